This design comes from an exercise in tuning for small area and a short achievable clock period on the open sky130 flow, not from production work.
At most, simulation tests tie the RTL to the original design; equivalence was not proved.
The runs stand in the order in which they began. Some may have run side by side, so a run need not build on the results above it, and the first need not be the original design.
Not every run is shown, and edits may drop behaviour that the tests do not exercise.
No functional check of the RTL was part of runs 2 to 5, 11, 12, 29, 32, 41, 42 and 49.
In runs 8 to 12 and 16 to 54 the design's own scripts or RTL, not TritonCTS, make the clock network.
The flow treats the clock pin as an ideal source. Dropping or thinning the clock tree relies on that and would not hold on a real chip.
Power is estimated from default activity; no workload was simulated.

File: flow/config.mk
export PLATFORM = sky130hd
export DESIGN_NAME = lightpipe_recv
export DESIGN_NICKNAME = lightpipe_recv
export VERILOG_FILES = /design/flow/design.v
export SDC_FILE = /design/flow/constraint.sdc
export NUM_CORES = 4
export LEC_CHECK = 0
export CAP_MARGIN = 20
export CORE_MARGIN = 2
export CORE_UTILIZATION = 40
export PLACE_DENSITY = 0.6
export SLEW_MARGIN = 20
File: flow/constraint.sdc
create_clock -name core_clock -period 3.0 [get_ports {mclk}]
set_input_delay 0.6000 -clock core_clock [delete_from_list [all_inputs] [get_ports {mclk}]]
set_output_delay 0.6000 -clock core_clock [all_outputs]
set_load 0.01 [all_outputs]
File: flow/design.v
module nrzi_decoder
(
    input refclk,
    input reset,
    input in,
    output oe,
    output reg out,
    output loss
);
reg [5:0] accum;
reg reset_d, reset_dd;
wire transition;
reg in_d, in_dd, in_ddd, in_dddd;
assign transition = in_dddd ^ in_ddd;
assign oe = (accum[1:0] == 2'b11 ? 1'b1 : 1'b0);
assign loss = (accum > 32 ? 1'b1 : 1'b0);
always @(posedge refclk) reset_d <= reset;
always @(posedge refclk) reset_dd <= reset_d;
always @(posedge refclk) begin
    if (reset_dd) begin
        in_d <= 1'b0;
        in_dd <= 1'b0;
        in_ddd <= 1'b0;
        in_dddd <= 1'b0;
    end else begin
        in_d <= in;
        in_dd <= in_d;
        in_ddd <= in_dd;
        in_dddd <= in_ddd;
    end
end
always @(posedge refclk) begin
    if (reset_dd || transition)
        accum <= 4'b0;
    else
        accum <= accum + 1'b1;
end
always @(posedge refclk) begin
    if (reset_dd)
        out <= 1'b0;
    else if (transition)
        out <= 1'b1;
    else if (accum == 3'b100)
        out <= 1'b0;
end
endmodule
module lightpipe_recv(
    input mclk,  
    input rst,
    input adat,
    output reg wclk, 
    output reg [23:0] word0,
    output reg [23:0] word1,
    output reg [23:0] word2,
    output reg [23:0] word3,
    output reg [23:0] word4,
    output reg [23:0] word5,
    output reg [23:0] word6,
    output reg [23:0] word7,
    output reg [3:0] user
);
reg [7:0]framebit;
reg [4:0]chan;
reg [7:0]chstart;
reg [29:0]word;
wire [23:0]oword;
wire oe, in, nrzi_loss;
wire bitclock = oe;
wire nloss = ~nrzi_loss;
reg nloss_d;
assign oword = {
	word[29], word[28], word[27], word[26],
	word[24], word[23], word[22], word[21],
	word[19], word[18], word[17], word[16],
	word[14], word[13], word[12], word[11],
	word[9],  word[8],  word[7],  word[6],
	word[4],  word[3],  word[2],  word[1]
};
nrzi_decoder nrzi_inst (
    mclk,
    ~rst,
    adat,
    oe,
    in,
    nrzi_loss
);
always @(posedge mclk)
    if(!rst)
        user <= 0;
    else if(bitclock && framebit == 0) 
        user[3:0]<=word[29:26];
always @(posedge mclk)
    if(!rst)
       wclk <= 0;
    else if(bitclock && framebit == 0) 
        wclk <= 1;
    else if(bitclock && framebit == 128) 
        wclk <= 0;
always @(posedge mclk)
    if(!rst)
        nloss_d <= 1;
    else if(bitclock)
        nloss_d <= nloss;
always @(posedge mclk)
    if(!rst)
        word <= 0;
    else if(bitclock)
        word <= {in, word[29:1]};
always @(posedge mclk)
begin
    if(!rst)
    begin
        chstart <= 0;
        chan <= 0;
        framebit <= 0;
        word0 <= 0;
        word1 <= 'hff;
        word2 <= 0;
        word3 <= 'hff;
        word4 <= 0;
        word5 <= 'hff;
        word6 <= 0;
        word7 <= 'hff;
    end else 
        if(bitclock)
            begin
                if(nloss && !nloss_d)
                begin
                    framebit <= 252;
                    chstart <= 252;
                    chan <= 8;
                end
                else
                begin
                    if(framebit == 255) begin
                        chstart <= framebit+1;
                        chan <= 0;
                    end else if(framebit == 30)begin
                        chstart <= framebit+1;
                        chan <= 1;
                        word0<=oword;
                    end else if(framebit == 60)begin
                        chstart <= framebit+1;
                        chan <= 2;
                        word1<=oword;
                    end else if(framebit == 90)begin
                        chstart <= framebit+1;
                        chan <= 3;
                        word2<=oword;
                    end else if(framebit == 120)begin
                        chstart <= framebit+1;
                        chan <= 4;
                        word3<=oword;
                    end else if(framebit == 150)begin
                        chstart <= framebit+1;
                        chan <= 5;
                        word4<=oword;
                    end else if(framebit == 180)begin
                        chstart <= framebit+1;
                        chan <= 6;
                        word5<=oword;
                    end else if(framebit == 210)begin
                        chstart <= framebit+1;
                        chan <= 7;
                        word6<=oword;
                    end else if(framebit == 240)begin
                        chstart <= framebit+1;
                        chan <= 8;
                        word7<=oword;
                    end
                    framebit <= framebit + 1;
                end
            end
end
endmodule
File: flow/run.sh
#!/bin/bash
# synth_recipe.tcl (not shown) runs the flow's synth.tcl, then flattens the netlist and writes it again
# the make line also repeats each setting of config.mk as NAME=value (left out here)
make -C /OpenROAD-flow-scripts/flow DESIGN_CONFIG=/design/flow/config.mk WORK_HOME=/design/flow/orfs CLKGATE_MAP_FILE= SYNTH_SCRIPT=/design/flow/synth_recipe.tcl finish
==> summary.txt, run 1 <==
status complete, no violations; clock skew ~13 ps; Total Die Area 0.0232 mm²; leakage power 4.57 nW; Crit path arrival time 2920 ps; vias in the first global route approximately 6300; Synth Register Bits 248; setup ws final 506 ps; gr busiest metal met2; final core utilization 55.1%; Sink Count 248; top_reg_cell synth dfxtp_1; GR Util met1 29.9%; final hold viol count 0; critical path type reg -> reg; Post-Route WL 24200 µm; Die W 152 µm; synthesized area 0.00882 mm²; via count 6857; Setup TNS 0 ps; Clk Tree Root Cell clkbuf_16; Diodes inserted 0; Avg Cell Area, Syn 9.78 µm²; H-Tree Depth 1; Die Span Y 152 µm; Placer Congestion 0.805; WP buf/inv 3; worst vdd ir 0.000396 V; Global Route met3 Usage 4.21%; fraction of the cycle the final worst path needs 83.1%; Reg clk slew, reported paths 60 ps; Min-Delay Path Class reg -> reg; ANT nets after route 0; number of vias per cell 4.98; CP endpoint kind flip-flop; Power Dens Cells 579 mW/mm²; drt pass-1 iters 4; cell total after placement approximately 1300; delay-heaviest family, CP simple AND/OR/NAND/NOR gates; # DRC 0; RSZ-0062 raised after global routing no; Crit Path Max Fanout 32; Clk Latency, worst-skew pair 510 ps; initial DRC count about 370; slowest stage cell, crit path or4b_1; hold_buf cts 0; WHS roughly 330 ps; max_slew headroom 57.3%; CTS tree yes; GRT met2 Usage 30.8%; wire per inst 17.6 µm; Max-Cap Viols 0; share of layout cells above drive strength 1 roughly 7.5%; total setup buffers inserted after CTS 0; Async SR Flop Fraction 0%; pre-CTS WS 502 ps; worst slew pin tran about 640 ps; Slew Limit Fails 0; core area 0.0218 mm²; critical-path cell list inv_1 > ha_1 > or4b_1 > buf_4 > o2111ai_4 > buf_4 > nand3_1 > o21ai_0; syn_nets around 900; Worst path max stage delay 600 ps; Max Freq 0.401 GHz; GRT overflow 0; PortBufs 199; Non-Filler Instances 1376; # nets final 1086; Post-CTS Resized 0; I/O pins 200; Rows 54; Syn Inst Count roughly 900; min Tclk post-route ~2500 ps; gr usage total 20.2%; final setup fails 0; startpoint types flip-flop; crit-path most repeated cell buf_4; DP Wirelength between 15000 and 20000 µm; antenna violations before repair 0; clock buffer count from CTS 26; sequential cell area fraction in the yosys report 56.3%; Layout area overhead 36.0%; first-pass GRT wire length between 30000 and 40000 µm; Post-synth EDFFs 0; Initial Util about 41%; Bufs on Longest Clock Path 3; Distinct cells, synth 46; Synthesis Warnings 2; CP required 3430 ps; largest net degree at the start of global routing 61
[state kept, by name, indices dropped and copies added, names as in the netlist, 4 cells and up]
signal,flops
framebit,8
word0,24
word2,24
word,29
word3,24
nrzi_inst.accum,6
word4,24
user,4
word7,24
word5,24
word6,24
word1,24
[cells in the mapped netlist (all sizes together) (2+ instances only)]
cell type,instances,area share (%)
o2111ai,6,1.0
o21ai,136,7.7
and4,2,0.20
nand4bb,2,0.26
buf,30,2.7
nor3b,2,0.17
nor3,5,0.28
clkbuf,43,1.8
a21oi,4,0.27
nand3,135,7.7
o21a,3,0.34
ha,5,0.71
dfxtp,248,56
xnor2,3,0.30
nor2b,4,0.28
xor2,2,0.20
mux2i,97,11
and3,2,0.14
and4bb,3,0.43
nor2,70,3.0
inv,5,0.21
nand2,78,3.3
o22ai,3,0.21
[area by class of cell]
class	instances	area, µm²
clock buffers	36	769
well taps	280	350
multi-input cells	575	3500
fillers	1970	9760
repair buffers	221	2210
flip-flops and latches	248	4960
inverters	6	22.5
clock inverters	10	178
[final timing paths]
path                                          from                  to  slack, ps  depth (start not counted)
worst max-delay path            nrzi_inst.accum[0]            word1[8]        510                          8
worst min-delay path             nrzi_inst.reset_d  nrzi_inst.reset_dd        330                          0
worst max register to register  nrzi_inst.accum[0]            word1[8]        510                          8
worst min register to register   nrzi_inst.reset_d  nrzi_inst.reset_dd        330                          0
[power by group]
part           total (mW)  leakage, nW  switching, mW  internal, mW
clock network        3.48        0.466           1.27          2.21
logic               0.151         2.10          0.108        0.0438
registers            3.31         2.00        0.00710          3.30
total                6.94         4.57           1.38          5.56
[cell usage in the layout, fill, tap and decap left out, types with 5 or more instances in the layout]
cell / n
o2111ai_4: 6
clkbuf_16: 27
nand2_1: 78
bufinv_16: 5
clkdlybuf4s50_1: 198
inv_1: 5
buf_4: 18
nor3_1: 5
o21ai_0: 123
o21ai_1: 13
mux2i_1: 97
nor2_1: 70
dfxtp_1: 248
nand3_1: 134
clkbuf_8: 6
[cells by family (layout without fill, tap and decap cells)]
group,Yosys count,after routing,synth area share (%)
DFF,248,248,56.3
buffers and inverters,79,273,4.81
adders and majority gates,5,5,0.710
xor gates and xnor gates,5,5,0.497
AOI/OAI and AO/OA,156,156,9.90
and+or+nand+nor,312,312,16.8
muxes,97,97,11.0
[worst reg2reg max path, cell delays in order (launching register included)]
cell,delay (ps)
dfxtp_1,330
inv_1,60
ha_1,150
or4b_1,600
buf_4,260
o2111ai_4,430
buf_4,380
nand3_1,110
o21ai_0,100
[metal layers]
layer,wire length [µm],part of all wire [%]
met2,10600,44
met3,1300,5.4
met5,0,0
met1,11900,49
met4,394,1.6
[through the flow]
stage | total power, mW | area (µm²)
floorplan | 3.49 | 8820
global placement | 3.54 | 11000
detailed placement | 3.53 | 11000
CTS | 7.01 | 12000
global route | 7.17 | 12000
finish | 6.94 | 12000
==> run 2, diff against run 1 <==
==> flow/design.v (replaced) <==
module lightpipe_recv(
    input mclk,
    input rst,
    input adat,
    output reg wclk,
    output reg [23:0] word0,
    output reg [23:0] word1,
    output reg [23:0] word2,
    output reg [23:0] word3,
    output reg [23:0] word4,
    output reg [23:0] word5,
    output reg [23:0] word6,
    output reg [23:0] word7,
    output reg [3:0] user
);
reg reset_d, reset_dd;
reg in_d, in_dd, in_ddd, in_dddd;
reg [5:0] accum;
reg dbit;
wire transition = in_dddd ^ in_ddd;
wire strobe = accum[1] & accum[0];
wire loss = accum[5] & (|accum[4:0]);
always @(posedge mclk) begin
    reset_d <= ~rst;
    reset_dd <= reset_d;
end
always @(posedge mclk)
    if (reset_dd) {in_d, in_dd, in_ddd, in_dddd} <= 4'b0;
    else {in_d, in_dd, in_ddd, in_dddd} <= {adat, in_d, in_dd, in_ddd};
always @(posedge mclk)
    if (reset_dd || transition) accum <= 6'd0;
    else accum <= accum + 6'd1;
always @(posedge mclk)
    if (reset_dd) dbit <= 1'b0;
    else if (transition) dbit <= 1'b1;
    else if (accum == 6'd4) dbit <= 1'b0;
reg [7:0] framebit;
reg nloss_d;
reg [29:1] sr;
wire resync = strobe & ~loss & ~nloss_d;
wire [23:0] oword = {sr[29:26], sr[24:21], sr[19:16], sr[14:11], sr[9:6], sr[4:1]};
always @(posedge mclk)
    if (!rst) nloss_d <= 1'b1;
    else if (strobe) nloss_d <= ~loss;
always @(posedge mclk)
    if (!rst) framebit <= 8'd0;
    else if (resync) framebit <= 8'd252;
    else if (strobe) framebit <= framebit + 8'd1;
wire ls = strobe & rst;
wire hs = ~strobe & rst;
wire [29:1] sr_d;
ao22 #(29) u_sr (.a({29{ls}}), .b({dbit, sr[29:2]}), .c({29{hs}}), .d(sr), .y(sr_d));
always @(posedge mclk) sr <= sr_d;
wire at0 = strobe & (framebit == 8'd0);
wire lu = at0 & rst;
wire hu = ~at0 & rst;
wire [3:0] user_d;
ao22 #(4) u_user (.a({4{lu}}), .b(sr[29:26]), .c({4{hu}}), .d(user), .y(user_d));
always @(posedge mclk) user <= user_d;
always @(posedge mclk)
    if (!rst) wclk <= 1'b0;
    else if (at0) wclk <= 1'b1;
    else if (strobe & (framebit == 8'd128)) wclk <= 1'b0;
wire ld = strobe & ~resync;
wire [7:0] ldw;
assign ldw[0] = ld & (framebit == 8'd30);
assign ldw[1] = ld & (framebit == 8'd60);
assign ldw[2] = ld & (framebit == 8'd90);
assign ldw[3] = ld & (framebit == 8'd120);
assign ldw[4] = ld & (framebit == 8'd150);
assign ldw[5] = ld & (framebit == 8'd180);
assign ldw[6] = ld & (framebit == 8'd210);
assign ldw[7] = ld & (framebit == 8'd240);
wire [7:0] L = ldw & {8{rst}};           
wire [7:0] L1 = ldw | {8{~rst}};         
wire [7:0] H = ~ldw & {8{rst}};          
wire [23:0] o1 = {oword[23:8], oword[7:0] | {8{~rst}}};
wire [23:0] d0, d1, d2, d3, d4, d5, d6, d7;
ao22 #(24) u_w0 (.a({24{L[0]}}), .b(oword), .c({24{H[0]}}), .d(word0), .y(d0));
ao22 #(24) u_w1 (.a({{16{L[1]}}, {8{L1[1]}}}), .b(o1), .c({24{H[1]}}), .d(word1), .y(d1));
ao22 #(24) u_w2 (.a({24{L[2]}}), .b(oword), .c({24{H[2]}}), .d(word2), .y(d2));
ao22 #(24) u_w3 (.a({{16{L[3]}}, {8{L1[3]}}}), .b(o1), .c({24{H[3]}}), .d(word3), .y(d3));
ao22 #(24) u_w4 (.a({24{L[4]}}), .b(oword), .c({24{H[4]}}), .d(word4), .y(d4));
ao22 #(24) u_w5 (.a({{16{L[5]}}, {8{L1[5]}}}), .b(o1), .c({24{H[5]}}), .d(word5), .y(d5));
ao22 #(24) u_w6 (.a({24{L[6]}}), .b(oword), .c({24{H[6]}}), .d(word6), .y(d6));
ao22 #(24) u_w7 (.a({{16{L[7]}}, {8{L1[7]}}}), .b(o1), .c({24{H[7]}}), .d(word7), .y(d7));
always @(posedge mclk) begin
    word0 <= d0; word1 <= d1; word2 <= d2; word3 <= d3;
    word4 <= d4; word5 <= d5; word6 <= d6; word7 <= d7;
end
endmodule
module ao22 #(parameter W = 1) (
    input [W-1:0] a,
    input [W-1:0] b,
    input [W-1:0] c,
    input [W-1:0] d,
    output [W-1:0] y
);
assign y = (a & b) | (c & d);
endmodule
--- a/flow/config.mk
+++ b/flow/config.mk
@@ -12 +12,2 @@
 export SLEW_MARGIN = 20
+export SYNTH_HIERARCHICAL = 1
==> run 2 against run 1 <==
Against the previous run:
- fmax rose by 6.6%
- critical path depth fell by 2
- cell count fell by 18%
- routed wire length fell by 0.12%
- synthesized area fell by 11%
- die area fell by 11%
- final area fell by 6.6%
- worst setup slack improved by 150 ps
- core utilization rose by 2.8 points
- clock skew fell by 4.2 ps
- flip-flop and latch count did not move
- largest power group is now sequential cells
==> summary.txt, run 2 <==
CP required 3460 ps; most frequent cells in the layout 248 x dfxtp_1, 225 x a22o_1, 199 x clkdlybuf4s50_1; max reg flops 29; final setup fails 0; first-pass GRT wire length 36400 µm; Worst path max stage delay 830 ps; # nets final 858; switch share 21.7%; cell depth of the worst setup path 6; Min-Delay Path Class reg -> reg; Setup TNS 0 ps; Synth Register Bits 248; CP endpoint kind flip-flop; pre-CTS WS 478 ps; wire per inst 21.3 µm; Final Instance Area 0.0112 mm²; Internal 5.42 mW; core area 0.0193 mm²; WHS around 340 ps; antenna violations before repair 0; share of layout cells above drive strength 1 10.3%; Rows 51; P_sw 1.50 mW; critical-path cell list inv_1 > ha_1 > nor4b_2 > o211a_4 > o21ai_0 > a22o_1; DP Wirelength 15700 µm; Die W 144 µm; count leader, synth dfxtp_1; drt pass-1 iters 5; slack of the worst reg-to-reg path between 600 and 700 ps; I/O pins 200; syn_nets 617; Avg Cell Area, Syn 12.8 µm²; Max Freq 0.428 GHz; Slew Limit Fails 0; leakage power roughly 4.2 nW; GRT overflow 0; H-Tree Depth 1; Async SR Flop Fraction 0%; clock buffer count from CTS 26; status complete, no violations; final hold viol count 0; RSZ-0062 raised after global routing no; Post-Route WL roughly 24000 µm; Critical Path Start accum[0]; FF-to-FF End word5[0]; Initial Util 40.5%; Post-CTS Resized 0; Placer Congestion 0.809; fraction of the cycle the final worst path needs ~80%; dominant cell type by area after synthesis dfxtp_1; Bufs on Longest Clock Path 3; Max-Cap Viols 0; worst vdd ir 0.000386 V; sequential cell area fraction in the yosys report between 60% and 70%; Post-synth EDFFs 0; CP Capture Point word5[0]; Layout area overhead 43.2%; Synth area leaders dfxtp_1 63%, a22o_1 25%, o21a_1 0.96%; Reg2Reg Depth 6; # DRC 0; Power Dens Cells just over 600 mW/mm²; sequential power share 48.9%; Comb power frac 4.1%; gr usage total approximately 22%; Clk network pwr share 47.0%; initial DRC count 377; delay-heaviest family, CP compound AO/OA/AOI/OAI gates; worst slew pin tran ~1000 ps; min Tclk post-route 2340 ps; Synthesis Warnings 7; Crit Path Max Fanout 24; vias in the first global route 6033; post-synth top area share a little under two thirds; most common cell after layout, fill and taps aside dfxtp_1; synthesized area just under 0.008 mm²; slowest stage cell, crit path o21ai_0; ANT nets after route 0; Diodes inserted 0; via count 6303; Syn Inst Count just over 600; max_slew headroom 32.9%; largest net degree at the start of global routing 30; clock skew 8.82 ps; top_reg_cell synth dfxtp_1; WP buf/inv 1; startpoint types flip-flop; Placed Area 0.0103 mm²; Distinct cells, synth 39; Clk Latency, worst-skew pair about 520 ps; number of vias per cell 5.55; total setup buffers inserted after CTS 0; Clk Tree Root Cell clkbuf_16; largest reg by FF count sr; CTS tree yes; Commonest cells post-synth 248 x dfxtp_1, 225 x a22o_1, 11 x nand2_1, 11 x nand3_1; Crit path arrival time ~2800 ps; setup ws final 661 ps; PortBufs 199; critical path type reg -> reg; Total Die Area around 0.021 mm²; Reg clk slew, reported paths approximately 60 ps; worst r2r src accum[0]; hold_buf cts 0; Sink Count 248; Die Span Y 144 µm
-- run 2: changes by cell type in the layout (fill, tap and decap cells not counted), sizes merged, moves of 6 or more --
cell | before | now
nand2b | 1 | 9
a22o | 0 | 225
nand3 | 135 | 11
o21a | 3 | 10
o31a | 0 | 6
mux2i | 97 | 1
nand2 | 78 | 11
o2111ai | 6 | 0
o21ai | 136 | 6
nor2 | 70 | 9
-- run 2: cells by family after synthesis --
group           count (synthesis)  synth area share (%)
buf+inv                        18                  1.14
mux                             1                 0.128
xor+xnor                        7                 0.784
compound gates                257                  28.1
fa+ha+maj                       5                 0.799
flops                         248                  63.4
simple gates                   73                  5.56
-- run 2: cell type report --
cell class / instances / area, µm²
fill: 1615 / 8130
multi-input combinational: 343 / 2830
tap: 265 / 332
clock inverter: 12 / 121
clock buffer: 36 / 759
inverter: 9 / 33.8
sequential: 248 / 4960
timing repair buffer: 222 / 2160
-- run 2: metrics by stage --
stage | cells | total power [mW] | util (%)
4_1_cts | 1134 | 6.96 | 57.9
3_5_place_dp | 1086 | 3.74 | 53.4
3_3_place_gp | 1086 | 3.73 | 53.4
2_1_floorplan | 609 | 3.58 | -
6_report | 1135 | 6.92 | 57.9
5_1_grt | 1135 | 7.12 | 57.9
-- run 2: worst min path at each step --
| stage | slack (ps) | cells past startpoint | endpoint | start |
|---|---|---|---|---|
| 3_3_place_gp | 320 | 0 | reset_dd | reset_d |
| 5_1_grt | 350 | 0 | reset_dd | reset_d |
| 6_report | 340 | 0 | reset_dd | reset_d |
| 4_1_cts | 340 | 0 | reset_dd | reset_d |
| 2_1_floorplan | 310 | 0 | reset_dd | reset_d |
| 3_5_place_dp | 320 | 0 | reset_dd | reset_d |
-- run 2: power groups by stage --
stage | clock network (mW) | registers [mW] | logic [mW]
after floorplan | 0 | 3.46 | 0.118
after global placement | 0 | 3.46 | 0.277
after detailed placement | 0 | 3.46 | 0.283
after CTS | 3.29 | 3.38 | 0.284
after global routing | 3.43 | 3.39 | 0.305
final | 3.25 | 3.38 | 0.284
-- run 2: worst register-to-register path: stages, from the launching register on --
cell and delay, ps:
dfxtp_1 380, inv_1 60, ha_1 200, nor4b_2 180
o211a_4 350, o21ai_0 830, a22o_1 270
-- run 2: metal layers --
layer	up-vias	global-route usage, %	wire length (µm)
met1	3115	32.4	11200
met3	41	3.67	1610
met2	270	34.9	10700
met5	-	0	0
li1	2877	-	-
met4	0	5.99	563
==> run 3, diff against run 2 <==
--- a/flow/design.v
+++ b/flow/design.v
@@ -21,3 +21,2 @@
 wire strobe = accum[1] & accum[0];
-wire loss = accum[5] & (|accum[4:0]);
 always @(posedge mclk) begin
@@ -39,3 +38,5 @@
 reg [29:1] sr;
-wire resync = strobe & ~loss & ~nloss_d;
+wire loss_s = accum[5];
+wire resync = strobe & ~loss_s & ~nloss_d;
+wire ld = strobe & (loss_s | nloss_d);
 wire [23:0] oword = {sr[29:26], sr[24:21], sr[19:16], sr[14:11], sr[9:6], sr[4:1]};
@@ -43,3 +44,3 @@
     if (!rst) nloss_d <= 1'b1;
-    else if (strobe) nloss_d <= ~loss;
+    else if (strobe) nloss_d <= ~loss_s;
 always @(posedge mclk)
@@ -63,3 +64,2 @@
     else if (strobe & (framebit == 8'd128)) wclk <= 1'b0;
-wire ld = strobe & ~resync;
 wire [7:0] ldw;
==> flow/flow/run.sh (new file) <==
#!/bin/bash
# Standard synthesis and layout, with the ports buffered by the smallest buffer.
set -euo pipefail
export BUFFER_PORTS_ARGS="-buffer_cell sky130_fd_sc_hd__buf_1"
bash standard.sh > make.log 2>&1
==> flow/standard.sh (new file) <==
#!/bin/bash
# synth_recipe.tcl (not shown) runs the flow's synth.tcl, then flattens the netlist and writes it again
# the make line also repeats each setting of config.mk as NAME=value (left out here)
make -C /OpenROAD-flow-scripts/flow DESIGN_CONFIG=/design/flow/config.mk WORK_HOME=/design/flow/orfs CLKGATE_MAP_FILE= SYNTH_SCRIPT=/design/flow/synth_recipe.tcl "${@:-finish}"
removed: flow/run.sh
==> run 3 against run 2 <==
Against the previous run:
- synthesized cell count down 1.5%
- clock power down 3%
- fmax up 2.3%
==> summary.txt, run 3 <==
WHS around 280 ps; ANT nets after route 0; leakage power 3.70 nW; CP required approximately 3500 ps; # nets final roughly 840; most frequent cells in the layout 248 x dfxtp_1, 225 x a22o_1, 199 x buf_1; dominant cell type by area after synthesis dfxtp_1; largest reg by FF count sr; Post-synth EDFFs 0; drt pass-1 iters 5; vias in the first global route about 6000; Initial Util 41.0%; Syn Inst Count 600; CTS tree yes; Slew Limit Fails 0; startpoint types flip-flop; Reg area 0.00496 mm²; Reg2Reg Depth 6; Total Die Area 0.0204 mm²; Diodes inserted 0; min Tclk post-route 2290 ps; hold_buf cts 0; Commonest cells post-synth 248 x dfxtp_1, 225 x a22o_1, 18 x nor2_1; worst r2r src framebit[1]; WP buf/inv 1; via count 6214; GRT overflow 0; Critical Path Start framebit[1]; Async SR Flop Fraction 0%; total setup buffers inserted after CTS 0; cell depth of the worst setup path 6; core area 0.0188 mm²; wire per inst ~20 µm; I/O pins 200; fraction of the cycle the final worst path needs 76.2%; Crit Path Max Fanout 24; gr usage total 21.1%; CP endpoint kind flip-flop; Final Instance Area 0.00975 mm²; critical-path cell list inv_1 > ha_1 > and3_1 > nand2_1 > o21a_1 > a22o_1; number of vias per cell 5.59; Reg clk slew, reported paths approximately 60 ps; most common cell after layout, fill and taps aside dfxtp_1; # DRC 0; Rows 50; clock buffer count from CTS 25; Min-Delay Path Class in -> reg; sequential cell area fraction in the yosys report 64.3%; syn_nets 608; clock skew approximately 19 ps; Synthesis Warnings 7; Worst path max stage delay 850 ps; FF-to-FF End word7[7]; H-Tree Depth 1; setup ws final 714 ps; Max-Cap Viols 0; Max Freq between 0.4 and 0.5 GHz; worst vdd ir roughly 0.00036 V; Post-Route WL approximately 22000 µm; Clk Latency, worst-skew pair roughly 530 ps; final setup fails 0; Die W 143 µm; Die Span Y between 100 and 150 µm; critical path type reg -> reg; final core utilization 51.8%; fill cell count 1676; initial DRC count 293; slack of the worst reg-to-reg path 710 ps; Clk Tree Root Cell clkbuf_16; PortBufs 199; final hold viol count 0; largest net degree at the start of global routing 30; Multi-input gate area 0.00271 mm²; Layout area overhead 26.3%; Distinct cells, synth 38; DP Wirelength 14700 µm; CP Capture Point word7[7]; Post-CTS Resized 0; worst slew pin tran 1070 ps; Placed Area 0.00891 mm²; antenna violations before repair 0; Synth Register Bits approximately 250; Synth area leaders dfxtp_1 64%, a22o_1 26%, nor2_1 0.88%; post-synth top area share about 64%; count leader, synth dfxtp_1; RSZ-0062 raised after global routing no; pre-CTS WS 707 ps; status complete, no violations; max_slew headroom 28.8%; Placer Congestion just under 0.9; synthesized area between 0.007 and 0.008 mm²; top_reg_cell synth dfxtp_1; Sink Count ~250; first-pass GRT wire length 34000 µm; Crit path arrival time around 2700 ps; Power Dens Cells 692 mW/mm²; share of layout cells above drive strength 1 8.57%; Setup TNS 0 ps; Avg Cell Area, Syn 12.9 µm²; delay-heaviest family, CP compound AO/OA/AOI/OAI gates; slowest stage cell, crit path o21a_1; Bufs on Longest Clock Path 3; max reg flops 29
==> run 3: power by group <==
group | switching (mW) | internal [mW] | total [mW]
logic | 0.147 | 0.0712 | 0.218
registers | 0.0330 | 3.34 | 3.38
clock network | 1.27 | 1.88 | 3.15
==> run 3: per-layer routing <==
metal,track usage [%],wire (µm),vias to the layer above
met4,8.34,719,0
li1,-,-,2833
met5,0,0,-
met1,29.8,10400,3051
met3,3.99,1640,45
met2,31.9,9670,285
==> run 3: worst min-delay path by stage <==
stage            start       end  slack (ps)  cells past startpoint
5_1_grt           adat      in_d         300                      2
3_5_place_dp   reset_d  reset_dd         320                      0
2_1_floorplan  reset_d  reset_dd         310                      0
3_3_place_gp   reset_d  reset_dd         330                      0
6_report          adat      in_d         280                      2
4_1_cts           adat      in_d         280                      2
==> run 3: area by class of cell <==
| type | instances | area share, % |
|---|---|---|
| Inverter | 6 | 0.231 |
| Timing Repair Buffer | 217 | 9.05 |
| Multi-Input combinational cell | 338 | 27.8 |
| Tap cell | 260 | 3.34 |
| Clock buffer | 36 | 7.56 |
| Sequential cell | 248 | 50.9 |
| Clock inverter | 7 | 1.07 |
==> run 3: cells by family after synthesis <==
logic type | share of synthesized area (%)
AOI/OAI and AO/OA | 28.1
and+or+nand+nor | 4.67
xor gates and xnor gates | 0.795
muxes | 0.405
buffers and inverters | 0.859
adders and majority gates | 0.811
DFF | 64.3
==> run 3: stage by stage <==
step | total power [mW] | instances
final | 6.75 | 1112
after detailed placement | 3.67 | 1069
after CTS | 6.79 | 1112
after floorplan | 3.57 | 600
after global routing | 6.96 | 1112
after global placement | 3.66 | 1069
==> run 4, diff against run 3 <==
==> flow/flow/run.sh (replaced) <==
#!/bin/bash
# Standard synthesis and layout, with the ports buffered by the smallest buffer
# and a clock tree of smaller buffers without dummy loads.
set -euo pipefail
export BUFFER_PORTS_ARGS="-buffer_cell sky130_fd_sc_hd__buf_1"
export CTS_ARGS="-sink_clustering_enable -repair_clock_nets -buf_list {sky130_fd_sc_hd__clkbuf_4 sky130_fd_sc_hd__clkbuf_8} -root_buf sky130_fd_sc_hd__clkbuf_16 -dont_use_dummy_load"
bash standard.sh > make.log 2>&1
--- a/flow/config.mk
+++ b/flow/config.mk
@@ -11,2 +11,3 @@
 export PLACE_DENSITY = 0.6
+export SETUP_SLACK_MARGIN = 1.5
 export SLEW_MARGIN = 20
==> run 4 against run 3 <==
Against the previous run:
- routed wire length up 36%
- sequential power about the same
- flip-flop and latch count unchanged
- highest routed layer unchanged
==> summary.txt, run 4 <==
gr usage total 27.7%; core area around 0.019 mm²; fill cell count 1225; Clk Latency, worst-skew pair around 500 ps; Placer Congestion 0.827; Synth area leaders dfxtp_1 64%, a22o_1 26%, nor2_1 0.88%; final setup fails 0; H-Tree Depth 2; slack of the worst reg-to-reg path 1080 ps; sequential cell area fraction in the yosys report roughly 64%; Commonest cells post-synth 248 x dfxtp_1, 225 x a22o_1, 18 x nor2_1; Met1 Wirelength 12200 µm; Syn Inst Count 600; Sink Count ~250; Non-Filler Instances 1254; min Tclk post-route 1920 ps; clock skew 35.9 ps; Diodes inserted 0; Rows 50; synthesized area roughly 0.0077 mm²; most frequent cells in the layout 225 x a22o_1, 212 x buf_6, 201 x dfxtp_2; Slew Limit Fails 0; worst vdd ir 0.000287 V; Crit path arrival time 2310 ps; critical path type reg -> reg; Synth Register Bits 248; Async SR Flop Fraction 0%; # nets final roughly 1000; Die Span Y roughly 140 µm; switch share 22.7%; largest reg by FF count sr; final hold viol count 0; Comb power frac 6.2%; I/O pins 200; dominant cell type by area after synthesis dfxtp_1; ANT nets after route 0; Avg Cell Area, Syn 12.9 µm²; PortBufs 199; worst slew pin tran 668 ps; Clk Tree Root Cell clkbuf_16; RSZ-0062 raised after global routing yes; GRT overflow 0; Reg2Reg Depth 6; CP required roughly 3400 ps; initial DRC count 560; Setup TNS 0 ps; Distinct cells, synth 38; Min-Delay Path Class reg -> reg; Worst Hold Depth 0; Clk network pwr share 40.0%; largest net degree at the start of global routing 30; Die W 143 µm; top sig layer met4; Max-Cap Viols 0; count leader, synth dfxtp_1; startpoint types flip-flop; number of vias per cell 5.83; Layout area overhead 69.8%; Max Freq 0.520 GHz; CP endpoint kind flip-flop; Internal 4.88 mW; status complete, no violations; Post-Route WL slightly above 30000 µm; post-synth top area share 64.3%; fraction of the cycle the final worst path needs 64.1%; Reg clk slew, reported paths ~60 ps; Total Die Area 0.0204 mm²; sequential power share approximately 54%; Crit Path Max Fanout 7; max reg flops 29; P_sw 1.43 mW; drt pass-1 iters 5; most common cell after layout, fill and taps aside a22o_1; CTS tree yes; wire per inst 24.3 µm; # DRC 0; cell total after placement 1053; WL met2 ~15000 µm; Initial Util between 40% and 50%; top_reg_cell synth dfxtp_1; antenna violations before repair 0; syn_nets approximately 600; max_slew headroom between 50% and 60%; Post-synth EDFFs 0; first-pass GRT wire length around 43000 µm; met3 routed wirelength approximately 2400 µm; share of layout cells above drive strength 1 65.5%; Power Dens Cells between 400 and 500 mW/mm²; via count 7305; Synthesis Warnings 7; Bufs on Longest Clock Path 3; DP Wirelength roughly 15000 µm; clock buffer count from CTS 40; leakage power 5.49 nW; vias in the first global route 7380
[run 4: cell counts after synthesis]
Identical to the previous run, type by type.
[run 4: final cells by class]
type	count	area, µm²	area share [%]
Tap cell	260	325	2.48
Sequential cell	248	5240	40.0
Clock buffer	40	607	4.63
Multi-Input combinational cell	356	3310	25.2
Timing Repair Buffer	344	3600	27.5
Inverter	6	25.0	0.191
[run 4: critical path: stages (launching register included)]
cell and delay (ps):
dfxtp_1 530, nand2_2 130, or4_4 480, buf_12 180
nor2_4 210, buf_12 160, a22o_1 160
[run 4: worst paths after layout]
check | start | to
hold reg to reg | reset_d | reset_dd
setup / recovery | framebit[4] | word2[6]
setup reg to reg | framebit[4] | word2[6]
hold / removal | reset_d | reset_dd
[run 4: power groups by stage]
stage	Clock (mW)	Sequential, mW	Combinational, mW
after floorplan	0	3.46	0.121
after global placement	0	3.45	0.210
after detailed placement	0	3.45	0.217
after CTS	2.52	3.39	0.343
after global routing	2.69	3.39	0.412
final	2.52	3.39	0.391
[run 4: per-layer routing]
metal  vias up  track usage (%)
li1       3172                -
met1      3657             35.0
met2       410             45.4
met3        66             6.64
met4         0             11.4
met5         -                0
[run 4: per-stage QoR]
step | setup slack, ps | utilization [%] | area, µm² | total power [mW] | hold slack, ps
2_1_floorplan | 1160 | - | 7910 | 3.58 | 310
3_3_place_gp | 762 | 47.5 | 8940 | 3.66 | 323
3_5_place_dp | 731 | 47.5 | 8940 | 3.67 | 322
4_1_cts | 1150 | 66.7 | 12600 | 6.26 | 330
5_1_grt | 1060 | 69.6 | 13100 | 6.50 | 345
6_report | 1080 | 69.6 | 13100 | 6.30 | 329
[run 4: repair_timing]
item                       in CTS  in global routing
setup buffers                 107                 33
gates cloned                   13                  8
gates resized for setup       651                 30
hold buffers                    0                  0
pin swaps                      50                 42
setup endpoints to repair     393                426
[run 4: cell families (layout without fill, tap and decap cells)]
kind of cell | count (synthesis) | after routing | synth area share [%]
AO/OA/AOI/OAI | 255 | 266 | 28.1
flip-flops | 248 | 248 | 64.3
AND/OR/NAND/NOR | 68 | 75 | 4.67
buffers and inverters | 14 | 390 | 0.859
XOR/XNOR | 7 | 7 | 0.795
adder cells (fa/ha/maj) | 5 | 5 | 0.811
multiplexers | 3 | 3 | 0.405
==> run 5, diff against run 4 <==
==> flow/flow/run.sh (replaced) <==
#!/bin/bash
# Standard synthesis and layout, with the ports buffered by the smallest buffer.
set -euo pipefail
export BUFFER_PORTS_ARGS="-buffer_cell sky130_fd_sc_hd__buf_1"
bash standard.sh > make.log 2>&1
==> run 5 against run 4 <==
Against the previous run:
- still clean on timing, DRC and antenna
- flip-flop and latch count stayed put
- register-to-register slack better by 50 ps
- clock skew is 16 ps lower
- count of clock-buffer cells in the layout fell by 2
- worst setup slack better by 47 ps
- die area is the same
- cell count grew 1.7%
- global-route usage up 2.0 points
- first-iteration DRC count is 27% higher
- routed wire length grew 6.4%
- critical path type unchanged
- largest power group unchanged
- highest routed layer unchanged
==> summary.txt, run 5 <==
I/O pins 200; Max-Cap Viols 0; DP Wirelength 15000 µm; P_sw 1.49 mW; share of layout cells above drive strength 1 about two thirds; first-pass GRT wire length around 46000 µm; # nets final 1010; fraction of the cycle the final worst path needs 62.5%; worst slew pin tran roughly 670 ps; final hold viol count 0; initial DRC count 709; slack of the worst reg-to-reg path about 1100 ps; FF-to-FF End word2[17]; Clk Tree Root Cell clkbuf_16; Die W 143 µm; core area ~0.019 mm²; Reg clk slew, reported paths 60 ps; Reg2Reg Depth 8; CP Capture Point word2[17]; drt pass-1 iters 5; switch share 22.0%; Distinct cells, synth 38; Die Span Y 143 µm; startpoint types flip-flop; Clk Latency, worst-skew pair 520 ps; Critical Path Start accum[1]; Crit path arrival time 2330 ps; most frequent cells in the layout 225 x a22o_1, 215 x buf_6, 199 x dfxtp_2; RSZ-0062 raised after global routing yes; syn_nets roughly 610; number of vias per cell 5.95; H-Tree Depth 1; final setup fails 0; # DRC 0; Power Dens Cells 500 mW/mm²; cell total after placement approximately 1100; critical path type reg -> reg; critical-path cell list ha_4 > o21ai_4 > or4_4 > buf_12 > buf_12 > nor2_4 > buf_6 > a22o_1; worst vdd ir 0.000425 V; Diodes inserted 0; Commonest cells post-synth 248 x dfxtp_1, 225 x a22o_1, 18 x nor2_1; post-synth top area share roughly 64%; antenna violations before repair 0; Internal 5.28 mW; Max Freq 0.533 GHz; wire per inst around 25 µm; top_reg_cell synth dfxtp_1; min Tclk post-route 1870 ps; CP endpoint kind flip-flop; crit-path most repeated cell buf_12; hold_buf cts 0; Post-Route WL 32400 µm; Min-Delay Path Class in -> reg; largest reg by FF count sr; CP required 3460 ps; most common cell after layout, fill and taps aside a22o_1; PortBufs 199; GRT overflow 0; Synth area leaders dfxtp_1 64%, a22o_1 26%, nor2_1 0.88%; CTS tree yes; gr usage total 29.7%; leakage power 5.68 nW; worst r2r src accum[1]; Worst path max stage delay 510 ps; Avg Cell Area, Syn 12.9 µm²; Comb power frac 6.1%; Crit Path Max Fanout 6; Non-Filler Instances around 1300; dominant cell type by area after synthesis dfxtp_1; Total Die Area 0.0204 mm²; Clk network pwr share 43.9%; sequential power share about half; max_slew headroom 55.5%; Rows 50; count leader, synth dfxtp_1; clock skew approximately 20 ps; status complete, no violations; Post-synth EDFFs 0; largest net degree at the start of global routing 32; clock buffer count from CTS 25; Bufs on Longest Clock Path 3; Layout area overhead 75.4%; Setup TNS 0 ps; synthesized area 0.00772 mm²; Hold Startpoint adat; Syn Inst Count 600; Async SR Flop Fraction 0%; Synth Register Bits 248; Sink Count around 250; max reg flops 29; Initial Util between 40% and 50%; vias in the first global route 7686; Placer Congestion slightly above 0.8; Synthesis Warnings 7; Slew Limit Fails 0; ANT nets after route 0; Pwr Total 6.77 mW; sequential cell area fraction in the yosys report 64.3%; slowest stage cell, crit path or4_4; via count about 7600; fill cell count ~1200
==> run 5: cells by family after synthesis <==
family	synth area share (%)
and+or+nand+nor	4.67
adders and majority gates	0.811
buffers and inverters	0.859
xor gates and xnor gates	0.795
DFF	64.3
muxes	0.405
AOI/OAI and AO/OA	28.1
==> run 5: how the worst min path moves through the flow <==
stage / endpoint / slack [ps] / cells past startpoint
5_1_grt: in_d / 330 / 2
3_3_place_gp: reset_dd / 320 / 0
4_1_cts: in_d / 310 / 2
3_5_place_dp: reset_dd / 320 / 0
2_1_floorplan: reset_dd / 310 / 0
6_report: in_d / 300 / 2
==> run 5: power by group through the flow <==
stage | sequential [mW] | clock, mW | combinational [mW]
after global routing | 3.39 | 3.11 | 0.433
after CTS | 3.38 | 2.96 | 0.365
final | 3.39 | 2.97 | 0.415
after global placement | 3.45 | 0 | 0.210
after detailed placement | 3.45 | 0 | 0.217
after floorplan | 3.46 | 0 | 0.121
==> run 5: what timing repair did <==
item	in CTS	in global routing
setup endpoints to repair	393	426
buffers inserted	129	29
gates cloned	19	5
resized for setup	668	22
pin swaps	82	15
==> run 5: metal layers <==
metal  vias to the layer above  track usage, %  share of wire, %
met5                         -               0                 0
met4                         0            13.7               4.3
met3                       106            5.53               9.5
met2                       511            49.2                48
met1                      3763            37.6                38
li1                       3211               -                 -
==> run 5: critical path: cells and delay by family, from the launching register on <==
family                   cells  cell delay, ps
AO/OA/AOI/OAI                2             210
adder cells (fa/ha/maj)      1             150
buffers and inverters        3             450
flip-flops                   1             350
AND/OR/NAND/NOR              2             640
==> run 5: layout make-up <==
class	count	area [µm²]	share of cell area [%]
Sequential cell	248	5250	38.8
Timing Repair Buffer	363	3810	28.2
Multi-Input combinational cell	358	3360	24.8
Clock buffer	38	724	5.35
Tap cell	260	325	2.40
Clock inverter	2	37.5	0.277
Inverter	6	25.0	0.185
==> run 5: metrics by stage <==
step | util, % | worst slack (ps) | cell area, µm² | hold slack (ps)
after floorplan | - | 1160 | 7910 | 310
after global placement | 47.5 | 762 | 8940 | 323
after detailed placement | 47.5 | 731 | 8940 | 322
after CTS | 69.8 | 1170 | 13200 | 308
after global routing | 71.9 | 1100 | 13500 | 329
final | 71.9 | 1130 | 13500 | 302
==> run 6, diff against run 5 <==
--- a/flow/design.v
+++ b/flow/design.v
@@ -38,5 +38,5 @@
 reg [29:1] sr;
+wire stb_next = ~reset_dd & ~transition & accum[1] & ~accum[0];
 wire loss_s = accum[5];
 wire resync = strobe & ~loss_s & ~nloss_d;
-wire ld = strobe & (loss_s | nloss_d);
 wire [23:0] oword = {sr[29:26], sr[24:21], sr[19:16], sr[14:11], sr[9:6], sr[4:1]};
@@ -49,2 +49,17 @@
     else if (strobe) framebit <= framebit + 8'd1;
+reg at0, at128;
+reg [7:0] ldw;
+wire ld_next = rst & stb_next & (loss_s | nloss_d);
+always @(posedge mclk) begin
+    at0 <= stb_next & (~rst | (framebit == 8'd0));
+    at128 <= rst & stb_next & (framebit == 8'd128);
+    ldw[0] <= ld_next & (framebit == 8'd30);
+    ldw[1] <= ld_next & (framebit == 8'd60);
+    ldw[2] <= ld_next & (framebit == 8'd90);
+    ldw[3] <= ld_next & (framebit == 8'd120);
+    ldw[4] <= ld_next & (framebit == 8'd150);
+    ldw[5] <= ld_next & (framebit == 8'd180);
+    ldw[6] <= ld_next & (framebit == 8'd210);
+    ldw[7] <= ld_next & (framebit == 8'd240);
+end
 wire ls = strobe & rst;
@@ -54,3 +69,2 @@
 always @(posedge mclk) sr <= sr_d;
-wire at0 = strobe & (framebit == 8'd0);
 wire lu = at0 & rst;
@@ -63,12 +77,3 @@
     else if (at0) wclk <= 1'b1;
-    else if (strobe & (framebit == 8'd128)) wclk <= 1'b0;
-wire [7:0] ldw;
-assign ldw[0] = ld & (framebit == 8'd30);
-assign ldw[1] = ld & (framebit == 8'd60);
-assign ldw[2] = ld & (framebit == 8'd90);
-assign ldw[3] = ld & (framebit == 8'd120);
-assign ldw[4] = ld & (framebit == 8'd150);
-assign ldw[5] = ld & (framebit == 8'd180);
-assign ldw[6] = ld & (framebit == 8'd210);
-assign ldw[7] = ld & (framebit == 8'd240);
+    else if (at128) wclk <= 1'b0;
 wire [7:0] L = ldw & {8{rst}};           
==> flow/flow/run.sh (replaced) <==
#!/bin/bash
# Standard synthesis and layout, with the ports buffered by the smallest buffer
# and a shallower clock tree of fewer, larger clusters without dummy loads.
set -euo pipefail
export BUFFER_PORTS_ARGS="-buffer_cell sky130_fd_sc_hd__buf_1"
export CTS_ARGS="-sink_clustering_enable -repair_clock_nets -sink_clustering_size 25 -sink_clustering_max_diameter 120 -buf_list {sky130_fd_sc_hd__clkbuf_8 sky130_fd_sc_hd__clkbuf_16} -root_buf sky130_fd_sc_hd__clkbuf_16 -dont_use_dummy_load"
bash standard.sh > make.log 2>&1
--- a/flow/config.mk
+++ b/flow/config.mk
@@ -11,3 +11,3 @@
 export PLACE_DENSITY = 0.6
-export SETUP_SLACK_MARGIN = 1.5
+export SETUP_SLACK_MARGIN = 1.2
 export SLEW_MARGIN = 20
==> run 6 against run 5 <==
Against the previous run:
- final area down 29%
- global-route usage down 9.0 points
- clock power down 37%
- critical path depth down 4
- count of clock-buffer cells in the layout down 24
- sequential power up 4%
- fmax up 4.5%
- highest routed layer unchanged
==> summary.txt, run 6 <==
status complete, no violations; final core utilization 48.9%; Worst Hold Depth 0; slowest stage cell, crit path or2b_1; max reg flops 29; gr usage total 20.6%; Bufs on Longest Clock Path 3; worst vdd ir 0.000287 V; Power Dens Cells between 500 and 600 mW/mm²; largest net degree at the start of global routing 26; sequential cell area fraction in the yosys report 64.4%; CP required 3370 ps; WP buf/inv 2; GRT overflow 0; core area a little under 0.02 mm²; vias in the first global route 6103; Avg Cell Area, Syn 12.9 µm²; Die W 146 µm; Clk Tree Root Cell clkbuf_16; Distinct cells, synth 44; top_reg_cell synth dfxtp_1; critical path type in -> reg; max_slew headroom roughly half; slack of the worst reg-to-reg path 1330 ps; wire per inst between 20 and 25 µm; Hold Startpoint reset_d; via count 6272; hold_buf cts 0; Worst path max stage delay 580 ps; first-pass GRT wire length 35400 µm; Post-Route WL 23200 µm; fill cell count roughly 1800; total setup buffers inserted after CTS 0; dominant cell type by area after synthesis dfxtp_1; PortBufs 199; Slew Limit Fails 0; Crit Path Max Fanout 13; delay-heaviest family, CP buffers and inverters; H-Tree Depth 1; Min-Delay Path Class reg -> reg; WHS 281 ps; count leader, synth dfxtp_1; fraction of the cycle the final worst path needs around three fifths; Diodes inserted 0; # DRC 0; critical-path cell list buf_1 > or2b_1 > clkinvlp_4 > a22o_1; ANT nets after route 0; initial DRC count 468; share of layout cells above drive strength 1 5.95%; Setup TNS 0 ps; Sink Count about 260; Layout area overhead 19.5%; Rows 51; CTS tree yes; Placer Congestion around 0.87; Syn Inst Count 619; clock skew ~57 ps; final hold viol count 0; CP endpoint kind flip-flop; Hold Path Sink reset_dd; leakage power between 3 and 4 nW; Placed Area 0.00919 mm²; Reg clk slew, reported paths about 100 ps; final setup fails 0; Crit path arrival time 2160 ps; startpoint types primary input; post-synth top area share about 64%; Commonest cells post-synth 258 x dfxtp_1, 225 x a22o_1, 17 x nor2_1; # nets final 851; I/O pins 200; Post-synth EDFFs 0; clock buffer count from CTS 14; syn_nets 627; Synth area leaders dfxtp_1 64%, a22o_1 25%, nand2b_1 1.0%; Max-Cap Viols 0; drt pass-1 iters 5; most frequent cells in the layout 258 x dfxtp_1, 225 x a22o_1, 199 x buf_1; most common cell after layout, fill and taps aside dfxtp_1; antenna violations before repair 0; DP Wirelength 15800 µm; Reg2Reg Depth 3; Synth Register Bits 258; Final Instance Area 0.00958 mm²; synthesized area 0.00801 mm²; FF-to-FF End word1[0]; number of vias per cell around 5.7; largest reg by FF count sr; worst r2r src ldw[1]; Total Die Area 0.0212 mm²; min Tclk post-route 1790 ps; Initial Util 40.9%; Async SR Flop Fraction 0%; Clk Latency, worst-skew pair around 480 ps; Die Span Y 146 µm; worst slew pin tran 742 ps; Max Freq ~0.56 GHz; Synthesis Warnings 7; RSZ-0062 raised after global routing yes
-- run 6: changes by cell type in the layout (fill, tap and decap cells not counted), moves of 15 or more --
cell / delta
dfxtp_1: +218
buf_6: -215
nor2_4: -15
dfxtp_2: -199
buf_1: +197
buf_4: -110
buf_12: -16
-- run 6: cells by family after synthesis --
family / after synthesis / share of synthesized area (%)
AOI/OAI and AO/OA: 242 / 26.0
xor gates and xnor gates: 8 / 0.968
adders and majority gates: 5 / 0.781
buffers and inverters: 21 / 1.22
DFF: 258 / 64.4
muxes: 1 / 0.125
and+or+nand+nor: 84 / 6.43
-- run 6: final cells by class --
| class | count | area, µm² | share of cell area [%] |
|---|---|---|---|
| flip-flops and latches | 258 | 5160 | 53.9 |
| multi-input cells | 340 | 2780 | 29.0 |
| well taps | 265 | 332 | 3.46 |
| repair buffers | 215 | 880 | 9.18 |
| repair inverters | 2 | 15.0 | 0.157 |
| clock buffers | 14 | 350 | 3.66 |
| inverters | 12 | 60.1 | 0.627 |
-- run 6: stage by stage --
step / power, mW / worst slack (ps) / instances
2_1_floorplan: 3.71 / 1060 / 619
3_3_place_gp: 3.80 / 719 / 1090
3_5_place_dp: 3.81 / 657 / 1090
4_1_cts: 5.65 / 1200 / 1104
5_1_grt: 5.81 / 1150 / 1106
6_report: 5.62 / 1210 / 1106
-- run 6: worst max path at each step --
| stage | from | endpoint | slack, ps | depth (start not counted) |
|---|---|---|---|---|
| 3_3_place_gp | rst | word5[3] | 720 | 4 |
| 6_report | rst | word5[6] | 1210 | 4 |
| 5_1_grt | rst | word5[7] | 1150 | 4 |
| 3_5_place_dp | rst | word5[21] | 660 | 4 |
| 4_1_cts | rst | word5[6] | 1200 | 4 |
| 2_1_floorplan | rst | word0[0] | 1060 | 4 |
-- run 6: repair_timing --
item | in CTS | in global routing
resized for setup | 2 | 6
endpoints found under the setup margin | 26 | 74
cloned | 0 | 2
-- run 6: routing by layer --
metal  wire, µm  track usage (%)
met4        740             7.55
met5          0                0
met3       1410             3.92
met1      10400             27.8
met2      10600             33.2
-- run 6: report_power, final --
| group | total [mW] | internal (mW) | switching [mW] |
|---|---|---|---|
| Sequential | 3.51 | 3.47 | 0.0410 |
| Combinational | 0.230 | 0.0745 | 0.155 |
| Clock | 1.87 | 0.840 | 1.03 |
==> run 7, diff against run 6 <==
--- a/flow/config.mk
+++ b/flow/config.mk
@@ -11,3 +11,2 @@
 export PLACE_DENSITY = 0.6
-export SETUP_SLACK_MARGIN = 1.2
 export SLEW_MARGIN = 20
==> run 7 against run 6 <==
Against the previous run:
- worst setup slack worse by 170 ps
- sequential power about the same
- fmax shrank 8.5%
- global-route usage fell by 1.0 points
- flip-flop and latch count is the same
- final area is 0.65% lower
- total power decreased by 0.42%
- largest cell class unchanged
- worst hold slack gained 66 ps
- critical path depth is the same
- critical path type is now reg -> reg
- still clean on timing, DRC and antenna
- count of clock-buffer cells in the layout unchanged
- combinational power decreased by 6%
==> summary.txt, run 7 <==
status complete, no violations; Internal 4.38 mW; P_sw 1.21 mW; Die Span Y 146 µm; pre-CTS WS 793 ps; syn_nets 627; switch share 21.6%; Worst Hold Depth 0; total setup buffers inserted after CTS 0; largest family of logic cells by synthesized area compound AO/OA/AOI/OAI gates; Max-Cap Viols 0; final setup fails 0; drt pass-1 iters 5; clock skew 48.9 ps; Die W 146 µm; final core utilization roughly half; ANT nets after route 0; PortBufs 199; share of layout cells above drive strength 1 under 10%; mux share of post-synthesis cell area 0.125%; adder-cell area share of the yosys netlist 0.781%; antenna violations before repair 0; startpoint types flip-flop; CTS tree yes; worst slew pin tran 741 ps; slack of the worst reg-to-reg path 1040 ps; Synth Area in Compound Gates between 20% and 30%; Initial Util approximately two fifths; gr usage total about a fifth; GRT overflow 0; Sink Count ~260; Reg clk slew, reported paths 100 ps; CP required 3410 ps; Hold Startpoint reset_d; Hold Path Sink reset_dd; post-synth top area share 64.4%; clock buffer count from CTS 14; Final Instance Area 0.00952 mm²; Pwr Total 5.59 mW; Setup TNS 0 ps; fraction of the cycle the final worst path needs 65.3%; Slew Limit Fails 0; via count 6116; Layout area overhead 18.7%; Total Die Area 0.0212 mm²; initial DRC count 414; max reg flops 29; Bufs on Longest Clock Path 3; Worst path max stage delay 540 ps; Syn Inst Count 619; wire per inst 19.9 µm; worst vdd ir 0.000315 V; Avg Cell Area, Syn 12.9 µm²; Reg2Reg Depth 4; WHS 347 ps; # DRC 0; Placed Area 0.00917 mm²; number of vias per cell about 5.5; Min-Delay Path Class reg -> reg; H-Tree Depth 1; Commonest cells post-synth 258 x dfxtp_1, 225 x a22o_1, 17 x nor2_1; I/O pins 200; Synthesis Warnings 7; final hold viol count 0; most frequent cells in the layout 258 x dfxtp_1, 225 x a22o_1, 199 x buf_1; Post-CTS Resized 0; critical-path cell list ha_1 > nand3_1 > or4_1 > a31oi_1; Async SR Flop Fraction 0%; worst r2r src accum[0]; Critical Path Start accum[0]; Clk Tree Root Cell clkbuf_16; Post-Route WL about 22000 µm; max_slew headroom 50.6%; critical path type reg -> reg; sequential cell area fraction in the yosys report 64.4%; synthesized area 0.00801 mm²; FF-to-FF End framebit[7]; RSZ-0062 raised after global routing no; vias in the first global route between 5000 and 6000; cell total after placement 1089; leakage power 3.64 nW; Rows 51; Simple-Gate Fraction of Synth Area 6.43%; Post-synth EDFFs 0; Placer Congestion 0.806; Diodes inserted 0; DP Wirelength 15500 µm; Distinct cells, synth 44; most common cell after layout, fill and taps aside dfxtp_1; min Tclk post-route 1960 ps; hold_buf cts 0; Power Dens Cells 588 mW/mm²; Synth Area in XOR/XNOR 0.968%; dominant cell type by area after synthesis dfxtp_1; Comb power frac 3.9%; Synth Register Bits around 260; setup ws final 1040 ps; CP endpoint kind flip-flop; Clk network pwr share 33.4%; largest net degree at the start of global routing 30; Max Freq between 0.5 and 0.6 GHz; # nets final 848; Crit Path Max Fanout 14; largest reg by FF count sr; first-pass GRT wire length 33900 µm; Synth area leaders dfxtp_1 64%, a22o_1 25%, nand2b_1 1.0%; count leader, synth dfxtp_1; sequential power share 62.8%; Non-Filler Instances 1103; Clk Latency, worst-skew pair 480 ps; core area 0.0196 mm²; Crit path arrival time 2370 ps; slowest stage cell, crit path ha_1; top_reg_cell synth dfxtp_1
==> run 7: cell counts after synthesis <==
Identical to the previous run, type by type.
==> run 7: critical path: cells and delay by family (launching register included) <==
| family | cells | cell delay, ps |
|---|---|---|
| DFF | 1 | 440 |
| AOI/OAI and AO/OA | 1 | 160 |
| and+or+nand+nor | 2 | 750 |
| adders and majority gates | 1 | 540 |
==> run 7: logic make-up (layout without fill, tap and decap cells) <==
| kind of cell | Yosys count | in the layout |
|---|---|---|
| DFF | 258 | 258 |
| and+or+nand+nor | 84 | 84 |
| muxes | 1 | 1 |
| AOI/OAI and AO/OA | 242 | 242 |
| adders and majority gates | 5 | 5 |
| xor gates and xnor gates | 8 | 8 |
| buffers and inverters | 21 | 240 |
==> run 7: layer usage <==
metal  global-route usage (%)  up-vias  wire [µm]
li1                         -     2833          -
met4                     5.39        0        525
met3                     3.10       39       1280
met5                        0        -          0
met1                     26.3     3030       9610
met2                     33.1      214      10600
==> run 7: cell type report <==
cell class,instances,area (µm²)
Fill cell,1833,10100
Sequential cell,258,5160
Multi-Input combinational cell,340,2760
Timing Repair Buffer,214,860
Clock buffer,14,350
Tap cell,265,332
Inverter,12,45.0
==> run 7: worst max-delay path by stage <==
stage             endpoint  slack (ps)  cells after the start
2_1_floorplan       sr[10]         920                      4
3_3_place_gp      word4[0]         850                      5
3_5_place_dp      word4[5]         790                      5
4_1_cts        framebit[7]        1060                      4
5_1_grt        framebit[7]         920                      4
6_report       framebit[7]        1040                      4
==> run 7: power groups by stage <==
stage               sequential (mW)  combinational, mW  clock [mW]
floorplan                      3.60              0.110           0
global placement               3.59              0.212           0
detailed placement             3.59              0.218           0
CTS                            3.51              0.219        1.91
global route                   3.52              0.235        2.03
finish                         3.51              0.216        1.87
==> run 8, diff against run 7 <==
==> flow/flow/run.sh (replaced) <==
#!/bin/bash
# Standard synthesis and layout (standard.sh), except: the ports are buffered
# by the smallest buffer, and the clock tree is a two-level tree built by
# flow/cts.tcl (settings in flow/cts.env).
set -euo pipefail
HERE=$(pwd)
export BUFFER_PORTS_ARGS="-buffer_cell sky130_fd_sc_hd__buf_1"
export PRE_CTS_TCL=$HERE/flow/cts.tcl
export CLOCK_PORT=mclk
source $HERE/flow/cts.env
bash standard.sh > make.log 2>&1
==> flow/flow/cts.env (new file) <==
export ROOT_BUF=sky130_fd_sc_hd__clkbuf_16
export LEAF_BUF=sky130_fd_sc_hd__clkbuf_16
export ROOT_COUNT=4
export LEAF_SINKS=20
==> flow/flow/cts.tcl (new file) <==
# Clock tree built here in place of TritonCTS: the clock port drives a few
# root buffers, each of which drives leaf buffers, one per cluster of
# flip-flops (k-means on their placed positions). Sourced by ORFS's cts.tcl
# as PRE_CTS_TCL; it then does what the rest of cts.tcl does and writes the
# CTS results itself.

proc kmeans {pts k} {
  # pts: list of {x y}; returns list of cluster index per point
  set n [llength $pts]
  set sorted [lsort -real -index 0 [lmap p $pts {set p}]]
  set cx {}; set cy {}
  for {set i 0} {$i < $k} {incr i} {
    set s [lindex $sorted [expr {int(($i + 0.5) * $n / $k)}]]
    lappend cx [lindex $s 0]; lappend cy [lindex $s 1]
  }
  for {set iter 0} {$iter < 60} {incr iter} {
    set assign {}
    foreach p $pts {
      set best 0; set bd 1e30
      for {set i 0} {$i < $k} {incr i} {
        set d [expr {abs([lindex $p 0] - [lindex $cx $i]) + abs([lindex $p 1] - [lindex $cy $i])}]
        if {$d < $bd} { set bd $d; set best $i }
      }
      lappend assign $best
    }
    set sx [lrepeat $k 0.0]; set sy [lrepeat $k 0.0]; set sc [lrepeat $k 0]
    foreach p $pts a $assign {
      lset sx $a [expr {[lindex $sx $a] + [lindex $p 0]}]
      lset sy $a [expr {[lindex $sy $a] + [lindex $p 1]}]
      lset sc $a [expr {[lindex $sc $a] + 1}]
    }
    for {set i 0} {$i < $k} {incr i} {
      if {[lindex $sc $i] > 0} {
        lset cx $i [expr {[lindex $sx $i] / [lindex $sc $i]}]
        lset cy $i [expr {[lindex $sy $i] / [lindex $sc $i]}]
      }
    }
  }
  return [list $assign $cx $cy $sc]
}

set db [ord::get_db]
set block [ord::get_db_block]
set clkport [$block findBTerm $::env(CLOCK_PORT)]
set clknet [$clkport getNet]
set leaf_master [$db findMaster $::env(LEAF_BUF)]
set root_master [$db findMaster $::env(ROOT_BUF)]
set nroot $::env(ROOT_COUNT)

set sinks {}; set pts {}
foreach it [$clknet getITerms] {
  set bb [[$it getInst] getBBox]
  lappend sinks $it
  lappend pts [list [expr {([$bb xMin] + [$bb xMax]) / 2.0}] [expr {([$bb yMin] + [$bb yMax]) / 2.0}]]
}
set n [llength $sinks]
set k [expr {int(ceil(double($n) / $::env(LEAF_SINKS)))}]
lassign [kmeans $pts $k] assign cx cy sc
puts "custom cts: $n sinks, $k leaf clusters, sizes $sc"

set leaves {}; set lpts {}
for {set i 0} {$i < $k} {incr i} {
  if {[lindex $sc $i] == 0} { lappend leaves {}; continue }
  lappend leaves $i
  lappend lpts [list [lindex $cx $i] [lindex $cy $i]]
}
lassign [kmeans $lpts $nroot] rassign rcx rcy rsc
puts "custom cts: $nroot root clusters, sizes $rsc"

set rootnets {}
for {set r 0} {$r < $nroot} {incr r} {
  if {[lindex $rsc $r] == 0} { lappend rootnets {}; continue }
  set b [odb::dbInst_create $block $root_master clkbuf_root_$r]
  $b setLocation [expr {int([lindex $rcx $r])}] [expr {int([lindex $rcy $r])}]
  $b setPlacementStatus PLACED
  set net [odb::dbNet_create $block clknet_root_$r]
  $net setSigType CLOCK
  [$b findITerm A] connect $clknet
  [$b findITerm X] connect $net
  lappend rootnets $net
}
set leafnet [dict create]
foreach i $leaves r $rassign {
  set b [odb::dbInst_create $block $leaf_master clkbuf_leaf_$i]
  $b setLocation [expr {int([lindex $cx $i])}] [expr {int([lindex $cy $i])}]
  $b setPlacementStatus PLACED
  set net [odb::dbNet_create $block clknet_leaf_$i]
  $net setSigType CLOCK
  [$b findITerm A] connect [lindex $rootnets $r]
  [$b findITerm X] connect $net
  dict set leafnet $i $net
}
foreach it $sinks a $assign {
  $it disconnect
  $it connect [dict get $leafnet $a]
}

set_propagated_clock [all_clocks]
set_placement_padding -global \
  -left $::env(CELL_PAD_IN_SITES_DETAIL_PLACEMENT) \
  -right $::env(CELL_PAD_IN_SITES_DETAIL_PLACEMENT)
detailed_placement
log_cmd estimate_parasitics -placement
report_clock_skew
report_clock_latency

repair_timing_helper
detailed_placement
check_placement -verbose
report_metrics 4 "cts final"
orfs_write_db $::env(RESULTS_DIR)/4_1_cts.odb
orfs_write_sdc $::env(RESULTS_DIR)/4_cts.sdc
exit
--- a/flow/config.mk
+++ b/flow/config.mk
@@ -9,4 +9,5 @@
 export CORE_MARGIN = 2
-export CORE_UTILIZATION = 40
-export PLACE_DENSITY = 0.6
+export CORE_UTILIZATION = 65
+export PLACE_DENSITY = 0.75
+export SETUP_SLACK_MARGIN = 1.3
 export SLEW_MARGIN = 20
==> run 8 against run 7 <==
Against the previous run:
- worst setup slack improved by 350 ps
- combinational power increased by 6%
- clock skew increased by 2.8 ps
- clock power increased by 6%
- register-to-register slack improved by 350 ps
- synthesized cell count unchanged
- critical path type is now in -> reg
==> summary.txt, run 8 <==
# DRC 0; GRT overflow 0; critical path type in -> reg; drt pass-1 iters 5; Async SR Flop Fraction 0%; max reg flops 29; WHS 333 ps; Crit path arrival time 1760 ps; Commonest cells post-synth 258 x dfxtp_1, 225 x a22o_1, 17 x nor2_1; min Tclk post-route 1610 ps; synthesized area 0.00801 mm²; Synthesis Warnings 7; Reg clk slew, reported paths 70 ps; Post-Route WL 21000 µm; via count approximately 6300; Reg2Reg Depth 4; fill cell count 805; worst slew pin tran 756 ps; FF-to-FF End framebit[7]; largest net degree at the start of global routing 30; most common cell after layout, fill and taps aside dfxtp_1; RSZ-0062 raised after global routing yes; CP endpoint kind flip-flop; Power Dens Cells 600 mW/mm²; final setup fails 0; final core utilization between 70% and 80%; leakage power around 3.7 nW; clock skew 51.7 ps; Max-Cap Viols 0; gr usage total 30.2%; largest reg by FF count sr; antenna violations before repair 0; Max Freq 0.621 GHz; final hold viol count 0; initial DRC count between 500 and 600; Synth area leaders dfxtp_1 64%, a22o_1 25%, nand2b_1 1.0%; Avg Cell Area, Syn approximately 13 µm²; Crit Path Max Fanout 19; Die W 115 µm; startpoint types primary input; PortBufs 199; vias in the first global route approximately 6000; Clk Latency, worst-skew pair 310 ps; Rows 40; CP required 3150 ps; share of layout cells above drive strength 1 6.52%; number of vias per cell 6.35; Distinct cells, synth 44; core area 0.0120 mm²; sequential cell area fraction in the yosys report 64.4%; count leader, synth dfxtp_1; Total Die Area 0.0132 mm²; Syn Inst Count 619; first-pass GRT wire length 32400 µm; Slew Limit Fails 0; status complete, no violations; wire per inst 21.2 µm; CP Capture Point word5[4]; Post-synth EDFFs 0; most frequent cells in the layout 257 x dfxtp_1, 225 x a22o_1, 198 x buf_1; DP Wirelength between 10000 and 15000 µm; Die Span Y 115 µm; Reg area 0.00517 mm²; Initial Util 66.7%; worst r2r src accum[1]; Setup TNS 0 ps; max_slew headroom 49.6%; Critical Path Start rst; Multi-input gate area 0.00278 mm²; post-synth top area share 64.4%; fraction of the cycle the final worst path needs 53.7%; Layout area overhead 18.8%; I/O pins 200; # nets final 853; dominant cell type by area after synthesis dfxtp_1; top_reg_cell synth dfxtp_1; Synth Register Bits 258; Placer Congestion roughly 0.86; slack of the worst reg-to-reg path 1390 ps; ANT nets after route 0; Diodes inserted 0; Min-Delay Path Class reg -> reg; worst vdd ir 0.000510 V; syn_nets 627
[run 8: cells by family (layout without fill, tap and decap cells)]
family | after synthesis | after routing | share of synthesized area [%]
multiplexers | 1 | 1 | 0.125
AND/OR/NAND/NOR | 84 | 84 | 6.43
AO/OA/AOI/OAI | 242 | 242 | 26.0
flip-flops | 258 | 258 | 64.4
adder cells (fa/ha/maj) | 5 | 5 | 0.781
buffers and inverters | 21 | 245 | 1.22
XOR/XNOR | 8 | 8 | 0.968
[run 8: metrics by stage]
step                power, mW  instance area, µm²  cells  worst slack (ps)
finish                   5.72                9520    990              1390
global route             5.89                9520    990              1280
CTS                      5.73                9500    989              1310
detailed placement       3.81                9040    971               612
global placement         3.80                9040    971               778
floorplan                3.71                8020    619              1060
[run 8: how the worst min path moves through the flow]
stage,from,end,slack (ps),cells after the start
6_report,reset_d,reset_dd,330,0
5_1_grt,reset_d,reset_dd,340,0
2_1_floorplan,reset_d,reset_dd,310,0
4_1_cts,reset_d,reset_dd,330,0
3_5_place_dp,reset_d,reset_dd,320,0
3_3_place_gp,reset_d,reset_dd,320,0
[run 8: critical path, cell delays in order]
cell	delay, ps
clkbuf_4	210
or2b_2	370
clkinvlp_4	310
a22o_1	270
[run 8: what timing repair did]
| item | CTS | global route |
|---|---|---|
| endpoints found under the hold margin | 0 | 0 |
| resized for setup | 7 | 3 |
| cloned | 1 | 0 |
| pin swaps | 0 | 0 |
| endpoints found under the setup margin | 240 | 126 |
| buffers inserted | 0 | 1 |
| hold buffers | 0 | 0 |
[run 8: layout make-up]
cell class	instances	area share (%)
buffer	17	4.47
inverter	12	0.552
multi-input combinational	340	29.2
sequential	258	54.2
tap	147	1.93
timing repair buffer	215	9.54
timing repair inverter	1	0.0788
[run 8: per-layer routing]
layer	wire [µm]	up-vias	track usage (%)	part of all wire (%)
met4	685	0	10.4	3.3
met2	10300	281	50.7	49
li1	-	2846	-	-
met1	8780	3095	41.3	42
met3	1170	61	3.06	5.6
met5	0	-	0	0
[run 8: report_power, final]
group          internal, mW  total (mW)  switching [mW]
logic                0.0802       0.230           0.150
registers              3.47        3.51          0.0361
clock network          1.01        1.98           0.966
==> run 9, diff against run 8 <==
--- a/flow/config.mk
+++ b/flow/config.mk
@@ -11,3 +11,3 @@
 export PLACE_DENSITY = 0.75
-export SETUP_SLACK_MARGIN = 1.3
+export SETUP_SLACK_MARGIN = 1.6
 export SLEW_MARGIN = 20
==> run 9 against run 8 <==
Against the previous run:
- highest routed layer unchanged
- flip-flop and latch count is the same
- worst setup slack gained 170 ps
- cell count grew 1.7%
- first-iteration DRC count grew 19%
- critical path type unchanged
- combinational power grew 26%
==> summary.txt, run 9 <==
status complete, no violations; Synth area leaders dfxtp_1 64%, a22o_1 25%, nand2b_1 1.0%; most common cell after layout, fill and taps aside a22o_1; WP buf/inv 2; Die W between 100 and 150 µm; antenna violations before repair 0; via count 6650; min Tclk post-route 1440 ps; Total Die Area 0.0132 mm²; number of vias per cell 6.60; clock skew 34.8 ps; Reg2Reg Depth 4; Comb power frac approximately 5.0%; share of layout cells above drive strength 1 45.6%; Synth Register Bits 258; Worst path max stage delay 390 ps; drt pass-1 iters 5; Async SR Flop Fraction 0%; vias in the first global route 5918; fraction of the cycle the final worst path needs 47.8%; Initial Util between 60% and 70%; Hold Startpoint reset_d; post-synth top area share 64.4%; P_sw 1.21 mW; sequential cell area fraction in the yosys report 64.4%; critical-path cell list buf_4 > buf_4 > and2_4 > a22o_1; leakage power 4.53 nW; Setup TNS 0 ps; wire per inst approximately 23 µm; CP endpoint kind flip-flop; Post-synth EDFFs 0; Clk Latency, worst-skew pair 310 ps; switch share 20.8%; worst vdd ir 0.000536 V; FF-to-FF End framebit[7]; Slew Limit Fails 0; Max-Cap Viols 0; Hold Path Sink reset_dd; Commonest cells post-synth 258 x dfxtp_1, 225 x a22o_1, 17 x nor2_1; Syn Inst Count between 600 and 700; fill cell count about 600; Die Span Y 115 µm; max_slew headroom 64.7%; delay-heaviest family, CP buffers and inverters; I/O pins 200; crit-path most repeated cell buf_4; count leader, synth dfxtp_1; largest reg by FF count sr; slack of the worst reg-to-reg path 1610 ps; Reg clk slew, reported paths 90 ps; first-pass GRT wire length 33900 µm; Rows 40; dominant cell type by area after synthesis dfxtp_1; Synthesis Warnings 7; ANT nets after route 0; GRT overflow 0; initial DRC count between 600 and 700; CP required around 3200 ps; # nets final 870; Avg Cell Area, Syn 12.9 µm²; gr usage total 32.4%; critical path type in -> reg; # DRC 0; Crit path arrival time ~1700 ps; core area 0.0120 mm²; Distinct cells, synth 44; cell depth of the worst setup path 4; final setup fails 0; Crit Path Max Fanout 24; slowest stage cell, crit path and2_4; Post-Route WL 23500 µm; sequential power share approximately three fifths; max reg flops 29; Clk network pwr share 34.6%; Diodes inserted 0; worst r2r src accum[1]; Pwr Total 5.81 mW; Placer Congestion 0.883; largest net degree at the start of global routing 30; Max Freq 0.697 GHz; Layout area overhead 29.0%; RSZ-0062 raised after global routing yes; final hold viol count 0; Final Instance Area around 0.010 mm²; most frequent cells in the layout 225 x a22o_1, 137 x dfxtp_1, 120 x dfxtp_2; Placed Area 0.00898 mm²; syn_nets 627; top_reg_cell synth dfxtp_1; PortBufs 199; Internal 4.60 mW; Min-Delay Path Class reg -> reg; synthesized area 0.00801 mm²; startpoint types primary input; Power Dens Cells between 500 and 600 mW/mm²; DP Wirelength approximately 14000 µm; Worst Hold Depth 0; worst slew pin tran between 500 and 600 ps
## run 9: cell counts after synthesis
Identical to the previous run, type by type.
## run 9: repair_timing
item                                    CTS  global route
setup buffers                            16             5
endpoints found under the setup margin  356           315
hold buffers                              0             0
pin swaps                                 6             1
cloned                                   12             0
resized for setup                       158           212
## run 9: kinds of logic (layout without fill, tap and decap cells)
| group | Yosys count | in the layout | share of synthesized area [%] |
|---|---|---|---|
| AO/OA/AOI/OAI | 242 | 242 | 26.0 |
| XOR/XNOR | 8 | 8 | 0.968 |
| adder cells (fa/ha/maj) | 5 | 5 | 0.781 |
| buffers and inverters | 21 | 256 | 1.22 |
| flip-flops | 258 | 258 | 64.4 |
| multiplexers | 1 | 1 | 0.125 |
| AND/OR/NAND/NOR | 84 | 90 | 6.43 |
## run 9: how the worst max path moves through the flow
stage	slack, ps	to	start
after CTS	1570	framebit[7]	framebit[2]
after floorplan	1540	word5[0]	rst
final	1560	word6[14]	rst
after global routing	1530	word6[5]	rst
after detailed placement	770	word6[8]	rst
after global placement	860	word6[9]	rst
## run 9: through the flow
stage	hold slack, ps	instances	worst slack (ps)	utilization, %
after floorplan	310	619	1540	-
final	356	1007	1560	86.1
after CTS	353	1002	1570	82.2
after global placement	322	957	862	74.8
after detailed placement	331	957	771	74.8
after global routing	361	1007	1530	86.1
## run 9: metal layers
metal / track usage, % / up-vias / wire (µm)
li1: - / 2897 / -
met1: 44.4 / 3282 / 9300
met2: 53.8 / 398 / 11400
met3: 5.38 / 73 / 2010
met4: 9.00 / 0 / 738
met5: 0 / - / 0
## run 9: area by class of cell
| cell class | count | area, µm² | share of cell area (%) |
|---|---|---|---|
| repair buffers | 221 | 1360 | 13.1 |
| repair inverters | 6 | 45.0 | 0.436 |
| well taps | 147 | 184 | 1.78 |
| inverters | 12 | 62.6 | 0.605 |
| plain buffers | 17 | 425 | 4.11 |
| multi-input cells | 346 | 2950 | 28.5 |
| flip-flops and latches | 258 | 5320 | 51.4 |
## run 9: power by group through the flow
stage / Sequential, mW / Clock (mW) / Combinational, mW
finish: 3.51 / 2.01 / 0.289
global placement: 3.58 / 0 / 0.211
CTS: 3.51 / 2.00 / 0.265
detailed placement: 3.59 / 0 / 0.215
floorplan: 3.60 / 0 / 0.122
global route: 3.52 / 2.14 / 0.303
==> run 10, diff against run 9 <==
--- a/flow/config.mk
+++ b/flow/config.mk
@@ -11,3 +11,3 @@
 export PLACE_DENSITY = 0.75
-export SETUP_SLACK_MARGIN = 1.6
+export SETUP_SLACK_MARGIN = 1.5
 export SLEW_MARGIN = 20
==> run 10 against run 9 <==
Against the previous run:
- die area unchanged
- first-iteration DRC count increased by 15%
- cell count increased by 0.50%
- synthesized area unchanged
- routed wire length decreased by 3.4%
- clock power about the same
- largest cell class unchanged
- fmax decreased by 3.4%
- sequential share of layout area increased by 1.3 points
- final area decreased by 5.1%
- still clean
- total power decreased by 0.27%
- critical endpoint is now word1[23]
- register-to-register slack got worse by 30 ps
- critical path depth decreased by 3
==> summary.txt, run 10 <==
wire per inst 22.4 µm; largest family of logic cells by synthesized area compound AO/OA/AOI/OAI gates; Synth area leaders dfxtp_1 64%, a22o_1 25%, nand2b_1 1.0%; Diodes inserted 0; ANT nets after route 0; fill cell count 726; syn_nets 627; Worst path max stage delay 410 ps; Rows 40; most frequent cells in the layout 253 x dfxtp_1, 225 x a22o_1, 198 x buf_1; Simple-Gate Fraction of Synth Area approximately 6.4%; RSZ-0062 raised after global routing yes; largest net degree at the start of global routing 30; fraction of the cycle the final worst path needs between 40% and 50%; count leader, synth dfxtp_1; synthesized area 0.00801 mm²; most common cell after layout, fill and taps aside dfxtp_1; # DRC 0; DP Wirelength 14200 µm; final hold viol count 0; min Tclk post-route 1490 ps; Comb power frac 4.9%; slowest stage cell, crit path dfxtp_1; Layout area overhead 22.5%; drt pass-1 iters 5; Post-synth EDFFs 0; CP endpoint kind primary output; GRT overflow 0; number of vias per cell 6.52; post-synth top area share roughly 64%; Max Freq 0.673 GHz; share of layout cells above drive strength 1 10.8%; Post-Route WL 22700 µm; startpoint types flip-flop; Crit path arrival time 890 ps; mux share of post-synthesis cell area 0.125%; Setup TNS 0 ps; Crit Path Max Fanout 2; sequential power share between 60% and 70%; gr usage total between 30 and 40%; Die W 115 µm; Async SR Flop Fraction 0%; Synthesis Warnings 7; max_slew headroom 61.7%; clock skew 38.2 ps; dominant cell type by area after synthesis dfxtp_1; Pwr Total 5.80 mW; Avg Cell Area, Syn between 10 and 15 µm²; Slew Limit Fails 0; antenna violations before repair 0; Reg clk slew, reported paths ~80 ps; Die Span Y 115 µm; delay-heaviest family, CP flip-flops; Synth Register Bits 258; WP buf/inv 1; Clk Latency, worst-skew pair 310 ps; initial DRC count 711; adder-cell area share of the yosys netlist 0.781%; slack of the worst reg-to-reg path 1580 ps; max reg flops 29; final setup fails 0; Synth Area in Compound Gates 26.0%; first-pass GRT wire length 34300 µm; CP required 2400 ps; Distinct cells, synth 44; Total Die Area between 0.01 and 0.015 mm²; leakage power 3.81 nW; # nets final 875; critical path type reg -> out; status complete, no violations; PortBufs 199; via count ~6600; Max-Cap Viols 0; worst slew pin tran about 580 ps; Commonest cells post-synth 258 x dfxtp_1, 225 x a22o_1, 17 x nor2_1; critical-path cell list buf_1; I/O pins 200; worst vdd ir 0.000437 V; vias in the first global route ~6200; Initial Util 66.7%; Syn Inst Count 619; Synth Area in XOR/XNOR less than 1%; sequential cell area fraction in the yosys report roughly 64%; core area 0.0120 mm²; Placer Congestion 0.825; Min-Delay Path Class reg -> reg; Clk network pwr share 34.6%; P_sw between 1 and 1.5 mW; Power Dens Cells 591 mW/mm²; Internal roughly 4.6 mW; top_reg_cell synth dfxtp_1; switch share 20.7%; largest reg by FF count sr
-- run 10: cell counts after synthesis --
No cell type changed its count.
-- run 10: area by class of cell --
type | count | area, µm² | share of cell area, %
Sequential cell | 258 | 5170 | 52.7
Inverter | 12 | 56.3 | 0.574
Timing Repair inverter | 2 | 15.0 | 0.153
Buffer | 17 | 425 | 4.34
Tap cell | 147 | 184 | 1.87
Multi-Input combinational cell | 346 | 2900 | 29.6
Timing Repair Buffer | 230 | 1060 | 10.8
-- run 10: final timing paths --
kind	endpoint	startpoint	depth (start not counted)
worst max-delay path	word1[23]	word1[23]	1
worst min register to register	reset_dd	reset_d	0
worst min-delay path	reset_dd	reset_d	0
worst max register to register	sr[27]	accum[0]	4
-- run 10: per-stage QoR --
stage | hold WS [ps] | area (µm²) | util [%] | worst slack (ps) | std cells
finish | 348 | 9810 | 81.7 | 1510 | 1012
global placement | 319 | 8980 | 74.8 | 668 | 961
CTS | 336 | 9760 | 81.3 | 1490 | 1011
floorplan | 310 | 8070 | - | 1510 | 619
detailed placement | 318 | 8980 | 74.8 | 576 | 961
global route | 353 | 9810 | 81.7 | 1500 | 1012
-- run 10: timing repair --
| item | in CTS | in global routing |
|---|---|---|
| gates resized for setup | 21 | 14 |
| buffers inserted | 26 | 0 |
| setup endpoints to repair | 240 | 109 |
| pin swaps | 10 | 1 |
| gates cloned | 7 | 1 |
| hold buffers | 0 | 0 |
-- run 10: logic make-up (layout without fill, tap and decap cells) --
family                   after synthesis  count (layout)
XOR/XNOR                               8               8
AO/OA/AOI/OAI                        242             242
buffers and inverters                 21             261
AND/OR/NAND/NOR                       84              90
multiplexers                           1               1
adder cells (fa/ha/maj)                5               5
flip-flops                           258             258
-- run 10: power groups by stage --
stage / clock, mW / sequential, mW / combinational, mW
global route: 2.13 / 3.51 / 0.300
floorplan: 0 / 3.60 / 0.117
finish: 2.00 / 3.51 / 0.283
CTS: 2.01 / 3.51 / 0.272
detailed placement: 0 / 3.59 / 0.215
global placement: 0 / 3.58 / 0.208
-- run 10: layer usage --
layer | wire length (µm) | track usage [%]
met5 | 0 | 0
met4 | 733 | 9.32
met3 | 1840 | 4.16
met2 | 11100 | 55.3
met1 | 9050 | 43.6
==> run 11, diff against run 10 <==
--- a/flow/design.v
+++ b/flow/design.v
@@ -20,3 +20,2 @@
 wire transition = in_dddd ^ in_ddd;
-wire strobe = accum[1] & accum[0];
 always @(posedge mclk) begin
@@ -39,2 +38,4 @@
 wire stb_next = ~reset_dd & ~transition & accum[1] & ~accum[0];
+reg strobe;      
+always @(posedge mclk) strobe <= stb_next;
 wire loss_s = accum[5];
--- a/flow/flow/run.sh
+++ b/flow/flow/run.sh
@@ -6,3 +6,3 @@
 HERE=$(pwd)
-export BUFFER_PORTS_ARGS="-buffer_cell sky130_fd_sc_hd__buf_1"
+export BUFFER_PORTS_ARGS="-buffer_cell sky130_fd_sc_hd__buf_2"
 export PRE_CTS_TCL=$HERE/flow/cts.tcl
--- a/flow/config.mk
+++ b/flow/config.mk
@@ -11,3 +11,3 @@
 export PLACE_DENSITY = 0.75
-export SETUP_SLACK_MARGIN = 1.5
+export SETUP_SLACK_MARGIN = 1.55
 export SLEW_MARGIN = 20
==> run 11 against run 10 <==
Against the previous run:
- critical path depth is 5 higher
- first-iteration DRC count increased by 11%
- register-to-register slack barely moved
- sequential power hardly changed
- core utilization up 2.1 points
- global-route usage about the same
- critical path type is now in -> reg
==> summary.txt, run 11 <==
Crit Path Max Fanout 16; first-pass GRT wire length 33800 µm; GRT overflow 0; most frequent cells in the layout 240 x dfxtp_1, 225 x a22o_1, 198 x buf_2; I/O pins 200; Total Die Area 0.0132 mm²; Synth Area in Compound Gates 25.7%; Clk Latency, worst-skew pair 320 ps; final setup fails 0; dominant cell type by area after synthesis dfxtp_1; Commonest cells post-synth 259 x dfxtp_1, 225 x a22o_1, 17 x nor2_1; Distinct cells, synth 41; Synth Register Bits 259; Pwr Total 5.82 mW; Final Instance Area around 0.010 mm²; RSZ-0062 raised after global routing yes; Simple-Gate Fraction of Synth Area 6.50%; worst slew pin tran 736 ps; Reg2Reg Depth 2; Min-Delay Path Class reg -> reg; drt pass-1 iters 5; DP Wirelength ~14000 µm; largest net degree at the start of global routing 30; Die Span Y 115 µm; via count 6673; Worst Hold Depth 0; switch share 20.7%; # nets final 876; Slew Limit Fails 0; Syn Inst Count 621; fraction of the cycle the final worst path needs between 40% and 50%; gr usage total between 30% and 40%; Clk network pwr share 34.5%; Rows 40; sequential power share 60.6%; # DRC 0; Placer Congestion ~0.86; count leader, synth dfxtp_1; antenna violations before repair 0; wire per inst 23.0 µm; synthesized area 0.00801 mm²; syn_nets approximately 630; CP endpoint kind flip-flop; largest family of logic cells by synthesized area compound AO/OA/AOI/OAI gates; vias in the first global route 5956; ANT nets after route 0; status complete, no violations; number of vias per cell ~6.6; Synthesis Warnings 7; initial DRC count 787; Synth area leaders dfxtp_1 65%, a22o_1 25%, nand2b_1 0.94%; PortBufs just under 200; critical path type in -> reg; CP required ~3200 ps; Internal 4.61 mW; leakage power 4.59 nW; Power Dens Cells 577 mW/mm²; Diodes inserted 0; share of layout cells above drive strength 1 35.0%; adder-cell area share of the yosys netlist 0.781%; Post-synth EDFFs 0; startpoint types primary input; mux share of post-synthesis cell area less than 1%; Die W around 110 µm; P_sw 1.20 mW; Reg clk slew, reported paths 80 ps; Setup TNS 0 ps; Async SR Flop Fraction 0%; Post-Route WL 23300 µm; Avg Cell Area, Syn 12.9 µm²; top_reg_cell synth dfxtp_1; min Tclk post-route 1480 ps; Initial Util 66.7%; Max Freq about 0.67 GHz; clock skew 33.6 ps; largest reg by FF count sr; sequential cell area fraction in the yosys report 64.8%; post-synth top area share between 60% and 70%; core area 0.0120 mm²; max_slew headroom 50.9%; final hold viol count 0; Crit path arrival time 1670 ps; Max-Cap Viols 0; Layout area overhead 25.8%; max reg flops 29; Synth Area in XOR/XNOR 0.969%; slack of the worst reg-to-reg path ~1600 ps; worst vdd ir 0.000365 V; Placed Area 0.00921 mm²; hold_buf cts 0; most common cell after layout, fill and taps aside dfxtp_1; Comb power frac 4.9%
-- run 11: changes by cell type in the layout (fill, tap and decap cells not counted), sizes merged, moves of 2 or more --
| cell | delta |
|---|---|
| clkinvlp | +6 |
| inv | -2 |
| buf | -7 |
| o2111ai | -2 |
-- run 11: power by group through the flow --
stage	clock [mW]	sequential (mW)	combinational (mW)
final	2.01	3.53	0.284
after global routing	2.14	3.53	0.302
after CTS	2.02	3.53	0.258
after detailed placement	0	3.61	0.220
after global placement	0	3.60	0.212
after floorplan	0	3.61	0.119
-- run 11: path summary, 6_finish.rpt --
check | endpoint | startpoint
hold / removal | reset_dd | reset_d
setup / recovery | ldw[6] | rst
hold reg to reg | reset_dd | reset_d
setup reg to reg | word0[20] | ldw[0]
-- run 11: cell type report --
cell class	count	area, µm²
well taps	147	184
inverters	11	56.3
repair inverters	7	50.0
repair buffers	224	1270
fillers	702	1940
plain buffers	17	425
multi-input cells	348	2880
flip-flops and latches	259	5210
-- run 11: repair_timing --
item | CTS | global route
cloned | 12 | 2
setup buffers | 11 | 11
pin swaps | 9 | 2
setup endpoints to repair | 237 | 130
gates resized for setup | 20 | 26
-- run 11: cells by family after synthesis --
kind of cell    after synthesis
fa+ha+maj                     5
compound gates              240
xor+xnor                      8
flops                       259
simple gates                 88
buf+inv                      20
mux                           1
-- run 11: metrics by stage --
stage               std cells  hold slack (ps)  util (%)  worst slack [ps]
detailed placement        960              318      76.7               819
global route             1013              345      83.8              1490
finish                   1013              335      83.8              1520
floorplan                 621              310         -              1540
global placement          960              311      76.7               917
CTS                      1000              334      82.5              1520
-- run 11: critical path, cell delays in order --
cell,delay (ps)
buf_8,140
buf_8,130
and3b_2,230
nand4b_1,160
buf_4,200
nor4_1,200
-- run 11: metal layers --
metal / part of all wire [%] / track usage, % / up-vias
met4: 3.5 / 12.2 / 0
met5: 0 / 0 / -
met1: 40 / 44.6 / 3265
met2: 47 / 53.2 / 437
li1: - / - / 2909
met3: 9.1 / 3.37 / 62
==> run 12, diff against run 11 <==
--- a/flow/flow/run.sh
+++ b/flow/flow/run.sh
@@ -6,3 +6,3 @@
 HERE=$(pwd)
-export BUFFER_PORTS_ARGS="-buffer_cell sky130_fd_sc_hd__buf_2"
+export BUFFER_PORTS_ARGS="-buffer_cell sky130_fd_sc_hd__buf_1"
 export PRE_CTS_TCL=$HERE/flow/cts.tcl
--- a/flow/config.mk
+++ b/flow/config.mk
@@ -11,3 +11,3 @@
 export PLACE_DENSITY = 0.75
-export SETUP_SLACK_MARGIN = 1.55
+export SETUP_SLACK_MARGIN = 1.5
 export SLEW_MARGIN = 20
==> run 12 against run 11 <==
Against the previous run:
- worst hold slack lost 14 ps
- critical path depth decreased by 2
- largest power group unchanged
- global-route usage increased by 0.80 points
- combinational power is 6% higher
- largest cell class unchanged
- fmax down 2.9%
- flip-flop and latch count is the same
- worst setup slack worse by 44 ps
==> summary.txt, run 12 <==
number of vias per cell 6.53; Slew Limit Fails 0; PortBufs 199; Crit path arrival time 1790 ps; Reg clk slew, reported paths ~90 ps; Non-Filler Instances 1017; Max Freq 0.654 GHz; Reg2Reg Depth 3; mux share of post-synthesis cell area 0.125%; clock skew about 39 ps; ANT nets after route 0; vias in the first global route 6193; Post-Route WL 23200 µm; max reg flops 29; fraction of the cycle the final worst path needs 50.9%; gr usage total 33.1%; max_slew headroom 51.3%; worst r2r src strobe; Synth Area in Compound Gates 25.7%; DP Wirelength 13900 µm; Critical Path Start rst; antenna violations before repair 0; Setup TNS 0 ps; GRT overflow 0; Distinct cells, synth between 40 and 50; largest net degree at the start of global routing 30; count leader, synth dfxtp_1; Internal 4.62 mW; Clk Latency, worst-skew pair ~300 ps; Layout area overhead 23.5%; Power Dens Cells ~590 mW/mm²; post-synth top area share 64.8%; final setup fails 0; most frequent cells in the layout 256 x dfxtp_1, 225 x a22o_1, 193 x buf_1; dominant cell type by area after synthesis dfxtp_1; Placer Congestion 0.849; min Tclk post-route roughly 1500 ps; CP Capture Point user[3]; RSZ-0062 raised after global routing yes; critical-path cell list buf_6 > clkinvlp_2 > nor2_1 > a22o_1; largest family of logic cells by synthesized area compound AO/OA/AOI/OAI gates; Commonest cells post-synth 259 x dfxtp_1, 225 x a22o_1, 17 x nor2_1; Clk network pwr share 34.4%; core area 0.0120 mm²; most common cell after layout, fill and taps aside dfxtp_1; Post-synth EDFFs 0; share of layout cells above drive strength 1 11.4%; top_reg_cell synth dfxtp_1; Comb power frac between 5 and 6%; worst vdd ir 0.000498 V; Diodes inserted 0; Die W approximately 110 µm; initial DRC count 687; Crit Path Max Fanout 17; CP endpoint kind flip-flop; startpoint types primary input; Total Die Area between 0.01 and 0.015 mm²; via count 6640; Die Span Y roughly 110 µm; cell total after placement 959; Synth Area in XOR/XNOR 0.969%; first-pass GRT wire length 34800 µm; adder-cell area share of the yosys netlist 0.781%; Simple-Gate Fraction of Synth Area 6.50%; sequential power share 60.5%; drt pass-1 iters 5; delay-heaviest family, CP buffers and inverters; final hold viol count 0; WP buf/inv 2; FF-to-FF End framebit[7]; Max-Cap Viols 0; Rows 40; I/O pins 200; cell depth of the worst setup path 4; hold_buf cts 0; sequential cell area fraction in the yosys report 64.8%; P_sw about 1.2 mW; switch share 20.8%; Synth area leaders dfxtp_1 65%, a22o_1 25%, nand2b_1 0.94%; Min-Delay Path Class reg -> reg; Initial Util 66.7%; CP required 3260 ps; critical path type in -> reg; Syn Inst Count 621; syn_nets between 600 and 700; Async SR Flop Fraction 0%; final core utilization between 80% and 90%; slowest stage cell, crit path nor2_1; Pwr Total 5.83 mW; leakage power about 3.8 nW; # DRC 0; worst slew pin tran 731 ps; wire per inst 22.8 µm; Worst path max stage delay roughly 420 ps; status complete, no violations; synthesized area approximately 0.008 mm²; # nets final 880; slack of the worst reg-to-reg path 1500 ps; Synthesis Warnings 7; largest reg by FF count sr; Avg Cell Area, Syn 12.9 µm²; Synth Register Bits 259
## run 12: timing repair
action                     4_1_cts  5_1_grt
gates cloned                    10        2
resized for setup               22       12
setup endpoints to repair      243       50
hold endpoints to repair         0        0
pin swaps                       10        1
buffers inserted                27        2
## run 12: per-stage QoR
step                      area (µm²)  hold slack [ps]  setup slack, ps
after global routing            9890              331             1440
after floorplan                 8070              310             1500
after global placement          8950              313              556
after CTS                       9820              316             1510
final                           9890              321             1470
after detailed placement        8950              316              451
## run 12: per-layer routing
layer	vias to the layer above	routed length, µm	track usage [%]
met5	-	0	0
met4	0	636	8.84
met3	58	1750	4.90
met2	368	11300	55.7
met1	3304	9550	45.3
li1	2910	-	-
## run 12: logic make-up (layout without fill, tap and decap cells)
family                     Yosys count  in the layout
DFF                                259            259
AOI/OAI and AO/OA                  240            240
and+or+nand+nor                     88             93
buffers and inverters               20            264
xor gates and xnor gates             8              8
adders and majority gates            5              5
muxes                                1              1
## run 12: cell type report
type | instances | area, µm²
plain buffers | 17 | 425
fillers | 720 | 2120
inverters | 11 | 60.1
multi-input cells | 347 | 2870
flip-flops and latches | 259 | 5190
well taps | 147 | 184
repair buffers | 229 | 1110
repair inverters | 7 | 50.0
## run 12: worst min-delay path by stage
| stage | endpoint | depth (start not counted) | startpoint |
|---|---|---|---|
| 2_1_floorplan | reset_dd | 0 | reset_d |
| 3_3_place_gp | reset_dd | 0 | reset_d |
| 3_5_place_dp | reset_dd | 0 | reset_d |
| 4_1_cts | reset_dd | 0 | reset_d |
| 5_1_grt | reset_dd | 0 | reset_d |
| 6_report | reset_dd | 0 | reset_d |
## run 12: power by group through the flow
stage	logic, mW	registers, mW	clock network (mW)
global placement	0.205	3.60	0
finish	0.300	3.53	2.00
floorplan	0.117	3.61	0
global route	0.316	3.53	2.12
detailed placement	0.212	3.60	0
CTS	0.284	3.52	1.99
==> run 13, diff against run 12 <==
--- a/flow/design.v
+++ b/flow/design.v
@@ -20,2 +20,3 @@
 wire transition = in_dddd ^ in_ddd;
+wire strobe = accum[1] & accum[0];
 always @(posedge mclk) begin
@@ -38,4 +39,2 @@
 wire stb_next = ~reset_dd & ~transition & accum[1] & ~accum[0];
-reg strobe;      
-always @(posedge mclk) strobe <= stb_next;
 wire loss_s = accum[5];
--- a/flow/config.mk
+++ b/flow/config.mk
@@ -9,4 +9,4 @@
 export CORE_MARGIN = 2
-export CORE_UTILIZATION = 65
-export PLACE_DENSITY = 0.75
+export CORE_UTILIZATION = 78
+export PLACE_DENSITY = 0.85
 export SETUP_SLACK_MARGIN = 1.5
==> run 13 against run 12 <==
Against the previous run:
- synthesized area about the same
- the run now fails in 5_1_grt
- synthesized cell count shrank 0.32%
==> summary.txt, run 13 <==
Synth area leaders dfxtp_1 64%, a22o_1 25%, nand2b_1 1.0%; sequential cell area fraction in the yosys report between 60% and 70%; cell total after placement 947; Initial Util 79.0%; top_reg_cell synth dfxtp_1; worst_ep kind register input; post-synth top area share 64.4%; Post-synth EDFFs 0; Placer Congestion 0.886; PortBufs a little under 200; Rows 37; count leader, synth dfxtp_1; Synth Register Bits between 200 and 300; largest net degree at the start of global routing 30; Async SR Flop Fraction 0%; Commonest cells post-synth 258 x dfxtp_1, 225 x a22o_1, 17 x nor2_1; Synthesis Warnings 7; syn_nets around 630; I/O pins 200; DP Wirelength between 10000 and 15000 µm; pre-CTS WS 539 ps; synthesized area 0.00801 mm²; Avg Cell Area, Syn 12.9 µm²; grt repair worst endpoint sr[27]$_DFF_P_/D; Syn Inst Count 619; dominant cell type by area after synthesis dfxtp_1; Distinct cells, synth 44; Die Span Y around 110 µm; status did not finish; First Err [ERROR DPL-0038] Utilization greater than 100%, impossible to legalize; Die W 105 µm; Fail Step 5_1_grt
## run 13: cells by family after synthesis
group	count (synthesis)	share of synthesized area, %
buffers and inverters	21	1.22
AND/OR/NAND/NOR	84	6.43
XOR/XNOR	8	0.968
AO/OA/AOI/OAI	242	26.0
multiplexers	1	0.125
adder cells (fa/ha/maj)	5	0.781
flip-flops	258	64.4
## run 13: worst min-delay path by stage
stage | to | cells past startpoint
CTS | reset_dd | 0
detailed placement | reset_dd | 0
global placement | reset_dd | 0
floorplan | reset_dd | 0
## run 13: power groups by stage
stage	logic (mW)	clock network [mW]	registers (mW)
2_1_floorplan	0.117	0	3.60
3_3_place_gp	0.205	0	3.58
3_5_place_dp	0.216	0	3.59
4_1_cts	0.286	1.99	3.51
## run 13: per-stage QoR
step / util, % / instance area [µm²] / hold WS, ps
after floorplan: - / 8070 / 310
after detailed placement: 88.2 / 8950 / 332
after CTS: 96.9 / 9830 / 362
after global placement: 88.2 / 8950 / 349
## run 13: what timing repair did
item	4_1_cts
resized for setup	35
gates cloned	9
pin swaps	14
endpoints found under the setup margin	245
buffers inserted	28
endpoints found under the hold margin	0
hold buffers	0
==> run 14, diff against run 13 <==
==> flow/flow/run.sh (replaced) <==
#!/bin/bash
# Standard synthesis and layout (standard.sh), except: the ports are buffered
# by a small buffer, the register-to-output paths are left as they are by the
# resizer (flow/hold_outputs.tcl), and the clock tree is a two-level tree built
# by flow/cts.tcl (settings in flow/cts.env).
set -euo pipefail
HERE=$(pwd)
export CLOCK_PORT=mclk
source $HERE/flow/cts.env
export BUFFER_PORTS_ARGS="-buffer_cell $PORT_BUF"
export PRE_CTS_TCL=$HERE/flow/cts.tcl
export PRE_FLOORPLAN_TCL=$HERE/flow/hold_outputs.tcl
export POST_GLOBAL_PLACE_TCL=$HERE/flow/hold_outputs.tcl
bash standard.sh > make.log 2>&1
--- a/flow/flow/cts.env
+++ b/flow/flow/cts.env
@@ -4 +4,2 @@
 export LEAF_SINKS=20
+export PORT_BUF=sky130_fd_sc_hd__buf_1
==> flow/flow/hold_outputs.tcl (new file) <==
# Marks the output ports' drivers (the flip-flop at floorplan, the port buffer
# after global placement) and the nets between them don't-touch, so that the
# resizer leaves the register-to-output paths as they are and spends its
# effort on the other paths. Sourced as PRE_FLOORPLAN_TCL / POST_GLOBAL_PLACE_TCL.
foreach port [get_ports -filter "direction==output"] {
  set net [get_nets -of_objects $port]
  foreach pin [get_pins -of_objects $net -filter "direction==output"] {
    set cell [get_cells -of_objects $pin]
    set_dont_touch $cell
    set_dont_touch $net
    foreach ipin [get_pins -of_objects $cell -filter "direction==input"] {
      set inet [get_nets -quiet -of_objects $ipin]
      if {$inet == ""} { continue }
      foreach dpin [get_pins -of_objects $inet -filter "direction==output"] {
        set dcell [get_cells -of_objects $dpin]
        if {[string match "*dfxtp*" [get_property [get_lib_cells -of_objects $dcell] name]]} {
          set_dont_touch $dcell
          set_dont_touch $inet
        }
      }
    }
  }
}
--- a/flow/config.mk
+++ b/flow/config.mk
@@ -9,5 +9,5 @@
 export CORE_MARGIN = 2
-export CORE_UTILIZATION = 78
-export PLACE_DENSITY = 0.85
-export SETUP_SLACK_MARGIN = 1.5
+export CORE_UTILIZATION = 65
+export PLACE_DENSITY = 0.75
+export SETUP_SLACK_MARGIN = 1.65
 export SLEW_MARGIN = 20
==> run 14 against run 13 <==
Against the previous run:
- the flow stops in 2_1_floorplan
==> summary.txt, run 14 <==
Fail Step 2_1_floorplan; Synthesis Warnings 7; First Err [ERROR STA-0100] unsupported object type Port.; status did not finish
==> run 15, diff against run 14 <==
==> flow/flow/hold_outputs.tcl (replaced) <==
# Marks the output ports' drivers (the flip-flop at floorplan, the port buffer
# and the flip-flop behind it after global placement) and the nets between
# them don't-touch, so that the resizer leaves the register-to-output paths as
# they are and spends its effort on the other paths. Sourced as
# PRE_FLOORPLAN_TCL and POST_GLOBAL_PLACE_TCL.
set hold_block [ord::get_db_block]
proc hold_driver {net} {
  foreach it [$net getITerms] {
    if {[$it isOutputSignal]} {
      set inst [$it getInst]
      $inst setDoNotTouch 1
      $net setDoNotTouch 1
      return $inst
    }
  }
  return ""
}
set n_held 0
foreach bt [$hold_block getBTerms] {
  if {[$bt getIoType] != "OUTPUT"} { continue }
  set net [$bt getNet]
  if {$net == "NULL"} { continue }
  set inst [hold_driver $net]
  if {$inst == ""} { continue }
  incr n_held
  if {![string match "*dfxtp*" [[$inst getMaster] getName]]} {
    # a port buffer: hold the flip-flop that feeds it too
    foreach it [$inst getITerms] {
      if {[$it isInputSignal] && [$it getNet] != "NULL"} { hold_driver [$it getNet] }
    }
  }
}
puts "hold_outputs: held the drivers of $n_held output ports"
==> run 15 against run 14 <==
Against the previous run:
- the run fails in 4_1_cts
==> summary.txt, run 15 <==
PortBufs 2; count leader, synth dfxtp_1; Fail Step 4_1_cts; Synth area leaders dfxtp_1 64%, a22o_1 25%, nand2b_1 1.0%; syn_nets around 630; I/O pins 200; Syn Inst Count 619; top_reg_cell synth dfxtp_1; Commonest cells post-synth 258 x dfxtp_1, 225 x a22o_1, 17 x nor2_1; status did not finish; Async SR Flop Fraction 0%; DP Wirelength approximately 13000 µm; Distinct cells, synth 44; post-synth top area share 64.4%; Rows 40; Die Span Y 115 µm; First Err [ERROR ODB-0370] Attempt to disconnect term CLK of dont_touch instance word7\[9\]$_DFF_P_; synthesized area 0.00801 mm²; cell total after placement 760; Avg Cell Area, Syn ~13 µm²; sequential cell area fraction in the yosys report 64.4%; Die W between 100 and 150 µm; Post-synth EDFFs 0; Synthesis Warnings 7; Initial Util between 60 and 70%; dominant cell type by area after synthesis dfxtp_1; Synth Register Bits around 260
[run 15: cell families after synthesis]
logic type,synth area share [%]
buf+inv,1.22
fa+ha+maj,0.781
flops,64.4
compound gates,26.0
xor+xnor,0.968
simple gates,6.43
mux,0.125
[run 15: power groups by stage]
| stage | sequential, mW | combinational (mW) | clock [mW] |
|---|---|---|---|
| 2_1_floorplan | 3.60 | 0.124 | 0 |
| 3_3_place_gp | 3.62 | 0.159 | 0 |
| 3_5_place_dp | 3.62 | 0.166 | 0 |
[run 15: stage by stage]
stage,worst slack [ps],cell area (µm²),util [%]
after floorplan,1540,8140,-
after global placement,979,8270,68.8
after detailed placement,944,8270,68.8
[run 15: worst max-delay path by stage]
stage          from  slack (ps)         to
2_1_floorplan   rst        1540   word5[0]
3_3_place_gp    rst         980  word5[23]
3_5_place_dp    rst         940   word5[5]
==> run 16, diff against run 15 <==
==> flow/flow/run.sh (replaced) <==
#!/bin/bash
# Standard synthesis and layout (standard.sh), except: the ports are buffered
# by the smallest buffer, and the clock tree is a two-level tree built by
# flow/cts.tcl (settings in flow/cts.env).
set -euo pipefail
HERE=$(pwd)
export BUFFER_PORTS_ARGS="-buffer_cell sky130_fd_sc_hd__buf_1"
export PRE_CTS_TCL=$HERE/flow/cts.tcl
export CLOCK_PORT=mclk
source $HERE/flow/cts.env
bash standard.sh > make.log 2>&1
--- a/flow/flow/cts.env
+++ b/flow/flow/cts.env
@@ -4,2 +4 @@
 export LEAF_SINKS=20
-export PORT_BUF=sky130_fd_sc_hd__buf_1
--- a/flow/config.mk
+++ b/flow/config.mk
@@ -9,5 +9,5 @@
 export CORE_MARGIN = 2
-export CORE_UTILIZATION = 65
-export PLACE_DENSITY = 0.75
-export SETUP_SLACK_MARGIN = 1.65
+export CORE_UTILIZATION = 48
+export PLACE_DENSITY = 0.65
+export SETUP_SLACK_MARGIN = 1.5
 export SLEW_MARGIN = 20
removed: flow/flow/hold_outputs.tcl
==> run 16 against run 15 <==
Against the previous run:
- now clean on timing, DRC and antenna
- synthesized cell count unchanged
- synthesized area unchanged
==> summary.txt, run 16 <==
Die Span Y between 100 and 150 µm; Post-Route WL 22400 µm; final setup fails 0; Crit Path Max Fanout 2; startpoint types flip-flop; post-synth top area share 64.4%; Max-Cap Viols 0; final core utilization 59.0%; worst vdd ir 0.000400 V; largest reg by FF count sr; slowest stage cell, crit path dfxtp_1; number of vias per cell 5.82; I/O pins 200; initial DRC count 412; Avg Cell Area, Syn 12.9 µm²; leakage power ~3.7 nW; Rows 47; fraction of the cycle the final worst path needs 49.8%; Setup TNS 0 ps; CP required 2400 ps; sequential cell area fraction in the yosys report between 60 and 70%; worst slew pin tran 709 ps; Total Die Area around 0.018 mm²; Post-synth EDFFs 0; share of layout cells above drive strength 1 10.1%; Syn Inst Count 619; DP Wirelength 14700 µm; WP buf/inv 1; Commonest cells post-synth 258 x dfxtp_1, 225 x a22o_1, 17 x nor2_1; min Tclk post-route about 1500 ps; top_reg_cell synth dfxtp_1; core area about 0.016 mm²; Reg clk slew, reported paths 80 ps; via count 6172; hold_buf cts 0; first-pass GRT wire length 34200 µm; Min-Delay Path Class reg -> reg; ANT nets after route 0; count leader, synth dfxtp_1; Diodes inserted 0; dominant cell type by area after synthesis dfxtp_1; Layout area overhead 21.3%; Slew Limit Fails 0; Max Freq approximately 0.67 GHz; Synth area leaders dfxtp_1 64%, a22o_1 25%, nand2b_1 1.0%; synthesized area 0.00801 mm²; Clk Latency, worst-skew pair approximately 320 ps; Distinct cells, synth between 40 and 50; gr usage total 23.9%; Initial Util between 40% and 50%; drt pass-1 iters 5; final hold viol count 0; max reg flops 29; setup ws final 1510 ps; PortBufs 199; status complete, no violations; Synthesis Warnings 7; CP endpoint kind primary output; Synth Register Bits 258; Async SR Flop Fraction 0%; delay-heaviest family, CP flip-flops; WHS 335 ps; Crit path arrival time slightly below 900 ps; largest net degree at the start of global routing 30; critical-path cell list buf_1; Power Dens Cells between 500 and 600 mW/mm²; Worst path max stage delay approximately 360 ps; # nets final ~850; RSZ-0062 raised after global routing yes; GRT overflow 0; antenna violations before repair 0; max_slew headroom 52.8%; Placer Congestion 0.839; most common cell after layout, fill and taps aside dfxtp_1; # DRC 0; most frequent cells in the layout 251 x dfxtp_1, 225 x a22o_1, 184 x buf_1; pre-CTS WS 671 ps; syn_nets around 630; Non-Filler Instances 1061; Die W about 130 µm; critical path type reg -> out; clock skew 73.9 ps; vias in the first global route 5750; cell total after placement approximately 1000; wire per inst 21.1 µm
## run 16: cell counts after synthesis
No cell type changed its count.
## run 16: layout make-up
type | instances | area (µm²)
inverter | 12 | 52.6
fill | 1362 | 6750
multi-input combinational | 345 | 2920
buffer | 17 | 425
tap | 220 | 275
sequential | 258 | 5180
timing repair inverter | 2 | 15.0
timing repair buffer | 207 | 848
## run 16: per-stage QoR
stage / instance area (µm²) / power, mW
after floorplan: 8070 / 3.71
after global placement: 9070 / 3.80
after detailed placement: 9070 / 3.81
after CTS: 9640 / 5.77
after global routing: 9720 / 5.92
final: 9720 / 5.75
## run 16: where the power goes
part	internal [mW]	leakage (nW)	switching (mW)
sequential	3.47	2.09	0.0374
clock	1.01	0.209	0.981
combinational	0.0799	1.43	0.163
## run 16: per-layer routing
layer  up-vias  GRT usage [%]  share of wire (%)
li1       2860              -                  -
met1      3078           33.2                 44
met2       200           41.9                 49
met3        34           2.05                5.3
met4         0           3.43                1.9
met5         -              0                  0
## run 16: kinds of logic (layout without fill, tap and decap cells)
kind of cell	after synthesis	after routing	share of synthesized area (%)
DFF	258	258	64.4
xor gates and xnor gates	8	8	0.968
buffers and inverters	21	238	1.22
AOI/OAI and AO/OA	242	242	26.0
and+or+nand+nor	84	89	6.43
muxes	1	1	0.125
adders and majority gates	5	5	0.781
## run 16: worst paths after layout
path                                from           to  slack [ps]  depth (start not counted)
worst min-delay path             reset_d     reset_dd         330                          0
worst min register to register   reset_d     reset_dd         330                          0
worst max register to register  accum[0]  framebit[5]        1570                          5
worst max-delay path            word6[6]     word6[6]        1510                          1
## run 16: what timing repair did
action,CTS,global route
buffers inserted,4,0
cloned,7,0
pin swaps,6,3
gates resized for setup,24,31
endpoints found under the setup margin,236,51
==> run 17, diff against run 16 <==
==> flow/flow/run.sh (replaced) <==
#!/bin/bash
# Standard synthesis and layout (standard.sh), except: the ports are buffered
# by a small buffer, the register-to-output paths are left as they are by the
# resizer (flow/hold_outputs.tcl), and the clock tree is a two-level tree built
# by flow/cts.tcl (settings in flow/cts.env).
set -euo pipefail
HERE=$(pwd)
export CLOCK_PORT=mclk
source $HERE/flow/cts.env
export BUFFER_PORTS_ARGS="-buffer_cell $PORT_BUF"
export PRE_CTS_TCL=$HERE/flow/cts.tcl
export PRE_FLOORPLAN_TCL=$HERE/flow/hold_outputs.tcl
export POST_GLOBAL_PLACE_TCL=$HERE/flow/hold_outputs.tcl
bash standard.sh > make.log 2>&1
--- a/flow/flow/cts.env
+++ b/flow/flow/cts.env
@@ -4 +4,2 @@
 export LEAF_SINKS=20
+export PORT_BUF=sky130_fd_sc_hd__buf_1
--- a/flow/flow/cts.tcl
+++ b/flow/flow/cts.tcl
@@ -93,4 +93,8 @@
 foreach it $sinks a $assign {
+  set inst [$it getInst]
+  set dt [$inst isDoNotTouch]
+  $inst setDoNotTouch 0
   $it disconnect
   $it connect [dict get $leafnet $a]
+  $inst setDoNotTouch $dt
 }
==> flow/flow/hold_outputs.tcl (new file) <==
# Marks the output ports' drivers (the flip-flop at floorplan, the port buffer
# and the flip-flop behind it after global placement) and the nets between
# them don't-touch, so that the resizer leaves the register-to-output paths as
# they are and spends its effort on the other paths. Sourced as
# PRE_FLOORPLAN_TCL and POST_GLOBAL_PLACE_TCL.
set hold_block [ord::get_db_block]
proc hold_driver {net} {
  foreach it [$net getITerms] {
    if {[$it isOutputSignal]} {
      set inst [$it getInst]
      $inst setDoNotTouch 1
      $net setDoNotTouch 1
      return $inst
    }
  }
  return ""
}
set n_held 0
foreach bt [$hold_block getBTerms] {
  if {[$bt getIoType] != "OUTPUT"} { continue }
  set net [$bt getNet]
  if {$net == "NULL"} { continue }
  set inst [hold_driver $net]
  if {$inst == ""} { continue }
  incr n_held
  if {![string match "*dfxtp*" [[$inst getMaster] getName]]} {
    # a port buffer: hold the flip-flop that feeds it too
    foreach it [$inst getITerms] {
      if {[$it isInputSignal] && [$it getNet] != "NULL"} { hold_driver [$it getNet] }
    }
  }
}
puts "hold_outputs: held the drivers of $n_held output ports"
--- a/flow/config.mk
+++ b/flow/config.mk
@@ -9,5 +9,5 @@
 export CORE_MARGIN = 2
-export CORE_UTILIZATION = 48
-export PLACE_DENSITY = 0.65
-export SETUP_SLACK_MARGIN = 1.5
+export CORE_UTILIZATION = 65
+export PLACE_DENSITY = 0.75
+export SETUP_SLACK_MARGIN = 1.65
 export SLEW_MARGIN = 20
==> run 17 against run 16 <==
Against the previous run:
- clock power about the same
- cell count shrank 22%
- largest cell class unchanged
- via count fell by 4.2%
- worst hold slack got worse by 1.7 ps
- global-route usage is 8.7 points higher
- fmax up 3.1%
- routed wire length grew 1.7%
- still clean
- first-iteration DRC count rose by 44%
==> summary.txt, run 17 <==
Crit Path Max Fanout 8; Die W 115 µm; Async SR Flop Fraction 0%; Layout area overhead 16.1%; Slew Limit Fails 0; I/O pins 200; Post-Route WL 22800 µm; wire per inst 27.6 µm; Synthesis Warnings 7; CP required 3190 ps; share of layout cells above drive strength 1 around 17%; Synth Register Bits 258; setup ws final 1550 ps; Synth area leaders dfxtp_1 64%, a22o_1 25%, nand2b_1 1.0%; Total Die Area 0.0132 mm²; met3 routed wirelength 2200 µm; worst vdd ir 0.000474 V; Non-Filler Instances 825; Max Freq 0.690 GHz; leakage power between 3 and 4 nW; most common cell after layout, fill and taps aside dfxtp_1; critical-path cell list buf_12 > buf_12 > buf_12 > and3b_2 > nand3b_1 > nor4_2; sequential cell area fraction in the yosys report roughly 64%; startpoint types primary input; RSZ-0062 raised after global routing yes; DP Wirelength 13300 µm; CP endpoint kind flip-flop; Avg Cell Area, Syn 12.9 µm²; status complete, no violations; largest net degree at the start of global routing 25; max_slew headroom 59.7%; PortBufs 2; Min-Delay Path Class reg -> reg; drt pass-1 iters 5; vias in the first global route 5644; hold_buf cts 0; cell total after placement 760; number of vias per cell 7.17; Crit path arrival time 1630 ps; Commonest cells post-synth 258 x dfxtp_1, 225 x a22o_1, 17 x nor2_1; WP buf/inv 3; Initial Util about 67%; dominant cell type by area after synthesis dfxtp_1; # DRC 0; Met1 Wirelength 8750 µm; gr usage total 32.5%; clock skew a little over 40 ps; Worst path max stage delay 280 ps; # nets final roughly 700; largest reg by FF count sr; worst slew pin tran 603 ps; post-synth top area share ~64%; Max-Cap Viols 0; Setup TNS 0 ps; critical path type in -> reg; max reg flops 29; Rows 40; first-pass GRT wire length 33800 µm; GRT overflow 0; final hold viol count 0; min Tclk post-route ~1400 ps; WL met2 11100 µm; count leader, synth dfxtp_1; final setup fails 0; crit-path most repeated cell buf_12; most frequent cells in the layout 252 x dfxtp_1, 225 x a22o_1, 26 x buf_4; core area around 0.012 mm²; Syn Inst Count 619; initial DRC count 595; synthesized area ~0.0080 mm²; fraction of the cycle the final worst path needs 48.3%; syn_nets 627; delay-heaviest family, CP simple AND/OR/NAND/NOR gates; Die Span Y 115 µm; slack of the worst reg-to-reg path 1640 ps; pre-CTS WS between 900 and 1000 ps; antenna violations before repair 0; ANT nets after route 0; slowest stage cell, crit path nor4_2; via count 5912; Reg clk slew, reported paths 80 ps; top sig layer met4; fill cell count 774; top_reg_cell synth dfxtp_1; Diodes inserted 0; Clk Latency, worst-skew pair 310 ps; Power Dens Cells 624 mW/mm²; Post-synth EDFFs 0; Pwr Total ~5.8 mW; Distinct cells, synth 44
==> run 17: cell types whose count changed in the layout (fill, tap and decap cells not counted), sizes merged <==
cell,delta
or2b,+1
clkinvlp,+9
buf,-158
inv,-2
clkbuf,-14
and2,+1
==> run 17: final timing paths <==
kind               startpoint       end  cells after the start
setup / recovery          rst    ldw[0]                      6
hold / removal        reset_d  reset_dd                      0
setup reg to reg  framebit[4]    ldw[0]                      2
hold reg to reg       reset_d  reset_dd                      0
==> run 17: repair_timing <==
item                       4_1_cts  5_1_grt
buffers inserted                25        6
pin swaps                       13        7
cloned                          17        0
setup endpoints to repair      240       75
gates resized for setup         47       11
==> run 17: metrics by stage <==
| stage | area (µm²) | hold WS [ps] | utilization [%] |
|---|---|---|---|
| finish | 9310 | 333 | 77.5 |
| global route | 9310 | 349 | 77.5 |
| CTS | 9210 | 334 | 76.6 |
| detailed placement | 8270 | 315 | 68.8 |
| global placement | 8270 | 312 | 68.8 |
| floorplan | 8140 | 310 | - |
==> run 17: layer usage <==
metal / up-vias / global-route usage [%]
met1: 2961 / 42.5
met2: 349 / 54.6
met3: 67 / 6.43
met5: - / 0
met4: 0 / 10.8
li1: 2535 / -
==> run 17: where the power goes <==
group	total [mW]	leakage, nW	internal, mW	switching [mW]
combinational	0.262	1.31	0.105	0.157
clock	2.00	0.209	1.01	0.987
sequential	3.54	2.09	3.47	0.0704
==> run 17: area by class of cell <==
cell class / count / area, µm² / share of cell area [%]
Timing Repair inverter: 9 / 67.6 / 0.726
Multi-Input combinational cell: 347 / 3020 / 32.4
Tap cell: 147 / 184 / 1.98
Timing Repair Buffer: 35 / 358 / 3.85
Buffer: 17 / 425 / 4.57
Sequential cell: 258 / 5180 / 55.7
Inverter: 12 / 76.3 / 0.820
==> run 17: logic make-up (layout without fill, tap and decap cells) <==
| family | Yosys count | after routing | synth area share [%] |
|---|---|---|---|
| muxes | 1 | 1 | 0.125 |
| AOI/OAI and AO/OA | 242 | 242 | 26.0 |
| and+or+nand+nor | 84 | 91 | 6.43 |
| xor gates and xnor gates | 8 | 8 | 0.968 |
| buffers and inverters | 21 | 73 | 1.22 |
| DFF | 258 | 258 | 64.4 |
| adders and majority gates | 5 | 5 | 0.781 |
==> run 18, diff against run 17 <==
--- a/flow/config.mk
+++ b/flow/config.mk
@@ -9,4 +9,4 @@
 export CORE_MARGIN = 2
-export CORE_UTILIZATION = 65
-export PLACE_DENSITY = 0.75
+export CORE_UTILIZATION = 50
+export PLACE_DENSITY = 0.65
 export SETUP_SLACK_MARGIN = 1.65
==> run 18 against run 17 <==
Against the previous run:
- still clean on timing, DRC and antenna
- final area increased by 2.2%
- routed wire length is 2.8% higher
- flip-flop and latch count is the same
- core utilization fell by 17 points
- via count shrank 1.4%
- worst setup slack lost 4.9 ps
- clock skew decreased by 3.8 ps
- fmax decreased by 0.34%
- global-route usage fell by 6.8 points
- die area increased by 29%
- sequential power about the same
- largest cell class unchanged
==> summary.txt, run 18 <==
Post-synth EDFFs 0; Crit path arrival time 1630 ps; most frequent cells in the layout 250 x dfxtp_1, 225 x a22o_1, 29 x buf_4; ANT nets after route 0; Diodes inserted 0; CP required 3180 ps; critical-path cell list buf_12 > buf_12 > or2b_4 > buf_6 > clkinvlp_4 > buf_12 > a22o_1; gr usage total 25.7%; Worst path max stage delay 230 ps; top_reg_cell synth dfxtp_1; initial DRC count 484; Reg area about 0.0052 mm²; Global Route met3 Usage 5.46%; Slew Limit Fails 0; drt pass-1 iters 5; Avg Cell Area, Syn 12.9 µm²; largest net degree at the start of global routing 30; Power Dens Cells 613 mW/mm²; fill cell count 1270; post-synth top area share around 64%; PortBufs 2; worst vdd ir approximately 0.00043 V; Initial Util 50.8%; Syn Inst Count 619; DP Wirelength 13900 µm; Synth area leaders dfxtp_1 64%, a22o_1 25%, nand2b_1 1.0%; GR Util met1 33.8%; via count 5832; # DRC 0; Synthesis Warnings 7; CP endpoint kind flip-flop; count leader, synth dfxtp_1; GRT met2 Usage 43.6%; # nets final 696; min Tclk post-route 1450 ps; clock skew 36.6 ps; most common cell after layout, fill and taps aside dfxtp_1; antenna violations before repair 0; slowest stage cell, crit path or2b_4; wire per inst 26.0 µm; critical path type in -> reg; Async SR Flop Fraction 0%; Total Die Area 0.0171 mm²; RSZ-0062 raised after global routing yes; slack of the worst reg-to-reg path 1680 ps; Critical Path Start rst; Post-Route WL between 20000 and 25000 µm; dominant cell type by area after synthesis dfxtp_1; synthesized area ~0.0080 mm²; vias in the first global route 5538; Multi-input gate area 0.00300 mm²; Reg clk slew, reported paths 90 ps; final hold viol count 0; FF-to-FF End sr[16]; Die Span Y 131 µm; Rows 46; Max-Cap Viols 0; Setup TNS 0 ps; sequential cell area fraction in the yosys report 64.4%; Final Instance Area 0.00951 mm²; Reg2Reg Depth 6; Hold Startpoint reset_d; first-pass GRT wire length between 30000 and 40000 µm; crit-path most repeated cell buf_12; leakage power between 3 and 4 nW; worst slew pin tran 501 ps; status complete, no violations; max_slew headroom 66.6%; CP Capture Point word5[21]; Pwr Total 5.83 mW; WHS 341 ps; Layout area overhead 18.7%; fraction of the cycle the final worst path needs roughly half; worst r2r src accum[0]; syn_nets around 630; gr busiest metal met2; Distinct cells, synth between 40 and 50; Placed Area between 0.008 and 0.009 mm²; Clk Latency, worst-skew pair about 310 ps; Crit Path Max Fanout 9; Synth Register Bits 258; share of layout cells above drive strength 1 18.1%; number of vias per cell 6.47; I/O pins 200; final setup fails 0; Max Freq ~0.69 GHz; startpoint types primary input; Worst Hold Depth 0; largest reg by FF count sr; GRT overflow 0; max reg flops 29; core area 0.0158 mm²; Min-Delay Path Class reg -> reg; Die W 131 µm; Commonest cells post-synth 258 x dfxtp_1, 225 x a22o_1, 17 x nor2_1
run 18: cell counts after synthesis:
Identical to the previous run, type by type.
run 18: worst min-delay path by stage:
stage | to | slack [ps]
after floorplan | reset_dd | 310
after global placement | reset_dd | 310
after detailed placement | reset_dd | 320
after CTS | reset_dd | 340
after global routing | reset_dd | 350
final | reset_dd | 340
run 18: repair_timing:
action                     in CTS  in global routing
cloned                         15                  1
setup buffers                  35                  5
setup endpoints to repair     240                 82
gates resized for setup        45                 17
pin swaps                      12                  9
hold buffers                    0                  0
run 18: cell type report:
type                            instances  area share [%]
Sequential cell                       258            54.5
Tap cell                              216            2.84
Timing Repair inverter                  6           0.474
Timing Repair Buffer                   46            5.35
Buffer                                 17            4.47
Multi-Input combinational cell        347            31.5
Inverter                               12           0.802
run 18: cell families after synthesis:
kind of cell / share of synthesized area [%]
flops: 64.4
compound gates: 26.0
simple gates: 6.43
buf+inv: 1.22
xor+xnor: 0.968
fa+ha+maj: 0.781
mux: 0.125
run 18: per-layer routing:
| metal | routed length, µm | up-vias |
|---|---|---|
| met3 | 2010 | 52 |
| li1 | - | 2551 |
| met5 | 0 | - |
| met2 | 11300 | 291 |
| met1 | 9500 | 2938 |
| met4 | 645 | 0 |
run 18: where the power goes:
group | total, mW | leakage (nW) | switching (mW) | internal, mW
combinational | 0.280 | 1.39 | 0.158 | 0.122
clock | 2.01 | 0.209 | 0.995 | 1.01
sequential | 3.54 | 2.10 | 0.0673 | 3.47
total | 5.83 | 3.70 | 1.22 | 4.61
run 18: per-stage QoR:
step           std cells  setup WS [ps]  utilization [%]
6_report             902           1550             60.3
5_1_grt              902           1550             60.3
4_1_cts              896           1580             59.6
3_5_place_dp         829            854             53.0
3_3_place_gp         829            839             53.0
2_1_floorplan        619           1540                -
run 18: critical path, delay by kind of cell:
kind            cells  cell delay (ps)
compound gates      1              210
simple gates        1              230
buf+inv             5              590
==> run 19, diff against run 18 <==
--- a/flow/flow/run.sh
+++ b/flow/flow/run.sh
@@ -13,2 +13,3 @@
 export POST_GLOBAL_PLACE_TCL=$HERE/flow/hold_outputs.tcl
+export POST_FLOORPLAN_TCL=$HERE/flow/release_all.tcl
 bash standard.sh > make.log 2>&1
==> flow/flow/hold_outputs.tcl (replaced) <==
# Marks the register-to-output paths don't-touch, so that the resizer leaves
# them as they are and spends its effort on the other paths. Sourced as
# PRE_FLOORPLAN_TCL, before the ports are buffered, where it holds only the
# flip-flops that drive output ports, and as POST_GLOBAL_PLACE_TCL, after the
# ports are buffered, where it holds each output port's buffer, the
# flip-flop behind it and the two nets.
set hold_block [ord::get_db_block]
proc hold_driver {net hold_net} {
  foreach it [$net getITerms] {
    if {[$it isOutputSignal]} {
      set inst [$it getInst]
      $inst setDoNotTouch 1
      if {$hold_net} { $net setDoNotTouch 1 }
      return $inst
    }
  }
  return ""
}
set n_held 0
set n_buffered 0
foreach bt [$hold_block getBTerms] {
  if {[$bt getIoType] != "OUTPUT"} { continue }
  set net [$bt getNet]
  if {$net == "NULL"} { continue }
  set inst ""
  foreach it [$net getITerms] {
    if {[$it isOutputSignal]} { set inst [$it getInst] }
  }
  if {$inst == ""} { continue }
  incr n_held
  if {[string match "*dfxtp*" [[$inst getMaster] getName]]} {
    # not buffered yet: hold the flip-flop only, so the port can be buffered
    $inst setDoNotTouch 1
  } else {
    incr n_buffered
    hold_driver $net 1
    foreach it [$inst getITerms] {
      if {[$it isInputSignal] && [$it getNet] != "NULL"} { hold_driver [$it getNet] 1 }
    }
  }
}
puts "hold_outputs: held the drivers of $n_held output ports, $n_buffered of them port buffers"
==> flow/flow/release_all.tcl (new file) <==
# Clears the don't-touch marks that flow/hold_outputs.tcl set before the
# floorplan's timing repair, so that the ports can be buffered in placement.
foreach inst [[ord::get_db_block] getInsts] { $inst setDoNotTouch 0 }
foreach net [[ord::get_db_block] getNets] { $net setDoNotTouch 0 }
--- a/flow/config.mk
+++ b/flow/config.mk
@@ -9,4 +9,4 @@
 export CORE_MARGIN = 2
-export CORE_UTILIZATION = 50
-export PLACE_DENSITY = 0.65
+export CORE_UTILIZATION = 65
+export PLACE_DENSITY = 0.75
 export SETUP_SLACK_MARGIN = 1.65
==> run 19 against run 18 <==
Against the previous run:
- worst hold slack improved by 2.8 ps
- register-to-register slack lost 120 ps
- die area decreased by 22%
- global-route usage rose by 6.6 points
- core utilization grew 23 points
- sequential share of layout area down 3.0 points
- first-iteration DRC count is 35% higher
- cell count is 13% higher
- synthesized cell count unchanged
- worst setup slack got worse by 70 ps
==> summary.txt, run 19 <==
status complete, no violations; Pwr Total 5.83 mW; switch share 21.0%; Reg area 0.00518 mm²; DP Wirelength approximately 14000 µm; dominant cell type by area after synthesis dfxtp_1; Synthesis Warnings 7; top_reg_cell synth dfxtp_1; I/O pins 200; max_slew headroom roughly 63%; Simple-Gate Fraction of Synth Area 6.43%; largest family of logic cells by synthesized area compound AO/OA/AOI/OAI gates; worst vdd ir 0.000492 V; first-pass GRT wire length ~34000 µm; Max Freq approximately 0.66 GHz; Placed Area roughly 0.0090 mm²; Internal 4.61 mW; Syn Inst Count 619; post-synth top area share 64.4%; largest reg by FF count sr; Multi-input gate area 0.00301 mm²; Synth Area in XOR/XNOR less than 1%; most common cell after layout, fill and taps aside dfxtp_1; synthesized area 0.00801 mm²; slowest stage cell, crit path dfxtp_1; most frequent cells in the layout 250 x dfxtp_1, 225 x a22o_1, 198 x buf_1; initial DRC count roughly 650; Avg Cell Area, Syn between 10 and 15 µm²; final setup fails 0; CP endpoint kind primary output; Crit Path Max Fanout 2; wire per inst 23.0 µm; delay-heaviest family, CP flip-flops; syn_nets 627; Rows 40; hold_buf cts 0; Reg clk slew, reported paths 90 ps; Layout area overhead 25.5%; ANT nets after route 0; Clk network pwr share 34.3%; sequential cell area fraction in the yosys report 64.4%; adder-cell area share of the yosys netlist less than 1%; Power Dens Cells about 580 mW/mm²; Final Instance Area a little over 0.01 mm²; Commonest cells post-synth 258 x dfxtp_1, 225 x a22o_1, 17 x nor2_1; Distinct cells, synth 44; GRT overflow 0; Post-Route WL 23400 µm; Worst path max stage delay 380 ps; Comb power frac 5.5%; RSZ-0062 raised after global routing yes; Synth area leaders dfxtp_1 64%, a22o_1 25%, nand2b_1 1.0%; Min-Delay Path Class reg -> reg; final hold viol count 0; critical-path cell list buf_1; Async SR Flop Fraction 0%; Post-synth EDFFs 0; Synth Area in Compound Gates 26.0%; Die Span Y 115 µm; clock skew 43.6 ps; critical path type reg -> out; vias in the first global route between 5000 and 6000; via count 6592; antenna violations before repair 0; Synth Register Bits ~260; core area 0.0120 mm²; Clk Latency, worst-skew pair 320 ps; Slew Limit Fails 0; worst slew pin tran 554 ps; count leader, synth dfxtp_1; gr usage total 32.3%; fraction of the cycle the final worst path needs 50.8%; Crit path arrival time between 900 and 1000 ps; leakage power 3.86 nW; Total Die Area between 0.01 and 0.015 mm²; number of vias per cell 6.47; Setup TNS 0 ps; drt pass-1 iters 5; WP buf/inv 1; P_sw 1.23 mW; PortBufs 199; Die W 115 µm; Initial Util between 60% and 70%; CP required around 2400 ps; share of layout cells above drive strength 1 13.4%; fill cell count about 650; # nets final 882; # DRC 0; startpoint types flip-flop; Max-Cap Viols 0; final core utilization 83.8%; Diodes inserted 0; mux share of post-synthesis cell area less than 1%; sequential power share between 60% and 70%; max reg flops 29; largest net degree at the start of global routing 30; min Tclk post-route 1520 ps
run 19: timing repair:
item,4_1_cts,5_1_grt
pin swaps,11,9
gates cloned,17,1
buffers inserted,18,9
endpoints found under the hold margin,0,0
setup endpoints to repair,436,311
gates resized for setup,45,14
run 19: worst register-to-register path, stage by stage (launching register included):
cell and delay (ps):
dfxtp_4 370, ha_4 180, buf_4 140, nand4_1 150, or3_1 350, a31oi_1 190
run 19: through the flow:
| step | worst slack (ps) | hold slack (ps) | std cells |
|---|---|---|---|
| final | 1480 | 343 | 1019 |
| after global routing | 1460 | 355 | 1019 |
| after CTS | 1520 | 344 | 1009 |
| after detailed placement | 915 | 319 | 957 |
| after global placement | 977 | 318 | 957 |
| after floorplan | 1540 | 310 | 619 |
run 19: power groups by stage:
stage	registers, mW	logic (mW)	clock network, mW
final	3.51	0.321	2.00
after global routing	3.51	0.336	2.12
after CTS	3.51	0.288	2.00
after detailed placement	3.59	0.221	0
after global placement	3.59	0.214	0
after floorplan	3.60	0.125	0
run 19: logic make-up (layout without fill, tap and decap cells):
group	Yosys count	in the layout
xor gates and xnor gates	8	8
and+or+nand+nor	84	91
AOI/OAI and AO/OA	242	242
adders and majority gates	5	5
DFF	258	258
buffers and inverters	21	267
muxes	1	1
run 19: worst paths after layout:
check,startpoint,end,slack [ps],cells past startpoint
setup reg to reg,accum[1],framebit[6],1560,5
hold reg to reg,reset_d,reset_dd,340,0
hold / removal,reset_d,reset_dd,340,0
setup / recovery,word3[7],word3[7],1480,1
run 19: layout make-up:
class	instances	area share, %
sequential	258	51.5
multi-input combinational	347	30.0
timing repair buffer	229	11.0
buffer	17	4.23
tap	147	1.83
inverter	12	0.759
timing repair inverter	9	0.684
run 19: layer usage:
metal	vias to the layer above	GRT usage (%)	routed length, µm
met3	66	3.22	1670
met4	0	9.08	859
li1	2922	-	-
met2	379	54.3	11500
met5	-	0	0
met1	3225	45.0	9350
==> run 20, diff against run 19 <==
--- a/flow/config.mk
+++ b/flow/config.mk
@@ -9,4 +9,4 @@
 export CORE_MARGIN = 2
-export CORE_UTILIZATION = 65
-export PLACE_DENSITY = 0.75
+export CORE_UTILIZATION = 55
+export PLACE_DENSITY = 0.7
 export SETUP_SLACK_MARGIN = 1.65
==> run 20 against run 19 <==
Against the previous run:
- core utilization shrank 11 points
- combinational power grew 9.0%
- synthesized cell count unchanged
- largest power group unchanged
- global-route usage decreased by 3.4 points
- routed wire length grew 4.4%
- still clean
- first-iteration DRC count down 12%
- via count up 2.6%
- sequential share of layout area down 1.6 points
==> summary.txt, run 20 <==
status complete, no violations; share of layout cells above drive strength 1 16.2%; count leader, synth dfxtp_1; clock skew approximately 36 ps; Commonest cells post-synth 258 x dfxtp_1, 225 x a22o_1, 17 x nor2_1; Non-Filler Instances around 1100; drt pass-1 iters 7; via count slightly below 7000; worst vdd ir 0.000436 V; Comb power frac under 10%; # nets final between 800 and 900; fill cell count 1004; switch share 21.1%; Initial Util 55.8%; sequential cell area fraction in the yosys report 64.4%; Syn Inst Count 619; GRT overflow 0; delay-heaviest family, CP simple AND/OR/NAND/NOR gates; I/O pins 200; startpoint types primary input; sequential cell power 3.51 mW; max reg flops 29; most frequent cells in the layout 248 x dfxtp_1, 225 x a22o_1, 198 x buf_1; number of vias per cell 6.30; slowest stage cell, crit path nor4_2; initial DRC count 573; combinational logic power 0.350 mW; most common cell after layout, fill and taps aside dfxtp_1; Synth Register Bits 258; Die Span Y 125 µm; Synthesis Warnings 7; Die W 125 µm; Reg clk slew, reported paths 80 ps; cell total after placement around 1000; syn_nets 627; Power Dens Cells roughly 560 mW/mm²; core area 0.0144 mm²; Diodes inserted 0; fraction of the cycle the final worst path needs roughly half; Setup TNS 0 ps; Layout area overhead 29.7%; ANT nets after route 0; highest-power group sequential cells; Clk Latency, worst-skew pair 310 ps; Post-Route WL 24400 µm; DP Wirelength around 14000 µm; final setup fails 0; top_reg_cell synth dfxtp_1; P_sw about 1.2 mW; Crit path arrival time 1690 ps; Total Die Area 0.0156 mm²; leakage power 3.98 nW; max_slew headroom 66.1%; vias in the first global route 6392; dominant cell type by area after synthesis dfxtp_1; antenna violations before repair 0; min Tclk post-route 1500 ps; Max-Cap Viols 0; Internal ~4.6 mW; Post-synth EDFFs 0; Worst path max stage delay around 350 ps; first-pass GRT wire length ~37000 µm; Crit Path Max Fanout 7; critical path type in -> reg; synthesized area 0.00801 mm²; Clk network pwr share 34.3%; largest reg by FF count sr; Slew Limit Fails 0; Rows between 40 and 50; largest net degree at the start of global routing 26; Max Freq 0.667 GHz; hold_buf cts 0; CP endpoint kind flip-flop; # DRC 0; Async SR Flop Fraction 0%; Avg Cell Area, Syn 12.9 µm²; post-synth top area share between 60 and 70%; PortBufs 199; wire per inst 22.8 µm; WP buf/inv 2; Synth area leaders dfxtp_1 64%, a22o_1 25%, nand2b_1 1.0%; Clk. pwr 2.01 mW; Distinct cells, synth 44; Min-Delay Path Class reg -> reg; sequential power share 59.8%; final hold viol count 0; gr usage total 28.9%; CP required 3190 ps; critical-path cell list buf_12 > clkbuf_4 > and3b_2 > nand4b_4 > nor4_2; worst slew pin tran 507 ps; RSZ-0062 raised after global routing yes
==> run 20: cell counts after synthesis <==
Identical to the previous run, type by type.
==> run 20: worst paths after layout <==
path / start / to / slack, ps / cells after the start
setup / recovery: rst / ldw[5] / 1500 / 5
hold / removal: reset_d / reset_dd / 360 / 0
setup reg to reg: accum[0] / ldw[5] / 1590 / 4
hold reg to reg: reset_d / reset_dd / 360 / 0
==> run 20: worst register-to-register path, delay by kind of cell, from the launching register on <==
family,cells,cell delay (ps)
AND/OR/NAND/NOR,3,840
buffers and inverters,1,130
flip-flops,1,360
==> run 20: layout make-up <==
| class | instances | area (µm²) | area share (%) |
|---|---|---|---|
| timing repair buffer | 250 | 1330 | 12.8 |
| timing repair inverter | 6 | 46.3 | 0.445 |
| sequential | 258 | 5190 | 49.9 |
| inverter | 12 | 72.6 | 0.698 |
| multi-input combinational | 346 | 3100 | 29.8 |
| tap | 184 | 230 | 2.21 |
| buffer | 17 | 425 | 4.09 |
==> run 20: cell families after synthesis <==
group,after synthesis,share of synthesized area (%)
flip-flops,258,64.4
AO/OA/AOI/OAI,242,26.0
AND/OR/NAND/NOR,84,6.43
buffers and inverters,21,1.22
XOR/XNOR,8,0.968
adder cells (fa/ha/maj),5,0.781
multiplexers,1,0.125
==> run 20: what timing repair did <==
item	in CTS	in global routing
gates resized for setup	38	35
setup endpoints to repair	440	288
gates cloned	11	2
setup buffers	31	17
pin swaps	10	12
==> run 20: through the flow <==
| step | power [mW] | hold slack [ps] | setup slack [ps] | util [%] | cell area, µm² |
|---|---|---|---|---|---|
| after floorplan | 3.72 | 310 | 1540 | - | 8140 |
| after global placement | 3.80 | 315 | 769 | 63.1 | 9060 |
| after detailed placement | 3.81 | 323 | 654 | 63.1 | 9060 |
| after CTS | 5.84 | 354 | 1530 | 69.7 | 10000 |
| after global routing | 6.05 | 369 | 1470 | 72.4 | 10400 |
| final | 5.87 | 358 | 1500 | 72.4 | 10400 |
==> run 20: metal layers <==
metal  wire length [µm]  vias to the layer above  global-route usage, %  share of wire [%]
li1                   -                     2953                      -                  -
met1               9860                     3401                   38.4                 40
met2              12000                      344                   50.0                 49
met3               1670                       64                   3.31                6.9
met4                891                        0                   8.33                3.6
met5                  0                        -                      0                  0
==> run 21, diff against run 20 <==
==> flow/flow/run.sh (replaced) <==
#!/bin/bash
# Standard synthesis and layout (standard.sh), except: the ports are buffered
# by the smallest buffer, and the clock tree is a two-level tree built by
# flow/cts.tcl (settings in flow/cts.env).
set -euo pipefail
HERE=$(pwd)
export BUFFER_PORTS_ARGS="-buffer_cell sky130_fd_sc_hd__buf_1"
export PRE_CTS_TCL=$HERE/flow/cts.tcl
export CLOCK_PORT=mclk
source $HERE/flow/cts.env
bash standard.sh > make.log 2>&1
--- a/flow/flow/cts.env
+++ b/flow/flow/cts.env
@@ -4,2 +4 @@
 export LEAF_SINKS=20
-export PORT_BUF=sky130_fd_sc_hd__buf_1
--- a/flow/flow/cts.tcl
+++ b/flow/flow/cts.tcl
@@ -93,8 +93,4 @@
 foreach it $sinks a $assign {
-  set inst [$it getInst]
-  set dt [$inst isDoNotTouch]
-  $inst setDoNotTouch 0
   $it disconnect
   $it connect [dict get $leafnet $a]
-  $inst setDoNotTouch $dt
 }
--- a/flow/config.mk
+++ b/flow/config.mk
@@ -11,3 +11,3 @@
 export PLACE_DENSITY = 0.7
-export SETUP_SLACK_MARGIN = 1.65
+export SETUP_SLACK_MARGIN = 1.5
 export SLEW_MARGIN = 20
removed: flow/flow/hold_outputs.tcl
removed: flow/flow/release_all.tcl
==> run 21 against run 20 <==
Against the previous run:
- still clean on timing, DRC and antenna
- flip-flop and latch count is the same
- sequential share of layout area increased by 3.3 points
- worst setup slack improved by 35 ps
- first-iteration DRC count decreased by 8.0%
- fmax increased by 2.4%
- cell count is 4.2% lower
- worst hold slack worse by 24 ps
- routed wire length shrank 9.1%
- final area decreased by 6.5%
- combinational power fell by 27%
- global-route usage is 2.2 points lower
- critical path type is now reg -> out
- critical endpoint is now word4[22]
- highest routed layer unchanged
==> summary.txt, run 21 <==
status complete, no violations; max_slew headroom about half; initial DRC count around 530; syn_nets 627; max reg flops 29; PortBufs ~200; final hold viol count 0; WHS 333 ps; Min-Delay Path Class reg -> reg; DP Wirelength around 14000 µm; Rows 44; clock skew roughly 40 ps; Reg clk slew, reported paths 100 ps; antenna violations before repair 0; largest net degree at the start of global routing 30; FF-to-FF End at0; cell total after placement 998; top_reg_cell synth dfxtp_1; Synthesis Warnings 7; delay-heaviest family, CP flip-flops; I/O pins 200; hold_buf cts 0; Initial Util 55.8%; most frequent cells in the layout 255 x dfxtp_1, 225 x a22o_1, 197 x buf_1; Pwr Total 5.78 mW; Layout area overhead 21.3%; count leader, synth dfxtp_1; Crit path arrival time ~870 ps; Post-Route WL roughly 22000 µm; CP endpoint kind primary output; RSZ-0062 raised after global routing yes; Setup TNS 0 ps; Reg area 0.00517 mm²; # DRC 0; GRT overflow 0; Diodes inserted 0; pre-CTS WS 611 ps; setup ws final 1530 ps; slack of the worst reg-to-reg path 1560 ps; Placer Congestion 0.885; Crit Path Max Fanout 2; Avg Cell Area, Syn about 13 µm²; Async SR Flop Fraction 0%; Hold Path Sink reset_dd; fill cell count 1124; WP buf/inv 1; # nets final 854; vias in the first global route approximately 5700; share of layout cells above drive strength 1 8.53%; final core utilization 67.7%; Total Die Area 0.0156 mm²; Synth Register Bits 258; min Tclk post-route between 1000 and 1500 ps; Synth area leaders dfxtp_1 64%, a22o_1 25%, nand2b_1 1.0%; Distinct cells, synth between 40 and 50; CP required 2400 ps; most common cell after layout, fill and taps aside dfxtp_1; Final Instance Area just under 0.01 mm²; Max Freq 0.682 GHz; Commonest cells post-synth 258 x dfxtp_1, 225 x a22o_1, 17 x nor2_1; Hold Startpoint reset_d; gr usage total 26.7%; via count 6268; Clk Latency, worst-skew pair 300 ps; wire per inst 21.6 µm; synthesized area between 0.008 and 0.009 mm²; largest reg by FF count sr; Non-Filler Instances ~1000; final setup fails 0; Post-synth EDFFs 0; number of vias per cell just over 6; Worst Hold Depth 0; Reg2Reg Depth 3; Die W 125 µm; post-synth top area share 64.4%; slowest stage cell, crit path dfxtp_1; Placed Area roughly 0.009 mm²; critical-path cell list buf_1; first-pass GRT wire length between 30000 and 40000 µm; critical path type reg -> out; startpoint types flip-flop; dominant cell type by area after synthesis dfxtp_1; Die Span Y 125 µm; Worst path max stage delay 410 ps; Power Dens Cells 594 mW/mm²; fraction of the cycle the final worst path needs 48.8%; ANT nets after route 0; Syn Inst Count ~620; drt pass-1 iters 5; Multi-input gate area 0.00295 mm²; worst r2r src framebit[2]; Max-Cap Viols 0; leakage power ~3.7 nW; worst slew pin tran 766 ps; sequential cell area fraction in the yosys report 64.4%; core area 0.0144 mm²; Slew Limit Fails 0; worst vdd ir 0.000346 V
## run 21: cell counts after synthesis
No cell type changed its count.
## run 21: worst max-delay path by stage
stage / startpoint / to / cells past startpoint
2_1_floorplan: rst / sr[10] / 4
3_3_place_gp: rst / word6[3] / 4
3_5_place_dp: rst / word0[9] / 4
4_1_cts: in_ddd / at0 / 3
5_1_grt: framebit[2] / at0 / 3
6_report: word4[22] / word4[22] / 1
## run 21: cell type report
type	count	area share, %
Sequential cell	258	53.2
Multi-Input combinational cell	345	30.4
Timing Repair Buffer	211	9.09
Buffer	17	4.38
Tap cell	184	2.37
Inverter	12	0.541
Timing Repair inverter	1	0.0772
## run 21: logic make-up (layout without fill, tap and decap cells)
group	after synthesis	in the layout	synth area share (%)
XOR/XNOR	8	8	0.968
AO/OA/AOI/OAI	242	242	26.0
flip-flops	258	258	64.4
AND/OR/NAND/NOR	84	89	6.43
adder cells (fa/ha/maj)	5	5	0.781
buffers and inverters	21	241	1.22
multiplexers	1	1	0.125
## run 21: report_power, final
| part | leakage (nW) | internal (mW) | switching (mW) |
|---|---|---|---|
| clock network | 0.209 | 1.01 | 1.00 |
| registers | 2.09 | 3.47 | 0.0358 |
| logic | 1.41 | 0.0867 | 0.167 |
## run 21: what timing repair did
item	CTS	global route
gates cloned	6	0
resized for setup	22	15
endpoints found under the setup margin	239	40
endpoints found under the hold margin	0	0
setup buffers	7	0
pin swaps	6	1
## run 21: metal layers
layer	vias up	wire length [µm]	GRT usage, %
met5	-	0	0
met4	0	634	6.81
met3	48	1260	3.26
met2	269	10600	44.4
met1	3092	9660	37.4
li1	2859	-	-
==> run 22, diff against run 21 <==
--- a/flow/flow/run.sh
+++ b/flow/flow/run.sh
@@ -6,3 +6,3 @@
 HERE=$(pwd)
-export BUFFER_PORTS_ARGS="-buffer_cell sky130_fd_sc_hd__buf_1"
+export BUFFER_PORTS_ARGS="-buffer_cell sky130_fd_sc_hd__buf_2"
 export PRE_CTS_TCL=$HERE/flow/cts.tcl
--- a/flow/flow/cts.tcl
+++ b/flow/flow/cts.tcl
@@ -93,4 +93,8 @@
 foreach it $sinks a $assign {
+  set inst [$it getInst]
+  set dt [$inst isDoNotTouch]
+  $inst setDoNotTouch 0
   $it disconnect
   $it connect [dict get $leafnet $a]
+  $inst setDoNotTouch $dt
 }
==> run 22 against run 21 <==
Against the previous run:
- largest power group unchanged
- total power is 0.24% lower
- first-iteration DRC count fell by 17%
- global-route usage up 0.25 points
- combinational power up 2%
- register-to-register slack barely moved
- clock skew increased by 13 ps
- flip-flop and latch count did not move
- sequential power is essentially flat
- synthesized cell count did not move
- critical path type is now in -> reg
==> summary.txt, run 22 <==
Layout area overhead 23.6%; Non-Filler Instances 1033; Synthesis Warnings 7; Worst path max stage delay 320 ps; Max-Cap Viols 0; CP endpoint kind flip-flop; WHS 342 ps; worst slew pin tran 711 ps; via count 6275; Reg2Reg Depth 3; Synth Area in XOR/XNOR 0.968%; DP Wirelength 14600 µm; Die Span Y 125 µm; adder-cell area share of the yosys netlist less than 1%; # nets final 859; Post-synth EDFFs 0; Diodes inserted 0; largest reg by FF count sr; critical path type in -> reg; Slew Limit Fails 0; status complete, no violations; largest net degree at the start of global routing 30; leakage power 4.54 nW; wire per inst 21.6 µm; startpoint types primary input; Final Instance Area between 0.009 and 0.01 mm²; setup ws final 1530 ps; Reg clk slew, reported paths 70 ps; Commonest cells post-synth 258 x dfxtp_1, 225 x a22o_1, 17 x nor2_1; Rows 44; ANT nets after route 0; Crit Path Max Fanout 19; GRT overflow 0; vias in the first global route 5840; sequential cell area fraction in the yosys report between 60 and 70%; WP buf/inv 2; Synth Area in Compound Gates a little over a quarter; Power Dens Cells 582 mW/mm²; largest family of logic cells by synthesized area compound AO/OA/AOI/OAI gates; count leader, synth dfxtp_1; most frequent cells in the layout 256 x dfxtp_1, 225 x a22o_1, 198 x buf_2; number of vias per cell 6.07; most common cell after layout, fill and taps aside dfxtp_1; antenna violations before repair 0; max_slew headroom approximately 53%; Setup TNS 0 ps; Die W 125 µm; syn_nets 627; initial DRC count 440; # DRC 0; first-pass GRT wire length 34400 µm; Synth area leaders dfxtp_1 64%, a22o_1 25%, nand2b_1 1.0%; cell total after placement 1000; Post-Route WL 22300 µm; Avg Cell Area, Syn ~13 µm²; slack of the worst reg-to-reg path 1560 ps; Initial Util ~56%; Synth Register Bits 258; Min-Delay Path Class reg -> reg; post-synth top area share 64.4%; mux share of post-synthesis cell area 0.125%; top_reg_cell synth dfxtp_1; Clk Latency, worst-skew pair 320 ps; dominant cell type by area after synthesis dfxtp_1; worst vdd ir ~0.00039 V; final core utilization 68.9%; Placed Area roughly 0.0093 mm²; Placer Congestion ~0.9; Worst Hold Depth 0; pre-CTS WS 812 ps; cell depth of the worst setup path 4; Async SR Flop Fraction 0%; Max Freq between 0.6 and 0.7 GHz; Simple-Gate Fraction of Synth Area ~6.4%; hold_buf cts 0; CP required ~3200 ps; delay-heaviest family, CP buffers and inverters; PortBufs between 150 and 200; min Tclk post-route 1470 ps; Total Die Area 0.0156 mm²; gr usage total 27.0%; Crit path arrival time 1650 ps; share of layout cells above drive strength 1 31.6%; fill cell count 1076; drt pass-1 iters 5; clock skew 52.0 ps; Distinct cells, synth 44; fraction of the cycle the final worst path needs 49.1%; final hold viol count 0; Pwr Total 5.76 mW; RSZ-0062 raised after global routing yes; synthesized area between 0.008 and 0.009 mm²; final setup fails 0; critical-path cell list buf_6 > or2b_4 > clkinvlp_4 > a22o_1; max reg flops 29; slowest stage cell, crit path or2b_4; I/O pins 200; core area 0.0144 mm²; Syn Inst Count 619
## run 22: report_power, final
part | internal, mW | switching (mW)
clock | 1.01 | 0.984
sequential | 3.47 | 0.0339
combinational | 0.0951 | 0.163
total | 4.58 | 1.18
## run 22: cell type report
class,count,area (µm²),area share [%]
sequential,258,5170,52.2
multi-input combinational,345,2880,29.1
timing repair buffer,216,1130,11.4
buffer,17,425,4.29
tap,184,230,2.32
inverter,12,60.1,0.606
timing repair inverter,1,7.51,0.0758
## run 22: what timing repair did
item,4_1_cts,5_1_grt
setup buffers,10,0
gates resized for setup,15,4
pin swaps,6,0
setup endpoints to repair,212,108
cloned,6,0
## run 22: kinds of logic after synthesis
group / Yosys count
AO/OA/AOI/OAI: 242
XOR/XNOR: 8
adder cells (fa/ha/maj): 5
buffers and inverters: 21
flip-flops: 258
multiplexers: 1
AND/OR/NAND/NOR: 84
## run 22: worst reg2reg max path, cell delays in order, from the launching register on
cell	delay (ps)
dfxtp_1	620
nand2_4	120
or4_1	510
a31oi_1	160
## run 22: per-layer routing
layer | track usage, % | part of all wire (%) | up-vias | wire (µm)
li1 | - | - | 2879 | -
met1 | 37.9 | 44 | 3117 | 9830
met2 | 45.1 | 48 | 236 | 10700
met3 | 2.79 | 5.1 | 43 | 1130
met4 | 6.81 | 2.7 | 0 | 605
met5 | 0 | 0 | - | 0
## run 22: final timing paths
kind	from	endpoint
min reg2reg	reset_d	reset_dd
max	rst	word5[16]
max reg2reg	framebit[3]	framebit[7]
min	reset_d	reset_dd
==> run 23, diff against run 22 <==
--- a/flow/flow/run.sh
+++ b/flow/flow/run.sh
@@ -6,3 +6,3 @@
 HERE=$(pwd)
-export BUFFER_PORTS_ARGS="-buffer_cell sky130_fd_sc_hd__buf_2"
+export BUFFER_PORTS_ARGS="-buffer_cell sky130_fd_sc_hd__buf_1"
 export PRE_CTS_TCL=$HERE/flow/cts.tcl
==> flow/flow/cts.env (replaced) <==
export ROOT_BUF=sky130_fd_sc_hd__clkbuf_16
export LEAF_BUF=sky130_fd_sc_hd__clkbuf_16
export ROOT_COUNT=4
export LEAF_SINKS=15
==> run 23 against run 22 <==
Against the previous run:
- clock skew is 13 ps lower
- combinational power hardly changed
- total power is 6.6% higher
- critical endpoint is now word2[22]
- largest cell class unchanged
==> summary.txt, run 23 <==
number of vias per cell ~6; worst vdd ir about 0.00035 V; Total Die Area 0.0156 mm²; WP buf/inv 1; worst slew pin tran 753 ps; WHS 337 ps; worst r2r src accum[0]; Synth Register Bits around 260; antenna violations before repair 0; Critical Path Start word2[22]; Synthesis Warnings 7; leakage power approximately 3.8 nW; top_reg_cell synth dfxtp_1; delay-heaviest family, CP flip-flops; most common cell after layout, fill and taps aside dfxtp_1; Initial Util 55.8%; Synth area leaders dfxtp_1 64%, a22o_1 25%, nand2b_1 1.0%; min Tclk post-route 1480 ps; post-synth top area share 64.4%; Post-Route WL about 22000 µm; Crit path arrival time a little under 900 ps; status complete, no violations; Slew Limit Fails 0; Die W between 100 and 150 µm; clock skew 38.6 ps; Reg clk slew, reported paths 80 ps; Hold Path Sink reset_dd; max reg flops 29; Distinct cells, synth 44; gr usage total 27.0%; final hold viol count 0; Internal 4.87 mW; Max Freq 0.677 GHz; count leader, synth dfxtp_1; largest net degree at the start of global routing 30; switch share 20.8%; Diodes inserted 0; dominant cell type by area after synthesis dfxtp_1; drt pass-1 iters 5; share of layout cells above drive strength 1 under 10%; first-pass GRT wire length 34500 µm; I/O pins 200; Clk network pwr share 38.6%; # DRC 0; CP endpoint kind primary output; GRT overflow 0; # nets final 861; cell total after placement 998; slack of the worst reg-to-reg path 1580 ps; Syn Inst Count 619; RSZ-0062 raised after global routing no; Max-Cap Viols 0; Layout area overhead 23.1%; largest reg by FF count sr; sequential cell area fraction in the yosys report 64.4%; ANT nets after route 0; final core utilization approximately 70%; Crit Path Max Fanout 2; vias in the first global route 5901; Placed Area 0.00903 mm²; core area 0.0144 mm²; Reg2Reg Depth 5; Avg Cell Area, Syn 12.9 µm²; Comb power frac approximately 4.2%; sequential power share 57.2%; initial DRC count 494; Non-Filler Instances 1035; Clk Latency, worst-skew pair 320 ps; Die Span Y 125 µm; hold_buf cts 0; DP Wirelength 14200 µm; Post-synth EDFFs 0; Min-Delay Path Class reg -> reg; syn_nets between 600 and 700; critical-path cell list buf_1; Async SR Flop Fraction 0%; final setup fails 0; wire per inst 21.6 µm; Commonest cells post-synth 258 x dfxtp_1, 225 x a22o_1, 17 x nor2_1; slowest stage cell, crit path dfxtp_1; Placer Congestion 0.885; FF-to-FF End sr[2]; Rows 44; Worst path max stage delay 350 ps; Setup TNS 0 ps; most frequent cells in the layout 252 x dfxtp_1, 225 x a22o_1, 195 x buf_1; PortBufs ~200; max_slew headroom approximately half; via count approximately 6400; Hold Startpoint reset_d; synthesized area 0.00801 mm²; fraction of the cycle the final worst path needs 49.3%; Power Dens Cells between 600 and 700 mW/mm²; Final Instance Area 0.00986 mm²; Worst Hold Depth 0; startpoint types flip-flop; P_sw 1.28 mW; CP required 2400 ps; critical path type reg -> out
==> run 23: cell counts after synthesis <==
Identical to the previous run, type by type.
==> run 23: final cells by class <==
type                       instances  area, µm²
buffer                            22        551
fill                            1105       4510
inverter                          12       52.6
multi-input combinational        345       2930
sequential                       258       5170
tap                              184        230
timing repair buffer             213        913
timing repair inverter             1       7.51
==> run 23: logic make-up (layout without fill, tap and decap cells) <==
| group | Yosys count | after routing | share of synthesized area (%) |
|---|---|---|---|
| flip-flops | 258 | 258 | 64.4 |
| AO/OA/AOI/OAI | 242 | 242 | 26.0 |
| AND/OR/NAND/NOR | 84 | 89 | 6.43 |
| buffers and inverters | 21 | 248 | 1.22 |
| XOR/XNOR | 8 | 8 | 0.968 |
| adder cells (fa/ha/maj) | 5 | 5 | 0.781 |
| multiplexers | 1 | 1 | 0.125 |
==> run 23: worst max-delay path by stage <==
stage,end,slack [ps],cells past startpoint
after floorplan,sr[10],1510,4
after global placement,word6[3],740,4
after detailed placement,word0[9],610,4
after CTS,word4[22],1510,1
after global routing,word6[22],1510,1
final,word2[22],1520,1
==> run 23: metal layers <==
layer / routed length, µm / part of all wire [%] / global-route usage (%)
met1: 9570 / 43 / 36.3
met2: 10700 / 48 / 45.7
met3: 1400 / 6.3 / 3.35
met4: 748 / 3.3 / 8.20
met5: 0 / 0 / 0
==> run 23: through the flow <==
step / total power [mW] / worst slack (ps)
floorplan: 3.71 / 1510
global placement: 3.80 / 740
detailed placement: 3.80 / 611
CTS: 6.15 / 1510
global route: 6.30 / 1510
finish: 6.14 / 1520
==> run 23: what timing repair did <==
item / CTS / global route
setup buffers: 8 / 1
gates resized for setup: 24 / 16
endpoints found under the setup margin: 241 / 35
pin swaps: 6 / 1
gates cloned: 6 / 0
==> run 23: power by group through the flow <==
stage / registers (mW) / clock network [mW] / logic, mW
final: 3.51 / 2.37 / 0.260
after global routing: 3.52 / 2.51 / 0.278
after CTS: 3.51 / 2.38 / 0.251
after detailed placement: 3.59 / 0 / 0.219
after global placement: 3.58 / 0 / 0.213
after floorplan: 3.60 / 0 / 0.117
==> run 24, diff against run 23 <==
==> flow/flow/cts.env (replaced) <==
export ROOT_BUF=sky130_fd_sc_hd__clkbuf_16
export LEAF_BUF=sky130_fd_sc_hd__clkbuf_16
export ROOT_COUNT=4
export LEAF_SINKS=32
==> run 24 against run 23 <==
Against the previous run:
- total power shrank 11%
- sequential power is essentially flat
- die area is the same
- still clean
- clock skew shrank 8.5 ps
- sequential share of layout area grew 1.4 points
- largest cell class unchanged
- routed wire length shrank 1.0%
- core utilization shrank 1.7 points
==> summary.txt, run 24 <==
status complete, no violations; gr usage total 26.6%; most common cell after layout, fill and taps aside dfxtp_1; first-pass GRT wire length 33800 µm; Reg clk slew, reported paths 100 ps; largest reg by FF count sr; Hold Startpoint reset_d; max reg flops 29; Worst Hold Depth 0; startpoint types flip-flop; share of layout cells above drive strength 1 8.92%; via count 6235; core area 0.0144 mm²; RSZ-0062 raised after global routing yes; critical path type reg -> out; Avg Cell Area, Syn 12.9 µm²; Total Die Area 0.0156 mm²; wire per inst approximately 22 µm; clock skew 30.0 ps; worst vdd ir 0.000339 V; Post-synth EDFFs 0; Multi-input gate area 0.00295 mm²; vias in the first global route approximately 5700; # DRC 0; largest net degree at the start of global routing 38; Initial Util 55.8%; FF-to-FF End framebit[7]; ANT nets after route 0; Layout area overhead 20.0%; leakage power 3.68 nW; most frequent cells in the layout 252 x dfxtp_1, 225 x a22o_1, 193 x buf_1; fill cell count 1132; top sig layer met4; initial DRC count 522; Placer Congestion between 0.8 and 0.9; Max Freq 0.681 GHz; Met1 Wirelength 9640 µm; number of vias per cell 6.08; Reg2Reg Depth 4; Synth Register Bits 258; WHS between 300 and 400 ps; critical-path cell list buf_1; Synthesis Warnings 7; final core utilization ~67%; fraction of the cycle the final worst path needs a little under 50%; min Tclk post-route 1470 ps; syn_nets 627; Max-Cap Viols 0; Non-Filler Instances 1025; hold_buf cts 0; slack of the worst reg-to-reg path ~1600 ps; post-synth top area share 64.4%; Syn Inst Count 619; Worst path max stage delay 360 ps; synthesized area 0.00801 mm²; Diodes inserted 0; Synth area leaders dfxtp_1 64%, a22o_1 25%, nand2b_1 1.0%; Reg area 0.00517 mm²; Distinct cells, synth 44; Rows 44; max_slew headroom ~50%; Setup TNS 0 ps; drt pass-1 iters 5; WL met2 10800 µm; dominant cell type by area after synthesis dfxtp_1; antenna violations before repair 0; cell total after placement 998; Die Span Y about 120 µm; Crit Path Max Fanout 2; Commonest cells post-synth 258 x dfxtp_1, 225 x a22o_1, 17 x nor2_1; delay-heaviest family, CP flip-flops; CP required 2400 ps; final setup fails 0; DP Wirelength 14200 µm; Die W 125 µm; Async SR Flop Fraction 0%; CP endpoint kind primary output; worst slew pin tran 751 ps; PortBufs 199; worst r2r src accum[1]; slowest stage cell, crit path dfxtp_1; final hold viol count 0; top_reg_cell synth dfxtp_1; Hold Path Sink reset_dd; WP buf/inv 1; # nets final 851; GRT overflow 0; Slew Limit Fails 0; met3 routed wirelength 1270 µm; count leader, synth dfxtp_1; Power Dens Cells 570 mW/mm²; sequential cell area fraction in the yosys report 64.4%; Clk Latency, worst-skew pair 310 ps; Post-Route WL 22200 µm; I/O pins 200; Min-Delay Path Class reg -> reg; Crit path arrival time 870 ps
-- run 24: cell counts after synthesis --
Identical to the previous run, type by type.
-- run 24: cell type report --
cell class                      count  area share, %
Buffer                             13           3.38
Timing Repair inverter              1         0.0781
Sequential cell                   258           53.8
Timing Repair Buffer              212           9.15
Tap cell                          184           2.39
Inverter                           12          0.547
Multi-Input combinational cell    345           30.6
-- run 24: worst max-delay path by stage --
stage	startpoint	endpoint	slack (ps)	depth (start not counted)
after CTS	rst	word1[1]	1480	5
after global routing	rst	ldw[5]	1440	5
after detailed placement	rst	word0[9]	610	4
final	word3[8]	word3[8]	1530	1
after floorplan	rst	sr[10]	1510	4
after global placement	rst	word6[3]	740	4
-- run 24: kinds of logic (layout without fill, tap and decap cells) --
logic type                 count (synthesis)  after routing  share of synthesized area [%]
DFF                                      258            258                           64.4
muxes                                      1              1                          0.125
adders and majority gates                  5              5                          0.781
xor gates and xnor gates                   8              8                          0.968
and+or+nand+nor                           84             89                           6.43
buffers and inverters                     21            238                           1.22
AOI/OAI and AO/OA                        242            242                           26.0
-- run 24: where the power goes --
part | total (mW) | switching, mW | internal, mW
combinational | 0.253 | 0.167 | 0.0862
clock | 1.72 | 0.938 | 0.783
sequential | 3.51 | 0.0350 | 3.47
total | 5.48 | 1.14 | 4.34
-- run 24: stage by stage --
step                power [mW]  area [µm²]  worst slack, ps
floorplan                 3.71        8070             1510
global placement          3.80        9030              740
detailed placement        3.80        9030              611
CTS                       5.49        9520             1480
global route              5.65        9620             1440
finish                    5.48        9620             1530
-- run 24: what timing repair did --
action	in CTS	in global routing
buffers inserted	6	2
gates resized for setup	22	20
endpoints found under the setup margin	239	65
pin swaps	6	0
gates cloned	6	0
-- run 24: metal layers --
| metal | track usage (%) | up-vias |
|---|---|---|
| li1 | - | 2846 |
| met1 | 37.0 | 3121 |
| met2 | 45.4 | 233 |
| met3 | 3.26 | 35 |
| met4 | 4.56 | 0 |
| met5 | 0 | - |
==> run 25, diff against run 24 <==
==> flow/flow/cts.env (replaced) <==
export ROOT_BUF=sky130_fd_sc_hd__clkbuf_8
export LEAF_BUF=sky130_fd_sc_hd__clkbuf_16
export ROOT_COUNT=4
export LEAF_SINKS=26
==> run 25 against run 24 <==
Against the previous run:
- still clean
- register-to-register slack lost 40 ps
- clock power fell by 2%
- core utilization is 0.22 points lower
- clock skew is 15 ps higher
- combinational power is essentially flat
- cell count unchanged
- total power down 0.75%
- fmax down 1.2%
- flip-flop and latch count did not move
- critical endpoint is now word3[3]
==> summary.txt, run 25 <==
status complete, no violations; I/O pins 200; Hold Startpoint reset_d; Clk network pwr share 30.9%; share of layout cells above drive strength 1 about a tenth; sequential power share 64.4%; RSZ-0062 raised after global routing yes; critical-path cell list buf_1; initial DRC count 536; Final Instance Area 0.00958 mm²; Power Dens Cells 568 mW/mm²; Placer Congestion between 0.8 and 0.9; Initial Util 55.8%; P_sw 1.16 mW; PortBufs 199; fraction of the cycle the final worst path needs 49.6%; setup ws final 1510 ps; Avg Cell Area, Syn 12.9 µm²; Layout area overhead 19.6%; pre-CTS WS roughly 610 ps; GRT overflow 0; Die Span Y 125 µm; Comb power frac between 4 and 5%; Syn Inst Count 619; Commonest cells post-synth 258 x dfxtp_1, 225 x a22o_1, 17 x nor2_1; Synth area leaders dfxtp_1 64%, a22o_1 25%, nand2b_1 1.0%; drt pass-1 iters 4; Min-Delay Path Class reg -> reg; post-synth top area share 64.4%; WL met2 between 10000 and 15000 µm; final core utilization around 67%; worst r2r src framebit[3]; gr usage total 26.2%; core area 0.0144 mm²; antenna violations before repair 0; Critical Path Start word3[3]; ANT nets after route 0; Setup TNS 0 ps; # DRC 0; Post-synth EDFFs 0; Rows 44; clock skew 44.7 ps; CP endpoint kind primary output; number of vias per cell 6.07; synthesized area 0.00801 mm²; top_reg_cell synth dfxtp_1; Post-Route WL roughly 22000 µm; hold_buf cts 0; DP Wirelength between 10000 and 15000 µm; Async SR Flop Fraction 0%; vias in the first global route 5681; leakage power ~3.7 nW; most common cell after layout, fill and taps aside dfxtp_1; # nets final 851; Die W 125 µm; Slew Limit Fails 0; Non-Filler Instances 1025; Diodes inserted 0; Synth Register Bits 258; largest net degree at the start of global routing 30; final setup fails 0; Internal 4.29 mW; min Tclk post-route 1490 ps; first-pass GRT wire length 33600 µm; delay-heaviest family, CP flip-flops; Clk Latency, worst-skew pair 330 ps; max_slew headroom between 40% and 50%; WP buf/inv 1; worst slew pin tran 776 ps; startpoint types flip-flop; Max-Cap Viols 0; critical path type reg -> out; Worst path max stage delay 360 ps; Crit Path Max Fanout 2; Total Die Area 0.0156 mm²; CP required 2400 ps; Met1 Wirelength 9610 µm; Synthesis Warnings 7; switch share 21.3%; syn_nets roughly 630; worst vdd ir 0.000338 V; Distinct cells, synth 44; Max Freq ~0.67 GHz; largest reg by FF count sr; via count 6217; most frequent cells in the layout 251 x dfxtp_1, 225 x a22o_1, 181 x buf_1; Placed Area 0.00903 mm²; sequential cell area fraction in the yosys report about 64%; max reg flops 29; count leader, synth dfxtp_1; final hold viol count 0; Crit path arrival time about 890 ps; cell total after placement 998; met3 routed wirelength 1280 µm; slowest stage cell, crit path dfxtp_1; top sig layer met4; dominant cell type by area after synthesis dfxtp_1; Reg clk slew, reported paths about 100 ps; wire per inst between 20 and 25 µm
[run 25: cell counts after synthesis]
Identical to the previous run, type by type.
[run 25: cell families after synthesis]
kind of cell | Yosys count | share of synthesized area, %
flip-flops | 258 | 64.4
adder cells (fa/ha/maj) | 5 | 0.781
multiplexers | 1 | 0.125
XOR/XNOR | 8 | 0.968
AND/OR/NAND/NOR | 84 | 6.43
AO/OA/AOI/OAI | 242 | 26.0
buffers and inverters | 21 | 1.22
[run 25: timing repair]
item                       in CTS  in global routing
setup endpoints to repair     238                 74
resized for setup              22                 31
pin swaps                       6                  0
gates cloned                    6                  0
buffers inserted                6                  1
[run 25: final cells by class]
cell class	instances	area, µm²
plain buffers	14	305
fillers	1146	4780
repair buffers	211	891
multi-input cells	345	2920
repair inverters	1	7.51
inverters	12	52.6
flip-flops and latches	258	5180
well taps	184	230
[run 25: power groups by stage]
stage,Sequential (mW),Combinational [mW],Clock (mW)
2_1_floorplan,3.60,0.117,0
5_1_grt,3.51,0.272,1.82
3_5_place_dp,3.59,0.219,0
4_1_cts,3.51,0.243,1.70
6_report,3.51,0.253,1.68
3_3_place_gp,3.58,0.213,0
[run 25: metrics by stage]
step	hold WS [ps]	power [mW]
6_report	339	5.44
4_1_cts	339	5.45
3_3_place_gp	314	3.80
5_1_grt	342	5.61
2_1_floorplan	310	3.71
3_5_place_dp	315	3.80
[run 25: final timing paths]
path / endpoint / slack (ps) / cells past startpoint
min: reset_dd / 340 / 0
max: word3[3] / 1510 / 1
min reg2reg: reset_dd / 340 / 0
max reg2reg: at0 / 1540 / 3
[run 25: routing by layer]
metal	GRT usage [%]	vias to the layer above
li1	-	2844
met1	36.8	3094
met2	43.6	238
met3	3.35	41
met4	6.15	0
met5	0	-
==> run 26, diff against run 25 <==
==> flow/flow/cts.env (replaced) <==
export ROOT_BUF=sky130_fd_sc_hd__clkbuf_16
export LEAF_BUF=sky130_fd_sc_hd__clkbuf_16
export ROOT_COUNT=4
export LEAF_SINKS=26
--- a/flow/config.mk
+++ b/flow/config.mk
@@ -11,3 +11,3 @@
 export PLACE_DENSITY = 0.7
-export SETUP_SLACK_MARGIN = 1.5
+export SETUP_SLACK_MARGIN = 1.56
 export SLEW_MARGIN = 20
==> run 26 against run 25 <==
Against the previous run:
- register-to-register slack got worse by 30 ps
- synthesized area stayed put
- routed wire length shrank 1.5%
- global-route usage decreased by 0.66 points
- total power is 1.9% higher
==> summary.txt, run 26 <==
CP endpoint kind flip-flop; Die Span Y between 100 and 150 µm; slack of the worst reg-to-reg path 1510 ps; max reg flops 29; Internal ~4.4 mW; CP required 3220 ps; most frequent cells in the layout 225 x a22o_1, 213 x dfxtp_1, 83 x buf_1; synthesized area 0.00801 mm²; largest reg by FF count sr; Layout area overhead 22.2%; Synth Register Bits 258; cell depth of the worst setup path 4; Setup TNS 0 ps; Synthesis Warnings 7; Max-Cap Viols 0; critical-path cell list ha_4 > buf_4 > nor2_4 > a22o_1; # nets final 851; startpoint types flip-flop; drt pass-1 iters 6; Clk Latency, worst-skew pair 310 ps; Max Freq a little under 0.7 GHz; final hold viol count 0; delay-heaviest family, CP simple AND/OR/NAND/NOR gates; Min-Delay Path Class reg -> reg; wire per inst 21.0 µm; number of vias per cell 6.15; ANT nets after route 0; Initial Util 55.8%; Commonest cells post-synth 258 x dfxtp_1, 225 x a22o_1, 17 x nor2_1; Diodes inserted 0; vias in the first global route 5811; Post-Route WL 21500 µm; critical path type reg -> reg; Distinct cells, synth 44; share of layout cells above drive strength 1 26.9%; Pwr Total ~5.5 mW; Syn Inst Count 619; slowest stage cell, crit path nor2_4; Worst path max stage delay 480 ps; leakage power between 4 and 5 nW; Placed Area around 0.009 mm²; RSZ-0062 raised after global routing yes; Synth area leaders dfxtp_1 64%, a22o_1 25%, nand2b_1 1.0%; Crit path arrival time 1710 ps; P_sw 1.14 mW; initial DRC count 453; Comb power frac 4.5%; CP Capture Point sr[20]; Async SR Flop Fraction 0%; post-synth top area share 64.4%; Avg Cell Area, Syn 12.9 µm²; FF-to-FF End sr[20]; Total Die Area about 0.016 mm²; DP Wirelength 14400 µm; Post-synth EDFFs 0; syn_nets between 600 and 700; Placer Congestion 0.869; Power Dens Cells 566 mW/mm²; GRT overflow 0; sequential power share 63.3%; most common cell after layout, fill and taps aside a22o_1; max_slew headroom 54.3%; final setup fails 0; count leader, synth dfxtp_1; PortBufs about 200; Final Instance Area just under 0.01 mm²; Clk network pwr share about a third; fraction of the cycle the final worst path needs 49.6%; hold_buf cts 0; Reg2Reg Depth 4; # DRC 0; sequential cell area fraction in the yosys report between 60 and 70%; via count roughly 6300; worst r2r src accum[0]; status complete, no violations; WHS 336 ps; antenna violations before repair 0; Rows 44; first-pass GRT wire length roughly 33000 µm; worst vdd ir between 0.0004 and 0.0005 V; Die W approximately 120 µm; Crit Path Max Fanout 29; switch share 20.5%; WP buf/inv 1; I/O pins 200; core area 0.0144 mm²; Critical Path Start accum[0]; largest net degree at the start of global routing 33; dominant cell type by area after synthesis dfxtp_1; gr usage total 25.6%; clock skew approximately 32 ps; worst slew pin tran 684 ps; Slew Limit Fails 0; top_reg_cell synth dfxtp_1; Reg clk slew, reported paths 80 ps; min Tclk post-route 1490 ps
-- run 26: metal layers --
metal	vias up	global-route usage [%]	part of all wire, %
met5	-	0	0
met4	0	6.48	2.9
met3	41	2.23	5.9
met2	280	44.3	50
met1	3130	34.7	42
li1	2857	-	-
-- run 26: what timing repair did --
| action | CTS | global route |
|---|---|---|
| gates cloned | 4 | 2 |
| pin swaps | 6 | 6 |
| resized for setup | 59 | 133 |
| buffers inserted | 5 | 3 |
| setup endpoints to repair | 273 | 258 |
-- run 26: worst register-to-register path: stages (launching register included) --
cell     delay, ps
dfxtp_4        370
ha_4           180
buf_4          140
nor2_4         480
a22o_1         230
-- run 26: area by class of cell --
class	count	area, µm²
plain buffers	14	350
fillers	1088	4570
inverters	12	48.8
multi-input cells	341	2880
flip-flops and latches	258	5230
well taps	184	230
repair buffers	213	1040
repair inverters	3	22.5
-- run 26: kinds of logic after synthesis --
logic type      after synthesis  share of synthesized area, %
compound gates              242                          26.0
xor+xnor                      8                         0.968
fa+ha+maj                     5                         0.781
buf+inv                      21                          1.22
flops                       258                          64.4
mux                           1                         0.125
simple gates                 84                          6.43
-- run 26: power groups by stage --
stage,Combinational [mW],Sequential (mW),Clock [mW]
final,0.252,3.51,1.78
after global routing,0.271,3.52,1.93
after CTS,0.233,3.51,1.81
after detailed placement,0.217,3.59,0
after global placement,0.211,3.59,0
after floorplan,0.118,3.60,0
-- run 26: how the worst min path moves through the flow --
stage	slack, ps	from	to	cells after the start
global route	350	reset_d	reset_dd	0
detailed placement	320	reset_d	reset_dd	0
floorplan	310	reset_d	reset_dd	0
global placement	310	reset_d	reset_dd	0
finish	340	reset_d	reset_dd	0
CTS	340	reset_d	reset_dd	0
-- run 26: metrics by stage --
stage	setup slack, ps	cells	utilization [%]
floorplan	1540	619	-
global placement	1070	997	62.8
detailed placement	1030	997	62.8
CTS	1460	1020	66.4
global route	1420	1025	68.2
finish	1510	1025	68.2
==> run 27, diff against run 26 <==
--- a/flow/config.mk
+++ b/flow/config.mk
@@ -9,5 +9,5 @@
 export CORE_MARGIN = 2
-export CORE_UTILIZATION = 55
-export PLACE_DENSITY = 0.7
-export SETUP_SLACK_MARGIN = 1.56
+export CORE_UTILIZATION = 60
+export PLACE_DENSITY = 0.72
+export SETUP_SLACK_MARGIN = 1.5
 export SLEW_MARGIN = 20
==> run 27 against run 26 <==
Against the previous run:
- register-to-register slack better by 80 ps
- sequential power about the same
- fmax increased by 0.98%
- critical endpoint is now word4[19]
- flip-flop and latch count stayed put
- highest routed layer unchanged
==> summary.txt, run 27 <==
status complete, no violations; Reg clk slew, reported paths roughly 110 ps; syn_nets 627; via count 6286; clock skew 64.6 ps; count leader, synth dfxtp_1; Power Dens Cells about 580 mW/mm²; first-pass GRT wire length 33100 µm; min Tclk post-route 1470 ps; GRT overflow 0; worst r2r src in_ddd; Distinct cells, synth 44; antenna violations before repair 0; Synth area leaders dfxtp_1 64%, a22o_1 25%, nand2b_1 1.0%; Clk Latency, worst-skew pair 320 ps; I/O pins 200; Total Die Area 0.0143 mm²; gr usage total 28.6%; Syn Inst Count 619; synthesized area 0.00801 mm²; Max Freq 0.679 GHz; Max-Cap Viols 0; PortBufs 199; CP required 2400 ps; Post-Route WL around 22000 µm; leakage power around 3.7 nW; final setup fails 0; Global Route met3 Usage 3.18%; GRT met2 Usage around 48%; CP endpoint kind primary output; Crit Path Max Fanout 2; dominant cell type by area after synthesis dfxtp_1; Hold Startpoint reset_d; core area between 0.01 and 0.015 mm²; Worst path max stage delay approximately 400 ps; critical path type reg -> out; number of vias per cell 6.16; critical-path cell list buf_1; most common cell after layout, fill and taps aside dfxtp_1; Slew Limit Fails 0; GR Util met1 40.0%; Crit path arrival time ~870 ps; Critical Path Start word4[19]; worst slew pin tran 694 ps; max reg flops 29; Placer Congestion 0.892; startpoint types flip-flop; Async SR Flop Fraction 0%; largest net degree at the start of global routing 35; Setup TNS 0 ps; Die Span Y around 120 µm; post-synth top area share 64.4%; RSZ-0062 raised after global routing yes; largest reg by FF count sr; slowest stage cell, crit path dfxtp_1; # nets final 855; # DRC 0; ANT nets after route 0; initial DRC count 525; Post-synth EDFFs 0; top_reg_cell synth dfxtp_1; Min-Delay Path Class reg -> reg; Diodes inserted 0; Synthesis Warnings 7; DP Wirelength 13800 µm; final hold viol count 0; Die W 120 µm; sequential cell area fraction in the yosys report roughly 64%; Avg Cell Area, Syn about 13 µm²; delay-heaviest family, CP flip-flops; Initial Util 61.0%; most frequent cells in the layout 254 x dfxtp_1, 225 x a22o_1, 183 x buf_1; Commonest cells post-synth 258 x dfxtp_1, 225 x a22o_1, 17 x nor2_1; max_slew headroom 53.7%; share of layout cells above drive strength 1 roughly a tenth; vias in the first global route 5811; Layout area overhead 20.2%; Synth Register Bits 258; drt pass-1 iters 5; fraction of the cycle the final worst path needs between 40% and 50%; wire per inst 21.3 µm; worst vdd ir 0.000494 V; Placed Area 0.00901 mm²; gr busiest metal met2; WP buf/inv 1; Final Instance Area 0.00963 mm²; Rows between 40 and 50
-- run 27: changes by cell type in the layout (fill, tap and decap cells not counted), sizes merged --
cell / delta
or2b: -1
clkinvlp: -1
inv: -1
buf: +65
nor2: +5
clkbuf: -63
-- run 27: area by class of cell --
| type | instances | area (µm²) |
|---|---|---|
| buffer | 14 | 350 |
| fill | 1000 | 3510 |
| inverter | 12 | 52.6 |
| multi-input combinational | 345 | 2920 |
| sequential | 258 | 5170 |
| tap | 176 | 220 |
| timing repair buffer | 215 | 913 |
| timing repair inverter | 1 | 7.51 |
-- run 27: layer usage --
layer / vias up / wire (µm)
met1: 3134 / 9400
met2: 261 / 10300
met3: 45 / 1400
met5: - / 0
met4: 0 / 617
li1: 2846 / -
-- run 27: kinds of logic after synthesis --
| logic type | count (synthesis) | synth area share (%) |
|---|---|---|
| mux | 1 | 0.125 |
| xor+xnor | 8 | 0.968 |
| fa+ha+maj | 5 | 0.781 |
| flops | 258 | 64.4 |
| compound gates | 242 | 26.0 |
| buf+inv | 21 | 1.22 |
| simple gates | 84 | 6.43 |
-- run 27: what timing repair did --
item | 4_1_cts | 5_1_grt
pin swaps | 7 | 0
buffers inserted | 12 | 0
endpoints found under the hold margin | 0 | 0
gates cloned | 6 | 0
resized for setup | 19 | 28
endpoints found under the setup margin | 239 | 50
hold buffers | 0 | 0
-- run 27: stage by stage --
stage | utilization, % | total power, mW | hold slack, ps | worst slack [ps] | cells
2_1_floorplan | - | 3.71 | 310 | 1510 | 619
3_3_place_gp | 68.6 | 3.79 | 314 | 712 | 989
3_5_place_dp | 68.6 | 3.80 | 314 | 606 | 989
4_1_cts | 72.8 | 5.56 | 337 | 1500 | 1021
5_1_grt | 73.3 | 5.70 | 344 | 1470 | 1021
6_report | 73.3 | 5.54 | 338 | 1530 | 1021
-- run 27: report_power, final --
part	switching (mW)	internal (mW)	total [mW]	leakage (nW)
registers	0.0332	3.47	3.51	2.09
clock network	0.945	0.841	1.79	0.173
logic	0.161	0.0869	0.248	1.47
-- run 27: final timing paths --
kind / to / slack [ps] / depth (start not counted)
worst min register to register: reset_dd / 340 / 0
worst min-delay path: reset_dd / 340 / 0
worst max register to register: at0 / 1590 / 3
worst max-delay path: word4[19] / 1530 / 1
==> run 28, diff against run 27 <==
--- a/flow/config.mk
+++ b/flow/config.mk
@@ -9,4 +9,4 @@
 export CORE_MARGIN = 2
-export CORE_UTILIZATION = 60
-export PLACE_DENSITY = 0.72
+export CORE_UTILIZATION = 55
+export PLACE_DENSITY = 0.7
 export SETUP_SLACK_MARGIN = 1.5
==> run 28 against run 27 <==
Against the previous run:
- final area is 0.26% lower
- flip-flop and latch count stayed put
- critical endpoint is now user[2]
- critical path depth stayed put
- combinational power hardly changed
==> summary.txt, run 28 <==
final setup fails 0; critical-path cell list buf_1; Power Dens Cells 579 mW/mm²; largest reg by FF count sr; Die Span Y between 100 and 150 µm; Layout area overhead 19.9%; min Tclk post-route 1470 ps; Synth Register Bits 258; Rows 44; initial DRC count 501; Synthesis Warnings 7; sequential cell area fraction in the yosys report 64.4%; setup ws final roughly 1500 ps; gr usage total a little over a quarter; dominant cell type by area after synthesis dfxtp_1; Non-Filler Instances 1024; worst slew pin tran 781 ps; wire per inst roughly 22 µm; post-synth top area share 64.4%; via count 6267; most frequent cells in the layout 254 x dfxtp_1, 225 x a22o_1, 192 x buf_1; Clk Latency, worst-skew pair 320 ps; Min-Delay Path Class reg -> reg; Reg clk slew, reported paths 100 ps; worst r2r src accum[0]; hold_buf cts 0; Avg Cell Area, Syn 12.9 µm²; count leader, synth dfxtp_1; number of vias per cell 6.12; Commonest cells post-synth 258 x dfxtp_1, 225 x a22o_1, 17 x nor2_1; cell total after placement about 1000; max reg flops 29; antenna violations before repair 0; critical path type reg -> out; GRT overflow 0; pre-CTS WS 611 ps; vias in the first global route about 5700; fill cell count between 1000 and 1500; most common cell after layout, fill and taps aside dfxtp_1; cell depth of the worst setup path 1; Pwr Total 5.56 mW; core area 0.0144 mm²; share of layout cells above drive strength 1 8.45%; # DRC 0; final core utilization 66.9%; I/O pins 200; Setup TNS 0 ps; CP required 2400 ps; status complete, no violations; syn_nets 627; Placer Congestion 0.885; startpoint types flip-flop; Post-Route WL 22200 µm; first-pass GRT wire length between 30000 and 40000 µm; Slew Limit Fails 0; largest net degree at the start of global routing 30; PortBufs 199; DP Wirelength 14200 µm; Crit Path Max Fanout 2; WHS 342 ps; FF-to-FF End framebit[7]; Max Freq approximately 0.7 GHz; Final Instance Area 0.00961 mm²; Initial Util 55.8%; ANT nets after route 0; drt pass-1 iters 5; Critical Path Start user[2]; Synth area leaders dfxtp_1 64%, a22o_1 25%, nand2b_1 1.0%; final hold viol count 0; slowest stage cell, crit path dfxtp_1; CP Capture Point user[2]; Reg2Reg Depth 4; # nets final 850; clock skew just under 30 ps; Placed Area 0.00903 mm²; delay-heaviest family, CP flip-flops; slack of the worst reg-to-reg path 1560 ps; Post-synth EDFFs 0; Die W 125 µm; Diodes inserted 0; fraction of the cycle the final worst path needs 48.9%; leakage power 3.69 nW; Worst path max stage delay 350 ps; Syn Inst Count 619; synthesized area 0.00801 mm²; Async SR Flop Fraction 0%; CP endpoint kind primary output; top_reg_cell synth dfxtp_1; Max-Cap Viols 0; Distinct cells, synth 44; Crit path arrival time 870 ps; RSZ-0062 raised after global routing yes; max_slew headroom 47.9%; WP buf/inv 1; Total Die Area about 0.016 mm²; worst vdd ir roughly 0.00034 V
run 28: changes by cell type in the layout (fill, tap and decap cells not counted), moves of 2 or more:
cell      change
and2_2        -2
clkbuf_2      -9
and2_1        +2
buf_4         -5
buf_1         +9
run 28: timing repair:
item | 4_1_cts | 5_1_grt
resized for setup | 24 | 15
setup endpoints to repair | 240 | 53
buffers inserted | 6 | 0
pin swaps | 6 | 1
cloned | 6 | 0
run 28: worst min path at each step:
stage,from,to,cells after the start
after floorplan,reset_d,reset_dd,0
after global placement,reset_d,reset_dd,0
after detailed placement,reset_d,reset_dd,0
after CTS,reset_d,reset_dd,0
after global routing,reset_d,reset_dd,0
final,reset_d,reset_dd,0
run 28: kinds of logic (layout without fill, tap and decap cells):
group                      count (synthesis)  count (layout)  share of synthesized area [%]
DFF                                      258             258                           64.4
adders and majority gates                  5               5                          0.781
buffers and inverters                     21             237                           1.22
xor gates and xnor gates                   8               8                          0.968
muxes                                      1               1                          0.125
and+or+nand+nor                           84              89                           6.43
AOI/OAI and AO/OA                        242             242                           26.0
run 28: routing by layer:
| metal | GRT usage [%] | share of wire (%) | vias to the layer above |
|---|---|---|---|
| li1 | - | - | 2841 |
| met2 | 44.8 | 48 | 274 |
| met4 | 5.88 | 2.4 | 0 |
| met3 | 3.18 | 6.8 | 42 |
| met1 | 37.5 | 43 | 3110 |
| met5 | 0 | 0 | - |
run 28: area by class of cell:
class / count / area [µm²] / share of cell area [%]
flip-flops and latches: 258 / 5170 / 53.8
multi-input cells: 345 / 2920 / 30.4
repair buffers: 210 / 870 / 9.05
plain buffers: 14 / 350 / 3.65
well taps: 184 / 230 / 2.40
inverters: 12 / 52.6 / 0.547
repair inverters: 1 / 7.51 / 0.0781
run 28: power breakdown:
part | internal (mW) | switching (mW)
logic | 0.0842 | 0.167
registers | 3.47 | 0.0360
clock network | 0.842 | 0.956
==> run 29, diff against run 28 <==
--- a/flow/design.v
+++ b/flow/design.v
@@ -38,5 +38,5 @@
 reg [29:1] sr;
-wire stb_next = ~reset_dd & ~transition & accum[1] & ~accum[0];
 wire loss_s = accum[5];
 wire resync = strobe & ~loss_s & ~nloss_d;
+wire ld = strobe & (loss_s | nloss_d);
 wire [23:0] oword = {sr[29:26], sr[24:21], sr[19:16], sr[14:11], sr[9:6], sr[4:1]};
@@ -49,17 +49,2 @@
     else if (strobe) framebit <= framebit + 8'd1;
-reg at0, at128;
-reg [7:0] ldw;
-wire ld_next = rst & stb_next & (loss_s | nloss_d);
-always @(posedge mclk) begin
-    at0 <= stb_next & (~rst | (framebit == 8'd0));
-    at128 <= rst & stb_next & (framebit == 8'd128);
-    ldw[0] <= ld_next & (framebit == 8'd30);
-    ldw[1] <= ld_next & (framebit == 8'd60);
-    ldw[2] <= ld_next & (framebit == 8'd90);
-    ldw[3] <= ld_next & (framebit == 8'd120);
-    ldw[4] <= ld_next & (framebit == 8'd150);
-    ldw[5] <= ld_next & (framebit == 8'd180);
-    ldw[6] <= ld_next & (framebit == 8'd210);
-    ldw[7] <= ld_next & (framebit == 8'd240);
-end
 wire ls = strobe & rst;
@@ -69,2 +54,3 @@
 always @(posedge mclk) sr <= sr_d;
+wire at0 = strobe & (framebit == 8'd0);
 wire lu = at0 & rst;
@@ -77,3 +63,12 @@
     else if (at0) wclk <= 1'b1;
-    else if (at128) wclk <= 1'b0;
+    else if (strobe & (framebit == 8'd128)) wclk <= 1'b0;
+wire [7:0] ldw;
+assign ldw[0] = ld & (framebit == 8'd30);
+assign ldw[1] = ld & (framebit == 8'd60);
+assign ldw[2] = ld & (framebit == 8'd90);
+assign ldw[3] = ld & (framebit == 8'd120);
+assign ldw[4] = ld & (framebit == 8'd150);
+assign ldw[5] = ld & (framebit == 8'd180);
+assign ldw[6] = ld & (framebit == 8'd210);
+assign ldw[7] = ld & (framebit == 8'd240);
 wire [7:0] L = ldw & {8{rst}};           
==> run 29 against run 28 <==
Against the previous run:
- sequential power decreased by 4%
- final area increased by 11%
- cell count increased by 4.7%
- total power decreased by 1.7%
- global-route usage increased by 6.7 points
- core utilization increased by 10 points
- clock skew increased by 14 ps
- synthesized cell count decreased by 3.1%
- fmax decreased by 23%
==> summary.txt, run 29 <==
# nets final about 900; Reg clk slew, reported paths 110 ps; core area 0.0138 mm²; drt pass-1 iters 5; CP required 3190 ps; clock skew 43.7 ps; Rows 43; Worst path max stage delay 560 ps; slowest stage cell, crit path o41a_2; max reg flops 29; Commonest cells post-synth 248 x dfxtp_1, 225 x a22o_1, 18 x nor2_1; synthesized area between 0.007 and 0.008 mm²; WP buf/inv 1; CP endpoint kind flip-flop; GRT overflow 0; status complete, no violations; Layout area overhead 37.7%; DP Wirelength 13700 µm; hold_buf cts 0; syn_nets 608; dominant cell type by area after synthesis dfxtp_1; Non-Filler Instances 1072; Distinct cells, synth 38; critical path type reg -> reg; Slew Limit Fails 0; Multi-input gate area 0.00345 mm²; worst slew pin tran 705 ps; Syn Inst Count 600; Avg Cell Area, Syn 12.9 µm²; Clk Latency, worst-skew pair approximately 320 ps; Setup TNS 0 ps; worst vdd ir around 0.00044 V; Max-Cap Viols 0; number of vias per cell ~6.6; antenna violations before repair 0; most frequent cells in the layout 239 x dfxtp_1, 225 x a22o_1, 193 x buf_1; largest reg by FF count sr; I/O pins 200; Post-synth EDFFs 0; min Tclk post-route 1910 ps; Synth Register Bits 248; post-synth top area share 64.3%; top_reg_cell synth dfxtp_1; Async SR Flop Fraction 0%; Max Freq 0.523 GHz; max_slew headroom 52.9%; RSZ-0062 raised after global routing yes; Total Die Area roughly 0.015 mm²; Die W 122 µm; leakage power 3.94 nW; Reg area 0.00499 mm²; Post-Route WL 28000 µm; startpoint types flip-flop; sequential cell area fraction in the yosys report 64.3%; Synth area leaders dfxtp_1 64%, a22o_1 26%, nor2_1 0.88%; critical-path cell list nor2b_4 > nand3b_1 > buf_4 > o41a_2 > a22o_1; Diodes inserted 0; Initial Util between 50% and 60%; via count 7063; most common cell after layout, fill and taps aside dfxtp_1; Crit Path Max Fanout 12; first-pass GRT wire length between 30000 and 40000 µm; vias in the first global route 6463; Min-Delay Path Class reg -> reg; wire per inst about 26 µm; gr usage total 33.5%; Synthesis Warnings 7; largest net degree at the start of global routing 38; Pwr Total 5.46 mW; count leader, synth dfxtp_1; initial DRC count 736; Crit path arrival time about 2100 ps; final setup fails 0; share of layout cells above drive strength 1 between 10% and 20%; # DRC 0; delay-heaviest family, CP compound AO/OA/AOI/OAI gates; final hold viol count 0; Placer Congestion a little under 0.9; fraction of the cycle the final worst path needs 63.7%; cell total after placement 973; PortBufs 199; Power Dens Cells 514 mW/mm²; Die Span Y 122 µm; fill cell count 881; ANT nets after route 0
[run 29: path summary, 6_finish.rpt]
| path | startpoint | end | slack [ps] | cells past startpoint |
|---|---|---|---|---|
| max reg2reg | framebit[2] | word2[21] | 1090 | 5 |
| min | reset_d | reset_dd | 330 | 0 |
| min reg2reg | reset_d | reset_dd | 330 | 0 |
| max | framebit[2] | word2[21] | 1090 | 5 |
[run 29: cell type report]
class	count	area share, %
tap	180	2.12
inverter	6	0.236
sequential	248	47.0
timing repair buffer	260	14.8
multi-input combinational	364	32.5
buffer	14	3.30
[run 29: layer usage]
metal / global-route usage (%) / vias up / wire (µm)
met2: 53.1 / 520 / 12900
met3: 5.99 / 77 / 2950
met1: 45.9 / 3468 / 11100
li1: - / 2998 / -
met5: 0 / - / 0
met4: 12.4 / 0 / 1030
[run 29: repair_timing]
| action | CTS | global route |
|---|---|---|
| setup buffers | 44 | 12 |
| resized for setup | 74 | 31 |
| gates cloned | 24 | 5 |
| pin swaps | 67 | 39 |
| setup endpoints to repair | 196 | 233 |
[run 29: cells by family after synthesis]
group                    share of synthesized area [%]
XOR/XNOR                                         0.795
buffers and inverters                            0.859
flip-flops                                        64.3
multiplexers                                     0.405
AND/OR/NAND/NOR                                   4.67
AO/OA/AOI/OAI                                     28.1
adder cells (fa/ha/maj)                          0.811
[run 29: worst register-to-register path, stage by stage, from the launching register on]
cell	delay (ps)
dfxtp_4	450
nor2b_4	200
nand3b_1	140
buf_4	200
o41a_2	560
a22o_1	240
[run 29: metrics by stage]
stage | worst slack (ps) | area [µm²] | hold slack, ps | util, %
CTS | 1210 | 10300 | 339 | 75.1
global placement | 794 | 8840 | 317 | 64.2
floorplan | 1160 | 7910 | 310 | -
finish | 1090 | 10600 | 335 | 77.1
detailed placement | 736 | 8840 | 314 | 64.2
global route | 1060 | 10600 | 359 | 77.1
[run 29: report_power, final]
part / switching, mW / total [mW] / leakage [nW] / internal [mW]
registers: 0.0348 / 3.37 / 2.02 / 3.34
logic: 0.193 / 0.309 / 1.75 / 0.116
clock network: 0.944 / 1.79 / 0.173 / 0.842
total: 1.17 / 5.46 / 3.94 / 4.29
==> run 30, diff against run 29 <==
--- a/flow/design.v
+++ b/flow/design.v
@@ -38,5 +38,5 @@
 reg [29:1] sr;
+wire stb_next = ~reset_dd & ~transition & accum[1] & ~accum[0];
 wire loss_s = accum[5];
 wire resync = strobe & ~loss_s & ~nloss_d;
-wire ld = strobe & (loss_s | nloss_d);
 wire [23:0] oword = {sr[29:26], sr[24:21], sr[19:16], sr[14:11], sr[9:6], sr[4:1]};
@@ -49,2 +49,17 @@
     else if (strobe) framebit <= framebit + 8'd1;
+reg at0, at128;
+reg [7:0] ldw;
+wire ld_next = rst & stb_next & (loss_s | nloss_d);
+always @(posedge mclk) begin
+    at0 <= stb_next & (~rst | (framebit == 8'd0));
+    at128 <= rst & stb_next & (framebit == 8'd128);
+    ldw[0] <= ld_next & (framebit == 8'd30);
+    ldw[1] <= ld_next & (framebit == 8'd60);
+    ldw[2] <= ld_next & (framebit == 8'd90);
+    ldw[3] <= ld_next & (framebit == 8'd120);
+    ldw[4] <= ld_next & (framebit == 8'd150);
+    ldw[5] <= ld_next & (framebit == 8'd180);
+    ldw[6] <= ld_next & (framebit == 8'd210);
+    ldw[7] <= ld_next & (framebit == 8'd240);
+end
 wire ls = strobe & rst;
@@ -54,3 +69,2 @@
 always @(posedge mclk) sr <= sr_d;
-wire at0 = strobe & (framebit == 8'd0);
 wire lu = at0 & rst;
@@ -63,12 +77,3 @@
     else if (at0) wclk <= 1'b1;
-    else if (strobe & (framebit == 8'd128)) wclk <= 1'b0;
-wire [7:0] ldw;
-assign ldw[0] = ld & (framebit == 8'd30);
-assign ldw[1] = ld & (framebit == 8'd60);
-assign ldw[2] = ld & (framebit == 8'd90);
-assign ldw[3] = ld & (framebit == 8'd120);
-assign ldw[4] = ld & (framebit == 8'd150);
-assign ldw[5] = ld & (framebit == 8'd180);
-assign ldw[6] = ld & (framebit == 8'd210);
-assign ldw[7] = ld & (framebit == 8'd240);
+    else if (at128) wclk <= 1'b0;
 wire [7:0] L = ldw & {8{rst}};           
--- a/flow/config.mk
+++ b/flow/config.mk
@@ -10,3 +10,3 @@
 export CORE_UTILIZATION = 55
-export PLACE_DENSITY = 0.7
+export PLACE_DENSITY = 0.82
 export SETUP_SLACK_MARGIN = 1.5
==> run 30 against run 29 <==
Against the previous run:
- clock power about the same
- final area down 8.7%
- via count down 9.1%
- register-to-register slack better by 500 ps
- fmax up 29%
- cell count down 3.8%
- first-iteration DRC count down 17%
- synthesized cell count up 3.2%
- combinational power down 14%
- global-route usage down 6.0 points
- still clean on timing, DRC and antenna
- highest routed layer unchanged
==> summary.txt, run 30 <==
Slew Limit Fails 0; # DRC 0; Syn Inst Count 619; number of vias per cell approximately 6.2; antenna violations before repair 0; Placer Congestion 0.834; core area about 0.014 mm²; Die Span Y roughly 120 µm; status complete, no violations; first-pass GRT wire length 34900 µm; I/O pins 200; count leader, synth dfxtp_1; RSZ-0062 raised after global routing no; Commonest cells post-synth 258 x dfxtp_1, 225 x a22o_1, 17 x nor2_1; Distinct cells, synth 44; wire per inst between 20 and 25 µm; Post-Route WL 22600 µm; Initial Util 55.8%; PortBufs 199; CP Capture Point word5[12]; Worst path max stage delay 370 ps; largest reg by FF count sr; share of layout cells above drive strength 1 10.0%; cell depth of the worst setup path 1; worst slew pin tran 714 ps; initial DRC count 610; Post-synth EDFFs 0; Crit Path Max Fanout 2; clock skew 51.3 ps; Total Die Area approximately 0.016 mm²; Layout area overhead 21.0%; fraction of the cycle the final worst path needs 49.3%; CP required around 2400 ps; dominant cell type by area after synthesis dfxtp_1; CP endpoint kind primary output; final hold viol count 0; drt pass-1 iters 5; Reg2Reg Depth 4; Max-Cap Viols 0; Synthesis Warnings 7; slack of the worst reg-to-reg path 1590 ps; Min-Delay Path Class reg -> reg; ANT nets after route 0; FF-to-FF End framebit[7]; largest net degree at the start of global routing 34; most frequent cells in the layout 253 x dfxtp_1, 225 x a22o_1, 185 x buf_1; synthesized area 0.00801 mm²; Synth Register Bits 258; Clk Latency, worst-skew pair 320 ps; # nets final 857; slowest stage cell, crit path dfxtp_1; Synth area leaders dfxtp_1 64%, a22o_1 25%, nand2b_1 1.0%; critical path type reg -> out; worst r2r src accum[0]; hold_buf cts 0; syn_nets 627; gr usage total about 27%; GRT overflow 0; final setup fails 0; worst vdd ir between 0.0003 and 0.0004 V; WP buf/inv 1; DP Wirelength 14400 µm; post-synth top area share between 60 and 70%; Setup TNS 0 ps; Reg clk slew, reported paths around 110 ps; max_slew headroom between 50% and 60%; vias in the first global route 6012; Diodes inserted 0; top_reg_cell synth dfxtp_1; critical-path cell list buf_1; startpoint types flip-flop; leakage power 3.73 nW; Avg Cell Area, Syn approximately 13 µm²; Crit path arrival time 880 ps; via count 6417; Power Dens Cells roughly 570 mW/mm²; most common cell after layout, fill and taps aside dfxtp_1; sequential cell area fraction in the yosys report 64.4%; Critical Path Start word5[12]; max reg flops 29; Pwr Total between 5 and 6 mW; min Tclk post-route between 1000 and 1500 ps; Max Freq 0.676 GHz; delay-heaviest family, CP flip-flops; Async SR Flop Fraction 0%; Rows 44; Die W 125 µm
## run 30: stage by stage
| stage | worst slack [ps] | hold WS [ps] | area (µm²) | std cells | util (%) |
|---|---|---|---|---|---|
| after global routing | 1500 | 347 | 9700 | 1031 | 67.5 |
| after global placement | 792 | 319 | 9020 | 997 | 62.8 |
| after detailed placement | 639 | 320 | 9020 | 997 | 62.8 |
| after floorplan | 1510 | 310 | 8070 | 619 | - |
| after CTS | 1510 | 331 | 9620 | 1030 | 67.0 |
| final | 1520 | 331 | 9700 | 1031 | 67.5 |
## run 30: worst min-delay path by stage
stage / from / slack [ps] / depth (start not counted) / to
after global routing: reset_d / 350 / 0 / reset_dd
after global placement: reset_d / 320 / 0 / reset_dd
after detailed placement: reset_d / 320 / 0 / reset_dd
final: reset_d / 330 / 0 / reset_dd
after CTS: reset_d / 330 / 0 / reset_dd
after floorplan: reset_d / 310 / 0 / reset_dd
## run 30: cells by family (layout without fill, tap and decap cells)
kind of cell	Yosys count	after routing	share of synthesized area, %
adders and majority gates	5	5	0.781
AOI/OAI and AO/OA	242	242	26.0
muxes	1	1	0.125
DFF	258	258	64.4
and+or+nand+nor	84	89	6.43
buffers and inverters	21	244	1.22
xor gates and xnor gates	8	8	0.968
## run 30: area by class of cell
class                   instances  area (µm²)
well taps                     184         230
multi-input cells             345        2900
fillers                      1049        4670
inverters                      12        63.8
flip-flops and latches        258        5170
repair buffers                214         953
plain buffers                  14         350
repair inverters                4        30.0
## run 30: report_power, final
group	internal (mW)	leakage, nW	switching (mW)
Combinational	0.0947	1.46	0.172
Sequential	3.47	2.09	0.0387
Clock	0.842	0.173	0.951
## run 30: layer usage
metal | up-vias | global-route usage, % | routed length, µm | share of wire [%]
li1 | 2858 | - | - | -
met1 | 3116 | 37.3 | 9210 | 41
met2 | 387 | 46.4 | 10900 | 48
met3 | 56 | 4.30 | 1940 | 8.6
met4 | 0 | 6.41 | 634 | 2.8
met5 | - | 0 | 0 | 0
## run 30: what timing repair did
item                                    4_1_cts  5_1_grt
endpoints found under the setup margin      243      139
hold endpoints to repair                      0        0
gates cloned                                  9        0
resized for setup                            21       24
pin swaps                                     7        0
setup buffers                                10        1
==> run 31, diff against run 30 <==
--- a/flow/config.mk
+++ b/flow/config.mk
@@ -10,3 +10,3 @@
 export CORE_UTILIZATION = 55
-export PLACE_DENSITY = 0.82
+export PLACE_DENSITY = 0.6
 export SETUP_SLACK_MARGIN = 1.5
==> run 31 against run 30 <==
Against the previous run:
- synthesized cell count is the same
- flip-flop and latch count is the same
- combinational power shrank 2%
- core utilization hardly changed
- via count decreased by 3.8%
- worst hold slack improved by 5.8 ps
- global-route usage decreased by 1.1 points
- final area about the same
- routed wire length is 2.8% lower
- critical path depth did not move
- critical endpoint is now word1[9]
- highest routed layer unchanged
==> summary.txt, run 31 <==
P_sw 1.16 mW; Synthesis Warnings 7; Synth Register Bits 258; largest net degree at the start of global routing 36; GRT overflow 0; Distinct cells, synth 44; antenna violations before repair 0; Post-synth EDFFs 0; slowest stage cell, crit path dfxtp_1; post-synth top area share around 64%; synthesized area 0.00801 mm²; initial DRC count about 430; Clk network pwr share 32.4%; status complete, no violations; Synth area leaders dfxtp_1 64%, a22o_1 25%, nand2b_1 1.0%; final hold viol count 0; Slew Limit Fails 0; PortBufs 199; Crit Path Max Fanout 2; Hold Startpoint reset_d; syn_nets 627; wire per inst 21.3 µm; worst slew pin tran 506 ps; via count 6173; # DRC 0; worst vdd ir 0.000392 V; clock skew 47.1 ps; worst r2r src accum[0]; FF-to-FF End framebit[7]; Avg Cell Area, Syn 12.9 µm²; dominant cell type by area after synthesis dfxtp_1; Pwr Total 5.57 mW; switch share 20.9%; min Tclk post-route 1480 ps; Worst path max stage delay between 300 and 400 ps; count leader, synth dfxtp_1; delay-heaviest family, CP flip-flops; Total Die Area 0.0156 mm²; WP buf/inv 1; share of layout cells above drive strength 1 10.2%; Syn Inst Count 619; I/O pins 200; Placer Congestion 0.862; final setup fails 0; Reg2Reg Depth 4; startpoint types flip-flop; first-pass GRT wire length 33500 µm; Commonest cells post-synth 258 x dfxtp_1, 225 x a22o_1, 17 x nor2_1; CP endpoint kind primary output; Setup TNS 0 ps; largest reg by FF count sr; Crit path arrival time 880 ps; most frequent cells in the layout 254 x dfxtp_1, 225 x a22o_1, 189 x buf_1; # nets final 857; gr usage total 26.4%; sequential cell area fraction in the yosys report approximately 64%; DP Wirelength about 14000 µm; critical-path cell list buf_1; max reg flops 29; hold_buf cts 0; fraction of the cycle the final worst path needs 49.4%; Power Dens Cells between 500 and 600 mW/mm²; fill cell count about 1100; vias in the first global route 5743; RSZ-0062 raised after global routing yes; most common cell after layout, fill and taps aside dfxtp_1; Reg clk slew, reported paths 120 ps; CP required 2400 ps; core area 0.0144 mm²; Rows 44; Initial Util 55.8%; max_slew headroom between 60 and 70%; Layout area overhead 21.0%; leakage power ~3.7 nW; Clk Latency, worst-skew pair 320 ps; Internal 4.41 mW; Min-Delay Path Class reg -> reg; critical path type reg -> out; Die Span Y 125 µm; slack of the worst reg-to-reg path 1540 ps; Post-Route WL 22000 µm; Max-Cap Viols 0; Max Freq 0.675 GHz; Comb power frac 4.7%; Worst Hold Depth 0; top_reg_cell synth dfxtp_1; ANT nets after route 0; drt pass-1 iters 5; Async SR Flop Fraction 0%; number of vias per cell 5.99; Die W 125 µm; sequential power share 63.0%; Diodes inserted 0; Hold Path Sink reset_dd
[run 31: cell counts after synthesis]
Identical to the previous run, type by type.
[run 31: routing by layer]
metal,vias to the layer above,wire (µm),GRT usage (%)
li1,2857,-,-
met1,3079,9570,36.8
met2,213,11000,45.4
met3,24,1130,2.84
met4,0,342,4.16
met5,-,0,0
[run 31: power groups by stage]
stage               combinational, mW  sequential (mW)  clock, mW
finish                          0.261             3.51       1.80
global route                    0.280             3.51       1.93
CTS                             0.258             3.51       1.81
detailed placement              0.216             3.58          0
global placement                0.213             3.58          0
floorplan                       0.117             3.60          0
[run 31: per-stage QoR]
stage / hold WS [ps] / instance area, µm² / util [%] / std cells / setup slack, ps
5_1_grt: 350 / 9700 / 67.5 / 1031 / 1450
4_1_cts: 340 / 9650 / 67.2 / 1031 / 1490
2_1_floorplan: 310 / 8070 / - / 619 / 1510
3_5_place_dp: 319 / 9020 / 62.8 / 997 / 968
3_3_place_gp: 311 / 9020 / 62.8 / 997 / 1020
6_report: 337 / 9700 / 67.5 / 1031 / 1520
[run 31: worst max path at each step]
stage / start / endpoint / slack, ps / cells past startpoint
2_1_floorplan: rst / sr[10] / 1510 / 4
3_3_place_gp: rst / word0[0] / 1020 / 4
3_5_place_dp: rst / word0[3] / 970 / 4
4_1_cts: accum[0] / framebit[7] / 1490 / 4
5_1_grt: accum[0] / framebit[7] / 1450 / 4
6_report: word1[9] / word1[9] / 1520 / 1
[run 31: kinds of logic after synthesis]
logic type | share of synthesized area [%]
xor gates and xnor gates | 0.968
buffers and inverters | 1.22
AOI/OAI and AO/OA | 26.0
muxes | 0.125
and+or+nand+nor | 6.43
DFF | 64.4
adders and majority gates | 0.781
[run 31: timing repair]
action / CTS / global route
buffers inserted: 13 / 0
endpoints found under the setup margin: 231 / 80
gates resized for setup: 23 / 21
cloned: 7 / 0
pin swaps: 6 / 0
[run 31: cell type report]
type,instances,area [µm²],area share [%]
inverter,12,52.6,0.542
tap,184,230,2.37
multi-input combinational,345,2930,30.2
sequential,258,5170,53.3
timing repair inverter,1,7.51,0.0774
buffer,14,350,3.61
timing repair buffer,217,957,9.87
==> run 32, diff against run 31 <==
--- a/flow/design.v
+++ b/flow/design.v
@@ -20,3 +20,2 @@
 wire transition = in_dddd ^ in_ddd;
-wire strobe = accum[1] & accum[0];
 always @(posedge mclk) begin
@@ -39,2 +38,4 @@
 wire stb_next = ~reset_dd & ~transition & accum[1] & ~accum[0];
+reg strobe;      
+always @(posedge mclk) strobe <= stb_next;
 wire loss_s = accum[5];
--- a/flow/config.mk
+++ b/flow/config.mk
@@ -10,3 +10,3 @@
 export CORE_UTILIZATION = 55
-export PLACE_DENSITY = 0.6
+export PLACE_DENSITY = 0.7
 export SETUP_SLACK_MARGIN = 1.5
==> run 32 against run 31 <==
Against the previous run:
- still clean
- combinational power shrank 5%
- cell count is essentially flat
- final area shrank 0.95%
- clock power is essentially flat
- synthesized cell count grew 0.32%
- core utilization shrank 0.64 points
- worst hold slack gained 6.8 ps
- global-route usage grew 0.44 points
- critical path type is now in -> reg
- largest cell class unchanged
- highest routed layer unchanged
==> summary.txt, run 32 <==
FF-to-FF End ldw[7]; max_slew headroom 53.3%; worst slew pin tran approximately 700 ps; gr usage total 26.8%; Initial Util 55.7%; Min-Delay Path Class reg -> reg; Non-Filler Instances 1030; count leader, synth dfxtp_1; Crit path arrival time 1710 ps; RSZ-0062 raised after global routing no; top sig layer met4; Met1 Wirelength 9340 µm; startpoint types primary input; hold_buf cts 0; worst vdd ir 0.000301 V; Max Freq between 0.6 and 0.7 GHz; Die Span Y 125 µm; Async SR Flop Fraction 0%; Slew Limit Fails 0; Hold Startpoint reset_d; sequential cell area fraction in the yosys report 64.8%; critical path type in -> reg; Total Die Area 0.0155 mm²; drt pass-1 iters 5; dominant cell type by area after synthesis dfxtp_1; via count 6349; Distinct cells, synth a little over 40; share of layout cells above drive strength 1 8.63%; PortBufs 199; syn_nets 629; largest net degree at the start of global routing 32; Pwr Total 5.56 mW; Worst Hold Depth 0; number of vias per cell 6.16; clock skew 40.9 ps; status complete, no violations; leakage power 3.63 nW; Synth Register Bits 259; Synthesis Warnings 7; met3 routed wirelength approximately 1200 µm; final setup fails 0; largest reg by FF count sr; GRT overflow 0; Post-Route WL 22300 µm; Reg2Reg Depth 4; Diodes inserted 0; Avg Cell Area, Syn approximately 13 µm²; max reg flops 29; Power Dens Cells 579 mW/mm²; wire per inst around 22 µm; first-pass GRT wire length 34100 µm; synthesized area 0.00801 mm²; WL met2 11000 µm; most frequent cells in the layout 257 x dfxtp_1, 225 x a22o_1, 195 x buf_1; final hold viol count 0; Crit Path Max Fanout 17; fraction of the cycle the final worst path needs 50.6%; final core utilization between 60% and 70%; top_reg_cell synth dfxtp_1; Clk Latency, worst-skew pair just over 300 ps; Layout area overhead 20.0%; Syn Inst Count 621; Rows 44; post-synth top area share approximately 65%; worst r2r src in_ddd; initial DRC count ~600; vias in the first global route slightly below 6000; most common cell after layout, fill and taps aside dfxtp_1; Hold Path Sink reset_dd; Placer Congestion 0.848; slack of the worst reg-to-reg path 1570 ps; DP Wirelength about 14000 µm; Synth area leaders dfxtp_1 65%, a22o_1 25%, nand2b_1 0.94%; # DRC 0; CP endpoint kind flip-flop; I/O pins 200; antenna violations before repair 0; Reg clk slew, reported paths 80 ps; CP required roughly 3200 ps; cell total after placement about 1000; Commonest cells post-synth 259 x dfxtp_1, 225 x a22o_1, 17 x nor2_1; core area approximately 0.014 mm²; Die W 125 µm; Post-synth EDFFs 0; Max-Cap Viols 0; ANT nets after route 0; min Tclk post-route approximately 1500 ps; Setup TNS 0 ps; # nets final about 860
## run 32: what timing repair did
action	in CTS	in global routing
pin swaps	10	1
setup endpoints to repair	243	122
setup buffers	9	1
gates resized for setup	19	14
gates cloned	9	0
## run 32: cell families after synthesis
logic type	Yosys count	synth area share (%)
AO/OA/AOI/OAI	240	25.7
adder cells (fa/ha/maj)	5	0.781
multiplexers	1	0.125
XOR/XNOR	8	0.969
flip-flops	259	64.7
buffers and inverters	20	1.16
AND/OR/NAND/NOR	88	6.50
## run 32: critical path: stages
cell and delay, ps:
buf_8 140, buf_8 140, and3b_2 210, nand4b_1 230, buf_4 240, nor4_2 140
## run 32: power breakdown
group | switching [mW] | total [mW] | internal, mW
clock | 0.949 | 1.79 | 0.841
sequential | 0.0386 | 3.53 | 3.49
combinational | 0.165 | 0.248 | 0.0833
## run 32: metal layers
metal,track usage [%],vias up
li1,-,2859
met1,36.8,3198
met5,0,-
met2,45.8,244
met4,7.93,0
met3,1.98,48
## run 32: final cells by class
class	instances	area (µm²)
fillers	1130	4760
repair buffers	211	872
multi-input cells	347	2880
inverters	11	60.1
repair inverters	4	30.0
well taps	184	230
plain buffers	14	350
flip-flops and latches	259	5190
## run 32: stage by stage
stage | setup WS (ps) | cell area [µm²] | hold slack [ps]
floorplan | 1500 | 8070 | 310
global placement | 512 | 9010 | 316
detailed placement | 441 | 9010 | 331
CTS | 1470 | 9550 | 349
global route | 1440 | 9610 | 350
finish | 1480 | 9610 | 343
## run 32: worst max path at each step
stage / start / end / slack (ps)
finish: rst / ldw[7] / 1480
global route: rst / ldw[7] / 1440
CTS: rst / word4[23] / 1470
detailed placement: rst / word7[18] / 440
global placement: rst / word5[3] / 510
floorplan: rst / sr[10] / 1500
==> run 33, diff against run 32 <==
--- a/flow/design.v
+++ b/flow/design.v
@@ -20,2 +20,3 @@
 wire transition = in_dddd ^ in_ddd;
+wire strobe = accum[1] & accum[0];
 always @(posedge mclk) begin
@@ -38,4 +39,2 @@
 wire stb_next = ~reset_dd & ~transition & accum[1] & ~accum[0];
-reg strobe;      
-always @(posedge mclk) strobe <= stb_next;
 wire loss_s = accum[5];
==> flow/flow/cts.env (replaced) <==
export ROOT_BUF=sky130_fd_sc_hd__clkbuf_16
export LEAF_BUF=sky130_fd_sc_hd__clkbuf_16
export ROOT_COUNT=3
export LEAF_SINKS=26
==> run 33 against run 32 <==
Against the previous run:
- still clean
- final area up 0.31%
- clock skew up 15 ps
- first-iteration DRC count down 4.2%
- critical endpoint is now word5[13]
- largest cell class unchanged
- highest routed layer unchanged
==> summary.txt, run 33 <==
delay-heaviest family, CP buffers and inverters; Syn Inst Count between 600 and 700; Clk Latency, worst-skew pair 330 ps; top_reg_cell synth dfxtp_1; final hold viol count 0; most frequent cells in the layout 250 x dfxtp_1, 225 x a22o_1, 174 x buf_1; Critical Path Start rst; status complete, no violations; Die W 125 µm; setup ws final 1510 ps; final core utilization 67.1%; CP endpoint kind flip-flop; vias in the first global route roughly 5700; Final Instance Area between 0.009 and 0.01 mm²; ANT nets after route 0; Worst path max stage delay 310 ps; Hold Startpoint reset_d; Reg2Reg Depth 4; count leader, synth dfxtp_1; Setup TNS 0 ps; leakage power approximately 3.8 nW; startpoint types primary input; initial DRC count 573; FF-to-FF End framebit[7]; Synthesis Warnings 7; Layout area overhead 20.3%; Crit Path Max Fanout 14; gr usage total 26.7%; worst vdd ir 0.000337 V; Slew Limit Fails 0; largest reg by FF count sr; Min-Delay Path Class reg -> reg; Reg clk slew, reported paths roughly 90 ps; syn_nets approximately 630; CP required 3180 ps; critical path type in -> reg; Initial Util a little under three fifths; slowest stage cell, crit path or2b_4; GRT overflow 0; Worst Hold Depth 0; hold_buf cts 0; slack of the worst reg-to-reg path 1540 ps; via count 6284; drt pass-1 iters 5; Non-Filler Instances 1026; largest net degree at the start of global routing 30; Commonest cells post-synth 258 x dfxtp_1, 225 x a22o_1, 17 x nor2_1; antenna violations before repair 0; worst r2r src accum[0]; clock skew 56.3 ps; PortBufs 199; min Tclk post-route ~1500 ps; Placed Area roughly 0.0090 mm²; cell total after placement 998; critical-path cell list buf_4 > or2b_4 > clkinvlp_4 > a22o_1; pre-CTS WS roughly 600 ps; Synth Register Bits 258; Power Dens Cells between 500 and 600 mW/mm²; WHS 340 ps; core area 0.0144 mm²; final setup fails 0; RSZ-0062 raised after global routing yes; Hold Path Sink reset_dd; Distinct cells, synth 44; most common cell after layout, fill and taps aside dfxtp_1; max reg flops 29; first-pass GRT wire length ~34000 µm; # nets final between 800 and 900; number of vias per cell 6.12; Pwr Total approximately 5.5 mW; # DRC 0; post-synth top area share 64.4%; Total Die Area 0.0156 mm²; Crit path arrival time 1670 ps; wire per inst 21.7 µm; Max Freq 0.671 GHz; Diodes inserted 0; sequential cell area fraction in the yosys report 64.4%; Max-Cap Viols 0; worst slew pin tran 705 ps; max_slew headroom between 50% and 60%; Post-synth EDFFs 0; Die Span Y between 100 and 150 µm; I/O pins 200; fraction of the cycle the final worst path needs 49.7%; Synth area leaders dfxtp_1 64%, a22o_1 25%, nand2b_1 1.0%; synthesized area 0.00801 mm²; share of layout cells above drive strength 1 11.4%; Async SR Flop Fraction 0%; Post-Route WL 22200 µm; Avg Cell Area, Syn 12.9 µm²; DP Wirelength approximately 14000 µm; Placer Congestion roughly 0.9; dominant cell type by area after synthesis dfxtp_1; fill cell count 1140; WP buf/inv 2; cell depth of the worst setup path 4; Rows 44
## run 33: cell count changes in the layout (fill, tap and decap cells not counted), sizes merged, moves of 2 or more
cell      before  now
buf          208  188
inv            6   10
clkinvlp       9    3
clkbuf        17   37
o2111ai        0    2
## run 33: power breakdown
group	switching [mW]	total, mW	leakage (nW)	internal (mW)
combinational	0.167	0.252	1.50	0.0853
sequential	0.0358	3.51	2.09	3.47
clock	0.963	1.75	0.160	0.784
## run 33: worst max path at each step
stage / endpoint / slack [ps]
detailed placement: word0[9] / 610
global placement: word6[3] / 740
CTS: framebit[7] / 1440
global route: framebit[7] / 1450
floorplan: sr[10] / 1510
finish: word5[13] / 1510
## run 33: per-layer routing
layer	up-vias	GRT usage, %	wire length (µm)	share of wire (%)
met1	3127	37.6	9500	43
met5	-	0	0	0
met2	265	44.3	10700	48
li1	2846	-	-	-
met3	46	3.01	1400	6.3
met4	0	6.68	655	2.9
## run 33: cells by family (layout without fill, tap and decap cells)
logic type | count (synthesis) | count (layout) | synth area share (%)
DFF | 258 | 258 | 64.4
xor gates and xnor gates | 8 | 8 | 0.968
buffers and inverters | 21 | 238 | 1.22
muxes | 1 | 1 | 0.125
AOI/OAI and AO/OA | 242 | 242 | 26.0
adders and majority gates | 5 | 5 | 0.781
and+or+nand+nor | 84 | 90 | 6.43
## run 33: what timing repair did
item | in CTS | in global routing
endpoints found under the hold margin | 0 | 0
resized for setup | 23 | 39
setup buffers | 6 | 2
pin swaps | 6 | 0
endpoints found under the setup margin | 240 | 75
cloned | 7 | 0
## run 33: worst register-to-register path: stages (launching register included)
cell     delay (ps)
dfxtp_4         410
ha_4            180
nand3_1         130
or4_1           490
a31oi_1         170
## run 33: layout make-up
cell class | count | area (µm²) | area share, %
Sequential cell | 258 | 5180 | 53.7
Multi-Input combinational cell | 346 | 2940 | 30.5
Timing Repair Buffer | 212 | 903 | 9.37
Buffer | 13 | 325 | 3.38
Tap cell | 184 | 230 | 2.39
Inverter | 12 | 52.6 | 0.545
Timing Repair inverter | 1 | 7.51 | 0.0779
==> run 34, diff against run 33 <==
==> flow/flow/cts.env (replaced) <==
export ROOT_BUF=sky130_fd_sc_hd__clkbuf_16
export LEAF_BUF=sky130_fd_sc_hd__clkbuf_16
export ROOT_COUNT=4
export LEAF_SINKS=26
--- a/flow/config.mk
+++ b/flow/config.mk
@@ -11,3 +11,3 @@
 export PLACE_DENSITY = 0.7
-export SETUP_SLACK_MARGIN = 1.5
+export SETUP_SLACK_MARGIN = 1.42
 export SLEW_MARGIN = 20
==> run 34 against run 33 <==
Against the previous run:
- still clean on timing, DRC and antenna
- worst setup slack got worse by 13 ps
- first-iteration DRC count fell by 20%
- sequential power barely moved
- via count fell by 0.24%
- critical path depth fell by 3
- synthesized cell count did not move
- cell count rose by 0.19%
- total power rose by 1.0%
- sequential share of layout area rose by 0.072 points
- flip-flop and latch count did not move
- clock skew fell by 36 ps
- routed wire length fell by 0.34%
- highest routed layer unchanged
==> summary.txt, run 34 <==
status complete, no violations; gr usage total 26.6%; fraction of the cycle the final worst path needs 50.1%; dominant cell type by area after synthesis dfxtp_1; Final Instance Area between 0.009 and 0.01 mm²; Avg Cell Area, Syn around 13 µm²; first-pass GRT wire length 34000 µm; min Tclk post-route 1500 ps; synthesized area about 0.008 mm²; count leader, synth dfxtp_1; Post-Route WL 22200 µm; Initial Util 55.8%; top_reg_cell synth dfxtp_1; vias in the first global route roughly 5800; Crit Path Max Fanout 2; sequential cell area fraction in the yosys report 64.4%; # nets final 854; Total Die Area around 0.016 mm²; Max Freq 0.665 GHz; Setup TNS 0 ps; max_slew headroom 64.0%; Pwr Total 5.56 mW; Max-Cap Viols 0; Clk Latency, worst-skew pair 310 ps; clock skew 20.7 ps; critical path type reg -> out; Placed Area 0.00902 mm²; final core utilization 66.8%; initial DRC count roughly 460; Power Dens Cells 579 mW/mm²; syn_nets 627; final setup fails 0; slowest stage cell, crit path dfxtp_1; largest reg by FF count sr; ANT nets after route 0; Synthesis Warnings 7; Crit path arrival time 900 ps; most common cell after layout, fill and taps aside dfxtp_1; DP Wirelength 14100 µm; PortBufs 199; Distinct cells, synth 44; share of layout cells above drive strength 1 8.18%; Syn Inst Count around 620; largest net degree at the start of global routing 37; WP buf/inv 1; post-synth top area share 64.4%; drt pass-1 iters 5; startpoint types flip-flop; antenna violations before repair 0; Rows 44; final hold viol count 0; Async SR Flop Fraction 0%; I/O pins 200; delay-heaviest family, CP flip-flops; core area 0.0144 mm²; Diodes inserted 0; wire per inst approximately 22 µm; Die W 125 µm; Min-Delay Path Class reg -> reg; leakage power 3.68 nW; worst vdd ir 0.000417 V; WHS 338 ps; Slew Limit Fails 0; # DRC 0; Synth Register Bits 258; most frequent cells in the layout 257 x dfxtp_1, 225 x a22o_1, 198 x buf_1; Placer Congestion 0.898; Post-synth EDFFs 0; RSZ-0062 raised after global routing no; critical-path cell list buf_1; Die Span Y 125 µm; Reg clk slew, reported paths 120 ps; hold_buf cts 0; via count 6269; Commonest cells post-synth 258 x dfxtp_1, 225 x a22o_1, 17 x nor2_1; GRT overflow 0; Layout area overhead 19.8%; CP endpoint kind primary output; Worst path max stage delay 410 ps; CP required 2400 ps; worst slew pin tran about 540 ps; number of vias per cell 6.10; Synth area leaders dfxtp_1 64%, a22o_1 25%, nand2b_1 1.0%; max reg flops 29
## run 34: path summary, 6_finish.rpt
check	cells past startpoint	end	slack, ps	startpoint
min reg2reg	0	reset_dd	340	reset_d
max	1	user[3]	1500	user[3]
min	0	reset_dd	340	reset_d
max reg2reg	3	framebit[6]	1520	framebit[3]
## run 34: final cells by class
class,count,area (µm²)
repair buffers,214,891
repair inverters,1,7.51
flip-flops and latches,258,5170
inverters,12,56.3
fillers,1164,4760
well taps,184,230
multi-input cells,345,2900
plain buffers,14,350
## run 34: cell families (layout without fill, tap and decap cells)
group / Yosys count / in the layout / share of synthesized area, %
mux: 1 / 1 / 0.125
fa+ha+maj: 5 / 5 / 0.781
flops: 258 / 258 / 64.4
buf+inv: 21 / 241 / 1.22
xor+xnor: 8 / 8 / 0.968
simple gates: 84 / 89 / 6.43
compound gates: 242 / 242 / 26.0
## run 34: where the power goes
| part | switching, mW | total (mW) | internal (mW) |
|---|---|---|---|
| Combinational | 0.166 | 0.252 | 0.0853 |
| Sequential | 0.0362 | 3.51 | 3.47 |
| Clock | 0.960 | 1.80 | 0.842 |
| Total | 1.16 | 5.56 | 4.40 |
## run 34: stage by stage
stage / instances / setup WS [ps]
final: 1028 / 1500
after global routing: 1028 / 1440
after CTS: 1023 / 1370
after detailed placement: 998 / 787
after global placement: 998 / 841
after floorplan: 619 / 1460
## run 34: layer usage
| layer | part of all wire [%] | vias to the layer above | wire length, µm | track usage [%] |
|---|---|---|---|---|
| li1 | - | 2846 | - | - |
| met1 | 43 | 3095 | 9580 | 37.0 |
| met2 | 48 | 278 | 10600 | 45.0 |
| met3 | 5.8 | 50 | 1290 | 2.62 |
| met4 | 3.1 | 0 | 690 | 6.81 |
| met5 | 0 | - | 0 | 0 |
## run 34: repair_timing
item                       CTS  global route
setup endpoints to repair  225           197
pin swaps                    6             1
cloned                       6             0
buffers inserted             5             5
gates resized for setup     18            15
==> run 35, diff against run 34 <==
==> flow/flow/cts.env (replaced) <==
export ROOT_BUF=sky130_fd_sc_hd__inv_16
export LEAF_BUF=sky130_fd_sc_hd__inv_16
export ROOT_COUNT=4
export LEAF_SINKS=26
--- a/flow/flow/cts.tcl
+++ b/flow/flow/cts.tcl
@@ -1,4 +1,5 @@
 # Clock tree built here in place of TritonCTS: the clock port drives a few
-# root buffers, each of which drives leaf buffers, one per cluster of
-# flip-flops (k-means on their placed positions). Sourced by ORFS's cts.tcl
+# root buffers (or inverters), each of which drives leaf buffers (or
+# inverters), one per cluster of flip-flops (k-means on their placed
+# positions). With inverters at both levels the clock keeps its polarity. Sourced by ORFS's cts.tcl
 # as PRE_CTS_TCL; it then does what the rest of cts.tcl does and writes the
@@ -48,2 +49,14 @@
 set nroot $::env(ROOT_COUNT)
+proc out_pin {master} {
+  foreach mt [$master getMTerms] {
+    if {[$mt getSigType] == "SIGNAL" && [$mt getIoType] == "OUTPUT"} { return [$mt getName] }
+  }
+}
+proc in_pin {master} {
+  foreach mt [$master getMTerms] {
+    if {[$mt getSigType] == "SIGNAL" && [$mt getIoType] == "INPUT"} { return [$mt getName] }
+  }
+}
+set root_in [in_pin $root_master]; set root_out [out_pin $root_master]
+set leaf_in [in_pin $leaf_master]; set leaf_out [out_pin $leaf_master]
 
@@ -77,4 +90,4 @@
   $net setSigType CLOCK
-  [$b findITerm A] connect $clknet
-  [$b findITerm X] connect $net
+  [$b findITerm $root_in] connect $clknet
+  [$b findITerm $root_out] connect $net
   lappend rootnets $net
@@ -88,4 +101,4 @@
   $net setSigType CLOCK
-  [$b findITerm A] connect [lindex $rootnets $r]
-  [$b findITerm X] connect $net
+  [$b findITerm $leaf_in] connect [lindex $rootnets $r]
+  [$b findITerm $leaf_out] connect $net
   dict set leafnet $i $net
--- a/flow/config.mk
+++ b/flow/config.mk
@@ -11,3 +11,3 @@
 export PLACE_DENSITY = 0.7
-export SETUP_SLACK_MARGIN = 1.42
+export SETUP_SLACK_MARGIN = 1.5
 export SLEW_MARGIN = 20
==> run 35 against run 34 <==
Against the previous run:
- critical endpoint is now word2[19]
- cell count grew 1.8%
- sequential power about the same
- largest cell class unchanged
- still clean on timing, DRC and antenna
- fmax rose by 1.2%
- final area grew 2.5%
==> summary.txt, run 35 <==
PortBufs a little under 200; top_reg_cell synth dfxtp_1; Reg clk slew, reported paths ~80 ps; WHS about 340 ps; ANT nets after route 0; CP required 3040 ps; critical path type in -> reg; # DRC 0; fraction of the cycle the final worst path needs between 40 and 50%; final hold viol count 0; Rows 44; initial DRC count 551; min Tclk post-route around 1500 ps; final setup fails 0; Placed Area roughly 0.009 mm²; wire per inst 21.5 µm; largest reg by FF count sr; worst slew pin tran about 670 ps; hold_buf cts 0; fill cell count 1114; count leader, synth dfxtp_1; Synth area leaders dfxtp_1 64%, a22o_1 25%, nand2b_1 1.0%; startpoint types primary input; share of layout cells above drive strength 1 10.9%; status complete, no violations; Post-Route WL between 20000 and 25000 µm; # nets final 872; Crit Path Max Fanout 11; leakage power ~3.8 nW; Async SR Flop Fraction 0%; Layout area overhead 22.8%; Synth Register Bits 258; Syn Inst Count 619; Crit path arrival time 1520 ps; most common cell after layout, fill and taps aside dfxtp_1; Worst Hold Depth 0; gr usage total 27.3%; Min-Delay Path Class reg -> reg; via count 6448; Distinct cells, synth 44; vias in the first global route approximately 5800; max_slew headroom a little under three fifths; Max Freq 0.673 GHz; dominant cell type by area after synthesis dfxtp_1; slack of the worst reg-to-reg path 1580 ps; Clk Latency, worst-skew pair 140 ps; post-synth top area share 64.4%; syn_nets 627; first-pass GRT wire length 34800 µm; Total Die Area 0.0156 mm²; Avg Cell Area, Syn 12.9 µm²; core area 0.0144 mm²; RSZ-0062 raised after global routing yes; CP endpoint kind flip-flop; synthesized area 0.00801 mm²; Post-synth EDFFs 0; final core utilization between 60% and 70%; Reg2Reg Depth 4; DP Wirelength 14200 µm; most frequent cells in the layout 254 x dfxtp_1, 225 x a22o_1, 198 x buf_1; Setup TNS 0 ps; worst vdd ir 0.000315 V; Slew Limit Fails 0; Power Dens Cells 547 mW/mm²; Final Instance Area 0.00984 mm²; Initial Util 55.8%; max reg flops 29; Placer Congestion 0.885; Diodes inserted 0; largest net degree at the start of global routing 30; sequential cell area fraction in the yosys report ~64%; Synthesis Warnings 7; drt pass-1 iters 5; Die Span Y 125 µm; Max-Cap Viols 0; GRT overflow 0; Commonest cells post-synth 258 x dfxtp_1, 225 x a22o_1, 17 x nor2_1; Die W 125 µm; Pwr Total approximately 5.4 mW; I/O pins 200; antenna violations before repair 0; number of vias per cell 6.16; clock skew ~27 ps
## run 35: cell types whose count changed in the layout (fill, tap and decap cells not counted), sizes merged
cell,before,now
clkbuf,15,1
and2,10,11
buf,213,230
clkinvlp,4,3
inv,9,24
## run 35: power by group
group,internal (mW),switching [mW]
clock,0.339,1.24
combinational,0.118,0.176
sequential,3.48,0.0341
## run 35: cell type report
class,instances,area [µm²],share of cell area [%]
Inverter,26,333,3.38
Tap cell,184,230,2.34
Sequential cell,258,5170,52.6
Multi-Input combinational cell,346,2970,30.2
Timing Repair inverter,1,7.51,0.0763
Timing Repair Buffer,231,1120,11.4
## run 35: final timing paths
check                start     endpoint
setup reg to reg  accum[1]  framebit[7]
hold / removal     reset_d     reset_dd
setup / recovery       rst    word2[19]
hold reg to reg    reset_d     reset_dd
## run 35: worst max-delay path, stage by stage
cell and delay, ps:
buf_12 120, clkinvlp_4 90, buf_12 180, buf_4 140
nor2_4 40, buf_12 150, a22o_1 200
## run 35: layer usage
layer / global-route usage (%) / vias up / wire [µm] / share of wire (%)
li1: - / 2900 / - / -
met1: 38.2 / 3225 / 9510 / 42
met2: 45.2 / 282 / 10900 / 48
met3: 3.35 / 41 / 1490 / 6.6
met4: 7.07 / 0 / 630 / 2.8
met5: 0 / - / 0 / 0
## run 35: per-stage QoR
stage,worst slack (ps),cells
detailed placement,611,998
floorplan,1510,619
global placement,740,998
global route,1490,1046
finish,1510,1046
CTS,1490,1041
## run 35: logic make-up after synthesis
group / after synthesis / share of synthesized area (%)
buffers and inverters: 21 / 1.22
DFF: 258 / 64.4
AOI/OAI and AO/OA: 242 / 26.0
muxes: 1 / 0.125
xor gates and xnor gates: 8 / 0.968
and+or+nand+nor: 84 / 6.43
adders and majority gates: 5 / 0.781
## run 35: timing repair
item,in CTS,in global routing
gates cloned,7,1
setup buffers,22,4
pin swaps,9,6
resized for setup,33,13
setup endpoints to repair,246,145
==> run 36, diff against run 35 <==
==> flow/flow/cts.env (replaced) <==
export ROOT_BUF=sky130_fd_sc_hd__clkinv_16
export LEAF_BUF=sky130_fd_sc_hd__clkinv_16
export ROOT_COUNT=4
export LEAF_SINKS=26
==> run 36 against run 35 <==
Against the previous run:
- die area did not move
- synthesized area unchanged
- via count decreased by 0.68%
- first-iteration DRC count is 13% higher
- cell count unchanged
- flip-flop and latch count unchanged
- routed wire length shrank 0.28%
- highest routed layer unchanged
==> summary.txt, run 36 <==
Post-synth EDFFs 0; # nets final 872; antenna violations before repair 0; core area roughly 0.014 mm²; slowest stage cell, crit path nor4_1; via count 6404; Crit Path Max Fanout 14; Synth area leaders dfxtp_1 64%, a22o_1 25%, nand2b_1 1.0%; Worst path max stage delay 340 ps; Clk Latency, worst-skew pair 200 ps; number of vias per cell 6.12; Setup TNS 0 ps; worst slew pin tran 575 ps; count leader, synth dfxtp_1; sequential cell area fraction in the yosys report 64.4%; Die Span Y roughly 120 µm; final setup fails 0; Max-Cap Viols 0; largest net degree at the start of global routing 30; Avg Cell Area, Syn 12.9 µm²; Total Die Area 0.0156 mm²; Placer Congestion 0.885; Syn Inst Count 619; most common cell after layout, fill and taps aside dfxtp_1; WHS 333 ps; vias in the first global route 5790; Power Dens Cells between 500 and 600 mW/mm²; critical path type in -> reg; critical-path cell list buf_12 > buf_8 > and3b_2 > nand3b_1 > nor4_1; clock skew 39.8 ps; wire per inst 21.5 µm; synthesized area 0.00801 mm²; Synth Register Bits ~260; leakage power between 3 and 4 nW; max_slew headroom between 60% and 70%; Initial Util 55.8%; most frequent cells in the layout 254 x dfxtp_1, 225 x a22o_1, 198 x buf_1; Slew Limit Fails 0; initial DRC count 622; first-pass GRT wire length approximately 34000 µm; final core utilization 69.3%; Diodes inserted 0; Post-Route WL between 20000 and 25000 µm; Async SR Flop Fraction 0%; Max Freq 0.673 GHz; worst vdd ir ~0.00033 V; Reg clk slew, reported paths roughly 60 ps; Distinct cells, synth between 40 and 50; share of layout cells above drive strength 1 10.8%; I/O pins 200; # DRC 0; DP Wirelength about 14000 µm; PortBufs 199; Rows 44; CP endpoint kind flip-flop; max reg flops 29; RSZ-0062 raised after global routing yes; top_reg_cell synth dfxtp_1; Crit path arrival time 1540 ps; startpoint types primary input; delay-heaviest family, CP simple AND/OR/NAND/NOR gates; Synthesis Warnings 7; min Tclk post-route 1490 ps; gr usage total 27.0%; drt pass-1 iters 5; Min-Delay Path Class reg -> reg; Die W 125 µm; Layout area overhead 24.2%; CP required 3050 ps; final hold viol count 0; status complete, no violations; ANT nets after route 0; fraction of the cycle the final worst path needs 49.5%; largest reg by FF count sr; WP buf/inv 2; Pwr Total 5.47 mW; syn_nets 627; dominant cell type by area after synthesis dfxtp_1; GRT overflow 0; post-synth top area share between 60% and 70%; Commonest cells post-synth 258 x dfxtp_1, 225 x a22o_1, 17 x nor2_1
run 36: cell counts after synthesis:
No cell type changed its count.
run 36: cells by family (layout without fill, tap and decap cells):
family | after synthesis | in the layout | synth area share, %
buffers and inverters | 21 | 259 | 1.22
and+or+nand+nor | 84 | 89 | 6.43
xor gates and xnor gates | 8 | 8 | 0.968
adders and majority gates | 5 | 5 | 0.781
AOI/OAI and AO/OA | 242 | 242 | 26.0
muxes | 1 | 1 | 0.125
DFF | 258 | 258 | 64.4
run 36: per-stage QoR:
stage	worst slack (ps)	cells	instance area, µm²
after global routing	1400	1046	9960
final	1510	1046	9960
after CTS	1500	1043	9870
after global placement	740	998	9030
after detailed placement	611	998	9030
after floorplan	1510	619	8070
run 36: metal layers:
| metal | up-vias | share of wire, % | global-route usage (%) |
|---|---|---|---|
| met3 | 49 | 6.4 | 2.96 |
| met2 | 284 | 49 | 45.5 |
| met1 | 3188 | 42 | 37.8 |
| met4 | 0 | 2.7 | 6.15 |
| li1 | 2883 | - | - |
| met5 | - | 0 | 0 |
run 36: what timing repair did:
| item | CTS | global route |
|---|---|---|
| gates resized for setup | 29 | 13 |
| hold buffers | 0 | 0 |
| pin swaps | 10 | 1 |
| cloned | 6 | 0 |
| endpoints found under the hold margin | 0 | 0 |
| endpoints found under the setup margin | 245 | 54 |
| setup buffers | 25 | 3 |
run 36: final timing paths:
path	start	to	slack, ps	depth (start not counted)
worst max register to register	accum[0]	sr[9]	1570	4
worst max-delay path	rst	ldw[0]	1510	5
worst min register to register	reset_d	reset_dd	330	0
worst min-delay path	reset_d	reset_dd	330	0
run 36: power breakdown:
group	leakage (nW)	switching, mW	internal [mW]
Combinational	1.54	0.174	0.118
Sequential	2.09	0.0362	3.47
Clock	0.160	1.30	0.373
Total	3.79	1.51	3.96
run 36: layout make-up:
| cell class | count | area (µm²) |
|---|---|---|
| fill | 1101 | 4410 |
| tap | 184 | 230 |
| multi-input combinational | 345 | 2950 |
| timing repair inverter | 1 | 7.51 |
| sequential | 258 | 5170 |
| inverter | 26 | 473 |
| timing repair buffer | 232 | 1120 |
==> run 37, diff against run 36 <==
==> flow/flow/cts.env (replaced) <==
export ROOT_BUF=sky130_fd_sc_hd__inv_16
export LEAF_BUF=sky130_fd_sc_hd__inv_16
export ROOT_COUNT=4
export LEAF_SINKS=26
--- a/flow/config.mk
+++ b/flow/config.mk
@@ -11,3 +11,3 @@
 export PLACE_DENSITY = 0.7
-export SETUP_SLACK_MARGIN = 1.5
+export SETUP_SLACK_MARGIN = 1.65
 export SLEW_MARGIN = 20
==> run 37 against run 36 <==
Against the previous run:
- worst setup slack gained 41 ps
- critical path depth up 1
- cell count grew 3.6%
- synthesized area unchanged
- fmax up 2.8%
- die area did not move
- sequential share of layout area fell by 2.4 points
- clock power shrank 5%
- via count grew 8.3%
- core utilization is 3.6 points higher
- global-route usage is 3.4 points higher
- critical path type unchanged
- highest routed layer unchanged
==> summary.txt, run 37 <==
# DRC 0; Worst Hold Depth 0; min Tclk post-route roughly 1400 ps; CP endpoint kind flip-flop; ANT nets after route 0; worst r2r src accum[0]; Internal 3.98 mW; Layout area overhead 30.6%; Diodes inserted 0; max_slew headroom 65.6%; Synth area leaders dfxtp_1 64%, a22o_1 25%, nand2b_1 1.0%; Worst path max stage delay approximately 200 ps; top_reg_cell synth dfxtp_1; Post-Route WL 26100 µm; GRT overflow 0; Max-Cap Viols 0; Setup TNS 0 ps; Slew Limit Fails 0; largest net degree at the start of global routing 31; slack of the worst reg-to-reg path 1630 ps; Placer Congestion 0.902; clock skew 35.8 ps; core area 0.0144 mm²; critical-path cell list buf_12 > buf_12 > nand2b_4 > clkinvlp_4 > buf_12 > a22o_1; CP required 3030 ps; Commonest cells post-synth 258 x dfxtp_1, 225 x a22o_1, 17 x nor2_1; RSZ-0062 raised after global routing yes; most frequent cells in the layout 249 x dfxtp_1, 225 x a22o_1, 198 x buf_1; DP Wirelength roughly 14000 µm; share of layout cells above drive strength 1 17.1%; Power Dens Cells 524 mW/mm²; WP buf/inv 4; Distinct cells, synth 44; dominant cell type by area after synthesis dfxtp_1; final hold viol count 0; vias in the first global route 6527; Die W 125 µm; initial DRC count 592; post-synth top area share 64.4%; worst slew pin tran about 500 ps; Crit Path Max Fanout 12; drt pass-1 iters 5; FF-to-FF End ldw[1]; Pwr Total 5.48 mW; Max Freq 0.692 GHz; Hold Startpoint reset_d; leakage power 4.01 nW; crit-path most repeated cell buf_12; synthesized area 0.00801 mm²; Hold Path Sink reset_dd; final setup fails 0; Initial Util 55.8%; fill cell count 986; count leader, synth dfxtp_1; sequential power share around 64%; Avg Cell Area, Syn 12.9 µm²; slowest stage cell, crit path a22o_1; Crit path arrival time 1480 ps; Post-synth EDFFs 0; pre-CTS WS 654 ps; final core utilization 72.9%; number of vias per cell approximately 6.4; Die Span Y around 120 µm; Min-Delay Path Class reg -> reg; gr usage total between 30% and 40%; via count 6934; Synthesis Warnings 7; Syn Inst Count 619; Comb power frac roughly 7%; largest reg by FF count sr; status complete, no violations; first-pass GRT wire length 38000 µm; Synth Register Bits 258; Clk Latency, worst-skew pair 150 ps; I/O pins 200; worst vdd ir 0.000365 V; critical path type in -> reg; syn_nets 627; Async SR Flop Fraction 0%; delay-heaviest family, CP buffers and inverters; Clk network pwr share 29.1%; setup ws final about 1600 ps; Reg2Reg Depth 4; # nets final 910; startpoint types primary input; max reg flops 29; Reg clk slew, reported paths 80 ps; Rows 44; most common cell after layout, fill and taps aside dfxtp_1; fraction of the cycle the final worst path needs just under 50%; sequential cell area fraction in the yosys report between 60 and 70%; P_sw 1.50 mW; antenna violations before repair 0; wire per inst 24.1 µm; switch share between 20% and 30%; Total Die Area 0.0156 mm²; PortBufs 199
-- run 37: worst reg2reg max path: stages (launching register included) --
cell and delay [ps]:
dfxtp_4 350, buf_4 150, and3b_2 290, nand3b_1 160, nor4_2 320
-- run 37: logic make-up (layout without fill, tap and decap cells) --
family          after synthesis  in the layout  synth area share, %
fa+ha+maj                     5              5                0.781
mux                           1              1                0.125
simple gates                 84            101                 6.43
xor+xnor                      8              8                0.968
flops                       258            258                 64.4
buf+inv                      21            285                 1.22
compound gates              242            242                 26.0
-- run 37: power by group through the flow --
stage	combinational [mW]	clock, mW	sequential [mW]
finish	0.378	1.59	3.51
global route	0.395	1.74	3.51
CTS	0.334	1.60	3.51
detailed placement	0.224	0	3.59
global placement	0.218	0	3.58
floorplan	0.125	0	3.60
-- run 37: cell type report --
type                       instances  area [µm²]  share of cell area, %
inverter                          26         353                   3.37
multi-input combinational        357        3170                   30.3
sequential                       258        5190                   49.6
tap                              184         230                   2.20
timing repair buffer             252        1470                   14.0
timing repair inverter             7        56.3                  0.538
-- run 37: repair_timing --
item / 4_1_cts / 5_1_grt
pin swaps: 40 / 54
setup buffers: 37 / 9
gates cloned: 21 / 8
gates resized for setup: 63 / 34
endpoints found under the setup margin: 245 / 212
hold buffers: 0 / 0
-- run 37: per-stage QoR --
| stage | hold slack, ps | cells | area (µm²) |
|---|---|---|---|
| after global routing | 344 | 1084 | 10500 |
| after global placement | 315 | 995 | 9060 |
| after floorplan | 310 | 619 | 8140 |
| after detailed placement | 323 | 995 | 9060 |
| after CTS | 334 | 1067 | 10100 |
| final | 335 | 1084 | 10500 |
-- run 37: worst max path at each step --
stage / depth (start not counted) / from / slack, ps / to
final: 6 / rst / 1550 / word7[0]
after global routing: 6 / rst / 1510 / word7[9]
after CTS: 4 / accum[0] / 1550 / framebit[7]
after detailed placement: 5 / rst / 650 / word4[11]
after global placement: 5 / rst / 770 / word4[16]
after floorplan: 3 / rst / 1540 / word5[0]
-- run 37: per-layer routing --
layer | track usage [%] | wire length [µm] | vias up
li1 | - | - | 2991
met1 | 40.9 | 10500 | 3469
met2 | 51.6 | 12700 | 400
met3 | 3.05 | 1910 | 74
met4 | 10.1 | 992 | 0
met5 | 0 | 0 | -
==> run 38, diff against run 37 <==
--- a/flow/config.mk
+++ b/flow/config.mk
@@ -11,3 +11,3 @@
 export PLACE_DENSITY = 0.7
-export SETUP_SLACK_MARGIN = 1.65
+export SETUP_SLACK_MARGIN = 1.72
 export SLEW_MARGIN = 20
==> run 38 against run 37 <==
Against the previous run:
- still clean
- largest power group unchanged
- synthesized area unchanged
- global-route usage shrank 0.53 points
- sequential power about the same
- flip-flop and latch count stayed put
- total power fell by 0.65%
- highest routed layer unchanged
==> summary.txt, run 38 <==
sequential cell area fraction in the yosys report 64.4%; Comb power frac 6.5%; final setup fails 0; syn_nets 627; Commonest cells post-synth 258 x dfxtp_1, 225 x a22o_1, 17 x nor2_1; PortBufs 199; hold_buf cts 0; final core utilization around 73%; Max Freq around 0.66 GHz; synthesized area 0.00801 mm²; Clk Latency, worst-skew pair 150 ps; min Tclk post-route between 1500 and 2000 ps; DP Wirelength 14200 µm; Synth area leaders dfxtp_1 64%, a22o_1 25%, nand2b_1 1.0%; first-pass GRT wire length around 37000 µm; final hold viol count 0; ANT nets after route 0; Slew Limit Fails 0; critical path type in -> reg; Layout area overhead 31.8%; Internal 3.97 mW; Async SR Flop Fraction 0%; dominant cell type by area after synthesis dfxtp_1; leakage power 4.32 nW; post-synth top area share 64.4%; Crit Path Max Fanout 6; number of vias per cell 6.28; largest reg by FF count sr; Die W ~120 µm; Rows 44; P_sw 1.48 mW; Max-Cap Viols 0; Crit path arrival time 1500 ps; I/O pins 200; RSZ-0062 raised after global routing yes; Avg Cell Area, Syn about 13 µm²; most common cell after layout, fill and taps aside dfxtp_1; initial DRC count 730; clock skew 51.8 ps; largest net degree at the start of global routing 34; most frequent cells in the layout 234 x dfxtp_1, 225 x a22o_1, 110 x buf_1; Post-Route WL 25400 µm; # DRC 0; Die Span Y 125 µm; sequential power share between 60% and 70%; worst vdd ir 0.000377 V; Synthesis Warnings 7; Synth Register Bits 258; GRT overflow 0; max_slew headroom 60.1%; worst r2r src framebit[4]; Post-synth EDFFs 0; Syn Inst Count between 600 and 700; Min-Delay Path Class reg -> reg; antenna violations before repair 0; core area 0.0144 mm²; Total Die Area between 0.015 and 0.02 mm²; fraction of the cycle the final worst path needs 50.4%; share of layout cells above drive strength 1 29.1%; gr usage total between 20% and 30%; count leader, synth dfxtp_1; CP endpoint kind flip-flop; Reg clk slew, reported paths ~90 ps; Diodes inserted 0; status complete, no violations; top_reg_cell synth dfxtp_1; Placer Congestion 0.855; switch share 27.1%; wire per inst 23.4 µm; Critical Path Start rst; Initial Util 55.8%; CP required 2990 ps; Distinct cells, synth 44; max reg flops 29; vias in the first global route about 6200; Clk network pwr share about 29%; drt pass-1 iters 6; Hold Startpoint reset_d; via count 6830; # nets final 913; worst slew pin tran 598 ps; Setup TNS 0 ps; startpoint types primary input; Power Dens Cells 516 mW/mm²
## run 38: cells by family (layout without fill, tap and decap cells)
| logic type | Yosys count | count (layout) | share of synthesized area (%) |
|---|---|---|---|
| compound gates | 242 | 242 | 26.0 |
| xor+xnor | 8 | 8 | 0.968 |
| fa+ha+maj | 5 | 5 | 0.781 |
| buf+inv | 21 | 285 | 1.22 |
| flops | 258 | 258 | 64.4 |
| mux | 1 | 1 | 0.125 |
| simple gates | 84 | 104 | 6.43 |
## run 38: per-stage QoR
| step | instances | setup WS [ps] | instance area (µm²) | power (mW) | hold slack (ps) |
|---|---|---|---|---|---|
| floorplan | 619 | 1540 | 8170 | 3.73 | 310 |
| global placement | 994 | 798 | 9070 | 3.80 | 311 |
| global route | 1087 | 1480 | 10600 | 5.60 | 337 |
| detailed placement | 994 | 762 | 9070 | 3.81 | 319 |
| finish | 1087 | 1490 | 10600 | 5.45 | 335 |
| CTS | 1082 | 1540 | 10200 | 5.44 | 334 |
## run 38: power by group through the flow
stage | Clock [mW] | Combinational [mW] | Sequential [mW]
global route | 1.71 | 0.374 | 3.52
finish | 1.58 | 0.353 | 3.51
global placement | 0 | 0.218 | 3.59
detailed placement | 0 | 0.221 | 3.59
CTS | 1.60 | 0.333 | 3.51
floorplan | 0 | 0.127 | 3.60
## run 38: critical path: stages
cell and delay [ps]:
buf_12 110, buf_12 140, nand2b_4 140, clkinvlp_4 150, buf_6 160, a22o_1 180
## run 38: area by class of cell
cell class	count	area (µm²)
flip-flops and latches	258	5200
fillers	1007	3810
multi-input cells	360	3240
repair buffers	253	1480
inverters	26	353
well taps	184	230
repair inverters	6	45.0
## run 38: path summary, 6_finish.rpt
kind | to | slack, ps | depth (start not counted)
setup / recovery | word7[0] | 1490 | 6
setup reg to reg | framebit[7] | 1600 | 3
hold reg to reg | reset_dd | 340 | 0
hold / removal | reset_dd | 340 | 0
## run 38: layer usage
layer	global-route usage, %	part of all wire [%]	vias to the layer above
met5	0	0	-
met4	3.97	1.7	0
met3	5.20	9.1	41
met2	48.8	47	385
met1	42.9	42	3400
li1	-	-	3004
## run 38: repair_timing
item | 4_1_cts | 5_1_grt
pin swaps | 43 | 29
gates resized for setup | 74 | 124
gates cloned | 26 | 2
setup buffers | 48 | 3
endpoints found under the setup margin | 256 | 320
==> run 39, diff against run 38 <==
--- a/flow/config.mk
+++ b/flow/config.mk
@@ -11,3 +11,3 @@
 export PLACE_DENSITY = 0.7
-export SETUP_SLACK_MARGIN = 1.72
+export SETUP_SLACK_MARGIN = 1.58
 export SLEW_MARGIN = 20
==> run 39 against run 38 <==
Against the previous run:
- sequential share of layout area is 2.0 points higher
- global-route usage is 0.52 points lower
- synthesized area unchanged
- core utilization shrank 3.2 points
- largest cell class unchanged
==> summary.txt, run 39 <==
status complete, no violations; worst slew pin tran roughly 530 ps; gr usage total 29.3%; ANT nets after route 0; initial DRC count 637; Hold Path Sink reset_dd; critical-path cell list buf_12 > buf_8 > or2b_4 > clkinvlp_4 > a22o_1; Async SR Flop Fraction 0%; Clk Latency, worst-skew pair 140 ps; Diodes inserted 0; CP endpoint kind flip-flop; Worst path max stage delay between 300 and 400 ps; Avg Cell Area, Syn 12.9 µm²; Internal 3.95 mW; Distinct cells, synth 44; fill cell count ~1100; RSZ-0062 raised after global routing yes; WP buf/inv 3; Syn Inst Count 619; Die Span Y roughly 120 µm; Multi-input gate area between 0.003 and 0.004 mm²; DP Wirelength 14100 µm; Worst Hold Depth 0; Commonest cells post-synth 258 x dfxtp_1, 225 x a22o_1, 17 x nor2_1; CP required between 3000 and 4000 ps; hold_buf cts 0; Final Instance Area 0.0101 mm²; Min-Delay Path Class reg -> reg; syn_nets roughly 630; dominant cell type by area after synthesis dfxtp_1; fraction of the cycle the final worst path needs 53.2%; Reg2Reg Depth 6; Post-synth EDFFs 0; Crit Path Max Fanout 7; clock skew 33.1 ps; P_sw 1.49 mW; critical path type in -> reg; PortBufs 199; Max Freq around 0.63 GHz; Reg clk slew, reported paths 60 ps; count leader, synth dfxtp_1; Slew Limit Fails 0; top_reg_cell synth dfxtp_1; Initial Util 55.8%; Comb power frac ~6.0%; I/O pins 200; Placer Congestion 0.876; share of layout cells above drive strength 1 14.6%; delay-heaviest family, CP buffers and inverters; Layout area overhead 26.0%; Placed Area 0.00902 mm²; most common cell after layout, fill and taps aside dfxtp_1; slowest stage cell, crit path or2b_4; Synthesis Warnings 7; Hold Startpoint reset_d; Setup TNS 0 ps; FF-to-FF End sr[6]; sequential cell area fraction in the yosys report between 60 and 70%; # DRC 0; first-pass GRT wire length 37000 µm; startpoint types primary input; leakage power 3.87 nW; max reg flops 29; Crit path arrival time 1610 ps; # nets final 899; Post-Route WL 24400 µm; final hold viol count 0; number of vias per cell 6.19; Reg area just over 0.005 mm²; sequential power share 64.7%; Total Die Area about 0.016 mm²; worst vdd ir around 0.00035 V; Synth Register Bits 258; final core utilization 70.3%; Synth area leaders dfxtp_1 64%, a22o_1 25%, nand2b_1 1.0%; antenna violations before repair 0; Die W 125 µm; GRT overflow 0; post-synth top area share 64.4%; largest net degree at the start of global routing 37; switch share 27.4%; drt pass-1 iters 5; wire per inst ~23 µm; Max-Cap Viols 0; Rows 44; min Tclk post-route 1600 ps; most frequent cells in the layout 252 x dfxtp_1, 225 x a22o_1, 198 x buf_1; core area 0.0144 mm²; synthesized area between 0.008 and 0.009 mm²; via count 6645; max_slew headroom 64.6%; worst r2r src accum[0]; Clk network pwr share 29.3%; Power Dens Cells 538 mW/mm²; final setup fails 0; largest reg by FF count sr; vias in the first global route 6307; slack of the worst reg-to-reg path ~1600 ps
==> run 39: worst reg2reg max path: stages, from the launching register on <==
cell and delay [ps]:
dfxtp_4 370, ha_4 180, buf_4 190, buf_4 180, nor2_4 50, buf_12 150
a22o_1 190
==> run 39: repair_timing <==
item,CTS,global route
pin swaps,36,36
resized for setup,58,25
hold endpoints to repair,0,0
gates cloned,29,0
setup buffers,27,9
endpoints found under the setup margin,240,234
==> run 39: metal layers <==
metal  wire length, µm  GRT usage, %  vias up
li1                  -             -     2965
met1             10300          39.5     3304
met2             11700          50.2      311
met3              1560          3.48       65
met4               862          7.87        0
met5                 0             0        -
==> run 39: kinds of logic (layout without fill, tap and decap cells) <==
logic type	count (synthesis)	count (layout)	synth area share, %
mux	1	1	0.125
buf+inv	21	271	1.22
xor+xnor	8	8	0.968
compound gates	242	242	26.0
flops	258	258	64.4
simple gates	84	104	6.43
fa+ha+maj	5	5	0.781
==> run 39: worst max path at each step <==
stage | depth (start not counted) | slack (ps) | end | startpoint
detailed placement | 5 | 900 | word3[0] | rst
global route | 5 | 1400 | word5[19] | rst
floorplan | 3 | 1540 | word5[0] | rst
global placement | 5 | 940 | word3[18] | rst
CTS | 5 | 1430 | word5[23] | rst
finish | 5 | 1400 | word5[19] | rst
==> run 39: stage by stage <==
stage	cells	worst slack, ps	power (mW)	hold slack (ps)
after floorplan	619	1540	3.72	310
after global placement	994	936	3.80	314
after detailed placement	994	900	3.81	318
after CTS	1064	1430	5.41	339
after global routing	1073	1400	5.60	353
final	1073	1400	5.43	339
==> run 39: power groups by stage <==
stage | logic (mW) | clock network, mW | registers (mW)
finish | 0.328 | 1.59 | 3.52
global route | 0.345 | 1.73 | 3.52
CTS | 0.298 | 1.60 | 3.51
detailed placement | 0.217 | 0 | 3.59
global placement | 0.212 | 0 | 3.59
floorplan | 0.121 | 0 | 3.60
==> run 39: layout make-up <==
cell class / count / area share [%]
well taps: 184 / 2.28
flip-flops and latches: 258 / 51.3
multi-input cells: 360 / 30.7
inverters: 26 / 3.44
repair buffers: 238 / 11.8
repair inverters: 7 / 0.520
==> run 40, diff against run 39 <==
==> flow/flow/run.sh (replaced) <==
#!/bin/bash
# Standard synthesis and layout (standard.sh), except: the ports are buffered
# by the smallest buffer, the reset port buffer and the drivers of the
# high-fanout select nets start strong (flow/presize.tcl), and the clock tree
# is a two-level tree built by flow/cts.tcl (settings in flow/cts.env).
set -euo pipefail
HERE=$(pwd)
export BUFFER_PORTS_ARGS="-buffer_cell sky130_fd_sc_hd__buf_1"
export POST_GLOBAL_PLACE_TCL=$HERE/flow/presize.tcl
export PRE_CTS_TCL=$HERE/flow/cts.tcl
export CLOCK_PORT=mclk
source $HERE/flow/cts.env
bash standard.sh > make.log 2>&1
--- a/flow/flow/cts.env
+++ b/flow/flow/cts.env
@@ -4 +4,2 @@
 export LEAF_SINKS=26
+export PRESIZE_FANOUT=10
==> flow/flow/presize.tcl (new file) <==
# Gives the reset input a strong port buffer and the gates that drive many
# register loads a strong drive, so the resizer starts from a sensible tree
# for the high-fanout select nets. Sourced as POST_GLOBAL_PLACE_TCL, after
# the ports are buffered.
set db [ord::get_db]
set block [ord::get_db_block]
proc strong_variant {name} {
  if {[regexp {^(sky130_fd_sc_hd__[a-z0-9]+)_([0-9]+)$} $name -> base drive]} {
    foreach d {4} {
      if {$d > $drive && [[ord::get_db] findMaster ${base}_$d] != "NULL"} { return ${base}_$d }
    }
  }
  return ""
}
set n 0
foreach inst [$block getInsts] {
  set m [$inst getMaster]
  if {[string match "*dfxtp*" [$m getName]]} { continue }
  foreach it [$inst getITerms] {
    if {![$it isOutputSignal]} { continue }
    set net [$it getNet]
    if {$net == "NULL"} { continue }
    set loads [expr {[llength [$net getITerms]] - 1}]
    if {$loads >= $::env(PRESIZE_FANOUT)} {
      set v [strong_variant [$m getName]]
      if {$v != ""} {
        $inst swapMaster [$db findMaster $v]
        incr n
      }
    }
  }
}
set rstnet [[$block findBTerm rst] getNet]
foreach it [$rstnet getITerms] {
  set inst [$it getInst]
  if {[string match "*buf*" [[$inst getMaster] getName]]} {
    $inst swapMaster [$db findMaster sky130_fd_sc_hd__buf_16]
  }
}
puts "presize: upsized $n high-fanout drivers"
--- a/flow/config.mk
+++ b/flow/config.mk
@@ -11,3 +11,3 @@
 export PLACE_DENSITY = 0.7
-export SETUP_SLACK_MARGIN = 1.58
+export SETUP_SLACK_MARGIN = 1.55
 export SLEW_MARGIN = 20
==> run 40 against run 39 <==
Against the previous run:
- clock power about the same
- core utilization grew 0.84 points
- first-iteration DRC count is 16% higher
- combinational power grew 6%
- largest cell class unchanged
==> summary.txt, run 40 <==
status complete, no violations; Async SR Flop Fraction 0%; worst slew pin tran ~550 ps; Initial Util 55.8%; Pwr Total 5.45 mW; Die Span Y around 120 µm; max_slew headroom 63.3%; most frequent cells in the layout 252 x dfxtp_1, 225 x a22o_1, 198 x buf_1; Power Dens Cells 534 mW/mm²; Slew Limit Fails 0; hold_buf cts 0; CP required 3000 ps; Die W 125 µm; clock skew 51.5 ps; PortBufs around 200; synthesized area 0.00801 mm²; post-synth top area share between 60% and 70%; dominant cell type by area after synthesis dfxtp_1; I/O pins 200; Total Die Area about 0.016 mm²; Layout area overhead 27.6%; Max-Cap Viols 0; count leader, synth dfxtp_1; leakage power around 4 nW; first-pass GRT wire length 36400 µm; min Tclk post-route 1660 ps; antenna violations before repair 0; drt pass-1 iters 5; fraction of the cycle the final worst path needs 55.3%; Diodes inserted 0; gr usage total 28.7%; most common cell after layout, fill and taps aside dfxtp_1; RSZ-0062 raised after global routing yes; number of vias per cell 6.40; Max Freq 0.603 GHz; Synth area leaders dfxtp_1 64%, a22o_1 25%, nand2b_1 1.0%; fill cell count 1014; Clk Latency, worst-skew pair 150 ps; # nets final 898; core area 0.0144 mm²; Setup TNS 0 ps; largest reg by FF count sr; DP Wirelength 14100 µm; Min-Delay Path Class reg -> reg; Avg Cell Area, Syn 12.9 µm²; sequential cell area fraction in the yosys report 64.4%; ANT nets after route 0; # DRC 0; largest net degree at the start of global routing 38; Commonest cells post-synth 258 x dfxtp_1, 225 x a22o_1, 17 x nor2_1; vias in the first global route 6165; via count between 6000 and 7000; Reg clk slew, reported paths 80 ps; worst vdd ir between 0.0003 and 0.0004 V; Synth Register Bits 258; Synthesis Warnings 7; Crit path arrival time 1650 ps; initial DRC count 740; syn_nets 627; Syn Inst Count 619; max reg flops 29; Rows 44; Post-Route WL 24900 µm; top_reg_cell synth dfxtp_1; final core utilization around 70%; GRT overflow 0; share of layout cells above drive strength 1 14.5%; Post-synth EDFFs 0; critical path type in -> reg; CP endpoint kind flip-flop; wire per inst around 23 µm; final setup fails 0; final hold viol count 0; startpoint types primary input; Distinct cells, synth 44; Crit Path Max Fanout 8
==> run 40: cell counts after synthesis <==
Identical to the previous run, type by type.
==> run 40: final cells by class <==
type | count | area [µm²] | area share, %
timing repair buffer | 240 | 1320 | 12.9
tap | 184 | 230 | 2.25
inverter | 26 | 359 | 3.51
sequential | 258 | 5170 | 50.6
timing repair inverter | 4 | 38.8 | 0.379
multi-input combinational | 360 | 3100 | 30.4
==> run 40: what timing repair did <==
item,4_1_cts,5_1_grt
pin swaps,41,81
resized for setup,38,32
setup buffers,6,28
setup endpoints to repair,238,237
gates cloned,22,5
==> run 40: cells by family (layout without fill, tap and decap cells) <==
family	count (synthesis)	after routing	share of synthesized area, %
XOR/XNOR	8	8	0.968
flip-flops	258	258	64.4
adder cells (fa/ha/maj)	5	5	0.781
AO/OA/AOI/OAI	242	242	26.0
multiplexers	1	1	0.125
buffers and inverters	21	270	1.22
AND/OR/NAND/NOR	84	104	6.43
==> run 40: metal layers <==
layer,global-route usage [%],vias to the layer above,wire length [µm]
met1,39.9,3425,10100
met4,7.01,0,699
met3,4.30,60,2190
met5,0,-,0
li1,-,2980,-
met2,47.3,395,11900
==> run 40: worst max-delay path: stages <==
cell and delay, ps:
buf_16 100, buf_12 130, or2b_4 320, clkinvlp_4 250
a22o_1 240
==> run 40: final timing paths <==
| path | from | depth (start not counted) | to | slack [ps] |
|---|---|---|---|---|
| hold reg to reg | reset_d | 0 | reset_dd | 340 |
| setup reg to reg | accum[0] | 5 | framebit[5] | 1590 |
| hold / removal | reset_d | 0 | reset_dd | 340 |
| setup / recovery | rst | 5 | word5[13] | 1340 |
==> run 40: power by group <==
| group | switching (mW) | leakage [nW] | internal [mW] |
|---|---|---|---|
| combinational | 0.198 | 1.72 | 0.149 |
| clock | 1.25 | 0.137 | 0.340 |
| sequential | 0.0366 | 2.09 | 3.48 |
==> run 40: per-stage QoR <==
stage	setup WS (ps)	instance area (µm²)	cells	hold slack [ps]
final	1340	10200	1072	343
after detailed placement	965	9070	997	324
after floorplan	1540	8070	619	310
after CTS	1380	9700	1039	345
after global routing	1340	10200	1072	359
after global placement	796	9020	997	319
==> run 41, diff against run 40 <==
--- a/flow/design.v
+++ b/flow/design.v
@@ -64,4 +64,4 @@
 end
-wire ls = strobe & rst;
-wire hs = ~strobe & rst;
+wire ls, hs;
+loadhold u_shs (.sel(strobe), .en(rst), .load(ls), .hold(hs));
 wire [29:1] sr_d;
@@ -69,4 +69,4 @@
 always @(posedge mclk) sr <= sr_d;
-wire lu = at0 & rst;
-wire hu = ~at0 & rst;
+wire lu, hu;
+loadhold u_suser (.sel(at0), .en(rst), .load(lu), .hold(hu));
 wire [3:0] user_d;
@@ -78,6 +78,8 @@
     else if (at128) wclk <= 1'b0;
-wire [7:0] L = ldw & {8{rst}};           
-wire [7:0] L1 = ldw | {8{~rst}};         
-wire [7:0] H = ~ldw & {8{rst}};          
-wire [23:0] o1 = {oword[23:8], oword[7:0] | {8{~rst}}};
+wire [7:0] L, L1, H;
+loadhold #(8) u_sw (.sel(ldw), .en({8{rst}}), .load(L), .hold(H));
+orn #(8) u_sw1 (.a(ldw), .b_n({8{rst}}), .y(L1));
+wire [7:0] o1_lo;
+orn #(8) u_o1 (.a(oword[7:0]), .b_n({8{rst}}), .y(o1_lo));
+wire [23:0] o1 = {oword[23:8], o1_lo};
 wire [23:0] d0, d1, d2, d3, d4, d5, d6, d7;
@@ -105 +107,17 @@
 endmodule
+module loadhold #(parameter W = 1) (
+    input [W-1:0] sel,
+    input [W-1:0] en,
+    output [W-1:0] load,
+    output [W-1:0] hold
+);
+assign load = sel & en;
+assign hold = ~sel & en;
+endmodule
+module orn #(parameter W = 1) (
+    input [W-1:0] a,
+    input [W-1:0] b_n,
+    output [W-1:0] y
+);
+assign y = a | ~b_n;
+endmodule
==> flow/flow/run.sh (replaced) <==
#!/bin/bash
# Standard synthesis and layout (standard.sh), except: the ports are buffered
# by the smallest buffer, and the clock tree is a two-level tree built by
# flow/cts.tcl (settings in flow/cts.env).
set -euo pipefail
HERE=$(pwd)
export BUFFER_PORTS_ARGS="-buffer_cell sky130_fd_sc_hd__buf_1"
export PRE_CTS_TCL=$HERE/flow/cts.tcl
export CLOCK_PORT=mclk
source $HERE/flow/cts.env
bash standard.sh > make.log 2>&1
--- a/flow/flow/cts.env
+++ b/flow/flow/cts.env
@@ -4,2 +4 @@
 export LEAF_SINKS=26
-export PRESIZE_FANOUT=10
--- a/flow/config.mk
+++ b/flow/config.mk
@@ -11,3 +11,3 @@
 export PLACE_DENSITY = 0.7
-export SETUP_SLACK_MARGIN = 1.55
+export SETUP_SLACK_MARGIN = 1.5
 export SLEW_MARGIN = 20
removed: flow/flow/presize.tcl
==> run 41 against run 40 <==
Against the previous run:
- still clean
- sequential power hardly changed
- die area decreased by 0.22%
- synthesized cell count down 0.65%
- critical path type unchanged
- largest cell class unchanged
- highest routed layer unchanged
==> summary.txt, run 41 <==
most common cell after layout, fill and taps aside dfxtp_1; final setup fails 0; core area 0.0144 mm²; Initial Util 55.6%; Rows 44; Layout area overhead 18.8%; synthesized area 0.00800 mm²; Power Dens Cells 560 mW/mm²; max_slew headroom about 54%; worst vdd ir 0.000385 V; min Tclk post-route 1550 ps; Pwr Total around 5.3 mW; final hold viol count 0; slowest stage cell, crit path or4_4; wire per inst 20.4 µm; # nets final 852; Synthesis Warnings 7; Reg area 0.00517 mm²; PortBufs 199; Total Die Area 0.0155 mm²; Crit path arrival time 1570 ps; initial DRC count 441; I/O pins 200; Avg Cell Area, Syn 13.0 µm²; Worst path max stage delay just under 500 ps; via count 6236; top sig layer met4; first-pass GRT wire length 33000 µm; RSZ-0062 raised after global routing yes; critical-path cell list buf_12 > nand3b_1 > or4_4 > nor4b_4; worst slew pin tran 693 ps; max reg flops 29; number of vias per cell 6.08; Die Span Y 125 µm; startpoint types primary input; worst r2r src in_ddd; Syn Inst Count 615; fraction of the cycle the final worst path needs 51.8%; Hold Startpoint reset_d; largest reg by FF count sr; CP required 3020 ps; Slew Limit Fails 0; fill cell count 1115; critical path type in -> reg; Setup TNS 0 ps; Multi-input gate area around 0.0029 mm²; vias in the first global route 5770; gr usage total 25.5%; syn_nets 623; GRT overflow 0; status complete, no violations; met3 routed wirelength 1320 µm; Die W 125 µm; Max-Cap Viols 0; Diodes inserted 0; share of layout cells above drive strength 1 around 7.6%; most frequent cells in the layout 253 x dfxtp_1, 225 x a22o_1, 198 x buf_1; CP endpoint kind flip-flop; # DRC 0; leakage power ~3.6 nW; Met1 Wirelength about 8900 µm; Crit Path Max Fanout 12; Critical Path Start rst; clock skew about 60 ps; Clk Latency, worst-skew pair 170 ps; Max Freq 0.644 GHz; Reg clk slew, reported paths about 70 ps; largest net degree at the start of global routing 34; WL met2 10200 µm; drt pass-1 iters 5; DP Wirelength 14100 µm; Post-Route WL 21000 µm; ANT nets after route 0; antenna violations before repair 0; Min-Delay Path Class reg -> reg; Placer Congestion between 0.8 and 0.9
-- run 41: cell types whose count changed in the layout (fill, tap and decap cells not counted), sizes merged, moves of 3 or more --
cell,delta
buf,-20
nand2b,+3
clkinvlp,-4
nor2,-12
and2,-15
nor2b,+8
-- run 41: path summary, 6_finish.rpt --
kind                                 end  slack, ps  cells after the start
worst max-delay path              ldw[5]       1450                      4
worst min-delay path            reset_dd        330                      0
worst max register to register    ldw[5]       1460                      3
worst min register to register  reset_dd        330                      0
-- run 41: worst max-delay path: cells and delay by family --
kind	cells	cell delay, ps
buffers and inverters	1	100
AND/OR/NAND/NOR	3	870
-- run 41: where the power goes --
group	switching, mW	total, mW	internal (mW)
Sequential	0.0357	3.51	3.48
Clock	1.23	1.57	0.340
Combinational	0.149	0.232	0.0830
-- run 41: stage by stage --
| step | std cells | setup slack (ps) | utilization [%] | cell area, µm² | hold WS (ps) |
|---|---|---|---|---|---|
| floorplan | 615 | 1550 | - | 8020 | 310 |
| global placement | 1007 | 937 | 63.1 | 9060 | 316 |
| detailed placement | 1007 | 813 | 63.1 | 9060 | 315 |
| CTS | 1026 | 1470 | 65.7 | 9440 | 330 |
| global route | 1026 | 1390 | 66.1 | 9500 | 342 |
| finish | 1026 | 1450 | 66.1 | 9500 | 327 |
-- run 41: cell type report --
cell class	count	share of cell area (%)
flip-flops and latches	258	54.5
well taps	184	2.42
multi-input cells	344	30.1
repair buffers	218	9.78
inverters	22	3.27
-- run 41: routing by layer --
layer,track usage (%),vias to the layer above
li1,-,2855
met1,34.7,3089
met2,43.6,255
met3,3.48,37
met4,5.29,0
met5,0,-
-- run 41: what timing repair did --
action	CTS	global route
pin swaps	3	0
hold buffers	0	0
resized for setup	14	16
setup buffers	5	0
endpoints found under the setup margin	240	46
gates cloned	0	0
==> run 42, diff against run 41 <==
==> flow/flow/cts.env (replaced) <==
export ROOT_BUF=sky130_fd_sc_hd__clkbuf_16
export LEAF_BUF=sky130_fd_sc_hd__clkbuf_16
export ROOT_COUNT=4
export LEAF_SINKS=26
==> run 42 against run 41 <==
Against the previous run:
- still clean on timing, DRC and antenna
- flip-flop and latch count unchanged
- synthesized area unchanged
- clock power increased by 14%
- routed wire length increased by 0.76%
- critical path depth unchanged
- sequential power about the same
- final area increased by 0.22%
- clock skew about the same
- core utilization increased by 0.15 points
- combinational power decreased by 3%
- synthesized cell count unchanged
- fmax increased by 3.1%
- critical path type is now reg -> reg
- largest power group unchanged
- highest routed layer unchanged
==> summary.txt, run 42 <==
status complete, no violations; fill cell count ~1100; Syn Inst Count 615; final setup fails 0; drt pass-1 iters 5; core area between 0.01 and 0.015 mm²; Die Span Y 125 µm; Met1 Wirelength ~9200 µm; vias in the first global route 5741; final core utilization around two thirds; Power Dens Cells 580 mW/mm²; startpoint types flip-flop; CP endpoint kind flip-flop; slowest stage cell, crit path or4_1; initial DRC count 476; antenna violations before repair 0; Worst path max stage delay ~500 ps; share of layout cells above drive strength 1 8.69%; number of vias per cell 6.09; switch share 20.5%; final hold viol count 0; met3 routed wirelength roughly 1200 µm; top sig layer met4; PortBufs around 200; Reg clk slew, reported paths ~80 ps; CP Capture Point framebit[7]; most frequent cells in the layout 254 x dfxtp_1, 225 x a22o_1, 184 x buf_1; Clk network pwr share 32.4%; leakage power 3.65 nW; Diodes inserted 0; ANT nets after route 0; Total Die Area 0.0155 mm²; largest reg by FF count sr; Crit path arrival time 1720 ps; fraction of the cycle the final worst path needs 50.2%; # nets final 850; min Tclk post-route about 1500 ps; Synthesis Warnings 7; Layout area overhead 19.0%; Post-Route WL 21100 µm; Rows 44; Comb power frac between 4 and 5%; Placed Area 0.00906 mm²; Placer Congestion around 0.86; P_sw 1.13 mW; Max-Cap Viols 0; RSZ-0062 raised after global routing yes; slack of the worst reg-to-reg path 1490 ps; first-pass GRT wire length 32900 µm; gr usage total 25.4%; hold_buf cts 0; Slew Limit Fails 0; Reg area between 0.005 and 0.006 mm²; via count 6237; Min-Delay Path Class reg -> reg; worst slew pin tran 754 ps; syn_nets between 600 and 700; Critical Path Start accum[0]; Clk Latency, worst-skew pair 330 ps; I/O pins 200; FF-to-FF End framebit[7]; Final Instance Area 0.00952 mm²; clock skew 60.0 ps; Multi-input gate area 0.00284 mm²; max reg flops 29; Crit Path Max Fanout 12; Max Freq 0.664 GHz; delay-heaviest family, CP simple AND/OR/NAND/NOR gates; Setup TNS 0 ps; Reg2Reg Depth 4; wire per inst 20.6 µm; WL met2 between 10000 and 15000 µm; sequential power share 63.5%; worst r2r src accum[0]; critical-path cell list ha_4 > nand3_1 > or4_1 > a31oi_1; critical path type reg -> reg; largest net degree at the start of global routing 34; DP Wirelength 14100 µm; CP required 3210 ps; Avg Cell Area, Syn roughly 13 µm²; cell depth of the worst setup path 4; worst vdd ir between 0.0004 and 0.0005 V; # DRC 0; max_slew headroom 49.7%; WP buf/inv 0; most common cell after layout, fill and taps aside dfxtp_1; Die W 125 µm; synthesized area 0.00800 mm²; GRT overflow 0; Initial Util a little under three fifths; Internal 4.39 mW
==> run 42: power by group through the flow <==
stage / registers [mW] / logic [mW] / clock network [mW]
floorplan: 3.60 / 0.108 / 0
global placement: 3.58 / 0.213 / 0
detailed placement: 3.59 / 0.216 / 0
CTS: 3.51 / 0.220 / 1.81
global route: 3.52 / 0.243 / 1.96
finish: 3.51 / 0.225 / 1.79
==> run 42: worst reg2reg max path, cell delays in order, from the launching register on <==
cell and delay, ps:
dfxtp_2 410, ha_4 230, nand3_1 140, or4_1 500
a31oi_1 170
==> run 42: worst min-delay path by stage <==
stage | startpoint | to | slack (ps) | depth (start not counted)
after global routing | reset_d | reset_dd | 350 | 0
after CTS | reset_d | reset_dd | 330 | 0
after global placement | reset_d | reset_dd | 320 | 0
after detailed placement | reset_d | reset_dd | 310 | 0
after floorplan | reset_d | reset_dd | 310 | 0
final | reset_d | reset_dd | 330 | 0
==> run 42: stage by stage <==
| step | std cells | power [mW] | setup WS (ps) | hold slack (ps) |
|---|---|---|---|---|
| global route | 1024 | 5.72 | 1420 | 345 |
| detailed placement | 1007 | 3.80 | 813 | 315 |
| floorplan | 615 | 3.71 | 1550 | 310 |
| CTS | 1021 | 5.54 | 1450 | 333 |
| finish | 1024 | 5.52 | 1490 | 331 |
| global placement | 1007 | 3.80 | 937 | 316 |
==> run 42: final cells by class <==
| class | instances | share of cell area (%) |
|---|---|---|
| well taps | 184 | 2.42 |
| flip-flops and latches | 258 | 54.3 |
| multi-input cells | 344 | 29.8 |
| inverters | 8 | 0.315 |
| plain buffers | 14 | 3.68 |
| repair buffers | 216 | 9.45 |
==> run 42: layer usage <==
metal	up-vias	track usage, %
li1	2848	-
met1	3122	34.6
met2	228	43.9
met3	39	3.05
met4	0	5.16
met5	-	0
==> run 42: what timing repair did <==
item / 4_1_cts / 5_1_grt
endpoints found under the setup margin: 241 / 57
setup buffers: 0 / 3
gates cloned: 0 / 0
pin swaps: 0 / 2
gates resized for setup: 8 / 22
==> run 43, diff against run 42 <==
--- a/flow/design.v
+++ b/flow/design.v
@@ -16,6 +16,6 @@
 reg reset_d, reset_dd;
-reg in_d, in_dd, in_ddd, in_dddd;
+reg in_d, in_dd, in_ddd;
+reg transition;      
 reg [5:0] accum;
 reg dbit;
-wire transition = in_dddd ^ in_ddd;
 wire strobe = accum[1] & accum[0];
@@ -26,4 +26,4 @@
 always @(posedge mclk)
-    if (reset_dd) {in_d, in_dd, in_ddd, in_dddd} <= 4'b0;
-    else {in_d, in_dd, in_ddd, in_dddd} <= {adat, in_d, in_dd, in_ddd};
+    if (reset_dd) {in_d, in_dd, in_ddd, transition} <= 4'b0;
+    else {in_d, in_dd, in_ddd, transition} <= {adat, in_d, in_dd, in_dd ^ in_ddd};
 always @(posedge mclk)
@@ -51,14 +51,16 @@
 reg [7:0] ldw;
-wire ld_next = rst & stb_next & (loss_s | nloss_d);
+wire ld_pre = stb_next & (loss_s | nloss_d);
+wire [7:0] ldw_pre = {
+    ld_pre & (framebit == 8'd240), ld_pre & (framebit == 8'd210),
+    ld_pre & (framebit == 8'd180), ld_pre & (framebit == 8'd150),
+    ld_pre & (framebit == 8'd120), ld_pre & (framebit == 8'd90),
+    ld_pre & (framebit == 8'd60),  ld_pre & (framebit == 8'd30)};
+wire [7:0] ldw_d;
+wire at128_d, fb0_or_reset;
+gate_and #(9) u_ldw (.a({ldw_pre, stb_next & (framebit == 8'd128)}), .b({9{rst}}), .y({ldw_d, at128_d}));
+orn #(1) u_at0 (.a(framebit == 8'd0), .b_n(rst), .y(fb0_or_reset));
 always @(posedge mclk) begin
-    at0 <= stb_next & (~rst | (framebit == 8'd0));
-    at128 <= rst & stb_next & (framebit == 8'd128);
-    ldw[0] <= ld_next & (framebit == 8'd30);
-    ldw[1] <= ld_next & (framebit == 8'd60);
-    ldw[2] <= ld_next & (framebit == 8'd90);
-    ldw[3] <= ld_next & (framebit == 8'd120);
-    ldw[4] <= ld_next & (framebit == 8'd150);
-    ldw[5] <= ld_next & (framebit == 8'd180);
-    ldw[6] <= ld_next & (framebit == 8'd210);
-    ldw[7] <= ld_next & (framebit == 8'd240);
+    at0 <= stb_next & fb0_or_reset;
+    at128 <= at128_d;
+    ldw <= ldw_d;
 end
@@ -123 +125,8 @@
 endmodule
+module gate_and #(parameter W = 1) (
+    input [W-1:0] a,
+    input [W-1:0] b,
+    output [W-1:0] y
+);
+assign y = a & b;
+endmodule
==> flow/flow/cts.env (replaced) <==
export ROOT_BUF=sky130_fd_sc_hd__inv_16
export LEAF_BUF=sky130_fd_sc_hd__inv_16
export ROOT_COUNT=4
export LEAF_SINKS=26
==> run 43 against run 42 <==
Against the previous run:
- flip-flop and latch count unchanged
- cell count increased by 1.2%
- clock skew fell by 25 ps
- global-route usage shrank 0.26 points
- combinational power rose by 8%
- critical path type is now in -> reg
==> summary.txt, run 43 <==
critical-path cell list clkbuf_2 > buf_12 > and2_1 > buf_12 > a22o_1; CP required 3010 ps; slack of the worst reg-to-reg path 1570 ps; Post-Route WL roughly 21000 µm; Pwr Total around 5.3 mW; drt pass-1 iters 6; Non-Filler Instances around 1000; wire per inst 20.3 µm; Crit Path Max Fanout 24; worst r2r src framebit[0]; vias in the first global route 5798; Hold Startpoint reset_d; RSZ-0062 raised after global routing no; first-pass GRT wire length about 33000 µm; Max Freq 0.676 GHz; Max-Cap Viols 0; worst slew pin tran approximately 560 ps; Syn Inst Count between 600 and 700; Worst Hold Depth 0; synthesized area about 0.0080 mm²; Initial Util 55.7%; gr usage total 25.1%; Reg clk slew, reported paths about 60 ps; Critical Path Start rst; Die W about 120 µm; share of layout cells above drive strength 1 between 7 and 8%; most frequent cells in the layout 255 x dfxtp_1, 225 x a22o_1, 198 x buf_1; pre-CTS WS 1020 ps; Worst path max stage delay roughly 240 ps; startpoint types primary input; Placer Congestion 0.827; largest net degree at the start of global routing 48; slowest stage cell, crit path a22o_1; final hold viol count 0; setup ws final 1520 ps; most common cell after layout, fill and taps aside dfxtp_1; clock skew approximately 35 ps; cell total after placement 1015; min Tclk post-route roughly 1500 ps; Total Die Area 0.0156 mm²; hold_buf cts 0; Min-Delay Path Class reg -> reg; # nets final 862; Clk Latency, worst-skew pair 150 ps; PortBufs between 150 and 200; Crit path arrival time about 1500 ps; FF-to-FF End ldw[5]; Reg2Reg Depth 6; Slew Limit Fails 0; via count 6200; Power Dens Cells 556 mW/mm²; Diodes inserted 0; DP Wirelength ~14000 µm; final core utilization 66.4%; Synthesis Warnings 7; critical path type in -> reg; worst vdd ir 0.000350 V; final setup fails 0; max_slew headroom between 60% and 70%; syn_nets 633; status complete, no violations; # DRC 0; largest reg by FF count sr; leakage power 3.65 nW; max reg flops 29; core area 0.0144 mm²; crit-path most repeated cell buf_12; initial DRC count 452; Setup TNS 0 ps; antenna violations before repair 0; number of vias per cell approximately 6.0; GRT overflow 0; fraction of the cycle the final worst path needs 49.3%; CP endpoint kind flip-flop; Die Span Y 125 µm; Layout area overhead 19.2%; Avg Cell Area, Syn 12.9 µm²; ANT nets after route 0; Hold Path Sink reset_dd; Rows 44; I/O pins 200
-- run 43: power by group --
| group | total (mW) | internal, mW | switching, mW |
|---|---|---|---|
| Sequential | 3.51 | 3.48 | 0.0348 |
| Clock | 1.57 | 0.338 | 1.23 |
| Combinational | 0.242 | 0.0911 | 0.151 |
-- run 43: worst max-delay path by stage --
| stage | slack, ps | endpoint |
|---|---|---|
| after floorplan | 1540 | framebit[7] |
| after global placement | 1050 | word1[9] |
| after detailed placement | 1020 | word1[18] |
| after CTS | 1500 | word1[5] |
| after global routing | 1490 | word7[5] |
| final | 1520 | word0[2] |
-- run 43: through the flow --
stage	instance area, µm²	hold slack [ps]
after global routing	9570	334
after detailed placement	9100	318
final	9570	328
after floorplan	8060	310
after CTS	9470	333
after global placement	9100	318
-- run 43: critical path: cells and delay by family --
family                 cells  cell delay, ps
buffers and inverters      3             470
AO/OA/AOI/OAI              1             240
AND/OR/NAND/NOR            1             170
-- run 43: layout make-up --
| cell class | instances | area, µm² |
|---|---|---|
| inverter | 22 | 310 |
| multi-input combinational | 353 | 2870 |
| timing repair buffer | 219 | 997 |
| tap | 184 | 230 |
| fill | 1144 | 4850 |
| sequential | 258 | 5170 |
-- run 43: routing by layer --
layer / wire length [µm] / vias to the layer above / GRT usage, %
met5: 0 / - / 0
met2: 10100 / 231 / 42.7
met4: 577 / 0 / 6.27
met3: 1210 / 43 / 3.31
met1: 9150 / 3059 / 34.3
li1: - / 2867 / -
-- run 43: what timing repair did --
| action | in CTS | in global routing |
|---|---|---|
| pin swaps | 0 | 4 |
| cloned | 0 | 1 |
| gates resized for setup | 26 | 14 |
| setup endpoints to repair | 229 | 205 |
| setup buffers | 0 | 6 |
==> run 44, diff against run 43 <==
==> flow/flow/cts.env (replaced) <==
export ROOT_BUF=sky130_fd_sc_hd__clkbuf_16
export LEAF_BUF=sky130_fd_sc_hd__clkbuf_16
export ROOT_COUNT=4
export LEAF_SINKS=26
==> run 44 against run 43 <==
Against the previous run:
- final area is 0.48% lower
- via count is 0.13% lower
- clock power is 13% higher
- global-route usage is 0.083 points lower
- clock skew is 1.1 ps lower
- total power is 3.7% higher
- combinational power is 6% lower
- flip-flop and latch count stayed put
- largest cell class unchanged
- sequential power hardly changed
- fmax is 0.82% higher
- routed wire length is 1.1% lower
- die area stayed put
==> summary.txt, run 44 <==
first-pass GRT wire length 32500 µm; slack of the worst reg-to-reg path 1580 ps; Non-Filler Instances 1033; worst slew pin tran 552 ps; Min-Delay Path Class reg -> reg; Reg2Reg Depth 6; Power Dens Cells between 500 and 600 mW/mm²; final core utilization 66.1%; Worst Hold Depth 0; final hold viol count 0; Diodes inserted 0; leakage power between 3 and 4 nW; slowest stage cell, crit path dfxtp_1; antenna violations before repair 0; # DRC 0; FF-to-FF End ldw[5]; clock skew 34.3 ps; critical-path cell list buf_1; final setup fails 0; WP buf/inv 1; max reg flops 29; Crit path arrival time 870 ps; startpoint types flip-flop; drt pass-1 iters 5; Max-Cap Viols 0; Multi-input gate area 0.00286 mm²; syn_nets roughly 630; Clk Latency, worst-skew pair between 300 and 400 ps; GRT overflow 0; largest reg by FF count sr; most common cell after layout, fill and taps aside dfxtp_1; Die W between 100 and 150 µm; Max Freq 0.682 GHz; synthesized area 0.00804 mm²; Hold Startpoint reset_d; Crit Path Max Fanout 2; PortBufs just under 200; via count a little over 6000; RSZ-0062 raised after global routing yes; DP Wirelength 13900 µm; Post-Route WL 20700 µm; number of vias per cell 5.99; worst r2r src framebit[0]; delay-heaviest family, CP flip-flops; Initial Util 55.7%; Critical Path Start word3[22]; gr usage total 25.1%; initial DRC count 508; Layout area overhead 18.6%; I/O pins 200; Setup TNS 0 ps; Syn Inst Count 625; CP endpoint kind primary output; Total Die Area ~0.016 mm²; wire per inst 20.1 µm; min Tclk post-route around 1500 ps; ANT nets after route 0; CP required 2400 ps; worst vdd ir around 0.00036 V; share of layout cells above drive strength 1 6.83%; fill cell count 1159; # nets final 859; Reg area 0.00517 mm²; Die Span Y 125 µm; critical path type reg -> out; status complete, no violations; cell total after placement approximately 1000; Avg Cell Area, Syn 12.9 µm²; Slew Limit Fails 0; WHS around 330 ps; core area approximately 0.014 mm²; fraction of the cycle the final worst path needs 48.9%; Synthesis Warnings 7; hold_buf cts 0; max_slew headroom 63.2%; most frequent cells in the layout 255 x dfxtp_1, 225 x a22o_1, 197 x buf_1; Placer Congestion between 0.8 and 0.9; largest net degree at the start of global routing 48; Reg clk slew, reported paths 80 ps; Worst path max stage delay between 300 and 400 ps; Hold Path Sink reset_dd; Rows 44; vias in the first global route 5756
-- run 44: how the worst max path moves through the flow --
| stage | endpoint | slack (ps) | cells after the start |
|---|---|---|---|
| finish | word3[22] | 1530 | 1 |
| global route | word7[5] | 1490 | 5 |
| CTS | word7[5] | 1500 | 5 |
| detailed placement | word1[18] | 1020 | 4 |
| global placement | word1[9] | 1050 | 4 |
| floorplan | framebit[7] | 1540 | 5 |
-- run 44: stage by stage --
stage / area [µm²] / worst slack [ps] / power (mW)
after floorplan: 8060 / 1540 / 3.71
after global placement: 9100 / 1050 / 3.80
after detailed placement: 9100 / 1020 / 3.80
after global routing: 9530 / 1490 / 5.68
final: 9530 / 1530 / 5.52
after CTS: 9470 / 1500 / 5.53
-- run 44: layout make-up --
cell class | instances | share of cell area, %
flip-flops and latches | 258 | 54.2
inverters | 8 | 0.315
multi-input cells | 353 | 30.0
well taps | 184 | 2.42
repair buffers | 216 | 9.36
plain buffers | 14 | 3.68
-- run 44: repair_timing --
action                                  CTS  global route
pin swaps                                 0             3
endpoints found under the setup margin  110            67
setup buffers                             0             4
gates resized for setup                   8            10
cloned                                    0             0
-- run 44: where the power goes --
group	switching [mW]	internal, mW	total [mW]
logic	0.147	0.0806	0.227
registers	0.0345	3.47	3.51
clock network	0.942	0.841	1.78
-- run 44: per-layer routing --
layer / global-route usage (%) / part of all wire (%) / up-vias
met4: 6.08 / 2.9 / 0
li1: - / - / 2847
met5: 0 / 0 / -
met1: 34.1 / 44 / 3069
met3: 2.96 / 5.6 / 43
met2: 43.0 / 48 / 233
==> run 45, diff against run 44 <==
==> flow/flow/run.sh (replaced) <==
#!/bin/bash
# Standard synthesis and layout (standard.sh), except: the ports are buffered
# by the smallest buffer, the reset port buffer and the drivers of the
# high-fanout select nets start strong (flow/presize.tcl), and the clock tree
# is a two-level tree built by flow/cts.tcl (settings in flow/cts.env).
set -euo pipefail
HERE=$(pwd)
export BUFFER_PORTS_ARGS="-buffer_cell sky130_fd_sc_hd__buf_1"
export POST_GLOBAL_PLACE_TCL=$HERE/flow/presize.tcl
export PRE_CTS_TCL=$HERE/flow/cts.tcl
export CLOCK_PORT=mclk
source $HERE/flow/cts.env
bash standard.sh > make.log 2>&1
==> flow/flow/cts.env (replaced) <==
export ROOT_BUF=sky130_fd_sc_hd__inv_16
export LEAF_BUF=sky130_fd_sc_hd__inv_16
export ROOT_COUNT=4
export LEAF_SINKS=26
export PRESIZE_FANOUT=10
==> flow/flow/presize.tcl (new file) <==
# Gives the reset input a strong port buffer and the gates that drive many
# register loads a strong drive, so the resizer starts from a sensible tree
# for the high-fanout select nets. Sourced as POST_GLOBAL_PLACE_TCL, after
# the ports are buffered.
set db [ord::get_db]
set block [ord::get_db_block]
proc strong_variant {name} {
  if {[regexp {^(sky130_fd_sc_hd__[a-z0-9]+)_([0-9]+)$} $name -> base drive]} {
    foreach d {4} {
      if {$d > $drive && [[ord::get_db] findMaster ${base}_$d] != "NULL"} { return ${base}_$d }
    }
  }
  return ""
}
set n 0
foreach inst [$block getInsts] {
  set m [$inst getMaster]
  if {[string match "*dfxtp*" [$m getName]]} { continue }
  foreach it [$inst getITerms] {
    if {![$it isOutputSignal]} { continue }
    set net [$it getNet]
    if {$net == "NULL"} { continue }
    set loads [expr {[llength [$net getITerms]] - 1}]
    if {$loads >= $::env(PRESIZE_FANOUT)} {
      set v [strong_variant [$m getName]]
      if {$v != ""} {
        $inst swapMaster [$db findMaster $v]
        incr n
      }
    }
  }
}
set rstnet [[$block findBTerm rst] getNet]
foreach it [$rstnet getITerms] {
  set inst [$it getInst]
  if {[string match "*buf*" [[$inst getMaster] getName]]} {
    $inst swapMaster [$db findMaster sky130_fd_sc_hd__buf_16]
  }
}
puts "presize: upsized $n high-fanout drivers"
--- a/flow/config.mk
+++ b/flow/config.mk
@@ -11,3 +11,3 @@
 export PLACE_DENSITY = 0.7
-export SETUP_SLACK_MARGIN = 1.5
+export SETUP_SLACK_MARGIN = 1.62
 export SLEW_MARGIN = 20
==> run 45 against run 44 <==
Against the previous run:
- synthesized area is the same
- still clean on timing, DRC and antenna
- highest routed layer unchanged
- sequential share of layout area shrank 2.1 points
- register-to-register slack better by 30 ps
- flip-flop and latch count is the same
==> summary.txt, run 45 <==
final setup fails 0; most frequent cells in the layout 250 x dfxtp_1, 225 x a22o_1, 198 x buf_1; Die W approximately 120 µm; wire per inst 22.0 µm; final core utilization between 60% and 70%; fraction of the cycle the final worst path needs approximately half; via count 6468; critical path type in -> reg; GRT overflow 0; vias in the first global route 5946; fill cell count 1106; Max Freq 0.675 GHz; GRT met2 Usage between 40% and 50%; DP Wirelength 14100 µm; status complete, no violations; gr usage total 25.6%; Layout area overhead 23.6%; antenna violations before repair 0; initial DRC count 563; Crit Path Max Fanout 15; crit-path most repeated cell buf_4; Max-Cap Viols 0; Power Dens Cells ~540 mW/mm²; Pwr Total approximately 5.4 mW; worst vdd ir 0.000356 V; Worst path max stage delay roughly 250 ps; final hold viol count 0; hold_buf cts 0; synthesized area 0.00804 mm²; largest reg by FF count sr; Total Die Area 0.0156 mm²; CP required 3020 ps; GR Util met1 34.8%; PortBufs 199; # DRC 0; largest net degree at the start of global routing 32; Syn Inst Count 625; Rows 44; slowest stage cell, crit path a22o_1; max reg flops 29; Synthesis Warnings 7; Placed Area just over 0.009 mm²; share of layout cells above drive strength 1 a little under an eighth; leakage power 3.84 nW; Avg Cell Area, Syn approximately 13 µm²; Diodes inserted 0; RSZ-0062 raised after global routing yes; I/O pins 200; ANT nets after route 0; gr busiest metal met2; # nets final around 880; core area 0.0144 mm²; drt pass-1 iters 5; CP endpoint kind flip-flop; Final Instance Area 0.00993 mm²; Die Span Y about 120 µm; first-pass GRT wire length between 30000 and 40000 µm; number of vias per cell 6.13; Initial Util 55.7%; Global Route met3 Usage 3.69%; startpoint types primary input; critical-path cell list buf_16 > buf_4 > and2_4 > buf_4 > a22o_1; Clk Latency, worst-skew pair 140 ps; max_slew headroom 54.7%; slack of the worst reg-to-reg path about 1600 ps; min Tclk post-route roughly 1500 ps; Min-Delay Path Class reg -> reg; Reg clk slew, reported paths 80 ps; Slew Limit Fails 0; Multi-input gate area 0.00304 mm²; Reg area just over 0.005 mm²; Crit path arrival time 1500 ps; clock skew 20.4 ps; most common cell after layout, fill and taps aside dfxtp_1; Post-Route WL around 23000 µm; Setup TNS 0 ps; syn_nets roughly 630; worst slew pin tran 677 ps
## run 45: layer usage
metal / up-vias / routed length [µm]
li1: 2918 / -
met1: 3208 / 9860
met2: 292 / 11100
met3: 50 / 1650
met4: 0 / 595
met5: - / 0
## run 45: through the flow
step	cells	worst slack (ps)	hold WS, ps
finish	1055	1520	339
detailed placement	1008	1320	321
CTS	1031	1480	337
global placement	1008	854	317
floorplan	625	1640	310
global route	1055	1490	338
## run 45: cell type report
class / count / area share, %
Tap cell: 184 / 2.32
Inverter: 22 / 3.12
Timing Repair Buffer: 231 / 11.8
Multi-Input combinational cell: 360 / 30.6
Sequential cell: 258 / 52.2
## run 45: report_power, final
part / internal, mW / switching, mW / total (mW)
sequential: 3.48 / 0.0365 / 3.51
combinational: 0.110 / 0.162 / 0.272
clock: 0.340 / 1.26 / 1.60
## run 45: path summary, 6_finish.rpt
kind / startpoint / end / depth (start not counted)
setup / recovery: rst / word0[3] / 5
hold / removal: reset_d / reset_dd / 0
setup reg to reg: accum[0] / accum[4] / 7
hold reg to reg: reset_d / reset_dd / 0
## run 45: what timing repair did
item,CTS,global route
setup buffers,8,11
setup endpoints to repair,179,233
pin swaps,4,15
cloned,1,13
gates resized for setup,9,38
## run 45: worst max-delay path, delay by kind of cell
family | cells | cell delay (ps)
AND/OR/NAND/NOR | 1 | 180
buffers and inverters | 3 | 460
AO/OA/AOI/OAI | 1 | 250
==> run 46, diff against run 45 <==
==> flow/flow/run.sh (replaced) <==
#!/bin/bash
# Standard synthesis and layout (standard.sh), except: the ports are buffered
# by the smallest buffer, and the clock tree is a two-level tree built by
# flow/cts.tcl (settings in flow/cts.env).
set -euo pipefail
HERE=$(pwd)
export BUFFER_PORTS_ARGS="-buffer_cell sky130_fd_sc_hd__buf_1"
export PRE_CTS_TCL=$HERE/flow/cts.tcl
export CLOCK_PORT=mclk
source $HERE/flow/cts.env
bash standard.sh > make.log 2>&1
--- a/flow/flow/cts.env
+++ b/flow/flow/cts.env
@@ -4,2 +4 @@
 export LEAF_SINKS=26
-export PRESIZE_FANOUT=10
--- a/flow/config.mk
+++ b/flow/config.mk
@@ -11,3 +11,3 @@
 export PLACE_DENSITY = 0.7
-export SETUP_SLACK_MARGIN = 1.62
+export SETUP_SLACK_MARGIN = 1.58
 export SLEW_MARGIN = 20
removed: flow/flow/presize.tcl
==> run 46 against run 45 <==
Against the previous run:
- worst setup slack better by 71 ps
- critical path depth stayed put
- synthesized area stayed put
- synthesized cell count stayed put
- sequential power hardly changed
- via count is 0.14% lower
- cell count hardly changed
- critical path type unchanged
- still clean
==> summary.txt, run 46 <==
Total Die Area 0.0156 mm²; largest net degree at the start of global routing 36; Comb power frac 5.3%; P_sw 1.46 mW; WHS 330 ps; critical path type in -> reg; Crit Path Max Fanout 15; most frequent cells in the layout 252 x dfxtp_1, 225 x a22o_1, 198 x buf_1; clock skew 23.7 ps; slowest stage cell, crit path a22o_1; Reg clk slew, reported paths 80 ps; worst slew pin tran 533 ps; Clk Latency, worst-skew pair 140 ps; worst vdd ir 0.000392 V; DP Wirelength 14100 µm; switch share 27.0%; final setup fails 0; Die Span Y about 120 µm; wire per inst between 20 and 25 µm; CP endpoint kind flip-flop; number of vias per cell 6.13; Clk network pwr share 29.6%; sequential power share about two thirds; drt pass-1 iters 5; via count roughly 6500; syn_nets 633; initial DRC count ~540; first-pass GRT wire length 33700 µm; Die W around 120 µm; synthesized area ~0.008 mm²; Avg Cell Area, Syn 12.9 µm²; core area 0.0144 mm²; min Tclk post-route 1410 ps; most common cell after layout, fill and taps aside dfxtp_1; gr usage total 26.1%; PortBufs 199; CP required 3030 ps; Rows 44; Synthesis Warnings 7; largest reg by FF count sr; Max-Cap Viols 0; max_slew headroom 64.4%; hold_buf cts 0; startpoint types primary input; final hold viol count 0; leakage power ~3.8 nW; Min-Delay Path Class reg -> reg; Initial Util 55.7%; critical-path cell list buf_6 > buf_12 > buf_4 > and2_4 > a22o_1; status complete, no violations; GRT overflow 0; ANT nets after route 0; Reg2Reg Depth 7; share of layout cells above drive strength 1 a little over a tenth; fraction of the cycle the final worst path needs 47.0%; Layout area overhead 23.1%; Worst path max stage delay 250 ps; I/O pins 200; fill cell count 1105; Setup TNS 0 ps; antenna violations before repair 0; # nets final 880; Internal 3.94 mW; Power Dens Cells 545 mW/mm²; Crit path arrival time 1440 ps; Slew Limit Fails 0; max reg flops 29; Syn Inst Count 625; RSZ-0062 raised after global routing yes; # DRC 0; vias in the first global route ~6100; Post-Route WL 22400 µm; Worst Hold Depth 0; Max Freq roughly 0.7 GHz; Placer Congestion 0.865; Diodes inserted 0
[run 46: cell types whose count changed in the layout (fill, tap and decap cells not counted), sizes merged]
cell and change:
dlymetal6s2s -1, buf +4, nor2b -5, clkbuf -2, bufbuf +1, and2 +1
and2b +1
[run 46: layer usage]
metal	up-vias	part of all wire, %	track usage, %
met5	-	0	0
met4	0	2.3	5.62
met3	36	6.2	2.96
met2	270	49	45.5
met1	3235	43	35.2
li1	2918	-	-
[run 46: worst paths after layout]
check,startpoint,end,slack [ps]
hold / removal,reset_d,reset_dd,330
setup reg to reg,framebit[1],ldw[5],1610
setup / recovery,rst,sr[12],1590
hold reg to reg,reset_d,reset_dd,330
[run 46: worst max-delay path: cells and delay by family]
family	cells	cell delay [ps]
buffers and inverters	3	390
AOI/OAI and AO/OA	1	250
and+or+nand+nor	1	190
[run 46: power by group through the flow]
stage | sequential [mW] | combinational [mW] | clock [mW]
6_report | 3.51 | 0.287 | 1.60
2_1_floorplan | 3.60 | 0.110 | 0
4_1_cts | 3.51 | 0.253 | 1.61
3_3_place_gp | 3.58 | 0.215 | 0
3_5_place_dp | 3.59 | 0.219 | 0
5_1_grt | 3.51 | 0.307 | 1.73
[run 46: final cells by class]
type | count | area (µm²) | area share, %
Sequential cell | 258 | 5180 | 52.4
Multi-Input combinational cell | 357 | 2950 | 29.8
Timing Repair Buffer | 233 | 1220 | 12.3
Inverter | 22 | 310 | 3.14
Tap cell | 184 | 230 | 2.33
[run 46: through the flow]
step / util (%) / worst slack (ps) / total power [mW] / instances / instance area, µm²
after CTS: 66.9 / 1510 / 5.38 / 1041 / 9650
after detailed placement: 63.2 / 965 / 3.81 / 1016 / 9110
after floorplan: - / 1600 / 3.71 / 625 / 8060
final: 68.6 / 1590 / 5.39 / 1054 / 9890
after global placement: 63.2 / 1030 / 3.80 / 1016 / 9110
after global routing: 68.6 / 1560 / 5.55 / 1054 / 9890
[run 46: what timing repair did]
| item | CTS | global route |
|---|---|---|
| pin swaps | 2 | 8 |
| buffers inserted | 7 | 7 |
| setup endpoints to repair | 232 | 154 |
| resized for setup | 42 | 28 |
| cloned | 4 | 6 |
==> run 47, diff against run 46 <==
--- a/flow/config.mk
+++ b/flow/config.mk
@@ -11,3 +11,3 @@
 export PLACE_DENSITY = 0.7
-export SETUP_SLACK_MARGIN = 1.58
+export SETUP_SLACK_MARGIN = 1.68
 export SLEW_MARGIN = 20
==> run 47 against run 46 <==
Against the previous run:
- synthesized area is the same
- register-to-register slack lost 40 ps
- fmax is 1.4% lower
- routed wire length up 20%
- clock power about the same
- core utilization increased by 6.3 points
- clock skew rose by 7.2 ps
- worst setup slack got worse by 20 ps
- synthesized cell count did not move
- final area increased by 9.1%
- total power grew 2.9%
- still clean on timing, DRC and antenna
- combinational power increased by about 50%
==> summary.txt, run 47 <==
status complete, no violations; share of layout cells above drive strength 1 17.4%; wire per inst 24.4 µm; RSZ-0062 raised after global routing yes; initial DRC count between 700 and 800; fill cell count 938; gr usage total between 20 and 30%; min Tclk post-route 1430 ps; # nets final 929; Clk Latency, worst-skew pair 150 ps; first-pass GRT wire length 37200 µm; Reg clk slew, reported paths approximately 80 ps; Die Span Y 125 µm; largest net degree at the start of global routing 33; fraction of the cycle the final worst path needs between 40% and 50%; I/O pins 200; Die W 125 µm; Slew Limit Fails 0; Min-Delay Path Class reg -> reg; startpoint types flip-flop; syn_nets around 630; final hold viol count 0; worst vdd ir approximately 0.00045 V; CP required between 3000 and 4000 ps; via count 7014; number of vias per cell 6.36; Crit path arrival time between 1500 and 2000 ps; synthesized area 0.00804 mm²; drt pass-1 iters 5; most common cell after layout, fill and taps aside dfxtp_1; setup ws final 1570 ps; Rows 44; Max Freq 0.699 GHz; Synthesis Warnings 7; hold_buf cts 0; vias in the first global route 6479; Total Die Area 0.0156 mm²; max reg flops 29; PortBufs 199; Max-Cap Viols 0; Pwr Total ~5.6 mW; Diodes inserted 0; Layout area overhead 34.3%; Power Dens Cells 514 mW/mm²; critical path type reg -> reg; max_slew headroom 63.4%; pre-CTS WS 978 ps; # DRC 0; core area 0.0144 mm²; DP Wirelength about 14000 µm; worst slew pin tran 548 ps; Crit Path Max Fanout 4; ANT nets after route 0; Syn Inst Count 625; Initial Util 55.7%; Post-Route WL 26900 µm; final setup fails 0; largest reg by FF count sr; GRT overflow 0; antenna violations before repair 0; WHS 331 ps; clock skew 31.0 ps; CP endpoint kind flip-flop; Setup TNS 0 ps; most frequent cells in the layout 249 x dfxtp_1, 225 x a22o_1, 193 x buf_1; Placer Congestion between 0.8 and 0.9; leakage power 4.26 nW; Avg Cell Area, Syn ~13 µm²
-- run 47: through the flow --
| stage | utilization [%] | cell area (µm²) | cells |
|---|---|---|---|
| floorplan | - | 8120 | 625 |
| global placement | 62.9 | 9070 | 1003 |
| detailed placement | 62.9 | 9070 | 1003 |
| CTS | 71.2 | 10300 | 1076 |
| global route | 74.8 | 10800 | 1103 |
| finish | 74.8 | 10800 | 1103 |
-- run 47: layout make-up --
type	instances	area, µm²	share of cell area (%)
flip-flops and latches	258	5190	48.1
multi-input cells	375	3220	29.8
repair buffers	264	1840	17.1
inverters	22	310	2.88
well taps	184	230	2.13
-- run 47: routing by layer --
layer,vias to the layer above,track usage [%],routed length (µm)
met2,440,49.5,12900
met4,0,7.45,732
met1,3479,41.2,10900
met3,61,2.88,2350
met5,-,0,0
li1,3034,-,-
-- run 47: worst max-delay path, stage by stage (launching register included) --
cell and delay (ps):
dfxtp_4 360, nor4b_4 370, o211ai_1 240, buf_4 190, nor2_2 90, and2_1 130
-- run 47: timing repair --
item | 4_1_cts | 5_1_grt
pin swaps | 37 | 166
gates resized for setup | 75 | 36
setup endpoints to repair | 241 | 221
cloned | 24 | 18
setup buffers | 35 | 9
-- run 47: final timing paths --
path                               start  cells past startpoint  slack (ps)        to
worst min register to register   reset_d                      0         330  reset_dd
worst max-delay path            reset_dd                      5        1570    ldw[5]
worst max register to register  reset_dd                      5        1570    ldw[5]
worst min-delay path             reset_d                      0         330  reset_dd
-- run 47: report_power, final --
group / switching (mW) / total (mW) / internal [mW]
Clock: 1.27 / 1.61 / 0.340
Sequential: 0.0354 / 3.51 / 3.48
Combinational: 0.211 / 0.430 / 0.218
==> run 48, diff against run 47 <==
--- a/flow/config.mk
+++ b/flow/config.mk
@@ -11,3 +11,3 @@
 export PLACE_DENSITY = 0.7
-export SETUP_SLACK_MARGIN = 1.68
+export SETUP_SLACK_MARGIN = 1.62
 export SLEW_MARGIN = 20
==> run 48 against run 47 <==
Against the previous run:
- global-route usage shrank 2.3 points
- worst setup slack gained 42 ps
- clock skew grew 22 ps
- worst hold slack gained 3.1 ps
- sequential share of layout area grew 4.9 points
- first-iteration DRC count shrank 36%
- register-to-register slack gained 40 ps
- critical path depth shrank 1
- final area shrank 9.5%
- clock power is essentially flat
- synthesized cell count is the same
- highest routed layer unchanged
==> summary.txt, run 48 <==
Internal 3.92 mW; worst r2r src accum[0]; critical-path cell list ha_4 > clkbuf_2 > and2_2 > a22o_1; # nets final slightly below 900; final setup fails 0; most common cell after layout, fill and taps aside dfxtp_1; CP endpoint kind flip-flop; vias in the first global route 6069; switch share 26.8%; Layout area overhead 21.6%; Post-Route WL 22800 µm; gr usage total 27.2%; DP Wirelength 14100 µm; final hold viol count 0; worst vdd ir 0.000514 V; core area 0.0144 mm²; status complete, no violations; slowest stage cell, crit path dfxtp_4; clock skew 52.8 ps; Avg Cell Area, Syn 12.9 µm²; Die W around 120 µm; P_sw 1.43 mW; via count roughly 6400; initial DRC count 486; Crit Path Max Fanout 14; antenna violations before repair 0; Die Span Y 125 µm; max_slew headroom 66.1%; leakage power 3.77 nW; max reg flops 29; PortBufs between 150 and 200; fraction of the cycle the final worst path needs a little under half; sequential power share 65.6%; Reg clk slew, reported paths 100 ps; worst slew pin tran 506 ps; Comb power frac 4.9%; first-pass GRT wire length 34900 µm; Total Die Area about 0.016 mm²; Final Instance Area 0.00977 mm²; share of layout cells above drive strength 1 between 9 and 10%; Diodes inserted 0; Min-Delay Path Class reg -> reg; min Tclk post-route 1390 ps; Max Freq ~0.72 GHz; largest net degree at the start of global routing 40; # DRC 0; Critical Path Start accum[0]; largest reg by FF count sr; ANT nets after route 0; Clk Latency, worst-skew pair roughly 160 ps; most frequent cells in the layout 250 x dfxtp_1, 225 x a22o_1, 198 x buf_1; Slew Limit Fails 0; Rows 44; wire per inst 21.8 µm; syn_nets 633; Worst path max stage delay 380 ps; GRT overflow 0; Power Dens Cells 548 mW/mm²; Syn Inst Count 625; critical path type reg -> reg; WHS 334 ps; Crit path arrival time about 1400 ps; number of vias per cell 6.14; Synthesis Warnings 7; Placer Congestion 0.815; I/O pins 200; CP required roughly 3100 ps; Placed Area between 0.009 and 0.01 mm²; hold_buf cts 0; drt pass-1 iters 5; Hold Startpoint reset_d; Initial Util 55.7%; startpoint types flip-flop; RSZ-0062 raised after global routing yes; Clk network pwr share 29.5%; Setup TNS 0 ps; synthesized area 0.00804 mm²; Max-Cap Viols 0
-- run 48: worst max-delay path: cells and delay by family (launching register included) --
| family | cells | cell delay (ps) |
|---|---|---|
| AOI/OAI and AO/OA | 1 | 260 |
| DFF | 1 | 380 |
| buffers and inverters | 1 | 180 |
| adders and majority gates | 1 | 190 |
| and+or+nand+nor | 1 | 300 |
-- run 48: through the flow --
step	util, %	power, mW	worst slack, ps	std cells
6_report	67.7	5.36	1610	1046
3_3_place_gp	63.0	3.80	854	1008
3_5_place_dp	63.0	3.80	755	1008
5_1_grt	67.7	5.53	1530	1046
4_1_cts	67.1	5.36	1570	1040
2_1_floorplan	-	3.71	1640	625
-- run 48: path summary, 6_finish.rpt --
| check | slack (ps) | to | cells past startpoint |
|---|---|---|---|
| hold reg to reg | 330 | reset_dd | 0 |
| setup reg to reg | 1610 | sr[7] | 4 |
| hold / removal | 330 | reset_dd | 0 |
| setup / recovery | 1610 | sr[7] | 4 |
-- run 48: power groups by stage --
stage / registers (mW) / logic (mW) / clock network [mW]
3_5_place_dp: 3.59 / 0.217 / 0
3_3_place_gp: 3.59 / 0.213 / 0
5_1_grt: 3.52 / 0.281 / 1.73
2_1_floorplan: 3.60 / 0.114 / 0
4_1_cts: 3.51 / 0.249 / 1.60
6_report: 3.51 / 0.263 / 1.58
-- run 48: area by class of cell --
| class | instances | area, µm² |
|---|---|---|
| Timing Repair Buffer | 220 | 1020 |
| Sequential cell | 258 | 5180 |
| Tap cell | 184 | 230 |
| Inverter | 22 | 310 |
| Fill cell | 1151 | 4650 |
| Multi-Input combinational cell | 362 | 3030 |
-- run 48: per-layer routing --
layer	wire length, µm	part of all wire, %	vias to the layer above	track usage [%]
li1	-	-	2905	-
met1	9750	43	3207	37.5
met2	10900	48	271	45.5
met3	1620	7.1	37	3.78
met4	559	2.5	0	6.99
met5	0	0	-	0
-- run 48: what timing repair did --
action,CTS,global route
resized for setup,42,7
buffers inserted,9,2
endpoints found under the setup margin,246,91
pin swaps,6,8
endpoints found under the hold margin,0,0
gates cloned,9,4
==> run 49, diff against run 48 <==
--- a/flow/design.v
+++ b/flow/design.v
@@ -20,3 +20,2 @@
 reg dbit;
-wire strobe = accum[1] & accum[0];
 always @(posedge mclk) begin
@@ -39,2 +38,4 @@
 wire stb_next = ~reset_dd & ~transition & accum[1] & ~accum[0];
+reg strobe;      
+always @(posedge mclk) strobe <= stb_next;
 wire loss_s = accum[5];
==> run 49 against run 48 <==
Against the previous run:
- die area rose by 0.50%
- critical path depth rose by 1
- synthesized area rose by 0.51%
- worst setup slack got worse by 32 ps
- fmax fell by 2.3%
- critical path type is now in -> reg
- largest cell class unchanged
- highest routed layer unchanged
==> summary.txt, run 49 <==
status complete, no violations; initial DRC count 570; Crit path arrival time 1430 ps; Max Freq 0.704 GHz; Final Instance Area 0.0100 mm²; via count 6447; first-pass GRT wire length between 30000 and 40000 µm; Clk network pwr share 29.3%; antenna violations before repair 0; Reg clk slew, reported paths 70 ps; max_slew headroom 65.9%; DP Wirelength 14000 µm; fraction of the cycle the final worst path needs 47.3%; Worst path max stage delay 230 ps; CP endpoint kind flip-flop; largest reg by FF count sr; sequential power share 65.4%; critical path type in -> reg; clock skew 32.8 ps; Initial Util around 56%; WP buf/inv 3; leakage power 3.89 nW; min Tclk post-route 1420 ps; Pwr Total 5.39 mW; Placed Area between 0.009 and 0.01 mm²; core area 0.0144 mm²; Crit Path Max Fanout 8; Non-Filler Instances 1061; Avg Cell Area, Syn between 10 and 15 µm²; # nets final 887; Slew Limit Fails 0; I/O pins 200; hold_buf cts 0; Layout area overhead 24.4%; number of vias per cell 6.08; final hold viol count 0; vias in the first global route 5813; slowest stage cell, crit path a22o_1; drt pass-1 iters 5; Clk Latency, worst-skew pair roughly 140 ps; delay-heaviest family, CP buffers and inverters; Syn Inst Count approximately 630; startpoint types primary input; Internal approximately 4 mW; Min-Delay Path Class reg -> reg; GRT overflow 0; worst vdd ir 0.000354 V; # DRC 0; share of layout cells above drive strength 1 11.5%; RSZ-0062 raised after global routing yes; final setup fails 0; worst slew pin tran 511 ps; fill cell count 1078; most frequent cells in the layout 253 x dfxtp_1, 225 x a22o_1, 198 x buf_1; Power Dens Cells between 500 and 600 mW/mm²; critical-path cell list buf_16 > buf_6 > and2_4 > clkbuf_16 > a22o_1; switch share a little over a quarter; Synthesis Warnings 7; Die W 125 µm; ANT nets after route 0; wire per inst ~21 µm; Setup TNS 0 ps; cell total after placement roughly 1000; Max-Cap Viols 0; Diodes inserted 0; gr usage total 26.4%; Placer Congestion 0.827; largest net degree at the start of global routing 33; synthesized area around 0.008 mm²; Comb power frac 5.3%; Die Span Y ~130 µm; max reg flops 29; most common cell after layout, fill and taps aside dfxtp_1; CP required 3010 ps; P_sw 1.44 mW; PortBufs ~200; Total Die Area between 0.015 and 0.02 mm²; syn_nets 633; Post-Route WL between 20000 and 25000 µm; Rows 44
[run 49: changes by cell type in the layout (fill, tap and decap cells not counted), moves of 3 or more]
cell,change
buf_4,+11
buf_12,+7
nor2_1,-7
nand2b_1,-5
nand2b_4,+5
nor3_1,+4
and2_2,-3
dfxtp_1,+3
o21ai_0,+3
o21ai_1,-3
[run 49: power by group through the flow]
stage,Combinational (mW),Sequential (mW),Clock (mW)
floorplan,0.115,3.61,0
global placement,0.205,3.60,0
detailed placement,0.211,3.61,0
CTS,0.262,3.53,1.60
global route,0.304,3.53,1.73
finish,0.285,3.53,1.58
[run 49: metal layers]
layer  routed length [µm]  vias to the layer above  part of all wire [%]  global-route usage [%]
li1                     -                     2938                     -                       -
met1                 9910                     3224                    44                    37.0
met2                10900                      241                    48                    44.4
met3                 1390                       44                   6.1                    3.12
met4                  608                        0                   2.7                    6.14
met5                    0                        -                     0                       0
[run 49: worst reg2reg max path: cells and delay by family (launching register included)]
| family | cells | cell delay [ps] |
|---|---|---|
| compound gates | 1 | 190 |
| simple gates | 3 | 800 |
| flops | 1 | 350 |
[run 49: path summary, 6_finish.rpt]
| kind | cells after the start | from | end | slack, ps |
|---|---|---|---|---|
| worst max-delay path | 5 | rst | word0[20] | 1580 |
| worst min-delay path | 0 | reset_d | reset_dd | 330 |
| worst max register to register | 4 | reset_dd | ldw[1] | 1630 |
| worst min register to register | 0 | reset_d | reset_dd | 330 |
[run 49: cell type report]
class | count | area [µm²] | share of cell area, %
inverters | 22 | 310 | 3.09
repair buffers | 237 | 1250 | 12.4
multi-input cells | 359 | 3060 | 30.4
well taps | 184 | 230 | 2.29
flip-flops and latches | 259 | 5200 | 51.7
[run 49: metrics by stage]
step	utilization (%)	hold WS, ps	setup slack (ps)
4_1_cts	68.0	325	1550
2_1_floorplan	-	310	1630
3_3_place_gp	63.2	317	887
5_1_grt	69.6	326	1560
6_report	69.6	325	1580
3_5_place_dp	63.2	313	814
[run 49: repair_timing]
item | CTS | global route
pin swaps | 6 | 14
setup endpoints to repair | 244 | 120
cloned | 9 | 4
resized for setup | 50 | 9
buffers inserted | 17 | 9
==> run 50, diff against run 49 <==
--- a/flow/design.v
+++ b/flow/design.v
@@ -20,2 +20,3 @@
 reg dbit;
+wire strobe = accum[1] & accum[0];
 always @(posedge mclk) begin
@@ -38,4 +39,2 @@
 wire stb_next = ~reset_dd & ~transition & accum[1] & ~accum[0];
-reg strobe;      
-always @(posedge mclk) strobe <= stb_next;
 wire loss_s = accum[5];
--- a/flow/flow/run.sh
+++ b/flow/flow/run.sh
@@ -10,2 +10,3 @@
 source $HERE/flow/cts.env
+export SKIP_GATE_CLONING=1
 bash standard.sh > make.log 2>&1
==> run 50 against run 49 <==
Against the previous run:
- still clean
- synthesized cell count is the same
- final area fell by 1.3%
- clock power hardly changed
- synthesized area fell by 0.51%
- die area is 0.49% lower
- register-to-register slack worse by 20 ps
- worst hold slack better by 8.7 ps
- first-iteration DRC count fell by 12%
- clock skew is 18 ps higher
- critical path type unchanged
- largest cell class unchanged
==> summary.txt, run 50 <==
status complete, no violations; WHS 334 ps; Clk Latency, worst-skew pair 160 ps; Max-Cap Viols 0; Hold Startpoint reset_d; Hold Path Sink reset_dd; Comb power frac 5.3%; final hold viol count 0; pre-CTS WS about 760 ps; gr usage total 27.4%; FF-to-FF End sr[13]; Slew Limit Fails 0; Critical Path Start rst; Non-Filler Instances 1064; share of layout cells above drive strength 1 between 10 and 15%; syn_nets 633; Layout area overhead 23.4%; Setup TNS 0 ps; worst slew pin tran 488 ps; Initial Util a little under three fifths; Clk network pwr share 29.4%; first-pass GRT wire length 35200 µm; largest net degree at the start of global routing 40; ANT nets after route 0; vias in the first global route 6200; Die Span Y 125 µm; drt pass-1 iters 5; DP Wirelength 14100 µm; clock skew 50.6 ps; worst vdd ir slightly above 0.0005 V; Total Die Area between 0.015 and 0.02 mm²; max reg flops 29; final setup fails 0; Rows 44; synthesized area 0.00804 mm²; critical-path cell list buf_12 > buf_6 > and2_4 > buf_12 > buf_12 > a22o_1; fill cell count 1133; antenna violations before repair 0; CP endpoint kind flip-flop; critical path type in -> reg; crit-path most repeated cell buf_12; Post-Route WL roughly 23000 µm; Crit path arrival time 1480 ps; setup ws final 1560 ps; cell total after placement slightly above 1000; Reg2Reg Depth 4; initial DRC count roughly 500; Min-Delay Path Class reg -> reg; Diodes inserted 0; Placer Congestion 0.815; RSZ-0062 raised after global routing yes; switch share a little over a quarter; GRT overflow 0; fraction of the cycle the final worst path needs around half; CP required 3040 ps; Syn Inst Count between 600 and 700; leakage power 3.84 nW; slack of the worst reg-to-reg path 1610 ps; slowest stage cell, crit path a22o_1; number of vias per cell 6.08; startpoint types primary input; P_sw 1.44 mW; most frequent cells in the layout 250 x dfxtp_1, 225 x a22o_1, 198 x buf_1; min Tclk post-route 1440 ps; PortBufs around 200; worst r2r src accum[0]; Crit Path Max Fanout 13; Power Dens Cells 542 mW/mm²; Internal 3.94 mW; sequential power share approximately 65%; most common cell after layout, fill and taps aside dfxtp_1; via count 6464; max_slew headroom 67.4%; Avg Cell Area, Syn 12.9 µm²; Max Freq 0.693 GHz; Worst path max stage delay about 220 ps; Worst Hold Depth 0; Die W 125 µm; # nets final 890; I/O pins 200; Synthesis Warnings 7; # DRC 0; largest reg by FF count sr; Reg clk slew, reported paths 80 ps; core area 0.0144 mm²; wire per inst around 21 µm
run 50: changes by cell type in the layout (fill, tap and decap cells not counted), sizes merged:
| cell | change |
|---|---|
| a211oi | -1 |
| a21oi | +1 |
| buf | +13 |
| clkbuf | -3 |
| dfxtp | -1 |
| nand3b | +1 |
| nand4bb | +1 |
| nor2 | +6 |
| nor2b | -8 |
| nor3 | -4 |
| nor3b | -1 |
| nor4b | -1 |
| or2 | +1 |
| or4bb | -1 |
run 50: cell type report:
type | instances | area, µm² | area share [%]
flip-flops and latches | 258 | 5180 | 52.3
inverters | 22 | 310 | 3.13
repair buffers | 247 | 1240 | 12.5
multi-input cells | 353 | 2950 | 29.7
well taps | 184 | 230 | 2.32
run 50: critical path: cells and delay by family:
kind,cells,cell delay (ps)
buf+inv,4,520
compound gates,1,220
simple gates,1,130
run 50: power by group through the flow:
| stage | clock network [mW] | logic (mW) | registers, mW |
|---|---|---|---|
| 2_1_floorplan | 0 | 0.114 | 3.60 |
| 3_3_place_gp | 0 | 0.213 | 3.59 |
| 3_5_place_dp | 0 | 0.217 | 3.59 |
| 4_1_cts | 1.60 | 0.275 | 3.51 |
| 5_1_grt | 1.73 | 0.305 | 3.52 |
| 6_report | 1.58 | 0.286 | 3.51 |
run 50: metal layers:
metal / track usage, % / share of wire, % / up-vias
li1: - / - / 2927
met1: 37.1 / 42 / 3225
met2: 46.0 / 48 / 254
met3: 3.91 / 6.4 / 58
met4: 8.30 / 3.3 / 0
met5: 0 / 0 / -
run 50: stage by stage:
stage	instance area, µm²	power [mW]	util, %
2_1_floorplan	8100	3.71	-
3_3_place_gp	9090	3.80	63.0
6_report	9920	5.38	68.7
4_1_cts	9830	5.39	68.2
3_5_place_dp	9090	3.80	63.0
5_1_grt	9920	5.56	68.7
run 50: how the worst max path moves through the flow:
stage                        endpoint  slack (ps)  cells after the start
after floorplan           framebit[7]        1640                      5
after detailed placement     word6[3]         760                      3
after global routing           ldw[1]        1530                      4
after CTS                   word2[14]        1560                      6
after global placement      word6[11]         850                      3
final                       word2[20]        1560                      6
run 50: timing repair:
action,4_1_cts,5_1_grt
gates resized for setup,38,21
hold buffers,0,0
pin swaps,11,8
buffers inserted,39,3
endpoints found under the setup margin,246,64
==> run 51, diff against run 50 <==
--- a/flow/flow/run.sh
+++ b/flow/flow/run.sh
@@ -10,3 +10,2 @@
 source $HERE/flow/cts.env
-export SKIP_GATE_CLONING=1
 bash standard.sh > make.log 2>&1
==> flow/flow/cts.env (replaced) <==
export ROOT_BUF=sky130_fd_sc_hd__inv_16
export LEAF_BUF=sky130_fd_sc_hd__inv_16
export ROOT_COUNT=4
export LEAF_SINKS=20
==> run 51 against run 50 <==
Against the previous run:
- combinational power grew about 10%
- total power grew 3.7%
- register-to-register slack worse by 20 ps
- largest power group unchanged
- synthesized area is the same
- sequential share of layout area fell by 1.4 points
- critical endpoint is now sr[7]
- highest routed layer unchanged
- worst setup slack better by 34 ps
==> summary.txt, run 51 <==
status complete, no violations; Max Freq around 0.7 GHz; slack of the worst reg-to-reg path between 1500 and 2000 ps; DP Wirelength about 14000 µm; CP endpoint kind flip-flop; met3 routed wirelength 1600 µm; Reg clk slew, reported paths about 70 ps; Diodes inserted 0; Placer Congestion 0.815; most common cell after layout, fill and taps aside dfxtp_1; Crit path arrival time 1440 ps; syn_nets 633; wire per inst ~22 µm; Crit Path Max Fanout 10; largest reg by FF count sr; top sig layer met4; Min-Delay Path Class reg -> reg; GRT overflow 0; critical-path cell list ha_4 > buf_4 > buf_4 > and2_4 > a22o_1; PortBufs 199; min Tclk post-route 1410 ps; Post-Route WL 23700 µm; # nets final 902; synthesized area ~0.0080 mm²; Comb power frac 5.7%; antenna violations before repair 0; Die W 125 µm; critical path type reg -> reg; via count 6585; Rows between 40 and 50; Syn Inst Count 625; Power Dens Cells 547 mW/mm²; Setup TNS 0 ps; Worst path max stage delay 370 ps; ANT nets after route 0; final hold viol count 0; Clk Latency, worst-skew pair 150 ps; crit-path most repeated cell buf_4; sequential power share 63.0%; gr usage total 28.7%; final core utilization 70.7%; Met1 Wirelength 10200 µm; CP required 3030 ps; final setup fails 0; switch share 28.1%; Initial Util 55.7%; clock skew 27.8 ps; Die Span Y 125 µm; Slew Limit Fails 0; Synthesis Warnings 7; first-pass GRT wire length approximately 36000 µm; Max-Cap Viols 0; P_sw 1.57 mW; hold_buf cts 0; Total Die Area ~0.016 mm²; Avg Cell Area, Syn 12.9 µm²; Critical Path Start accum[0]; most frequent cells in the layout 251 x dfxtp_1, 225 x a22o_1, 198 x buf_1; Layout area overhead 26.9%; startpoint types flip-flop; drt pass-1 iters 4; leakage power 3.98 nW; Internal about 4.0 mW; CP Capture Point sr[7]; worst slew pin tran 509 ps; worst vdd ir 0.000413 V; core area 0.0144 mm²; Clk network pwr share 31.3%; worst r2r src accum[0]; # DRC 0; WHS 332 ps; I/O pins 200; max_slew headroom about two thirds; share of layout cells above drive strength 1 13.3%; number of vias per cell ~6.1; initial DRC count approximately 530; FF-to-FF End sr[7]; Reg2Reg Depth 5; RSZ-0062 raised after global routing yes; slowest stage cell, crit path dfxtp_4; WL met2 11300 µm; largest net degree at the start of global routing 28; fraction of the cycle the final worst path needs 46.9%; max reg flops 29; vias in the first global route 6227
==> run 51: repair_timing <==
item | 4_1_cts | 5_1_grt
setup endpoints to repair | 246 | 104
buffers inserted | 21 | 12
cloned | 16 | 2
gates resized for setup | 50 | 18
pin swaps | 14 | 17
==> run 51: final cells by class <==
type / count / area, µm²
Tap cell: 184 / 230
Multi-Input combinational cell: 366 / 3090
Inverter: 25 / 370
Timing Repair Buffer: 243 / 1320
Sequential cell: 258 / 5180
Fill cell: 1088 / 4230
==> run 51: how the worst min path moves through the flow <==
| stage | startpoint | to | slack (ps) | cells after the start |
|---|---|---|---|---|
| 2_1_floorplan | reset_d | reset_dd | 310 | 0 |
| 3_3_place_gp | reset_d | reset_dd | 320 | 0 |
| 3_5_place_dp | reset_d | reset_dd | 320 | 0 |
| 4_1_cts | reset_d | reset_dd | 330 | 0 |
| 5_1_grt | reset_d | reset_dd | 340 | 0 |
| 6_report | reset_d | reset_dd | 330 | 0 |
==> run 51: layer usage <==
layer	global-route usage, %	up-vias
met1	39.3	3284
met3	3.48	42
met5	0	-
met2	48.5	279
met4	7.25	0
li1	-	2980
==> run 51: worst max-delay path: cells and delay by family (launching register included) <==
family                   cells  cell delay [ps]
flip-flops                   1              370
buffers and inverters        2              310
AO/OA/AOI/OAI                1              230
adder cells (fa/ha/maj)      1              190
AND/OR/NAND/NOR              1              190
==> run 51: stage by stage <==
stage / total power, mW / setup slack [ps] / instance area (µm²) / cells
3_5_place_dp: 3.80 / 755 / 9090 / 1008
4_1_cts: 5.57 / 1610 / 9960 / 1062
3_3_place_gp: 3.80 / 854 / 9090 / 1008
6_report: 5.58 / 1590 / 10200 / 1076
5_1_grt: 5.75 / 1510 / 10200 / 1076
2_1_floorplan: 3.71 / 1640 / 8100 / 625
==> run 51: power groups by stage <==
| stage | combinational, mW | clock (mW) | sequential [mW] |
|---|---|---|---|
| floorplan | 0.114 | 0 | 3.60 |
| global placement | 0.213 | 0 | 3.59 |
| detailed placement | 0.217 | 0 | 3.59 |
| CTS | 0.286 | 1.77 | 3.51 |
| global route | 0.334 | 1.90 | 3.52 |
| finish | 0.316 | 1.75 | 3.51 |
==> run 52, diff against run 51 <==
==> flow/flow/cts.env (replaced) <==
export ROOT_BUF=sky130_fd_sc_hd__inv_16
export LEAF_BUF=sky130_fd_sc_hd__inv_16
export ROOT_COUNT=4
export LEAF_SINKS=26
--- a/flow/config.mk
+++ b/flow/config.mk
@@ -9,4 +9,4 @@
 export CORE_MARGIN = 2
-export CORE_UTILIZATION = 55
-export PLACE_DENSITY = 0.7
+export CORE_UTILIZATION = 60
+export PLACE_DENSITY = 0.72
 export SETUP_SLACK_MARGIN = 1.62
==> run 52 against run 51 <==
Against the previous run:
- still clean
- synthesized cell count unchanged
- final area grew 1.3%
- sequential power barely moved
- flip-flop and latch count did not move
- total power decreased by 2.6%
- clock power shrank 9.7%
- combinational power is 6% higher
- cell count down 0.56%
- critical path depth unchanged
- largest power group unchanged
- highest routed layer unchanged
==> summary.txt, run 52 <==
status complete, no violations; Clk Latency, worst-skew pair about 150 ps; share of layout cells above drive strength 1 13.4%; GRT overflow 0; Crit Path Max Fanout 8; gr usage total 31.7%; antenna violations before repair 0; max reg flops 29; syn_nets 633; slowest stage cell, crit path a22o_1; final setup fails 0; DP Wirelength ~14000 µm; sequential power share 64.7%; clock skew 43.8 ps; hold_buf cts 0; CP endpoint kind flip-flop; Critical Path Start rst; most frequent cells in the layout 252 x dfxtp_1, 225 x a22o_1, 198 x buf_1; drt pass-1 iters 5; min Tclk post-route 1410 ps; Hold Startpoint reset_d; Rows 42; critical-path cell list buf_12 > buf_12 > and2_4 > clkbuf_16 > a22o_1; final hold viol count 0; largest reg by FF count sr; switch share 26.9%; RSZ-0062 raised after global routing yes; Reg clk slew, reported paths 90 ps; most common cell after layout, fill and taps aside dfxtp_1; Global Route met3 Usage 3.66%; Max Freq 0.708 GHz; Die Span Y around 120 µm; Diodes inserted 0; Layout area overhead 28.6%; Comb power frac around 6.2%; Max-Cap Viols 0; worst r2r src reset_dd; Worst path max stage delay 220 ps; P_sw approximately 1.5 mW; # DRC 0; GRT met2 Usage 53.5%; Min-Delay Path Class reg -> reg; number of vias per cell 6.27; Initial Util 61.2%; Reg area 0.00518 mm²; Non-Filler Instances 1070; ANT nets after route 0; initial DRC count between 600 and 700; Total Die Area 0.0143 mm²; synthesized area 0.00804 mm²; critical path type in -> reg; largest net degree at the start of global routing 32; Placer Congestion 0.864; Avg Cell Area, Syn between 10 and 15 µm²; Internal between 3 and 4 mW; core area 0.0131 mm²; startpoint types primary input; leakage power just over 4 nW; worst vdd ir 0.000409 V; cell total after placement 998; Syn Inst Count 625; Clk network pwr share 29.2%; first-pass GRT wire length approximately 36000 µm; PortBufs 199; wire per inst 22.5 µm; Post-Route WL approximately 24000 µm; Crit path arrival time about 1500 ps; CP required 3040 ps; Synthesis Warnings 7; crit-path most repeated cell buf_12; Die W 120 µm; worst slew pin tran just over 500 ps; Setup TNS 0 ps; vias in the first global route 6208; max_slew headroom 65.5%; I/O pins 200; via count 6707; fill cell count 862; gr busiest metal met2; Slew Limit Fails 0; # nets final 904; GR Util met1 43.1%; Multi-input gate area 0.00309 mm²; fraction of the cycle the final worst path needs a little under half; Power Dens Cells about 530 mW/mm²; WHS 329 ps
[run 52: critical path: cells and delay by family]
family	cells	cell delay [ps]
AO/OA/AOI/OAI	1	220
buffers and inverters	3	440
AND/OR/NAND/NOR	1	180
[run 52: worst paths after layout]
path | to | slack (ps) | cells after the start
setup reg to reg | ldw[6] | 1620 | 5
hold / removal | reset_dd | 330 | 0
setup / recovery | word0[10] | 1590 | 5
hold reg to reg | reset_dd | 330 | 0
[run 52: metrics by stage]
stage	util, %	total power, mW	worst slack [ps]	instance area, µm²
2_1_floorplan	-	3.71	1640	8100
5_1_grt	78.6	5.59	1560	10300
6_report	78.6	5.43	1590	10300
3_5_place_dp	69.0	3.80	903	9070
3_3_place_gp	69.0	3.79	943	9070
4_1_cts	77.1	5.41	1600	10100
[run 52: per-layer routing]
layer | part of all wire, % | wire (µm) | vias to the layer above
met1 | 41 | 9780 | 3291
li1 | - | - | 2987
met2 | 49 | 11800 | 370
met5 | 0 | 0 | -
met4 | 2.9 | 691 | 0
met3 | 7.5 | 1820 | 59
[run 52: repair_timing]
| action | CTS | global route |
|---|---|---|
| endpoints found under the setup margin | 234 | 84 |
| pin swaps | 8 | 30 |
| gates cloned | 17 | 3 |
| setup buffers | 31 | 7 |
| gates resized for setup | 64 | 13 |
[run 52: cell type report]
| cell class | instances | share of cell area, % |
|---|---|---|
| multi-input cells | 364 | 29.9 |
| well taps | 176 | 2.13 |
| repair buffers | 250 | 14.8 |
| inverters | 22 | 3.00 |
| flip-flops and latches | 258 | 50.1 |
[run 52: power by group through the flow]
stage | logic, mW | clock network [mW] | registers, mW
after global routing | 0.354 | 1.73 | 3.51
after detailed placement | 0.212 | 0 | 3.59
after global placement | 0.207 | 0 | 3.58
after floorplan | 0.114 | 0 | 3.60
final | 0.335 | 1.58 | 3.51
after CTS | 0.309 | 1.59 | 3.51
==> run 53, diff against run 52 <==
--- a/flow/config.mk
+++ b/flow/config.mk
@@ -9,4 +9,4 @@
 export CORE_MARGIN = 2
-export CORE_UTILIZATION = 60
-export PLACE_DENSITY = 0.72
+export CORE_UTILIZATION = 50
+export PLACE_DENSITY = 0.68
 export SETUP_SLACK_MARGIN = 1.62
==> run 53 against run 52 <==
Against the previous run:
- still clean
- sequential share of layout area decreased by 0.71 points
- fmax decreased by 1.3%
- register-to-register slack got worse by 20 ps
- core utilization decreased by 12 points
- sequential power about the same
- global-route usage decreased by 5.7 points
- cell count increased by 4.5%
- routed wire length increased by 3.9%
- synthesized cell count unchanged
- critical path depth unchanged
- combinational power decreased by 3%
- worst setup slack got worse by 18 ps
==> summary.txt, run 53 <==
Initial Util between 50% and 60%; Total Die Area 0.0171 mm²; Setup TNS 0 ps; ANT nets after route 0; synthesized area 0.00804 mm²; Power Dens Cells 517 mW/mm²; final core utilization 66.5%; largest net degree at the start of global routing 34; RSZ-0062 raised after global routing yes; max_slew headroom 65.2%; Crit Path Max Fanout 7; CP required 3030 ps; number of vias per cell 6.00; GR Util met1 35.5%; slowest stage cell, crit path a22o_1; via count 6712; Final Instance Area 0.0105 mm²; fraction of the cycle the final worst path needs 47.7%; critical path type in -> reg; Post-Route WL 25000 µm; Reg clk slew, reported paths about 70 ps; # nets final between 900 and 1000; GRT overflow 0; I/O pins 200; status complete, no violations; Synthesis Warnings 7; Critical Path Start rst; initial DRC count 535; worst vdd ir 0.000388 V; Worst path max stage delay 220 ps; share of layout cells above drive strength 1 between 10% and 20%; syn_nets ~630; delay-heaviest family, CP buffers and inverters; Placer Congestion 0.830; DP Wirelength 14300 µm; gr busiest metal met2; worst slew pin tran 521 ps; crit-path most repeated cell buf_12; Placed Area 0.00913 mm²; leakage power 4.08 nW; Max-Cap Viols 0; Die Span Y ~130 µm; first-pass GRT wire length 35100 µm; Min-Delay Path Class reg -> reg; worst r2r src reset_dd; slack of the worst reg-to-reg path ~1600 ps; gr usage total between 20% and 30%; Max Freq about 0.7 GHz; Diodes inserted 0; vias in the first global route roughly 6100; min Tclk post-route 1430 ps; fill cell count between 1000 and 1500; final hold viol count 0; Avg Cell Area, Syn 12.9 µm²; core area 0.0158 mm²; Global Route met3 Usage 3.05%; largest reg by FF count sr; WP buf/inv 3; hold_buf cts 0; startpoint types primary input; critical-path cell list buf_12 > buf_12 > and2_4 > clkbuf_16 > a22o_1; Crit path arrival time between 1000 and 1500 ps; Hold Startpoint reset_d; Layout area overhead 30.5%; final setup fails 0; CP endpoint kind flip-flop; wire per inst about 22 µm; max reg flops 29; Rows 46; clock skew 30.7 ps; GRT met2 Usage a little under half; Syn Inst Count ~630; Die W approximately 130 µm; PortBufs 199; most common cell after layout, fill and taps aside dfxtp_1; # DRC 0; antenna violations before repair 0; Clk Latency, worst-skew pair 140 ps; most frequent cells in the layout 253 x dfxtp_1, 225 x a22o_1, 198 x buf_1; drt pass-1 iters 5; Slew Limit Fails 0
run 53: worst reg2reg max path: cells and delay by family (launching register included):
family | cells | cell delay (ps)
DFF | 1 | 370
and+or+nand+nor | 3 | 720
AOI/OAI and AO/OA | 1 | 270
run 53: power breakdown:
group / switching, mW / internal [mW] / leakage (nW)
Clock: 1.24 / 0.338 / 0.137
Combinational: 0.176 / 0.150 / 1.85
Sequential: 0.0375 / 3.48 / 2.09
Total: 1.46 / 3.96 / 4.08
run 53: metal layers:
metal | wire, µm | part of all wire, % | vias up
li1 | - | - | 2977
met1 | 10600 | 43 | 3380
met2 | 12100 | 48 | 315
met3 | 1790 | 7.1 | 40
met4 | 503 | 2.0 | 0
met5 | 0 | 0 | -
run 53: stage by stage:
stage | power [mW] | std cells | hold slack (ps) | setup WS (ps)
6_report | 5.42 | 1118 | 327 | 1570
5_1_grt | 5.58 | 1118 | 340 | 1510
4_1_cts | 5.43 | 1100 | 338 | 1550
3_5_place_dp | 3.80 | 1039 | 321 | 796
3_3_place_gp | 3.80 | 1039 | 322 | 843
2_1_floorplan | 3.71 | 625 | 310 | 1640
run 53: path summary, 6_finish.rpt:
path                to  cells after the start
min reg2reg   reset_dd                      0
max          word0[21]                      5
max reg2reg     ldw[1]                      4
min           reset_dd                      0
run 53: what timing repair did:
item                       4_1_cts  5_1_grt
pin swaps                        7       56
gates cloned                    12       13
resized for setup               52       17
buffers inserted                35        5
setup endpoints to repair      239      163
run 53: layout make-up:
| type | count | area (µm²) | share of cell area, % |
|---|---|---|---|
| tap | 216 | 270 | 2.58 |
| sequential | 258 | 5180 | 49.4 |
| timing repair buffer | 260 | 1680 | 16.0 |
| multi-input combinational | 362 | 3050 | 29.0 |
| inverter | 22 | 310 | 2.96 |
==> run 54, diff against run 53 <==
==> flow/flow/cts.env (replaced) <==
export ROOT_BUF=sky130_fd_sc_hd__inv_16
export LEAF_BUF=sky130_fd_sc_hd__inv_16
export ROOT_COUNT=4
export LEAF_SINKS=32
--- a/flow/config.mk
+++ b/flow/config.mk
@@ -9,4 +9,4 @@
 export CORE_MARGIN = 2
-export CORE_UTILIZATION = 50
-export PLACE_DENSITY = 0.68
+export CORE_UTILIZATION = 55
+export PLACE_DENSITY = 0.7
 export SETUP_SLACK_MARGIN = 1.62
==> run 54 against run 53 <==
Against the previous run:
- highest routed layer unchanged
- synthesized area unchanged
- sequential share of layout area increased by 2.9 points
- worst setup slack improved by 16 ps
- register-to-register slack improved by 30 ps
- combinational power decreased by 13%
==> summary.txt, run 54 <==
Reg area 0.00518 mm²; vias in the first global route 6223; P_sw 1.42 mW; Syn Inst Count approximately 630; Max-Cap Viols 0; setup ws final 1590 ps; Comb power frac ~5.3%; PortBufs around 200; startpoint types primary input; Synthesis Warnings 7; worst slew pin tran between 500 and 600 ps; leakage power approximately 3.8 nW; # nets final 879; WHS 292 ps; Die W about 120 µm; Diodes inserted 0; GRT overflow 0; I/O pins 200; Placer Congestion 0.815; Layout area overhead 23.1%; Die Span Y 125 µm; Rows 44; final setup fails 0; Multi-input gate area 0.00309 mm²; antenna violations before repair 0; largest net degree at the start of global routing 40; drt pass-1 iters 5; pre-CTS WS around 760 ps; wire per inst approximately 22 µm; CP endpoint kind flip-flop; hold_buf cts 0; max reg flops 29; fill cell count 1145; core area 0.0144 mm²; Min-Delay Path Class reg -> reg; synthesized area 0.00804 mm²; sequential power share between 60% and 70%; worst vdd ir about 0.00035 V; max_slew headroom 62.8%; Power Dens Cells roughly 540 mW/mm²; final hold viol count 0; switch share a little over a quarter; Post-Route WL 23500 µm; first-pass GRT wire length 35900 µm; Slew Limit Fails 0; number of vias per cell 6.17; CP required around 3000 ps; clock skew 45.0 ps; DP Wirelength 14100 µm; Avg Cell Area, Syn 12.9 µm²; most frequent cells in the layout 252 x dfxtp_1, 225 x a22o_1, 198 x buf_1; status complete, no violations; # DRC 0; Setup TNS 0 ps; critical path type in -> reg; Max Freq a little over 0.7 GHz; via count 6495; gr usage total between 20 and 30%; ANT nets after route 0; share of layout cells above drive strength 1 between 10% and 20%; largest reg by FF count sr; syn_nets 633; fraction of the cycle the final worst path needs 47.1%; most common cell after layout, fill and taps aside dfxtp_1; Clk Latency, worst-skew pair ~150 ps; Crit path arrival time 1440 ps; Clk network pwr share 28.8%; Initial Util 55.7%; RSZ-0062 raised after global routing yes; initial DRC count just over 500; Crit Path Max Fanout 6; Reg clk slew, reported paths ~90 ps; min Tclk post-route between 1000 and 1500 ps; Internal 3.91 mW; Total Die Area 0.0156 mm²
[run 54: cell type report]
| class | instances | share of cell area [%] |
|---|---|---|
| multi-input cells | 365 | 31.2 |
| well taps | 184 | 2.33 |
| repair buffers | 225 | 11.2 |
| flip-flops and latches | 258 | 52.4 |
| inverters | 21 | 2.93 |
[run 54: final timing paths]
path | slack [ps] | cells after the start | from | to
worst max-delay path | 1590 | 5 | rst | word2[11]
worst min-delay path | 290 | 0 | reset_d | reset_dd
worst max register to register | 1630 | 5 | accum[0] | ldw[4]
worst min register to register | 290 | 0 | reset_d | reset_dd
[run 54: power groups by stage]
stage	registers (mW)	clock network, mW	logic, mW
after global placement	3.59	0	0.213
after floorplan	3.60	0	0.114
after detailed placement	3.59	0	0.217
after global routing	3.52	1.70	0.299
final	3.51	1.54	0.282
after CTS	3.51	1.56	0.258
[run 54: stage by stage]
stage	utilization, %	power (mW)	instances	cell area [µm²]
after floorplan	-	3.71	625	8100
after global placement	63.0	3.80	1008	9090
after detailed placement	63.0	3.80	1008	9090
after CTS	67.3	5.33	1043	9700
after global routing	68.6	5.52	1053	9890
final	68.6	5.33	1053	9890
[run 54: per-layer routing]
| metal | vias to the layer above | wire (µm) | GRT usage [%] |
|---|---|---|---|
| li1 | 2919 | - | - |
| met1 | 3231 | 9950 | 38.8 |
| met2 | 299 | 11200 | 46.7 |
| met3 | 46 | 1830 | 4.60 |
| met4 | 0 | 491 | 6.80 |
| met5 | - | 0 | 0 |
[run 54: repair_timing]
action | in CTS | in global routing
setup buffers | 9 | 6
pin swaps | 8 | 27
endpoints found under the setup margin | 245 | 115
cloned | 13 | 4
resized for setup | 44 | 23
hold endpoints to repair | 0 | 0
[run 54: worst max-delay path: stages]
cell       delay [ps]
buf_16            110
buf_8             120
and2_4            190
clkbuf_16         180
a22o_1            230

port drivers added, routing unchanged:
How much do the figures lean on ideal ports? The routed layouts below were timed once more, with nothing changed but the port constraints. Step 1, drivers: a clkbuf_16 drives mclk and a buf_2 each remaining input, both assumed. Step 2 also shifts input and output timing later by t, the mid clock arrival at the registers, as if the neighbouring blocks saw the same clock. Slacks: ideal / step 1 / step 2; pairs: ideal / step 1.
run | t, ns | setup slack, ns | worst setup path at the end
run 1 | 0.552 | 0.506 / 0.506 / 0.506 | register to register
run 2 | 0.558 | 0.661 / 0.661 / 0.516 | input to register
run 3 | 0.569 | 0.714 / 0.714 / 0.714 | register to register
run 4 | 0.516 | 1.078 / 1.078 / 0.805 | input to register
run 5 | 0.553 | 1.125 / 1.125 / 0.855 | input to register
run 6 | 0.493 | 1.206 / 1.210 / 0.717 | input to register
run 7 | 0.494 | 1.040 / 1.040 / 0.763 | input to register
run 8 | 0.371 | 1.390 / 1.393 / 1.084 | input to register
run 9 | 0.387 | 1.565 / 1.503 / 1.249 | input to register
run 10 | 0.385 | 1.514 / 1.421 / 1.213 | input to register
run 11 | 0.380 | 1.516 / 1.476 / 1.160 | input to register
run 12 | 0.379 | 1.472 / 1.422 / 1.147 | input to register
run 16 | 0.371 | 1.507 / 1.423 / 1.219 | input to register
run 17 | 0.386 | 1.552 / 1.528 / 1.197 | input to register
run 18 | 0.383 | 1.547 / 1.535 / 1.209 | input to register
run 19 | 0.392 | 1.477 / 1.380 / 1.236 | input to register
run 20 | 0.380 | 1.500 / 1.452 / 1.143 | input to register
run 21 | 0.370 | 1.535 / 1.448 / 1.213 | input to register
run 22 | 0.382 | 1.527 / 1.439 / 1.206 | input to register
run 23 | 0.385 | 1.522 / 1.440 / 1.214 | input to register
run 24 | 0.384 | 1.532 / 1.446 / 1.201 | input to register
run 25 | 0.385 | 1.513 / 1.439 / 1.207 | input to register
run 26 | 0.383 | 1.513 / 1.490 / 1.185 | input to register
run 27 | 0.378 | 1.528 / 1.440 / 1.232 | input to register
run 28 | 0.386 | 1.534 / 1.448 / 1.220 | input to register
run 29 | 0.392 | 1.090 / 1.090 / 0.892 | input to register
run 30 | 0.384 | 1.521 / 1.433 / 1.222 | input to register
run 31 | 0.389 | 1.518 / 1.424 / 1.231 | input to register
run 32 | 0.372 | 1.481 / 1.428 / 1.144 | input to register
run 33 | 0.378 | 1.509 / 1.451 / 1.166 | input to register
run 34 | 0.393 | 1.496 / 1.402 / 1.195 | input to register
run 35 | 0.319 | 1.515 / 1.485 / 1.265 | input to register
run 36 | 0.388 | 1.514 / 1.432 / 1.238 | input to register
run 37 | 0.318 | 1.555 / 1.498 / 1.348 | input to register
run 38 | 0.316 | 1.487 / 1.525 / 1.314 | input to register
run 39 | 0.322 | 1.405 / 1.491 / 1.230 | input to register
run 40 | 0.321 | 1.341 / 1.463 / 1.145 | input to register
run 41 | 0.330 | 1.447 / 1.463 / 1.232 | input to register
run 42 | 0.394 | 1.495 / 1.448 / 1.213 | input to register
run 43 | 0.315 | 1.521 / 1.511 / 1.372 | input to register
run 44 | 0.384 | 1.533 / 1.447 / 1.248 | input to register
run 45 | 0.321 | 1.519 / 1.497 / 1.176 | input to register
run 46 | 0.318 | 1.590 / 1.506 / 1.428 | input to register
run 47 | 0.323 | 1.570 / 1.477 / 1.354 | input to register
run 48 | 0.329 | 1.612 / 1.476 / 1.322 | input to register
run 49 | 0.325 | 1.580 / 1.484 / 1.347 | input to register
run 50 | 0.326 | 1.558 / 1.490 / 1.369 | input to register
run 51 | 0.322 | 1.592 / 1.512 / 1.321 | input to register
run 52 | 0.317 | 1.588 / 1.496 / 1.420 | input to register
run 53 | 0.315 | 1.570 / 1.492 / 1.364 | input to register
run 54 | 0.313 | 1.586 / 1.503 / 1.295 | input to register
After both steps setup and hold are still met in every run listed. For run 6, which loses most, drivers alone change the setup slack by +0.004 ns; drivers and shift together by -0.489 ns.
